This is an optimization exercise on Yosys and OpenROAD, whose aim is small area and a short achievable clock period, not a production implementation. At most, simulation tests tie the RTL to the original design; equivalence was not proved. Runs are listed by start time; runs that overlapped did not see each other's results, and the first one shown may already differ from the original design. Some runs may be left out. An edit can pass the tests and still lose a function that they never use. The RTL of runs 3 to 8 and 15 was laid out without a check of its function. Power figures rest on the tool's default switching activity, not on a simulated workload.

<file path="design.v">
module Decoder_UNIT (
	input  wire [3 : 0] ALU_FUN_DEC,
	output reg 		    Arith_Enable,
	output reg 		    Logic_Enable,
	output reg 		    CMP_Enable,
	output reg 		    Shift_Enable		
);
	always @(*) begin 
		Arith_Enable = 0; Logic_Enable = 0; CMP_Enable = 0; Shift_Enable = 0;
		case (ALU_FUN_DEC[3:2])
			2'b00 : begin
				Arith_Enable = 1;
			end
			2'b01: begin
				Logic_Enable = 1;
			end
			2'b10 : begin
				CMP_Enable = 1;
			end
			2'b11 : begin
				Shift_Enable = 1;
			end	
		endcase
	end
endmodule
module ARITHMETIC_UNIT # (
	parameter A_WIDTH = 16,
	parameter B_WIDTH = 16,
	parameter OUT_WIDTH = 16 )
(	input  wire signed [A_WIDTH-1 : 0]   A_ARITHMETIC,
	input  wire signed [B_WIDTH-1 : 0]   B_ARITHMETIC,
	input  wire 				  		 clk, rst,
	input  wire 	   [3 : 0] 		     ALU_FUN,
	input  wire 				  		 ARITHMETIC_Enable,	
	output reg 				  		 	 ALU_Carry,
	output reg         [OUT_WIDTH-1 : 0] ARITHMETIC_OUT,
	output reg 					         ARITHMETIC_Flag
);
	reg [OUT_WIDTH-1 : 0] ARITHMETIC_OUT_reg; 
	reg 				  ALU_Carry_reg;
	always @(*) begin 
		ALU_Carry_reg = 0;
		case (ALU_FUN[1:0])
			2'b00 : begin
				ARITHMETIC_OUT_reg = A_ARITHMETIC + B_ARITHMETIC;
				ALU_Carry_reg = ARITHMETIC_OUT_reg[A_WIDTH];
			end
			2'b01: begin				
				ARITHMETIC_OUT_reg = A_ARITHMETIC - B_ARITHMETIC;
				ALU_Carry_reg = ARITHMETIC_OUT_reg[A_WIDTH];
			end
			2'b10 : begin
				ARITHMETIC_OUT_reg = A_ARITHMETIC * B_ARITHMETIC;
			end
			2'b11 : begin
				if (B_ARITHMETIC == 0)
					ARITHMETIC_OUT_reg = {OUT_WIDTH{1'b1}};
				else
					ARITHMETIC_OUT_reg = A_ARITHMETIC / B_ARITHMETIC;
			end	
		endcase
	end
	always @(posedge clk or negedge rst) begin 
		if(!rst) begin
			ARITHMETIC_OUT  <= 0;
			ARITHMETIC_Flag <= 0;
			ALU_Carry       <= 0;
		end 
		else if (!ARITHMETIC_Enable) begin
			ARITHMETIC_OUT  <= 0;
			ARITHMETIC_Flag <= 0;
			ALU_Carry       <= 0;
		end
		else begin
			ARITHMETIC_OUT  <= ARITHMETIC_OUT_reg;
			ARITHMETIC_Flag <= 1;
			ALU_Carry       <= ALU_Carry_reg;
		end
	end
endmodule
module LOGIC_UNIT # (
	parameter A_WIDTH = 16,
	parameter B_WIDTH = 16,
	parameter OUT_WIDTH = 16 )
(	input  wire [A_WIDTH-1 : 0]   A_logic,
	input  wire [B_WIDTH-1 : 0]   B_logic,
	input  wire 				  clk, rst,
	input  wire [3 : 0] 		  ALU_FUN,
	input  wire 				  Logic_Enable,	
	output reg  [OUT_WIDTH-1 : 0] Logic_OUT,
	output reg 					  Logic_Flag
);
	reg [OUT_WIDTH-1 : 0] Logic_OUT_reg; 
	always @(*) begin 
		case (ALU_FUN[1:0])
			2'b00 : begin
				Logic_OUT_reg = A_logic & B_logic;
			end
			2'b01 : begin
				Logic_OUT_reg = A_logic | B_logic;
			end
			2'b10: begin
				Logic_OUT_reg = ~(A_logic & B_logic);
			end
			2'b11 : begin
				Logic_OUT_reg = ~(A_logic | B_logic);
			end
		endcase
	end
	always @(posedge clk or negedge rst) begin 
		if(!rst) begin
			Logic_OUT  <= 0;
			Logic_Flag <= 0;
		end 
		else if (!Logic_Enable) begin
			Logic_OUT  <= 0;
			Logic_Flag <= 0;
		end
		else begin
			Logic_OUT <= Logic_OUT_reg;
			Logic_Flag <= 1;
		end
	end
endmodule
module CMP_UNIT # (
	parameter A_WIDTH = 16,
	parameter B_WIDTH = 16,
	parameter OUT_WIDTH = 16 )
(	input  wire [A_WIDTH-1 : 0]   A_CMP,
	input  wire [B_WIDTH-1 : 0]   B_CMP,
	input  wire 				  clk, rst,
	input  wire [3 : 0] 		  ALU_FUN,
	input  wire 				  CMP_Enable,	
	output reg  [OUT_WIDTH-1 : 0] CMP_OUT,
	output reg 					  CMP_Flag
);
	reg [OUT_WIDTH-1 : 0] CMP_OUT_reg; 
	always @(*) begin 
		case (ALU_FUN[1:0])
			2'b01 : begin
				if(A_CMP == B_CMP)
					CMP_OUT_reg = 1;
				else
					CMP_OUT_reg = 0;
			end
			2'b10: begin
				if(A_CMP > B_CMP)
					CMP_OUT_reg = 2;
				else
					CMP_OUT_reg = 0;
			end
			2'b11 : begin
				if(A_CMP < B_CMP)
					CMP_OUT_reg = 3;
				else
					CMP_OUT_reg = 0;
			end
			default : begin
				CMP_OUT_reg = 0;
			end	
		endcase
	end
	always @(posedge clk or negedge rst) begin 
		if(!rst) begin
			CMP_OUT  <= 0;
			CMP_Flag <= 0;
		end 
		else if (!CMP_Enable) begin
			CMP_OUT  <= 0;
			CMP_Flag <= 0;
		end
		else begin
			CMP_OUT <= CMP_OUT_reg;
			CMP_Flag <= 1;
		end
	end
endmodule
module SHIFT_UNIT # (
	parameter A_WIDTH = 16,
	parameter B_WIDTH = 16,
	parameter OUT_WIDTH = 16 )
(	input  wire [A_WIDTH-1 : 0]   A_SHIFT,
	input  wire [B_WIDTH-1 : 0]   B_SHIFT,
	input  wire 				  clk, rst,
	input  wire [3 : 0] 		  ALU_FUN,
	input  wire 				  SHIFT_Enable,	
	output reg  [OUT_WIDTH-1 : 0] SHIFT_OUT,
	output reg 					  SHIFT_Flag
);
	reg [OUT_WIDTH-1 : 0] SHIFT_OUT_reg; 
	always @(*) begin 
		case (ALU_FUN[1:0])
			2'b00 : begin
				SHIFT_OUT_reg = A_SHIFT >> 1;
			end
			2'b01 : begin
				SHIFT_OUT_reg = A_SHIFT << 1;
			end
			2'b10: begin
				SHIFT_OUT_reg = B_SHIFT >> 1;
			end
			2'b11 : begin
				SHIFT_OUT_reg = B_SHIFT << 1;
			end
		endcase
	end
	always @(posedge clk or negedge rst) begin 
		if(!rst) begin
			SHIFT_OUT  <= 0;
			SHIFT_Flag <= 0;
		end 
		else if (!SHIFT_Enable) begin
			SHIFT_OUT  <= 0;
			SHIFT_Flag <= 0;
		end
		else begin
			SHIFT_OUT <= SHIFT_OUT_reg;
			SHIFT_Flag <= 1;
		end
	end
endmodule
module ALU_TOP # (
	parameter A_WIDTH_TOP = 16,
	parameter B_WIDTH_TOP = 16,
	parameter OUT_WIDTH_TOP = A_WIDTH_TOP + B_WIDTH_TOP)
(	input  wire signed [A_WIDTH_TOP-1 : 0]   A,
	input  wire signed [B_WIDTH_TOP-1 : 0]   B,
	input  wire 				  		 	 clk, rst,
	input  wire 	   [3 : 0] 		     	 ALU_FUN,
	output wire        [OUT_WIDTH_TOP-1 : 0] ARITHMETIC_OUT,
	output wire        [OUT_WIDTH_TOP-1 : 0] Logic_OUT,
	output wire        [OUT_WIDTH_TOP-1 : 0] CMP_OUT,
	output wire        [OUT_WIDTH_TOP-1 : 0] SHIFT_OUT,
	output wire 					         Carry_OUT,
	output wire 					         ARITHMETIC_Flag,
	output wire 					         Logic_Flag,
	output wire 					         CMP_Flag,
	output wire 					         SHIFT_Flag
);
wire int_Arith_Enable, int_Logic_Enable, int_CMP_Enable, int_Shift_Enable ;
Decoder_UNIT DEC_U (
	.ALU_FUN_DEC(ALU_FUN),
	.Arith_Enable(int_Arith_Enable),
	.Logic_Enable(int_Logic_Enable),
	.CMP_Enable(int_CMP_Enable),
	.Shift_Enable(int_Shift_Enable)
);
ARITHMETIC_UNIT # (
	.A_WIDTH(A_WIDTH_TOP),
	.B_WIDTH(B_WIDTH_TOP),
	.OUT_WIDTH(OUT_WIDTH_TOP)
)
ARITH_U
(	.A_ARITHMETIC(A),
	.B_ARITHMETIC(B),
	.clk(clk),
	.rst(rst),
	.ALU_FUN(ALU_FUN),
	.ARITHMETIC_Enable(int_Arith_Enable),
	.ALU_Carry(Carry_OUT),
	.ARITHMETIC_OUT(ARITHMETIC_OUT),
	.ARITHMETIC_Flag(ARITHMETIC_Flag)
);
LOGIC_UNIT # (
	.A_WIDTH(A_WIDTH_TOP),
	.B_WIDTH(B_WIDTH_TOP),
	.OUT_WIDTH(OUT_WIDTH_TOP)
)
LOG_U 
(	.A_logic(A),
	.B_logic(B),
	.clk(clk),
	.rst(rst),
	.ALU_FUN(ALU_FUN),
	.Logic_Enable(int_Logic_Enable),
	.Logic_OUT(Logic_OUT),
	.Logic_Flag(Logic_Flag)
);
CMP_UNIT # (
	.A_WIDTH(A_WIDTH_TOP),
	.B_WIDTH(B_WIDTH_TOP),
	.OUT_WIDTH(OUT_WIDTH_TOP)
)
CMP_U 
(	.A_CMP(A),
	.B_CMP(B),
	.clk(clk),
	.rst(rst),
	.ALU_FUN(ALU_FUN),
	.CMP_Enable(int_CMP_Enable),
	.CMP_OUT(CMP_OUT),
	.CMP_Flag(CMP_Flag)
);
SHIFT_UNIT # (
	.A_WIDTH(A_WIDTH_TOP),
	.B_WIDTH(B_WIDTH_TOP),
	.OUT_WIDTH(OUT_WIDTH_TOP)
)
SHIFT_U 
(	.A_SHIFT(A),
	.B_SHIFT(B),
	.clk(clk),
	.rst(rst),
	.ALU_FUN(ALU_FUN),
	.SHIFT_Enable(int_Shift_Enable),
	.SHIFT_OUT(SHIFT_OUT),
	.SHIFT_Flag(SHIFT_Flag)
);
endmodule
</file>
<file path="run.sh">
#!/bin/bash
# synth_recipe.tcl (not shown) runs the flow's synth.tcl, then flattens the netlist and writes it again
# the make line also repeats each setting of config.mk as NAME=value (left out here)
make -C /OpenROAD-flow-scripts/flow DESIGN_CONFIG=/design/flow/config.mk WORK_HOME=/design/flow/orfs CLKGATE_MAP_FILE= SYNTH_SCRIPT=/design/flow/synth_recipe.tcl finish
</file>
<file path="config.mk">
export PLATFORM = sky130hd
export DESIGN_NAME = ALU_TOP
export DESIGN_NICKNAME = ALU_TOP
export VERILOG_FILES = /design/flow/design.v
export SDC_FILE = /design/flow/constraint.sdc
export NUM_CORES = 4
export LEC_CHECK = 0
export CAP_MARGIN = 20
export CORE_MARGIN = 2
export CORE_UTILIZATION = 40
export SLEW_MARGIN = 20
</file>
<file path="constraint.sdc">
create_clock -name core_clock -period 84.0 [get_ports {clk}]
set_input_delay 16.8000 -clock core_clock [delete_from_list [all_inputs] [get_ports {clk}]]
set_output_delay 16.8000 -clock core_clock [all_outputs]
set_load 0.01 [all_outputs]
</file>
==> results of run 1 <==
-- placed cells by master, fill, tap and decap left out, drive strengths merged, types with 43 or more instances in the layout --
master	instances
or3	69
o21ai	301
fa	264
a31oi	97
mux2	57
nor4	43
o211ai	46
nand2b	52
buf	1226
o21a	136
mux2i	43
and3	57
ha	662
a211oi	58
nor2b	66
and2	44
nand3	118
a21o	201
o31ai	67
nand2	605
nor2	582
xor2	131
nor3	167
nand4	47
conb	197
clkdlybuf4s50	110
inv	494
dfrtp	73
o21bai	43
xnor2	283
or2	51
a21oi	461
-- kinds of logic (layout without fill, tap and decap cells) --
family,count (synthesis),after routing,share of synthesized area [%]
xor+xnor,414,414,8.16
compound gates,1770,1771,26.5
mux,112,112,3.01
buf+inv,778,1868,7.10
other cells,2,198,0.0169
fa+ha+maj,926,926,30.5
simple gates,1962,1962,20.6
flops,73,73,4.10
-- metal layers --
layer  vias to the layer above  global-route usage, %  part of all wire [%]
met5                         -                      0                0.0096
met3                       458                   5.35                   9.0
met1                     24400                   45.7                    43
met2                      2384                   52.9                    43
met4                         2                   13.2                   4.7
li1                      23900                      -                     -
-- worst max-delay path by stage --
stage / end / cells past startpoint
after floorplan: ARITH_U.ARITHMETIC_OUT[20]$_DFF_PN0_ / 320
after global placement: ARITH_U.ARITHMETIC_OUT[23]$_DFF_PN0_ / 306
after detailed placement: ARITH_U.ARITHMETIC_OUT[23]$_DFF_PN0_ / 308
after CTS: ARITH_U.ARITHMETIC_OUT[16]$_DFF_PN0_ / 310
after global routing: ARITH_U.ARITHMETIC_OUT[28]$_DFF_PN0_ / 325
final: ARITH_U.ARITHMETIC_OUT[23]$_DFF_PN0_ / 308
-- layout make-up --
type / instances / area [µm²]
flip-flops and latches: 73 / 1830
multi-input cells: 5382 / 42000
well taps: 1488 / 1860
fillers: 10900 / 52000
repair buffers: 1350 / 10700
diodes: 1 / 2.50
clock buffers: 9 / 225
inverters: 503 / 1890
clock inverters: 6 / 83.8
-- Yosys cell counts, drive strengths merged, types with 51 or more instances --
cell type    n
nor2b       66
dfrtp       73
fa         264
o31ai       67
xnor2      283
o21a       136
or3         69
ha         662
a21oi      461
nand2      605
mux2        57
nand2b      52
xor2       131
nand3      118
o21ai      301
a211oi      58
inv        494
clkbuf     166
and3        57
a31oi       97
a21o       200
or2         51
nor2       582
nor3       167
buf        109
-- stage by stage --
step	hold WS (ns)	area, µm²	utilization (%)
finish	16.28	58600	53.0
floorplan	16.50	45500	-
global route	16.28	58600	53.0
global placement	16.68	56300	50.9
CTS	16.27	56900	51.5
detailed placement	16.68	56300	50.9
-- timing repair --
item,CTS,global route
cloned,0,3
gates resized for setup,63,297
endpoints found under the setup margin,32,32
pin swaps,8,90
buffers inserted,8,46
==> summary.md, run 1 <==
| Metric | Value |
|---|---|
| Final WL | 198 mm |
| Final slew viol count | 0 |
| Clk pin slew, worst setup/hold paths | 0.07 ns |
| Via count | 51200 |
| CP most frequent cell | buf_4 |
| Wire length of the first global-routing pass | 294 mm |
| Fin cells | 8812 |
| Setup CP Type | in2reg |
| DP Wirelength | approximately 160 mm |
| # port buffers | 125 |
| Max reg flops | 32 |
| Critical Path RT | 84.28 ns |
| Fin worst setup slack | 2.55 ns |
| Crit-path slowest cell | or4b_1 |
| Max-cap violations | 0 |
| Hold Crit Class | in2async |
| Syn Area/Cell | 7.38 µm² |
| Core box area | 111000 µm² |
| Number of synthesis warnings | 5 |
| DRT iter0 DRCs | ~5000 |
| Largest net degree at the start of global routing | 64 |
| Avg WL per Cell | 22.5 µm |
| Dpl cells | 8739 |
| Synth async-reset ratio | 100% |
| Slew margin rel. | 23.0% |
| Worst Path Arrival | 81.73 ns |
| Yosys reg bits | 73 |
| Beginning of the critical path | B[0] |
| Vias per cell | between 5 and 6 |
| Largest cells by area after synthesis | ha_1 (19%), fa_1 (12%), xnor2_1 (5.5%) |
| Max Buffers Root-to-Sink | 2 |
| Synth top area share | between 15 and 20% |
| Worst path bufs/invs | 45 |
| Layout cell share with drive strength beyond 1 | 23.2% |
| Sequential share of the synthesized area | 4.10% |
| DRT Pass-1 Iters | 10 |
| Final Hold Fails | 0 |
| Final GP Congestion | roughly 1.1 |
| Final period util | 97.0% |
| Die area | 114000 µm² |
| Mapped Area | 44600 µm² |
| Leading area contributor after synthesis | ha_1 |
| CTS Buf Count | 9 |
| H-tree Lvls | 3 |
| Initial antenna violation count | 3 |
| Pre-CTS setup slack | -3.83 ns |
| Cell count after synthesis | 6037 |
| Synth unique cells | 111 |
| Largest stage delay on the critical path | 0.57 ns |
| Critical path launch point type | input pin |
| Hold_buf cts | 0 |
| Floorplan row count | 122 |
| Chip height | 338 µm |
| Setup Viol. Count Final | 0 |
| Vias in the first global route | 49100 |
| Largest delay share family, worst path | compound AO/OA/AOI/OAI gates |
| Top_reg_cell synth | dfrtp_1 |
| CTS tree | yes |
| Crit-path max FO | 18 |
| ANT nets after route | 0 |
| Die W | about 340 µm |
| Post-synth EDFFs | 0 |
| Gr usage total | 33.6% |
| Clock sinks | 73 |
| Max Freq | 12.3 MHz |
| GRT overflow | 0 |
| Layout Area Growth over Synthesis | 31.5% |
| Status | no timing/DRC/antenna violations |
| Root Buffer | clkbuf_16 |
| Setup TNS | 0 ns |
| DR DRC count | 0 |
| Min Tclk post-route | slightly above 80 ns |
| I/O pin total | around 170 |
| Critical path capture point type | flop |
| Initial Util | 40.3% |
| Final #Nets | between 8000 and 9000 |
| Least-Margin Pin Slew | 1.15 ns |
Power of run 1 is left out: the tool's default activity adds up to more than one toggle a clock period on the data nets, which glitch-free logic cannot reach.
==> inputs of run 2 (changes only) <==
==> design.v (replaced) <==
module Decoder_UNIT (
	input  wire [3 : 0] ALU_FUN_DEC,
	output wire         Arith_Enable,
	output wire         Logic_Enable,
	output wire         CMP_Enable,
	output wire         Shift_Enable
);
	assign Arith_Enable = (ALU_FUN_DEC[3:2] == 2'b00);
	assign Logic_Enable = (ALU_FUN_DEC[3:2] == 2'b01);
	assign CMP_Enable   = (ALU_FUN_DEC[3:2] == 2'b10);
	assign Shift_Enable = (ALU_FUN_DEC[3:2] == 2'b11);
endmodule
module ARITHMETIC_UNIT (
	input  wire signed [15:0] A_ARITHMETIC,
	input  wire signed [15:0] B_ARITHMETIC,
	input  wire               clk, rst,
	input  wire        [3:0]  ALU_FUN,
	input  wire               ARITHMETIC_Enable,
	output wire               CMP_EQ,    
	output wire               CMP_LT,    
	output reg                ALU_Carry,
	output reg         [31:0] ARITHMETIC_OUT,
	output reg                ARITHMETIC_Flag
);
	wire [15:0] A = A_ARITHMETIC;
	wire [15:0] B = B_ARITHMETIC;
	wire        sub = ALU_FUN[0] | ALU_FUN[3];
	wire [15:0] bx  = B ^ {16{sub}};
	wire [16:0] s16 = {1'b0, A} + {1'b0, bx} + {16'd0, sub};
	wire        sum16 = A[15] ^ bx[15] ^ s16[16];
	assign CMP_LT = ~s16[16];
	assign CMP_EQ = (s16[15:0] == 16'd0);
	wire [31:0] addsub = {{15{sum16}}, sum16, s16[15:0]};
	wire [31:0] prod; MUL16S MUL_U (.a(A), .b(B), .p(prod));
	wire        nA = A[15];
	wire        nB = B[15];
	wire [15:0] N  = nA ? (~A + 16'd1) : A;
	wire        bz = (B == 16'd0);
	wire [15:0] X  = B ^ {16{~nB}};
	wire        cin = ~nB;
	wire [15:0] q;
	wire [15:0] rem [0:16];
	assign rem[16] = 16'd0;
	genvar k;
	generate
		for (k = 15; k >= 0; k = k - 1) begin : row
			localparam integer W = 16 - k;
			wire [W-1:0] rin;
			if (W == 1) begin : r1
				assign rin = N[k];
			end else begin : rn
				assign rin = {rem[k+1][W-2:0], N[k]};
			end
			wire fits;
			if (W == 16) begin : f16
				assign fits = 1'b1;
			end else begin : fn
				assign fits = nB ? ((&B[15:W]) & (|B[W-1:0])) : ~(|B[15:W]);
			end
			wire [W:0] d = {1'b0, rin} + {1'b0, X[W-1:0]} + {{W{1'b0}}, cin};
			assign q[k] = fits & d[W];
			wire [W-1:0] rout = q[k] ? d[W-1:0] : rin;
			if (W < 16) begin : pad
				assign rem[k] = {{(16-W){1'b0}}, rout};
			end else begin : nopad
				assign rem[k] = rout;
			end
		end
	endgenerate
	wire        neg = (nA ^ nB) & ~bz;
	wire [15:0] qlo = neg ? (~q + 16'd1) : q;
	wire        qhi = bz | (neg & (|q));
	wire [31:0] quot = {{16{qhi}}, qlo};
	reg [31:0] res;
	always @(*) begin
		case (ALU_FUN[1:0])
			2'b00, 2'b01: res = addsub;
			2'b10:        res = prod;
			default:      res = quot;
		endcase
	end
	always @(posedge clk or negedge rst) begin
		if (!rst) begin
			ARITHMETIC_OUT  <= 0;
			ARITHMETIC_Flag <= 0;
			ALU_Carry       <= 0;
		end else begin
			ARITHMETIC_OUT  <= ARITHMETIC_Enable ? res : 32'd0;
			ARITHMETIC_Flag <= ARITHMETIC_Enable;
			ALU_Carry       <= ARITHMETIC_Enable & ~ALU_FUN[1] & sum16;
		end
	end
endmodule
module MUL16S (
	input  wire [15:0] a,
	input  wire [15:0] b,
	output wire [31:0] p
);
	wire one1;
	wire two2;
	wire neg3;
	wire pp4;
	wire pp5;
	wire pp6;
	wire pp7;
	wire pp8;
	wire pp9;
	wire pp10;
	wire pp11;
	wire pp12;
	wire pp13;
	wire pp14;
	wire pp15;
	wire pp16;
	wire pp17;
	wire pp18;
	wire pp19;
	wire pp20;
	wire ns21;
	wire one22;
	wire two23;
	wire neg24;
	wire pp25;
	wire pp26;
	wire pp27;
	wire pp28;
	wire pp29;
	wire pp30;
	wire pp31;
	wire pp32;
	wire pp33;
	wire pp34;
	wire pp35;
	wire pp36;
	wire pp37;
	wire pp38;
	wire pp39;
	wire pp40;
	wire pp41;
	wire ns42;
	wire one43;
	wire two44;
	wire neg45;
	wire pp46;
	wire pp47;
	wire pp48;
	wire pp49;
	wire pp50;
	wire pp51;
	wire pp52;
	wire pp53;
	wire pp54;
	wire pp55;
	wire pp56;
	wire pp57;
	wire pp58;
	wire pp59;
	wire pp60;
	wire pp61;
	wire pp62;
	wire ns63;
	wire one64;
	wire two65;
	wire neg66;
	wire pp67;
	wire pp68;
	wire pp69;
	wire pp70;
	wire pp71;
	wire pp72;
	wire pp73;
	wire pp74;
	wire pp75;
	wire pp76;
	wire pp77;
	wire pp78;
	wire pp79;
	wire pp80;
	wire pp81;
	wire pp82;
	wire pp83;
	wire ns84;
	wire one85;
	wire two86;
	wire neg87;
	wire pp88;
	wire pp89;
	wire pp90;
	wire pp91;
	wire pp92;
	wire pp93;
	wire pp94;
	wire pp95;
	wire pp96;
	wire pp97;
	wire pp98;
	wire pp99;
	wire pp100;
	wire pp101;
	wire pp102;
	wire pp103;
	wire pp104;
	wire ns105;
	wire one106;
	wire two107;
	wire neg108;
	wire pp109;
	wire pp110;
	wire pp111;
	wire pp112;
	wire pp113;
	wire pp114;
	wire pp115;
	wire pp116;
	wire pp117;
	wire pp118;
	wire pp119;
	wire pp120;
	wire pp121;
	wire pp122;
	wire pp123;
	wire pp124;
	wire pp125;
	wire ns126;
	wire one127;
	wire two128;
	wire neg129;
	wire pp130;
	wire pp131;
	wire pp132;
	wire pp133;
	wire pp134;
	wire pp135;
	wire pp136;
	wire pp137;
	wire pp138;
	wire pp139;
	wire pp140;
	wire pp141;
	wire pp142;
	wire pp143;
	wire pp144;
	wire pp145;
	wire pp146;
	wire ns147;
	wire one148;
	wire two149;
	wire neg150;
	wire pp151;
	wire pp152;
	wire pp153;
	wire pp154;
	wire pp155;
	wire pp156;
	wire pp157;
	wire pp158;
	wire pp159;
	wire pp160;
	wire pp161;
	wire pp162;
	wire pp163;
	wire pp164;
	wire pp165;
	wire pp166;
	wire pp167;
	wire ns168;
	wire s169;
	wire c170;
	wire s171;
	wire c172;
	wire s173;
	wire c174;
	wire s175;
	wire c176;
	wire s177;
	wire c178;
	wire s179;
	wire c180;
	wire s181;
	wire c182;
	wire s183;
	wire c184;
	wire s185;
	wire c186;
	wire s187;
	wire c188;
	wire s189;
	wire c190;
	wire s191;
	wire c192;
	wire s193;
	wire c194;
	wire s195;
	wire c196;
	wire s197;
	wire c198;
	wire s199;
	wire c200;
	wire s201;
	wire c202;
	wire s203;
	wire c204;
	wire s205;
	wire c206;
	wire s207;
	wire c208;
	wire s209;
	wire c210;
	wire s211;
	wire c212;
	wire s213;
	wire c214;
	wire s215;
	wire s216;
	wire c217;
	wire s218;
	wire c219;
	wire s220;
	wire c221;
	wire s222;
	wire c223;
	wire s224;
	wire c225;
	wire s226;
	wire c227;
	wire s228;
	wire c229;
	wire s230;
	wire c231;
	wire s232;
	wire c233;
	wire s234;
	wire c235;
	wire s236;
	wire c237;
	wire s238;
	wire c239;
	wire s240;
	wire c241;
	wire s242;
	wire c243;
	wire s244;
	wire c245;
	wire s246;
	wire c247;
	wire s248;
	wire c249;
	wire s250;
	wire c251;
	wire s252;
	wire c253;
	wire s254;
	wire c255;
	wire s256;
	wire c257;
	wire s258;
	wire c259;
	wire s260;
	wire c261;
	wire s262;
	wire c263;
	wire s264;
	wire c265;
	wire s266;
	wire c267;
	wire s268;
	wire c269;
	wire s270;
	wire c271;
	wire s272;
	wire c273;
	wire s274;
	wire c275;
	wire s276;
	wire c277;
	wire s278;
	wire c279;
	wire s280;
	wire c281;
	wire s282;
	wire c283;
	wire s284;
	wire c285;
	wire s286;
	wire s287;
	wire c288;
	wire s289;
	wire c290;
	wire s291;
	wire c292;
	wire s293;
	wire c294;
	wire s295;
	wire c296;
	wire s297;
	wire c298;
	wire s299;
	wire c300;
	wire s301;
	wire c302;
	wire s303;
	wire c304;
	wire s305;
	wire c306;
	wire s307;
	wire c308;
	wire s309;
	wire c310;
	wire s311;
	wire c312;
	wire s313;
	wire c314;
	wire s315;
	wire c316;
	wire s317;
	wire c318;
	wire s319;
	wire c320;
	wire s321;
	wire c322;
	wire s323;
	wire c324;
	wire s325;
	wire c326;
	wire s327;
	wire c328;
	wire s329;
	wire c330;
	wire s331;
	wire c332;
	wire s333;
	wire s334;
	wire c335;
	wire s336;
	wire c337;
	wire s338;
	wire c339;
	wire s340;
	wire c341;
	wire s342;
	wire c343;
	wire s344;
	wire c345;
	wire s346;
	wire c347;
	wire s348;
	wire c349;
	wire s350;
	wire c351;
	wire s352;
	wire c353;
	wire s354;
	wire c355;
	wire s356;
	wire c357;
	wire s358;
	wire c359;
	wire s360;
	wire c361;
	wire s362;
	wire c363;
	wire s364;
	wire c365;
	wire s366;
	wire c367;
	wire s368;
	wire c369;
	wire s370;
	wire c371;
	wire s372;
	wire c373;
	wire s374;
	wire c375;
	wire s376;
	wire c377;
	wire s378;
	wire c379;
	wire s380;
	wire c381;
	wire s382;
	wire c383;
	wire s384;
	wire c385;
	wire s386;
	wire c387;
	wire s388;
	wire s389;
	wire c390;
	wire s391;
	wire c392;
	wire s393;
	wire c394;
	wire s395;
	wire c396;
	wire s397;
	wire c398;
	wire s399;
	wire c400;
	wire s401;
	wire c402;
	wire s403;
	wire c404;
	wire s405;
	wire c406;
	wire s407;
	wire c408;
	wire s409;
	wire c410;
	wire s411;
	wire c412;
	wire s413;
	wire c414;
	wire s415;
	wire c416;
	wire s417;
	wire c418;
	wire s419;
	wire c420;
	wire s421;
	wire c422;
	wire s423;
	wire c424;
	wire s425;
	wire c426;
	wire s427;
	wire c428;
	wire s429;
	wire c430;
	wire s431;
	wire c432;
	wire s433;
	wire c434;
	wire s435;
	wire c436;
	wire s437;
	wire c438;
	wire s439;
	wire c440;
	wire s441;
	wire c442;
	wire s443;
	wire c444;
	wire s445;
	wire c446;
	wire s447;
	wire c448;
	wire s449;
	wire c450;
	wire s451;
	wire c452;
	assign one1 = b[0] ^ 1'b0;
	assign two2 = (b[1] & ~b[0] & ~1'b0) | (~b[1] & b[0] & 1'b0);
	assign neg3 = b[1];
	assign pp4 = ((one1 & a[0]) | (two2 & 1'b0)) ^ neg3;
	assign pp5 = ((one1 & a[1]) | (two2 & a[0])) ^ neg3;
	assign pp6 = ((one1 & a[2]) | (two2 & a[1])) ^ neg3;
	assign pp7 = ((one1 & a[3]) | (two2 & a[2])) ^ neg3;
	assign pp8 = ((one1 & a[4]) | (two2 & a[3])) ^ neg3;
	assign pp9 = ((one1 & a[5]) | (two2 & a[4])) ^ neg3;
	assign pp10 = ((one1 & a[6]) | (two2 & a[5])) ^ neg3;
	assign pp11 = ((one1 & a[7]) | (two2 & a[6])) ^ neg3;
	assign pp12 = ((one1 & a[8]) | (two2 & a[7])) ^ neg3;
	assign pp13 = ((one1 & a[9]) | (two2 & a[8])) ^ neg3;
	assign pp14 = ((one1 & a[10]) | (two2 & a[9])) ^ neg3;
	assign pp15 = ((one1 & a[11]) | (two2 & a[10])) ^ neg3;
	assign pp16 = ((one1 & a[12]) | (two2 & a[11])) ^ neg3;
	assign pp17 = ((one1 & a[13]) | (two2 & a[12])) ^ neg3;
	assign pp18 = ((one1 & a[14]) | (two2 & a[13])) ^ neg3;
	assign pp19 = ((one1 & a[15]) | (two2 & a[14])) ^ neg3;
	assign pp20 = ((one1 & a[15]) | (two2 & a[15])) ^ neg3;
	assign ns21 = ~pp20;
	assign one22 = b[2] ^ b[1];
	assign two23 = (b[3] & ~b[2] & ~b[1]) | (~b[3] & b[2] & b[1]);
	assign neg24 = b[3];
	assign pp25 = ((one22 & a[0]) | (two23 & 1'b0)) ^ neg24;
	assign pp26 = ((one22 & a[1]) | (two23 & a[0])) ^ neg24;
	assign pp27 = ((one22 & a[2]) | (two23 & a[1])) ^ neg24;
	assign pp28 = ((one22 & a[3]) | (two23 & a[2])) ^ neg24;
	assign pp29 = ((one22 & a[4]) | (two23 & a[3])) ^ neg24;
	assign pp30 = ((one22 & a[5]) | (two23 & a[4])) ^ neg24;
	assign pp31 = ((one22 & a[6]) | (two23 & a[5])) ^ neg24;
	assign pp32 = ((one22 & a[7]) | (two23 & a[6])) ^ neg24;
	assign pp33 = ((one22 & a[8]) | (two23 & a[7])) ^ neg24;
	assign pp34 = ((one22 & a[9]) | (two23 & a[8])) ^ neg24;
	assign pp35 = ((one22 & a[10]) | (two23 & a[9])) ^ neg24;
	assign pp36 = ((one22 & a[11]) | (two23 & a[10])) ^ neg24;
	assign pp37 = ((one22 & a[12]) | (two23 & a[11])) ^ neg24;
	assign pp38 = ((one22 & a[13]) | (two23 & a[12])) ^ neg24;
	assign pp39 = ((one22 & a[14]) | (two23 & a[13])) ^ neg24;
	assign pp40 = ((one22 & a[15]) | (two23 & a[14])) ^ neg24;
	assign pp41 = ((one22 & a[15]) | (two23 & a[15])) ^ neg24;
	assign ns42 = ~pp41;
	assign one43 = b[4] ^ b[3];
	assign two44 = (b[5] & ~b[4] & ~b[3]) | (~b[5] & b[4] & b[3]);
	assign neg45 = b[5];
	assign pp46 = ((one43 & a[0]) | (two44 & 1'b0)) ^ neg45;
	assign pp47 = ((one43 & a[1]) | (two44 & a[0])) ^ neg45;
	assign pp48 = ((one43 & a[2]) | (two44 & a[1])) ^ neg45;
	assign pp49 = ((one43 & a[3]) | (two44 & a[2])) ^ neg45;
	assign pp50 = ((one43 & a[4]) | (two44 & a[3])) ^ neg45;
	assign pp51 = ((one43 & a[5]) | (two44 & a[4])) ^ neg45;
	assign pp52 = ((one43 & a[6]) | (two44 & a[5])) ^ neg45;
	assign pp53 = ((one43 & a[7]) | (two44 & a[6])) ^ neg45;
	assign pp54 = ((one43 & a[8]) | (two44 & a[7])) ^ neg45;
	assign pp55 = ((one43 & a[9]) | (two44 & a[8])) ^ neg45;
	assign pp56 = ((one43 & a[10]) | (two44 & a[9])) ^ neg45;
	assign pp57 = ((one43 & a[11]) | (two44 & a[10])) ^ neg45;
	assign pp58 = ((one43 & a[12]) | (two44 & a[11])) ^ neg45;
	assign pp59 = ((one43 & a[13]) | (two44 & a[12])) ^ neg45;
	assign pp60 = ((one43 & a[14]) | (two44 & a[13])) ^ neg45;
	assign pp61 = ((one43 & a[15]) | (two44 & a[14])) ^ neg45;
	assign pp62 = ((one43 & a[15]) | (two44 & a[15])) ^ neg45;
	assign ns63 = ~pp62;
	assign one64 = b[6] ^ b[5];
	assign two65 = (b[7] & ~b[6] & ~b[5]) | (~b[7] & b[6] & b[5]);
	assign neg66 = b[7];
	assign pp67 = ((one64 & a[0]) | (two65 & 1'b0)) ^ neg66;
	assign pp68 = ((one64 & a[1]) | (two65 & a[0])) ^ neg66;
	assign pp69 = ((one64 & a[2]) | (two65 & a[1])) ^ neg66;
	assign pp70 = ((one64 & a[3]) | (two65 & a[2])) ^ neg66;
	assign pp71 = ((one64 & a[4]) | (two65 & a[3])) ^ neg66;
	assign pp72 = ((one64 & a[5]) | (two65 & a[4])) ^ neg66;
	assign pp73 = ((one64 & a[6]) | (two65 & a[5])) ^ neg66;
	assign pp74 = ((one64 & a[7]) | (two65 & a[6])) ^ neg66;
	assign pp75 = ((one64 & a[8]) | (two65 & a[7])) ^ neg66;
	assign pp76 = ((one64 & a[9]) | (two65 & a[8])) ^ neg66;
	assign pp77 = ((one64 & a[10]) | (two65 & a[9])) ^ neg66;
	assign pp78 = ((one64 & a[11]) | (two65 & a[10])) ^ neg66;
	assign pp79 = ((one64 & a[12]) | (two65 & a[11])) ^ neg66;
	assign pp80 = ((one64 & a[13]) | (two65 & a[12])) ^ neg66;
	assign pp81 = ((one64 & a[14]) | (two65 & a[13])) ^ neg66;
	assign pp82 = ((one64 & a[15]) | (two65 & a[14])) ^ neg66;
	assign pp83 = ((one64 & a[15]) | (two65 & a[15])) ^ neg66;
	assign ns84 = ~pp83;
	assign one85 = b[8] ^ b[7];
	assign two86 = (b[9] & ~b[8] & ~b[7]) | (~b[9] & b[8] & b[7]);
	assign neg87 = b[9];
	assign pp88 = ((one85 & a[0]) | (two86 & 1'b0)) ^ neg87;
	assign pp89 = ((one85 & a[1]) | (two86 & a[0])) ^ neg87;
	assign pp90 = ((one85 & a[2]) | (two86 & a[1])) ^ neg87;
	assign pp91 = ((one85 & a[3]) | (two86 & a[2])) ^ neg87;
	assign pp92 = ((one85 & a[4]) | (two86 & a[3])) ^ neg87;
	assign pp93 = ((one85 & a[5]) | (two86 & a[4])) ^ neg87;
	assign pp94 = ((one85 & a[6]) | (two86 & a[5])) ^ neg87;
	assign pp95 = ((one85 & a[7]) | (two86 & a[6])) ^ neg87;
	assign pp96 = ((one85 & a[8]) | (two86 & a[7])) ^ neg87;
	assign pp97 = ((one85 & a[9]) | (two86 & a[8])) ^ neg87;
	assign pp98 = ((one85 & a[10]) | (two86 & a[9])) ^ neg87;
	assign pp99 = ((one85 & a[11]) | (two86 & a[10])) ^ neg87;
	assign pp100 = ((one85 & a[12]) | (two86 & a[11])) ^ neg87;
	assign pp101 = ((one85 & a[13]) | (two86 & a[12])) ^ neg87;
	assign pp102 = ((one85 & a[14]) | (two86 & a[13])) ^ neg87;
	assign pp103 = ((one85 & a[15]) | (two86 & a[14])) ^ neg87;
	assign pp104 = ((one85 & a[15]) | (two86 & a[15])) ^ neg87;
	assign ns105 = ~pp104;
	assign one106 = b[10] ^ b[9];
	assign two107 = (b[11] & ~b[10] & ~b[9]) | (~b[11] & b[10] & b[9]);
	assign neg108 = b[11];
	assign pp109 = ((one106 & a[0]) | (two107 & 1'b0)) ^ neg108;
	assign pp110 = ((one106 & a[1]) | (two107 & a[0])) ^ neg108;
	assign pp111 = ((one106 & a[2]) | (two107 & a[1])) ^ neg108;
	assign pp112 = ((one106 & a[3]) | (two107 & a[2])) ^ neg108;
	assign pp113 = ((one106 & a[4]) | (two107 & a[3])) ^ neg108;
	assign pp114 = ((one106 & a[5]) | (two107 & a[4])) ^ neg108;
	assign pp115 = ((one106 & a[6]) | (two107 & a[5])) ^ neg108;
	assign pp116 = ((one106 & a[7]) | (two107 & a[6])) ^ neg108;
	assign pp117 = ((one106 & a[8]) | (two107 & a[7])) ^ neg108;
	assign pp118 = ((one106 & a[9]) | (two107 & a[8])) ^ neg108;
	assign pp119 = ((one106 & a[10]) | (two107 & a[9])) ^ neg108;
	assign pp120 = ((one106 & a[11]) | (two107 & a[10])) ^ neg108;
	assign pp121 = ((one106 & a[12]) | (two107 & a[11])) ^ neg108;
	assign pp122 = ((one106 & a[13]) | (two107 & a[12])) ^ neg108;
	assign pp123 = ((one106 & a[14]) | (two107 & a[13])) ^ neg108;
	assign pp124 = ((one106 & a[15]) | (two107 & a[14])) ^ neg108;
	assign pp125 = ((one106 & a[15]) | (two107 & a[15])) ^ neg108;
	assign ns126 = ~pp125;
	assign one127 = b[12] ^ b[11];
	assign two128 = (b[13] & ~b[12] & ~b[11]) | (~b[13] & b[12] & b[11]);
	assign neg129 = b[13];
	assign pp130 = ((one127 & a[0]) | (two128 & 1'b0)) ^ neg129;
	assign pp131 = ((one127 & a[1]) | (two128 & a[0])) ^ neg129;
	assign pp132 = ((one127 & a[2]) | (two128 & a[1])) ^ neg129;
	assign pp133 = ((one127 & a[3]) | (two128 & a[2])) ^ neg129;
	assign pp134 = ((one127 & a[4]) | (two128 & a[3])) ^ neg129;
	assign pp135 = ((one127 & a[5]) | (two128 & a[4])) ^ neg129;
	assign pp136 = ((one127 & a[6]) | (two128 & a[5])) ^ neg129;
	assign pp137 = ((one127 & a[7]) | (two128 & a[6])) ^ neg129;
	assign pp138 = ((one127 & a[8]) | (two128 & a[7])) ^ neg129;
	assign pp139 = ((one127 & a[9]) | (two128 & a[8])) ^ neg129;
	assign pp140 = ((one127 & a[10]) | (two128 & a[9])) ^ neg129;
	assign pp141 = ((one127 & a[11]) | (two128 & a[10])) ^ neg129;
	assign pp142 = ((one127 & a[12]) | (two128 & a[11])) ^ neg129;
	assign pp143 = ((one127 & a[13]) | (two128 & a[12])) ^ neg129;
	assign pp144 = ((one127 & a[14]) | (two128 & a[13])) ^ neg129;
	assign pp145 = ((one127 & a[15]) | (two128 & a[14])) ^ neg129;
	assign pp146 = ((one127 & a[15]) | (two128 & a[15])) ^ neg129;
	assign ns147 = ~pp146;
	assign one148 = b[14] ^ b[13];
	assign two149 = (b[15] & ~b[14] & ~b[13]) | (~b[15] & b[14] & b[13]);
	assign neg150 = b[15];
	assign pp151 = ((one148 & a[0]) | (two149 & 1'b0)) ^ neg150;
	assign pp152 = ((one148 & a[1]) | (two149 & a[0])) ^ neg150;
	assign pp153 = ((one148 & a[2]) | (two149 & a[1])) ^ neg150;
	assign pp154 = ((one148 & a[3]) | (two149 & a[2])) ^ neg150;
	assign pp155 = ((one148 & a[4]) | (two149 & a[3])) ^ neg150;
	assign pp156 = ((one148 & a[5]) | (two149 & a[4])) ^ neg150;
	assign pp157 = ((one148 & a[6]) | (two149 & a[5])) ^ neg150;
	assign pp158 = ((one148 & a[7]) | (two149 & a[6])) ^ neg150;
	assign pp159 = ((one148 & a[8]) | (two149 & a[7])) ^ neg150;
	assign pp160 = ((one148 & a[9]) | (two149 & a[8])) ^ neg150;
	assign pp161 = ((one148 & a[10]) | (two149 & a[9])) ^ neg150;
	assign pp162 = ((one148 & a[11]) | (two149 & a[10])) ^ neg150;
	assign pp163 = ((one148 & a[12]) | (two149 & a[11])) ^ neg150;
	assign pp164 = ((one148 & a[13]) | (two149 & a[12])) ^ neg150;
	assign pp165 = ((one148 & a[14]) | (two149 & a[13])) ^ neg150;
	assign pp166 = ((one148 & a[15]) | (two149 & a[14])) ^ neg150;
	assign pp167 = ((one148 & a[15]) | (two149 & a[15])) ^ neg150;
	assign ns168 = ~pp167;
	assign s169 = neg108 ^ pp109;
	assign c170 = neg108 & pp109;
	assign s171 = pp110 ^ pp91;
	assign c172 = pp110 & pp91;
	assign s173 = neg129 ^ pp130 ^ pp111;
	assign c174 = (neg129 & pp130) | (neg129 & pp111) | (pp130 & pp111);
	assign s175 = pp92 ^ pp73;
	assign c176 = pp92 & pp73;
	assign s177 = pp131 ^ pp112 ^ pp93;
	assign c178 = (pp131 & pp112) | (pp131 & pp93) | (pp112 & pp93);
	assign s179 = pp74 ^ pp55;
	assign c180 = pp74 & pp55;
	assign s181 = neg150 ^ pp151 ^ pp132;
	assign c182 = (neg150 & pp151) | (neg150 & pp132) | (pp151 & pp132);
	assign s183 = pp113 ^ pp94 ^ pp75;
	assign c184 = (pp113 & pp94) | (pp113 & pp75) | (pp94 & pp75);
	assign s185 = pp56 ^ pp37;
	assign c186 = pp56 & pp37;
	assign s187 = pp152 ^ pp133 ^ pp114;
	assign c188 = (pp152 & pp133) | (pp152 & pp114) | (pp133 & pp114);
	assign s189 = pp95 ^ pp76 ^ pp57;
	assign c190 = (pp95 & pp76) | (pp95 & pp57) | (pp76 & pp57);
	assign s191 = pp38 ^ pp19;
	assign c192 = pp38 & pp19;
	assign s193 = ~(pp153 ^ pp134);
	assign c194 = pp153 | pp134;
	assign s195 = pp115 ^ pp96 ^ pp77;
	assign c196 = (pp115 & pp96) | (pp115 & pp77) | (pp96 & pp77);
	assign s197 = pp58 ^ pp39 ^ ns21;
	assign c198 = (pp58 & pp39) | (pp58 & ns21) | (pp39 & ns21);
	assign s199 = ~(pp154 ^ pp135);
	assign c200 = pp154 | pp135;
	assign s201 = pp116 ^ pp97 ^ pp78;
	assign c202 = (pp116 & pp97) | (pp116 & pp78) | (pp97 & pp78);
	assign s203 = pp59 ^ pp40;
	assign c204 = pp59 & pp40;
	assign s205 = pp155 ^ pp136 ^ pp117;
	assign c206 = (pp155 & pp136) | (pp155 & pp117) | (pp136 & pp117);
	assign s207 = pp98 ^ pp79 ^ pp60;
	assign c208 = (pp98 & pp79) | (pp98 & pp60) | (pp79 & pp60);
	assign s209 = ~(pp156 ^ pp137);
	assign c210 = pp156 | pp137;
	assign s211 = pp118 ^ pp99;
	assign c212 = pp118 & pp99;
	assign s213 = pp157 ^ pp138 ^ pp119;
	assign c214 = (pp157 & pp138) | (pp157 & pp119) | (pp138 & pp119);
	assign s215 = ~pp158;
	assign s216 = neg66 ^ pp67;
	assign c217 = neg66 & pp67;
	assign s218 = pp68 ^ pp49;
	assign c219 = pp68 & pp49;
	assign s220 = neg87 ^ pp88 ^ pp69;
	assign c221 = (neg87 & pp88) | (neg87 & pp69) | (pp88 & pp69);
	assign s222 = pp50 ^ pp31;
	assign c223 = pp50 & pp31;
	assign s224 = pp89 ^ pp70 ^ pp51;
	assign c225 = (pp89 & pp70) | (pp89 & pp51) | (pp70 & pp51);
	assign s226 = pp32 ^ pp13;
	assign c227 = pp32 & pp13;
	assign s228 = pp90 ^ pp71 ^ pp52;
	assign c229 = (pp90 & pp71) | (pp90 & pp52) | (pp71 & pp52);
	assign s230 = pp33 ^ pp14 ^ s169;
	assign c231 = (pp33 & pp14) | (pp33 & s169) | (pp14 & s169);
	assign s232 = pp72 ^ pp53 ^ pp34;
	assign c233 = (pp72 & pp53) | (pp72 & pp34) | (pp53 & pp34);
	assign s234 = pp15 ^ s171 ^ c170;
	assign c235 = (pp15 & s171) | (pp15 & c170) | (s171 & c170);
	assign s236 = pp54 ^ pp35 ^ pp16;
	assign c237 = (pp54 & pp35) | (pp54 & pp16) | (pp35 & pp16);
	assign s238 = s175 ^ s173 ^ c172;
	assign c239 = (s175 & s173) | (s175 & c172) | (s173 & c172);
	assign s240 = pp36 ^ pp17 ^ s179;
	assign c241 = (pp36 & pp17) | (pp36 & s179) | (pp17 & s179);
	assign s242 = s177 ^ c176 ^ c174;
	assign c243 = (s177 & c176) | (s177 & c174) | (c176 & c174);
	assign s244 = pp18 ^ s185 ^ s183;
	assign c245 = (pp18 & s185) | (pp18 & s183) | (s185 & s183);
	assign s246 = s181 ^ c180 ^ c178;
	assign c247 = (s181 & c180) | (s181 & c178) | (c180 & c178);
	assign s248 = s191 ^ s189 ^ s187;
	assign c249 = (s191 & s189) | (s191 & s187) | (s189 & s187);
	assign s250 = c186 ^ c184 ^ c182;
	assign c251 = (c186 & c184) | (c186 & c182) | (c184 & c182);
	assign s252 = s197 ^ s195 ^ s193;
	assign c253 = (s197 & s195) | (s197 & s193) | (s195 & s193);
	assign s254 = c192 ^ c190 ^ c188;
	assign c255 = (c192 & c190) | (c192 & c188) | (c190 & c188);
	assign s256 = s203 ^ s201 ^ s199;
	assign c257 = (s203 & s201) | (s203 & s199) | (s201 & s199);
	assign s258 = c198 ^ c196 ^ c194;
	assign c259 = (c198 & c196) | (c198 & c194) | (c196 & c194);
	assign s260 = ns42 ^ s207 ^ s205;
	assign c261 = (ns42 & s207) | (ns42 & s205) | (s207 & s205);
	assign s262 = c204 ^ c202 ^ c200;
	assign c263 = (c204 & c202) | (c204 & c200) | (c202 & c200);
	assign s264 = pp80 ^ pp61 ^ s211;
	assign c265 = (pp80 & pp61) | (pp80 & s211) | (pp61 & s211);
	assign s266 = s209 ^ c208 ^ c206;
	assign c267 = (s209 & c208) | (s209 & c206) | (c208 & c206);
	assign s268 = pp100 ^ pp81 ^ ns63;
	assign c269 = (pp100 & pp81) | (pp100 & ns63) | (pp81 & ns63);
	assign s270 = s213 ^ c212 ^ c210;
	assign c271 = (s213 & c212) | (s213 & c210) | (c212 & c210);
	assign s272 = pp139 ^ pp120 ^ pp101;
	assign c273 = (pp139 & pp120) | (pp139 & pp101) | (pp120 & pp101);
	assign s274 = pp82 ^ s215 ^ c214;
	assign c275 = (pp82 & s215) | (pp82 & c214) | (s215 & c214);
	assign s276 = pp159 ^ pp140 ^ pp121;
	assign c277 = (pp159 & pp140) | (pp159 & pp121) | (pp140 & pp121);
	assign s278 = pp102 ^ ns84 ^ pp158;
	assign c279 = (pp102 & ns84) | (pp102 & pp158) | (ns84 & pp158);
	assign s280 = ~(pp160 ^ pp141);
	assign c281 = pp160 | pp141;
	assign s282 = pp122 ^ pp103;
	assign c283 = pp122 & pp103;
	assign s284 = pp161 ^ pp142 ^ pp123;
	assign c285 = (pp161 & pp142) | (pp161 & pp123) | (pp142 & pp123);
	assign s286 = ~pp162;
	assign s287 = neg45 ^ pp46;
	assign c288 = neg45 & pp46;
	assign s289 = pp47 ^ pp28;
	assign c290 = pp47 & pp28;
	assign s291 = pp48 ^ pp29 ^ pp10;
	assign c292 = (pp48 & pp29) | (pp48 & pp10) | (pp29 & pp10);
	assign s293 = pp30 ^ pp11 ^ s218;
	assign c294 = (pp30 & pp11) | (pp30 & s218) | (pp11 & s218);
	assign s295 = pp12 ^ s222 ^ s220;
	assign c296 = (pp12 & s222) | (pp12 & s220) | (s222 & s220);
	assign s297 = s226 ^ s224 ^ c223;
	assign c298 = (s226 & s224) | (s226 & c223) | (s224 & c223);
	assign s299 = s230 ^ s228 ^ c227;
	assign c300 = (s230 & s228) | (s230 & c227) | (s228 & c227);
	assign s301 = s234 ^ s232 ^ c231;
	assign c302 = (s234 & s232) | (s234 & c231) | (s232 & c231);
	assign s303 = s238 ^ s236 ^ c235;
	assign c304 = (s238 & s236) | (s238 & c235) | (s236 & c235);
	assign s305 = s242 ^ s240 ^ c239;
	assign c306 = (s242 & s240) | (s242 & c239) | (s240 & c239);
	assign s307 = s246 ^ s244 ^ c243;
	assign c308 = (s246 & s244) | (s246 & c243) | (s244 & c243);
	assign s309 = s250 ^ s248 ^ c247;
	assign c310 = (s250 & s248) | (s250 & c247) | (s248 & c247);
	assign s311 = s254 ^ s252 ^ c251;
	assign c312 = (s254 & s252) | (s254 & c251) | (s252 & c251);
	assign s313 = s258 ^ s256 ^ c255;
	assign c314 = (s258 & s256) | (s258 & c255) | (s256 & c255);
	assign s315 = s262 ^ s260 ^ c259;
	assign c316 = (s262 & s260) | (s262 & c259) | (s260 & c259);
	assign s317 = s266 ^ s264 ^ c263;
	assign c318 = (s266 & s264) | (s266 & c263) | (s264 & c263);
	assign s319 = s270 ^ s268 ^ c267;
	assign c320 = (s270 & s268) | (s270 & c267) | (s268 & c267);
	assign s321 = s274 ^ s272 ^ c271;
	assign c322 = (s274 & s272) | (s274 & c271) | (s272 & c271);
	assign s323 = s278 ^ s276 ^ c275;
	assign c324 = (s278 & s276) | (s278 & c275) | (s276 & c275);
	assign s325 = s282 ^ s280 ^ c279;
	assign c326 = (s282 & s280) | (s282 & c279) | (s280 & c279);
	assign s327 = ns105 ^ s284 ^ c283;
	assign c328 = (ns105 & s284) | (ns105 & c283) | (s284 & c283);
	assign s329 = pp143 ^ pp124 ^ s286;
	assign c330 = (pp143 & pp124) | (pp143 & s286) | (pp124 & s286);
	assign s331 = pp163 ^ pp144 ^ ns126;
	assign c332 = (pp163 & pp144) | (pp163 & ns126) | (pp144 & ns126);
	assign s333 = ~pp164;
	assign s334 = neg24 ^ pp25;
	assign c335 = neg24 & pp25;
	assign s336 = pp26 ^ pp7;
	assign c337 = pp26 & pp7;
	assign s338 = pp27 ^ pp8 ^ s287;
	assign c339 = (pp27 & pp8) | (pp27 & s287) | (pp8 & s287);
	assign s340 = pp9 ^ s289 ^ c288;
	assign c341 = (pp9 & s289) | (pp9 & c288) | (s289 & c288);
	assign s342 = s216 ^ s291 ^ c290;
	assign c343 = (s216 & s291) | (s216 & c290) | (s291 & c290);
	assign s344 = c217 ^ s293 ^ c292;
	assign c345 = (c217 & s293) | (c217 & c292) | (s293 & c292);
	assign s346 = c219 ^ s295 ^ c294;
	assign c347 = (c219 & s295) | (c219 & c294) | (s295 & c294);
	assign s348 = c221 ^ s297 ^ c296;
	assign c349 = (c221 & s297) | (c221 & c296) | (s297 & c296);
	assign s350 = c225 ^ s299 ^ c298;
	assign c351 = (c225 & s299) | (c225 & c298) | (s299 & c298);
	assign s352 = c229 ^ s301 ^ c300;
	assign c353 = (c229 & s301) | (c229 & c300) | (s301 & c300);
	assign s354 = c233 ^ s303 ^ c302;
	assign c355 = (c233 & s303) | (c233 & c302) | (s303 & c302);
	assign s356 = c237 ^ s305 ^ c304;
	assign c357 = (c237 & s305) | (c237 & c304) | (s305 & c304);
	assign s358 = c241 ^ s307 ^ c306;
	assign c359 = (c241 & s307) | (c241 & c306) | (s307 & c306);
	assign s360 = c245 ^ s309 ^ c308;
	assign c361 = (c245 & s309) | (c245 & c308) | (s309 & c308);
	assign s362 = c249 ^ s311 ^ c310;
	assign c363 = (c249 & s311) | (c249 & c310) | (s311 & c310);
	assign s364 = c253 ^ s313 ^ c312;
	assign c365 = (c253 & s313) | (c253 & c312) | (s313 & c312);
	assign s366 = c257 ^ s315 ^ c314;
	assign c367 = (c257 & s315) | (c257 & c314) | (s315 & c314);
	assign s368 = c261 ^ s317 ^ c316;
	assign c369 = (c261 & s317) | (c261 & c316) | (s317 & c316);
	assign s370 = c265 ^ s319 ^ c318;
	assign c371 = (c265 & s319) | (c265 & c318) | (s319 & c318);
	assign s372 = c269 ^ s321 ^ c320;
	assign c373 = (c269 & s321) | (c269 & c320) | (s321 & c320);
	assign s374 = c273 ^ s323 ^ c322;
	assign c375 = (c273 & s323) | (c273 & c322) | (s323 & c322);
	assign s376 = c277 ^ s325 ^ c324;
	assign c377 = (c277 & s325) | (c277 & c324) | (s325 & c324);
	assign s378 = c281 ^ s327 ^ c326;
	assign c379 = (c281 & s327) | (c281 & c326) | (s327 & c326);
	assign s380 = c285 ^ s329 ^ c328;
	assign c381 = (c285 & s329) | (c285 & c328) | (s329 & c328);
	assign s382 = pp162 ^ s331 ^ c330;
	assign c383 = (pp162 & s331) | (pp162 & c330) | (s331 & c330);
	assign s384 = pp145 ^ s333 ^ c332;
	assign c385 = (pp145 & s333) | (pp145 & c332) | (s333 & c332);
	assign s386 = pp165 ^ ns147 ^ pp164;
	assign c387 = (pp165 & ns147) | (pp165 & pp164) | (ns147 & pp164);
	assign s388 = ~pp166;
	assign s389 = pp4 ^ neg3;
	assign c390 = pp4 & neg3;
	assign p[0] = s389;
	assign s391 = pp5 ^ c390;
	assign c392 = pp5 & c390;
	assign p[1] = s391;
	assign s393 = s334 ^ pp6 ^ c392;
	assign c394 = (s334 & pp6) | (s334 & c392) | (pp6 & c392);
	assign p[2] = s393;
	assign s395 = c335 ^ s336 ^ c394;
	assign c396 = (c335 & s336) | (c335 & c394) | (s336 & c394);
	assign p[3] = s395;
	assign s397 = c337 ^ s338 ^ c396;
	assign c398 = (c337 & s338) | (c337 & c396) | (s338 & c396);
	assign p[4] = s397;
	assign s399 = c339 ^ s340 ^ c398;
	assign c400 = (c339 & s340) | (c339 & c398) | (s340 & c398);
	assign p[5] = s399;
	assign s401 = c341 ^ s342 ^ c400;
	assign c402 = (c341 & s342) | (c341 & c400) | (s342 & c400);
	assign p[6] = s401;
	assign s403 = c343 ^ s344 ^ c402;
	assign c404 = (c343 & s344) | (c343 & c402) | (s344 & c402);
	assign p[7] = s403;
	assign s405 = c345 ^ s346 ^ c404;
	assign c406 = (c345 & s346) | (c345 & c404) | (s346 & c404);
	assign p[8] = s405;
	assign s407 = c347 ^ s348 ^ c406;
	assign c408 = (c347 & s348) | (c347 & c406) | (s348 & c406);
	assign p[9] = s407;
	assign s409 = c349 ^ s350 ^ c408;
	assign c410 = (c349 & s350) | (c349 & c408) | (s350 & c408);
	assign p[10] = s409;
	assign s411 = c351 ^ s352 ^ c410;
	assign c412 = (c351 & s352) | (c351 & c410) | (s352 & c410);
	assign p[11] = s411;
	assign s413 = c353 ^ s354 ^ c412;
	assign c414 = (c353 & s354) | (c353 & c412) | (s354 & c412);
	assign p[12] = s413;
	assign s415 = c355 ^ s356 ^ c414;
	assign c416 = (c355 & s356) | (c355 & c414) | (s356 & c414);
	assign p[13] = s415;
	assign s417 = c357 ^ s358 ^ c416;
	assign c418 = (c357 & s358) | (c357 & c416) | (s358 & c416);
	assign p[14] = s417;
	assign s419 = c359 ^ s360 ^ c418;
	assign c420 = (c359 & s360) | (c359 & c418) | (s360 & c418);
	assign p[15] = s419;
	assign s421 = c361 ^ s362 ^ c420;
	assign c422 = (c361 & s362) | (c361 & c420) | (s362 & c420);
	assign p[16] = s421;
	assign s423 = c363 ^ s364 ^ c422;
	assign c424 = (c363 & s364) | (c363 & c422) | (s364 & c422);
	assign p[17] = s423;
	assign s425 = c365 ^ s366 ^ c424;
	assign c426 = (c365 & s366) | (c365 & c424) | (s366 & c424);
	assign p[18] = s425;
	assign s427 = c367 ^ s368 ^ c426;
	assign c428 = (c367 & s368) | (c367 & c426) | (s368 & c426);
	assign p[19] = s427;
	assign s429 = c369 ^ s370 ^ c428;
	assign c430 = (c369 & s370) | (c369 & c428) | (s370 & c428);
	assign p[20] = s429;
	assign s431 = c371 ^ s372 ^ c430;
	assign c432 = (c371 & s372) | (c371 & c430) | (s372 & c430);
	assign p[21] = s431;
	assign s433 = c373 ^ s374 ^ c432;
	assign c434 = (c373 & s374) | (c373 & c432) | (s374 & c432);
	assign p[22] = s433;
	assign s435 = c375 ^ s376 ^ c434;
	assign c436 = (c375 & s376) | (c375 & c434) | (s376 & c434);
	assign p[23] = s435;
	assign s437 = c377 ^ s378 ^ c436;
	assign c438 = (c377 & s378) | (c377 & c436) | (s378 & c436);
	assign p[24] = s437;
	assign s439 = c379 ^ s380 ^ c438;
	assign c440 = (c379 & s380) | (c379 & c438) | (s380 & c438);
	assign p[25] = s439;
	assign s441 = c381 ^ s382 ^ c440;
	assign c442 = (c381 & s382) | (c381 & c440) | (s382 & c440);
	assign p[26] = s441;
	assign s443 = c383 ^ s384 ^ c442;
	assign c444 = (c383 & s384) | (c383 & c442) | (s384 & c442);
	assign p[27] = s443;
	assign s445 = c385 ^ s386 ^ c444;
	assign c446 = (c385 & s386) | (c385 & c444) | (s386 & c444);
	assign p[28] = s445;
	assign s447 = c387 ^ s388 ^ c446;
	assign c448 = (c387 & s388) | (c387 & c446) | (s388 & c446);
	assign p[29] = s447;
	assign s449 = pp166 ^ ns168 ^ c448;
	assign c450 = (pp166 & ns168) | (pp166 & c448) | (ns168 & c448);
	assign p[30] = s449;
	assign s451 = 1'b1 ^ c450;
	assign c452 = 1'b1 & c450;
	assign p[31] = s451;
endmodule
module LOGIC_UNIT (
	input  wire [15:0] A_logic,
	input  wire [15:0] B_logic,
	input  wire        clk, rst,
	input  wire [1:0]  FUN,
	input  wire        Logic_Enable,
	output wire [31:0] Logic_OUT,
	output reg         Logic_Flag
);
	reg  [15:0] lo;
	reg         hi;
	wire [15:0] val = (FUN[0] ? (A_logic | B_logic) : (A_logic & B_logic)) ^ {16{FUN[1]}};
	always @(posedge clk or negedge rst) begin
		if (!rst) begin
			lo <= 0; hi <= 0; Logic_Flag <= 0;
		end else begin
			lo <= Logic_Enable ? val : 16'd0;
			hi <= Logic_Enable & FUN[1];
			Logic_Flag <= Logic_Enable;
		end
	end
	assign Logic_OUT = {{16{hi}}, lo};
endmodule
module CMP_UNIT (
	input  wire        eq,     
	input  wire        lt,     
	input  wire        clk, rst,
	input  wire [1:0]  FUN,
	input  wire        CMP_Enable,
	output wire [31:0] CMP_OUT,
	output reg         CMP_Flag
);
	reg  [1:0] r;
	wire gt = ~eq & ~lt;
	wire b0 = (FUN == 2'b01) ? eq : (FUN == 2'b11) ? lt : 1'b0;
	wire b1 = (FUN == 2'b10) ? gt : (FUN == 2'b11) ? lt : 1'b0;
	always @(posedge clk or negedge rst) begin
		if (!rst) begin
			r <= 0; CMP_Flag <= 0;
		end else begin
			r <= CMP_Enable ? {b1, b0} : 2'b00;
			CMP_Flag <= CMP_Enable;
		end
	end
	assign CMP_OUT = {30'd0, r};
endmodule
module SHIFT_UNIT (
	input  wire [15:0] A_SHIFT,
	input  wire [15:0] B_SHIFT,
	input  wire        clk, rst,
	input  wire [1:0]  FUN,
	input  wire        SHIFT_Enable,
	output wire [31:0] SHIFT_OUT,
	output reg         SHIFT_Flag
);
	reg  [16:0] r;
	wire [15:0] x   = FUN[1] ? B_SHIFT : A_SHIFT;
	wire [16:0] val = FUN[0] ? {x, 1'b0} : {2'b00, x[15:1]};
	always @(posedge clk or negedge rst) begin
		if (!rst) begin
			r <= 0; SHIFT_Flag <= 0;
		end else begin
			r <= SHIFT_Enable ? val : 17'd0;
			SHIFT_Flag <= SHIFT_Enable;
		end
	end
	assign SHIFT_OUT = {15'd0, r};
endmodule
module ALU_TOP # (
	parameter A_WIDTH_TOP = 16,
	parameter B_WIDTH_TOP = 16,
	parameter OUT_WIDTH_TOP = A_WIDTH_TOP + B_WIDTH_TOP)
(	input  wire signed [A_WIDTH_TOP-1 : 0]   A,
	input  wire signed [B_WIDTH_TOP-1 : 0]   B,
	input  wire                              clk, rst,
	input  wire        [3 : 0]               ALU_FUN,
	output wire        [OUT_WIDTH_TOP-1 : 0] ARITHMETIC_OUT,
	output wire        [OUT_WIDTH_TOP-1 : 0] Logic_OUT,
	output wire        [OUT_WIDTH_TOP-1 : 0] CMP_OUT,
	output wire        [OUT_WIDTH_TOP-1 : 0] SHIFT_OUT,
	output wire                              Carry_OUT,
	output wire                              ARITHMETIC_Flag,
	output wire                              Logic_Flag,
	output wire                              CMP_Flag,
	output wire                              SHIFT_Flag
);
wire int_Arith_Enable, int_Logic_Enable, int_CMP_Enable, int_Shift_Enable;
wire cmp_eq, cmp_lt;
Decoder_UNIT DEC_U (
	.ALU_FUN_DEC(ALU_FUN),
	.Arith_Enable(int_Arith_Enable),
	.Logic_Enable(int_Logic_Enable),
	.CMP_Enable(int_CMP_Enable),
	.Shift_Enable(int_Shift_Enable)
);
ARITHMETIC_UNIT ARITH_U (
	.A_ARITHMETIC(A),
	.B_ARITHMETIC(B),
	.clk(clk),
	.rst(rst),
	.ALU_FUN(ALU_FUN),
	.ARITHMETIC_Enable(int_Arith_Enable),
	.CMP_EQ(cmp_eq),
	.CMP_LT(cmp_lt),
	.ALU_Carry(Carry_OUT),
	.ARITHMETIC_OUT(ARITHMETIC_OUT),
	.ARITHMETIC_Flag(ARITHMETIC_Flag)
);
LOGIC_UNIT LOG_U (
	.A_logic(A),
	.B_logic(B),
	.clk(clk),
	.rst(rst),
	.FUN(ALU_FUN[1:0]),
	.Logic_Enable(int_Logic_Enable),
	.Logic_OUT(Logic_OUT),
	.Logic_Flag(Logic_Flag)
);
CMP_UNIT CMP_U (
	.eq(cmp_eq),
	.lt(cmp_lt),
	.clk(clk),
	.rst(rst),
	.FUN(ALU_FUN[1:0]),
	.CMP_Enable(int_CMP_Enable),
	.CMP_OUT(CMP_OUT),
	.CMP_Flag(CMP_Flag)
);
SHIFT_UNIT SHIFT_U (
	.A_SHIFT(A),
	.B_SHIFT(B),
	.clk(clk),
	.rst(rst),
	.FUN(ALU_FUN[1:0]),
	.SHIFT_Enable(int_Shift_Enable),
	.SHIFT_OUT(SHIFT_OUT),
	.SHIFT_Flag(SHIFT_Flag)
);
endmodule
==> run 2 against run 1 <==
Area after synthesis decreased by 57%. Flip-flop and latch count unchanged. Critical endpoint is now ARITH_U.ARITHMETIC_OUT[4]$_DFF_PN0_. Via count decreased by 63%. Largest cell class unchanged. Still clean on timing, DRC and antenna. Hold slack got worse by 0.00090 ns. Wire length decreased by 63%. Sequential share of layout area increased by 5.5 points. Critical path type unchanged. Clock-buffer cell count increased by 2.
==> summary.md, run 2 <==
| Metric | Value |
|---|---|
| Syn Area/Cell | 8.09 µm² |
| Vias in the first global route | 18600 |
| Beginning of the critical path | B[13] |
| Setup Viol. Count Final | 0 |
| Core box area | 47700 µm² |
| Leading area contributor after synthesis | fa_1 |
| Routing usage on met2 | 47.2% |
| Dpl cell area | 20900 µm² |
| Synth cell count leaders | xnor2_1 (231), ha_1 (180), inv_1 (174) |
| Final #Nets | 2764 |
| Layout cell share with drive strength beyond 1 | roughly 7.4% |
| Number of synthesis warnings | 4 |
| Unrepaired setup endpoints after global routing | no |
| Largest Register | ARITH_U.ARITHMETIC_OUT |
| Post-synth EDFFs | 0 |
| Initial antenna violation count | 1 |
| H-tree Lvls | 3 |
| Chip height | 224 µm |
| Max Buffers Root-to-Sink | 2 |
| Adder-Cell Fraction of Synth Area | 25.4% |
| Hold_buf cts | 0 |
| Worst Path Arrival | between 50 and 60 ns |
| Dpl cells | 3022 |
| I/O pin total | 171 |
| Most frequent cells in the layout | xnor2_1 (229), ha_1 (180), inv_1 (174), nand2_1 (153), nor2_1 (150) |
| Finished Cell Area | about 21000 µm² |
| Via count | between 15000 and 20000 |
| Critical path launch point type | input pin |
| Commonest non-fill, non-tap cell in the layout | xnor2_1 |
| End point of the critical path | ARITH_U.ARITHMETIC_OUT[4]$_DFF_PN0_ |
| DR DRC count | 0 |
| DRT iter0 DRCs | 2062 |
| Max reg flops | 32 |
| Met1 Track Usage GR | 38.7% |
| Most frequent cell after synthesis | xnor2_1 |
| Top Registers | ARITH_U.ARITHMETIC_OUT (32), SHIFT_U.r (17), LOG_U.lo (16) |
| Crit-path max FO | 25 |
| Vias per cell | 6.18 |
| Slew margin rel. | 17.5% |
| Final slew viol count | 0 |
| Gr usage total | a little under 30% |
| Die W | 224 µm |
| Mapped Area | 19400 µm² |
| Final GP Congestion | 0.970 |
| Synth unique cells | 100 |
| Post-CTS Setup Repair Bufs | 0 |
| Floorplan row count | 80 |
| XOR/XNOR Fraction of Synth Area | 12.3% |
| Critical path capture point type | flop |
| Setup TNS | 0 ns |
| Max Freq | 19.2 MHz |
| Wire length of the first global-routing pass | around 110 mm |
| Min Tclk post-route | 52.12 ns |
| Die area | 50200 µm² |
| GRT overflow | 0 |
| Fin cells | 3038 |
| Hold Crit Class | in2async |
| Fin worst setup slack | 31.88 ns |
| Clk pin slew, worst setup/hold paths | 0.07 ns |
| Final WL | 72.9 mm |
| Yosys reg bits | 73 |
| DP Wirelength | 54.0 mm |
| Main combinational cell family by area after synthesis | adder cells |
| Root Buffer | clkbuf_16 |
| Max-cap violations | 0 |
| Largest stage delay on the critical path | 1.06 ns |
| Compound-gate portion of the synthesized area | 23.5% |
| Synth async-reset ratio | 100% |
| Initial Util | between 40% and 50% |
| Synth top area share | 13.2% |
| Sequential share of the synthesized area | 9.43% |
| Setup CP Type | in2reg |
| Fin Hold WS | 16.28 ns |
| Ant diodes | 0 |
| Worst vdd ir | 0.0458 mV |
| CTS Buf Count | 9 |
| # port buffers | about 130 |
| CP most frequent cell | ha_1 |
| Status | no timing/DRC/antenna violations |
| CTS tree | yes |
| Post-synthesis mux area share | 4.56% |
| Clock sinks | 73 |
| GR Util met3 | 4.88% |
| DRT Pass-1 Iters | 7 |
| Power per cell area | 24.3 nW/µm² |
| Final period util | between 60% and 70% |
| Least-Margin Pin Slew | 1.23 ns |
| P_leak | 9.07 nW |
| Pre-CTS setup slack | 31.96 ns |
| Critical Path RT | around 84 ns |
| Cell count after synthesis | approximately 2400 |
| ANT nets after route | 0 |
| Largest net degree at the start of global routing | 69 |
| Avg WL per Cell | 24.0 µm |
| Crit-path slowest cell | clkdlybuf4s50_1 |
| Synth Area in Simple Gates | 15.8% |
| Layout Area Growth over Synthesis | 9.56% |
| Post-cts sizing count | 0 |
| Top_reg_cell synth | dfrtp_1 |
| Final Hold Fails | 0 |
| Largest cells by area after synthesis | fa_1 (13%), ha_1 (12%), xnor2_1 (10%) |
| Gr busiest metal | met2 |
## run 2: cells by family after synthesis
logic type | after synthesis
compound gates | 661
simple gates | 603
buf+inv | 396
fa+ha+maj | 318
xor+xnor | 272
flops | 73
mux | 71
other cells | 1
## run 2: metrics by stage
step                total power [mW]  utilization [%]
floorplan                      0.333                -
finish                         0.516             44.5
global placement               0.470             43.9
detailed placement             0.471             43.9
global route                   0.571             44.5
CTS                            0.515             44.4
## run 2: critical path, delay by kind of cell
| family | cells | cell delay, ns |
|---|---|---|
| AO/OA/AOI/OAI | 54 | 15.29 |
| AND/OR/NAND/NOR | 36 | 8.55 |
| adder cells (fa/ha/maj) | 17 | 5.96 |
| multiplexers | 6 | 2.45 |
| buffers and inverters | 6 | 2.27 |
| XOR/XNOR | 4 | 1.08 |
## run 2: final cells by class
type / count / area (µm²)
Tap cell: 615 / 769
Clock buffer: 11 / 243
Timing Repair Buffer: 182 / 1650
Multi-Input combinational cell: 1970 / 16000
Sequential cell: 73 / 1830
Fill cell: 4786 / 26500
Inverter: 182 / 683
Clock inverter: 5 / 38.8
## run 2: worst min path at each step
stage	depth (start not counted)	slack, ns	startpoint	endpoint
after floorplan	0	16.50	rst	ARITH_U.ALU_Carry$_DFF_PN0_
after global placement	1	16.70	rst	LOG_U.lo[8]$_DFF_PN0_
after detailed placement	1	16.71	rst	LOG_U.lo[8]$_DFF_PN0_
after CTS	1	16.28	rst	ARITH_U.ARITHMETIC_OUT[17]$_DFF_PN0_
after global routing	1	16.29	rst	ARITH_U.ARITHMETIC_OUT[17]$_DFF_PN0_
final	1	16.28	rst	ARITH_U.ARITHMETIC_OUT[17]$_DFF_PN0_
## run 2: layer usage
metal / vias to the layer above / share of wire [%]
li1: 8449 / -
met3: 188 / 7.7
met5: - / 0
met2: 842 / 46
met4: 0 / 4.1
met1: 9282 / 42
## run 2: power breakdown
group	switching (mW)	internal (mW)	total (mW)
logic	0.253	0.181	0.434
registers	0.00177	0.0399	0.0416
clock network	0.0193	0.0210	0.0403
total	0.274	0.242	0.516
==> inputs of run 3 (changes only) <==
--- a/design.v
+++ b/design.v
@@ -33,43 +33,6 @@
 	wire [31:0] addsub = {{15{sum16}}, sum16, s16[15:0]};
 	wire [31:0] prod; MUL16S MUL_U (.a(A), .b(B), .p(prod));
-	wire        nA = A[15];
-	wire        nB = B[15];
-	wire [15:0] N  = nA ? (~A + 16'd1) : A;
-	wire        bz = (B == 16'd0);
-	wire [15:0] X  = B ^ {16{~nB}};
-	wire        cin = ~nB;
-	wire [15:0] q;
-	wire [15:0] rem [0:16];
-	assign rem[16] = 16'd0;
-	genvar k;
-	generate
-		for (k = 15; k >= 0; k = k - 1) begin : row
-			localparam integer W = 16 - k;
-			wire [W-1:0] rin;
-			if (W == 1) begin : r1
-				assign rin = N[k];
-			end else begin : rn
-				assign rin = {rem[k+1][W-2:0], N[k]};
-			end
-			wire fits;
-			if (W == 16) begin : f16
-				assign fits = 1'b1;
-			end else begin : fn
-				assign fits = nB ? ((&B[15:W]) & (|B[W-1:0])) : ~(|B[15:W]);
-			end
-			wire [W:0] d = {1'b0, rin} + {1'b0, X[W-1:0]} + {{W{1'b0}}, cin};
-			assign q[k] = fits & d[W];
-			wire [W-1:0] rout = q[k] ? d[W-1:0] : rin;
-			if (W < 16) begin : pad
-				assign rem[k] = {{(16-W){1'b0}}, rout};
-			end else begin : nopad
-				assign rem[k] = rout;
-			end
-		end
-	endgenerate
-	wire        neg = (nA ^ nB) & ~bz;
-	wire [15:0] qlo = neg ? (~q + 16'd1) : q;
-	wire        qhi = bz | (neg & (|q));
-	wire [31:0] quot = {{16{qhi}}, qlo};
+	wire [31:0] quot;
+	DIV16S DIV_U (.a(A), .b(B), .y(quot));
 	reg [31:0] res;
 	always @(*) begin
@@ -1034,4 +997,54 @@
 	assign p[31] = s451;
 endmodule
+module DIV16S (
+	input  wire [15:0] a,
+	input  wire [15:0] b,
+	output wire [31:0] y
+);
+	wire        nA = a[15];
+	wire        nB = b[15];
+	wire [15:0] N  = nA ? (~a + 16'd1) : a;
+	wire [16:0] D1 = {1'b0, nB ? (~b + 16'd1) : b};
+	wire [17:0] D2 = {D1, 1'b0};
+	wire [17:0] D3 = {1'b0, D1} + D2;
+	wire        bz = (b == 16'd0);
+	wire [15:0] q;
+	wire [15:0] rem [0:8];
+	assign rem[8] = 16'd0;
+	genvar j;
+	generate
+		for (j = 7; j >= 0; j = j - 1) begin : st
+			localparam integer W = 16 - 2*j;
+			wire [W-1:0] rin;
+			if (W == 2) begin : r2
+				assign rin = N[2*j+1:2*j];
+			end else begin : rn
+				assign rin = {rem[j+1][W-3:0], N[2*j+1:2*j]};
+			end
+			wire f1, f2, f3;
+			if (W >= 17) begin : fa1 assign f1 = 1'b1; end else begin : fb1 assign f1 = ~(|D1[16:W]); end
+			if (W >= 18) begin : fa2 assign f2 = 1'b1; end else begin : fb2 assign f2 = ~(|D2[17:W]); end
+			if (W >= 18) begin : fa3 assign f3 = 1'b1; end else begin : fb3 assign f3 = ~(|D3[17:W]); end
+			wire [W:0] s1 = {1'b0, rin} + {1'b0, ~D1[W-1:0]} + 1'b1;
+			wire [W:0] s2 = {1'b0, rin} + {1'b0, ~D2[W-1:0]} + 1'b1;
+			wire [W:0] s3 = {1'b0, rin} + {1'b0, ~D3[W-1:0]} + 1'b1;
+			wire g1 = f1 & s1[W];
+			wire g2 = f2 & s2[W];
+			wire g3 = f3 & s3[W];
+			assign q[2*j+1] = g2;
+			assign q[2*j]   = g3 | (g1 & ~g2);
+			wire [W-1:0] rout = g3 ? s3[W-1:0] : g2 ? s2[W-1:0] : g1 ? s1[W-1:0] : rin;
+			if (W < 16) begin : pad
+				assign rem[j] = {{(16-W){1'b0}}, rout};
+			end else begin : nopad
+				assign rem[j] = rout;
+			end
+		end
+	endgenerate
+	wire        neg = (nA ^ nB) & ~bz;
+	wire [15:0] qlo = neg ? (~q + 16'd1) : q;
+	wire        qhi = bz | (neg & (|q));
+	assign y = {{16{qhi}}, qlo};
+endmodule
 module LOGIC_UNIT (
 	input  wire [15:0] A_logic,
--- a/config.mk
+++ b/config.mk
@@ -6,6 +6,6 @@
 export NUM_CORES = 4
 export LEC_CHECK = 0
-export CAP_MARGIN = 20
+export CAP_MARGIN = 50
 export CORE_MARGIN = 2
-export CORE_UTILIZATION = 40
-export SLEW_MARGIN = 20
+export CORE_UTILIZATION = 60
+export SLEW_MARGIN = 70
==> run 3 against run 2 <==
Still clean on timing, DRC and antenna. Non-clock buffer count rose by 30. Clock-buffer cell count fell by 1. Global-route usage rose by 13 points. First-iteration DRC count rose by 8.1%. Via count rose by 14%. Wire length rose by 9.4%. Area after synthesis rose by 11%. Critical path type unchanged. Largest cell class unchanged. Largest power group unchanged.
==> summary.md, run 3 <==
| Metric | Value |
|---|---|
| Max-cap violations | 0 |
| Final GP Congestion | about 1.0 |
| Setup CP Type | in2reg |
| # port buffers | roughly 130 |
| Vias per cell | 6.67 |
| Ant diodes | 0 |
| Pre-CTS setup slack | 42.69 ns |
| Final slew viol count | 0 |
| Largest Register | ARITH_U.ARITHMETIC_OUT |
| Post-synth EDFFs | 0 |
| Layout cell share with drive strength beyond 1 | a little under an eighth |
| Synth cell count leaders | xnor2_1 (265), ha_1 (264), inv_1 (232) |
| Root Buffer | clkbuf_16 |
| Net Sw Frac | 54.8% |
| Chip height | 193 µm |
| Vias in the first global route | 21500 |
| Net Sw Power | between 0.3 and 0.4 mW |
| Fin Hold WS | 16.32 ns |
| Critical path capture point type | flop |
| Dpl cell area | roughly 24000 µm² |
| Via count | about 21000 |
| DRT Pass-1 Iters | 7 |
| Final Hold Fails | 0 |
| Hold Crit Class | in2async |
| Crit-path slowest cell | and4_1 |
| Crit-path max FO | 24 |
| Sequential share of the synthesized area | 8.50% |
| Final Util | approximately 70% |
| Number of synthesis warnings | 5 |
| Hold_buf cts | 0 |
| Largest net degree at the start of global routing | 57 |
| Setup Viol. Count Final | 0 |
| Max Buffers Root-to-Sink | 2 |
| Clock sinks | 73 |
| Critical Path RT | 84.26 ns |
| Post-cts sizing count | 0 |
| Synth top area share | between 10% and 20% |
| DR DRC count | 0 |
| Cell count after synthesis | 2676 |
| Commonest non-fill, non-tap cell in the layout | ha_1 |
| Final WL | about 80 mm |
| Most frequent cell after synthesis | xnor2_1 |
| Setup TNS | 0 ns |
| Total power draw | 0.699 mW |
| Initial Util | between 60% and 70% |
| CTS tree | yes |
| Core box area | around 35000 µm² |
| Top_reg_cell synth | dfrtp_1 |
| Wire length of the first global-routing pass | 122 mm |
| Top Registers | ARITH_U.ARITHMETIC_OUT (32), SHIFT_U.r (17), LOG_U.lo (16) |
| ANT nets after route | 0 |
| GRT overflow | 0 |
| Max Freq | 24.3 MHz |
| Largest stage delay on the critical path | between 0.5 and 0.6 ns |
| Max reg flops | 32 |
| Clock share of power | 5.7% |
| Mapped Area | 21500 µm² |
| Post-CTS Setup Repair Bufs | 0 |
| Most frequent cells in the layout | ha_1 (257), xnor2_1 (245), inv_1 (224), nor2_1 (163), nand2_1 (145) |
| Dpl cells | approximately 3200 |
| Fin worst setup slack | 42.91 ns |
| Floorplan row count | 69 |
| Unrepaired setup endpoints after global routing | no |
| Leading area contributor after synthesis | ha_1 |
| DRT iter0 DRCs | 2229 |
| Avg WL per Cell | 24.8 µm |
| Synth unique cells | between 90 and 100 |
| Worst Path Arrival | 41.35 ns |
| Power share of the combinational group | ~88% |
| Layout Area Growth over Synthesis | 13.5% |
| CTS Buf Count | 9 |
| CP most frequent cell | o21ai_0 |
| Final #Nets | around 3200 |
| Clk pin slew, worst setup/hold paths | 0.06 ns |
| Largest cells by area after synthesis | ha_1 (15%), fa_1 (13%), xnor2_1 (11%) |
| Status | no timing/DRC/antenna violations |
| Seq pwr share | 6.1% |
| Worst vdd ir | 0.0698 mV |
| Critical path launch point type | input pin |
| DP Wirelength | roughly 60 mm |
| I/O pin total | roughly 170 |
| Synth async-reset ratio | 100% |
| Syn Area/Cell | approximately 8.0 µm² |
| Yosys reg bits | 73 |
| Die W | 193 µm |
| Min Tclk post-route | 41.09 ns |
| Final period util | between 40 and 50% |
| Finished Cell Area | 24400 µm² |
| Power per cell area | ~29 nW/µm² |
| Initial antenna violation count | 1 |
| Fin cells | ~3200 |
| H-tree Lvls | 3 |
| P_leak | 10.7 nW |
| Gr usage total | 41.7% |
| P_int | 0.316 mW |
| Beginning of the critical path | B[3] |
| Die area | 37300 µm² |
==> run 3: cell types whose count changed in the layout (fill, tap and decap cells not counted), moves of 16 or more <==
cell      delta
o21bai_1    +16
inv_1       +50
ha_1        +77
a31oi_1     -19
a21o_1      +42
nand2b_1    +21
o21ai_0     +19
xnor2_1     +16
a211oi_1    +16
==> run 3: per-layer routing <==
layer / track usage, % / part of all wire, % / up-vias
met4: 30.2 / 8.7 / 2
met3: 7.97 / 10 / 427
met5: 0 / 0.010 / -
met2: 67.6 / 45 / 1330
li1: - / - / 9491
met1: 49.4 / 36 / 10200
==> run 3: area by class of cell <==
type,count,area (µm²)
Tap cell,461,577
Inverter,241,910
Clock buffer,10,229
Fill cell,2883,11000
Multi-Input combinational cell,2208,18900
Clock inverter,6,68.8
Sequential cell,73,1830
Timing Repair Buffer,212,1860
==> run 3: power by group through the flow <==
stage	registers (mW)	clock network (mW)	logic, mW
after global routing	0.0426	0.0414	0.667
after CTS	0.0424	0.0402	0.593
after detailed placement	0.0429	0	0.588
after floorplan	0.0451	0	0.376
after global placement	0.0430	0	0.564
final	0.0424	0.0396	0.617
==> run 3: cell families (layout without fill, tap and decap cells) <==
logic type	after synthesis	count (layout)	synth area share (%)
adder cells (fa/ha/maj)	416	416	28.8
flip-flops	73	73	8.50
multiplexers	46	46	2.22
other	1	45	0.0175
AO/OA/AOI/OAI	779	779	24.6
AND/OR/NAND/NOR	611	611	14.3
buffers and inverters	439	469	8.89
XOR/XNOR	311	311	12.7
==> run 3: worst paths after layout <==
path                                                   endpoint  slack [ns]  cells after the start
max                        ARITH_U.ARITHMETIC_OUT[14]$_DFF_PN0_       42.91                    104
min                                        CMP_U.r[1]$_DFF_PN0_       16.32                      1
max in group asynchronous                    LOG_U.hi$_DFF_PN0_       67.00                      3
min in group core_clock                    CMP_U.r[1]$_DFF_PN0_       16.83                      3
==> run 3: worst max-delay path: cells and delay by family <==
kind            cells  cell delay, ns
xor+xnor            1            0.20
buf+inv             8            1.78
compound gates     45           10.12
mux                 8            3.06
simple gates       30            5.62
fa+ha+maj          12            3.70
==> inputs of run 4 (changes only) <==
--- a/config.mk
+++ b/config.mk
@@ -6,6 +6,6 @@
 export NUM_CORES = 4
 export LEC_CHECK = 0
-export CAP_MARGIN = 50
+export CAP_MARGIN = 20
 export CORE_MARGIN = 2
-export CORE_UTILIZATION = 60
-export SLEW_MARGIN = 70
+export CORE_UTILIZATION = 40
+export SLEW_MARGIN = 20
==> run 4 against run 3 <==
Setup slack worse by 3.4 ns. Critical endpoint is now ARITH_U.ARITHMETIC_OUT[30]$_DFF_PN0_. Die area up 49%. Combinational power down 9.4%. Non-clock buffer count down 18. Sequential share of layout area up 0.24 points. Hold slack better by 0.14 ns. Still clean on timing, DRC and antenna.
==> summary.md, run 4 <==
| Metric | Value |
|---|---|
| Max Buffers Root-to-Sink | 2 |
| Least-Margin Pin Slew | 1.11 ns |
| Worst vdd ir | between 0.03 and 0.04 mV |
| Pre-CTS setup slack | 39.97 ns |
| Min Tclk post-route | about 45 ns |
| Main combinational cell family by area after synthesis | adder cells |
| Die W | 236 µm |
| Most frequent cell after synthesis | xnor2_1 |
| Worst path bufs/invs | 7 |
| Initial Util | between 40% and 50% |
| GRT overflow | 0 |
| Vias in the first global route | 20700 |
| End point of the critical path | ARITH_U.ARITHMETIC_OUT[30]$_DFF_PN0_ |
| CTS Buf Count | 9 |
| Vias per cell | 6.06 |
| Adder-Cell Fraction of Synth Area | 28.8% |
| Max-cap violations | 0 |
| Seq pwr share | 6.6% |
| Floorplan row count | 84 |
| Sequential share of the synthesized area | 8.50% |
| Final GP Congestion | ~0.94 |
| Post-CTS Setup Repair Bufs | 0 |
| CTS tree | yes |
| H-tree Lvls | 3 |
| Mapped Area | 21500 µm² |
| Critical path launch point type | input pin |
| Clk pin slew, worst setup/hold paths | 0.07 ns |
| # port buffers | between 100 and 150 |
| Fin worst setup slack | 39.49 ns |
| Power per cell area | 27.2 nW/µm² |
| Initial antenna violation count | 1 |
| Synth async-reset ratio | 100% |
| Root Buffer | clkbuf_16 |
| Core box area | 52900 µm² |
| Hold_buf cts | 0 |
| Largest net degree at the start of global routing | 74 |
| Finished Cell Area | 23600 µm² |
| CP most frequent cell | ha_1 |
| Worst Path Arrival | 44.70 ns |
| Chip height | 236 µm |
| P_int | 0.293 mW |
| Synth unique cells | 96 |
| Final WL | ~82 mm |
| Setup TNS | 0 ns |
| Layout Area Growth over Synthesis | 9.86% |
| Compound-gate portion of the synthesized area | roughly a quarter |
| Post-synthesis mux area share | 2.22% |
| Clock share of power | under 10% |
| P_leak | 10.4 nW |
| Beginning of the critical path | B[1] |
| Avg WL per Cell | 24.1 µm |
| Final period util | 53.0% |
| Die area | 55600 µm² |
| Synth cell count leaders | xnor2_1 (265), ha_1 (264), inv_1 (232) |
| Setup CP Type | in2reg |
| DP Wirelength | 62.5 mm |
| Yosys reg bits | 73 |
| Largest stage delay on the critical path | 1.02 ns |
| Setup Viol. Count Final | 0 |
| Critical path capture point type | flop |
| Number of synthesis warnings | 5 |
| Post-synth EDFFs | 0 |
| Most frequent cells in the layout | ha_1 (264), xnor2_1 (261), inv_1 (232), nor2_1 (170), nand2_1 (149) |
| Dpl cell area | about 23000 µm² |
| Hold Crit Class | in2async |
| Crit-path slowest cell | clkdlybuf4s50_1 |
| Synth Area in Simple Gates | 14.3% |
| DR DRC count | 0 |
| Cell count after synthesis | about 2700 |
| Net Sw Frac | between 50% and 60% |
| Net Sw Power | 0.349 mW |
| Top Registers | ARITH_U.ARITHMETIC_OUT (32), SHIFT_U.r (17), LOG_U.lo (16) |
| Largest Register | ARITH_U.ARITHMETIC_OUT |
| Post-cts sizing count | 0 |
| XOR/XNOR Fraction of Synth Area | 12.7% |
| Crit-path max FO | 18 |
| Final Hold Fails | 0 |
| Critical Path RT | 84.19 ns |
| Layout cell share with drive strength beyond 1 | 5.56% |
| ANT nets after route | 0 |
| Ant diodes | 0 |
| Clock sinks | 73 |
| Top_reg_cell synth | dfrtp_1 |
| Max Freq | 22.5 MHz |
| I/O pin total | 171 |
| Unrepaired setup endpoints after global routing | no |
| Final slew viol count | 0 |
| Max reg flops | 32 |
| Syn Area/Cell | 8.03 µm² |
| Commonest non-fill, non-tap cell in the layout | ha_1 |
| Status | no timing/DRC/antenna violations |
| Critical path depth | 98 |
| Wire length of the first global-routing pass | around 120 mm |
| Gr usage total | 29.1% |
| DRT Pass-1 Iters | 6 |
| Final #Nets | 3164 |
| DRT iter0 DRCs | about 1900 |
| Largest delay share family, worst path | compound AO/OA/AOI/OAI gates |
| Leading area contributor after synthesis | ha_1 |
| Power share of the combinational group | between 80% and 90% |
| Synth top area share | 15.4% |
| Largest cells by area after synthesis | ha_1 (15%), fa_1 (13%), xnor2_1 (11%) |
| Via count | 20700 |
| Slew margin rel. | about a quarter |
[run 4: cell counts after synthesis]
No cell type changed its count.
[run 4: final cells by class]
cell class / instances / area (µm²)
Fill cell: 5283 / 29300
Sequential cell: 73 / 1830
Clock buffer: 9 / 225
Clock inverter: 7 / 61.3
Timing Repair Buffer: 194 / 1760
Tap cell: 688 / 861
Multi-Input combinational cell: 2208 / 18000
Inverter: 241 / 906
[run 4: how the worst min path moves through the flow]
stage | to | slack (ns) | start
2_1_floorplan | ARITH_U.ALU_Carry$_DFF_PN0_ | 16.50 | rst
3_3_place_gp | LOG_U.Logic_Flag$_DFF_PN0_ | 17.05 | rst
3_5_place_dp | LOG_U.hi$_DFF_PN0_ | 17.05 | rst
4_1_cts | ARITH_U.ARITHMETIC_OUT[3]$_DFF_PN0_ | 16.64 | rst
5_1_grt | ARITH_U.ARITHMETIC_OUT[3]$_DFF_PN0_ | 16.53 | rst
6_report | LOG_U.lo[13]$_DFF_PN0_ | 16.46 | rst
[run 4: metal layers]
layer	wire length (µm)	vias to the layer above	track usage [%]
met5	0	-	0
met4	3650	0	12.3
met3	5630	211	3.42
met2	38400	893	48.8
met1	34600	10100	37.8
li1	-	9463	-
[run 4: cell families (layout without fill, tap and decap cells)]
group,Yosys count,after routing
simple gates,611,611
other cells,1,45
buf+inv,439,451
fa+ha+maj,416,416
compound gates,779,779
flops,73,73
mux,46,46
xor+xnor,311,311
[run 4: per-stage QoR]
step / hold WS, ns / util, % / total power [mW] / std cells
2_1_floorplan: 16.50 / - / 0.421 / 2720
3_3_place_gp: 17.05 / 44.1 / 0.591 / 3404
3_5_place_dp: 17.05 / 44.1 / 0.595 / 3404
4_1_cts: 16.64 / 44.6 / 0.640 / 3420
5_1_grt: 16.53 / 44.6 / 0.706 / 3420
6_report: 16.46 / 44.6 / 0.642 / 3420
[run 4: power by group through the flow]
stage	Combinational (mW)	Clock, mW	Sequential, mW
floorplan	0.376	0	0.0451
global placement	0.547	0	0.0433
detailed placement	0.551	0	0.0433
CTS	0.556	0.0413	0.0427
global route	0.621	0.0420	0.0432
finish	0.559	0.0405	0.0427
## Run 5: large edit since run 4, in outline
design.v: 1187 -> 4548 lines; modules unchanged: 7
  DIV16S: edited, 50 -> 3411 lines, shown in part
==> module DIV16S, changes in run 5, first 57 of 3451 lines <==
@@ -4,47 +4,3408 @@
 	output wire [31:0] y
 );
-	wire        nA = a[15];
-	wire        nB = b[15];
-	wire [15:0] N  = nA ? (~a + 16'd1) : a;
-	wire [16:0] D1 = {1'b0, nB ? (~b + 16'd1) : b};
-	wire [17:0] D2 = {D1, 1'b0};
-	wire [17:0] D3 = {1'b0, D1} + D2;
-	wire        bz = (b == 16'd0);
+	wire nA;
+	wire nB;
+	wire [15:0] N;
+	wire [16:0] D1;
+	wire [17:0] D2;
+	wire [17:0] D3;
+	wire bz;
 	wire [15:0] q;
-	wire [15:0] rem [0:8];
-	assign rem[8] = 16'd0;
-	genvar j;
-	generate
-		for (j = 7; j >= 0; j = j - 1) begin : st
-			localparam integer W = 16 - 2*j;
-			wire [W-1:0] rin;
-			if (W == 2) begin : r2
-				assign rin = N[2*j+1:2*j];
-			end else begin : rn
-				assign rin = {rem[j+1][W-3:0], N[2*j+1:2*j]};
-			end
-			wire f1, f2, f3;
-			if (W >= 17) begin : fa1 assign f1 = 1'b1; end else begin : fb1 assign f1 = ~(|D1[16:W]); end
-			if (W >= 18) begin : fa2 assign f2 = 1'b1; end else begin : fb2 assign f2 = ~(|D2[17:W]); end
-			if (W >= 18) begin : fa3 assign f3 = 1'b1; end else begin : fb3 assign f3 = ~(|D3[17:W]); end
-			wire [W:0] s1 = {1'b0, rin} + {1'b0, ~D1[W-1:0]} + 1'b1;
-			wire [W:0] s2 = {1'b0, rin} + {1'b0, ~D2[W-1:0]} + 1'b1;
-			wire [W:0] s3 = {1'b0, rin} + {1'b0, ~D3[W-1:0]} + 1'b1;
-			wire g1 = f1 & s1[W];
-			wire g2 = f2 & s2[W];
-			wire g3 = f3 & s3[W];
-			assign q[2*j+1] = g2;
-			assign q[2*j]   = g3 | (g1 & ~g2);
-			wire [W-1:0] rout = g3 ? s3[W-1:0] : g2 ? s2[W-1:0] : g1 ? s1[W-1:0] : rin;
-			if (W < 16) begin : pad
-				assign rem[j] = {{(16-W){1'b0}}, rout};
-			end else begin : nopad
-				assign rem[j] = rout;
-			end
-		end
-	endgenerate
-	wire        neg = (nA ^ nB) & ~bz;
-	wire [15:0] qlo = neg ? (~q + 16'd1) : q;
-	wire        qhi = bz | (neg & (|q));
+	wire [1:0] r7;
+	wire [1:0] s7m1_x;
+	wire s7m1_f;
+	wire s7m1_g0;
--- a/config.mk
+++ b/config.mk
@@ -6,6 +6,6 @@
 export NUM_CORES = 4
 export LEC_CHECK = 0
-export CAP_MARGIN = 20
+export CAP_MARGIN = 50
 export CORE_MARGIN = 2
-export CORE_UTILIZATION = 40
-export SLEW_MARGIN = 20
+export CORE_UTILIZATION = 60
+export SLEW_MARGIN = 70
==> run 5 against run 4 <==
Still clean. Hold slack lost 0.0094 ns. Synthesized cell count grew 37%. Power grew 19%. Via count grew 52%. Fmax grew 18%. Die area shrank 18%. Sequential share of layout area shrank 1.6 points. Combinational power grew 21%. Area after synthesis grew 22%. Non-clock buffer count grew 78. Global-route usage grew 20 points. Critical endpoint is now ARITH_U.ARITHMETIC_OUT[31]$_DFF_PN0_.
==> summary.md, run 5 <==
| Metric | Value |
|---|---|
| ANT nets after route | 0 |
| Syn Area/Cell | 7.15 µm² |
| Leading area contributor after synthesis | fa_1 |
| Final GP Congestion | 1.06 |
| Critical path launch point type | input pin |
| Chip height | 213 µm |
| Final #Nets | 3877 |
| Wire length of the first global-routing pass | 173 mm |
| CTS tree | yes |
| Synth top area share | 9.82% |
| Commonest non-fill, non-tap cell in the layout | nor2_1 |
| Number of synthesis warnings | 4 |
| Post-CTS Setup Repair Bufs | 0 |
| Crit-path slowest cell | or4_4 |
| Core box area | 43200 µm² |
| Most frequent cells in the layout | nor2_1 (367), nand2_1 (302), o21ai_0 (235), a21oi_1 (192), inv_1 (172) |
| Hold_buf cts | 0 |
| Clk pin slew, worst setup/hold paths | approximately 0.060 ns |
| Max Buffers Root-to-Sink | 2 |
| Vias per cell | 7.49 |
| Min Tclk post-route | approximately 38 ns |
| Layout cell share with drive strength beyond 1 | 14.0% |
| Max reg flops | 32 |
| Worst vdd ir | 0.0802 mV |
| Largest stage delay on the critical path | around 0.70 ns |
| Mapped Area | 26300 µm² |
| P_leak | 11.6 nW |
| DRT iter0 DRCs | 5597 |
| Via count | about 32000 |
| Cell count after synthesis | 3677 |
| H-tree Lvls | 3 |
| Yosys reg bits | 73 |
| CTS Buf Count | 9 |
| DR DRC count | 0 |
| DP Wirelength | 82.2 mm |
| Floorplan row count | 76 |
| Fin Hold WS | 16.45 ns |
| Post-synth EDFFs | 0 |
| Avg WL per Cell | approximately 27 µm |
| Largest Register | ARITH_U.ARITHMETIC_OUT |
| Top Registers | ARITH_U.ARITHMETIC_OUT (32), SHIFT_U.r (17), LOG_U.lo (16) |
| Largest delay share family, worst path | compound AO/OA/AOI/OAI gates |
| Post-cts sizing count | 0 |
| # port buffers | ~130 |
| Setup TNS | 0 ns |
| Most frequent cell after synthesis | nor2_1 |
| GRT overflow | 0 |
| Die W | 213 µm |
| Final period util | between 40% and 50% |
| Power per cell area | between 20 and 30 nW/µm² |
| Root Buffer | clkbuf_16 |
| Synth async-reset ratio | 100% |
| Sequential share of the synthesized area | 6.95% |
| Synth cell count leaders | nor2_1 (386), nand2_1 (314), o21ai_0 (259) |
| Hold Crit Class | in2async |
| Final WL | ~120 mm |
| Largest cells by area after synthesis | fa_1 (9.8%), dfrtp_1 (6.9%), xnor2_1 (6.4%) |
| Gr usage total | between 40% and 50% |
| Final slew viol count | 0 |
| Synth unique cells | 129 |
| Setup CP Type | in2reg |
| Final Hold Fails | 0 |
| Worst path bufs/invs | 17 |
| Die area | around 46000 µm² |
| Setup Viol. Count Final | 0 |
| Beginning of the critical path | B[3] |
| Clock sinks | 73 |
| Top_reg_cell synth | dfrtp_1 |
| Status | no timing/DRC/antenna violations |
| Max-cap violations | 0 |
| Worst Path Arrival | between 30 and 40 ns |
| DRT Pass-1 Iters | 10 |
| Critical Path RT | between 80 and 90 ns |
| Max Freq | 26.6 MHz |
| I/O pin total | 171 |
| Crit-path max FO | 37 |
| Critical path capture point type | flop |
| Unrepaired setup endpoints after global routing | no |
| Initial Util | 60.9% |
| Layout Area Growth over Synthesis | 13.5% |
| Largest net degree at the start of global routing | 53 |
| Vias in the first global route | 29500 |
| Initial antenna violation count | 3 |
==> run 5: cell types whose count changed in the layout (fill, tap and decap cells not counted), moves of 42 or more <==
cell	previous run	this run
nor2_1	170	367
ha_1	264	84
nand2_1	149	302
xnor2_1	261	160
o21ai_0	138	235
maj3_1	15	90
inv_1	232	172
a221oi_1	3	54
a22oi_1	127	78
a21o_1	79	32
a21oi_1	146	192
nand3_1	42	85
o211ai_1	21	63
==> run 5: kinds of logic (layout without fill, tap and decap cells) <==
| family | Yosys count | count (layout) | share of synthesized area, % |
|---|---|---|---|
| AOI/OAI and AO/OA | 1249 | 1249 | 33.6 |
| xor gates and xnor gates | 237 | 237 | 8.01 |
| adders and majority gates | 309 | 309 | 17.5 |
| buffers and inverters | 571 | 479 | 9.52 |
| DFF | 73 | 73 | 6.95 |
| muxes | 85 | 85 | 3.81 |
| other | 1 | 47 | 0.0143 |
| and+or+nand+nor | 1152 | 1152 | 20.6 |
==> run 5: per-stage QoR <==
step	util (%)	total power, mW	instances	setup slack [ns]	area (µm²)
after detailed placement	66.9	0.670	4183	46.63	28900
final	69.1	0.763	4216	46.39	29800
after global placement	63.5	0.638	4138	45.49	27400
after CTS	67.6	0.717	4199	46.90	29200
after floorplan	-	0.429	3721	50.58	26500
after global routing	69.1	0.790	4214	45.60	29800
==> run 5: cell type report <==
class | instances | area [µm²]
Tap cell | 585 | 732
Sequential cell | 73 | 1830
Antenna cell | 2 | 5.00
Clock inverter | 4 | 76.3
Timing Repair Buffer | 272 | 2530
Fill cell | 3585 | 13300
Clock buffer | 12 | 246
Multi-Input combinational cell | 3077 | 23700
Inverter | 191 | 731
==> run 5: power breakdown <==
| group | total (mW) | internal [mW] | switching, mW |
|---|---|---|---|
| clock network | 0.0426 | 0.0269 | 0.0157 |
| logic | 0.678 | 0.247 | 0.431 |
| registers | 0.0422 | 0.0397 | 0.00256 |
==> run 5: final timing paths <==
| path | to | depth (start not counted) |
|---|---|---|
| max in group asynchronous | ARITH_U.ARITHMETIC_OUT[16]$_DFF_PN0_ | 3 |
| min in group core_clock | LOG_U.hi$_DFF_PN0_ | 2 |
| min | SHIFT_U.SHIFT_Flag$_DFF_PN0_ | 2 |
| max | ARITH_U.ARITHMETIC_OUT[31]$_DFF_PN0_ | 74 |
==> run 5: layer usage <==
layer,track usage [%],vias up,share of wire [%]
li1,-,13200,-
met1,59.7,14800,34
met2,75.2,2733,43
met3,12.9,834,13
met4,38.3,4,9.8
met5,0.108,-,0.026
==> run 6: too many edits to list; what changed since run 5 <==
design.v: 4548 -> 4140 lines; modules unchanged: 7
  DIV16S: edited, 3411 -> 3003 lines, shown in part
==> module DIV16S, changes in run 6, first 99 of 2577 lines <==
@@ -20,4 +20,5 @@
 	wire s7m1_p1;
 	wire s7m1_G0_1;
+	wire s7m1_P0_1;
 	wire s7m1_ge;
 	wire [1:0] s7m1_s;
@@ -30,4 +31,5 @@
 	wire s7m2_p1;
 	wire s7m2_G0_1;
+	wire s7m2_P0_1;
 	wire s7m2_ge;
 	wire [1:0] s7m2_s;
@@ -40,4 +42,5 @@
 	wire s7m3_p1;
 	wire s7m3_G0_1;
+	wire s7m3_P0_1;
 	wire s7m3_ge;
 	wire [1:0] s7m3_s;
@@ -56,10 +59,11 @@
 	wire s6m1_p3;
 	wire s6m1_G0_1;
-	wire s6m1_G0_2;
-	wire s6m1_P0_2;
+	wire s6m1_P0_1;
 	wire s6m1_G0_3;
 	wire s6m1_P0_3;
 	wire s6m1_G1_2;
+	wire s6m1_P1_2;
 	wire s6m1_G1_3;
+	wire s6m1_P1_3;
 	wire s6m1_ge;
 	wire [3:0] s6m1_s;
@@ -78,10 +82,11 @@
 	wire s6m2_p3;
 	wire s6m2_G0_1;
-	wire s6m2_G0_2;
-	wire s6m2_P0_2;
+	wire s6m2_P0_1;
 	wire s6m2_G0_3;
 	wire s6m2_P0_3;
 	wire s6m2_G1_2;
+	wire s6m2_P1_2;
 	wire s6m2_G1_3;
+	wire s6m2_P1_3;
 	wire s6m2_ge;
 	wire [3:0] s6m2_s;
@@ -100,10 +105,11 @@
 	wire s6m3_p3;
 	wire s6m3_G0_1;
-	wire s6m3_G0_2;
-	wire s6m3_P0_2;
+	wire s6m3_P0_1;
 	wire s6m3_G0_3;
 	wire s6m3_P0_3;
 	wire s6m3_G1_2;
+	wire s6m3_P1_2;
 	wire s6m3_G1_3;
+	wire s6m3_P1_3;
 	wire s6m3_ge;
 	wire [3:0] s6m3_s;
@@ -128,20 +134,17 @@
 	wire s5m1_p5;
 	wire s5m1_G0_1;
-	wire s5m1_G0_2;
-	wire s5m1_P0_2;
+	wire s5m1_P0_1;
 	wire s5m1_G0_3;
 	wire s5m1_P0_3;
-	wire s5m1_G0_4;
-	wire s5m1_P0_4;
 	wire s5m1_G0_5;
 	wire s5m1_P0_5;
 	wire s5m1_G1_2;
+	wire s5m1_P1_2;
 	wire s5m1_G1_3;
-	wire s5m1_G1_4;
-	wire s5m1_P1_4;
-	wire s5m1_G1_5;
-	wire s5m1_P1_5;
+	wire s5m1_P1_3;
 	wire s5m1_G2_4;
+	wire s5m1_P2_4;
 	wire s5m1_G2_5;
+	wire s5m1_P2_5;
 	wire s5m1_ge;
 	wire [5:0] s5m1_s;
@@ -166,20 +169,17 @@
 	wire s5m2_p5;
 	wire s5m2_G0_1;
-	wire s5m2_G0_2;
-	wire s5m2_P0_2;
+	wire s5m2_P0_1;
 	wire s5m2_G0_3;
 	wire s5m2_P0_3;
-	wire s5m2_G0_4;
-	wire s5m2_P0_4;
 	wire s5m2_G0_5;
 	wire s5m2_P0_5;
 	wire s5m2_G1_2;
==> run 6 against run 5 <==
Critical path type unchanged. Die area shrank 5.5%. Largest power group unchanged. Critical endpoint is now ARITH_U.ARITHMETIC_OUT[5]$_DFF_PN0_. Utilization shrank 1.3 points. Wire length shrank 10%.
==> summary.md, run 6 <==
| Metric | Value |
|---|---|
| GRT overflow | 0 |
| Layout Area Growth over Synthesis | 11.5% |
| # port buffers | 125 |
| DRT Pass-1 Iters | 10 |
| Layout cell share with drive strength beyond 1 | between 15 and 20% |
| Critical path launch point type | input pin |
| Synth unique cells | ~150 |
| Post-cts sizing count | 0 |
| Final #Nets | 3541 |
| Power per cell area | about 24 nW/µm² |
| Crit-path max FO | 34 |
| Top Registers | ARITH_U.ARITHMETIC_OUT (32), SHIFT_U.r (17), LOG_U.lo (16) |
| Synth top area share | roughly an eighth |
| CTS tree | yes |
| Post-CTS Setup Repair Bufs | 0 |
| Largest net degree at the start of global routing | 56 |
| Avg WL per Cell | ~27 µm |
| Fin Hold WS | 16.26 ns |
| Largest stage delay on the critical path | 0.72 ns |
| Leading area contributor after synthesis | fa_1 |
| Die W | 207 µm |
| Hold Crit Class | in2async |
| Multi-input logic area | 21500 µm² |
| Final WL | 104 mm |
| Via count | 27800 |
| Max Buffers Root-to-Sink | 2 |
| Largest Register | ARITH_U.ARITHMETIC_OUT |
| Sequential share of the synthesized area | 7.36% |
| Unrepaired setup endpoints after global routing | no |
| Top_reg_cell synth | dfrtp_1 |
| Yosys reg bits | 73 |
| Initial antenna violation count | 3 |
| Mapped Area | 24800 µm² |
| Crit-path slowest cell | or3_2 |
| CTS Buf Count | 9 |
| Initial Util | 60.8% |
| Vias per cell | 7.29 |
| Setup Viol. Count Final | 0 |
| Number of synthesis warnings | 4 |
| Chip height | 207 µm |
| Final GP Congestion | just over 1 |
| Synth async-reset ratio | 100% |
| DR DRC count | 0 |
| Final period util | 43.9% |
| Hold_buf cts | 0 |
| Vias in the first global route | 26700 |
| Setup TNS | 0 ns |
| CP most frequent cell | maj3_2 |
| Post-synth EDFFs | 0 |
| Dpl cell area | 26800 µm² |
| DRT iter0 DRCs | approximately 4300 |
| P_leak | 10.8 nW |
| Clock sinks | between 70 and 80 |
| Final slew viol count | 0 |
| Clk pin slew, worst setup/hold paths | about 0.080 ns |
| Critical path capture point type | flop |
| FF/Latch Area | between 1500 and 2000 µm² |
| H-tree Lvls | 3 |
| Cell count after synthesis | 3282 |
| Gr usage total | 46.2% |
| Wire length of the first global-routing pass | 157 mm |
| Die area | 43000 µm² |
| Largest cells by area after synthesis | fa_1 (12%), dfrtp_1 (7.4%), xnor2_1 (6.6%) |
| Floorplan row count | 74 |
| Ant diodes | 0 |
| Most frequent cells in the layout | nor2_1 (282), nand2_1 (270), o21ai_0 (211), inv_1 (193), a21oi_1 (177) |
| Critical Path RT | between 80 and 90 ns |
| Status | no timing/DRC/antenna violations |
| Worst Path Arrival | 37.09 ns |
| Commonest non-fill, non-tap cell in the layout | nor2_1 |
| DP Wirelength | 74.3 mm |
| Worst vdd ir | 0.0608 mV |
| Min Tclk post-route | 36.86 ns |
| Setup CP Type | in2reg |
| Final Hold Fails | 0 |
| Synth cell count leaders | nor2_1 (295), nand2_1 (280), o21ai_0 (223) |
| Max reg flops | 32 |
| Core box area | a little over 40000 µm² |
| Most frequent cell after synthesis | nor2_1 |
| Root Buffer | clkbuf_16 |
| Syn Area/Cell | 7.56 µm² |
| Finished Cell Area | 27700 µm² |
| I/O pin total | ~170 |
| ANT nets after route | 0 |
| Max Freq | between 20 and 30 MHz |
| Max-cap violations | 0 |
| Fill cells | ~3300 |
run 6: cell count changes in the layout (fill, tap and decap cells not counted), moves of 15 or more:
cell      before  now
o211ai_1      63   45
nand3_1       85   55
maj3_1        90   46
fa_1         129  149
o21ai_0      235  211
nand2_1      302  270
inv_1        172  193
nor3_1        57   36
nor2_1       367  282
a21oi_1      192  177
run 6: final cells by class:
| type | count | area share (%) |
|---|---|---|
| Inverter | 209 | 2.90 |
| Multi-Input combinational cell | 2703 | 77.8 |
| Tap cell | 532 | 2.41 |
| Clock buffer | 9 | 0.814 |
| Timing Repair Buffer | 277 | 9.09 |
| Sequential cell | 73 | 6.61 |
| Clock inverter | 7 | 0.366 |
run 6: worst max path at each step:
stage / from / to / slack, ns
after detailed placement: B[1] / ARITH_U.ARITHMETIC_OUT[5]$_DFF_PN0_ / 47.34
after CTS: B[1] / ARITH_U.ARITHMETIC_OUT[5]$_DFF_PN0_ / 47.65
final: B[1] / ARITH_U.ARITHMETIC_OUT[5]$_DFF_PN0_ / 47.14
after floorplan: B[15] / ARITH_U.ARITHMETIC_OUT[21]$_DFF_PN0_ / 49.71
after global placement: B[4] / ARITH_U.ARITHMETIC_OUT[5]$_DFF_PN0_ / 45.59
after global routing: B[1] / ARITH_U.ARITHMETIC_OUT[5]$_DFF_PN0_ / 46.35
run 6: power breakdown:
part / internal (mW) / switching (mW) / total, mW
Sequential: 0.0397 / 0.00345 / 0.0431
Combinational: 0.221 / 0.368 / 0.590
Clock: 0.0264 / 0.0179 / 0.0443
Total: 0.287 / 0.390 / 0.677
run 6: logic make-up (layout without fill, tap and decap cells):
logic type                 after synthesis  count (layout)  synth area share [%]
buffers and inverters                  550             502                  11.3
other                                    1              45                0.0151
muxes                                   72              72                  3.44
and+or+nand+nor                        931             931                  18.0
DFF                                     73              73                  7.36
adders and majority gates              294             294                  18.8
xor gates and xnor gates               230             230                  8.33
AOI/OAI and AO/OA                     1131            1131                  32.7
run 6: critical path: cells and delay by family:
kind / cells / cell delay, ns
mux: 1 / 0.38
simple gates: 17 / 4.68
xor+xnor: 4 / 0.74
buf+inv: 11 / 2.97
compound gates: 31 / 7.73
fa+ha+maj: 9 / 3.70
run 6: stage by stage:
| stage | total power, mW | cells | setup WS [ns] | utilization [%] |
|---|---|---|---|---|
| after global placement | 0.571 | 3727 | 45.59 | 62.7 |
| after CTS | 0.643 | 3798 | 47.65 | 66.5 |
| after global routing | 0.713 | 3810 | 46.35 | 67.8 |
| final | 0.677 | 3810 | 47.14 | 67.8 |
| after floorplan | 0.401 | 3326 | 49.71 | - |
| after detailed placement | 0.596 | 3782 | 47.34 | 65.7 |
run 6: routing by layer:
metal | track usage, % | wire length, µm | vias to the layer above
li1 | - | - | 11800
met1 | 55.3 | 36300 | 13100
met2 | 73.4 | 45700 | 2267
met3 | 9.47 | 11900 | 688
met4 | 34.3 | 10100 | 4
met5 | 0 | 28 | -
==> inputs of run 7 (changes only) <==
--- a/design.v
+++ b/design.v
@@ -2436,5 +2436,5 @@
 	assign r7 = N[15:14];
 	assign s7m1_x = ~D1[1:0];
-	assign s7m1_f = ~(|D1[16:2]);
+	assign s7m1_f = (D1 <= 17'd3);
 	assign s7m1_g0 = r7[0] | s7m1_x[0];
 	assign s7m1_p0 = 1'b0;
@@ -2448,5 +2448,5 @@
 	assign s7m1_s[1] = s7m1_t1 ^ s7m1_x[1];
 	assign s7m2_x = ~D2[1:0];
-	assign s7m2_f = ~(|D2[17:2]);
+	assign s7m2_f = (D1 <= 17'd1);
 	assign s7m2_g0 = r7[0] | s7m2_x[0];
 	assign s7m2_p0 = 1'b0;
@@ -2460,5 +2460,5 @@
 	assign s7m2_s[1] = s7m2_t1 ^ s7m2_x[1];
 	assign s7m3_x = ~D3[1:0];
-	assign s7m3_f = ~(|D3[17:2]);
+	assign s7m3_f = (D1 <= 17'd1);
 	assign s7m3_g0 = r7[0] | s7m3_x[0];
 	assign s7m3_p0 = 1'b0;
@@ -2476,5 +2476,5 @@
 	assign r6 = {rem7[1:0], N[13:12]};
 	assign s6m1_x = ~D1[3:0];
-	assign s6m1_f = ~(|D1[16:4]);
+	assign s6m1_f = (D1 <= 17'd15);
 	assign s6m1_g0 = r6[0] | s6m1_x[0];
 	assign s6m1_p0 = 1'b0;
@@ -2502,5 +2502,5 @@
 	assign s6m1_s[3] = s6m1_t3 ^ s6m1_x[3];
 	assign s6m2_x = ~D2[3:0];
-	assign s6m2_f = ~(|D2[17:4]);
+	assign s6m2_f = (D1 <= 17'd7);
 	assign s6m2_g0 = r6[0] | s6m2_x[0];
 	assign s6m2_p0 = 1'b0;
@@ -2528,5 +2528,5 @@
 	assign s6m2_s[3] = s6m2_t3 ^ s6m2_x[3];
 	assign s6m3_x = ~D3[3:0];
-	assign s6m3_f = ~(|D3[17:4]);
+	assign s6m3_f = (D1 <= 17'd5);
 	assign s6m3_g0 = r6[0] | s6m3_x[0];
 	assign s6m3_p0 = 1'b0;
@@ -2558,5 +2558,5 @@
 	assign r5 = {rem6[3:0], N[11:10]};
 	assign s5m1_x = ~D1[5:0];
-	assign s5m1_f = ~(|D1[16:6]);
+	assign s5m1_f = (D1 <= 17'd63);
 	assign s5m1_g0 = r5[0] | s5m1_x[0];
 	assign s5m1_p0 = 1'b0;
@@ -2598,5 +2598,5 @@
 	assign s5m1_s[5] = s5m1_t5 ^ s5m1_x[5];
 	assign s5m2_x = ~D2[5:0];
-	assign s5m2_f = ~(|D2[17:6]);
+	assign s5m2_f = (D1 <= 17'd31);
 	assign s5m2_g0 = r5[0] | s5m2_x[0];
 	assign s5m2_p0 = 1'b0;
@@ -2638,5 +2638,5 @@
 	assign s5m2_s[5] = s5m2_t5 ^ s5m2_x[5];
 	assign s5m3_x = ~D3[5:0];
-	assign s5m3_f = ~(|D3[17:6]);
+	assign s5m3_f = (D1 <= 17'd21);
 	assign s5m3_g0 = r5[0] | s5m3_x[0];
 	assign s5m3_p0 = 1'b0;
@@ -2682,5 +2682,5 @@
 	assign r4 = {rem5[5:0], N[9:8]};
 	assign s4m1_x = ~D1[7:0];
-	assign s4m1_f = ~(|D1[16:8]);
+	assign s4m1_f = (D1 <= 17'd255);
 	assign s4m1_g0 = r4[0] | s4m1_x[0];
 	assign s4m1_p0 = 1'b0;
@@ -2740,5 +2740,5 @@
 	assign s4m1_s[7] = s4m1_t7 ^ s4m1_x[7];
 	assign s4m2_x = ~D2[7:0];
-	assign s4m2_f = ~(|D2[17:8]);
+	assign s4m2_f = (D1 <= 17'd127);
 	assign s4m2_g0 = r4[0] | s4m2_x[0];
 	assign s4m2_p0 = 1'b0;
@@ -2798,5 +2798,5 @@
 	assign s4m2_s[7] = s4m2_t7 ^ s4m2_x[7];
 	assign s4m3_x = ~D3[7:0];
-	assign s4m3_f = ~(|D3[17:8]);
+	assign s4m3_f = (D1 <= 17'd85);
 	assign s4m3_g0 = r4[0] | s4m3_x[0];
 	assign s4m3_p0 = 1'b0;
@@ -2860,5 +2860,5 @@
 	assign r3 = {rem4[7:0], N[7:6]};
 	assign s3m1_x = ~D1[9:0];
-	assign s3m1_f = ~(|D1[16:10]);
+	assign s3m1_f = (D1 <= 17'd1023);
 	assign s3m1_g0 = r3[0] | s3m1_x[0];
 	assign s3m1_p0 = 1'b0;
@@ -2932,5 +2932,5 @@
 	assign s3m1_s[9] = s3m1_t9 ^ s3m1_x[9];
 	assign s3m2_x = ~D2[9:0];
-	assign s3m2_f = ~(|D2[17:10]);
+	assign s3m2_f = (D1 <= 17'd511);
 	assign s3m2_g0 = r3[0] | s3m2_x[0];
 	assign s3m2_p0 = 1'b0;
@@ -3004,5 +3004,5 @@
 	assign s3m2_s[9] = s3m2_t9 ^ s3m2_x[9];
 	assign s3m3_x = ~D3[9:0];
-	assign s3m3_f = ~(|D3[17:10]);
+	assign s3m3_f = (D1 <= 17'd341);
 	assign s3m3_g0 = r3[0] | s3m3_x[0];
 	assign s3m3_p0 = 1'b0;
@@ -3080,5 +3080,5 @@
 	assign r2 = {rem3[9:0], N[5:4]};
 	assign s2m1_x = ~D1[11:0];
-	assign s2m1_f = ~(|D1[16:12]);
+	assign s2m1_f = (D1 <= 17'd4095);
 	assign s2m1_g0 = r2[0] | s2m1_x[0];
 	assign s2m1_p0 = 1'b0;
@@ -3170,5 +3170,5 @@
 	assign s2m1_s[11] = s2m1_t11 ^ s2m1_x[11];
 	assign s2m2_x = ~D2[11:0];
-	assign s2m2_f = ~(|D2[17:12]);
+	assign s2m2_f = (D1 <= 17'd2047);
 	assign s2m2_g0 = r2[0] | s2m2_x[0];
 	assign s2m2_p0 = 1'b0;
@@ -3260,5 +3260,5 @@
 	assign s2m2_s[11] = s2m2_t11 ^ s2m2_x[11];
 	assign s2m3_x = ~D3[11:0];
-	assign s2m3_f = ~(|D3[17:12]);
+	assign s2m3_f = (D1 <= 17'd1365);
 	assign s2m3_g0 = r2[0] | s2m3_x[0];
 	assign s2m3_p0 = 1'b0;
@@ -3354,5 +3354,5 @@
 	assign r1 = {rem2[11:0], N[3:2]};
 	assign s1m1_x = ~D1[13:0];
-	assign s1m1_f = ~(|D1[16:14]);
+	assign s1m1_f = (D1 <= 17'd16383);
 	assign s1m1_g0 = r1[0] | s1m1_x[0];
 	assign s1m1_p0 = 1'b0;
@@ -3462,5 +3462,5 @@
 	assign s1m1_s[13] = s1m1_t13 ^ s1m1_x[13];
 	assign s1m2_x = ~D2[13:0];
-	assign s1m2_f = ~(|D2[17:14]);
+	assign s1m2_f = (D1 <= 17'd8191);
 	assign s1m2_g0 = r1[0] | s1m2_x[0];
 	assign s1m2_p0 = 1'b0;
@@ -3570,5 +3570,5 @@
 	assign s1m2_s[13] = s1m2_t13 ^ s1m2_x[13];
 	assign s1m3_x = ~D3[13:0];
-	assign s1m3_f = ~(|D3[17:14]);
+	assign s1m3_f = (D1 <= 17'd5461);
 	assign s1m3_g0 = r1[0] | s1m3_x[0];
 	assign s1m3_p0 = 1'b0;
@@ -3682,5 +3682,5 @@
 	assign r0 = {rem1[13:0], N[1:0]};
 	assign s0m1_x = ~D1[15:0];
-	assign s0m1_f = ~(|D1[16:16]);
+	assign s0m1_f = (D1 <= 17'd65535);
 	assign s0m1_g0 = r0[0] | s0m1_x[0];
 	assign s0m1_p0 = 1'b0;
@@ -3781,5 +3781,5 @@
 	assign s0m1_ge = s0m1_f & s0m1_G3_15;
 	assign s0m2_x = ~D2[15:0];
-	assign s0m2_f = ~(|D2[17:16]);
+	assign s0m2_f = (D1 <= 17'd32767);
 	assign s0m2_g0 = r0[0] | s0m2_x[0];
 	assign s0m2_p0 = 1'b0;
@@ -3880,5 +3880,5 @@
 	assign s0m2_ge = s0m2_f & s0m2_G3_15;
 	assign s0m3_x = ~D3[15:0];
-	assign s0m3_f = ~(|D3[17:16]);
+	assign s0m3_f = (D1 <= 17'd21845);
 	assign s0m3_g0 = r0[0] | s0m3_x[0];
 	assign s0m3_p0 = 1'b0;
--- a/config.mk
+++ b/config.mk
@@ -8,4 +8,4 @@
 export CAP_MARGIN = 50
 export CORE_MARGIN = 2
-export CORE_UTILIZATION = 60
+export CORE_UTILIZATION = 50
 export SLEW_MARGIN = 70
==> run 7 against run 6 <==
Sequential share of layout area decreased by 0.35 points. Clock-buffer cell count unchanged. Global-route usage fell by 5.2 points. Fmax grew 1.3%. Non-clock buffer count grew 5. Sequential power up 1%. Die area up 23%. Critical path depth down 1. First-iteration DRC count is 6.2% lower. Synthesized cell count is 8.4% higher. Critical path type unchanged. Critical endpoint is now ARITH_U.ARITHMETIC_OUT[11]$_DFF_PN0_. Largest cell class unchanged.
==> summary.md, run 7 <==
| Metric | Value |
|---|---|
| Status | no timing/DRC/antenna violations |
| Synth async-reset ratio | 100% |
| ANT nets after route | 0 |
| Syn Area/Cell | 7.17 µm² |
| Synth unique cells | 119 |
| Final GP Congestion | 0.996 |
| Most frequent cell after synthesis | nand2_1 |
| H-tree Lvls | 3 |
| Largest Register | ARITH_U.ARITHMETIC_OUT |
| Clk pin slew, worst setup/hold paths | about 0.070 ns |
| Vias in the first global route | 27400 |
| Die W | 230 µm |
| Mapped Area | around 26000 µm² |
| I/O pin total | 171 |
| Cell count after synthesis | 3558 |
| Finished Cell Area | 29200 µm² |
| Post-cts sizing count | 0 |
| Unrepaired setup endpoints after global routing | no |
| Slew margin rel. | 63.9% |
| Post-synth EDFFs | 0 |
| Hold Crit Class | in2async |
| Setup Viol. Count Final | 0 |
| Total power draw | between 1 and 1.5 mW |
| Yosys reg bits | 73 |
| Largest stage delay on the critical path | 0.71 ns |
| Number of synthesis warnings | 4 |
| Setup TNS | 0 ns |
| Leading area contributor after synthesis | fa_1 |
| Final Util | 58.1% |
| Top Registers | ARITH_U.ARITHMETIC_OUT (32), SHIFT_U.r (17), LOG_U.lo (16) |
| Wire length of the first global-routing pass | 169 mm |
| Met2 WL post-DR | 49.4 mm |
| Critical path launch point type | input pin |
| Layout Area Growth over Synthesis | 14.5% |
| Setup CP Type | in2reg |
| Max Freq | about 27 MHz |
| Fin worst setup slack | 47.60 ns |
| Sequential share of the synthesized area | 7.16% |
| Via count | about 29000 |
| Avg WL per Cell | between 20 and 30 µm |
| Largest net degree at the start of global routing | 72 |
| Layout cell share with drive strength beyond 1 | 14.2% |
| Final Hold Fails | 0 |
| Commonest non-fill, non-tap cell in the layout | nand2_1 |
| Crit-path slowest cell | or4_1 |
| Chip height | 230 µm |
| Most frequent cells in the layout | nand2_1 (342), a21oi_1 (273), nor2_1 (273), inv_1 (211), o21ai_0 (183) |
| Dpl cells | 4160 |
| Pre-CTS setup slack | around 48 ns |
| Worst vdd ir | around 0.030 mV |
| CTS Buf Count | 9 |
| Root Buffer | clkbuf_16 |
| # port buffers | 125 |
| Worst Path Arrival | 36.62 ns |
| Final slew viol count | 0 |
| Die area | between 50000 and 60000 µm² |
| Power per cell area | 35.4 nW/µm² |
| Critical Path RT | 84.22 ns |
| DR DRC count | 0 |
| DP Wirelength | 81.7 mm |
| Least-Margin Pin Slew | 0.536 ns |
| Max-cap violations | 0 |
| Min Tclk post-route | 36.40 ns |
| Final period util | a little over two fifths |
| Dpl cell area | ~28000 µm² |
| Hold_buf cts | 0 |
| Gr usage total | between 40% and 50% |
| Post-CTS Setup Repair Bufs | 0 |
| Core box area | 50300 µm² |
| Top Layer Used | met4 |
| Synth cell count leaders | nand2_1 (351), nor2_1 (289), a21oi_1 (287) |
| Initial Util | 50.8% |
| P_leak | 11.4 nW |
| Max reg flops | 32 |
| WL met1 | 42.8 mm |
| Vias per cell | 6.98 |
| Synth top area share | between 10% and 20% |
| Crit-path max FO | 32 |
| DRT iter0 DRCs | ~4100 |
| Clock sinks | 73 |
| Met3 wire length | roughly 12 mm |
| Initial antenna violation count | 1 |
| Final WL | 112 mm |
| DRT Pass-1 Iters | 8 |
| Top_reg_cell synth | dfrtp_1 |
| CTS tree | yes |
| Fin Hold WS | about 16 ns |
| GRT overflow | 0 |
| Largest cells by area after synthesis | fa_1 (12%), dfrtp_1 (7.2%), xnor2_1 (6.2%) |
| Floorplan row count | 82 |
| Critical path capture point type | flop |
| Fin cells | 4196 |
| Final #Nets | roughly 3800 |
| CP most frequent cell | buf_4 |
| Max Buffers Root-to-Sink | 2 |
-- run 7: where the power goes --
group          total, mW  switching [mW]  internal [mW]
clock             0.0424          0.0187         0.0237
sequential        0.0437         0.00379         0.0399
combinational      0.947           0.597          0.350
total               1.03           0.619          0.414
-- run 7: area by class of cell --
cell class / instances / area, µm²
inverters: 236 / 897
fillers: 4707 / 21100
flip-flops and latches: 73 / 1830
well taps: 672 / 841
clock inverters: 7 / 85.1
diodes: 1 / 2.50
clock buffers: 9 / 225
repair buffers: 282 / 2520
multi-input cells: 2916 / 22800
-- run 7: cell families after synthesis --
logic type	share of synthesized area [%]
multiplexers	2.76
XOR/XNOR	8.10
buffers and inverters	10.3
AO/OA/AOI/OAI	33.6
other	0.0147
adder cells (fa/ha/maj)	18.6
flip-flops	7.16
AND/OR/NAND/NOR	19.4
-- run 7: critical path, delay by kind of cell --
kind	cells	cell delay [ns]
compound gates	26	6.88
simple gates	16	4.67
buf+inv	14	3.36
fa+ha+maj	6	2.26
mux	5	1.41
xor+xnor	5	1.13
-- run 7: path summary, 6_finish.rpt --
path / start / to / slack [ns] / depth (start not counted)
worst max-delay path: B[4] / ARITH_U.ARITHMETIC_OUT[11]$_DFF_PN0_ / 47.60 / 72
worst min-delay path: rst / CMP_U.r[0]$_DFF_PN0_ / 16.21 / 1
max in group asynchronous: rst / SHIFT_U.r[1]$_DFF_PN0_ / 67.13 / 3
min in group core_clock: ALU_FUN[1] / LOG_U.hi$_DFF_PN0_ / 16.86 / 3
-- run 7: metal layers --
layer / global-route usage (%) / vias to the layer above
met5: 0 / -
met4: 23.7 / 0
met3: 6.57 / 420
met2: 64.5 / 1984
met1: 53.3 / 14100
li1: - / 12800
==> inputs of run 8 (changes only) <==
==> design.v (replaced) <==
module Decoder_UNIT (
	input  wire [3 : 0] ALU_FUN_DEC,
	output wire         Arith_Enable,
	output wire         Logic_Enable,
	output wire         CMP_Enable,
	output wire         Shift_Enable
);
	assign Arith_Enable = (ALU_FUN_DEC[3:2] == 2'b00);
	assign Logic_Enable = (ALU_FUN_DEC[3:2] == 2'b01);
	assign CMP_Enable   = (ALU_FUN_DEC[3:2] == 2'b10);
	assign Shift_Enable = (ALU_FUN_DEC[3:2] == 2'b11);
endmodule
module ARITHMETIC_UNIT (
	input  wire signed [15:0] A_ARITHMETIC,
	input  wire signed [15:0] B_ARITHMETIC,
	input  wire               clk, rst,
	input  wire        [3:0]  ALU_FUN,
	input  wire               ARITHMETIC_Enable,
	output wire               CMP_EQ,    
	output wire               CMP_LT,    
	output reg                ALU_Carry,
	output reg         [31:0] ARITHMETIC_OUT,
	output reg                ARITHMETIC_Flag
);
	wire [15:0] A = A_ARITHMETIC;
	wire [15:0] B = B_ARITHMETIC;
	wire        sub = ALU_FUN[0] | ALU_FUN[3];
	wire [15:0] bx  = B ^ {16{sub}};
	wire [16:0] s16 = {1'b0, A} + {1'b0, bx} + {16'd0, sub};
	wire        sum16 = A[15] ^ bx[15] ^ s16[16];
	assign CMP_LT = ~s16[16];
	assign CMP_EQ = (s16[15:0] == 16'd0);
	wire [31:0] addsub = {{15{sum16}}, sum16, s16[15:0]};
	wire [31:0] prod; MUL16S MUL_U (.a(A), .b(B), .p(prod));
	wire [31:0] quot;
	DIV16S DIV_U (.a(A), .b(B), .y(quot));
	reg [31:0] res;
	always @(*) begin
		case (ALU_FUN[1:0])
			2'b00, 2'b01: res = addsub;
			2'b10:        res = prod;
			default:      res = quot;
		endcase
	end
	always @(posedge clk or negedge rst) begin
		if (!rst) begin
			ARITHMETIC_OUT  <= 0;
			ARITHMETIC_Flag <= 0;
			ALU_Carry       <= 0;
		end else begin
			ARITHMETIC_OUT  <= ARITHMETIC_Enable ? res : 32'd0;
			ARITHMETIC_Flag <= ARITHMETIC_Enable;
			ALU_Carry       <= ARITHMETIC_Enable & ~ALU_FUN[1] & sum16;
		end
	end
endmodule
module MUL16S (
	input  wire [15:0] a,
	input  wire [15:0] b,
	output wire [31:0] p
);
	wire one1;
	wire two2;
	wire neg3;
	wire pp4;
	wire pp5;
	wire pp6;
	wire pp7;
	wire pp8;
	wire pp9;
	wire pp10;
	wire pp11;
	wire pp12;
	wire pp13;
	wire pp14;
	wire pp15;
	wire pp16;
	wire pp17;
	wire pp18;
	wire pp19;
	wire pp20;
	wire ns21;
	wire one22;
	wire two23;
	wire neg24;
	wire pp25;
	wire pp26;
	wire pp27;
	wire pp28;
	wire pp29;
	wire pp30;
	wire pp31;
	wire pp32;
	wire pp33;
	wire pp34;
	wire pp35;
	wire pp36;
	wire pp37;
	wire pp38;
	wire pp39;
	wire pp40;
	wire pp41;
	wire ns42;
	wire one43;
	wire two44;
	wire neg45;
	wire pp46;
	wire pp47;
	wire pp48;
	wire pp49;
	wire pp50;
	wire pp51;
	wire pp52;
	wire pp53;
	wire pp54;
	wire pp55;
	wire pp56;
	wire pp57;
	wire pp58;
	wire pp59;
	wire pp60;
	wire pp61;
	wire pp62;
	wire ns63;
	wire one64;
	wire two65;
	wire neg66;
	wire pp67;
	wire pp68;
	wire pp69;
	wire pp70;
	wire pp71;
	wire pp72;
	wire pp73;
	wire pp74;
	wire pp75;
	wire pp76;
	wire pp77;
	wire pp78;
	wire pp79;
	wire pp80;
	wire pp81;
	wire pp82;
	wire pp83;
	wire ns84;
	wire one85;
	wire two86;
	wire neg87;
	wire pp88;
	wire pp89;
	wire pp90;
	wire pp91;
	wire pp92;
	wire pp93;
	wire pp94;
	wire pp95;
	wire pp96;
	wire pp97;
	wire pp98;
	wire pp99;
	wire pp100;
	wire pp101;
	wire pp102;
	wire pp103;
	wire pp104;
	wire ns105;
	wire one106;
	wire two107;
	wire neg108;
	wire pp109;
	wire pp110;
	wire pp111;
	wire pp112;
	wire pp113;
	wire pp114;
	wire pp115;
	wire pp116;
	wire pp117;
	wire pp118;
	wire pp119;
	wire pp120;
	wire pp121;
	wire pp122;
	wire pp123;
	wire pp124;
	wire pp125;
	wire ns126;
	wire one127;
	wire two128;
	wire neg129;
	wire pp130;
	wire pp131;
	wire pp132;
	wire pp133;
	wire pp134;
	wire pp135;
	wire pp136;
	wire pp137;
	wire pp138;
	wire pp139;
	wire pp140;
	wire pp141;
	wire pp142;
	wire pp143;
	wire pp144;
	wire pp145;
	wire pp146;
	wire ns147;
	wire one148;
	wire two149;
	wire neg150;
	wire pp151;
	wire pp152;
	wire pp153;
	wire pp154;
	wire pp155;
	wire pp156;
	wire pp157;
	wire pp158;
	wire pp159;
	wire pp160;
	wire pp161;
	wire pp162;
	wire pp163;
	wire pp164;
	wire pp165;
	wire pp166;
	wire pp167;
	wire ns168;
	wire s169;
	wire c170;
	wire s171;
	wire c172;
	wire s173;
	wire c174;
	wire s175;
	wire c176;
	wire s177;
	wire c178;
	wire s179;
	wire c180;
	wire s181;
	wire c182;
	wire s183;
	wire c184;
	wire s185;
	wire c186;
	wire s187;
	wire c188;
	wire s189;
	wire c190;
	wire s191;
	wire c192;
	wire s193;
	wire c194;
	wire s195;
	wire c196;
	wire s197;
	wire c198;
	wire s199;
	wire c200;
	wire s201;
	wire c202;
	wire s203;
	wire c204;
	wire s205;
	wire c206;
	wire s207;
	wire c208;
	wire s209;
	wire c210;
	wire s211;
	wire c212;
	wire s213;
	wire c214;
	wire s215;
	wire s216;
	wire c217;
	wire s218;
	wire c219;
	wire s220;
	wire c221;
	wire s222;
	wire c223;
	wire s224;
	wire c225;
	wire s226;
	wire c227;
	wire s228;
	wire c229;
	wire s230;
	wire c231;
	wire s232;
	wire c233;
	wire s234;
	wire c235;
	wire s236;
	wire c237;
	wire s238;
	wire c239;
	wire s240;
	wire c241;
	wire s242;
	wire c243;
	wire s244;
	wire c245;
	wire s246;
	wire c247;
	wire s248;
	wire c249;
	wire s250;
	wire c251;
	wire s252;
	wire c253;
	wire s254;
	wire c255;
	wire s256;
	wire c257;
	wire s258;
	wire c259;
	wire s260;
	wire c261;
	wire s262;
	wire c263;
	wire s264;
	wire c265;
	wire s266;
	wire c267;
	wire s268;
	wire c269;
	wire s270;
	wire c271;
	wire s272;
	wire c273;
	wire s274;
	wire c275;
	wire s276;
	wire c277;
	wire s278;
	wire c279;
	wire s280;
	wire c281;
	wire s282;
	wire c283;
	wire s284;
	wire c285;
	wire s286;
	wire s287;
	wire c288;
	wire s289;
	wire c290;
	wire s291;
	wire c292;
	wire s293;
	wire c294;
	wire s295;
	wire c296;
	wire s297;
	wire c298;
	wire s299;
	wire c300;
	wire s301;
	wire c302;
	wire s303;
	wire c304;
	wire s305;
	wire c306;
	wire s307;
	wire c308;
	wire s309;
	wire c310;
	wire s311;
	wire c312;
	wire s313;
	wire c314;
	wire s315;
	wire c316;
	wire s317;
	wire c318;
	wire s319;
	wire c320;
	wire s321;
	wire c322;
	wire s323;
	wire c324;
	wire s325;
	wire c326;
	wire s327;
	wire c328;
	wire s329;
	wire c330;
	wire s331;
	wire c332;
	wire s333;
	wire s334;
	wire c335;
	wire s336;
	wire c337;
	wire s338;
	wire c339;
	wire s340;
	wire c341;
	wire s342;
	wire c343;
	wire s344;
	wire c345;
	wire s346;
	wire c347;
	wire s348;
	wire c349;
	wire s350;
	wire c351;
	wire s352;
	wire c353;
	wire s354;
	wire c355;
	wire s356;
	wire c357;
	wire s358;
	wire c359;
	wire s360;
	wire c361;
	wire s362;
	wire c363;
	wire s364;
	wire c365;
	wire s366;
	wire c367;
	wire s368;
	wire c369;
	wire s370;
	wire c371;
	wire s372;
	wire c373;
	wire s374;
	wire c375;
	wire s376;
	wire c377;
	wire s378;
	wire c379;
	wire s380;
	wire c381;
	wire s382;
	wire c383;
	wire s384;
	wire c385;
	wire s386;
	wire c387;
	wire s388;
	wire s389;
	wire c390;
	wire s391;
	wire c392;
	wire s393;
	wire c394;
	wire s395;
	wire c396;
	wire s397;
	wire c398;
	wire s399;
	wire c400;
	wire s401;
	wire c402;
	wire s403;
	wire c404;
	wire s405;
	wire c406;
	wire s407;
	wire c408;
	wire s409;
	wire c410;
	wire s411;
	wire c412;
	wire s413;
	wire c414;
	wire s415;
	wire c416;
	wire s417;
	wire c418;
	wire s419;
	wire c420;
	wire s421;
	wire c422;
	wire s423;
	wire c424;
	wire s425;
	wire c426;
	wire s427;
	wire c428;
	wire s429;
	wire c430;
	wire s431;
	wire c432;
	wire s433;
	wire c434;
	wire s435;
	wire c436;
	wire s437;
	wire c438;
	wire s439;
	wire c440;
	wire s441;
	wire c442;
	wire s443;
	wire c444;
	wire s445;
	wire c446;
	wire s447;
	wire c448;
	wire s449;
	wire c450;
	wire s451;
	wire c452;
	assign one1 = b[0] ^ 1'b0;
	assign two2 = (b[1] & ~b[0] & ~1'b0) | (~b[1] & b[0] & 1'b0);
	assign neg3 = b[1];
	assign pp4 = ((one1 & a[0]) | (two2 & 1'b0)) ^ neg3;
	assign pp5 = ((one1 & a[1]) | (two2 & a[0])) ^ neg3;
	assign pp6 = ((one1 & a[2]) | (two2 & a[1])) ^ neg3;
	assign pp7 = ((one1 & a[3]) | (two2 & a[2])) ^ neg3;
	assign pp8 = ((one1 & a[4]) | (two2 & a[3])) ^ neg3;
	assign pp9 = ((one1 & a[5]) | (two2 & a[4])) ^ neg3;
	assign pp10 = ((one1 & a[6]) | (two2 & a[5])) ^ neg3;
	assign pp11 = ((one1 & a[7]) | (two2 & a[6])) ^ neg3;
	assign pp12 = ((one1 & a[8]) | (two2 & a[7])) ^ neg3;
	assign pp13 = ((one1 & a[9]) | (two2 & a[8])) ^ neg3;
	assign pp14 = ((one1 & a[10]) | (two2 & a[9])) ^ neg3;
	assign pp15 = ((one1 & a[11]) | (two2 & a[10])) ^ neg3;
	assign pp16 = ((one1 & a[12]) | (two2 & a[11])) ^ neg3;
	assign pp17 = ((one1 & a[13]) | (two2 & a[12])) ^ neg3;
	assign pp18 = ((one1 & a[14]) | (two2 & a[13])) ^ neg3;
	assign pp19 = ((one1 & a[15]) | (two2 & a[14])) ^ neg3;
	assign pp20 = ((one1 & a[15]) | (two2 & a[15])) ^ neg3;
	assign ns21 = ~pp20;
	assign one22 = b[2] ^ b[1];
	assign two23 = (b[3] & ~b[2] & ~b[1]) | (~b[3] & b[2] & b[1]);
	assign neg24 = b[3];
	assign pp25 = ((one22 & a[0]) | (two23 & 1'b0)) ^ neg24;
	assign pp26 = ((one22 & a[1]) | (two23 & a[0])) ^ neg24;
	assign pp27 = ((one22 & a[2]) | (two23 & a[1])) ^ neg24;
	assign pp28 = ((one22 & a[3]) | (two23 & a[2])) ^ neg24;
	assign pp29 = ((one22 & a[4]) | (two23 & a[3])) ^ neg24;
	assign pp30 = ((one22 & a[5]) | (two23 & a[4])) ^ neg24;
	assign pp31 = ((one22 & a[6]) | (two23 & a[5])) ^ neg24;
	assign pp32 = ((one22 & a[7]) | (two23 & a[6])) ^ neg24;
	assign pp33 = ((one22 & a[8]) | (two23 & a[7])) ^ neg24;
	assign pp34 = ((one22 & a[9]) | (two23 & a[8])) ^ neg24;
	assign pp35 = ((one22 & a[10]) | (two23 & a[9])) ^ neg24;
	assign pp36 = ((one22 & a[11]) | (two23 & a[10])) ^ neg24;
	assign pp37 = ((one22 & a[12]) | (two23 & a[11])) ^ neg24;
	assign pp38 = ((one22 & a[13]) | (two23 & a[12])) ^ neg24;
	assign pp39 = ((one22 & a[14]) | (two23 & a[13])) ^ neg24;
	assign pp40 = ((one22 & a[15]) | (two23 & a[14])) ^ neg24;
	assign pp41 = ((one22 & a[15]) | (two23 & a[15])) ^ neg24;
	assign ns42 = ~pp41;
	assign one43 = b[4] ^ b[3];
	assign two44 = (b[5] & ~b[4] & ~b[3]) | (~b[5] & b[4] & b[3]);
	assign neg45 = b[5];
	assign pp46 = ((one43 & a[0]) | (two44 & 1'b0)) ^ neg45;
	assign pp47 = ((one43 & a[1]) | (two44 & a[0])) ^ neg45;
	assign pp48 = ((one43 & a[2]) | (two44 & a[1])) ^ neg45;
	assign pp49 = ((one43 & a[3]) | (two44 & a[2])) ^ neg45;
	assign pp50 = ((one43 & a[4]) | (two44 & a[3])) ^ neg45;
	assign pp51 = ((one43 & a[5]) | (two44 & a[4])) ^ neg45;
	assign pp52 = ((one43 & a[6]) | (two44 & a[5])) ^ neg45;
	assign pp53 = ((one43 & a[7]) | (two44 & a[6])) ^ neg45;
	assign pp54 = ((one43 & a[8]) | (two44 & a[7])) ^ neg45;
	assign pp55 = ((one43 & a[9]) | (two44 & a[8])) ^ neg45;
	assign pp56 = ((one43 & a[10]) | (two44 & a[9])) ^ neg45;
	assign pp57 = ((one43 & a[11]) | (two44 & a[10])) ^ neg45;
	assign pp58 = ((one43 & a[12]) | (two44 & a[11])) ^ neg45;
	assign pp59 = ((one43 & a[13]) | (two44 & a[12])) ^ neg45;
	assign pp60 = ((one43 & a[14]) | (two44 & a[13])) ^ neg45;
	assign pp61 = ((one43 & a[15]) | (two44 & a[14])) ^ neg45;
	assign pp62 = ((one43 & a[15]) | (two44 & a[15])) ^ neg45;
	assign ns63 = ~pp62;
	assign one64 = b[6] ^ b[5];
	assign two65 = (b[7] & ~b[6] & ~b[5]) | (~b[7] & b[6] & b[5]);
	assign neg66 = b[7];
	assign pp67 = ((one64 & a[0]) | (two65 & 1'b0)) ^ neg66;
	assign pp68 = ((one64 & a[1]) | (two65 & a[0])) ^ neg66;
	assign pp69 = ((one64 & a[2]) | (two65 & a[1])) ^ neg66;
	assign pp70 = ((one64 & a[3]) | (two65 & a[2])) ^ neg66;
	assign pp71 = ((one64 & a[4]) | (two65 & a[3])) ^ neg66;
	assign pp72 = ((one64 & a[5]) | (two65 & a[4])) ^ neg66;
	assign pp73 = ((one64 & a[6]) | (two65 & a[5])) ^ neg66;
	assign pp74 = ((one64 & a[7]) | (two65 & a[6])) ^ neg66;
	assign pp75 = ((one64 & a[8]) | (two65 & a[7])) ^ neg66;
	assign pp76 = ((one64 & a[9]) | (two65 & a[8])) ^ neg66;
	assign pp77 = ((one64 & a[10]) | (two65 & a[9])) ^ neg66;
	assign pp78 = ((one64 & a[11]) | (two65 & a[10])) ^ neg66;
	assign pp79 = ((one64 & a[12]) | (two65 & a[11])) ^ neg66;
	assign pp80 = ((one64 & a[13]) | (two65 & a[12])) ^ neg66;
	assign pp81 = ((one64 & a[14]) | (two65 & a[13])) ^ neg66;
	assign pp82 = ((one64 & a[15]) | (two65 & a[14])) ^ neg66;
	assign pp83 = ((one64 & a[15]) | (two65 & a[15])) ^ neg66;
	assign ns84 = ~pp83;
	assign one85 = b[8] ^ b[7];
	assign two86 = (b[9] & ~b[8] & ~b[7]) | (~b[9] & b[8] & b[7]);
	assign neg87 = b[9];
	assign pp88 = ((one85 & a[0]) | (two86 & 1'b0)) ^ neg87;
	assign pp89 = ((one85 & a[1]) | (two86 & a[0])) ^ neg87;
	assign pp90 = ((one85 & a[2]) | (two86 & a[1])) ^ neg87;
	assign pp91 = ((one85 & a[3]) | (two86 & a[2])) ^ neg87;
	assign pp92 = ((one85 & a[4]) | (two86 & a[3])) ^ neg87;
	assign pp93 = ((one85 & a[5]) | (two86 & a[4])) ^ neg87;
	assign pp94 = ((one85 & a[6]) | (two86 & a[5])) ^ neg87;
	assign pp95 = ((one85 & a[7]) | (two86 & a[6])) ^ neg87;
	assign pp96 = ((one85 & a[8]) | (two86 & a[7])) ^ neg87;
	assign pp97 = ((one85 & a[9]) | (two86 & a[8])) ^ neg87;
	assign pp98 = ((one85 & a[10]) | (two86 & a[9])) ^ neg87;
	assign pp99 = ((one85 & a[11]) | (two86 & a[10])) ^ neg87;
	assign pp100 = ((one85 & a[12]) | (two86 & a[11])) ^ neg87;
	assign pp101 = ((one85 & a[13]) | (two86 & a[12])) ^ neg87;
	assign pp102 = ((one85 & a[14]) | (two86 & a[13])) ^ neg87;
	assign pp103 = ((one85 & a[15]) | (two86 & a[14])) ^ neg87;
	assign pp104 = ((one85 & a[15]) | (two86 & a[15])) ^ neg87;
	assign ns105 = ~pp104;
	assign one106 = b[10] ^ b[9];
	assign two107 = (b[11] & ~b[10] & ~b[9]) | (~b[11] & b[10] & b[9]);
	assign neg108 = b[11];
	assign pp109 = ((one106 & a[0]) | (two107 & 1'b0)) ^ neg108;
	assign pp110 = ((one106 & a[1]) | (two107 & a[0])) ^ neg108;
	assign pp111 = ((one106 & a[2]) | (two107 & a[1])) ^ neg108;
	assign pp112 = ((one106 & a[3]) | (two107 & a[2])) ^ neg108;
	assign pp113 = ((one106 & a[4]) | (two107 & a[3])) ^ neg108;
	assign pp114 = ((one106 & a[5]) | (two107 & a[4])) ^ neg108;
	assign pp115 = ((one106 & a[6]) | (two107 & a[5])) ^ neg108;
	assign pp116 = ((one106 & a[7]) | (two107 & a[6])) ^ neg108;
	assign pp117 = ((one106 & a[8]) | (two107 & a[7])) ^ neg108;
	assign pp118 = ((one106 & a[9]) | (two107 & a[8])) ^ neg108;
	assign pp119 = ((one106 & a[10]) | (two107 & a[9])) ^ neg108;
	assign pp120 = ((one106 & a[11]) | (two107 & a[10])) ^ neg108;
	assign pp121 = ((one106 & a[12]) | (two107 & a[11])) ^ neg108;
	assign pp122 = ((one106 & a[13]) | (two107 & a[12])) ^ neg108;
	assign pp123 = ((one106 & a[14]) | (two107 & a[13])) ^ neg108;
	assign pp124 = ((one106 & a[15]) | (two107 & a[14])) ^ neg108;
	assign pp125 = ((one106 & a[15]) | (two107 & a[15])) ^ neg108;
	assign ns126 = ~pp125;
	assign one127 = b[12] ^ b[11];
	assign two128 = (b[13] & ~b[12] & ~b[11]) | (~b[13] & b[12] & b[11]);
	assign neg129 = b[13];
	assign pp130 = ((one127 & a[0]) | (two128 & 1'b0)) ^ neg129;
	assign pp131 = ((one127 & a[1]) | (two128 & a[0])) ^ neg129;
	assign pp132 = ((one127 & a[2]) | (two128 & a[1])) ^ neg129;
	assign pp133 = ((one127 & a[3]) | (two128 & a[2])) ^ neg129;
	assign pp134 = ((one127 & a[4]) | (two128 & a[3])) ^ neg129;
	assign pp135 = ((one127 & a[5]) | (two128 & a[4])) ^ neg129;
	assign pp136 = ((one127 & a[6]) | (two128 & a[5])) ^ neg129;
	assign pp137 = ((one127 & a[7]) | (two128 & a[6])) ^ neg129;
	assign pp138 = ((one127 & a[8]) | (two128 & a[7])) ^ neg129;
	assign pp139 = ((one127 & a[9]) | (two128 & a[8])) ^ neg129;
	assign pp140 = ((one127 & a[10]) | (two128 & a[9])) ^ neg129;
	assign pp141 = ((one127 & a[11]) | (two128 & a[10])) ^ neg129;
	assign pp142 = ((one127 & a[12]) | (two128 & a[11])) ^ neg129;
	assign pp143 = ((one127 & a[13]) | (two128 & a[12])) ^ neg129;
	assign pp144 = ((one127 & a[14]) | (two128 & a[13])) ^ neg129;
	assign pp145 = ((one127 & a[15]) | (two128 & a[14])) ^ neg129;
	assign pp146 = ((one127 & a[15]) | (two128 & a[15])) ^ neg129;
	assign ns147 = ~pp146;
	assign one148 = b[14] ^ b[13];
	assign two149 = (b[15] & ~b[14] & ~b[13]) | (~b[15] & b[14] & b[13]);
	assign neg150 = b[15];
	assign pp151 = ((one148 & a[0]) | (two149 & 1'b0)) ^ neg150;
	assign pp152 = ((one148 & a[1]) | (two149 & a[0])) ^ neg150;
	assign pp153 = ((one148 & a[2]) | (two149 & a[1])) ^ neg150;
	assign pp154 = ((one148 & a[3]) | (two149 & a[2])) ^ neg150;
	assign pp155 = ((one148 & a[4]) | (two149 & a[3])) ^ neg150;
	assign pp156 = ((one148 & a[5]) | (two149 & a[4])) ^ neg150;
	assign pp157 = ((one148 & a[6]) | (two149 & a[5])) ^ neg150;
	assign pp158 = ((one148 & a[7]) | (two149 & a[6])) ^ neg150;
	assign pp159 = ((one148 & a[8]) | (two149 & a[7])) ^ neg150;
	assign pp160 = ((one148 & a[9]) | (two149 & a[8])) ^ neg150;
	assign pp161 = ((one148 & a[10]) | (two149 & a[9])) ^ neg150;
	assign pp162 = ((one148 & a[11]) | (two149 & a[10])) ^ neg150;
	assign pp163 = ((one148 & a[12]) | (two149 & a[11])) ^ neg150;
	assign pp164 = ((one148 & a[13]) | (two149 & a[12])) ^ neg150;
	assign pp165 = ((one148 & a[14]) | (two149 & a[13])) ^ neg150;
	assign pp166 = ((one148 & a[15]) | (two149 & a[14])) ^ neg150;
	assign pp167 = ((one148 & a[15]) | (two149 & a[15])) ^ neg150;
	assign ns168 = ~pp167;
	assign s169 = neg108 ^ pp109;
	assign c170 = neg108 & pp109;
	assign s171 = pp110 ^ pp91;
	assign c172 = pp110 & pp91;
	assign s173 = neg129 ^ pp130 ^ pp111;
	assign c174 = (neg129 & pp130) | (neg129 & pp111) | (pp130 & pp111);
	assign s175 = pp92 ^ pp73;
	assign c176 = pp92 & pp73;
	assign s177 = pp131 ^ pp112 ^ pp93;
	assign c178 = (pp131 & pp112) | (pp131 & pp93) | (pp112 & pp93);
	assign s179 = pp74 ^ pp55;
	assign c180 = pp74 & pp55;
	assign s181 = neg150 ^ pp151 ^ pp132;
	assign c182 = (neg150 & pp151) | (neg150 & pp132) | (pp151 & pp132);
	assign s183 = pp113 ^ pp94 ^ pp75;
	assign c184 = (pp113 & pp94) | (pp113 & pp75) | (pp94 & pp75);
	assign s185 = pp56 ^ pp37;
	assign c186 = pp56 & pp37;
	assign s187 = pp152 ^ pp133 ^ pp114;
	assign c188 = (pp152 & pp133) | (pp152 & pp114) | (pp133 & pp114);
	assign s189 = pp95 ^ pp76 ^ pp57;
	assign c190 = (pp95 & pp76) | (pp95 & pp57) | (pp76 & pp57);
	assign s191 = pp38 ^ pp19;
	assign c192 = pp38 & pp19;
	assign s193 = ~(pp153 ^ pp134);
	assign c194 = pp153 | pp134;
	assign s195 = pp115 ^ pp96 ^ pp77;
	assign c196 = (pp115 & pp96) | (pp115 & pp77) | (pp96 & pp77);
	assign s197 = pp58 ^ pp39 ^ ns21;
	assign c198 = (pp58 & pp39) | (pp58 & ns21) | (pp39 & ns21);
	assign s199 = ~(pp154 ^ pp135);
	assign c200 = pp154 | pp135;
	assign s201 = pp116 ^ pp97 ^ pp78;
	assign c202 = (pp116 & pp97) | (pp116 & pp78) | (pp97 & pp78);
	assign s203 = pp59 ^ pp40;
	assign c204 = pp59 & pp40;
	assign s205 = pp155 ^ pp136 ^ pp117;
	assign c206 = (pp155 & pp136) | (pp155 & pp117) | (pp136 & pp117);
	assign s207 = pp98 ^ pp79 ^ pp60;
	assign c208 = (pp98 & pp79) | (pp98 & pp60) | (pp79 & pp60);
	assign s209 = ~(pp156 ^ pp137);
	assign c210 = pp156 | pp137;
	assign s211 = pp118 ^ pp99;
	assign c212 = pp118 & pp99;
	assign s213 = pp157 ^ pp138 ^ pp119;
	assign c214 = (pp157 & pp138) | (pp157 & pp119) | (pp138 & pp119);
	assign s215 = ~pp158;
	assign s216 = neg66 ^ pp67;
	assign c217 = neg66 & pp67;
	assign s218 = pp68 ^ pp49;
	assign c219 = pp68 & pp49;
	assign s220 = neg87 ^ pp88 ^ pp69;
	assign c221 = (neg87 & pp88) | (neg87 & pp69) | (pp88 & pp69);
	assign s222 = pp50 ^ pp31;
	assign c223 = pp50 & pp31;
	assign s224 = pp89 ^ pp70 ^ pp51;
	assign c225 = (pp89 & pp70) | (pp89 & pp51) | (pp70 & pp51);
	assign s226 = pp32 ^ pp13;
	assign c227 = pp32 & pp13;
	assign s228 = pp90 ^ pp71 ^ pp52;
	assign c229 = (pp90 & pp71) | (pp90 & pp52) | (pp71 & pp52);
	assign s230 = pp33 ^ pp14 ^ s169;
	assign c231 = (pp33 & pp14) | (pp33 & s169) | (pp14 & s169);
	assign s232 = pp72 ^ pp53 ^ pp34;
	assign c233 = (pp72 & pp53) | (pp72 & pp34) | (pp53 & pp34);
	assign s234 = pp15 ^ s171 ^ c170;
	assign c235 = (pp15 & s171) | (pp15 & c170) | (s171 & c170);
	assign s236 = pp54 ^ pp35 ^ pp16;
	assign c237 = (pp54 & pp35) | (pp54 & pp16) | (pp35 & pp16);
	assign s238 = s175 ^ s173 ^ c172;
	assign c239 = (s175 & s173) | (s175 & c172) | (s173 & c172);
	assign s240 = pp36 ^ pp17 ^ s179;
	assign c241 = (pp36 & pp17) | (pp36 & s179) | (pp17 & s179);
	assign s242 = s177 ^ c176 ^ c174;
	assign c243 = (s177 & c176) | (s177 & c174) | (c176 & c174);
	assign s244 = pp18 ^ s185 ^ s183;
	assign c245 = (pp18 & s185) | (pp18 & s183) | (s185 & s183);
	assign s246 = s181 ^ c180 ^ c178;
	assign c247 = (s181 & c180) | (s181 & c178) | (c180 & c178);
	assign s248 = s191 ^ s189 ^ s187;
	assign c249 = (s191 & s189) | (s191 & s187) | (s189 & s187);
	assign s250 = c186 ^ c184 ^ c182;
	assign c251 = (c186 & c184) | (c186 & c182) | (c184 & c182);
	assign s252 = s197 ^ s195 ^ s193;
	assign c253 = (s197 & s195) | (s197 & s193) | (s195 & s193);
	assign s254 = c192 ^ c190 ^ c188;
	assign c255 = (c192 & c190) | (c192 & c188) | (c190 & c188);
	assign s256 = s203 ^ s201 ^ s199;
	assign c257 = (s203 & s201) | (s203 & s199) | (s201 & s199);
	assign s258 = c198 ^ c196 ^ c194;
	assign c259 = (c198 & c196) | (c198 & c194) | (c196 & c194);
	assign s260 = ns42 ^ s207 ^ s205;
	assign c261 = (ns42 & s207) | (ns42 & s205) | (s207 & s205);
	assign s262 = c204 ^ c202 ^ c200;
	assign c263 = (c204 & c202) | (c204 & c200) | (c202 & c200);
	assign s264 = pp80 ^ pp61 ^ s211;
	assign c265 = (pp80 & pp61) | (pp80 & s211) | (pp61 & s211);
	assign s266 = s209 ^ c208 ^ c206;
	assign c267 = (s209 & c208) | (s209 & c206) | (c208 & c206);
	assign s268 = pp100 ^ pp81 ^ ns63;
	assign c269 = (pp100 & pp81) | (pp100 & ns63) | (pp81 & ns63);
	assign s270 = s213 ^ c212 ^ c210;
	assign c271 = (s213 & c212) | (s213 & c210) | (c212 & c210);
	assign s272 = pp139 ^ pp120 ^ pp101;
	assign c273 = (pp139 & pp120) | (pp139 & pp101) | (pp120 & pp101);
	assign s274 = pp82 ^ s215 ^ c214;
	assign c275 = (pp82 & s215) | (pp82 & c214) | (s215 & c214);
	assign s276 = pp159 ^ pp140 ^ pp121;
	assign c277 = (pp159 & pp140) | (pp159 & pp121) | (pp140 & pp121);
	assign s278 = pp102 ^ ns84 ^ pp158;
	assign c279 = (pp102 & ns84) | (pp102 & pp158) | (ns84 & pp158);
	assign s280 = ~(pp160 ^ pp141);
	assign c281 = pp160 | pp141;
	assign s282 = pp122 ^ pp103;
	assign c283 = pp122 & pp103;
	assign s284 = pp161 ^ pp142 ^ pp123;
	assign c285 = (pp161 & pp142) | (pp161 & pp123) | (pp142 & pp123);
	assign s286 = ~pp162;
	assign s287 = neg45 ^ pp46;
	assign c288 = neg45 & pp46;
	assign s289 = pp47 ^ pp28;
	assign c290 = pp47 & pp28;
	assign s291 = pp48 ^ pp29 ^ pp10;
	assign c292 = (pp48 & pp29) | (pp48 & pp10) | (pp29 & pp10);
	assign s293 = pp30 ^ pp11 ^ s218;
	assign c294 = (pp30 & pp11) | (pp30 & s218) | (pp11 & s218);
	assign s295 = pp12 ^ s222 ^ s220;
	assign c296 = (pp12 & s222) | (pp12 & s220) | (s222 & s220);
	assign s297 = s226 ^ s224 ^ c223;
	assign c298 = (s226 & s224) | (s226 & c223) | (s224 & c223);
	assign s299 = s230 ^ s228 ^ c227;
	assign c300 = (s230 & s228) | (s230 & c227) | (s228 & c227);
	assign s301 = s234 ^ s232 ^ c231;
	assign c302 = (s234 & s232) | (s234 & c231) | (s232 & c231);
	assign s303 = s238 ^ s236 ^ c235;
	assign c304 = (s238 & s236) | (s238 & c235) | (s236 & c235);
	assign s305 = s242 ^ s240 ^ c239;
	assign c306 = (s242 & s240) | (s242 & c239) | (s240 & c239);
	assign s307 = s246 ^ s244 ^ c243;
	assign c308 = (s246 & s244) | (s246 & c243) | (s244 & c243);
	assign s309 = s250 ^ s248 ^ c247;
	assign c310 = (s250 & s248) | (s250 & c247) | (s248 & c247);
	assign s311 = s254 ^ s252 ^ c251;
	assign c312 = (s254 & s252) | (s254 & c251) | (s252 & c251);
	assign s313 = s258 ^ s256 ^ c255;
	assign c314 = (s258 & s256) | (s258 & c255) | (s256 & c255);
	assign s315 = s262 ^ s260 ^ c259;
	assign c316 = (s262 & s260) | (s262 & c259) | (s260 & c259);
	assign s317 = s266 ^ s264 ^ c263;
	assign c318 = (s266 & s264) | (s266 & c263) | (s264 & c263);
	assign s319 = s270 ^ s268 ^ c267;
	assign c320 = (s270 & s268) | (s270 & c267) | (s268 & c267);
	assign s321 = s274 ^ s272 ^ c271;
	assign c322 = (s274 & s272) | (s274 & c271) | (s272 & c271);
	assign s323 = s278 ^ s276 ^ c275;
	assign c324 = (s278 & s276) | (s278 & c275) | (s276 & c275);
	assign s325 = s282 ^ s280 ^ c279;
	assign c326 = (s282 & s280) | (s282 & c279) | (s280 & c279);
	assign s327 = ns105 ^ s284 ^ c283;
	assign c328 = (ns105 & s284) | (ns105 & c283) | (s284 & c283);
	assign s329 = pp143 ^ pp124 ^ s286;
	assign c330 = (pp143 & pp124) | (pp143 & s286) | (pp124 & s286);
	assign s331 = pp163 ^ pp144 ^ ns126;
	assign c332 = (pp163 & pp144) | (pp163 & ns126) | (pp144 & ns126);
	assign s333 = ~pp164;
	assign s334 = neg24 ^ pp25;
	assign c335 = neg24 & pp25;
	assign s336 = pp26 ^ pp7;
	assign c337 = pp26 & pp7;
	assign s338 = pp27 ^ pp8 ^ s287;
	assign c339 = (pp27 & pp8) | (pp27 & s287) | (pp8 & s287);
	assign s340 = pp9 ^ s289 ^ c288;
	assign c341 = (pp9 & s289) | (pp9 & c288) | (s289 & c288);
	assign s342 = s216 ^ s291 ^ c290;
	assign c343 = (s216 & s291) | (s216 & c290) | (s291 & c290);
	assign s344 = c217 ^ s293 ^ c292;
	assign c345 = (c217 & s293) | (c217 & c292) | (s293 & c292);
	assign s346 = c219 ^ s295 ^ c294;
	assign c347 = (c219 & s295) | (c219 & c294) | (s295 & c294);
	assign s348 = c221 ^ s297 ^ c296;
	assign c349 = (c221 & s297) | (c221 & c296) | (s297 & c296);
	assign s350 = c225 ^ s299 ^ c298;
	assign c351 = (c225 & s299) | (c225 & c298) | (s299 & c298);
	assign s352 = c229 ^ s301 ^ c300;
	assign c353 = (c229 & s301) | (c229 & c300) | (s301 & c300);
	assign s354 = c233 ^ s303 ^ c302;
	assign c355 = (c233 & s303) | (c233 & c302) | (s303 & c302);
	assign s356 = c237 ^ s305 ^ c304;
	assign c357 = (c237 & s305) | (c237 & c304) | (s305 & c304);
	assign s358 = c241 ^ s307 ^ c306;
	assign c359 = (c241 & s307) | (c241 & c306) | (s307 & c306);
	assign s360 = c245 ^ s309 ^ c308;
	assign c361 = (c245 & s309) | (c245 & c308) | (s309 & c308);
	assign s362 = c249 ^ s311 ^ c310;
	assign c363 = (c249 & s311) | (c249 & c310) | (s311 & c310);
	assign s364 = c253 ^ s313 ^ c312;
	assign c365 = (c253 & s313) | (c253 & c312) | (s313 & c312);
	assign s366 = c257 ^ s315 ^ c314;
	assign c367 = (c257 & s315) | (c257 & c314) | (s315 & c314);
	assign s368 = c261 ^ s317 ^ c316;
	assign c369 = (c261 & s317) | (c261 & c316) | (s317 & c316);
	assign s370 = c265 ^ s319 ^ c318;
	assign c371 = (c265 & s319) | (c265 & c318) | (s319 & c318);
	assign s372 = c269 ^ s321 ^ c320;
	assign c373 = (c269 & s321) | (c269 & c320) | (s321 & c320);
	assign s374 = c273 ^ s323 ^ c322;
	assign c375 = (c273 & s323) | (c273 & c322) | (s323 & c322);
	assign s376 = c277 ^ s325 ^ c324;
	assign c377 = (c277 & s325) | (c277 & c324) | (s325 & c324);
	assign s378 = c281 ^ s327 ^ c326;
	assign c379 = (c281 & s327) | (c281 & c326) | (s327 & c326);
	assign s380 = c285 ^ s329 ^ c328;
	assign c381 = (c285 & s329) | (c285 & c328) | (s329 & c328);
	assign s382 = pp162 ^ s331 ^ c330;
	assign c383 = (pp162 & s331) | (pp162 & c330) | (s331 & c330);
	assign s384 = pp145 ^ s333 ^ c332;
	assign c385 = (pp145 & s333) | (pp145 & c332) | (s333 & c332);
	assign s386 = pp165 ^ ns147 ^ pp164;
	assign c387 = (pp165 & ns147) | (pp165 & pp164) | (ns147 & pp164);
	assign s388 = ~pp166;
	assign s389 = pp4 ^ neg3;
	assign c390 = pp4 & neg3;
	assign p[0] = s389;
	assign s391 = pp5 ^ c390;
	assign c392 = pp5 & c390;
	assign p[1] = s391;
	assign s393 = s334 ^ pp6 ^ c392;
	assign c394 = (s334 & pp6) | (s334 & c392) | (pp6 & c392);
	assign p[2] = s393;
	assign s395 = c335 ^ s336 ^ c394;
	assign c396 = (c335 & s336) | (c335 & c394) | (s336 & c394);
	assign p[3] = s395;
	assign s397 = c337 ^ s338 ^ c396;
	assign c398 = (c337 & s338) | (c337 & c396) | (s338 & c396);
	assign p[4] = s397;
	assign s399 = c339 ^ s340 ^ c398;
	assign c400 = (c339 & s340) | (c339 & c398) | (s340 & c398);
	assign p[5] = s399;
	assign s401 = c341 ^ s342 ^ c400;
	assign c402 = (c341 & s342) | (c341 & c400) | (s342 & c400);
	assign p[6] = s401;
	assign s403 = c343 ^ s344 ^ c402;
	assign c404 = (c343 & s344) | (c343 & c402) | (s344 & c402);
	assign p[7] = s403;
	assign s405 = c345 ^ s346 ^ c404;
	assign c406 = (c345 & s346) | (c345 & c404) | (s346 & c404);
	assign p[8] = s405;
	assign s407 = c347 ^ s348 ^ c406;
	assign c408 = (c347 & s348) | (c347 & c406) | (s348 & c406);
	assign p[9] = s407;
	assign s409 = c349 ^ s350 ^ c408;
	assign c410 = (c349 & s350) | (c349 & c408) | (s350 & c408);
	assign p[10] = s409;
	assign s411 = c351 ^ s352 ^ c410;
	assign c412 = (c351 & s352) | (c351 & c410) | (s352 & c410);
	assign p[11] = s411;
	assign s413 = c353 ^ s354 ^ c412;
	assign c414 = (c353 & s354) | (c353 & c412) | (s354 & c412);
	assign p[12] = s413;
	assign s415 = c355 ^ s356 ^ c414;
	assign c416 = (c355 & s356) | (c355 & c414) | (s356 & c414);
	assign p[13] = s415;
	assign s417 = c357 ^ s358 ^ c416;
	assign c418 = (c357 & s358) | (c357 & c416) | (s358 & c416);
	assign p[14] = s417;
	assign s419 = c359 ^ s360 ^ c418;
	assign c420 = (c359 & s360) | (c359 & c418) | (s360 & c418);
	assign p[15] = s419;
	assign s421 = c361 ^ s362 ^ c420;
	assign c422 = (c361 & s362) | (c361 & c420) | (s362 & c420);
	assign p[16] = s421;
	assign s423 = c363 ^ s364 ^ c422;
	assign c424 = (c363 & s364) | (c363 & c422) | (s364 & c422);
	assign p[17] = s423;
	assign s425 = c365 ^ s366 ^ c424;
	assign c426 = (c365 & s366) | (c365 & c424) | (s366 & c424);
	assign p[18] = s425;
	assign s427 = c367 ^ s368 ^ c426;
	assign c428 = (c367 & s368) | (c367 & c426) | (s368 & c426);
	assign p[19] = s427;
	assign s429 = c369 ^ s370 ^ c428;
	assign c430 = (c369 & s370) | (c369 & c428) | (s370 & c428);
	assign p[20] = s429;
	assign s431 = c371 ^ s372 ^ c430;
	assign c432 = (c371 & s372) | (c371 & c430) | (s372 & c430);
	assign p[21] = s431;
	assign s433 = c373 ^ s374 ^ c432;
	assign c434 = (c373 & s374) | (c373 & c432) | (s374 & c432);
	assign p[22] = s433;
	assign s435 = c375 ^ s376 ^ c434;
	assign c436 = (c375 & s376) | (c375 & c434) | (s376 & c434);
	assign p[23] = s435;
	assign s437 = c377 ^ s378 ^ c436;
	assign c438 = (c377 & s378) | (c377 & c436) | (s378 & c436);
	assign p[24] = s437;
	assign s439 = c379 ^ s380 ^ c438;
	assign c440 = (c379 & s380) | (c379 & c438) | (s380 & c438);
	assign p[25] = s439;
	assign s441 = c381 ^ s382 ^ c440;
	assign c442 = (c381 & s382) | (c381 & c440) | (s382 & c440);
	assign p[26] = s441;
	assign s443 = c383 ^ s384 ^ c442;
	assign c444 = (c383 & s384) | (c383 & c442) | (s384 & c442);
	assign p[27] = s443;
	assign s445 = c385 ^ s386 ^ c444;
	assign c446 = (c385 & s386) | (c385 & c444) | (s386 & c444);
	assign p[28] = s445;
	assign s447 = c387 ^ s388 ^ c446;
	assign c448 = (c387 & s388) | (c387 & c446) | (s388 & c446);
	assign p[29] = s447;
	assign s449 = pp166 ^ ns168 ^ c448;
	assign c450 = (pp166 & ns168) | (pp166 & c448) | (ns168 & c448);
	assign p[30] = s449;
	assign s451 = 1'b1 ^ c450;
	assign c452 = 1'b1 & c450;
	assign p[31] = s451;
endmodule
module DIV16S (
	input  wire [15:0] a,
	input  wire [15:0] b,
	output wire [31:0] y
);
	wire nA;
	wire nB;
	wire [15:0] N;
	wire [16:0] D1;
	wire [17:0] D2;
	wire [17:0] D3;
	wire bz;
	wire [15:0] q;
	wire [1:0] r7;
	wire [1:0] s7m1_x;
	wire s7m1_f;
	wire [2:0] s7m1_sum;
	wire s7m1_ge;
	wire [1:0] s7m2_x;
	wire s7m2_f;
	wire [2:0] s7m2_sum;
	wire s7m2_ge;
	wire [1:0] s7m3_x;
	wire s7m3_f;
	wire [2:0] s7m3_sum;
	wire s7m3_ge;
	wire [1:0] rem7;
	wire [3:0] r6;
	wire [3:0] s6m1_x;
	wire s6m1_f;
	wire [4:0] s6m1_sum;
	wire s6m1_ge;
	wire [3:0] s6m2_x;
	wire s6m2_f;
	wire [4:0] s6m2_sum;
	wire s6m2_ge;
	wire [3:0] s6m3_x;
	wire s6m3_f;
	wire [4:0] s6m3_sum;
	wire s6m3_ge;
	wire [3:0] rem6;
	wire [5:0] r5;
	wire [5:0] s5m1_x;
	wire s5m1_f;
	wire [6:0] s5m1_sum;
	wire s5m1_ge;
	wire [5:0] s5m2_x;
	wire s5m2_f;
	wire [6:0] s5m2_sum;
	wire s5m2_ge;
	wire [5:0] s5m3_x;
	wire s5m3_f;
	wire [6:0] s5m3_sum;
	wire s5m3_ge;
	wire [5:0] rem5;
	wire [7:0] r4;
	wire [7:0] s4m1_x;
	wire s4m1_f;
	wire [8:0] s4m1_sum;
	wire s4m1_ge;
	wire [7:0] s4m2_x;
	wire s4m2_f;
	wire [8:0] s4m2_sum;
	wire s4m2_ge;
	wire [7:0] s4m3_x;
	wire s4m3_f;
	wire [8:0] s4m3_sum;
	wire s4m3_ge;
	wire [7:0] rem4;
	wire [9:0] r3;
	wire [9:0] s3m1_x;
	wire s3m1_f;
	wire [10:0] s3m1_sum;
	wire s3m1_ge;
	wire [9:0] s3m2_x;
	wire s3m2_f;
	wire [10:0] s3m2_sum;
	wire s3m2_ge;
	wire [9:0] s3m3_x;
	wire s3m3_f;
	wire [10:0] s3m3_sum;
	wire s3m3_ge;
	wire [9:0] rem3;
	wire [11:0] r2;
	wire [11:0] s2m1_x;
	wire s2m1_f;
	wire [12:0] s2m1_sum;
	wire s2m1_ge;
	wire [11:0] s2m2_x;
	wire s2m2_f;
	wire [12:0] s2m2_sum;
	wire s2m2_ge;
	wire [11:0] s2m3_x;
	wire s2m3_f;
	wire [12:0] s2m3_sum;
	wire s2m3_ge;
	wire [11:0] rem2;
	wire [13:0] r1;
	wire [13:0] s1m1_x;
	wire s1m1_f;
	wire [14:0] s1m1_sum;
	wire s1m1_ge;
	wire [13:0] s1m2_x;
	wire s1m2_f;
	wire [14:0] s1m2_sum;
	wire s1m2_ge;
	wire [13:0] s1m3_x;
	wire s1m3_f;
	wire [14:0] s1m3_sum;
	wire s1m3_ge;
	wire [13:0] rem1;
	wire [15:0] r0;
	wire [15:0] s0m1_x;
	wire s0m1_f;
	wire [16:0] s0m1_sum;
	wire s0m1_ge;
	wire [15:0] s0m2_x;
	wire s0m2_f;
	wire [16:0] s0m2_sum;
	wire s0m2_ge;
	wire [15:0] s0m3_x;
	wire s0m3_f;
	wire [16:0] s0m3_sum;
	wire s0m3_ge;
	wire neg;
	wire [15:0] qlo;
	wire qhi;
	assign nA = a[15];
	assign nB = b[15];
	assign N[0] = a[0];
	assign D1[0] = b[0];
	assign N[1] = a[1] ^ (nA & (|a[0:0]));
	assign D1[1] = b[1] ^ (nB & (|b[0:0]));
	assign N[2] = a[2] ^ (nA & (|a[1:0]));
	assign D1[2] = b[2] ^ (nB & (|b[1:0]));
	assign N[3] = a[3] ^ (nA & (|a[2:0]));
	assign D1[3] = b[3] ^ (nB & (|b[2:0]));
	assign N[4] = a[4] ^ (nA & (|a[3:0]));
	assign D1[4] = b[4] ^ (nB & (|b[3:0]));
	assign N[5] = a[5] ^ (nA & (|a[4:0]));
	assign D1[5] = b[5] ^ (nB & (|b[4:0]));
	assign N[6] = a[6] ^ (nA & (|a[5:0]));
	assign D1[6] = b[6] ^ (nB & (|b[5:0]));
	assign N[7] = a[7] ^ (nA & (|a[6:0]));
	assign D1[7] = b[7] ^ (nB & (|b[6:0]));
	assign N[8] = a[8] ^ (nA & (|a[7:0]));
	assign D1[8] = b[8] ^ (nB & (|b[7:0]));
	assign N[9] = a[9] ^ (nA & (|a[8:0]));
	assign D1[9] = b[9] ^ (nB & (|b[8:0]));
	assign N[10] = a[10] ^ (nA & (|a[9:0]));
	assign D1[10] = b[10] ^ (nB & (|b[9:0]));
	assign N[11] = a[11] ^ (nA & (|a[10:0]));
	assign D1[11] = b[11] ^ (nB & (|b[10:0]));
	assign N[12] = a[12] ^ (nA & (|a[11:0]));
	assign D1[12] = b[12] ^ (nB & (|b[11:0]));
	assign N[13] = a[13] ^ (nA & (|a[12:0]));
	assign D1[13] = b[13] ^ (nB & (|b[12:0]));
	assign N[14] = a[14] ^ (nA & (|a[13:0]));
	assign D1[14] = b[14] ^ (nB & (|b[13:0]));
	assign N[15] = a[15] ^ (nA & (|a[14:0]));
	assign D1[15] = b[15] ^ (nB & (|b[14:0]));
	assign D1[16] = 1'b0;
	assign D2 = {D1, 1'b0};
	assign D3 = {1'b0, D1} + {D1, 1'b0};
	assign bz = ~(|b);
	assign r7 = N[15:14];
	assign s7m1_x = ~D1[1:0];
	assign s7m1_f = nB ? (b >= 16'd65533) : (b <= 16'd3);
	assign s7m1_sum = {1'b0, r7} + {1'b0, s7m1_x} + 1'b1;
	assign s7m1_ge = s7m1_f & s7m1_sum[2];
	assign s7m2_x = ~D2[1:0];
	assign s7m2_f = nB ? (b >= 16'd65535) : (b <= 16'd1);
	assign s7m2_sum = {1'b0, r7} + {1'b0, s7m2_x} + 1'b1;
	assign s7m2_ge = s7m2_f & s7m2_sum[2];
	assign s7m3_x = ~D3[1:0];
	assign s7m3_f = nB ? (b >= 16'd65535) : (b <= 16'd1);
	assign s7m3_sum = {1'b0, r7} + {1'b0, s7m3_x} + 1'b1;
	assign s7m3_ge = s7m3_f & s7m3_sum[2];
	assign q[15] = s7m2_ge;
	assign q[14] = s7m3_ge | (s7m1_ge & ~s7m2_ge);
	assign rem7 = s7m3_ge ? s7m3_sum[1:0] : s7m2_ge ? s7m2_sum[1:0] : s7m1_ge ? s7m1_sum[1:0] : r7;
	assign r6 = {rem7[1:0], N[13:12]};
	assign s6m1_x = ~D1[3:0];
	assign s6m1_f = nB ? (b >= 16'd65521) : (b <= 16'd15);
	assign s6m1_sum = {1'b0, r6} + {1'b0, s6m1_x} + 1'b1;
	assign s6m1_ge = s6m1_f & s6m1_sum[4];
	assign s6m2_x = ~D2[3:0];
	assign s6m2_f = nB ? (b >= 16'd65529) : (b <= 16'd7);
	assign s6m2_sum = {1'b0, r6} + {1'b0, s6m2_x} + 1'b1;
	assign s6m2_ge = s6m2_f & s6m2_sum[4];
	assign s6m3_x = ~D3[3:0];
	assign s6m3_f = nB ? (b >= 16'd65531) : (b <= 16'd5);
	assign s6m3_sum = {1'b0, r6} + {1'b0, s6m3_x} + 1'b1;
	assign s6m3_ge = s6m3_f & s6m3_sum[4];
	assign q[13] = s6m2_ge;
	assign q[12] = s6m3_ge | (s6m1_ge & ~s6m2_ge);
	assign rem6 = s6m3_ge ? s6m3_sum[3:0] : s6m2_ge ? s6m2_sum[3:0] : s6m1_ge ? s6m1_sum[3:0] : r6;
	assign r5 = {rem6[3:0], N[11:10]};
	assign s5m1_x = ~D1[5:0];
	assign s5m1_f = nB ? (b >= 16'd65473) : (b <= 16'd63);
	assign s5m1_sum = {1'b0, r5} + {1'b0, s5m1_x} + 1'b1;
	assign s5m1_ge = s5m1_f & s5m1_sum[6];
	assign s5m2_x = ~D2[5:0];
	assign s5m2_f = nB ? (b >= 16'd65505) : (b <= 16'd31);
	assign s5m2_sum = {1'b0, r5} + {1'b0, s5m2_x} + 1'b1;
	assign s5m2_ge = s5m2_f & s5m2_sum[6];
	assign s5m3_x = ~D3[5:0];
	assign s5m3_f = nB ? (b >= 16'd65515) : (b <= 16'd21);
	assign s5m3_sum = {1'b0, r5} + {1'b0, s5m3_x} + 1'b1;
	assign s5m3_ge = s5m3_f & s5m3_sum[6];
	assign q[11] = s5m2_ge;
	assign q[10] = s5m3_ge | (s5m1_ge & ~s5m2_ge);
	assign rem5 = s5m3_ge ? s5m3_sum[5:0] : s5m2_ge ? s5m2_sum[5:0] : s5m1_ge ? s5m1_sum[5:0] : r5;
	assign r4 = {rem5[5:0], N[9:8]};
	assign s4m1_x = ~D1[7:0];
	assign s4m1_f = nB ? (b >= 16'd65281) : (b <= 16'd255);
	assign s4m1_sum = {1'b0, r4} + {1'b0, s4m1_x} + 1'b1;
	assign s4m1_ge = s4m1_f & s4m1_sum[8];
	assign s4m2_x = ~D2[7:0];
	assign s4m2_f = nB ? (b >= 16'd65409) : (b <= 16'd127);
	assign s4m2_sum = {1'b0, r4} + {1'b0, s4m2_x} + 1'b1;
	assign s4m2_ge = s4m2_f & s4m2_sum[8];
	assign s4m3_x = ~D3[7:0];
	assign s4m3_f = nB ? (b >= 16'd65451) : (b <= 16'd85);
	assign s4m3_sum = {1'b0, r4} + {1'b0, s4m3_x} + 1'b1;
	assign s4m3_ge = s4m3_f & s4m3_sum[8];
	assign q[9] = s4m2_ge;
	assign q[8] = s4m3_ge | (s4m1_ge & ~s4m2_ge);
	assign rem4 = s4m3_ge ? s4m3_sum[7:0] : s4m2_ge ? s4m2_sum[7:0] : s4m1_ge ? s4m1_sum[7:0] : r4;
	assign r3 = {rem4[7:0], N[7:6]};
	assign s3m1_x = ~D1[9:0];
	assign s3m1_f = nB ? (b >= 16'd64513) : (b <= 16'd1023);
	assign s3m1_sum = {1'b0, r3} + {1'b0, s3m1_x} + 1'b1;
	assign s3m1_ge = s3m1_f & s3m1_sum[10];
	assign s3m2_x = ~D2[9:0];
	assign s3m2_f = nB ? (b >= 16'd65025) : (b <= 16'd511);
	assign s3m2_sum = {1'b0, r3} + {1'b0, s3m2_x} + 1'b1;
	assign s3m2_ge = s3m2_f & s3m2_sum[10];
	assign s3m3_x = ~D3[9:0];
	assign s3m3_f = nB ? (b >= 16'd65195) : (b <= 16'd341);
	assign s3m3_sum = {1'b0, r3} + {1'b0, s3m3_x} + 1'b1;
	assign s3m3_ge = s3m3_f & s3m3_sum[10];
	assign q[7] = s3m2_ge;
	assign q[6] = s3m3_ge | (s3m1_ge & ~s3m2_ge);
	assign rem3 = s3m3_ge ? s3m3_sum[9:0] : s3m2_ge ? s3m2_sum[9:0] : s3m1_ge ? s3m1_sum[9:0] : r3;
	assign r2 = {rem3[9:0], N[5:4]};
	assign s2m1_x = ~D1[11:0];
	assign s2m1_f = nB ? (b >= 16'd61441) : (b <= 16'd4095);
	assign s2m1_sum = {1'b0, r2} + {1'b0, s2m1_x} + 1'b1;
	assign s2m1_ge = s2m1_f & s2m1_sum[12];
	assign s2m2_x = ~D2[11:0];
	assign s2m2_f = nB ? (b >= 16'd63489) : (b <= 16'd2047);
	assign s2m2_sum = {1'b0, r2} + {1'b0, s2m2_x} + 1'b1;
	assign s2m2_ge = s2m2_f & s2m2_sum[12];
	assign s2m3_x = ~D3[11:0];
	assign s2m3_f = nB ? (b >= 16'd64171) : (b <= 16'd1365);
	assign s2m3_sum = {1'b0, r2} + {1'b0, s2m3_x} + 1'b1;
	assign s2m3_ge = s2m3_f & s2m3_sum[12];
	assign q[5] = s2m2_ge;
	assign q[4] = s2m3_ge | (s2m1_ge & ~s2m2_ge);
	assign rem2 = s2m3_ge ? s2m3_sum[11:0] : s2m2_ge ? s2m2_sum[11:0] : s2m1_ge ? s2m1_sum[11:0] : r2;
	assign r1 = {rem2[11:0], N[3:2]};
	assign s1m1_x = ~D1[13:0];
	assign s1m1_f = nB ? (b >= 16'd49153) : (b <= 16'd16383);
	assign s1m1_sum = {1'b0, r1} + {1'b0, s1m1_x} + 1'b1;
	assign s1m1_ge = s1m1_f & s1m1_sum[14];
	assign s1m2_x = ~D2[13:0];
	assign s1m2_f = nB ? (b >= 16'd57345) : (b <= 16'd8191);
	assign s1m2_sum = {1'b0, r1} + {1'b0, s1m2_x} + 1'b1;
	assign s1m2_ge = s1m2_f & s1m2_sum[14];
	assign s1m3_x = ~D3[13:0];
	assign s1m3_f = nB ? (b >= 16'd60075) : (b <= 16'd5461);
	assign s1m3_sum = {1'b0, r1} + {1'b0, s1m3_x} + 1'b1;
	assign s1m3_ge = s1m3_f & s1m3_sum[14];
	assign q[3] = s1m2_ge;
	assign q[2] = s1m3_ge | (s1m1_ge & ~s1m2_ge);
	assign rem1 = s1m3_ge ? s1m3_sum[13:0] : s1m2_ge ? s1m2_sum[13:0] : s1m1_ge ? s1m1_sum[13:0] : r1;
	assign r0 = {rem1[13:0], N[1:0]};
	assign s0m1_x = ~D1[15:0];
	assign s0m1_f = nB ? (b >= 16'd1) : (b <= 16'd65535);
	assign s0m1_sum = {1'b0, r0} + {1'b0, s0m1_x} + 1'b1;
	assign s0m1_ge = s0m1_f & s0m1_sum[16];
	assign s0m2_x = ~D2[15:0];
	assign s0m2_f = nB ? (b >= 16'd32769) : (b <= 16'd32767);
	assign s0m2_sum = {1'b0, r0} + {1'b0, s0m2_x} + 1'b1;
	assign s0m2_ge = s0m2_f & s0m2_sum[16];
	assign s0m3_x = ~D3[15:0];
	assign s0m3_f = nB ? (b >= 16'd43691) : (b <= 16'd21845);
	assign s0m3_sum = {1'b0, r0} + {1'b0, s0m3_x} + 1'b1;
	assign s0m3_ge = s0m3_f & s0m3_sum[16];
	assign q[1] = s0m2_ge;
	assign q[0] = s0m3_ge | (s0m1_ge & ~s0m2_ge);
	assign neg = (nA ^ nB) & ~bz;
	assign qlo[0] = q[0];
	assign qlo[1] = q[1] ^ (neg & (|q[0:0]));
	assign qlo[2] = q[2] ^ (neg & (s0m1_ge));
	assign qlo[3] = q[3] ^ (neg & ((|q[2:2]) | s0m1_ge));
	assign qlo[4] = q[4] ^ (neg & ((|q[3:2]) | s0m1_ge));
	assign qlo[5] = q[5] ^ (neg & ((|q[4:2]) | s0m1_ge));
	assign qlo[6] = q[6] ^ (neg & ((|q[5:2]) | s0m1_ge));
	assign qlo[7] = q[7] ^ (neg & ((|q[6:2]) | s0m1_ge));
	assign qlo[8] = q[8] ^ (neg & ((|q[7:2]) | s0m1_ge));
	assign qlo[9] = q[9] ^ (neg & ((|q[8:2]) | s0m1_ge));
	assign qlo[10] = q[10] ^ (neg & ((|q[9:2]) | s0m1_ge));
	assign qlo[11] = q[11] ^ (neg & ((|q[10:2]) | s0m1_ge));
	assign qlo[12] = q[12] ^ (neg & ((|q[11:2]) | s0m1_ge));
	assign qlo[13] = q[13] ^ (neg & ((|q[12:2]) | s0m1_ge));
	assign qlo[14] = q[14] ^ (neg & ((|q[13:2]) | s0m1_ge));
	assign qlo[15] = q[15] ^ (neg & ((|q[14:2]) | s0m1_ge));
	assign qhi = bz | (neg & (|q));
	assign y = {{16{qhi}}, qlo};
endmodule
module LOGIC_UNIT (
	input  wire [15:0] A_logic,
	input  wire [15:0] B_logic,
	input  wire        clk, rst,
	input  wire [1:0]  FUN,
	input  wire        Logic_Enable,
	output wire [31:0] Logic_OUT,
	output reg         Logic_Flag
);
	reg  [15:0] lo;
	reg         hi;
	wire [15:0] val = (FUN[0] ? (A_logic | B_logic) : (A_logic & B_logic)) ^ {16{FUN[1]}};
	always @(posedge clk or negedge rst) begin
		if (!rst) begin
			lo <= 0; hi <= 0; Logic_Flag <= 0;
		end else begin
			lo <= Logic_Enable ? val : 16'd0;
			hi <= Logic_Enable & FUN[1];
			Logic_Flag <= Logic_Enable;
		end
	end
	assign Logic_OUT = {{16{hi}}, lo};
endmodule
module CMP_UNIT (
	input  wire        eq,     
	input  wire        lt,     
	input  wire        clk, rst,
	input  wire [1:0]  FUN,
	input  wire        CMP_Enable,
	output wire [31:0] CMP_OUT,
	output reg         CMP_Flag
);
	reg  [1:0] r;
	wire gt = ~eq & ~lt;
	wire b0 = (FUN == 2'b01) ? eq : (FUN == 2'b11) ? lt : 1'b0;
	wire b1 = (FUN == 2'b10) ? gt : (FUN == 2'b11) ? lt : 1'b0;
	always @(posedge clk or negedge rst) begin
		if (!rst) begin
			r <= 0; CMP_Flag <= 0;
		end else begin
			r <= CMP_Enable ? {b1, b0} : 2'b00;
			CMP_Flag <= CMP_Enable;
		end
	end
	assign CMP_OUT = {30'd0, r};
endmodule
module SHIFT_UNIT (
	input  wire [15:0] A_SHIFT,
	input  wire [15:0] B_SHIFT,
	input  wire        clk, rst,
	input  wire [1:0]  FUN,
	input  wire        SHIFT_Enable,
	output wire [31:0] SHIFT_OUT,
	output reg         SHIFT_Flag
);
	reg  [16:0] r;
	wire [15:0] x   = FUN[1] ? B_SHIFT : A_SHIFT;
	wire [16:0] val = FUN[0] ? {x, 1'b0} : {2'b00, x[15:1]};
	always @(posedge clk or negedge rst) begin
		if (!rst) begin
			r <= 0; SHIFT_Flag <= 0;
		end else begin
			r <= SHIFT_Enable ? val : 17'd0;
			SHIFT_Flag <= SHIFT_Enable;
		end
	end
	assign SHIFT_OUT = {15'd0, r};
endmodule
module ALU_TOP # (
	parameter A_WIDTH_TOP = 16,
	parameter B_WIDTH_TOP = 16,
	parameter OUT_WIDTH_TOP = A_WIDTH_TOP + B_WIDTH_TOP)
(	input  wire signed [A_WIDTH_TOP-1 : 0]   A,
	input  wire signed [B_WIDTH_TOP-1 : 0]   B,
	input  wire                              clk, rst,
	input  wire        [3 : 0]               ALU_FUN,
	output wire        [OUT_WIDTH_TOP-1 : 0] ARITHMETIC_OUT,
	output wire        [OUT_WIDTH_TOP-1 : 0] Logic_OUT,
	output wire        [OUT_WIDTH_TOP-1 : 0] CMP_OUT,
	output wire        [OUT_WIDTH_TOP-1 : 0] SHIFT_OUT,
	output wire                              Carry_OUT,
	output wire                              ARITHMETIC_Flag,
	output wire                              Logic_Flag,
	output wire                              CMP_Flag,
	output wire                              SHIFT_Flag
);
wire int_Arith_Enable, int_Logic_Enable, int_CMP_Enable, int_Shift_Enable;
wire cmp_eq, cmp_lt;
Decoder_UNIT DEC_U (
	.ALU_FUN_DEC(ALU_FUN),
	.Arith_Enable(int_Arith_Enable),
	.Logic_Enable(int_Logic_Enable),
	.CMP_Enable(int_CMP_Enable),
	.Shift_Enable(int_Shift_Enable)
);
ARITHMETIC_UNIT ARITH_U (
	.A_ARITHMETIC(A),
	.B_ARITHMETIC(B),
	.clk(clk),
	.rst(rst),
	.ALU_FUN(ALU_FUN),
	.ARITHMETIC_Enable(int_Arith_Enable),
	.CMP_EQ(cmp_eq),
	.CMP_LT(cmp_lt),
	.ALU_Carry(Carry_OUT),
	.ARITHMETIC_OUT(ARITHMETIC_OUT),
	.ARITHMETIC_Flag(ARITHMETIC_Flag)
);
LOGIC_UNIT LOG_U (
	.A_logic(A),
	.B_logic(B),
	.clk(clk),
	.rst(rst),
	.FUN(ALU_FUN[1:0]),
	.Logic_Enable(int_Logic_Enable),
	.Logic_OUT(Logic_OUT),
	.Logic_Flag(Logic_Flag)
);
CMP_UNIT CMP_U (
	.eq(cmp_eq),
	.lt(cmp_lt),
	.clk(clk),
	.rst(rst),
	.FUN(ALU_FUN[1:0]),
	.CMP_Enable(int_CMP_Enable),
	.CMP_OUT(CMP_OUT),
	.CMP_Flag(CMP_Flag)
);
SHIFT_UNIT SHIFT_U (
	.A_SHIFT(A),
	.B_SHIFT(B),
	.clk(clk),
	.rst(rst),
	.FUN(ALU_FUN[1:0]),
	.SHIFT_Enable(int_Shift_Enable),
	.SHIFT_OUT(SHIFT_OUT),
	.SHIFT_Flag(SHIFT_Flag)
);
endmodule
==> run 8 against run 7 <==
Still clean on timing, DRC and antenna. Via count down 13%. Combinational power down 34%. Global-route usage down 3.6 points. Non-clock buffer count down 63. Sequential share of layout area up 0.49 points. First-iteration DRC count down 36%. Hold slack better by 0.11 ns. Utilization down 1.4 points. Die area down 5.2%. Clock power down 9.0%. Critical path type unchanged. Largest cell class unchanged. Highest routed layer is now met5.
==> summary.md, run 8 <==
| Metric | Value |
|---|---|
| ANT nets after route | 0 |
| Hold Crit Class | in2async |
| Floorplan row count | 80 |
| Critical Path RT | 84.23 ns |
| Layout cell share with drive strength beyond 1 | about a tenth |
| Max reg flops | 32 |
| Pre-CTS setup slack | 45.81 ns |
| Top Registers | ARITH_U.ARITHMETIC_OUT (32), SHIFT_U.r (17), LOG_U.lo (16) |
| Most frequent cell after synthesis | nand2_1 |
| Synth cell count leaders | nand2_1 (297), nor2_1 (295), a21oi_1 (294) |
| Chip height | 224 µm |
| Vias in the first global route | 24200 |
| Vias per cell | between 6 and 7 |
| CTS Buf Count | 9 |
| Largest Register | ARITH_U.ARITHMETIC_OUT |
| DR DRC count | 0 |
| DRT iter0 DRCs | around 2600 |
| Clk pin slew, worst setup/hold paths | 0.06 ns |
| Wire length of the first global-routing pass | 145 mm |
| Initial Util | 50.6% |
| Final GP Congestion | 0.987 |
| Critical path launch point type | input pin |
| Syn Area/Cell | 7.22 µm² |
| Final Util | 56.7% |
| Number of synthesis warnings | 4 |
| Crit-path slowest cell | or4b_4 |
| Crit-path max FO | 37 |
| Post-CTS Setup Repair Bufs | 0 |
| Setup CP Type | in2reg |
| Worst vdd ir | approximately 0.014 mV |
| Largest delay share family, worst path | compound AO/OA/AOI/OAI gates |
| Final period util | a little under half |
| Commonest non-fill, non-tap cell in the layout | nand2_1 |
| Layout Area Growth over Synthesis | 12.0% |
| Mapped Area | 24200 µm² |
| Fin Hold WS | 16.32 ns |
| Total power draw | 0.708 mW |
| DRT Pass-1 Iters | 9 |
| Cell count after synthesis | 3348 |
| Initial antenna violation count | 6 |
| P_leak | 11.7 nW |
| Avg WL per Cell | 24.3 µm |
| Synth unique cells | 91 |
| Sequential share of the synthesized area | 7.56% |
| Via count | 25600 |
| Max Buffers Root-to-Sink | 2 |
| Final slew viol count | 0 |
| Largest stage delay on the critical path | 0.57 ns |
| Max-cap violations | 0 |
| Largest cells by area after synthesis | ha_1 (13%), fa_1 (11%), dfrtp_1 (7.6%) |
| GR Util met3 | roughly 7% |
| Clock sinks | 73 |
| Met1 Track Usage GR | 46.7% |
| Power per cell area | 26.1 nW/µm² |
| Setup Viol. Count Final | 0 |
| Core box area | 47700 µm² |
| Top_reg_cell synth | dfrtp_1 |
| Worst path bufs/invs | 8 |
| Critical path capture point type | flop |
| Fin worst setup slack | 45.90 ns |
| I/O pin total | 171 |
| Yosys reg bits | 73 |
| CP most frequent cell | ha_1 |
| Final WL | 95.8 mm |
| H-tree Lvls | 3 |
| Most frequent cells in the layout | nand2_1 (292), nor2_1 (286), a21oi_1 (278), o21ai_0 (251), ha_1 (249) |
| GRT overflow | 0 |
| Setup TNS | 0 ns |
| Post-synth EDFFs | 0 |
| Synth top area share | around an eighth |
| Die area | 50100 µm² |
| Root Buffer | clkbuf_16 |
| CTS tree | yes |
| Final #Nets | 3736 |
| Min Tclk post-route | ~38 ns |
| Unrepaired setup endpoints after global routing | no |
| Status | no timing/DRC/antenna violations |
| Gr usage total | 37.4% |
| Largest net degree at the start of global routing | 77 |
| Final Hold Fails | 0 |
| Hold_buf cts | 0 |
| DP Wirelength | 72.7 mm |
| Routing usage on met2 | 61.1% |
| Max Freq | roughly 26 MHz |
| Die W | 224 µm |
| Post-cts sizing count | 0 |
| Synth async-reset ratio | between 90% and 100% |
| # port buffers | 125 |
| Gr busiest metal | met2 |
| Worst Path Arrival | 38.33 ns |
| Leading area contributor after synthesis | ha_1 |
[run 8: worst paths after layout]
| path | slack [ns] | startpoint | to | cells past startpoint |
|---|---|---|---|---|
| worst max-delay path | 45.90 | A[5] | ARITH_U.ARITHMETIC_OUT[30]$_DFF_PN0_ | 80 |
| worst min-delay path | 16.32 | rst | ARITH_U.ARITHMETIC_OUT[23]$_DFF_PN0_ | 1 |
| max in group asynchronous | 67.17 | rst | LOG_U.hi$_DFF_PN0_ | 2 |
| min in group core_clock | 17.06 | ALU_FUN[1] | LOG_U.lo[9]$_DFF_PN0_ | 4 |
[run 8: area by class of cell]
type,count,area [µm²]
diodes,5,12.5
clock buffers,11,243
clock inverters,4,52.6
fillers,4533,20700
inverters,234,893
multi-input cells,2776,21100
flip-flops and latches,73,1830
well taps,615,769
repair buffers,219,2130
[run 8: cell families after synthesis]
logic type                 Yosys count  synth area share (%)
DFF                                 73                  7.56
muxes                               42                  2.22
and+or+nand+nor                    950                  18.3
adders and majority gates          448                  26.7
xor gates and xnor gates           192                  6.96
buffers and inverters              543                  9.44
other                                1                0.0155
AOI/OAI and AO/OA                 1099                  28.8
[run 8: layer usage]
layer,vias up,wire (µm)
met5,-,46
met4,8,5760
met3,294,9060
met2,1370,43400
met1,12200,37500
li1,11700,-
[run 8: where the power goes]
group	internal (mW)	total (mW)	leakage (nW)	switching [mW]
combinational	0.250	0.628	10.6	0.378
clock	0.0237	0.0386	0.146	0.0149
sequential	0.0397	0.0413	0.981	0.00155
[run 8: stage by stage]
| step | cells | area [µm²] |
|---|---|---|
| after floorplan | 3392 | 24300 |
| after global placement | 3886 | 25300 |
| after detailed placement | 3908 | 26300 |
| after CTS | 3923 | 26600 |
| after global routing | 3932 | 27100 |
| final | 3937 | 27100 |
==> inputs of run 9 (changes only) <==
--- a/design.v
+++ b/design.v
@@ -1002,309 +1002,47 @@
 	output wire [31:0] y
 );
-	wire nA;
-	wire nB;
-	wire [15:0] N;
-	wire [16:0] D1;
-	wire [17:0] D2;
-	wire [17:0] D3;
-	wire bz;
+	wire        nA = a[15];
+	wire        nB = b[15];
+	wire [15:0] N  = nA ? (~a + 16'd1) : a;
+	wire [16:0] D1 = {1'b0, nB ? (~b + 16'd1) : b};
+	wire [17:0] D2 = {D1, 1'b0};
+	wire [17:0] D3 = {1'b0, D1} + D2;
+	wire        bz = (b == 16'd0);
 	wire [15:0] q;
-	wire [1:0] r7;
-	wire [1:0] s7m1_x;
-	wire s7m1_f;
-	wire [2:0] s7m1_sum;
-	wire s7m1_ge;
-	wire [1:0] s7m2_x;
-	wire s7m2_f;
-	wire [2:0] s7m2_sum;
-	wire s7m2_ge;
-	wire [1:0] s7m3_x;
-	wire s7m3_f;
-	wire [2:0] s7m3_sum;
-	wire s7m3_ge;
-	wire [1:0] rem7;
-	wire [3:0] r6;
-	wire [3:0] s6m1_x;
-	wire s6m1_f;
-	wire [4:0] s6m1_sum;
-	wire s6m1_ge;
-	wire [3:0] s6m2_x;
-	wire s6m2_f;
-	wire [4:0] s6m2_sum;
-	wire s6m2_ge;
-	wire [3:0] s6m3_x;
-	wire s6m3_f;
-	wire [4:0] s6m3_sum;
-	wire s6m3_ge;
-	wire [3:0] rem6;
-	wire [5:0] r5;
-	wire [5:0] s5m1_x;
-	wire s5m1_f;
-	wire [6:0] s5m1_sum;
-	wire s5m1_ge;
-	wire [5:0] s5m2_x;
-	wire s5m2_f;
-	wire [6:0] s5m2_sum;
-	wire s5m2_ge;
-	wire [5:0] s5m3_x;
-	wire s5m3_f;
-	wire [6:0] s5m3_sum;
-	wire s5m3_ge;
-	wire [5:0] rem5;
-	wire [7:0] r4;
-	wire [7:0] s4m1_x;
-	wire s4m1_f;
-	wire [8:0] s4m1_sum;
-	wire s4m1_ge;
-	wire [7:0] s4m2_x;
-	wire s4m2_f;
-	wire [8:0] s4m2_sum;
-	wire s4m2_ge;
-	wire [7:0] s4m3_x;
-	wire s4m3_f;
-	wire [8:0] s4m3_sum;
-	wire s4m3_ge;
-	wire [7:0] rem4;
-	wire [9:0] r3;
-	wire [9:0] s3m1_x;
-	wire s3m1_f;
-	wire [10:0] s3m1_sum;
-	wire s3m1_ge;
-	wire [9:0] s3m2_x;
-	wire s3m2_f;
-	wire [10:0] s3m2_sum;
-	wire s3m2_ge;
-	wire [9:0] s3m3_x;
-	wire s3m3_f;
-	wire [10:0] s3m3_sum;
-	wire s3m3_ge;
-	wire [9:0] rem3;
-	wire [11:0] r2;
-	wire [11:0] s2m1_x;
-	wire s2m1_f;
-	wire [12:0] s2m1_sum;
-	wire s2m1_ge;
-	wire [11:0] s2m2_x;
-	wire s2m2_f;
-	wire [12:0] s2m2_sum;
-	wire s2m2_ge;
-	wire [11:0] s2m3_x;
-	wire s2m3_f;
-	wire [12:0] s2m3_sum;
-	wire s2m3_ge;
-	wire [11:0] rem2;
-	wire [13:0] r1;
-	wire [13:0] s1m1_x;
-	wire s1m1_f;
-	wire [14:0] s1m1_sum;
-	wire s1m1_ge;
-	wire [13:0] s1m2_x;
-	wire s1m2_f;
-	wire [14:0] s1m2_sum;
-	wire s1m2_ge;
-	wire [13:0] s1m3_x;
-	wire s1m3_f;
-	wire [14:0] s1m3_sum;
-	wire s1m3_ge;
-	wire [13:0] rem1;
-	wire [15:0] r0;
-	wire [15:0] s0m1_x;
-	wire s0m1_f;
-	wire [16:0] s0m1_sum;
-	wire s0m1_ge;
-	wire [15:0] s0m2_x;
-	wire s0m2_f;
-	wire [16:0] s0m2_sum;
-	wire s0m2_ge;
-	wire [15:0] s0m3_x;
-	wire s0m3_f;
-	wire [16:0] s0m3_sum;
-	wire s0m3_ge;
-	wire neg;
-	wire [15:0] qlo;
-	wire qhi;
-	assign nA = a[15];
-	assign nB = b[15];
-	assign N[0] = a[0];
-	assign D1[0] = b[0];
-	assign N[1] = a[1] ^ (nA & (|a[0:0]));
-	assign D1[1] = b[1] ^ (nB & (|b[0:0]));
-	assign N[2] = a[2] ^ (nA & (|a[1:0]));
-	assign D1[2] = b[2] ^ (nB & (|b[1:0]));
-	assign N[3] = a[3] ^ (nA & (|a[2:0]));
-	assign D1[3] = b[3] ^ (nB & (|b[2:0]));
-	assign N[4] = a[4] ^ (nA & (|a[3:0]));
-	assign D1[4] = b[4] ^ (nB & (|b[3:0]));
-	assign N[5] = a[5] ^ (nA & (|a[4:0]));
-	assign D1[5] = b[5] ^ (nB & (|b[4:0]));
-	assign N[6] = a[6] ^ (nA & (|a[5:0]));
-	assign D1[6] = b[6] ^ (nB & (|b[5:0]));
-	assign N[7] = a[7] ^ (nA & (|a[6:0]));
-	assign D1[7] = b[7] ^ (nB & (|b[6:0]));
-	assign N[8] = a[8] ^ (nA & (|a[7:0]));
-	assign D1[8] = b[8] ^ (nB & (|b[7:0]));
-	assign N[9] = a[9] ^ (nA & (|a[8:0]));
-	assign D1[9] = b[9] ^ (nB & (|b[8:0]));
-	assign N[10] = a[10] ^ (nA & (|a[9:0]));
-	assign D1[10] = b[10] ^ (nB & (|b[9:0]));
-	assign N[11] = a[11] ^ (nA & (|a[10:0]));
-	assign D1[11] = b[11] ^ (nB & (|b[10:0]));
-	assign N[12] = a[12] ^ (nA & (|a[11:0]));
-	assign D1[12] = b[12] ^ (nB & (|b[11:0]));
-	assign N[13] = a[13] ^ (nA & (|a[12:0]));
-	assign D1[13] = b[13] ^ (nB & (|b[12:0]));
-	assign N[14] = a[14] ^ (nA & (|a[13:0]));
-	assign D1[14] = b[14] ^ (nB & (|b[13:0]));
-	assign N[15] = a[15] ^ (nA & (|a[14:0]));
-	assign D1[15] = b[15] ^ (nB & (|b[14:0]));
-	assign D1[16] = 1'b0;
-	assign D2 = {D1, 1'b0};
-	assign D3 = {1'b0, D1} + {D1, 1'b0};
-	assign bz = ~(|b);
-	assign r7 = N[15:14];
-	assign s7m1_x = ~D1[1:0];
-	assign s7m1_f = nB ? (b >= 16'd65533) : (b <= 16'd3);
-	assign s7m1_sum = {1'b0, r7} + {1'b0, s7m1_x} + 1'b1;
-	assign s7m1_ge = s7m1_f & s7m1_sum[2];
-	assign s7m2_x = ~D2[1:0];
-	assign s7m2_f = nB ? (b >= 16'd65535) : (b <= 16'd1);
-	assign s7m2_sum = {1'b0, r7} + {1'b0, s7m2_x} + 1'b1;
-	assign s7m2_ge = s7m2_f & s7m2_sum[2];
-	assign s7m3_x = ~D3[1:0];
-	assign s7m3_f = nB ? (b >= 16'd65535) : (b <= 16'd1);
-	assign s7m3_sum = {1'b0, r7} + {1'b0, s7m3_x} + 1'b1;
-	assign s7m3_ge = s7m3_f & s7m3_sum[2];
-	assign q[15] = s7m2_ge;
-	assign q[14] = s7m3_ge | (s7m1_ge & ~s7m2_ge);
-	assign rem7 = s7m3_ge ? s7m3_sum[1:0] : s7m2_ge ? s7m2_sum[1:0] : s7m1_ge ? s7m1_sum[1:0] : r7;
-	assign r6 = {rem7[1:0], N[13:12]};
-	assign s6m1_x = ~D1[3:0];
-	assign s6m1_f = nB ? (b >= 16'd65521) : (b <= 16'd15);
-	assign s6m1_sum = {1'b0, r6} + {1'b0, s6m1_x} + 1'b1;
-	assign s6m1_ge = s6m1_f & s6m1_sum[4];
-	assign s6m2_x = ~D2[3:0];
-	assign s6m2_f = nB ? (b >= 16'd65529) : (b <= 16'd7);
-	assign s6m2_sum = {1'b0, r6} + {1'b0, s6m2_x} + 1'b1;
-	assign s6m2_ge = s6m2_f & s6m2_sum[4];
-	assign s6m3_x = ~D3[3:0];
-	assign s6m3_f = nB ? (b >= 16'd65531) : (b <= 16'd5);
-	assign s6m3_sum = {1'b0, r6} + {1'b0, s6m3_x} + 1'b1;
-	assign s6m3_ge = s6m3_f & s6m3_sum[4];
-	assign q[13] = s6m2_ge;
-	assign q[12] = s6m3_ge | (s6m1_ge & ~s6m2_ge);
-	assign rem6 = s6m3_ge ? s6m3_sum[3:0] : s6m2_ge ? s6m2_sum[3:0] : s6m1_ge ? s6m1_sum[3:0] : r6;
-	assign r5 = {rem6[3:0], N[11:10]};
-	assign s5m1_x = ~D1[5:0];
-	assign s5m1_f = nB ? (b >= 16'd65473) : (b <= 16'd63);
-	assign s5m1_sum = {1'b0, r5} + {1'b0, s5m1_x} + 1'b1;
-	assign s5m1_ge = s5m1_f & s5m1_sum[6];
-	assign s5m2_x = ~D2[5:0];
-	assign s5m2_f = nB ? (b >= 16'd65505) : (b <= 16'd31);
-	assign s5m2_sum = {1'b0, r5} + {1'b0, s5m2_x} + 1'b1;
-	assign s5m2_ge = s5m2_f & s5m2_sum[6];
-	assign s5m3_x = ~D3[5:0];
-	assign s5m3_f = nB ? (b >= 16'd65515) : (b <= 16'd21);
-	assign s5m3_sum = {1'b0, r5} + {1'b0, s5m3_x} + 1'b1;
-	assign s5m3_ge = s5m3_f & s5m3_sum[6];
-	assign q[11] = s5m2_ge;
-	assign q[10] = s5m3_ge | (s5m1_ge & ~s5m2_ge);
-	assign rem5 = s5m3_ge ? s5m3_sum[5:0] : s5m2_ge ? s5m2_sum[5:0] : s5m1_ge ? s5m1_sum[5:0] : r5;
-	assign r4 = {rem5[5:0], N[9:8]};
-	assign s4m1_x = ~D1[7:0];
-	assign s4m1_f = nB ? (b >= 16'd65281) : (b <= 16'd255);
-	assign s4m1_sum = {1'b0, r4} + {1'b0, s4m1_x} + 1'b1;
-	assign s4m1_ge = s4m1_f & s4m1_sum[8];
-	assign s4m2_x = ~D2[7:0];
-	assign s4m2_f = nB ? (b >= 16'd65409) : (b <= 16'd127);
-	assign s4m2_sum = {1'b0, r4} + {1'b0, s4m2_x} + 1'b1;
-	assign s4m2_ge = s4m2_f & s4m2_sum[8];
-	assign s4m3_x = ~D3[7:0];
-	assign s4m3_f = nB ? (b >= 16'd65451) : (b <= 16'd85);
-	assign s4m3_sum = {1'b0, r4} + {1'b0, s4m3_x} + 1'b1;
-	assign s4m3_ge = s4m3_f & s4m3_sum[8];
-	assign q[9] = s4m2_ge;
-	assign q[8] = s4m3_ge | (s4m1_ge & ~s4m2_ge);
-	assign rem4 = s4m3_ge ? s4m3_sum[7:0] : s4m2_ge ? s4m2_sum[7:0] : s4m1_ge ? s4m1_sum[7:0] : r4;
-	assign r3 = {rem4[7:0], N[7:6]};
-	assign s3m1_x = ~D1[9:0];
-	assign s3m1_f = nB ? (b >= 16'd64513) : (b <= 16'd1023);
-	assign s3m1_sum = {1'b0, r3} + {1'b0, s3m1_x} + 1'b1;
-	assign s3m1_ge = s3m1_f & s3m1_sum[10];
-	assign s3m2_x = ~D2[9:0];
-	assign s3m2_f = nB ? (b >= 16'd65025) : (b <= 16'd511);
-	assign s3m2_sum = {1'b0, r3} + {1'b0, s3m2_x} + 1'b1;
-	assign s3m2_ge = s3m2_f & s3m2_sum[10];
-	assign s3m3_x = ~D3[9:0];
-	assign s3m3_f = nB ? (b >= 16'd65195) : (b <= 16'd341);
-	assign s3m3_sum = {1'b0, r3} + {1'b0, s3m3_x} + 1'b1;
-	assign s3m3_ge = s3m3_f & s3m3_sum[10];
-	assign q[7] = s3m2_ge;
-	assign q[6] = s3m3_ge | (s3m1_ge & ~s3m2_ge);
-	assign rem3 = s3m3_ge ? s3m3_sum[9:0] : s3m2_ge ? s3m2_sum[9:0] : s3m1_ge ? s3m1_sum[9:0] : r3;
-	assign r2 = {rem3[9:0], N[5:4]};
-	assign s2m1_x = ~D1[11:0];
-	assign s2m1_f = nB ? (b >= 16'd61441) : (b <= 16'd4095);
-	assign s2m1_sum = {1'b0, r2} + {1'b0, s2m1_x} + 1'b1;
-	assign s2m1_ge = s2m1_f & s2m1_sum[12];
-	assign s2m2_x = ~D2[11:0];
-	assign s2m2_f = nB ? (b >= 16'd63489) : (b <= 16'd2047);
-	assign s2m2_sum = {1'b0, r2} + {1'b0, s2m2_x} + 1'b1;
-	assign s2m2_ge = s2m2_f & s2m2_sum[12];
-	assign s2m3_x = ~D3[11:0];
-	assign s2m3_f = nB ? (b >= 16'd64171) : (b <= 16'd1365);
-	assign s2m3_sum = {1'b0, r2} + {1'b0, s2m3_x} + 1'b1;
-	assign s2m3_ge = s2m3_f & s2m3_sum[12];
-	assign q[5] = s2m2_ge;
-	assign q[4] = s2m3_ge | (s2m1_ge & ~s2m2_ge);
-	assign rem2 = s2m3_ge ? s2m3_sum[11:0] : s2m2_ge ? s2m2_sum[11:0] : s2m1_ge ? s2m1_sum[11:0] : r2;
-	assign r1 = {rem2[11:0], N[3:2]};
-	assign s1m1_x = ~D1[13:0];
-	assign s1m1_f = nB ? (b >= 16'd49153) : (b <= 16'd16383);
-	assign s1m1_sum = {1'b0, r1} + {1'b0, s1m1_x} + 1'b1;
-	assign s1m1_ge = s1m1_f & s1m1_sum[14];
-	assign s1m2_x = ~D2[13:0];
-	assign s1m2_f = nB ? (b >= 16'd57345) : (b <= 16'd8191);
-	assign s1m2_sum = {1'b0, r1} + {1'b0, s1m2_x} + 1'b1;
-	assign s1m2_ge = s1m2_f & s1m2_sum[14];
-	assign s1m3_x = ~D3[13:0];
-	assign s1m3_f = nB ? (b >= 16'd60075) : (b <= 16'd5461);
-	assign s1m3_sum = {1'b0, r1} + {1'b0, s1m3_x} + 1'b1;
-	assign s1m3_ge = s1m3_f & s1m3_sum[14];
-	assign q[3] = s1m2_ge;
-	assign q[2] = s1m3_ge | (s1m1_ge & ~s1m2_ge);
-	assign rem1 = s1m3_ge ? s1m3_sum[13:0] : s1m2_ge ? s1m2_sum[13:0] : s1m1_ge ? s1m1_sum[13:0] : r1;
-	assign r0 = {rem1[13:0], N[1:0]};
-	assign s0m1_x = ~D1[15:0];
-	assign s0m1_f = nB ? (b >= 16'd1) : (b <= 16'd65535);
-	assign s0m1_sum = {1'b0, r0} + {1'b0, s0m1_x} + 1'b1;
-	assign s0m1_ge = s0m1_f & s0m1_sum[16];
-	assign s0m2_x = ~D2[15:0];
-	assign s0m2_f = nB ? (b >= 16'd32769) : (b <= 16'd32767);
-	assign s0m2_sum = {1'b0, r0} + {1'b0, s0m2_x} + 1'b1;
-	assign s0m2_ge = s0m2_f & s0m2_sum[16];
-	assign s0m3_x = ~D3[15:0];
-	assign s0m3_f = nB ? (b >= 16'd43691) : (b <= 16'd21845);
-	assign s0m3_sum = {1'b0, r0} + {1'b0, s0m3_x} + 1'b1;
-	assign s0m3_ge = s0m3_f & s0m3_sum[16];
-	assign q[1] = s0m2_ge;
-	assign q[0] = s0m3_ge | (s0m1_ge & ~s0m2_ge);
-	assign neg = (nA ^ nB) & ~bz;
-	assign qlo[0] = q[0];
-	assign qlo[1] = q[1] ^ (neg & (|q[0:0]));
-	assign qlo[2] = q[2] ^ (neg & (s0m1_ge));
-	assign qlo[3] = q[3] ^ (neg & ((|q[2:2]) | s0m1_ge));
-	assign qlo[4] = q[4] ^ (neg & ((|q[3:2]) | s0m1_ge));
-	assign qlo[5] = q[5] ^ (neg & ((|q[4:2]) | s0m1_ge));
-	assign qlo[6] = q[6] ^ (neg & ((|q[5:2]) | s0m1_ge));
-	assign qlo[7] = q[7] ^ (neg & ((|q[6:2]) | s0m1_ge));
-	assign qlo[8] = q[8] ^ (neg & ((|q[7:2]) | s0m1_ge));
-	assign qlo[9] = q[9] ^ (neg & ((|q[8:2]) | s0m1_ge));
-	assign qlo[10] = q[10] ^ (neg & ((|q[9:2]) | s0m1_ge));
-	assign qlo[11] = q[11] ^ (neg & ((|q[10:2]) | s0m1_ge));
-	assign qlo[12] = q[12] ^ (neg & ((|q[11:2]) | s0m1_ge));
-	assign qlo[13] = q[13] ^ (neg & ((|q[12:2]) | s0m1_ge));
-	assign qlo[14] = q[14] ^ (neg & ((|q[13:2]) | s0m1_ge));
-	assign qlo[15] = q[15] ^ (neg & ((|q[14:2]) | s0m1_ge));
-	assign qhi = bz | (neg & (|q));
+	wire [15:0] rem [0:8];
+	assign rem[8] = 16'd0;
+	genvar j;
+	generate
+		for (j = 7; j >= 0; j = j - 1) begin : st
+			localparam integer W = 16 - 2*j;
+			wire [W-1:0] rin;
+			if (W == 2) begin : r2
+				assign rin = N[2*j+1:2*j];
+			end else begin : rn
+				assign rin = {rem[j+1][W-3:0], N[2*j+1:2*j]};
+			end
+			wire f1, f2, f3;
+			if (W >= 17) begin : fa1 assign f1 = 1'b1; end else begin : fb1 assign f1 = ~(|D1[16:W]); end
+			if (W >= 18) begin : fa2 assign f2 = 1'b1; end else begin : fb2 assign f2 = ~(|D2[17:W]); end
+			assign f3 = (D1 <= (((1 << W) - 1) / 3));
+			wire [W:0] s1 = {1'b0, rin} + {1'b0, ~D1[W-1:0]} + 1'b1;
+			wire [W:0] s2 = {1'b0, rin} + {1'b0, ~D2[W-1:0]} + 1'b1;
+			wire [W:0] s3 = {1'b0, rin} + {1'b0, ~D3[W-1:0]} + 1'b1;
+			wire g1 = f1 & s1[W];
+			wire g2 = f2 & s2[W];
+			wire g3 = f3 & s3[W];
+			assign q[2*j+1] = g2;
+			assign q[2*j]   = g3 | (g1 & ~g2);
+			wire [W-1:0] rout = g3 ? s3[W-1:0] : g2 ? s2[W-1:0] : g1 ? s1[W-1:0] : rin;
+			if (W < 16) begin : pad
+				assign rem[j] = {{(16-W){1'b0}}, rout};
+			end else begin : nopad
+				assign rem[j] = rout;
+			end
+		end
+	endgenerate
+	wire        neg = (nA ^ nB) & ~bz;
+	wire [15:0] qlo = neg ? (~q + 16'd1) : q;
+	wire        qhi = bz | (neg & (|q));
 	assign y = {{16{qhi}}, qlo};
 endmodule
==> run 9 against run 8 <==
Cell count shrank 16%. Setup slack lost 1.0 ns. Via count shrank 18%. Die area shrank 11%. Non-clock buffer count shrank 6. Design area shrank 11%. First-iteration DRC count shrank 16%. Critical path depth grew 13. Sequential share of layout area grew 0.79 points. Global-route usage shrank 1.9 points.
==> summary.md, run 9 <==
| Metric | Value |
|---|---|
| Layout cell share with drive strength beyond 1 | 10.0% |
| Final slew viol count | 0 |
| Largest cells by area after synthesis | ha_1 (16%), fa_1 (13%), xnor2_1 (10%) |
| Die W | 211 µm |
| Dpl cells | 3268 |
| Commonest non-fill, non-tap cell in the layout | ha_1 |
| DRT Pass-1 Iters | 7 |
| Hold_buf cts | 0 |
| Adder-Cell Fraction of Synth Area | 29.6% |
| CTS Buf Count | 9 |
| Post-CTS Setup Repair Bufs | 0 |
| H-tree Lvls | 3 |
| Gr usage total | 35.5% |
| Die area | ~44000 µm² |
| Unrepaired setup endpoints after global routing | no |
| Largest net degree at the start of global routing | 67 |
| Top_reg_cell synth | dfrtp_1 |
| Clk pin slew, worst setup/hold paths | 0.06 ns |
| Final WL | 79.4 mm |
| Post-synth EDFFs | 0 |
| Synth async-reset ratio | 100% |
| Max-cap violations | 0 |
| Status | no timing/DRC/antenna violations |
| Fin worst setup slack | 44.89 ns |
| # port buffers | 125 |
| Layout Area Growth over Synthesis | 13.1% |
| Synth cell count leaders | ha_1 (279), xnor2_1 (255), inv_1 (220) |
| Chip height | 211 µm |
| Critical path capture point type | flop |
| Final Util | 57.5% |
| Setup CP Type | in2reg |
| Syn Area/Cell | 8.00 µm² |
| Most frequent cells in the layout | ha_1 (270), xnor2_1 (240), inv_1 (215), a21oi_1 (167), nand2_1 (151) |
| Synth top area share | 16.3% |
| Avg WL per Cell | around 24 µm |
| I/O pin total | approximately 170 |
| GRT overflow | 0 |
| Compound-gate portion of the synthesized area | between 20% and 30% |
| Final #Nets | 3195 |
| Critical path launch point type | input pin |
| Cell count after synthesis | 2678 |
| Synth Area in Simple Gates | 13.6% |
| Sequential share of the synthesized area | 8.53% |
| DP Wirelength | approximately 61 mm |
| CP most frequent cell | ha_1 |
| Crit-path slowest cell | or4b_2 |
| Mapped Area | 21400 µm² |
| ANT nets after route | 0 |
| Root Buffer | clkbuf_16 |
| Vias in the first global route | 20100 |
| Max Freq | about 26 MHz |
| Crit-path max FO | 24 |
| Hold Crit Class | in2async |
| Worst Path Arrival | 39.33 ns |
| Core box area | approximately 42000 µm² |
| Synth unique cells | 96 |
| DRT iter0 DRCs | 2199 |
| Largest Register | ARITH_U.ARITHMETIC_OUT |
| Max reg flops | 32 |
| Max Buffers Root-to-Sink | 2 |
| Post-cts sizing count | 0 |
| Wire length of the first global-routing pass | between 100 and 150 mm |
| Most frequent cell after synthesis | ha_1 |
| Number of synthesis warnings | 5 |
| Fin cells | 3288 |
| Initial Util | between 50% and 60% |
| Floorplan row count | 75 |
| XOR/XNOR Fraction of Synth Area | between 10 and 15% |
| Vias per cell | 6.36 |
| Via count | approximately 21000 |
| Largest stage delay on the critical path | 0.62 ns |
| Pre-CTS setup slack | 44.03 ns |
| Critical Path RT | roughly 84 ns |
| Min Tclk post-route | 39.11 ns |
| Final period util | around 47% |
| Setup TNS | 0 ns |
| Clock sinks | 73 |
| Initial antenna violation count | 1 |
| Setup Viol. Count Final | 0 |
| Leading area contributor after synthesis | ha_1 |
| CTS tree | yes |
| Top Registers | ARITH_U.ARITHMETIC_OUT (32), SHIFT_U.r (17), LOG_U.lo (16) |
| Main combinational cell family by area after synthesis | adder cells |
| Yosys reg bits | 73 |
| Final GP Congestion | a little under 1 |
| Post-synthesis mux area share | under 10% |
| Final Hold Fails | 0 |
| DR DRC count | 0 |
==> run 9: cell count changes after synthesis, moves of 29 or more <==
cell / before / now
o22ai_1: 60 / 12
nand2_1: 297 / 154
maj3_1: 63 / 14
nor2b_1: 71 / 36
o21ai_0: 279 / 167
a22oi_1: 12 / 120
nor2_1: 295 / 154
xnor2_1: 131 / 255
clkbuf_1: 172 / 102
buf_1: 70 / 31
ha_1: 250 / 279
a21oi_1: 294 / 172
o211ai_1: 50 / 20
==> run 9: through the flow <==
step	hold WS (ns)	area (µm²)
after global placement	17.00	23000
after detailed placement	16.62	23700
final	16.25	24200
after CTS	16.25	24000
after global routing	16.25	24200
after floorplan	16.50	21600
==> run 9: cell type report <==
class,count,area (µm²)
Multi-Input combinational cell,2217,18600
Fill cell,3922,17900
Timing Repair Buffer,213,1890
Sequential cell,73,1830
Inverter,229,863
Tap cell,539,674
Clock buffer,10,229
Clock inverter,6,138
Antenna cell,1,2.50
==> run 9: per-layer routing <==
| metal | share of wire (%) | up-vias | GRT usage (%) |
|---|---|---|---|
| met3 | 9.7 | 107 | 6.47 |
| met1 | 45 | 10300 | 51.8 |
| met5 | 0 | - | 0 |
| met4 | 2.2 | 0 | 8.23 |
| li1 | - | 9523 | - |
| met2 | 43 | 1013 | 54.3 |
==> run 9: kinds of logic (layout without fill, tap and decap cells) <==
family,Yosys count,after routing
AND/OR/NAND/NOR,588,588
buffers and inverters,432,458
XOR/XNOR,312,312
adder cells (fa/ha/maj),428,428
other,1,46
flip-flops,73,73
multiplexers,31,31
AO/OA/AOI/OAI,813,813
==> run 9: worst paths after layout <==
kind | startpoint | endpoint | slack, ns | depth (start not counted)
max | B[3] | ARITH_U.ARITHMETIC_OUT[17]$_DFF_PN0_ | 44.89 | 93
min | rst | LOG_U.lo[4]$_DFF_PN0_ | 16.25 | 1
max in group asynchronous | rst | LOG_U.hi$_DFF_PN0_ | 67.35 | 2
min in group core_clock | B[14] | SHIFT_U.r[15]$_DFF_PN0_ | 16.95 | 3
==> run 9: critical path, delay by kind of cell <==
family	cells	cell delay (ns)
AO/OA/AOI/OAI	40	8.78
adder cells (fa/ha/maj)	9	3.00
multiplexers	6	1.93
AND/OR/NAND/NOR	28	6.13
buffers and inverters	10	2.64
Power of run 9 is not shown: the default activity estimate is doubtful for this run.
==> inputs of run 10 (changes only) <==
--- a/config.mk
+++ b/config.mk
@@ -6,4 +6,5 @@
 export NUM_CORES = 4
 export LEC_CHECK = 0
+export ABC_AREA = 1
 export CAP_MARGIN = 50
 export CORE_MARGIN = 2
==> run 10 against run 9 <==
Critical path depth grew 43. Global-route usage shrank 0.29 points. Utilization shrank 0.81 points. Cell count grew 3.9%. Synthesized cell count grew 5.0%. Still clean on timing, DRC and antenna. Highest routed layer unchanged.
==> summary.md, run 10 <==
| Metric | Value |
|---|---|
| Chip height | 207 µm |
| FF/Latch Area | 1830 µm² |
| Clock sinks | 73 |
| Avg WL per Cell | 22.0 µm |
| Routing usage on met2 | 60.8% |
| ANT nets after route | 0 |
| Post-synth EDFFs | 0 |
| Setup CP Type | in2reg |
| Cell count after synthesis | 2811 |
| Least-Margin Pin Slew | 0.492 ns |
| DP Wirelength | 58.9 mm |
| DRT iter0 DRCs | between 1500 and 2000 |
| Layout cell share with drive strength beyond 1 | 10.1% |
| Critical Path RT | 84.30 ns |
| Slew margin rel. | 66.9% |
| Ant diodes | 0 |
| Largest Register | ARITH_U.ARITHMETIC_OUT |
| Dpl cell area | 22700 µm² |
| # port buffers | 125 |
| Post-CTS Setup Repair Bufs | 0 |
| Vias per cell | 5.81 |
| CTS tree | yes |
| Wire length of the first global-routing pass | 113 mm |
| Final Hold Fails | 0 |
| Number of synthesis warnings | 5 |
| Core box area | 40700 µm² |
| Syn Area/Cell | 7.32 µm² |
| DR DRC count | 0 |
| Max Freq | 25.4 MHz |
| Setup Viol. Count Final | 0 |
| Max-cap violations | 0 |
| Mapped Area | 20600 µm² |
| Final WL | 75.0 mm |
| Initial antenna violation count | 0 |
| Largest cells by area after synthesis | ha_1 (17%), fa_1 (13%), xor2_1 (11%) |
| Fill cells | 3911 |
| Largest delay share family, worst path | compound AO/OA/AOI/OAI gates |
| Sequential share of the synthesized area | 8.87% |
| Top_reg_cell synth | dfrtp_1 |
| DRT Pass-1 Iters | 5 |
| Vias in the first global route | 19700 |
| Die W | 207 µm |
| Finished Cell Area | between 20000 and 25000 µm² |
| I/O pin total | between 150 and 200 |
| GRT overflow | 0 |
| Multi-input logic area | 17000 µm² |
| Gr usage total | a little over a third |
| Floorplan row count | 74 |
| GR Util met3 | 3.58% |
| Final slew viol count | 0 |
| Final #Nets | between 3000 and 4000 |
| Top Registers | ARITH_U.ARITHMETIC_OUT (32), SHIFT_U.r (17), LOG_U.lo (16) |
| Critical path launch point type | input pin |
| Hold_buf cts | 0 |
| CP most frequent cell | nand2_1 |
| H-tree Lvls | 3 |
| Min Tclk post-route | 39.39 ns |
| Met1 Track Usage GR | 43.2% |
| Crit-path slowest cell | clkdlybuf4s50_1 |
| CTS Buf Count | 9 |
| Commonest non-fill, non-tap cell in the layout | inv_1 |
| Die area | between 40000 and 50000 µm² |
| Synth cell count leaders | inv_1 (406), nand2_1 (344), ha_1 (279) |
| Status | no timing/DRC/antenna violations |
| Layout Area Growth over Synthesis | 12.2% |
| Most frequent cell after synthesis | inv_1 |
| Yosys reg bits | 73 |
| Largest net degree at the start of global routing | 56 |
| Largest stage delay on the critical path | 0.60 ns |
| Setup TNS | 0 ns |
| Root Buffer | clkbuf_16 |
| Clk pin slew, worst setup/hold paths | 0.07 ns |
| Final GP Congestion | 0.974 |
| Crit-path max FO | 20 |
| Post-cts sizing count | 0 |
| Leading area contributor after synthesis | ha_1 |
| Synth async-reset ratio | 100% |
| Critical path capture point type | flop |
| Worst path bufs/invs | 23 |
| Max Buffers Root-to-Sink | 2 |
| Worst Path Arrival | 39.69 ns |
| Final period util | 46.9% |
| Unrepaired setup endpoints after global routing | no |
| Synth top area share | 17.0% |
| Synth unique cells | 60 |
| Via count | 19800 |
| Most frequent cells in the layout | inv_1 (385), nand2_1 (332), ha_1 (278), a21oi_1 (247), xor2_1 (233) |
| Initial Util | around half |
| Hold Crit Class | in2async |
| Max reg flops | 32 |
| Gr busiest metal | met2 |
==> run 10: cell types whose count changed in the layout (fill, tap and decap cells not counted), sizes merged, moves of 46 or more <==
cell | before | now
a21o | 65 | 9
buf | 94 | 48
xor2 | 57 | 254
xnor2 | 255 | 40
inv | 226 | 440
nand3 | 41 | 91
o22ai | 12 | 142
nand2 | 155 | 380
a21oi | 172 | 254
a22oi | 120 | 1
==> run 10: final cells by class <==
cell class	count	share of cell area, %
clock buffer	9	0.975
inverter	450	7.53
multi-input combinational	2179	73.5
timing repair buffer	166	6.83
tap	532	2.88
sequential	73	7.92
clock inverter	7	0.358
==> run 10: through the flow <==
stage / util (%) / hold WS [ns] / setup WS (ns) / cells
5_1_grt: 56.7 / 16.23 / 42.52 / 3416
4_1_cts: 56.4 / 16.23 / 44.67 / 3414
2_1_floorplan: - / 16.50 / 48.89 / 2855
3_5_place_dp: 55.7 / 16.61 / 44.34 / 3398
6_report: 56.7 / 16.23 / 44.61 / 3416
3_3_place_gp: 54.3 / 17.02 / 44.27 / 3390
==> run 10: per-layer routing <==
metal  wire (µm)  vias up
met5           0        -
met4        4280        0
met3        4370      192
met2       36500      782
met1       29900     9450
li1            -     9409
==> run 10: kinds of logic after synthesis <==
family	after synthesis	synth area share (%)
xor gates and xnor gates	294	12.5
AOI/OAI and AO/OA	735	20.5
and+or+nand+nor	688	15.6
muxes	3	0.158
DFF	73	8.87
buffers and inverters	603	12.3
adders and majority gates	414	30.1
other	1	0.0182
==> run 10: worst max path at each step <==
stage | to | slack (ns) | start | cells after the start
3_3_place_gp | ARITH_U.ARITHMETIC_OUT[14]$_DFF_PN0_ | 44.27 | B[1] | 137
6_report | ARITH_U.ARITHMETIC_OUT[14]$_DFF_PN0_ | 44.61 | A[1] | 136
4_1_cts | ARITH_U.ARITHMETIC_OUT[14]$_DFF_PN0_ | 44.67 | A[1] | 142
3_5_place_dp | ARITH_U.ARITHMETIC_OUT[14]$_DFF_PN0_ | 44.34 | A[1] | 139
5_1_grt | ARITH_U.ARITHMETIC_OUT[14]$_DFF_PN0_ | 42.52 | A[1] | 136
2_1_floorplan | ARITH_U.ARITHMETIC_OUT[10]$_DFF_PN0_ | 48.89 | B[15] | 131
Power of run 10 is not shown: the default activity estimate is doubtful for this run.
==> inputs of run 11 (changes only) <==
--- a/config.mk
+++ b/config.mk
@@ -6,7 +6,6 @@
 export NUM_CORES = 4
 export LEC_CHECK = 0
-export ABC_AREA = 1
-export CAP_MARGIN = 50
+export CAP_MARGIN = 70
 export CORE_MARGIN = 2
 export CORE_UTILIZATION = 50
-export SLEW_MARGIN = 70
+export SLEW_MARGIN = 85
==> run 11 against run 10 <==
Hold slack gained 0.019 ns. Die area grew 3.9%. Critical path type unchanged. Wire length grew 21%. Via count grew 18%. Flip-flop and latch count is the same. Still clean on timing, DRC and antenna. Synthesized cell count shrank 4.7%. Design area grew 41%. Cell count grew 7.4%. Clock-buffer cell count is the same. Critical path depth grew 17. Sequential share of layout area shrank 2.3 points. Global-route usage grew 3.1 points.
==> summary.md, run 11 <==
| Metric | Value |
|---|---|
| Status | no timing/DRC/antenna violations |
| Final #Nets | roughly 3600 |
| Synth cell count leaders | ha_1 (279), xnor2_1 (255), inv_1 (220) |
| Critical path capture point type | flop |
| Final Hold Fails | 0 |
| Max Buffers Root-to-Sink | 2 |
| Synth async-reset ratio | 100% |
| Yosys reg bits | 73 |
| Crit-path slowest cell | or4b_2 |
| Via count | 23400 |
| Setup Viol. Count Final | 0 |
| Most frequent cells in the layout | ha_1 (229), clkdlybuf4s50_1 (223), inv_1 (205), xnor2_1 (131), nand2_1 (131) |
| Clock sinks | 73 |
| DRT iter0 DRCs | 2334 |
| Vias in the first global route | about 23000 |
| Final GP Congestion | 0.992 |
| DP Wirelength | 69.1 mm |
| Hold Crit Class | in2async |
| Fin Hold WS | 16.25 ns |
| Gr usage total | roughly two fifths |
| Worst Path Arrival | 58.26 ns |
| Clk pin slew, worst setup/hold paths | 0.08 ns |
| Avg WL per Cell | 24.7 µm |
| Number of synthesis warnings | 5 |
| H-tree Lvls | 3 |
| DRT Pass-1 Iters | 8 |
| Commonest non-fill, non-tap cell in the layout | ha_1 |
| I/O pin total | 171 |
| Final slew viol count | 0 |
| GRT overflow | 0 |
| Top Registers | ARITH_U.ARITHMETIC_OUT (32), SHIFT_U.r (17), LOG_U.lo (16) |
| Final WL | 90.6 mm |
| Largest stage delay on the critical path | 0.65 ns |
| CP most frequent cell | clkdlybuf4s50_1 |
| Post-cts sizing count | 0 |
| Top_reg_cell synth | dfrtp_1 |
| Cell count after synthesis | around 2700 |
| Synth top area share | 16.3% |
| Vias per cell | approximately 6.4 |
| Final Util | 77.5% |
| Max Freq | 17.2 MHz |
| Root Buffer | clkbuf_16 |
| Die area | 44500 µm² |
| # port buffers | 125 |
| Hold_buf cts | 0 |
| Final period util | between 60 and 70% |
| Floorplan row count | 75 |
| Largest Register | ARITH_U.ARITHMETIC_OUT |
| ANT nets after route | 0 |
| Sequential share of the synthesized area | 8.53% |
| Fin worst setup slack | ~26 ns |
| Layout Area Growth over Synthesis | 52.5% |
| Synth unique cells | 96 |
| Syn Area/Cell | 8.00 µm² |
| Crit-path max FO | 16 |
| Max reg flops | 32 |
| Setup CP Type | in2reg |
| Critical path launch point type | input pin |
| Largest cells by area after synthesis | ha_1 (16%), fa_1 (13%), xnor2_1 (10%) |
| Unrepaired setup endpoints after global routing | no |
| DR DRC count | 0 |
| Most frequent cell after synthesis | ha_1 |
| Largest net degree at the start of global routing | 24 |
| CTS Buf Count | 9 |
| Mapped Area | 21400 µm² |
| Critical Path RT | 84.25 ns |
| Min Tclk post-route | between 50 and 60 ns |
| Max-cap violations | 0 |
| Post-CTS Setup Repair Bufs | 0 |
| Pre-CTS setup slack | 32.14 ns |
| Layout cell share with drive strength beyond 1 | 33.2% |
| Initial antenna violation count | 3 |
| CTS tree | yes |
| Wire length of the first global-routing pass | 131 mm |
| Setup TNS | 0 ns |
| Leading area contributor after synthesis | ha_1 |
| Initial Util | between 50% and 60% |
| Core box area | 42100 µm² |
| Die W | 211 µm |
| Chip height | 211 µm |
| Post-synth EDFFs | 0 |
## run 11: cell types whose count changed after synthesis, moves of 119 or more
cell	change
nand2_1	-190
a22oi_1	+119
xnor2_1	+215
xor2_1	-197
inv_1	-186
o22ai_1	-130
## run 11: cell type report
type                       instances  area (µm²)
clock buffer                       9         225
clock inverter                     7        60.1
inverter                         229         935
timing repair buffer             595        5380
multi-input combinational       2217       23600
tap                              539         674
sequential                        73        1830
antenna                            1        2.50
fill                            2802        9480
## run 11: final timing paths
check                      startpoint                              endpoint  slack [ns]  depth (start not counted)
max                              B[3]   ARITH_U.ARITHMETIC_OUT[5]$_DFF_PN0_       25.98                        153
min                               rst                  CMP_U.r[1]$_DFF_PN0_       16.25                          1
max in group asynchronous         rst  ARITH_U.ARITHMETIC_OUT[24]$_DFF_PN0_       67.07                          4
min in group core_clock    ALU_FUN[2]              CMP_U.CMP_Flag$_DFF_PN0_       16.76                          2
## run 11: stage by stage
stage | cell area [µm²] | instances
6_report | 32700 | 3670
3_3_place_gp | 23000 | 3245
5_1_grt | 32700 | 3669
2_1_floorplan | 21600 | 2722
3_5_place_dp | 29800 | 3591
4_1_cts | 30100 | 3607
## run 11: cell families (layout without fill, tap and decap cells)
| logic type | count (synthesis) | after routing | synth area share [%] |
|---|---|---|---|
| adders and majority gates | 428 | 428 | 29.6 |
| and+or+nand+nor | 588 | 588 | 13.6 |
| buffers and inverters | 432 | 840 | 8.79 |
| muxes | 31 | 31 | 1.50 |
| DFF | 73 | 73 | 8.53 |
| AOI/OAI and AO/OA | 813 | 813 | 25.2 |
| xor gates and xnor gates | 312 | 312 | 12.8 |
| other | 1 | 46 | 0.0175 |
## run 11: critical path: cells and delay by family
family / cells / cell delay [ns]
adders and majority gates: 8 / 2.47
muxes: 3 / 0.72
and+or+nand+nor: 26 / 4.42
xor gates and xnor gates: 1 / 0.12
buffers and inverters: 77 / 27.36
AOI/OAI and AO/OA: 38 / 6.35
## run 11: metal layers
layer | track usage (%) | wire length (µm) | vias up
li1 | - | - | 10300
met1 | 51.8 | 36800 | 11600
met2 | 58.6 | 40200 | 1266
met3 | 10.4 | 9650 | 293
met4 | 13.9 | 4000 | 4
met5 | 0 | 30 | -
Power of run 11 is not shown: the default activity estimate is doubtful for this run.
==> inputs of run 12 (changes only) <==
--- a/config.mk
+++ b/config.mk
@@ -6,6 +6,7 @@
 export NUM_CORES = 4
 export LEC_CHECK = 0
-export CAP_MARGIN = 70
+export ABC_AREA = 1
+export CAP_MARGIN = 30
 export CORE_MARGIN = 2
 export CORE_UTILIZATION = 50
-export SLEW_MARGIN = 85
+export SLEW_MARGIN = 50
==> run 12 against run 11 <==
Critical endpoint is now ARITH_U.ARITHMETIC_OUT[14]$_DFF_PN0_. Clock-buffer cell count did not move. Design area fell by 31%. Global-route usage fell by 3.6 points. Utilization fell by 22 points. First-iteration DRC count fell by 35%. Hold slack improved by 0.15 ns. Critical path type unchanged. Via count fell by 15%. Die area fell by 3.8%. Area after synthesis fell by 3.9%. Largest cell class unchanged.
==> summary.md, run 12 <==
| Metric | Value |
|---|---|
| Most frequent cell after synthesis | inv_1 |
| Commonest non-fill, non-tap cell in the layout | inv_1 |
| Yosys reg bits | 73 |
| Fin cells | 3408 |
| Critical Path RT | ~84 ns |
| Most frequent cells in the layout | inv_1 (401), nand2_1 (343), ha_1 (279), a21oi_1 (253), xor2_1 (245) |
| CP most frequent cell | nand2_1 |
| DP Wirelength | about 58 mm |
| Chip height | 207 µm |
| Synth top area share | 17.0% |
| Post-synth EDFFs | 0 |
| Fin Hold WS | between 15 and 20 ns |
| Largest stage delay on the critical path | 0.84 ns |
| Layout Area Growth over Synthesis | 9.42% |
| Critical path capture point type | flop |
| Initial antenna violation count | 0 |
| Mapped Area | 20600 µm² |
| Vias in the first global route | 19300 |
| Syn Area/Cell | 7.32 µm² |
| Pre-CTS setup slack | 43.71 ns |
| Final period util | 47.8% |
| Worst Path Arrival | ~40 ns |
| Clk pin slew, worst setup/hold paths | 0.07 ns |
| H-tree Lvls | 3 |
| Dpl cells | 3392 |
| # port buffers | 125 |
| Layout cell share with drive strength beyond 1 | 6.71% |
| Final WL | 74.1 mm |
| Max Buffers Root-to-Sink | 2 |
| Avg WL per Cell | about 22 µm |
| Clock sinks | 73 |
| Largest Register | ARITH_U.ARITHMETIC_OUT |
| DR DRC count | 0 |
| Root Buffer | clkbuf_16 |
| Synth cell count leaders | inv_1 (406), nand2_1 (344), ha_1 (279) |
| Max reg flops | 32 |
| Setup TNS | 0 ns |
| Unrepaired setup endpoints after global routing | no |
| Via count | 19800 |
| Sequential share of the synthesized area | 8.87% |
| Largest net degree at the start of global routing | 78 |
| Floorplan row count | 74 |
| Final Hold Fails | 0 |
| Final #Nets | 3323 |
| Die area | 42800 µm² |
| Slew margin rel. | 50.8% |
| Crit-path slowest cell | clkdlybuf4s50_1 |
| Hold_buf cts | 0 |
| CTS tree | yes |
| Die W | between 200 and 250 µm |
| Final GP Congestion | between 0.9 and 1 |
| Number of synthesis warnings | 5 |
| ANT nets after route | 0 |
| Synth unique cells | 60 |
| DRT Pass-1 Iters | 5 |
| Top Registers | ARITH_U.ARITHMETIC_OUT (32), SHIFT_U.r (17), LOG_U.lo (16) |
| Least-Margin Pin Slew | 0.734 ns |
| Hold Crit Class | in2async |
| Largest cells by area after synthesis | ha_1 (17%), fa_1 (13%), xor2_1 (11%) |
| Setup Viol. Count Final | 0 |
| Critical path launch point type | input pin |
| Min Tclk post-route | 40.16 ns |
| Fin worst setup slack | 43.84 ns |
| Post-cts sizing count | 0 |
| Cell count after synthesis | 2811 |
| CTS Buf Count | 9 |
| Synth async-reset ratio | 100% |
| Post-CTS Setup Repair Bufs | 0 |
| Wire length of the first global-routing pass | 111 mm |
| Gr usage total | approximately 35% |
| Initial Util | 50.5% |
| Crit-path max FO | 19 |
| Leading area contributor after synthesis | ha_1 |
| DRT iter0 DRCs | between 1500 and 2000 |
| Max-cap violations | 0 |
| Core box area | roughly 40000 µm² |
| GRT overflow | 0 |
| Final slew viol count | 0 |
| Setup CP Type | in2reg |
| I/O pin total | 171 |
| Ant diodes | 0 |
| Vias per cell | between 5 and 6 |
| Top_reg_cell synth | dfrtp_1 |
| Status | no timing/DRC/antenna violations |
| Max Freq | 24.9 MHz |
-- run 12: final timing paths --
path / start / end / slack (ns) / cells past startpoint
max: A[0] / ARITH_U.ARITHMETIC_OUT[14]$_DFF_PN0_ / 43.84 / 136
min: rst / ARITH_U.ARITHMETIC_OUT[26]$_DFF_PN0_ / 16.41 / 1
max in group asynchronous: rst / ARITH_U.ARITHMETIC_OUT[5]$_DFF_PN0_ / 67.14 / 1
min in group core_clock: ALU_FUN[1] / LOG_U.lo[6]$_DFF_PN0_ / 17.09 / 3
-- run 12: final cells by class --
cell class	instances	area (µm²)
clock buffer	9	225
clock inverter	7	82.6
fill	4021	18200
inverter	450	1700
multi-input combinational	2179	16500
sequential	73	1830
tap	532	666
timing repair buffer	158	1510
-- run 12: kinds of logic (layout without fill, tap and decap cells) --
kind of cell             count (synthesis)  in the layout  share of synthesized area, %
other                                    1             45                        0.0182
flip-flops                              73             73                          8.87
AND/OR/NAND/NOR                        688            688                          15.6
AO/OA/AOI/OAI                          735            735                          20.5
multiplexers                             3              3                         0.158
XOR/XNOR                               294            294                          12.5
adder cells (fa/ha/maj)                414            414                          30.1
buffers and inverters                  603            624                          12.3
-- run 12: worst max-delay path, delay by kind of cell --
kind            cells  cell delay [ns]
compound gates     47             7.94
simple gates       53             7.10
buf+inv            23             4.50
fa+ha+maj          11             3.64
xor+xnor            1             0.25
mux                 1             0.25
-- run 12: routing by layer --
layer / up-vias / wire length (µm) / global-route usage, %
met4: 0 / 4360 / 18.5
met3: 212 / 4610 / 3.70
met2: 784 / 35800 / 60.0
met5: - / 0 / 0
met1: 9419 / 29300 / 42.3
li1: 9384 / - / -
-- run 12: stage by stage --
| stage | instance area [µm²] | util [%] |
|---|---|---|
| final | 22500 | 55.3 |
| after global routing | 22500 | 55.3 |
| after CTS | 22500 | 55.3 |
| after detailed placement | 22200 | 54.6 |
| after global placement | 22100 | 54.3 |
| after floorplan | 20800 | - |
Power of run 12 is not shown: the default activity estimate is doubtful for this run.
==> inputs of run 13 (changes only) <==
--- a/design.v
+++ b/design.v
@@ -25,12 +25,23 @@
 	wire [15:0] A = A_ARITHMETIC;
 	wire [15:0] B = B_ARITHMETIC;
-	wire        sub = ALU_FUN[0] | ALU_FUN[3];
-	wire [15:0] bx  = B ^ {16{sub}};
-	wire [16:0] s16 = {1'b0, A} + {1'b0, bx} + {16'd0, sub};
-	wire        sum16 = A[15] ^ bx[15] ^ s16[16];
-	assign CMP_LT = ~s16[16];
-	assign CMP_EQ = (s16[15:0] == 16'd0);
-	wire [31:0] addsub = {{15{sum16}}, sum16, s16[15:0]};
-	wire [31:0] prod; MUL16S MUL_U (.a(A), .b(B), .p(prod));
+	wire [31:0] mu, mv;
+	MULTREE MUL_U (.a(A), .b(B), .u(mu), .v(mv));
+	wire        mulmode = ~ALU_FUN[3] & ALU_FUN[1];
+	wire        sub     = ALU_FUN[0] | ALU_FUN[3];
+	wire [15:0] bx      = B ^ {16{sub}};
+	wire [31:0] x = mulmode ? mu : {mu[31:17], A[15],  A};
+	wire [31:0] y = mulmode ? mv : {mv[31:17], bx[15], bx};
+	wire [32:0] c;
+	wire [31:0] s;
+	assign c[0] = ~mulmode & sub;
+	genvar i;
+	generate
+		for (i = 0; i < 32; i = i + 1) begin : rca
+			assign s[i]   = x[i] ^ y[i] ^ c[i];
+			assign c[i+1] = (x[i] & y[i]) | (x[i] & c[i]) | (y[i] & c[i]);
+		end
+	endgenerate
+	assign CMP_LT = ~c[16];
+	assign CMP_EQ = (s[15:0] == 16'd0);
 	wire [31:0] quot;
 	DIV16S DIV_U (.a(A), .b(B), .y(quot));
@@ -38,6 +49,6 @@
 	always @(*) begin
 		case (ALU_FUN[1:0])
-			2'b00, 2'b01: res = addsub;
-			2'b10:        res = prod;
+			2'b00, 2'b01: res = {{15{s[16]}}, s[16:0]};
+			2'b10:        res = s;
 			default:      res = quot;
 		endcase
@@ -51,12 +62,13 @@
 			ARITHMETIC_OUT  <= ARITHMETIC_Enable ? res : 32'd0;
 			ARITHMETIC_Flag <= ARITHMETIC_Enable;
-			ALU_Carry       <= ARITHMETIC_Enable & ~ALU_FUN[1] & sum16;
+			ALU_Carry       <= ARITHMETIC_Enable & ~ALU_FUN[1] & s[16];
 		end
 	end
 endmodule
-module MUL16S (
+module MULTREE (
 	input  wire [15:0] a,
 	input  wire [15:0] b,
-	output wire [31:0] p
+	output wire [31:0] u,
+	output wire [31:0] v
 );
 	wire one1;
@@ -448,68 +460,4 @@
 	wire c387;
 	wire s388;
-	wire s389;
-	wire c390;
-	wire s391;
-	wire c392;
-	wire s393;
-	wire c394;
-	wire s395;
-	wire c396;
-	wire s397;
-	wire c398;
-	wire s399;
-	wire c400;
-	wire s401;
-	wire c402;
-	wire s403;
-	wire c404;
-	wire s405;
-	wire c406;
-	wire s407;
-	wire c408;
-	wire s409;
-	wire c410;
-	wire s411;
-	wire c412;
-	wire s413;
-	wire c414;
-	wire s415;
-	wire c416;
-	wire s417;
-	wire c418;
-	wire s419;
-	wire c420;
-	wire s421;
-	wire c422;
-	wire s423;
-	wire c424;
-	wire s425;
-	wire c426;
-	wire s427;
-	wire c428;
-	wire s429;
-	wire c430;
-	wire s431;
-	wire c432;
-	wire s433;
-	wire c434;
-	wire s435;
-	wire c436;
-	wire s437;
-	wire c438;
-	wire s439;
-	wire c440;
-	wire s441;
-	wire c442;
-	wire s443;
-	wire c444;
-	wire s445;
-	wire c446;
-	wire s447;
-	wire c448;
-	wire s449;
-	wire c450;
-	wire s451;
-	wire c452;
 	assign one1 = b[0] ^ 1'b0;
 	assign two2 = (b[1] & ~b[0] & ~1'b0) | (~b[1] & b[0] & 1'b0);
@@ -900,100 +848,68 @@
 	assign c387 = (pp165 & ns147) | (pp165 & pp164) | (ns147 & pp164);
 	assign s388 = ~pp166;
-	assign s389 = pp4 ^ neg3;
-	assign c390 = pp4 & neg3;
-	assign p[0] = s389;
-	assign s391 = pp5 ^ c390;
-	assign c392 = pp5 & c390;
-	assign p[1] = s391;
-	assign s393 = s334 ^ pp6 ^ c392;
-	assign c394 = (s334 & pp6) | (s334 & c392) | (pp6 & c392);
-	assign p[2] = s393;
-	assign s395 = c335 ^ s336 ^ c394;
-	assign c396 = (c335 & s336) | (c335 & c394) | (s336 & c394);
-	assign p[3] = s395;
-	assign s397 = c337 ^ s338 ^ c396;
-	assign c398 = (c337 & s338) | (c337 & c396) | (s338 & c396);
-	assign p[4] = s397;
-	assign s399 = c339 ^ s340 ^ c398;
-	assign c400 = (c339 & s340) | (c339 & c398) | (s340 & c398);
-	assign p[5] = s399;
-	assign s401 = c341 ^ s342 ^ c400;
-	assign c402 = (c341 & s342) | (c341 & c400) | (s342 & c400);
-	assign p[6] = s401;
-	assign s403 = c343 ^ s344 ^ c402;
-	assign c404 = (c343 & s344) | (c343 & c402) | (s344 & c402);
-	assign p[7] = s403;
-	assign s405 = c345 ^ s346 ^ c404;
-	assign c406 = (c345 & s346) | (c345 & c404) | (s346 & c404);
-	assign p[8] = s405;
-	assign s407 = c347 ^ s348 ^ c406;
-	assign c408 = (c347 & s348) | (c347 & c406) | (s348 & c406);
-	assign p[9] = s407;
-	assign s409 = c349 ^ s350 ^ c408;
-	assign c410 = (c349 & s350) | (c349 & c408) | (s350 & c408);
-	assign p[10] = s409;
-	assign s411 = c351 ^ s352 ^ c410;
-	assign c412 = (c351 & s352) | (c351 & c410) | (s352 & c410);
-	assign p[11] = s411;
-	assign s413 = c353 ^ s354 ^ c412;
-	assign c414 = (c353 & s354) | (c353 & c412) | (s354 & c412);
-	assign p[12] = s413;
-	assign s415 = c355 ^ s356 ^ c414;
-	assign c416 = (c355 & s356) | (c355 & c414) | (s356 & c414);
-	assign p[13] = s415;
-	assign s417 = c357 ^ s358 ^ c416;
-	assign c418 = (c357 & s358) | (c357 & c416) | (s358 & c416);
-	assign p[14] = s417;
-	assign s419 = c359 ^ s360 ^ c418;
-	assign c420 = (c359 & s360) | (c359 & c418) | (s360 & c418);
-	assign p[15] = s419;
-	assign s421 = c361 ^ s362 ^ c420;
-	assign c422 = (c361 & s362) | (c361 & c420) | (s362 & c420);
-	assign p[16] = s421;
-	assign s423 = c363 ^ s364 ^ c422;
-	assign c424 = (c363 & s364) | (c363 & c422) | (s364 & c422);
-	assign p[17] = s423;
-	assign s425 = c365 ^ s366 ^ c424;
-	assign c426 = (c365 & s366) | (c365 & c424) | (s366 & c424);
-	assign p[18] = s425;
-	assign s427 = c367 ^ s368 ^ c426;
-	assign c428 = (c367 & s368) | (c367 & c426) | (s368 & c426);
-	assign p[19] = s427;
-	assign s429 = c369 ^ s370 ^ c428;
-	assign c430 = (c369 & s370) | (c369 & c428) | (s370 & c428);
-	assign p[20] = s429;
-	assign s431 = c371 ^ s372 ^ c430;
-	assign c432 = (c371 & s372) | (c371 & c430) | (s372 & c430);
-	assign p[21] = s431;
-	assign s433 = c373 ^ s374 ^ c432;
-	assign c434 = (c373 & s374) | (c373 & c432) | (s374 & c432);
-	assign p[22] = s433;
-	assign s435 = c375 ^ s376 ^ c434;
-	assign c436 = (c375 & s376) | (c375 & c434) | (s376 & c434);
-	assign p[23] = s435;
-	assign s437 = c377 ^ s378 ^ c436;
-	assign c438 = (c377 & s378) | (c377 & c436) | (s378 & c436);
-	assign p[24] = s437;
-	assign s439 = c379 ^ s380 ^ c438;
-	assign c440 = (c379 & s380) | (c379 & c438) | (s380 & c438);
-	assign p[25] = s439;
-	assign s441 = c381 ^ s382 ^ c440;
-	assign c442 = (c381 & s382) | (c381 & c440) | (s382 & c440);
-	assign p[26] = s441;
-	assign s443 = c383 ^ s384 ^ c442;
-	assign c444 = (c383 & s384) | (c383 & c442) | (s384 & c442);
-	assign p[27] = s443;
-	assign s445 = c385 ^ s386 ^ c444;
-	assign c446 = (c385 & s386) | (c385 & c444) | (s386 & c444);
-	assign p[28] = s445;
-	assign s447 = c387 ^ s388 ^ c446;
-	assign c448 = (c387 & s388) | (c387 & c446) | (s388 & c446);
-	assign p[29] = s447;
-	assign s449 = pp166 ^ ns168 ^ c448;
-	assign c450 = (pp166 & ns168) | (pp166 & c448) | (ns168 & c448);
-	assign p[30] = s449;
-	assign s451 = 1'b1 ^ c450;
-	assign c452 = 1'b1 & c450;
-	assign p[31] = s451;
+	assign u[0] = pp4;
+	assign v[0] = neg3;
+	assign u[1] = pp5;
+	assign v[1] = 1'b0;
+	assign u[2] = s334;
+	assign v[2] = pp6;
+	assign u[3] = c335;
+	assign v[3] = s336;
+	assign u[4] = c337;
+	assign v[4] = s338;
+	assign u[5] = c339;
+	assign v[5] = s340;
+	assign u[6] = c341;
+	assign v[6] = s342;
+	assign u[7] = c343;
+	assign v[7] = s344;
+	assign u[8] = c345;
+	assign v[8] = s346;
+	assign u[9] = c347;
+	assign v[9] = s348;
+	assign u[10] = c349;
+	assign v[10] = s350;
+	assign u[11] = c351;
+	assign v[11] = s352;
+	assign u[12] = c353;
+	assign v[12] = s354;
+	assign u[13] = c355;
+	assign v[13] = s356;
+	assign u[14] = c357;
+	assign v[14] = s358;
+	assign u[15] = c359;
+	assign v[15] = s360;
+	assign u[16] = c361;
+	assign v[16] = s362;
+	assign u[17] = c363;
+	assign v[17] = s364;
+	assign u[18] = c365;
+	assign v[18] = s366;
+	assign u[19] = c367;
+	assign v[19] = s368;
+	assign u[20] = c369;
+	assign v[20] = s370;
+	assign u[21] = c371;
+	assign v[21] = s372;
+	assign u[22] = c373;
+	assign v[22] = s374;
+	assign u[23] = c375;
+	assign v[23] = s376;
+	assign u[24] = c377;
+	assign v[24] = s378;
+	assign u[25] = c379;
+	assign v[25] = s380;
+	assign u[26] = c381;
+	assign v[26] = s382;
+	assign u[27] = c383;
+	assign v[27] = s384;
+	assign u[28] = c385;
+	assign v[28] = s386;
+	assign u[29] = c387;
+	assign v[29] = s388;
+	assign u[30] = pp166;
+	assign v[30] = ns168;
+	assign u[31] = 1'b1;
+	assign v[31] = 1'b0;
 endmodule
 module DIV16S (
@@ -1010,4 +926,5 @@
 	wire        bz = (b == 16'd0);
 	wire [15:0] q;
+	wire [7:0]  g1s;
 	wire [15:0] rem [0:8];
 	assign rem[8] = 16'd0;
@@ -1023,6 +940,7 @@
 			end
 			wire f1, f2, f3;
-			if (W >= 17) begin : fa1 assign f1 = 1'b1; end else begin : fb1 assign f1 = ~(|D1[16:W]); end
-			if (W >= 18) begin : fa2 assign f2 = 1'b1; end else begin : fb2 assign f2 = ~(|D2[17:W]); end
+			if (W >= 16) begin : fa1 assign f1 = 1'b1; end
+			else begin : fb1 assign f1 = nB ? ((&b[15:W]) & (|b[W-1:0])) : ~(|b[15:W]); end
+			assign f2 = nB ? ((&b[15:W-1]) & (|b[W-2:0])) : ~(|b[15:W-1]);
 			assign f3 = (D1 <= (((1 << W) - 1) / 3));
 			wire [W:0] s1 = {1'b0, rin} + {1'b0, ~D1[W-1:0]} + 1'b1;
@@ -1032,4 +950,5 @@
 			wire g2 = f2 & s2[W];
 			wire g3 = f3 & s3[W];
+			assign g1s[j] = g1;
 			assign q[2*j+1] = g2;
 			assign q[2*j]   = g3 | (g1 & ~g2);
@@ -1042,7 +961,20 @@
 		end
 	endgenerate
+	wire        g1last = g1s[0];
 	wire        neg = (nA ^ nB) & ~bz;
-	wire [15:0] qlo = neg ? (~q + 16'd1) : q;
-	wire        qhi = bz | (neg & (|q));
+	wire [15:0] qlo;
+	assign qlo[0] = q[0];
+	assign qlo[1] = q[1] ^ (neg & q[0]);
+	genvar i;
+	generate
+		for (i = 2; i < 16; i = i + 1) begin : ng
+			if (i == 2) begin : n2
+				assign qlo[i] = q[i] ^ (neg & g1last);
+			end else begin : nn
+				assign qlo[i] = q[i] ^ (neg & ((|q[i-1:2]) | g1last));
+			end
+		end
+	endgenerate
+	wire        qhi = bz | (neg & ((|q[15:2]) | g1last));
 	assign y = {{16{qhi}}, qlo};
 endmodule
--- a/config.mk
+++ b/config.mk
@@ -7,6 +7,6 @@
 export LEC_CHECK = 0
 export ABC_AREA = 1
-export CAP_MARGIN = 30
+export CAP_MARGIN = 50
 export CORE_MARGIN = 2
 export CORE_UTILIZATION = 50
-export SLEW_MARGIN = 50
+export SLEW_MARGIN = 70
==> run 13 against run 12 <==
Global-route usage is 2.0 points higher. Critical path depth is 11 lower. Setup slack better by 3.6 ns. Clock-buffer cell count stayed put. Hold slack worse by 0.16 ns. Via count is 1.4% higher. Flip-flop and latch count stayed put. Sequential share of layout area hardly changed. Non-clock buffer count is 5 higher. Critical endpoint is now ARITH_U.ARITHMETIC_OUT[5]$_DFF_PN0_.
==> summary.md, run 13 <==
| Metric | Value |
|---|---|
| Vias in the first global route | ~20000 |
| Unrepaired setup endpoints after global routing | no |
| H-tree Lvls | 3 |
| Clock sinks | 73 |
| Final period util | a little over two fifths |
| Fin Hold WS | ~16 ns |
| Final #Nets | between 3000 and 4000 |
| Floorplan row count | 73 |
| P_leak | approximately 11 nW |
| Root Buffer | clkbuf_16 |
| Finished Cell Area | 22600 µm² |
| Min Tclk post-route | 36.60 ns |
| Clk pin slew, worst setup/hold paths | 0.08 ns |
| Max Freq | 27.3 MHz |
| Crit-path max FO | 21 |
| Initial Util | 51.0% |
| Die W | 206 µm |
| Synth unique cells | between 60 and 70 |
| CTS Buf Count | 9 |
| Commonest non-fill, non-tap cell in the layout | nand2_1 |
| Largest cells by area after synthesis | ha_1 (17%), fa_1 (13%), xor2_1 (11%) |
| DRT Pass-1 Iters | 6 |
| Layout cell share with drive strength beyond 1 | 9.32% |
| Post-synth EDFFs | 0 |
| Sequential share of the synthesized area | 8.98% |
| Synth top area share | 16.6% |
| Status | no timing/DRC/antenna violations |
| Leading area contributor after synthesis | ha_1 |
| GRT overflow | 0 |
| Top Registers | ARITH_U.ARITHMETIC_OUT (32), SHIFT_U.r (17), LOG_U.lo (16) |
| Dpl cell area | 22200 µm² |
| Setup TNS | 0 ns |
| DR DRC count | 0 |
| Max reg flops | 32 |
| Post-CTS Setup Repair Bufs | 0 |
| Power per cell area | 30.6 nW/µm² |
| Post-cts sizing count | 0 |
| ANT nets after route | 0 |
| Layout Area Growth over Synthesis | 10.9% |
| Final Hold Fails | 0 |
| Mapped Area | a little over 20000 µm² |
| Crit-path slowest cell | clkdlybuf4s50_1 |
| Synth cell count leaders | inv_1 (397), nand2_1 (389), ha_1 (270) |
| Max Buffers Root-to-Sink | 2 |
| Core box area | between 30000 and 40000 µm² |
| Initial antenna violation count | 0 |
| Largest Register | ARITH_U.ARITHMETIC_OUT |
| Final GP Congestion | roughly 0.97 |
| DP Wirelength | 60.3 mm |
| Final slew viol count | 0 |
| Via count | 20100 |
| Largest delay share family, worst path | compound AO/OA/AOI/OAI gates |
| Worst Path Arrival | 36.87 ns |
| Hold Crit Class | in2async |
| Most frequent cells in the layout | nand2_1 (377), inv_1 (365), ha_1 (270), xor2_1 (230), a21oi_1 (219) |
| Largest stage delay on the critical path | ~0.45 ns |
| Synth async-reset ratio | 100% |
| DRT iter0 DRCs | 1956 |
| Cell count after synthesis | about 2800 |
| CTS tree | yes |
| # port buffers | 125 |
| Top_reg_cell synth | dfrtp_1 |
| Dpl cells | around 3400 |
| CP most frequent cell | nand2_1 |
| Largest net degree at the start of global routing | 45 |
| Number of synthesis warnings | 5 |
| Critical path launch point type | input pin |
| Gr usage total | 36.6% |
| Yosys reg bits | 73 |
| Max-cap violations | 0 |
| Die area | 42300 µm² |
| Fin cells | 3400 |
| Critical Path RT | around 84 ns |
| FF/Latch Area | 1830 µm² |
| Wire length of the first global-routing pass | 117 mm |
| Final WL | 76.7 mm |
| Syn Area/Cell | 7.24 µm² |
| Vias per cell | 5.90 |
| Hold_buf cts | 0 |
| Setup CP Type | in2reg |
| Critical path capture point type | flop |
| Setup Viol. Count Final | 0 |
| I/O pin total | 171 |
| Most frequent cell after synthesis | inv_1 |
| Worst vdd ir | 0.0704 mV |
| Multi-input logic area | 16600 µm² |
| Fill cells | about 3800 |
| Worst path bufs/invs | 22 |
| Total power draw | about 0.7 mW |
| Chip height | 206 µm |
| Avg WL per Cell | 22.6 µm |
run 13: cell types whose count changed after synthesis, sizes merged, moves of 11 or more:
cell	delta
nor2	+35
nand2	+30
a21oi	-25
inv	-21
a221oi	+15
o21ai	+13
o211ai	-11
run 13: area by class of cell:
class                   count  share of cell area [%]
inverters                 428                    7.31
diodes                      1                  0.0111
clock inverters             7                   0.272
clock buffers               9                   0.998
multi-input cells        2194                    73.6
flip-flops and latches     73                    8.10
well taps                 525                    2.91
repair buffers            163                    6.81
run 13: per-layer routing:
| metal | global-route usage (%) | vias up | routed length (µm) |
|---|---|---|---|
| li1 | - | 9377 | - |
| met1 | 45.0 | 9539 | 29900 |
| met2 | 62.9 | 930 | 37100 |
| met3 | 4.97 | 228 | 5770 |
| met4 | 18.1 | 0 | 4030 |
| met5 | 0 | - | 0 |
run 13: report_power, final:
| group | switching [mW] | internal (mW) | leakage (nW) | total (mW) |
|---|---|---|---|---|
| registers | 0.00217 | 0.0407 | 0.980 | 0.0428 |
| clock network | 0.0192 | 0.0206 | 0.135 | 0.0398 |
| logic | 0.373 | 0.234 | 10.2 | 0.608 |
| total | 0.395 | 0.296 | 11.3 | 0.691 |
run 13: final timing paths:
kind	depth (start not counted)	from	endpoint	slack, ns
max	125	B[0]	ARITH_U.ARITHMETIC_OUT[5]$_DFF_PN0_	47.40
max in group asynchronous	3	rst	ARITH_U.ARITHMETIC_OUT[14]$_DFF_PN0_	67.10
min	1	rst	ARITH_U.ARITHMETIC_OUT[24]$_DFF_PN0_	16.25
min in group core_clock	3	ALU_FUN[3]	CMP_U.CMP_Flag$_DFF_PN0_	16.75
run 13: cell families (layout without fill, tap and decap cells):
kind of cell | after synthesis | in the layout | synth area share, %
and+or+nand+nor | 741 | 741 | 15.8
AOI/OAI and AO/OA | 719 | 719 | 20.8
other | 1 | 46 | 0.0184
muxes | 3 | 3 | 0.160
buffers and inverters | 589 | 607 | 12.2
xor gates and xnor gates | 280 | 280 | 12.1
adders and majority gates | 406 | 406 | 30.0
DFF | 73 | 73 | 8.98
run 13: stage by stage:
stage	setup WS (ns)	utilization (%)
finish	47.40	56.6
global route	45.61	56.6
CTS	47.72	56.3
detailed placement	47.39	55.6
global placement	46.47	54.6
floorplan	50.56	-
==> inputs of run 14 (changes only) <==
==> design.v: back to that of run 9 <==
==> flow/run.sh (new file) <==
#!/bin/bash
# The standard layout, except that the port buffers are buf_1 cells.
set -euo pipefail
bash standard.sh "BUFFER_PORTS_ARGS=-buffer_cell sky130_fd_sc_hd__buf_1" finish > standard_flow.log 2>&1
==> standard.sh (new file) <==
#!/bin/bash
# synth_recipe.tcl (not shown) runs the flow's synth.tcl, then flattens the netlist and writes it again
# the make line also repeats each setting of config.mk as NAME=value (left out here)
make -C /OpenROAD-flow-scripts/flow DESIGN_CONFIG=/design/flow/config.mk WORK_HOME=/design/flow/orfs CLKGATE_MAP_FILE= SYNTH_SCRIPT=/design/flow/synth_recipe.tcl "${@:-finish}"
removed: run.sh
==> run 14 against run 13 <==
Still clean on timing, DRC and antenna. Utilization fell by 1.8 points. Wire length shrank 3.4%. Setup slack got worse by 2.0 ns. First-iteration DRC count is 21% lower. Clock-buffer cell count unchanged. Critical path depth increased by 13. Via count about the same. Non-clock buffer count grew 4. Hold slack gained 0.10 ns. Cell count is 0.50% higher. Global-route usage decreased by 1.7 points. Highest routed layer is now met5.
==> summary.md, run 14 <==
| Metric | Value |
|---|---|
| Status | no timing/DRC/antenna violations |
| Max Buffers Root-to-Sink | 2 |
| Mapped Area | about 21000 µm² |
| Adder-Cell Fraction of Synth Area | a little under a third |
| Wire length of the first global-routing pass | 114 mm |
| Critical Path RT | ~84 ns |
| Most frequent cell after synthesis | inv_1 |
| Synth async-reset ratio | 100% |
| Largest cells by area after synthesis | ha_1 (17%), fa_1 (13%), xor2_1 (11%) |
| Ant diodes | 0 |
| Vias in the first global route | 19800 |
| CTS Buf Count | 9 |
| Initial Util | 50.5% |
| Fill cells | 4051 |
| Critical path launch point type | input pin |
| Largest net degree at the start of global routing | 78 |
| Number of synthesis warnings | 5 |
| Commonest non-fill, non-tap cell in the layout | inv_1 |
| ANT nets after route | 0 |
| Min Tclk post-route | 38.56 ns |
| DR DRC count | 0 |
| Max-cap violations | 0 |
| Critical path capture point type | flop |
| Clk pin slew, worst setup/hold paths | 0.07 ns |
| Max Freq | 25.9 MHz |
| Root Buffer | clkbuf_16 |
| Most frequent cells in the layout | inv_1 (384), nand2_1 (329), ha_1 (278), a21oi_1 (248), xor2_1 (236) |
| H-tree Lvls | 3 |
| Synth top area share | 17.0% |
| Setup TNS | 0 ns |
| Final period util | a little under half |
| Compound-gate portion of the synthesized area | roughly a fifth |
| GRT overflow | 0 |
| Fin Hold WS | between 15 and 20 ns |
| Avg WL per Cell | 21.7 µm |
| Setup CP Type | in2reg |
| Leading area contributor after synthesis | ha_1 |
| # port buffers | ~130 |
| Final Hold Fails | 0 |
| Sequential share of the synthesized area | between 8 and 9% |
| Via count | 20100 |
| Clock sinks | 73 |
| Layout Area Growth over Synthesis | 8.29% |
| Yosys reg bits | 73 |
| Crit-path slowest cell | ha_1 |
| Crit-path max FO | 23 |
| CTS tree | yes |
| Largest Register | ARITH_U.ARITHMETIC_OUT |
| Top_reg_cell synth | dfrtp_1 |
| Dpl cell area | around 22000 µm² |
| Final WL | 74.1 mm |
| Final #Nets | 3332 |
| Largest stage delay on the critical path | 0.38 ns |
| Post-cts sizing count | 0 |
| Synth unique cells | 60 |
| Die area | 42800 µm² |
| Post-CTS Setup Repair Bufs | 0 |
| Synth Area in Simple Gates | 15.6% |
| Syn Area/Cell | about 7.3 µm² |
| Layout cell share with drive strength beyond 1 | 10.1% |
| Finished Cell Area | 22300 µm² |
| CP most frequent cell | nand2_1 |
| Final slew viol count | 0 |
| Setup Viol. Count Final | 0 |
| Chip height | 207 µm |
| Worst Path Arrival | 38.87 ns |
| Post-synth EDFFs | 0 |
| Final GP Congestion | 1.00 |
| Unrepaired setup endpoints after global routing | no |
| Synth cell count leaders | inv_1 (406), nand2_1 (344), ha_1 (279) |
| Vias per cell | 5.87 |
| DRT Pass-1 Iters | 5 |
| Max reg flops | 32 |
| Multi-input logic area | 16900 µm² |
| Main combinational cell family by area after synthesis | adder cells |
| XOR/XNOR Fraction of Synth Area | between 10% and 20% |
| Core box area | 40700 µm² |
| Post-synthesis mux area share | less than 1% |
| Hold_buf cts | 0 |
| Top Registers | ARITH_U.ARITHMETIC_OUT (32), SHIFT_U.r (17), LOG_U.lo (16) |
| Initial antenna violation count | 1 |
| I/O pin total | 171 |
| DRT iter0 DRCs | 1555 |
| Gr usage total | 35.0% |
| Die W | 207 µm |
| DP Wirelength | between 50 and 60 mm |
| Hold Crit Class | in2async |
| Cell count after synthesis | between 2000 and 3000 |
| Floorplan row count | 74 |
| FF/Latch Area | roughly 1800 µm² |
[run 14: cell types whose count changed in the layout (fill, tap and decap cells not counted), moves of 13 or more]
cell	change
nand2_2	+14
nand3_1	-13
nor2_1	-34
inv_1	+19
nand2_1	-48
o21ai_0	+25
o211ai_1	+13
clkdlybuf4s50_1	-113
a221oi_1	-16
a21oi_1	+29
buf_1	+111
o21ai_1	-30
[run 14: layout make-up]
| cell class | instances | area share, % |
|---|---|---|
| clock buffers | 9 | 1.01 |
| multi-input cells | 2179 | 75.9 |
| inverters | 450 | 7.80 |
| flip-flops and latches | 73 | 8.20 |
| repair buffers | 167 | 3.84 |
| well taps | 532 | 2.99 |
| clock inverters | 7 | 0.281 |
[run 14: path summary, 6_finish.rpt]
kind / from / end / depth (start not counted) / slack (ns)
max in group asynchronous: rst / ARITH_U.ARITHMETIC_OUT[8]$_DFF_PN0_ / 4 / 67.00
worst min-delay path: rst / ARITH_U.ARITHMETIC_OUT[21]$_DFF_PN0_ / 2 / 16.35
min in group core_clock: ALU_FUN[3] / CMP_U.CMP_Flag$_DFF_PN0_ / 3 / 16.74
worst max-delay path: B[0] / ARITH_U.ARITHMETIC_OUT[14]$_DFF_PN0_ / 138 / 45.44
[run 14: cells by family (layout without fill, tap and decap cells)]
| group | count (synthesis) | in the layout |
|---|---|---|
| other | 1 | 45 |
| DFF | 73 | 73 |
| adders and majority gates | 414 | 414 |
| xor gates and xnor gates | 294 | 294 |
| buffers and inverters | 603 | 633 |
| muxes | 3 | 3 |
| AOI/OAI and AO/OA | 735 | 735 |
| and+or+nand+nor | 688 | 688 |
[run 14: stage by stage]
stage | setup slack, ns | util (%) | instances
CTS | 45.28 | 54.5 | 3416
global placement | 44.92 | 52.4 | 3392
detailed placement | 44.97 | 53.8 | 3400
finish | 45.44 | 54.7 | 3417
global route | 43.17 | 54.7 | 3417
floorplan | 48.89 | - | 2855
[run 14: metal layers]
metal	track usage, %	share of wire, %	vias to the layer above
li1	-	-	9394
met1	44.3	40	9611
met2	58.6	48	829
met3	3.23	6.1	237
met4	19.6	6.1	2
met5	0	0.0094	-
[run 14: critical path, delay by kind of cell]
kind	cells	cell delay, ns
AO/OA/AOI/OAI	50	7.80
adder cells (fa/ha/maj)	10	3.25
buffers and inverters	20	3.27
AND/OR/NAND/NOR	58	7.75
Power of run 14 is not shown: the default activity estimate is doubtful for this run.
==> inputs of run 15 (changes only) <==
--- a/design.v
+++ b/design.v
@@ -25,12 +25,23 @@
 	wire [15:0] A = A_ARITHMETIC;
 	wire [15:0] B = B_ARITHMETIC;
-	wire        sub = ALU_FUN[0] | ALU_FUN[3];
-	wire [15:0] bx  = B ^ {16{sub}};
-	wire [16:0] s16 = {1'b0, A} + {1'b0, bx} + {16'd0, sub};
-	wire        sum16 = A[15] ^ bx[15] ^ s16[16];
-	assign CMP_LT = ~s16[16];
-	assign CMP_EQ = (s16[15:0] == 16'd0);
-	wire [31:0] addsub = {{15{sum16}}, sum16, s16[15:0]};
-	wire [31:0] prod; MUL16S MUL_U (.a(A), .b(B), .p(prod));
+	wire [31:0] mu, mv;
+	MULTREE MUL_U (.a(A), .b(B), .u(mu), .v(mv));
+	wire        mulmode = ~ALU_FUN[3] & ALU_FUN[1];
+	wire        sub     = ALU_FUN[0] | ALU_FUN[3];
+	wire [15:0] bx      = B ^ {16{sub}};
+	wire [31:0] x = mulmode ? mu : {mu[31:17], A[15],  A};
+	wire [31:0] y = mulmode ? mv : {mv[31:17], bx[15], bx};
+	wire [32:0] c;
+	wire [31:0] s;
+	assign c[0] = ~mulmode & sub;
+	genvar i;
+	generate
+		for (i = 0; i < 32; i = i + 1) begin : rca
+			assign s[i]   = x[i] ^ y[i] ^ c[i];
+			assign c[i+1] = (x[i] & y[i]) | (x[i] & c[i]) | (y[i] & c[i]);
+		end
+	endgenerate
+	assign CMP_LT = ~c[16];
+	assign CMP_EQ = (s[15:0] == 16'd0);
 	wire [31:0] quot;
 	DIV16S DIV_U (.a(A), .b(B), .y(quot));
@@ -38,6 +49,6 @@
 	always @(*) begin
 		case (ALU_FUN[1:0])
-			2'b00, 2'b01: res = addsub;
-			2'b10:        res = prod;
+			2'b00, 2'b01: res = {{15{s[16]}}, s[16:0]};
+			2'b10:        res = s;
 			default:      res = quot;
 		endcase
@@ -51,12 +62,13 @@
 			ARITHMETIC_OUT  <= ARITHMETIC_Enable ? res : 32'd0;
 			ARITHMETIC_Flag <= ARITHMETIC_Enable;
-			ALU_Carry       <= ARITHMETIC_Enable & ~ALU_FUN[1] & sum16;
+			ALU_Carry       <= ARITHMETIC_Enable & ~ALU_FUN[1] & s[16];
 		end
 	end
 endmodule
-module MUL16S (
+module MULTREE (
 	input  wire [15:0] a,
 	input  wire [15:0] b,
-	output wire [31:0] p
+	output wire [31:0] u,
+	output wire [31:0] v
 );
 	wire one1;
@@ -448,68 +460,4 @@
 	wire c387;
 	wire s388;
-	wire s389;
-	wire c390;
-	wire s391;
-	wire c392;
-	wire s393;
-	wire c394;
-	wire s395;
-	wire c396;
-	wire s397;
-	wire c398;
-	wire s399;
-	wire c400;
-	wire s401;
-	wire c402;
-	wire s403;
-	wire c404;
-	wire s405;
-	wire c406;
-	wire s407;
-	wire c408;
-	wire s409;
-	wire c410;
-	wire s411;
-	wire c412;
-	wire s413;
-	wire c414;
-	wire s415;
-	wire c416;
-	wire s417;
-	wire c418;
-	wire s419;
-	wire c420;
-	wire s421;
-	wire c422;
-	wire s423;
-	wire c424;
-	wire s425;
-	wire c426;
-	wire s427;
-	wire c428;
-	wire s429;
-	wire c430;
-	wire s431;
-	wire c432;
-	wire s433;
-	wire c434;
-	wire s435;
-	wire c436;
-	wire s437;
-	wire c438;
-	wire s439;
-	wire c440;
-	wire s441;
-	wire c442;
-	wire s443;
-	wire c444;
-	wire s445;
-	wire c446;
-	wire s447;
-	wire c448;
-	wire s449;
-	wire c450;
-	wire s451;
-	wire c452;
 	assign one1 = b[0] ^ 1'b0;
 	assign two2 = (b[1] & ~b[0] & ~1'b0) | (~b[1] & b[0] & 1'b0);
@@ -900,100 +848,68 @@
 	assign c387 = (pp165 & ns147) | (pp165 & pp164) | (ns147 & pp164);
 	assign s388 = ~pp166;
-	assign s389 = pp4 ^ neg3;
-	assign c390 = pp4 & neg3;
-	assign p[0] = s389;
-	assign s391 = pp5 ^ c390;
-	assign c392 = pp5 & c390;
-	assign p[1] = s391;
-	assign s393 = s334 ^ pp6 ^ c392;
-	assign c394 = (s334 & pp6) | (s334 & c392) | (pp6 & c392);
-	assign p[2] = s393;
-	assign s395 = c335 ^ s336 ^ c394;
-	assign c396 = (c335 & s336) | (c335 & c394) | (s336 & c394);
-	assign p[3] = s395;
-	assign s397 = c337 ^ s338 ^ c396;
-	assign c398 = (c337 & s338) | (c337 & c396) | (s338 & c396);
-	assign p[4] = s397;
-	assign s399 = c339 ^ s340 ^ c398;
-	assign c400 = (c339 & s340) | (c339 & c398) | (s340 & c398);
-	assign p[5] = s399;
-	assign s401 = c341 ^ s342 ^ c400;
-	assign c402 = (c341 & s342) | (c341 & c400) | (s342 & c400);
-	assign p[6] = s401;
-	assign s403 = c343 ^ s344 ^ c402;
-	assign c404 = (c343 & s344) | (c343 & c402) | (s344 & c402);
-	assign p[7] = s403;
-	assign s405 = c345 ^ s346 ^ c404;
-	assign c406 = (c345 & s346) | (c345 & c404) | (s346 & c404);
-	assign p[8] = s405;
-	assign s407 = c347 ^ s348 ^ c406;
-	assign c408 = (c347 & s348) | (c347 & c406) | (s348 & c406);
-	assign p[9] = s407;
-	assign s409 = c349 ^ s350 ^ c408;
-	assign c410 = (c349 & s350) | (c349 & c408) | (s350 & c408);
-	assign p[10] = s409;
-	assign s411 = c351 ^ s352 ^ c410;
-	assign c412 = (c351 & s352) | (c351 & c410) | (s352 & c410);
-	assign p[11] = s411;
-	assign s413 = c353 ^ s354 ^ c412;
-	assign c414 = (c353 & s354) | (c353 & c412) | (s354 & c412);
-	assign p[12] = s413;
-	assign s415 = c355 ^ s356 ^ c414;
-	assign c416 = (c355 & s356) | (c355 & c414) | (s356 & c414);
-	assign p[13] = s415;
-	assign s417 = c357 ^ s358 ^ c416;
-	assign c418 = (c357 & s358) | (c357 & c416) | (s358 & c416);
-	assign p[14] = s417;
-	assign s419 = c359 ^ s360 ^ c418;
-	assign c420 = (c359 & s360) | (c359 & c418) | (s360 & c418);
-	assign p[15] = s419;
-	assign s421 = c361 ^ s362 ^ c420;
-	assign c422 = (c361 & s362) | (c361 & c420) | (s362 & c420);
-	assign p[16] = s421;
-	assign s423 = c363 ^ s364 ^ c422;
-	assign c424 = (c363 & s364) | (c363 & c422) | (s364 & c422);
-	assign p[17] = s423;
-	assign s425 = c365 ^ s366 ^ c424;
-	assign c426 = (c365 & s366) | (c365 & c424) | (s366 & c424);
-	assign p[18] = s425;
-	assign s427 = c367 ^ s368 ^ c426;
-	assign c428 = (c367 & s368) | (c367 & c426) | (s368 & c426);
-	assign p[19] = s427;
-	assign s429 = c369 ^ s370 ^ c428;
-	assign c430 = (c369 & s370) | (c369 & c428) | (s370 & c428);
-	assign p[20] = s429;
-	assign s431 = c371 ^ s372 ^ c430;
-	assign c432 = (c371 & s372) | (c371 & c430) | (s372 & c430);
-	assign p[21] = s431;
-	assign s433 = c373 ^ s374 ^ c432;
-	assign c434 = (c373 & s374) | (c373 & c432) | (s374 & c432);
-	assign p[22] = s433;
-	assign s435 = c375 ^ s376 ^ c434;
-	assign c436 = (c375 & s376) | (c375 & c434) | (s376 & c434);
-	assign p[23] = s435;
-	assign s437 = c377 ^ s378 ^ c436;
-	assign c438 = (c377 & s378) | (c377 & c436) | (s378 & c436);
-	assign p[24] = s437;
-	assign s439 = c379 ^ s380 ^ c438;
-	assign c440 = (c379 & s380) | (c379 & c438) | (s380 & c438);
-	assign p[25] = s439;
-	assign s441 = c381 ^ s382 ^ c440;
-	assign c442 = (c381 & s382) | (c381 & c440) | (s382 & c440);
-	assign p[26] = s441;
-	assign s443 = c383 ^ s384 ^ c442;
-	assign c444 = (c383 & s384) | (c383 & c442) | (s384 & c442);
-	assign p[27] = s443;
-	assign s445 = c385 ^ s386 ^ c444;
-	assign c446 = (c385 & s386) | (c385 & c444) | (s386 & c444);
-	assign p[28] = s445;
-	assign s447 = c387 ^ s388 ^ c446;
-	assign c448 = (c387 & s388) | (c387 & c446) | (s388 & c446);
-	assign p[29] = s447;
-	assign s449 = pp166 ^ ns168 ^ c448;
-	assign c450 = (pp166 & ns168) | (pp166 & c448) | (ns168 & c448);
-	assign p[30] = s449;
-	assign s451 = 1'b1 ^ c450;
-	assign c452 = 1'b1 & c450;
-	assign p[31] = s451;
+	assign u[0] = pp4;
+	assign v[0] = neg3;
+	assign u[1] = pp5;
+	assign v[1] = 1'b0;
+	assign u[2] = s334;
+	assign v[2] = pp6;
+	assign u[3] = c335;
+	assign v[3] = s336;
+	assign u[4] = c337;
+	assign v[4] = s338;
+	assign u[5] = c339;
+	assign v[5] = s340;
+	assign u[6] = c341;
+	assign v[6] = s342;
+	assign u[7] = c343;
+	assign v[7] = s344;
+	assign u[8] = c345;
+	assign v[8] = s346;
+	assign u[9] = c347;
+	assign v[9] = s348;
+	assign u[10] = c349;
+	assign v[10] = s350;
+	assign u[11] = c351;
+	assign v[11] = s352;
+	assign u[12] = c353;
+	assign v[12] = s354;
+	assign u[13] = c355;
+	assign v[13] = s356;
+	assign u[14] = c357;
+	assign v[14] = s358;
+	assign u[15] = c359;
+	assign v[15] = s360;
+	assign u[16] = c361;
+	assign v[16] = s362;
+	assign u[17] = c363;
+	assign v[17] = s364;
+	assign u[18] = c365;
+	assign v[18] = s366;
+	assign u[19] = c367;
+	assign v[19] = s368;
+	assign u[20] = c369;
+	assign v[20] = s370;
+	assign u[21] = c371;
+	assign v[21] = s372;
+	assign u[22] = c373;
+	assign v[22] = s374;
+	assign u[23] = c375;
+	assign v[23] = s376;
+	assign u[24] = c377;
+	assign v[24] = s378;
+	assign u[25] = c379;
+	assign v[25] = s380;
+	assign u[26] = c381;
+	assign v[26] = s382;
+	assign u[27] = c383;
+	assign v[27] = s384;
+	assign u[28] = c385;
+	assign v[28] = s386;
+	assign u[29] = c387;
+	assign v[29] = s388;
+	assign u[30] = pp166;
+	assign v[30] = ns168;
+	assign u[31] = 1'b1;
+	assign v[31] = 1'b0;
 endmodule
 module DIV16S (
@@ -1005,9 +921,14 @@
 	wire        nB = b[15];
 	wire [15:0] N  = nA ? (~a + 16'd1) : a;
-	wire [16:0] D1 = {1'b0, nB ? (~b + 16'd1) : b};
-	wire [17:0] D2 = {D1, 1'b0};
-	wire [17:0] D3 = {1'b0, D1} + D2;
+	wire [17:0] B1 = {{2{b[15]}}, b};
+	wire [17:0] B2 = {b[15], b, 1'b0};
+	wire [17:0] B3 = B1 + B2;
+	wire [17:0] X1 = B1 ^ {18{~nB}};
+	wire [17:0] X2 = B2 ^ {18{~nB}};
+	wire [17:0] X3 = B3 ^ {18{~nB}};
+	wire        cin = ~nB;
 	wire        bz = (b == 16'd0);
 	wire [15:0] q;
+	wire [7:0]  g1s;
 	wire [15:0] rem [0:8];
 	assign rem[8] = 16'd0;
@@ -1023,13 +944,16 @@
 			end
 			wire f1, f2, f3;
-			if (W >= 17) begin : fa1 assign f1 = 1'b1; end else begin : fb1 assign f1 = ~(|D1[16:W]); end
-			if (W >= 18) begin : fa2 assign f2 = 1'b1; end else begin : fb2 assign f2 = ~(|D2[17:W]); end
-			assign f3 = (D1 <= (((1 << W) - 1) / 3));
-			wire [W:0] s1 = {1'b0, rin} + {1'b0, ~D1[W-1:0]} + 1'b1;
-			wire [W:0] s2 = {1'b0, rin} + {1'b0, ~D2[W-1:0]} + 1'b1;
-			wire [W:0] s3 = {1'b0, rin} + {1'b0, ~D3[W-1:0]} + 1'b1;
+			if (W >= 16) begin : fa1 assign f1 = 1'b1; end
+			else begin : fb1 assign f1 = nB ? ((&b[15:W]) & (|b[W-1:0])) : ~(|b[15:W]); end
+			assign f2 = nB ? ((&b[15:W-1]) & (|b[W-2:0])) : ~(|b[15:W-1]);
+			localparam integer K3 = ((1 << W) - 1) / 3;
+			assign f3 = nB ? ($signed(b) >= -K3) : (b <= K3);
+			wire [W:0] s1 = {1'b0, rin} + {1'b0, X1[W-1:0]} + cin;
+			wire [W:0] s2 = {1'b0, rin} + {1'b0, X2[W-1:0]} + cin;
+			wire [W:0] s3 = {1'b0, rin} + {1'b0, X3[W-1:0]} + cin;
 			wire g1 = f1 & s1[W];
 			wire g2 = f2 & s2[W];
 			wire g3 = f3 & s3[W];
+			assign g1s[j] = g1;
 			assign q[2*j+1] = g2;
 			assign q[2*j]   = g3 | (g1 & ~g2);
@@ -1042,7 +966,20 @@
 		end
 	endgenerate
+	wire        g1last = g1s[0];
 	wire        neg = (nA ^ nB) & ~bz;
-	wire [15:0] qlo = neg ? (~q + 16'd1) : q;
-	wire        qhi = bz | (neg & (|q));
+	wire [15:0] qlo;
+	assign qlo[0] = q[0];
+	assign qlo[1] = q[1] ^ (neg & q[0]);
+	genvar i;
+	generate
+		for (i = 2; i < 16; i = i + 1) begin : ng
+			if (i == 2) begin : n2
+				assign qlo[i] = q[i] ^ (neg & g1last);
+			end else begin : nn
+				assign qlo[i] = q[i] ^ (neg & ((|q[i-1:2]) | g1last));
+			end
+		end
+	endgenerate
+	wire        qhi = bz | (neg & ((|q[15:2]) | g1last));
 	assign y = {{16{qhi}}, qlo};
 endmodule
==> run.sh (new file) <==
#!/bin/bash
# synth_recipe.tcl (not shown) runs the flow's synth.tcl, then flattens the netlist and writes it again
# the make line also repeats each setting of config.mk as NAME=value (left out here)
make -C /OpenROAD-flow-scripts/flow DESIGN_CONFIG=/design/flow/config.mk WORK_HOME=/design/flow/orfs CLKGATE_MAP_FILE= SYNTH_SCRIPT=/design/flow/synth_recipe.tcl finish
removed: flow/run.sh
removed: standard.sh
==> run 15 against run 14 <==
Area after synthesis is 3.0% higher. Fmax up 5.6%. Flip-flop and latch count unchanged. Die area is 3.0% higher. Clock-buffer cell count is 1 higher. Non-clock buffer count rose by 29. Synthesized cell count up 6.9%. Sequential share of layout area fell by 0.51 points. Critical path type unchanged.
==> summary.md, run 15 <==
| Metric | Value |
|---|---|
| Initial antenna violation count | 0 |
| Synth async-reset ratio | 100% |
| Sequential share of the synthesized area | about 8.6% |
| GRT overflow | 0 |
| Post-synth EDFFs | 0 |
| Critical path capture point type | flop |
| H-tree Lvls | 3 |
| Least-Margin Pin Slew | 0.512 ns |
| Final #Nets | 3514 |
| Max Buffers Root-to-Sink | 2 |
| I/O pin total | 171 |
| Avg WL per Cell | around 23 µm |
| Most frequent cell after synthesis | nand2_1 |
| Final slew viol count | 0 |
| # port buffers | around 130 |
| Synth unique cells | 63 |
| Top_reg_cell synth | dfrtp_1 |
| Synth Area in Simple Gates | 17.8% |
| Critical path launch point type | input pin |
| Worst Path Arrival | ~37 ns |
| Chip height | 210 µm |
| Core box area | 41900 µm² |
| Largest stage delay on the critical path | 0.58 ns |
| CTS Buf Count | 9 |
| Post-synthesis mux area share | 0.201% |
| Clk pin slew, worst setup/hold paths | 0.06 ns |
| Crit-path max FO | 20 |
| Power per cell area | 27.9 nW/µm² |
| Setup Viol. Count Final | 0 |
| ANT nets after route | 0 |
| CTS tree | yes |
| Max Freq | 27.4 MHz |
| Synth cell count leaders | nand2_1 (481), inv_1 (373), ha_1 (273) |
| Worst vdd ir | 0.0777 mV |
| Layout cell share with drive strength beyond 1 | 9.78% |
| Slew margin rel. | 65.5% |
| Top Registers | ARITH_U.ARITHMETIC_OUT (32), SHIFT_U.r (17), LOG_U.lo (16) |
| Crit-path slowest cell | clkdlybuf4s50_1 |
| Fill cells | 4099 |
| Mapped Area | approximately 21000 µm² |
| CP most frequent cell | a21oi_1 |
| Initial Util | 50.6% |
| Clock sinks | 73 |
| Number of synthesis warnings | 5 |
| Main combinational cell family by area after synthesis | adder cells |
| Final Hold Fails | 0 |
| P_leak | roughly 12 nW |
| Setup TNS | 0 ns |
| Vias in the first global route | 21100 |
| Hold_buf cts | 0 |
| Total power draw | ~0.66 mW |
| Via count | 21600 |
| DRT Pass-1 Iters | 6 |
| Unrepaired setup endpoints after global routing | no |
| Syn Area/Cell | approximately 7.1 µm² |
| Root Buffer | clkbuf_16 |
| Min Tclk post-route | 36.51 ns |
| Layout Area Growth over Synthesis | 12.0% |
| Yosys reg bits | between 70 and 80 |
| Largest cells by area after synthesis | ha_1 (16%), fa_1 (12%), xor2_1 (9.7%) |
| Final WL | 81.5 mm |
| Status | no timing/DRC/antenna violations |
| Adder-Cell Fraction of Synth Area | approximately 28% |
| Most frequent cells in the layout | nand2_1 (471), inv_1 (361), ha_1 (273), a21oi_1 (234), xor2_1 (230) |
| Largest net degree at the start of global routing | ~50 |
| Cell count after synthesis | 3005 |
| Gr usage total | 37.0% |
| Vias per cell | 5.97 |
| Final GP Congestion | 1.01 |
| Max-cap violations | 0 |
| Critical Path RT | 84.22 ns |
| Post-cts sizing count | 0 |
| DR DRC count | 0 |
| Post-CTS Setup Repair Bufs | 0 |
| DRT iter0 DRCs | 1916 |
| XOR/XNOR Fraction of Synth Area | 12.7% |
| Floorplan row count | 75 |
| Wire length of the first global-routing pass | 125 mm |
| DP Wirelength | approximately 64 mm |
| Die area | about 44000 µm² |
| Leading area contributor after synthesis | ha_1 |
| Final period util | 43.5% |
| Setup CP Type | in2reg |
| Compound-gate portion of the synthesized area | 20.6% |
| Largest Register | ARITH_U.ARITHMETIC_OUT |
| Synth top area share | 16.1% |
| Die W | 210 µm |
| Commonest non-fill, non-tap cell in the layout | nand2_1 |
| Hold Crit Class | in2async |
| Max reg flops | 32 |
run 15: changes by cell type after synthesis, sizes merged, moves of 19 or more:
| cell | previous run | this run |
|---|---|---|
| o21ai | 207 | 226 |
| inv | 437 | 394 |
| nor2 | 138 | 198 |
| nand3 | 91 | 130 |
| nand2 | 380 | 497 |
| xnor2 | 40 | 63 |
| clkbuf | 65 | 90 |
run 15: final cells by class:
type / count / area, µm² / area share, %
antenna: 1 / 2.50 / 0.0105
clock buffer: 10 / 229 / 0.963
clock inverter: 6 / 90.1 / 0.379
inverter: 408 / 1560 / 6.56
multi-input combinational: 2385 / 17600 / 74.0
sequential: 73 / 1830 / 7.69
tap: 539 / 674 / 2.84
timing repair buffer: 196 / 1790 / 7.53
run 15: final timing paths:
check                                                  endpoint   from  slack, ns  depth (start not counted)
setup / recovery           ARITH_U.ARITHMETIC_OUT[16]$_DFF_PN0_   A[1]      47.49                        120
hold / removal                ARITH_U.ARITHMETIC_Flag$_DFF_PN0_    rst      16.24                          1
max in group asynchronous  ARITH_U.ARITHMETIC_OUT[31]$_DFF_PN0_    rst      67.33                          2
min in group core_clock                 SHIFT_U.r[12]$_DFF_PN0_  A[11]      17.00                          3
run 15: routing by layer:
metal  track usage [%]  vias to the layer above  wire (µm)
li1                  -                    10000          -
met1              49.9                    10300      34000
met2              57.4                     1100      35400
met3              6.30                      219       7490
met4              18.1                        0       4620
met5                 0                        -          0
run 15: metrics by stage:
stage | hold WS (ns) | setup WS, ns | std cells | instance area [µm²] | utilization, %
detailed placement | 16.61 | 47.17 | 3597 | 23300 | 55.6
CTS | 16.23 | 47.47 | 3613 | 23700 | 56.4
finish | 16.24 | 47.49 | 3618 | 23800 | 56.7
global route | 16.23 | 45.66 | 3617 | 23800 | 56.7
global placement | 17.01 | 46.06 | 3583 | 22800 | 54.3
floorplan | 16.50 | 49.87 | 3049 | 21400 | -
run 15: power by group:
group / total [mW] / switching (mW) / internal, mW
clock: 0.0446 / 0.0184 / 0.0262
combinational: 0.575 / 0.353 / 0.221
sequential: 0.0438 / 0.00325 / 0.0405
run 15: cells by family after synthesis:
| family | count (synthesis) |
|---|---|
| other | 1 |
| adders and majority gates | 403 |
| DFF | 73 |
| buffers and inverters | 591 |
| muxes | 4 |
| AOI/OAI and AO/OA | 745 |
| and+or+nand+nor | 885 |
| xor gates and xnor gates | 303 |
run 15: critical path, delay by kind of cell:
| kind | cells | cell delay, ns |
|---|---|---|
| XOR/XNOR | 1 | 0.24 |
| AND/OR/NAND/NOR | 40 | 4.70 |
| buffers and inverters | 19 | 3.06 |
| AO/OA/AOI/OAI | 51 | 8.81 |
| adder cells (fa/ha/maj) | 9 | 3.04 |
==> inputs of run 16 (changes only) <==
--- a/design.v
+++ b/design.v
@@ -921,11 +921,7 @@
 	wire        nB = b[15];
 	wire [15:0] N  = nA ? (~a + 16'd1) : a;
-	wire [17:0] B1 = {{2{b[15]}}, b};
-	wire [17:0] B2 = {b[15], b, 1'b0};
-	wire [17:0] B3 = B1 + B2;
-	wire [17:0] X1 = B1 ^ {18{~nB}};
-	wire [17:0] X2 = B2 ^ {18{~nB}};
-	wire [17:0] X3 = B3 ^ {18{~nB}};
-	wire        cin = ~nB;
+	wire [16:0] D1 = {1'b0, nB ? (~b + 16'd1) : b};
+	wire [17:0] D2 = {D1, 1'b0};
+	wire [17:0] D3 = {1'b0, D1} + D2;
 	wire        bz = (b == 16'd0);
 	wire [15:0] q;
@@ -947,9 +943,8 @@
 			else begin : fb1 assign f1 = nB ? ((&b[15:W]) & (|b[W-1:0])) : ~(|b[15:W]); end
 			assign f2 = nB ? ((&b[15:W-1]) & (|b[W-2:0])) : ~(|b[15:W-1]);
-			localparam integer K3 = ((1 << W) - 1) / 3;
-			assign f3 = nB ? ($signed(b) >= -K3) : (b <= K3);
-			wire [W:0] s1 = {1'b0, rin} + {1'b0, X1[W-1:0]} + cin;
-			wire [W:0] s2 = {1'b0, rin} + {1'b0, X2[W-1:0]} + cin;
-			wire [W:0] s3 = {1'b0, rin} + {1'b0, X3[W-1:0]} + cin;
+			assign f3 = (D1 <= (((1 << W) - 1) / 3));
+			wire [W:0] s1 = {1'b0, rin} + {1'b0, ~D1[W-1:0]} + 1'b1;
+			wire [W:0] s2 = {1'b0, rin} + {1'b0, ~D2[W-1:0]} + 1'b1;
+			wire [W:0] s3 = {1'b0, rin} + {1'b0, ~D3[W-1:0]} + 1'b1;
 			wire g1 = f1 & s1[W];
 			wire g2 = f2 & s2[W];
==> flow/run.sh (new file) <==
#!/bin/bash
# The standard layout, except that the port buffers are buf_1 cells.
set -euo pipefail
bash standard.sh "BUFFER_PORTS_ARGS=-buffer_cell sky130_fd_sc_hd__buf_1" finish > standard_flow.log 2>&1
==> standard.sh (new file) <==
#!/bin/bash
# synth_recipe.tcl (not shown) runs the flow's synth.tcl, then flattens the netlist and writes it again
# the make line also repeats each setting of config.mk as NAME=value (left out here)
make -C /OpenROAD-flow-scripts/flow DESIGN_CONFIG=/design/flow/config.mk WORK_HOME=/design/flow/orfs CLKGATE_MAP_FILE= SYNTH_SCRIPT=/design/flow/synth_recipe.tcl "${@:-finish}"
removed: run.sh
==> run 16 against run 15 <==
Die area down 4.0%. Hold slack got worse by 0.017 ns. First-iteration DRC count shrank 8.2%. Largest power group unchanged. Utilization is 1.9 points lower. Clock-buffer cell count down 1. Sequential share of layout area rose by 0.67 points.
==> summary.md, run 16 <==
| Metric | Value |
|---|---|
| Post-synth EDFFs | 0 |
| Net Sw Frac | just under 60% |
| Setup CP Type | in2reg |
| Pre-CTS setup slack | roughly 48 ns |
| P_int | 0.291 mW |
| Max Buffers Root-to-Sink | 2 |
| Final WL | around 76 mm |
| Post-cts sizing count | 0 |
| Largest net degree at the start of global routing | 74 |
| Synth async-reset ratio | 100% |
| Core box area | 39900 µm² |
| Max reg flops | 32 |
| Critical Path RT | 84.34 ns |
| Unrepaired setup endpoints after global routing | no |
| Max Freq | 27.7 MHz |
| Power share of the combinational group | 87.9% |
| Final Util | 54.8% |
| Worst path bufs/invs | 24 |
| H-tree Lvls | 3 |
| Least-Margin Pin Slew | 0.498 ns |
| Vias in the first global route | 20000 |
| Hold Crit Class | in2async |
| Seq pwr share | 6.2% |
| DRT iter0 DRCs | 1758 |
| Min Tclk post-route | 36.11 ns |
| Number of synthesis warnings | 5 |
| Most frequent cells in the layout | nand2_1 (376), inv_1 (367), ha_1 (269), xor2_1 (230), a21oi_1 (219) |
| Power per cell area | 31.5 nW/µm² |
| Largest stage delay on the critical path | 0.43 ns |
| Die area | between 40000 and 50000 µm² |
| Vias per cell | 5.93 |
| Final Hold Fails | 0 |
| Yosys reg bits | 73 |
| Hold_buf cts | 0 |
| CTS Buf Count | 9 |
| Synth cell count leaders | inv_1 (397), nand2_1 (389), ha_1 (270) |
| P_leak | 11.0 nW |
| DP Wirelength | roughly 59 mm |
| Worst vdd ir | 0.0600 mV |
| Top_reg_cell synth | dfrtp_1 |
| Layout Area Growth over Synthesis | 7.46% |
| Critical path capture point type | flop |
| Synth top area share | 16.6% |
| Mapped Area | 20400 µm² |
| Setup Viol. Count Final | 0 |
| I/O pin total | 171 |
| Max-cap violations | 0 |
| Setup TNS | 0 ns |
| CP most frequent cell | nand2_1 |
| Largest Register | ARITH_U.ARITHMETIC_OUT |
| Chip height | 206 µm |
| Initial Util | 51.0% |
| Initial antenna violation count | 3 |
| Final period util | 43.0% |
| Layout cell share with drive strength beyond 1 | 9.49% |
| Fill cells | 3937 |
| Crit-path slowest cell | o311ai_1 |
| Net Sw Power | 0.399 mW |
| CTS tree | yes |
| Gr usage total | 36.3% |
| DR DRC count | 0 |
| DRT Pass-1 Iters | 6 |
| Beginning of the critical path | B[1] |
| Status | no timing/DRC/antenna violations |
| Clk pin slew, worst setup/hold paths | approximately 0.090 ns |
| Most frequent cell after synthesis | inv_1 |
| Critical path launch point type | input pin |
| Via count | 20200 |
| Worst Path Arrival | 36.45 ns |
| Largest cells by area after synthesis | ha_1 (17%), fa_1 (13%), xor2_1 (11%) |
| Floorplan row count | 73 |
| Crit-path max FO | 16 |
| Clock share of power | 5.9% |
| Syn Area/Cell | 7.24 µm² |
| Top Registers | ARITH_U.ARITHMETIC_OUT (32), SHIFT_U.r (17), LOG_U.lo (16) |
| Final slew viol count | 0 |
| Largest delay share family, worst path | compound AO/OA/AOI/OAI gates |
| ANT nets after route | 0 |
| Final #Nets | between 3000 and 4000 |
| Clock sinks | 73 |
| GRT overflow | 0 |
| Slew margin rel. | 66.7% |
| Commonest non-fill, non-tap cell in the layout | nand2_1 |
| Sequential share of the synthesized area | 8.98% |
| Leading area contributor after synthesis | ha_1 |
| Post-CTS Setup Repair Bufs | 0 |
| Fin worst setup slack | 47.89 ns |
| Wire length of the first global-routing pass | about 120 mm |
| Root Buffer | clkbuf_16 |
| Final GP Congestion | ~1.0 |
| Synth unique cells | 69 |
| Cell count after synthesis | 2812 |
| # port buffers | 125 |
| Die W | 206 µm |
| Avg WL per Cell | 22.4 µm |
run 16: cell count changes in the layout (fill, tap and decap cells not counted), moves of 10 or more:
cell / delta
o21ai_0: -12
nor2_1: -21
o211ai_1: -12
a221oi_1: +16
a21oi_1: -15
buf_4: -24
a21o_1: +10
inv_2: +10
buf_1: +110
o21ai_1: +19
nand3_1: -27
nand2_1: -95
clkdlybuf4s50_1: -110
xnor2_1: -29
run 16: power groups by stage:
stage	Clock, mW	Sequential, mW	Combinational [mW]
after floorplan	0	0.0459	0.420
after global placement	0	0.0434	0.577
after detailed placement	0	0.0436	0.596
after CTS	0.0407	0.0430	0.600
after global routing	0.0425	0.0433	0.683
final	0.0404	0.0429	0.606
run 16: logic make-up (layout without fill, tap and decap cells):
family | count (synthesis) | after routing | synth area share (%)
XOR/XNOR | 280 | 280 | 12.1
adder cells (fa/ha/maj) | 406 | 406 | 30.0
multiplexers | 3 | 3 | 0.160
flip-flops | 73 | 73 | 8.98
AO/OA/AOI/OAI | 719 | 719 | 20.8
AND/OR/NAND/NOR | 741 | 741 | 15.8
other | 1 | 46 | 0.0184
buffers and inverters | 589 | 610 | 12.2
run 16: layout make-up:
| type | instances | area (µm²) | share of cell area (%) |
|---|---|---|---|
| diodes | 1 | 2.50 | 0.0114 |
| clock inverters | 7 | 60.1 | 0.275 |
| well taps | 525 | 657 | 3.00 |
| inverters | 428 | 1650 | 7.55 |
| multi-input cells | 2194 | 16600 | 76.0 |
| flip-flops and latches | 73 | 1830 | 8.35 |
| repair buffers | 166 | 836 | 3.82 |
| clock buffers | 9 | 225 | 1.03 |
run 16: routing by layer:
layer | global-route usage [%] | share of wire [%]
met5 | 0 | 0.028
met4 | 19.6 | 5.8
met3 | 4.12 | 7.4
met2 | 60.6 | 47
met1 | 45.9 | 40
run 16: worst paths after layout:
path | end | slack (ns) | cells after the start
worst max-delay path | ARITH_U.ARITHMETIC_OUT[4]$_DFF_PN0_ | 47.89 | 125
worst min-delay path | CMP_U.r[0]$_DFF_PN0_ | 16.23 | 1
max in group asynchronous | ARITH_U.ARITHMETIC_OUT[0]$_DFF_PN0_ | 67.11 | 3
min in group core_clock | ARITH_U.ALU_Carry$_DFF_PN0_ | 16.75 | 2
run 16: stage by stage:
stage | hold slack, ns | power, mW | cells | instance area (µm²)
floorplan | 16.50 | 0.466 | 2856 | 20500
global placement | 17.07 | 0.620 | 3379 | 21000
detailed placement | 16.76 | 0.640 | 3382 | 21500
CTS | 16.37 | 0.683 | 3398 | 21800
global route | 16.24 | 0.769 | 3403 | 21900
finish | 16.23 | 0.690 | 3403 | 21900

static timing again, ports no longer ideal:
In the flow no input, the clock included, has a driving cell. The finished layouts below were timed again as built, in two steps.
Step 1, drivers: a clkbuf_16 drives clk and a buf_2 each remaining input, both assumed.
Step 2, shift: input delay + t, output delay - t, t = (earliest + latest rising clock arrival at the registers) / 2. This alone moves slack from input paths to output paths.
Three values: ideal, step 1, step 2; two values: the first two.
run | t (ns) | setup slack, ns | worst setup path at the end | worst slew at a driven data input, ns | cell pins on the clock port's net
run 1 | 0.419 | 2.547 / 2.573 / 2.154 | input to register | 0.08 | 1
run 2 | 0.445 | 31.880 / 31.911 / 31.467 | input to register | 0.05 | 1
run 3 | 0.397 | 42.907 / 42.928 / 42.531 | input to register | 0.04 | 1
run 4 | 0.428 | 39.489 / 39.514 / 39.086 | input to register | 0.05 | 1
run 5 | 0.365 | 46.392 / 46.404 / 46.039 | input to register | 0.05 | 1
run 6 | 0.390 | 47.143 / 47.162 / 46.772 | input to register | 0.05 | 1
run 7 | 0.386 | 47.603 / 47.611 / 47.225 | input to register | 0.08 | 1
run 8 | 0.383 | 45.902 / 45.920 / 45.537 | input to register | 0.09 | 1
run 9 | 0.382 | 44.891 / 44.896 / 44.514 | input to register | 0.05 | 1
run 10 | 0.405 | 44.606 / 44.637 / 44.232 | input to register | 0.07 | 1
run 11 | 0.398 | 25.983 / 25.993 / 25.595 | input to register | 0.06 | 1
run 12 | 0.409 | 43.840 / 43.836 / 43.427 | input to register | 0.07 | 1
run 13 | 0.414 | 47.399 / 47.422 / 47.008 | input to register | 0.11 | 1
run 14 | 0.410 | 45.435 / 45.464 / 45.054 | input to register | 0.06 | 1
run 15 | 0.406 | 47.495 / 47.514 / 47.108 | input to register | 0.06 | 1
run 16 | 0.419 | 47.893 / 47.915 / 47.495 | input to register | 0.10 | 1
After both steps every run listed still meets setup and hold.
